This design comes from an exercise in tuning for small area, a short achievable clock period and few clock cycles per item on the open sky130 flow, not from production work. At most, simulation tests tie the RTL to the original design; equivalence was not proved. The runs stand in the order in which they began. Some may have run side by side, so a run need not build on the results above it, and the first need not be the original design. Some runs may be left out. An edit can pass the tests and still lose a function that they never use. For runs 2 to 15, 18, 19, 26, 30, 31, 35, 36, 38, 39, 43 to 45, 47 and 51 to 53, only the layout was checked, not whether the RTL still works. Power figures rest on the tool's default switching activity, not on a simulated workload.

$ cat flow/config.mk
export PLATFORM = sky130hd
export DESIGN_NAME = wallace_multi
export DESIGN_NICKNAME = wallace_multi
export VERILOG_FILES = /design/flow/design.v
export SDC_FILE = /design/flow/constraint.sdc
export NUM_CORES = 4
export LEC_CHECK = 0
export CAP_MARGIN = 20
export CORE_MARGIN = 2
export CORE_UTILIZATION = 40
export SLEW_MARGIN = 20
$ cat flow/constraint.sdc
create_clock -name core_clock -period 4.0 [get_ports {clk}]
set_input_delay 0.8000 -clock core_clock [delete_from_list [all_inputs] [get_ports {clk}]]
set_output_delay 0.8000 -clock core_clock [all_outputs]
set_load 0.01 [all_outputs]
$ cat flow/design.v
`timescale 1ns / 1ps
module csa_32bit (
    input [31:0] a,
    input [31:0] b, 
    input [31:0] c,
    output [31:0] sum,
    output [31:0] carry
);
    assign sum = a ^ b ^ c;
    assign carry = ((a & b) | (a & c) | (b & c)) << 1;
endmodule
module comp_4to2_32bit (
    input [31:0] w,
    input [31:0] x, 
    input [31:0] y,
    input [31:0] z,
    output [31:0] sum,
    output [31:0] carry );
    wire [31:0] sum1, carry1;
    wire [31:0] sum2, carry2;
    csa_32bit csa1 (.a(w), .b(x), .c(y), .sum(sum1), .carry(carry1));
    csa_32bit csa2 (.a(sum1), .b(z), .c(carry1), .sum(sum2), .carry(carry2));
    assign sum = sum2;
    assign carry = carry2;
endmodule
module wallace_multi (
    input clk,                   
    input rst,                  
    input [15:0] a,             
    input [15:0] b,             
    output reg [31:0] p,         
    output reg done              
);
    reg [15:0] a_reg, b_reg;
    reg stage1_valid;
    always @(posedge clk or negedge rst) begin
        if (!rst) begin
            a_reg <= 0;
            b_reg <= 0;
            stage1_valid <= 0;
        end 
        else begin
            a_reg <= a;
            b_reg <= b;
            stage1_valid <= 1;
        end
    end
    wire [31:0] pp [0:15];
    reg [31:0] pp_reg [0:15];
    genvar i;
    generate
        for (i = 0; i < 16; i = i + 1) begin : pp_gen_loop
            wire [15:0] product_term = a_reg & {16{b_reg[i]}};
            assign pp[i] = product_term << i;
        end
    endgenerate
    reg stage2_valid;
    integer j; 
    always @(posedge clk or negedge rst) begin
        if (!rst) begin
            for (j = 0; j < 16; j = j + 1) begin
                pp_reg[j] <= 32'b0;
            end
            stage2_valid <= 0;
        end else begin
            for (j = 0; j < 16; j = j + 1) begin
                pp_reg[j] <= pp[j];
            end
            stage2_valid <= stage1_valid;
        end
    end
    wire [31:0] sum1_0, carry1_0, sum1_1, carry1_1;
    wire [31:0] sum1_2, carry1_2, sum1_3, carry1_3;
    comp_4to2_32bit comp_stage2_0 (.w(pp_reg[0]), .x(pp_reg[1]), .y(pp_reg[2]), .z(pp_reg[3]), .sum(sum1_0), .carry(carry1_0));
    comp_4to2_32bit comp_stage2_1 (.w(pp_reg[4]), .x(pp_reg[5]), .y(pp_reg[6]), .z(pp_reg[7]), .sum(sum1_1), .carry(carry1_1));
    comp_4to2_32bit comp_stage2_2 (.w(pp_reg[8]), .x(pp_reg[9]), .y(pp_reg[10]), .z(pp_reg[11]), .sum(sum1_2), .carry(carry1_2));
    comp_4to2_32bit comp_stage2_3 (.w(pp_reg[12]), .x(pp_reg[13]), .y(pp_reg[14]), .z(pp_reg[15]), .sum(sum1_3), .carry(carry1_3));
    reg [31:0] sum1_0_reg, sum1_1_reg, sum1_2_reg, sum1_3_reg;
    reg [31:0] carry1_0_reg, carry1_1_reg, carry1_2_reg, carry1_3_reg;
    reg stage3_valid;
    always @(posedge clk or negedge rst) begin
        if (!rst) begin
            sum1_0_reg <= 0; sum1_1_reg <= 0; sum1_2_reg <= 0; sum1_3_reg <= 0;
            carry1_0_reg <= 0; carry1_1_reg <= 0; carry1_2_reg <= 0; carry1_3_reg <= 0;
            stage3_valid <= 0;
        end else begin
            sum1_0_reg <= sum1_0; sum1_1_reg <= sum1_1; sum1_2_reg <= sum1_2; sum1_3_reg <= sum1_3;
            carry1_0_reg <= carry1_0; carry1_1_reg <= carry1_1; carry1_2_reg <= carry1_2; carry1_3_reg <= carry1_3;
            stage3_valid <= stage2_valid;
        end
    end
    wire [31:0] sum2_0, carry2_0, sum2_1, carry2_1;
    comp_4to2_32bit comp_stage3_0 (.w(sum1_0_reg), .x(sum1_1_reg), .y(sum1_2_reg), .z(sum1_3_reg), .sum(sum2_0), .carry(carry2_0));
    comp_4to2_32bit comp_stage3_1 (.w(carry1_0_reg), .x(carry1_1_reg), .y(carry1_2_reg), .z(carry1_3_reg), .sum(sum2_1), .carry(carry2_1));
    reg [31:0] sum2_0_reg, sum2_1_reg;
    reg [31:0] carry2_0_reg, carry2_1_reg;
    reg stage4_valid;
    always @(posedge clk or negedge rst) begin
        if (!rst) begin
            sum2_0_reg <= 0; sum2_1_reg <= 0;
            carry2_0_reg <= 0; carry2_1_reg <= 0; 
            stage4_valid <= 0;
        end else begin
            sum2_0_reg <= sum2_0; sum2_1_reg <= sum2_1;
            carry2_0_reg <= carry2_0; carry2_1_reg <= carry2_1;
            stage4_valid <= stage3_valid;
        end
    end
    wire [31:0] final_sum, final_carry;
    comp_4to2_32bit comp_stage4_0 (.w(sum2_0_reg), .x(sum2_1_reg), .y(carry2_0_reg), .z(carry2_1_reg), .sum(final_sum), .carry(final_carry));
    reg stage5_valid;
    reg [31:0] final_sum_reg, final_carry_reg;
    always @(posedge clk or negedge rst) begin
        if (!rst) begin
            final_sum_reg <= 0; final_carry_reg <= 0;
            stage5_valid <= 0;
        end else begin
            final_sum_reg <= final_sum; final_carry_reg <= final_carry;
            stage5_valid <= stage4_valid;
        end
    end
    wire [31:0] final_product;
    wire final_cout;
    cla_32bit_O_log_n final_cla (
        .x(final_sum_reg),
        .y(final_carry_reg),
        .cin(1'b0),
        .s(final_product),
        .cout(final_cout)
    );
    always @(posedge clk or negedge rst) begin
        if (!rst) begin
            p <= 0;
            done <= 0;
        end else begin
            p <= final_product;
            done <= stage5_valid;
        end
    end
endmodule
module cla_32bit_O_log_n (
    input [31:0] x,
    input [31:0] y,
    input cin,
    output [31:0] s,
    output cout);
    wire [7:0] P_g, G_g;
    wire [8:0] C_block;
    assign C_block[0] = cin;
    genvar i;
    generate
        for (i = 0; i < 8; i = i + 1) begin : block_gen
            cla_4bit_block cla_block (
                .x(x[4*i + 3 : 4*i]),
                .y(y[4*i + 3 : 4*i]),
                .cin(C_block[i]),
                .s(s[4*i + 3 : 4*i]),
                .P_g(P_g[i]),
                .G_g(G_g[i])
            );
            assign C_block[i+1] = G_g[i] | (P_g[i] & C_block[i]);
        end
    endgenerate
    assign cout = C_block[8];
endmodule
module cla_4bit_block (
    input [3:0] x, y,
    input cin,
    output [3:0] s,
    output P_g, G_g
);
    wire [3:0] p, g;
    wire [4:0] c;
    assign p = x ^ y;
    assign g = x & y;
    assign c[0] = cin;
    assign c[1] = g[0] | (p[0] & c[0]);
    assign c[2] = g[1] | (p[1] & c[1]);
    assign c[3] = g[2] | (p[2] & c[2]);
    assign c[4] = g[3] | (p[3] & c[3]);
    assign s = p ^ c[3:0];
    assign P_g = p[0] & p[1] & p[2] & p[3];
    assign G_g = g[3] | (p[3] & g[2]) | (p[3] & p[2] & g[1]) | (p[3] & p[2] & p[1] & g[0]);
endmodule
$ cat flow/run.sh
#!/bin/bash
# synth_recipe.tcl (not shown) runs the flow's synth.tcl, then flattens the netlist and writes it again
# the make line also repeats each setting of config.mk as NAME=value (left out here)
make -C /OpenROAD-flow-scripts/flow DESIGN_CONFIG=/design/flow/config.mk WORK_HOME=/design/flow/orfs CLKGATE_MAP_FILE= SYNTH_SCRIPT=/design/flow/synth_recipe.tcl finish
==> results of run 1 <==
layout by cell type (no fill, tap or decap), drive strengths merged:
cell type	count
a211oi	1
a21o	3
a21oi	8
a32oi	1
and2	257
and3	1
and4	2
buf	13
bufinv	7
clkbuf	73
clkdlybuf4s50	65
clkinv	21
clkinvlp	7
conb	1
dfrtp	625
fa	216
ha	85
inv	79
nand2	3
nand3	4
nand4	4
nor2	1
nor2b	1
o2111ai	1
o21ai	2
o22ai	1
or3	1
xnor2	3
xor2	5
cell families after synthesis:
family          Yosys count  share of synthesized area
xor+xnor                  8                   0.003005
compound gates           17                   0.004454
flops                   625                     0.6708
simple gates            274                    0.07330
other cells               1                  0.0001608
fa+ha+maj               301                     0.2311
buf+inv                 107                    0.01723
path summary, 6_finish.rpt:
| kind | depth (start not counted) | from | slack, ps | endpoint |
|---|---|---|---|---|
| min in group core_clock | 0 | comp_stage2_0.csa2.b[18]$_DFF_PN0_ | 340 | sum1_0_reg[18]$_DFF_PN0_ |
| max in group asynchronous | 2 | rst | 2830 | final_carry_reg[7]$_DFF_PN0_ |
| hold / removal | 1 | rst | 160 | a_reg[13]$_DFF_PN0_ |
| hold reg to reg | 0 | comp_stage2_0.csa2.b[18]$_DFF_PN0_ | 340 | sum1_0_reg[18]$_DFF_PN0_ |
| setup reg to reg | 10 | final_carry_reg[15]$_DFF_PN0_ | 670 | p[31]$_DFF_PN0_ |
| setup / recovery | 10 | final_carry_reg[15]$_DFF_PN0_ | 670 | p[31]$_DFF_PN0_ |
power breakdown:
part | leakage, nW | switching, W | internal, W
sequential | 7.88 | 0.000629 | 0.00742
combinational | 4.14 | 0.00149 | 0.00145
clock | 0.996 | 0.00241 | 0.00334
total | 13.0 | 0.00452 | 0.0122
worst max-delay path: stages (launching register included):
cell and delay, ps:
dfrtp_1 380, ha_1 370, a21oi_1 160, and3_1 220, o22ai_1 100, a211oi_1 420
a32oi_1 220, fa_1 420, fa_1 390, fa_1 380, xnor2_1 130
per-layer routing:
metal,share of wire,vias to the layer above,track usage
met5,0,-,0
met4,0.020,0,0.04100
met3,0.039,62,0.02859
met2,0.44,123,0.2096
met1,0.50,5355,0.2228
li1,-,4307,-
area by class of cell:
type | instances | area (um^2)
fill | 4886 | 30660
sequential | 625 | 15640
multi-input combinational | 601 | 7274
clock buffer | 73 | 1622
tap | 765 | 957.2
timing repair buffer | 78 | 855.8
clock inverter | 39 | 406.6
inverter | 75 | 281.5
metrics by stage:
step | setup WS (ps) | hold slack (ps) | power, W
2_1_floorplan | 1138 | 331.2 | 0.009694
3_3_place_gp | 668.8 | 333.1 | 0.01111
3_5_place_dp | 614.5 | 334.7 | 0.01125
4_1_cts | 584.2 | 166.8 | 0.01707
5_1_grt | 472.7 | 195.4 | 0.01787
6_report | 672.5 | 160.0 | 0.01674
cells in the mapped netlist:
master	instances	area [um^2]
dfrtp_1	625	15640
and2_1	257	1608
fa_1	216	4324
ha_1	85	1064
inv_1	75	281.5
clkbuf_1	32	120.1
a21oi_1	8	40.04
xor2_1	5	43.79
nand3_1	4	20.02
nand4_1	4	25.02
a21o_1	3	22.52
nand2_1	3	11.26
xnor2_1	3	26.28
and4_1	2	17.52
o21ai_0	2	10.01
a211oi_1	1	7.510
a32oi_1	1	8.760
and3_1	1	6.260
conb_1	1	3.750
nor2_1	1	3.750
nor2b_1	1	6.260
o2111ai_1	1	8.760
o22ai_1	1	6.260
or3_4	1	11.26
==> out/metrics.cfg, run 1 <==
[logic_synthesis]
synth.yosys.seq_area_share = 0.6708
syn_area_per_cell_um2 = 17.49
synth_cell_types = 24
synth_warnings = 3
synth_nets = 1668
syn_inst = 1333
syn_area_mm2 = 0.02332
synth-seq-cells = 625

[drt]
drcViolationCount = 0
ant_nets = 0
drtIter0Drc = 561
wl_um = 40420
drt-vias-per-instance = 4.365
wl_per_cell_um = 17.92
num_vias = 9847
dr.pass1.iters = 4

[timing]
worst_pin_slew_ps = 841.0
period_needed_ps = 3328
hold_violations = 0
setup_viol = 0
rsz0062_at_grt = no
slew_viol_final = 0
period_share = 0.8319
slew_headroom = 0.4394
fmax_ghz = 0.3005
finClkSkew_ps = 19.13
fin_setup_tns_ps = 0

[floorplanning]
ios = 67
core.rowCount = 88
start_util = 0.4041
die_y_um = 245.4
dieArea_mm2 = 0.06024
core_mm2 = 0.05770
die_width_um = 245.4

[clock_network]
path_clk_slew_ps = 60
clock_sinks = 625
cts_max_level = 2
clk_latency_ps = 620
cts_tree = built
postCtsSetupBuffers = 0
cts_root_buffer = clkbuf_16
ctsResizeCount = 0
cts_buffer_depth = 3
cts_buffers = 60
cts-hold-fix-buffers = 0

[cells_and_area]
drive_above_1_share = 0.07981
antenna_cells = 0
final_core_util = 0.4686
area_growth_pct = 15.96
final_cells = 2256
postLayoutCellArea_mm2 = 0.02704
nNetsFinal = 1776

[place]
dp_hpwl_um = 27590
place.gp.congestion = 0.7154
port_buffers = 66
place_inst = 2144
placed_area_mm2 = 0.02501

[critical_path]
worstPathMaxFanout = 5
critPathKind = reg2reg
arrival_ps = 3820
worstSetupEndpointType = flip-flop
required_ps = 4490
critPathLaunchType = flip-flop

[global_routing]
grt_pass1_wl_um = 66380
gr-total-overflow = 0
antenna_found_initial = 0
grt_use_total = 0.1446
first_global_vias = 11560
grt_max_degree = 101

[power]
ir_worst_vdd_v = 0.0003339
p_leak_nw = 13.02
power.density_mw_per_mm2 = 619.1

[job]
drv_cap = 0

[hold_path]
hold_path_class = in2async

[status]
status = complete, no violations

Testbench counts, summed over its fixed seeds: cycles 16,040, items 16,000.
==> run 2: too many edits to list; what changed since run 1 <==
flow/design.v: 184 -> 1981 lines; modules unchanged: 0
  wallace_multi: edited, 115 -> 1981 lines, shown in part
  removed: csa_32bit, comp_4to2_32bit, cla_32bit_O_log_n, cla_4bit_block
  code outside the modules changed too, not shown
==> module wallace_multi, changes in run 2, first 48 of 2085 lines <==
@@ -1,113 +1,1979 @@
 module wallace_multi (
-    input clk,                   
-    input rst,                  
-    input [15:0] a,             
-    input [15:0] b,             
-    output reg [31:0] p,         
-    output reg done              
+    input clk,
+    input rst,
+    input [15:0] a,
+    input [15:0] b,
+    output reg [31:0] p,
+    output reg done
 );
-    reg [15:0] a_reg, b_reg;
-    reg stage1_valid;
-    always @(posedge clk or negedge rst) begin
-        if (!rst) begin
-            a_reg <= 0;
-            b_reg <= 0;
-            stage1_valid <= 0;
-        end 
-        else begin
-            a_reg <= a;
-            b_reg <= b;
-            stage1_valid <= 1;
-        end
-    end
-    wire [31:0] pp [0:15];
-    reg [31:0] pp_reg [0:15];
-    genvar i;
-    generate
-        for (i = 0; i < 16; i = i + 1) begin : pp_gen_loop
-            wire [15:0] product_term = a_reg & {16{b_reg[i]}};
-            assign pp[i] = product_term << i;
-        end
-    endgenerate
-    reg stage2_valid;
-    integer j; 
-    always @(posedge clk or negedge rst) begin
-        if (!rst) begin
-            for (j = 0; j < 16; j = j + 1) begin
-                pp_reg[j] <= 32'b0;
-            end
-            stage2_valid <= 0;
-        end else begin
-            for (j = 0; j < 16; j = j + 1) begin
==> out/metrics.cfg, run 2 <==
[critical_path]
cp_top_family = adder cells
regToRegSetupSlack_ps = -170  ; -850 ps
rr_worst_depth = 14  ; +4
required_ps = 4320  ; -170 ps
slowest_delay_ps = 560  ; +140 ps
critical_path_buf_inv_count = 6  ; +6
path_cells = buf_6 > nand2_4 > fa_2 > fa_1 > inv_2 > fa_1 > inv_1 > fa_2 > inv_2 > fa_2 > inv_2 > fa_2 > inv_2 > ha_4
worstPathMaxFanout = 5  ; unchanged
critPathKind = reg2reg
worstSetupEndpointType = flip-flop
r2r_end = r753$_DFF_P_
critical_path_depth = 14  ; +4
arrival_ps = 4490  ; +670 ps
r2r-start = a_r[13]$_DFF_P_
critPathLaunchType = flip-flop
crit_slowest_cell = fa_2

[floorplanning]
start_util = 0.4057  ; +0.001596
core.rowCount = 59  ; -33%
core_mm2 = 0.02598  ; -55%
ios = 67  ; unchanged
die_width_um = 166.3  ; -32%
die_y_um = 166.3  ; -32%
dieArea_mm2 = 0.02767  ; -54%

[logic_synthesis]
synth-seq-cells = 129  ; -79%
yosysTopAreaCellShare = 0.3760  ; -0.2948
synth_warnings = 1  ; -2
synth_top_cells_by_area = fa_1 (38%), dfxtp_1 (24%), and2_1 (10%)
yosysTopAreaCell = fa_1
syn_area_per_cell_um2 = 10.18  ; -42%
synth.yosys.seq_area_share = 0.2464  ; -0.4244
synth_cell_types = 47  ; +96%
synth_top_family_by_area = adder cells
synth_ff_type = dfxtp_1
synth-async-reset-ratio = 0.02326  ; -0.9767
yosys.area_share.simple = 0.1670  ; +0.09368
syn_area_mm2 = 0.01054  ; -55%
synth-xor-area-share = 0.01246  ; +0.009456
synth_nets = 1314  ; -21%
syn_inst = 1036  ; -22%
synthTopCellsByCount = inv_1 (215), fa_1 (198), and2_1 (172)
synth.most_common_cell = inv_1
synth-adder-area-share = 0.4306  ; +0.1995
synth.area.mux_share = 0.001899  ; +0.001899
synth-compound-area-share = 0.04961  ; +0.04515
synth_edf_count = 0  ; unchanged

[timing]
finClkSkew_ps = 11.32  ; -7.811 ps
fmax_ghz = 0.2395  ; -20%
setup_viol = 13  ; +13
period_share = 1.044  ; +0.2118
slew_viol_final = 0  ; unchanged
rsz0062_at_grt = yes
fin_setup_tns_ps = -1502  ; -1502 ps
hold_violations = 0  ; unchanged
period_needed_ps = 4175  ; +847.3 ps
hold_slack_ps = 318.1  ; +158.1 ps
final.setup.worst_slack_ps = -174.8  ; -847.3 ps
worst_pin_slew_ps = 669.4  ; -171.5 ps
slew_headroom = 0.5537  ; +0.1144

[drt]
drtIter0Drc = 378  ; -33%
drt-vias-per-instance = 4.743  ; +8.7%
wl_per_cell_um = 16.37  ; -8.7%
num_vias = 7380  ; -25%
drcViolationCount = 0  ; unchanged
ant_nets = 0  ; unchanged
wl_um = 25470  ; -37%
dr.pass1.iters = 5  ; +1

[hold_path]
hold_path_class = reg2reg
worstHoldStart = r965$_DFF_P_
holdPathStages = 0
holdPathEnd = p[0]$_DFF_P_

[clock_network]
cts_max_level = 4  ; +2
clk_latency_ps = 430  ; -190 ps
cts_root_buffer = clkbuf_16
clock_sinks = 129  ; -79%
cts_buffers = 17  ; -72%
path_clk_slew_ps = 70  ; about the same
cts-hold-fix-buffers = 0  ; unchanged
cts_buffer_depth = 2  ; -1
cts_tree = built

[cells_and_area]
nNetsFinal = 1486  ; -16%
final_core_util = 0.5306  ; +0.06200
antenna_cells = 0  ; unchanged
final_common_cell = inv_1
largest_reg_flops = 32
drive_above_1_share = 0.2768  ; +0.1970
area_growth_pct = 30.79
layout_common_cells = inv_1 (181), fa_1 (151), and2_1 (146)
top_register = p

[power]
swShare = 0.3883  ; +0.1181
internal_power_w = 0.006371  ; -48%
pwr-share-clk = 0.162  ; -0.182
p_sw_w = 0.004044  ; -11%
comb_power_share = 0.639  ; +0.463
power.share.sequential = 0.199  ; -0.282
ir_worst_vdd_v = 0.0005242  ; +57%
power.density_mw_per_mm2 = 755.3  ; +22%
p_leak_nw = 6.343  ; -51%

[status]
violations = setup timing
status = failed layout checks

[place]
dp_hpwl_um = 18800  ; -32%
port_buffers = 66  ; unchanged
place.gp.congestion = 0.8744  ; +22%

[global_routing]
gr-total-overflow = 0  ; unchanged
grt_use_total = 0.1927  ; +0.04806
first_global_vias = 8100  ; -30%
grt_max_degree = 20  ; -80%
grt_pass1_wl_um = 41460  ; -38%
antenna_found_initial = 0  ; unchanged

[job]
drv_cap = 0  ; unchanged

## run 2: per-stage QoR
step	worst slack (ps)	total power, W	cell area (um^2)	std cells
floorplan	-56.30	0.005574	10980	1036
global placement	-276.2	0.007218	12270	1483
detailed placement	-388.1	0.007333	12270	1483
CTS	-152.6	0.009724	13410	1541
global route	-316.4	0.01142	13790	1556
finish	-174.8	0.01041	13790	1556
## run 2: metal layers
layer  GRT usage  part of all wire  up-vias
met5           0                 0        -
met4     0.07046             0.031        0
met3     0.03027             0.033       50
met2      0.3433              0.51      139
met1      0.2366              0.43     3756
li1            -                 -     3435
## run 2: how the worst max path moves through the flow
stage,from,endpoint,slack [ps]
after floorplan,b_r[10]$_DFF_P_,r832$_DFF_P_,-60
after global placement,a_r[6]$_DFF_P_,r860$_DFF_P_,-280
after detailed placement,a_r[6]$_DFF_P_,r860$_DFF_P_,-390
after CTS,b_r[2]$_DFF_P_,r977$_DFF_P_,-150
after global routing,b_r[2]$_DFF_P_,r934$_DFF_P_,-320
final,a_r[13]$_DFF_P_,r753$_DFF_P_,-170
## run 2: cells by family after synthesis
| family | after synthesis |
|---|---|
| simple gates | 325 |
| buf+inv | 252 |
| fa+ha+maj | 244 |
| flops | 129 |
| compound gates | 68 |
| xor+xnor | 15 |
| mux | 2 |
| other cells | 1 |
## run 2: final cells by class
class / instances / area [um^2]
fill: 2332 / 12200
multi-input combinational: 655 / 7502
sequential: 129 / 2694
timing repair buffer: 190 / 1739
inverter: 215 / 809.5
clock buffer: 17 / 425.4
tap: 335 / 419.2
clock inverter: 15 / 198.9
## run 2: repair_timing
action,in CTS,in global routing
setup endpoints to repair,31,30
resized for setup,105,85
pin swaps,27,64
endpoints found under the hold margin,0,0
buffers inserted,26,16
## run 2: power groups by stage
stage	Clock (W)	Combinational [W]	Sequential, W
4_1_cts	0.00172	0.00592	0.00208
5_1_grt	0.00178	0.00751	0.00213
6_report	0.00168	0.00666	0.00208
3_3_place_gp	0	0.00511	0.00211
2_1_floorplan	0	0.00349	0.00208
3_5_place_dp	0	0.00521	0.00212
==> run 3: too many edits to list; what changed since run 2 <==
flow/design.v: 1981 -> 2145 lines; modules unchanged: 0
  wallace_multi: edited, 1981 -> 2145 lines, shown in part
==> module wallace_multi, changes in run 3, first 83 of 2397 lines <==
@@ -40,3 +40,2 @@
     wire c310;
-    wire c312;
     wire c314;
@@ -49,3 +48,2 @@
     wire c328;
-    wire c330;
     wire c332;
@@ -58,5 +56,3 @@
     wire c346;
-    wire c348;
-    wire c350;
-    wire c352;
+    wire c351;
     wire c354;
@@ -70,16 +66,13 @@
     wire c370;
-    wire c372;
-    wire c374;
-    wire c376;
-    wire c378;
-    wire c380;
-    wire c382;
-    wire c384;
-    wire c386;
-    wire c388;
-    wire c390;
-    wire c392;
-    wire c394;
-    wire c396;
-    wire c398;
+    wire c375;
+    wire c377;
+    wire c379;
+    wire c381;
+    wire c383;
+    wire c385;
+    wire c387;
+    wire c389;
+    wire c391;
+    wire c393;
+    wire c395;
     wire c400;
@@ -96,18 +89,15 @@
     wire c422;
-    wire c424;
-    wire c426;
-    wire c428;
-    wire c430;
-    wire c432;
-    wire c434;
-    wire c436;
-    wire c438;
-    wire c440;
-    wire c442;
-    wire c444;
-    wire c446;
-    wire c448;
-    wire c450;
-    wire c452;
-    wire c454;
+    wire c427;
+    wire c429;
+    wire c431;
+    wire c433;
+    wire c435;
+    wire c437;
+    wire c439;
+    wire c441;
+    wire c443;
+    wire c445;
+    wire c447;
+    wire c449;
+    wire c451;
     wire c456;
@@ -126,20 +116,16 @@
     wire c482;
-    wire c484;
-    wire c486;
-    wire c488;
-    wire c490;
-    wire c492;
-    wire c494;
==> out/metrics.cfg, run 3 <==
[timing]
fin_setup_tns_ps = 0  ; +1502 ps
slew_headroom = 0.5008  ; -0.05290
period_share = 0.7766  ; -0.2671
slew_viol_final = 0  ; unchanged
finClkSkew_ps = 14.28  ; +2.960 ps
fmax_ghz = 0.3219  ; +34%
period_needed_ps = 3106  ; -1068 ps
rsz0062_at_grt = no
setup_viol = 0  ; -13
final.setup.worst_slack_ps = 893.5  ; +1068 ps
worst_pin_slew_ps = 747.8  ; +78.33 ps
hold_violations = 0  ; unchanged

[cells_and_area]
nNetsFinal = 1433  ; -3.6%
fillers = 2798  ; +20%
antenna_cells = 0  ; unchanged
largest_reg_flops = 32  ; unchanged
final_core_util = 0.4652  ; -0.06543
final_cells = 1559  ; +0.19%
area_growth_pct = 15.17
top_register = p
final_common_cell = inv_1
drive_above_1_share = 0.03764  ; -0.2392
layout_common_cells = inv_1 (239), dfxtp_1 (206), fa_1 (199)

[logic_synthesis]
synth.most_common_cell = inv_1
synth-seq-cells = 210  ; +63%
synth_top_cells_by_area = dfxtp_1 (35%), fa_1 (33%), and2_1 (8.4%)
yosysTopAreaCell = dfxtp_1
synth.yosys.seq_area_share = 0.3547  ; +0.1084
synth_edf_count = 0  ; unchanged
syn_area_mm2 = 0.01191  ; +13%
syn_inst = 1093  ; +5.5%
synthTopCellsByCount = inv_1 (239), dfxtp_1 (206), fa_1 (199)
synth_nets = 1371  ; +4.3%
synth_warnings = 1  ; unchanged
synth-async-reset-ratio = 0.01905  ; -0.004208
syn_area_per_cell_um2 = 10.89  ; +7.1%
synth_cell_types = 37  ; -21%
synth_ff_type = dfxtp_1
yosysTopAreaCellShare = 0.3463  ; -0.02965

[power]
internal_power_w = 0.006141  ; -3.6%
pwr-share-clk = 0.223  ; +0.061
ir_worst_vdd_v = 0.0003682  ; -30%
swShare = 0.3500  ; -0.03830
power.density_mw_per_mm2 = 688.9  ; -8.8%
comb_power_share = 0.434  ; -0.205
p_leak_nw = 6.596  ; +4.0%
p_sw_w = 0.003306  ; -18%
power.share.sequential = 0.344  ; +0.145

[clock_network]
cts_buffer_depth = 3  ; +1
cts-hold-fix-buffers = 0  ; unchanged
clk_latency_ps = 520  ; +90 ps
cts_max_level = 1  ; -3
ctsResizeCount = 0  ; -100%
postCtsSetupBuffers = 0  ; -100%
clock_sinks = 210  ; +63%
cts_buffers = 23  ; +6
path_clk_slew_ps = 60  ; about the same
cts_root_buffer = clkbuf_16
cts_tree = built

[floorplanning]
core_mm2 = 0.02948  ; +13%
die_y_um = 176.5  ; +6.1%
dieArea_mm2 = 0.03116  ; +13%
core.rowCount = 63  ; +6.8%
start_util = 0.4039  ; -0.001807
die_width_um = 176.5  ; +6.1%
ios = 67  ; unchanged

[global_routing]
grt_max_degree = 17  ; -15%
gr-total-overflow = 0  ; unchanged
antenna_found_initial = 0  ; unchanged
first_global_vias = 7842  ; -3.2%
grt_pass1_wl_um = 39560  ; -4.6%
grt_use_total = 0.1611  ; -0.03160

[place]
place_inst = 1520  ; +2.5%
dp_hpwl_um = 17280  ; -8.1%
pre_cts_ws_ps = 904.3  ; +1292 ps
place.gp.congestion = 0.8367  ; -4.3%
port_buffers = 66  ; unchanged

[drt]
drt-vias-per-instance = 4.493  ; -5.3%
wl_met1_um = 10270  ; -5.3%
wl_um = 23450  ; -7.9%
wl_per_cell_um = 15.04  ; -8.1%
ant_nets = 0  ; unchanged
wl_met2_um = 10840  ; -17%
dr.pass1.iters = 4  ; -1
routed.top_layer = met4
drtIter0Drc = 308  ; -19%
num_vias = 7005  ; -5.1%
dr_wl_met3_um = 1776  ; +110%
drcViolationCount = 0  ; unchanged

[critical_path]
rr_worst_depth = 11  ; -3
worstPathMaxFanout = 5  ; unchanged
cpMostUsedCell = inv_1
r2r-start = r454$_DFF_P_
critPathKind = reg2reg
critical_path_buf_inv_count = 3  ; -3
critPathLaunchType = flip-flop
slowest_delay_ps = 550  ; about the same
r2r_end = r1058$_DFF_P_
worstSetupEndpointType = flip-flop
required_ps = 4410  ; +90 ps
arrival_ps = 3510  ; -980 ps
cp_top_family = adder cells
path_cells = inv_1 > fa_1 > inv_1 > ha_1 > ha_1 > nand3_1 > o211a_1 > o22ai_1 > nor2_1 > fa_1 > inv_1
crit_slowest_cell = fa_1
regToRegSetupSlack_ps = 890  ; +1070 ps

[job]
drv_cap = 0  ; unchanged

[hold_path]
hold_path_class = reg2reg
holdPathStages = 0  ; unchanged
holdPathEnd = p[16]$_DFF_P_
worstHoldStart = r1058$_DFF_P_

[status]
status = complete, no violations

## run 3: kinds of logic after synthesis
group,synth area share
other,0.0003149
AND/OR/NAND/NOR,0.1274
flip-flops,0.3547
AO/OA/AOI/OAI,0.03236
buffers and inverters,0.08574
XOR/XNOR,0.01765
adder cells (fa/ha/maj),0.3818
## run 3: cell type report
cell class	instances	area [um^2]	area share
timing repair buffer	70	690.7	0.05036
multi-input combinational	611	6663	0.4858
clock buffer	29	639.4	0.04662
inverter	239	897.1	0.06541
sequential	210	4224	0.3080
tap	390	488.0	0.03558
clock inverter	10	112.6	0.008211
## run 3: routing by layer
layer,vias up,global-route usage
li1,3288,-
met1,3488,0.2114
met2,185,0.2694
met3,44,0.03402
met4,0,0.04649
met5,-,0
## run 3: worst reg2reg max path, stage by stage, from the launching register on
cell	delay [ps]
dfxtp_1	370
inv_1	80
fa_1	480
inv_1	40
ha_1	290
ha_1	380
nand3_1	120
o211a_1	250
o22ai_1	310
nor2_1	110
fa_1	550
inv_1	30
## run 3: through the flow
stage,instance area [um^2],hold slack (ps),total power [W]
after floorplan,11910,309.6,0.006197
after CTS,13710,326.6,0.009656
final,13710,324.1,0.009448
after detailed placement,12960,312.1,0.007489
after global placement,12960,309.7,0.007429
after global routing,13710,331.3,0.01050
## run 3: worst max path at each step
stage                     slack, ps       endpoint  cells after the start    startpoint
after global placement          940  r1058$_DFF_P_                     11  r396$_DFF_P_
after floorplan                1160  r1058$_DFF_P_                     11  r396$_DFF_P_
after detailed placement        900  r1058$_DFF_P_                     11  r454$_DFF_P_
after CTS                       880  r1058$_DFF_P_                     11  r454$_DFF_P_
after global routing            690  r1058$_DFF_P_                     11  r396$_DFF_P_
final                           890  r1058$_DFF_P_                     11  r454$_DFF_P_
## run 3: power by group through the flow
stage / registers [W] / logic, W / clock network [W]
after floorplan: 0.00325 / 0.00295 / 0
after global placement: 0.00329 / 0.00414 / 0
after detailed placement: 0.00330 / 0.00419 / 0
after CTS: 0.00326 / 0.00422 / 0.00218
after global routing: 0.00333 / 0.00490 / 0.00227
final: 0.00325 / 0.00410 / 0.00210
--- run 4: outline of the changes from run 3 ---
flow/design.v: 2145 -> 1651 lines; modules unchanged: 0
  wallace_multi: edited, 2145 -> 1643 lines, shown in part
  mfa: new, 4 lines
  mha: new, 4 lines
==> module wallace_multi, changes in run 4, first 57 of 2658 lines <==
@@ -10,4 +10,4 @@
     always @(posedge clk) begin
-        a_r <= a;
-        b_r <= b;
+        a_r <= ~a;
+        b_r <= ~b;
     end
@@ -40,2 +40,3 @@
     wire c310;
+    wire c312;
     wire c314;
@@ -48,2 +49,3 @@
     wire c328;
+    wire c330;
     wire c332;
@@ -56,3 +58,5 @@
     wire c346;
-    wire c351;
+    wire c348;
+    wire c350;
+    wire c352;
     wire c354;
@@ -66,13 +70,16 @@
     wire c370;
-    wire c375;
-    wire c377;
-    wire c379;
-    wire c381;
-    wire c383;
-    wire c385;
-    wire c387;
-    wire c389;
-    wire c391;
-    wire c393;
-    wire c395;
+    wire c372;
+    wire c374;
+    wire c376;
+    wire c378;
+    wire c380;
+    wire c382;
+    wire c384;
+    wire c386;
+    wire c388;
+    wire c390;
+    wire c392;
+    wire c394;
+    wire c396;
+    wire c398;
     wire c400;
@@ -89,15 +96,18 @@
     wire c422;
-    wire c427;
-    wire c429;
-    wire c431;
-    wire c433;
-    wire c435;
==> module mfa as of run 4 <==
module mfa (input a, input b, input c, output s, output co);
    assign s = a ^ b ^ c;
    assign co = (a & b) | (a & c) | (b & c);
endmodule
==> module mha as of run 4 <==
module mha (input a, input b, output s, output co);
    assign s = a ^ b;
    assign co = a & b;
endmodule
--- a/flow/config.mk
+++ b/flow/config.mk
@@ -11 +11,2 @@
 export SLEW_MARGIN = 20
+export SYNTH_HIERARCHICAL = 1
==> out/metrics.cfg, run 4 <==
[status]
status = failed layout checks
violations = setup timing

[critical_path]
worstSetupEndpointType = flip-flop
critPathLaunchType = flip-flop
r2r-start = a_r[2]$_DFF_P_
arrival_ps = 5250  ; +1740 ps
slowest_delay_ps = 590  ; +40 ps
crit_slowest_cell = fa_1
required_ps = 4290  ; -120 ps
cpMostUsedCell = fa_1
rr_worst_depth = 17  ; +6
critPathKind = reg2reg
critical_path_buf_inv_count = 1  ; -2
regToRegSetupSlack_ps = -950  ; -1850 ps
worstPathMaxFanout = 7  ; +2
path_cells = buf_12 > nor2_4 > fa_1 > fa_2 > fa_2 > fa_1 > fa_1 > ha_2 > ha_4 > ha_4 > and3_4 > nand2b_4 > a211o_4 > a31oi_4 > nor2_4 > or3_1 > nand3_1
cp_top_family = adder cells
r2r_end = p[28]$_DFF_P_

[clock_network]
cts_max_level = 3  ; +2
clock_sinks = 66  ; -69%
cts_buffers = 9  ; -61%
cts_buffer_depth = 2  ; -1
cts_tree = built
path_clk_slew_ps = 60  ; about the same
cts_root_buffer = clkbuf_16
cts-hold-fix-buffers = 0  ; unchanged
clk_latency_ps = 350  ; -170 ps

[drt]
drcViolationCount = 0  ; unchanged
routed.top_layer = met4
ant_nets = 0  ; unchanged
num_vias = 6212  ; -11%
wl_met1_um = 9961  ; -3.0%
dr_wl_met3_um = 1351  ; -24%
drt-vias-per-instance = 5.026  ; +12%
drtIter0Drc = 395  ; +28%
wl_met2_um = 10580  ; -2.4%
wl_um = 22170  ; -5.4%
wl_per_cell_um = 17.94  ; +19%
dr.pass1.iters = 5  ; +1

[global_routing]
gr-usage-met1 = 0.3118  ; +0.1004
first_global_vias = 6964  ; -11%
grt_pass1_wl_um = 36510  ; -7.7%
gr-total-overflow = 0  ; unchanged
grt_use_total = 0.2208  ; +0.05967
busiest_layer = met2
use_met2 = 0.3547  ; +0.08535
antenna_found_initial = 0  ; unchanged
grt_max_degree = 14  ; -3
grt_util_met3 = 0.03730  ; +0.003282

[hold_path]
holdPathEnd = done$_DFF_PN0_
worstHoldStart = v$_DFF_PN0_
holdPathStages = 0  ; unchanged
hold_path_class = reg2reg

[logic_synthesis]
synth-async-reset-ratio = 0.03030  ; +0.01126
synth-seq-cells = 66  ; -69%
synth_ff_type = dfxtp_1
syn_area_mm2 = 0.008028  ; -33%
yosysTopAreaCell = fa_1
synth_cell_types = 41  ; +11%
synth_top_cells_by_area = fa_1 (50%), dfxtp_1 (16%), nor2_1 (13%)
synth_edf_count = 0  ; unchanged
synth.yosys.seq_area_share = 0.1658  ; -0.1889
yosysTopAreaCellShare = 0.4963  ; +0.1499
syn_inst = 798  ; -27%
syn_area_per_cell_um2 = 10.06  ; -7.7%
synth.most_common_cell = nor2_1
synth_warnings = 7  ; +6
synthTopCellsByCount = nor2_1 (269), fa_1 (199), dfxtp_1 (64)
synth_nets = 1076  ; -22%

[cells_and_area]
antenna_cells = 0  ; unchanged
final_common_cell = nor2_1
nNetsFinal = 1244  ; -13%
largest_reg_flops = 32  ; unchanged
final_core_util = 0.5648  ; +0.09960
multi_input_area_mm2 = 0.006902  ; +3.6%
layout_common_cells = nor2_1 (233), fa_1 (158), buf_4 (128)
top_register = p
area_growth_pct = 37.83
final_cells = 1236  ; -21%
fillers = 1706  ; -39%
postLayoutCellArea_mm2 = 0.01106  ; -19%
drive_above_1_share = 0.3347  ; +0.2971
regArea_mm2 = 0.001389  ; -67%

[place]
dp_hpwl_um = 17780  ; +2.9%
placed_area_mm2 = 0.01008  ; -22%
pre_cts_ws_ps = -1132  ; -2036 ps
place_inst = 1204  ; -21%
place.gp.congestion = 0.8770  ; +4.8%
port_buffers = 66  ; unchanged

[timing]
slew_viol_final = 0  ; unchanged
final.setup.worst_slack_ps = -952.4  ; -1846 ps
finClkSkew_ps = 10.97  ; -3.308 ps
rsz0062_at_grt = yes
hold_violations = 0  ; unchanged
fmax_ghz = 0.2019  ; -37%
period_share = 1.238  ; +0.4615
setup_viol = 22  ; +22
period_needed_ps = 4952  ; +1846 ps

[power]
p_sw_w = 0.004917  ; +49%
pwr-share-clk = 0.073  ; -0.150
power.density_mw_per_mm2 = 1045  ; +52%
comb_power_share = 0.839  ; +0.405
ir_worst_vdd_v = 0.0008128  ; +120%
internal_power_w = 0.006639  ; +8.1%
p_leak_nw = 4.971  ; -25%
swShare = 0.4255  ; +0.07553
power.total_w = 0.01156  ; +22%
power.share.sequential = 0.088  ; -0.256

[floorplanning]
core.rowCount = 51  ; -19%
dieArea_mm2 = 0.02122  ; -32%
core_mm2 = 0.01959  ; -34%
die_width_um = 145.7  ; -17%
die_y_um = 145.7  ; -17%
start_util = 0.4098  ; +0.005872
ios = 67  ; unchanged

[job]
drv_cap = 0  ; unchanged

[run 4: cell types whose count changed after synthesis, moves of 4 or more]
cell	before	now
nor2_1	3	269
inv_1	239	45
and2_1	160	2
dfxtp_1	206	64
nand2_1	106	10
clkbuf_1	33	62
a21o_1	17	4
o21ai_0	3	11
and3_1	8	2
nand3_1	2	7
nor2b_1	0	5
nor3_1	1	5
xnor2_1	15	11
[run 4: worst max-delay path by stage]
stage	start	endpoint	slack (ps)	depth (start not counted)
2_1_floorplan	b_r[14]$_DFF_P_	p[28]$_DFF_P_	-880	18
3_3_place_gp	b_r[3]$_DFF_P_	p[28]$_DFF_P_	-1090	16
3_5_place_dp	b_r[0]$_DFF_P_	p[28]$_DFF_P_	-1130	16
4_1_cts	a_r[2]$_DFF_P_	p[28]$_DFF_P_	-980	17
5_1_grt	a_r[2]$_DFF_P_	p[28]$_DFF_P_	-1090	17
6_report	a_r[2]$_DFF_P_	p[28]$_DFF_P_	-950	17
[run 4: timing repair]
item                       CTS  global route
buffers inserted            12             6
setup endpoints to repair   24            23
gates resized for setup    108            50
pin swaps                   46            26
[run 4: power by group through the flow]
stage / registers (W) / clock network (W) / logic (W)
floorplan: 0.00108 / 0 / 0.00524
global placement: 0.00103 / 0 / 0.00831
detailed placement: 0.00103 / 0 / 0.00837
CTS: 0.00102 / 0.000876 / 0.00912
global route: 0.00104 / 0.000901 / 0.0107
finish: 0.00102 / 0.000845 / 0.00969
[run 4: kinds of logic after synthesis]
kind of cell               Yosys count  share of synthesized area
and+or+nand+nor                    314                     0.1574
xor gates and xnor gates            18                    0.01964
adders and majority gates          244                     0.5664
DFF                                 66                     0.1658
buffers and inverters              107                    0.05003
AOI/OAI and AO/OA                   48                    0.04021
other                                1                  0.0004671
[run 4: area by class of cell]
type                    instances  share of cell area
flip-flops and latches         66              0.1255
repair buffers                219              0.1775
clock inverters                 6            0.006333
clock buffers                  10             0.02160
inverters                      45             0.01527
well taps                     265             0.02997
multi-input cells             625              0.6238
[run 4: per-stage QoR]
stage / hold slack, ps / TNS (ps)
2_1_floorplan: 331.2 / -12820
3_3_place_gp: 332.3 / -19630
3_5_place_dp: 334.7 / -20080
4_1_cts: 348.8 / -14980
5_1_grt: 356.5 / -17450
6_report: 347.3 / -14450
[run 4: modules after synthesis, one instance, submodules excluded]
module	copies in the design	cells inside	cell area (um^2)
wallace_multi	1	588	3936
mha	15	1	12.51
mfa	195	1	20.02
--- run 5: outline of the changes from run 4 ---
flow/design.v: 1651 -> 1785 lines; modules unchanged: 2
  wallace_multi: edited, 1643 -> 1777 lines, shown in part
==> module wallace_multi, changes in run 5, first 83 of 1295 lines <==
@@ -131,3 +131,2 @@
     wire c492;
-    wire c494;
     wire c496;
@@ -145,80 +144,81 @@
     wire c520;
-    wire c522;
-    wire c524;
-    wire c526;
-    wire c528;
-    wire c530;
-    wire c532;
-    wire c534;
-    wire c536;
-    wire c538;
-    wire c540;
-    wire c542;
-    wire c544;
-    wire c546;
-    wire c548;
-    wire c550;
-    wire c552;
-    wire c554;
-    wire c556;
-    wire c558;
-    wire c560;
-    wire c562;
-    wire c564;
-    wire c566;
-    wire c568;
-    wire c570;
-    wire c572;
-    wire c574;
-    wire c576;
-    wire c578;
-    wire c580;
-    wire c582;
-    wire c584;
-    wire c586;
-    wire c588;
-    wire c590;
-    wire c592;
-    wire c594;
-    wire c596;
-    wire c598;
-    wire c600;
-    wire c602;
-    wire c604;
-    wire c606;
-    wire c608;
-    wire c610;
-    wire c612;
-    wire c614;
-    wire c616;
-    wire c618;
-    wire c620;
-    wire c622;
-    wire c624;
-    wire c626;
-    wire c628;
-    wire c630;
-    wire c632;
-    wire c634;
-    wire c636;
-    wire c638;
-    wire c640;
-    wire c642;
-    wire c644;
-    wire c646;
-    wire c648;
-    wire c650;
-    wire c652;
-    wire c654;
-    wire c656;
-    wire c658;
-    wire c660;
-    wire c662;
-    wire c664;
-    wire c666;
-    wire c668;
-    wire c670;
-    wire c672;
-    wire c674;
==> out/metrics.cfg, run 5 <==
[power]
internal_power_w = 0.004430  ; -33%
p_leak_nw = 5.265  ; +5.9%
power.share.sequential = 0.292  ; +0.204
comb_power_share = 0.480  ; -0.359
p_sw_w = 0.002542  ; -48%
ir_worst_vdd_v = 0.0003743  ; -54%
power.density_mw_per_mm2 = 620.2  ; -41%
pwr-share-clk = 0.228  ; +0.155
power.total_w = 0.006971  ; -40%
swShare = 0.3646  ; -0.06093

[cells_and_area]
final_common_cell = nor2_1
area_growth_pct = 19.75
nNetsFinal = 1212  ; -2.6%
top_register = p
layout_common_cells = nor2_1 (262), fa_1 (199), dfxtp_1 (129)
largest_reg_flops = 32  ; unchanged
final_core_util = 0.4832  ; -0.08158
antenna_cells = 0  ; unchanged
drive_above_1_share = 0.09810  ; -0.2366
fillers = 2188  ; +28%
postLayoutCellArea_mm2 = 0.01124  ; +1.6%

[floorplanning]
ios = 67  ; unchanged
core.rowCount = 56  ; +9.8%
start_util = 0.4035  ; -0.006278
dieArea_mm2 = 0.02471  ; +16%
core_mm2 = 0.02326  ; +19%
die_y_um = 157.2  ; +7.9%
die_width_um = 157.2  ; +7.9%

[timing]
period_needed_ps = 3885  ; -1067 ps
hold_violations = 0  ; unchanged
setup_viol = 0  ; -100%
period_share = 0.9713  ; -0.2668
worst_pin_slew_ps = 589.8
slew_headroom = 0.6068
rsz0062_at_grt = no
slew_viol_final = 0  ; unchanged
fmax_ghz = 0.2574  ; +27%
finClkSkew_ps = 10.50  ; -0.4737 ps
fin_setup_tns_ps = 0  ; +14450 ps
hold_slack_ps = 326.5  ; -20.78 ps

[logic_synthesis]
synth_ff_type = dfxtp_1
synth_cell_types = 35  ; -15%
synth_edf_count = 0  ; unchanged
syn_inst = 859  ; +7.6%
yosysTopAreaCell = fa_1
synthTopCellsByCount = nor2_1 (262), fa_1 (199), dfxtp_1 (129)
syn_area_per_cell_um2 = 10.93  ; +8.6%
synth.most_common_cell = nor2_1
synth.yosys.seq_area_share = 0.2831  ; +0.1173
synth_warnings = 7  ; unchanged
synth_top_cells_by_area = fa_1 (42%), dfxtp_1 (28%), nor2_1 (10%)
yosysTopAreaCellShare = 0.4244  ; -0.07184
synth-async-reset-ratio = 0.02273  ; -0.007576
synth_nets = 1136  ; +5.6%
synth-seq-cells = 132  ; +100%
syn_area_mm2 = 0.009387  ; +17%

[critical_path]
critical_path_buf_inv_count = 0  ; -1
critPathKind = reg2reg
crit_slowest_cell = fa_1
worstPathMaxFanout = 7  ; unchanged
required_ps = 4310  ; +20 ps
slowest_delay_ps = 620  ; +30 ps
path_cells = nor2_1 > fa_1 > fa_1 > fa_1 > fa_1 > fa_1 > ha_1 > ha_1
cp_top_family = adder cells
arrival_ps = 4190  ; -1060 ps
critPathLaunchType = flip-flop
cpMostUsedCell = fa_1
worstSetupEndpointType = flip-flop

[drt]
ant_nets = 0  ; unchanged
wl_per_cell_um = 17.27  ; -3.7%
drcViolationCount = 0  ; unchanged
wl_um = 21880  ; -1.3%
drtIter0Drc = 320  ; -19%
num_vias = 6174  ; -0.61%
dr.pass1.iters = 6  ; +1
drt-vias-per-instance = 4.873  ; -3.0%

[global_routing]
use_met2 = 0.3273  ; -0.02741
grt_util_met3 = 0.05094  ; +0.01363
grt_use_total = 0.1954  ; -0.02536
antenna_found_initial = 0  ; unchanged
gr-total-overflow = 0  ; unchanged
gr-usage-met1 = 0.2474  ; -0.06440
grt_max_degree = 17  ; +3
first_global_vias = 6882  ; -1.2%
grt_pass1_wl_um = 36140  ; -1.0%
busiest_layer = met2

[place]
dp_hpwl_um = 17410  ; -2.1%
port_buffers = 66  ; unchanged
placed_area_mm2 = 0.01065  ; +5.6%
place.gp.congestion = 0.9762  ; +11%

[clock_network]
cts-hold-fix-buffers = 0  ; unchanged
cts_root_buffer = clkbuf_16
clk_latency_ps = 420  ; +70 ps
path_clk_slew_ps = 60  ; about the same
cts_tree = built
clock_sinks = 132  ; +100%
cts_max_level = 4  ; +1
cts_buffers = 17  ; +8
postCtsSetupBuffers = 0  ; -12
ctsResizeCount = 0  ; -100%
cts_buffer_depth = 2  ; unchanged

[status]
status = complete, no violations

[job]
drv_cap = 0  ; unchanged

[hold_path]
hold_path_class = reg2reg

[run 5: changes by cell type after synthesis, moves of 3 or more]
cell / before / now
and2_1: 2 / 5
nor2_1: 269 / 262
nand3_1: 7 / 4
nor3_1: 5 / 2
a21o_1: 4 / 14
dfxtp_1: 64 / 129
o21ai_0: 11 / 5
a311o_1: 0 / 3
nand2_1: 10 / 6
xor2_1: 7 / 12
[run 5: modules after synthesis (local to each module, per instance)]
module,cell area (um^2),flip-flops and latches
mfa,20.02,0
mha,12.51,0
wallace_multi,5295,132
[run 5: worst paths after layout]
| kind | depth (start not counted) | start | slack, ps | endpoint |
|---|---|---|---|---|
| max in group asynchronous | 1 | rst | 3300 | v[1]$_DFF_PN0_ |
| min in group asynchronous | 1 | rst | 560 | v[0]$_DFF_PN0_ |
| min | 0 | r975$_DFF_P_ | 330 | p[3]$_DFF_P_ |
| max reg2reg | 8 | a_r[4]$_DFF_P_ | 110 | r772$_DFF_P_ |
| min reg2reg | 0 | r975$_DFF_P_ | 330 | p[3]$_DFF_P_ |
| max | 8 | a_r[4]$_DFF_P_ | 110 | r772$_DFF_P_ |
[run 5: cell type report]
class                   count  area (um^2)  area share
repair buffers            121         1111     0.09884
well taps                 319        399.1     0.03551
clock inverters            13        148.9     0.01325
multi-input cells         616         6305      0.5609
flip-flops and latches    132         2658      0.2364
clock buffers              19        442.9     0.03940
inverters                  47        176.4     0.01569
[run 5: power by group through the flow]
stage                     sequential [W]  clock [W]  combinational (W)
after floorplan                  0.00209          0            0.00230
after global placement           0.00207          0            0.00334
after detailed placement         0.00207          0            0.00341
after CTS                        0.00204    0.00163            0.00344
after global routing             0.00208    0.00169            0.00388
final                            0.00204    0.00159            0.00335
[run 5: through the flow]
stage / worst slack [ps] / std cells
3_3_place_gp: 246.2 / 1235
2_1_floorplan: 94.93 / 859
3_5_place_dp: 178.9 / 1235
4_1_cts: 135.2 / 1267
6_report: 114.9 / 1267
5_1_grt: 24.42 / 1267
[run 5: cells by family after synthesis]
logic type,Yosys count,synth area share
DFF,132,0.2831
adders and majority gates,243,0.4831
AOI/OAI and AO/OA,53,0.04199
buffers and inverters,111,0.04519
other,1,0.0003995
and+or+nand+nor,297,0.1257
xor gates and xnor gates,22,0.02053
[run 5: per-layer routing]
metal | wire [um] | up-vias
met5 | 0 | -
met4 | 510 | 0
met3 | 1467 | 46
met2 | 10750 | 217
met1 | 9148 | 3134
li1 | - | 2777
## Run 6: large edit since run 5, in outline
flow/design.v: 1785 -> 1943 lines; modules unchanged: 2
  wallace_multi: edited, 1777 -> 1935 lines, shown in part
==> module wallace_multi, changes in run 6, first 83 of 1870 lines <==
@@ -40,3 +40,2 @@
     wire c310;
-    wire c312;
     wire c314;
@@ -49,3 +48,2 @@
     wire c328;
-    wire c330;
     wire c332;
@@ -58,5 +56,3 @@
     wire c346;
-    wire c348;
-    wire c350;
-    wire c352;
+    wire c351;
     wire c354;
@@ -70,16 +66,13 @@
     wire c370;
-    wire c372;
-    wire c374;
-    wire c376;
-    wire c378;
-    wire c380;
-    wire c382;
-    wire c384;
-    wire c386;
-    wire c388;
-    wire c390;
-    wire c392;
-    wire c394;
-    wire c396;
-    wire c398;
+    wire c375;
+    wire c377;
+    wire c379;
+    wire c381;
+    wire c383;
+    wire c385;
+    wire c387;
+    wire c389;
+    wire c391;
+    wire c393;
+    wire c395;
     wire c400;
@@ -96,18 +89,15 @@
     wire c422;
-    wire c424;
-    wire c426;
-    wire c428;
-    wire c430;
-    wire c432;
-    wire c434;
-    wire c436;
-    wire c438;
-    wire c440;
-    wire c442;
-    wire c444;
-    wire c446;
-    wire c448;
-    wire c450;
-    wire c452;
-    wire c454;
+    wire c427;
+    wire c429;
+    wire c431;
+    wire c433;
+    wire c435;
+    wire c437;
+    wire c439;
+    wire c441;
+    wire c443;
+    wire c445;
+    wire c447;
+    wire c449;
+    wire c451;
     wire c456;
@@ -126,32 +116,29 @@
     wire c482;
-    wire c484;
-    wire c486;
-    wire c488;
-    wire c490;
-    wire c492;
-    wire c496;
==> out/metrics.cfg, run 6 <==
[status]
status = complete, no violations

[clock_network]
cts_buffers = 22  ; +5
cts_tree = built
clock_sinks = 210  ; +59%
cts_buffer_depth = 3  ; +1
clk_latency_ps = 510  ; +90 ps
cts_max_level = 1  ; -3
path_clk_slew_ps = 60  ; about the same
ctsResizeCount = 0  ; unchanged
cts_root_buffer = clkbuf_16
postCtsSetupBuffers = 0  ; unchanged
cts-hold-fix-buffers = 0  ; unchanged

[drt]
drtIter0Drc = 351  ; +9.7%
wl_met1_um = 9533  ; +4.2%
drt-vias-per-instance = 4.843  ; -0.61%
dr_wl_met3_um = 1952  ; +33%
wl_per_cell_um = 16.09  ; -6.8%
ant_nets = 0  ; unchanged
routed.top_layer = met4
dr.pass1.iters = 4  ; -2
wl_met2_um = 9639  ; -10%
wl_um = 21440  ; -2.0%
drcViolationCount = 0  ; unchanged
num_vias = 6451  ; +4.5%

[logic_synthesis]
yosysTopAreaCellShare = 0.3748  ; -0.04966
synth_edf_count = 0  ; unchanged
synth_ff_type = dfxtp_1
synth.yosys.seq_area_share = 0.3839  ; +0.1007
yosysTopAreaCell = dfxtp_1
synth.most_common_cell = nor2_1
synth_warnings = 7  ; unchanged
syn_inst = 939  ; +9.3%
synthTopCellsByCount = nor2_1 (259), dfxtp_1 (206), fa_1 (199)
synth_nets = 1217  ; +7.1%
syn_area_per_cell_um2 = 11.72  ; +7.2%
synth_cell_types = 42  ; +20%
synth-async-reset-ratio = 0.01905  ; -0.003680
syn_area_mm2 = 0.01100  ; +17%
synth_top_cells_by_area = dfxtp_1 (37%), fa_1 (36%), nor2_1 (8.8%)
synth-seq-cells = 210  ; +59%

[cells_and_area]
top_register = p
antenna_cells = 0  ; unchanged
drive_above_1_share = 0.05752  ; -0.04058
largest_reg_flops = 32  ; unchanged
layout_common_cells = nor2_1 (259), dfxtp_1 (206), fa_1 (199)
postLayoutCellArea_mm2 = 0.01264  ; +12%
final_common_cell = nor2_1
fillers = 2405  ; +9.9%
area_growth_pct = 14.85
nNetsFinal = 1255  ; +3.5%
final_cells = 1332  ; +5.1%

[global_routing]
first_global_vias = 7031  ; +2.2%
grt_util_met3 = 0.04605  ; -0.004890
antenna_found_initial = 0  ; unchanged
grt_pass1_wl_um = 36020  ; -0.33%
grt_use_total = 0.1587  ; -0.03675
grt_max_degree = 17  ; unchanged
busiest_layer = met2
use_met2 = 0.2500  ; -0.07726
gr-total-overflow = 0  ; unchanged
gr-usage-met1 = 0.2174  ; -0.03004

[floorplanning]
die_y_um = 169.9  ; +8.1%
start_util = 0.4083  ; +0.004803
ios = 67  ; unchanged
core_mm2 = 0.02695  ; +16%
core.rowCount = 60  ; +7.1%
dieArea_mm2 = 0.02885  ; +17%
die_width_um = 169.9  ; +8.1%

[critical_path]
arrival_ps = 3460  ; -730 ps
worstPathMaxFanout = 16  ; +9
critPathKind = reg2reg
r2r-start = b_r[2]$_DFF_P_
path_cells = nor2_1 > fa_1 > fa_1 > fa_1 > fa_1
slowest_delay_ps = 820  ; +200 ps
critPathLaunchType = flip-flop
r2r_end = r547$_DFF_P_
required_ps = 4390  ; +80 ps
rr_worst_depth = 5  ; -3
regToRegSetupSlack_ps = 930  ; +810 ps
cpMostUsedCell = fa_1
worstSetupEndpointType = flip-flop
crit_slowest_cell = dfxtp_1

[timing]
period_needed_ps = 3070  ; -814.7 ps
hold_violations = 0  ; unchanged
setup_viol = 0  ; unchanged
fmax_ghz = 0.3257  ; +27%
rsz0062_at_grt = no
slew_viol_final = 0  ; unchanged
fin_setup_tns_ps = 0  ; unchanged
worst_pin_slew_ps = 767.0  ; +177.2 ps
slew_headroom = 0.4880  ; -0.1188
finClkSkew_ps = 7.003  ; -3.494 ps
final.setup.worst_slack_ps = 929.6  ; +814.7 ps
period_share = 0.7676  ; -0.2037

[place]
place.gp.congestion = 0.8336  ; -15%
place_inst = 1294  ; +4.8%
placed_area_mm2 = 0.01193  ; +12%
pre_cts_ws_ps = 950.7  ; +771.8 ps
dp_hpwl_um = 15940  ; -8.5%
port_buffers = 66  ; unchanged

[power]
ir_worst_vdd_v = 0.0003061  ; -18%
power.density_mw_per_mm2 = 748.0  ; +21%
p_leak_nw = 5.824  ; +11%
power.total_w = 0.009453  ; +36%

[job]
drv_cap = 0  ; unchanged

[hold_path]
holdPathEnd = p[0]$_DFF_P_
worstHoldStart = r1037$_DFF_P_
hold_path_class = reg2reg
holdPathStages = 0  ; unchanged

## run 6: cell count changes in the layout (fill, tap and decap cells not counted), moves of 4 or more
cell       before  now
xnor2_1        10   14
nor2b_1         6    1
and3_1          4    8
clkbuf_16      17   22
clkinv_2        1    5
dfxtp_1       129  206
buf_4          52   12
a21o_1         14   20
## run 6: how the worst max path moves through the flow
stage / endpoint / slack, ps / cells after the start / startpoint
floorplan: r485$_DFF_P_ / 1100 / 7 / a_r[8]$_DFF_P_
global placement: r485$_DFF_P_ / 950 / 5 / b_r[1]$_DFF_P_
detailed placement: r1058$_DFF_P_ / 950 / 9 / r396$_DFF_P_
CTS: r1058$_DFF_P_ / 940 / 9 / r396$_DFF_P_
global route: r1058$_DFF_P_ / 740 / 9 / r425$_DFF_P_
finish: r547$_DFF_P_ / 930 / 5 / b_r[2]$_DFF_P_
## run 6: critical path: cells and delay by family, from the launching register on
kind          cells  cell delay (ps)
fa+ha+maj         4             1970
flops             1              820
simple gates      1              160
## run 6: logic make-up (layout without fill, tap and decap cells)
group,after synthesis,count (layout),share of synthesized area
flops,210,210,0.3839
buf+inv,110,162,0.03832
other cells,1,1,0.0003408
xor+xnor,23,23,0.01831
fa+ha+maj,244,244,0.4132
compound gates,60,60,0.04025
simple gates,291,291,0.1057
## run 6: area by class of cell
type                            instances  area, um^2  share of cell area
Clock buffer                           27       579.3             0.04584
Clock inverter                         11       126.4            0.009999
Inverter                               46       172.7             0.01366
Multi-Input combinational cell        619        6359              0.5031
Sequential cell                       210        4224              0.3342
Tap cell                              341       426.7             0.03376
Timing Repair Buffer                   78       750.7             0.05940
## run 6: through the flow
| step | hold slack [ps] | utilization |
|---|---|---|
| 6_report | 323.9 | 0.4689 |
| 2_1_floorplan | 309.6 | - |
| 4_1_cts | 326.8 | 0.4689 |
| 3_5_place_dp | 312.1 | 0.4428 |
| 3_3_place_gp | 309.7 | 0.4428 |
| 5_1_grt | 329.9 | 0.4689 |
## run 6: Yosys stat by module, one instance, submodules excluded
| module | cells | area (um^2) |
|---|---|---|
| mfa | 1 | 20.02 |
| mha | 1 | 12.51 |
| wallace_multi | 729 | 6913 |
## run 6: where the power goes
group	leakage, nW	switching (W)	internal [W]
clock network	0.347	0.000814	0.00117
logic	3.70	0.00212	0.00209
registers	1.77	0.000341	0.00293
==> inputs of run 7 (changes only) <==
--- a/flow/config.mk
+++ b/flow/config.mk
@@ -10,2 +10,3 @@
 export CORE_UTILIZATION = 40
+export SETUP_SLACK_MARGIN = 1.5
 export SLEW_MARGIN = 20
==> out/metrics.cfg, run 7 <==
[power]
p_leak_nw = 6.598  ; +13%
power.total_w = 0.01123  ; +19%
power.density_mw_per_mm2 = 743.0  ; -0.67%
ir_worst_vdd_v = 0.0004084  ; +33%

[hold_path]
hold_path_class = reg2reg
holdPathStages = 0  ; unchanged
worstHoldStart = r1039$_DFF_P_
holdPathEnd = p[1]$_DFF_P_

[logic_synthesis]
synth.yosys.seq_area_share = 0.3839  ; unchanged
synth_nets = 1217  ; unchanged
synth_edf_count = 0  ; unchanged
synth_cell_types = 42  ; unchanged
synth_warnings = 7  ; unchanged
synth.most_common_cell = nor2_1
syn_inst = 939  ; unchanged
synth_ff_type = dfxtp_1
synth-seq-cells = 210  ; unchanged
yosysTopAreaCellShare = 0.3748  ; unchanged
synth_top_cells_by_area = dfxtp_1 (37%), fa_1 (36%), nor2_1 (8.8%)
synthTopCellsByCount = nor2_1 (259), dfxtp_1 (206), fa_1 (199)
syn_area_per_cell_um2 = 11.72  ; unchanged
syn_area_mm2 = 0.01100  ; unchanged
yosysTopAreaCell = dfxtp_1
synth-async-reset-ratio = 0.01905  ; unchanged

[clock_network]
cts_max_level = 1  ; unchanged
cts_buffer_depth = 3  ; unchanged
cts_tree = built
cts_buffers = 24  ; +9.1%
cts_root_buffer = clkbuf_16
path_clk_slew_ps = 60  ; about the same
clk_latency_ps = 540  ; +30 ps
clock_sinks = 210  ; unchanged

[critical_path]
cp-endpoint = r1058$_DFF_P_
worstSetupEndpointType = flip-flop
r2r_end = r1058$_DFF_P_
rr_worst_depth = 9  ; +4
regToRegSetupSlack_ps = 1360  ; +430 ps
required_ps = 4460  ; +70 ps
worstPathMaxFanout = 4  ; -12
critPathKind = reg2reg
crit_path_start = r423$_DFF_P_
arrival_ps = 3110  ; -350 ps
critPathLaunchType = flip-flop
r2r-start = r423$_DFF_P_

[drt]
ant_nets = 0  ; unchanged
wl_um = 26590  ; +24%
drt-vias-per-instance = 4.987  ; +3.0%
num_vias = 7356  ; +14%
drcViolationCount = 0  ; unchanged
dr.pass1.iters = 5  ; +1
wl_per_cell_um = 18.03  ; +12%
drtIter0Drc = 589  ; +68%

[place]
dp_hpwl_um = 16330  ; +2.5%
place.gp.congestion = 0.8604  ; +3.2%
port_buffers = 66  ; unchanged

[timing]
fmax_ghz = 0.3783  ; +16%
rsz0062_at_grt = yes
hold_violations = 0  ; unchanged
fin_setup_tns_ps = 0  ; unchanged
finClkSkew_ps = 29.54  ; +22.53 ps
slew_viol_final = 0  ; unchanged
setup_viol = 0  ; unchanged
period_share = 0.6609  ; -0.1067
period_needed_ps = 2644  ; -426.8 ps

[cells_and_area]
top_register = p
final_common_cell = nor2_1
area_growth_pct = 37.32
nNetsFinal = 1393  ; +11%
drive_above_1_share = 0.3707  ; +0.3132
largest_reg_flops = 32  ; unchanged
layout_common_cells = nor2_1 (179), dfxtp_1 (169), fa_1 (114)

[floorplanning]
core.rowCount = 60  ; unchanged
start_util = 0.4083  ; unchanged
die_width_um = 169.9  ; unchanged
dieArea_mm2 = 0.02885  ; unchanged
core_mm2 = 0.02695  ; unchanged
ios = 67  ; unchanged
die_y_um = 169.9  ; unchanged

[global_routing]
grt_max_degree = 17  ; unchanged
gr-total-overflow = 0  ; unchanged
grt_pass1_wl_um = 40860  ; +13%
antenna_found_initial = 1  ; +1
first_global_vias = 7912  ; +13%
grt_use_total = 0.1846  ; +0.02592

[job]
drv_cap = 0  ; unchanged

[status]
status = complete, no violations

run 7: cells by family after synthesis:
| group | Yosys count | share of synthesized area |
|---|---|---|
| AO/OA/AOI/OAI | 60 | 0.04025 |
| XOR/XNOR | 23 | 0.01831 |
| adder cells (fa/ha/maj) | 244 | 0.4132 |
| buffers and inverters | 110 | 0.03832 |
| flip-flops | 210 | 0.3839 |
| other | 1 | 0.0003408 |
| AND/OR/NAND/NOR | 291 | 0.1057 |
run 7: power breakdown:
group / internal (W) / switching [W]
clock: 0.00153 / 0.000890
combinational: 0.00294 / 0.00262
sequential: 0.00293 / 0.000323
run 7: area by class of cell:
class | instances | area, um^2
multi-input cells | 619 | 7143
fillers | 2133 | 11840
flip-flops and latches | 210 | 4348
inverters | 46 | 172.7
diodes | 1 | 2.502
clock buffers | 28 | 635.6
clock inverters | 16 | 257.7
repair buffers | 214 | 2125
well taps | 341 | 426.7
run 7: critical path: stages, from the launching register on:
cell,delay [ps]
dfxtp_2,320
fa_1,580
ha_4,220
ha_4,230
a21o_1,190
a221oi_4,320
o32ai_4,140
nor2_2,110
fa_1,410
inv_1,60
run 7: modules after synthesis (local to each module, per instance):
module         times used  flip-flops and latches
mfa                   195                       0
mha                    15                       0
wallace_multi           1                     210
run 7: stage by stage:
stage	cell area (um^2)	utilization	hold WS [ps]	worst slack, ps	std cells
after floorplan	11850	-	309.6	1322	939
after global placement	12170	0.4516	310.6	975.6	1289
after detailed placement	12170	0.4516	312.1	952.0	1289
after CTS	14430	0.5355	326.3	1290	1427
after global routing	15110	0.5606	329.5	1254	1474
final	15110	0.5607	323.9	1356	1475
run 7: timing repair:
| action | 4_1_cts | 5_1_grt |
|---|---|---|
| cloned | 0 | 2 |
| resized for setup | 180 | 73 |
| endpoints found under the setup margin | 77 | 37 |
| pin swaps | 35 | 48 |
| setup buffers | 94 | 45 |
| hold buffers | 0 | 0 |
run 7: per-layer routing:
metal / vias up / share of wire / wire (um) / GRT usage
met2: 349 / 0.49 / 13160 / 0.3200
met4: 0 / 0.051 / 1355 / 0.07655
li1: 3238 / - / - / -
met5: - / 0 / 0 / 0
met1: 3657 / 0.37 / 9882 / 0.2210
met3: 112 / 0.082 / 2191 / 0.04395
## Run 8: large edit since run 7, in outline
flow/design.v: 1943 -> 1532 lines; modules unchanged: 2
  wallace_multi: edited, 1935 -> 1524 lines, shown in part
==> module wallace_multi, changes in run 8, first 73 of 2904 lines <==
@@ -8,25 +8,49 @@
 );
-    reg [15:0] a_r, b_r;
-    always @(posedge clk) begin
-        a_r <= ~a;
-        b_r <= ~b;
-    end
-    wire c258;
-    wire c260;
-    wire c262;
-    wire c264;
-    wire c266;
-    wire c268;
-    wire c270;
-    wire c272;
-    wire c274;
+    wire c185;
+    wire c187;
+    wire c189;
+    wire c191;
+    wire c193;
+    wire c195;
+    wire c197;
+    wire c199;
+    wire c201;
+    wire c203;
+    wire c205;
+    wire c207;
+    wire c209;
+    wire c211;
+    wire c213;
+    wire c215;
+    wire c217;
+    wire c219;
+    wire c221;
+    wire c225;
+    wire c227;
+    wire c229;
+    wire c231;
+    wire c233;
+    wire c237;
+    wire c239;
+    wire c241;
+    wire c243;
+    wire c245;
+    wire c249;
+    wire c251;
+    wire c253;
+    wire c255;
+    wire c257;
+    wire c259;
+    wire c263;
+    wire c265;
+    wire c267;
+    wire c269;
+    wire c271;
     wire c276;
-    wire c278;
-    wire c280;
-    wire c282;
-    wire c284;
-    wire c286;
-    wire c288;
-    wire c290;
-    wire c292;
+    wire c279;
+    wire c281;
+    wire c283;
+    wire c285;
+    wire c287;
+    wire c289;
     wire c294;
@@ -38,26 +62,24 @@
--- a/flow/config.mk
+++ b/flow/config.mk
@@ -10,3 +10,2 @@
 export CORE_UTILIZATION = 40
-export SETUP_SLACK_MARGIN = 1.5
 export SLEW_MARGIN = 20
==> out/metrics.cfg, run 8 <==
[status]
status = complete, no violations

[hold_path]
hold_path_class = reg2reg

[critical_path]
required_ps = 4300  ; -160 ps
critPathKind = in2reg
arrival_ps = 3830  ; +720 ps
critPathLaunchType = input port
worstSetupEndpointType = flip-flop
worstPathMaxFanout = 15  ; +11

[timing]
period_needed_ps = 3528  ; +884.0 ps
setup_viol = 0  ; unchanged
fmax_ghz = 0.2835  ; -25%
hold_violations = 0  ; unchanged
slew_headroom = 0.5955
period_share = 0.8819  ; +0.2210
worst_pin_slew_ps = 602.1
rsz0062_at_grt = no
finClkSkew_ps = 6.113  ; -23.42 ps
fin_setup_tns_ps = 0  ; unchanged
final.setup.worst_slack_ps = 472.4  ; -884.0 ps
slew_viol_final = 0  ; unchanged

[clock_network]
cts-hold-fix-buffers = 0  ; unchanged
clk_latency_ps = 420  ; -120 ps
path_clk_slew_ps = 60  ; about the same
cts_root_buffer = clkbuf_16
ctsResizeCount = 0  ; -100%
cts_max_level = 4  ; +3
postCtsSetupBuffers = 0  ; -100%
clock_sinks = 124  ; -41%
cts_buffers = 17  ; -29%
cts_buffer_depth = 2  ; -1
cts_tree = built

[logic_synthesis]
syn_inst = 1478  ; +57%
syn_area_per_cell_um2 = 8.242  ; -30%
synthTopCellsByCount = a21oi_1 (216), nand2_1 (130), dfxtp_1 (122)
synth.most_common_cell = a21oi_1
synth-async-reset-ratio = 0.01613  ; -0.002919
synth_edf_count = 0  ; unchanged
syn_area_mm2 = 0.01218  ; +11%
synth_top_cells_by_area = dfxtp_1 (20%), fa_1 (19%), a21oi_1 (8.9%)
yosysTopAreaCellShare = 0.2005  ; -0.1743
synth_nets = 1672  ; +37%
synth_warnings = 7  ; unchanged
yosysTopAreaCell = dfxtp_1
synth_cell_types = 52  ; +24%
synth.yosys.seq_area_share = 0.2046  ; -0.1793
synth-seq-cells = 124  ; -41%
synth_ff_type = dfxtp_1

[global_routing]
grt_util_met3 = 0.02813  ; -0.01582
gr-total-overflow = 0  ; unchanged
busiest_layer = met1
grt_max_degree = 84  ; +67
gr-usage-met1 = 0.3083  ; +0.08726
grt_use_total = 0.2041  ; +0.01950
first_global_vias = 9264  ; +17%
grt_pass1_wl_um = 51210  ; +25%
antenna_found_initial = 0  ; -1
use_met2 = 0.3071  ; -0.01285

[power]
p_leak_nw = 5.283  ; -20%
ir_worst_vdd_v = 0.0004698  ; +15%
power.total_w = 0.008519  ; -24%
power.density_mw_per_mm2 = 616.3  ; -17%

[drt]
wl_met2_um = 13810  ; +4.9%
drtIter0Drc = 996  ; +69%
dr_wl_met3_um = 2398  ; +9.4%
drcViolationCount = 0  ; unchanged
routed.top_layer = met4
wl_um = 31850  ; +20%
dr.pass1.iters = 6  ; +1
ant_nets = 0  ; unchanged
drt-vias-per-instance = 5.624  ; +13%
wl_met1_um = 15300  ; +55%
wl_per_cell_um = 17.30  ; -4.0%
num_vias = 10350  ; +41%

[floorplanning]
ios = 67  ; unchanged
dieArea_mm2 = 0.03187  ; +10%
core.rowCount = 63  ; +5.0%
die_width_um = 178.5  ; +5.1%
die_y_um = 178.5  ; +5.1%
core_mm2 = 0.02980  ; +11%
start_util = 0.4088  ; +0.0005250

[place]
place_inst = 1809  ; +40%
place.gp.congestion = 0.8463  ; -1.6%
port_buffers = 66  ; unchanged
pre_cts_ws_ps = 43.18  ; -908.8 ps
dp_hpwl_um = 22870  ; +40%

[cells_and_area]
final_cells = 1841  ; +25%
final_core_util = 0.4639  ; -0.09675
drive_above_1_share = 0.08270  ; -0.2880
layout_common_cells = a21oi_1 (216), nand2_1 (130), dfxtp_1 (122)
final_common_cell = a21oi_1
nNetsFinal = 1632  ; +17%
area_growth_pct = 13.48
antenna_cells = 0  ; -1

[job]
drv_cap = 0  ; unchanged

run 8: cell types whose count changed after synthesis, moves of 47 or more:
| cell | before | now |
|---|---|---|
| nor2_1 | 259 | 71 |
| o22ai_1 | 0 | 98 |
| dfxtp_1 | 206 | 122 |
| maj3_1 | 0 | 85 |
| fa_1 | 199 | 115 |
| nor2b_1 | 1 | 83 |
| a21oi_1 | 16 | 216 |
| clkbuf_1 | 62 | 120 |
| nand2_1 | 3 | 130 |
| o31ai_1 | 1 | 48 |
run 8: cells by family (layout without fill, tap and decap cells):
kind of cell               after synthesis  count (layout)  synth area share
AOI/OAI and AO/OA                      479             479            0.2373
xor gates and xnor gates                41              41           0.02948
adders and majority gates              245             245            0.3051
buffers and inverters                  223             196           0.08011
DFF                                    124             124            0.2046
other                                    1               1         0.0003078
and+or+nand+nor                        365             365            0.1432
run 8: worst max-delay path: stages:
cell	delay (ps)
clkdlybuf4s50_1	580
xor2_1	190
and2_1	500
a221oi_1	200
fa_1	570
fa_1	420
ha_1	290
ha_1	280
run 8: per-module statistics from Yosys, one instance, submodules excluded:
| module | copies in the design | cells inside | area (um^2) |
|---|---|---|---|
| mha | 14 | 1 | 12.51 |
| mfa | 112 | 1 | 20.02 |
| wallace_multi | 1 | 1352 | 9764 |
run 8: power by group:
group          switching, W  internal, W  total [W]
logic               0.00259      0.00233    0.00492
registers          0.000254      0.00191    0.00217
clock network      0.000605     0.000830    0.00143
total               0.00345      0.00507    0.00852
run 8: final cells by class:
type	count	area [um^2]
fillers	2887	15970
multi-input cells	1131	8713
flip-flops and latches	124	2492
repair buffers	136	1459
well taps	390	488.0
clock buffers	18	439.2
clock inverters	14	126.4
inverters	28	105.1
run 8: worst paths after layout:
path | cells past startpoint | end | start | slack [ps]
worst max register to register | 9 | r779$_DFF_P_ | r324$_DFF_P_ | 1020
min in group asynchronous | 1 | done$_DFF_PN0_ | rst | 540
worst min-delay path | 0 | r800$_DFF_P_ | r799$_DFF_P_ | 320
max in group asynchronous | 1 | v$_DFF_PN0_ | rst | 3350
worst max-delay path | 8 | r558$_DFF_P_ | b[2] | 470
worst min register to register | 0 | r800$_DFF_P_ | r799$_DFF_P_ | 320
run 8: stage by stage:
stage / area [um^2] / hold slack [ps]
2_1_floorplan: 12180 / 309.6
3_3_place_gp: 13260 / 309.6
3_5_place_dp: 13260 / 313.2
4_1_cts: 13820 / 326.3
5_1_grt: 13820 / 332.4
6_report: 13820 / 323.1
--- run 9: outline of the changes from run 8 ---
flow/design.v: 1532 -> 1618 lines; modules unchanged: 2
  wallace_multi: edited, 1524 -> 1610 lines, shown in part
==> module wallace_multi, changes in run 9, first 83 of 1965 lines <==
@@ -16,3 +16,2 @@
     wire c199;
-    wire c201;
     wire c203;
@@ -20,3 +19,2 @@
     wire c207;
-    wire c209;
     wire c211;
@@ -25,20 +23,18 @@
     wire c217;
-    wire c219;
     wire c221;
+    wire c223;
     wire c225;
-    wire c227;
-    wire c229;
-    wire c231;
+    wire c230;
     wire c233;
+    wire c235;
     wire c237;
     wire c239;
-    wire c241;
-    wire c243;
-    wire c245;
-    wire c249;
-    wire c251;
-    wire c253;
-    wire c255;
+    wire c244;
+    wire c246;
+    wire c248;
+    wire c250;
+    wire c252;
     wire c257;
     wire c259;
+    wire c261;
     wire c263;
@@ -46,18 +42,17 @@
     wire c267;
-    wire c269;
-    wire c271;
+    wire c272;
+    wire c274;
     wire c276;
-    wire c279;
-    wire c281;
-    wire c283;
+    wire c278;
+    wire c280;
     wire c285;
-    wire c287;
     wire c289;
-    wire c294;
-    wire c296;
-    wire c298;
-    wire c300;
-    wire c302;
+    wire c291;
+    wire c293;
+    wire c295;
+    wire c297;
+    wire c299;
     wire c304;
-    wire c306;
+    wire c307;
+    wire c309;
     wire c311;
@@ -66,6 +61,6 @@
     wire c317;
-    wire c319;
-    wire c321;
-    wire c323;
-    wire c328;
+    wire c322;
+    wire c325;
+    wire c327;
+    wire c329;
     wire c331;
@@ -73,20 +68,18 @@
     wire c335;
-    wire c337;
-    wire c339;
==> out/metrics.cfg, run 9 <==
[drt]
drtIter0Drc = 978  ; -1.8%
num_vias = 9471  ; -8.5%
drcViolationCount = 0  ; unchanged
dr.pass1.iters = 6  ; unchanged
wl_um = 32380  ; +1.7%
drt-vias-per-instance = 5.431  ; -3.4%
ant_nets = 0  ; unchanged
wl_per_cell_um = 18.57  ; +7.3%

[cells_and_area]
layout_common_cells = nand2_1 (215), dfxtp_1 (195), a21oi_1 (118)
nNetsFinal = 1536  ; -5.9%
antenna_cells = 0  ; unchanged
final_cells = 1744  ; -5.3%
largest_reg_flops = 32
postLayoutCellArea_mm2 = 0.01383  ; about the same
area_growth_pct = 16.39
drive_above_1_share = 0.09158  ; +0.008879
final_common_cell = nand2_1
top_register = p

[logic_synthesis]
synth.yosys.seq_area_share = 0.3349  ; +0.1303
synth.area.mux_share = 0.01179  ; +0.01179
synth_nets = 1492  ; -11%
synth_cell_types = 42  ; -19%
syn_area_per_cell_um2 = 9.161  ; +11%
syn_area_mm2 = 0.01188  ; -2.5%
syn_inst = 1297  ; -12%
synth_top_cells_by_area = dfxtp_1 (33%), fa_1 (19%), a221oi_1 (6.9%)
synthTopCellsByCount = nand2_1 (215), dfxtp_1 (195), a21oi_1 (118)
synth-seq-cells = 198  ; +60%
synth-compound-area-share = 0.1764  ; -0.06087
yosys.area_share.simple = 0.1462  ; +0.002987
synth_top_family_by_area = adder cells
synth_edf_count = 0  ; unchanged
yosysTopAreaCell = dfxtp_1
synth_ff_type = dfxtp_1
synth_warnings = 7  ; unchanged
synth-adder-area-share = 0.2466  ; -0.05842
synth-async-reset-ratio = 0.01515  ; -0.0009775
synth-xor-area-share = 0.03022  ; +0.0007450
yosysTopAreaCellShare = 0.3286  ; +0.1281
synth.most_common_cell = nand2_1

[power]
power.share.sequential = 0.348  ; +0.093
power.density_mw_per_mm2 = 667.7  ; +8.3%
internal_power_w = 0.005883  ; +16%
comb_power_share = 0.469  ; -0.108
p_leak_nw = 5.848  ; +11%
pg_comb_w = 0.00433  ; -12%
pwr-share-clk = 0.183  ; +0.015
ir_worst_vdd_v = 0.0003829  ; -19%
p_seq_w = 0.00322  ; +48%
p_clk_w = 0.00169  ; +18%
p_sw_w = 0.003350  ; -2.8%
maxPowerGroup = combinational logic
swShare = 0.3628  ; -0.04171
power.total_w = 0.009233  ; +8.4%

[timing]
slew_viol_final = 0  ; unchanged
period_share = 0.8655  ; -0.01643
fin_setup_tns_ps = 0  ; unchanged
setup_viol = 0  ; unchanged
fmax_ghz = 0.2889  ; +1.9%
period_needed_ps = 3462  ; -65.70 ps
hold_violations = 0  ; unchanged
final.setup.worst_slack_ps = 538.1  ; +65.70 ps
slew_headroom = 0.3455  ; -0.2500
worst_pin_slew_ps = 981.7  ; +379.6 ps
finClkSkew_ps = 11.40  ; +5.292 ps
rsz0062_at_grt = no

[critical_path]
critPathLaunchType = input port
rr_worst_depth = 8  ; -1
r2r-start = r452$_DFF_P_
r2r_end = r751$_DFF_P_
path_cells = clkdlybuf4s50_1 > buf_4 > nand2_1 > nand2_1 > a21oi_1 > nor2_1 > a221oi_1 > fa_1 > fa_1
crit_slowest_cell = fa_1
regToRegSetupSlack_ps = 1340  ; +320 ps
slowest_delay_ps = 550  ; -30 ps
worstPathMaxFanout = 13  ; -2
arrival_ps = 3770  ; -60 ps
crit_path_start = b[1]
worstSetupEndpointType = flip-flop
required_ps = 4310  ; about the same
cp-endpoint = r359$_DFF_P_
critPathKind = in2reg

[floorplanning]
dieArea_mm2 = 0.03110  ; -2.4%
core_mm2 = 0.02948  ; -1.1%
die_y_um = 176.3  ; -1.2%
start_util = 0.4030  ; -0.005813
core.rowCount = 63  ; unchanged
ios = 67  ; unchanged
die_width_um = 176.3  ; -1.2%

[global_routing]
first_global_vias = 9227  ; -0.40%
grt_util_met3 = 0.03252  ; +0.004382
grt_max_degree = 37  ; -56%
antenna_found_initial = 0  ; unchanged
gr-total-overflow = 0  ; unchanged
grt_pass1_wl_um = 52450  ; +2.4%
busiest_layer = met2
use_met2 = 0.3399  ; +0.03276
gr-usage-met1 = 0.3106  ; +0.002338
grt_use_total = 0.2168  ; +0.01275

[clock_network]
clock_sinks = 198  ; +60%
cts_buffer_depth = 2  ; unchanged
cts-hold-fix-buffers = 0  ; unchanged
clk_latency_ps = 440  ; +20 ps
ctsResizeCount = 0  ; unchanged
path_clk_slew_ps = 70  ; about the same
cts_max_level = 4  ; unchanged
cts_tree = built
cts_buffers = 17  ; unchanged
postCtsSetupBuffers = 0  ; unchanged
cts_root_buffer = clkbuf_16

[place]
pre_cts_ws_ps = 123.7  ; +80.54 ps
dp_hpwl_um = 24010  ; +5.0%
port_buffers = 66  ; unchanged
place_inst = 1712  ; -5.4%
place.gp.congestion = 0.9192  ; +8.6%
placed_area_mm2 = 0.01325  ; about the same

[job]
drv_cap = 0  ; unchanged

[status]
status = complete, no violations

[hold_path]
hold_path_class = reg2reg

==> run 9: cell count changes after synthesis, moves of 68 or more <==
cell | previous run | this run
a221oi_1 | 25 | 93
a21oi_1 | 216 | 118
o22ai_1 | 98 | 14
nand2_1 | 130 | 215
maj3_1 | 85 | 6
dfxtp_1 | 122 | 195
nor2b_1 | 83 | 13
==> run 9: logic make-up after synthesis <==
group / Yosys count
AOI/OAI and AO/OA: 303
xor gates and xnor gates: 41
adders and majority gates: 167
buffers and inverters: 162
DFF: 198
muxes: 14
other: 1
and+or+nand+nor: 411
==> run 9: layer usage <==
| layer | routed length (um) | vias up |
|---|---|---|
| li1 | - | 4491 |
| met1 | 14920 | 4594 |
| met2 | 14880 | 354 |
| met3 | 1918 | 32 |
| met4 | 666 | 0 |
| met5 | 0 | - |
==> run 9: critical path: cells and delay by family <==
kind	cells	cell delay (ps)
AO/OA/AOI/OAI	2	650
adder cells (fa/ha/maj)	2	1040
buffers and inverters	2	740
AND/OR/NAND/NOR	3	540
==> run 9: per-module statistics from Yosys, one instance, submodules excluded <==
module	cells inside	flip-flops and latches	area, um^2
mfa	1	0	20.02
mha	1	0	12.51
wallace_multi	1171	198	9464
==> run 9: per-stage QoR <==
stage | utilization | hold slack [ps]
final | 0.4691 | 325.8
after global routing | 0.4691 | 340.8
after CTS | 0.4690 | 329.4
after detailed placement | 0.4496 | 312.1
after global placement | 0.4496 | 309.7
after floorplan | - | 309.6
==> run 9: final cells by class <==
type,instances,area [um^2]
Inverter,36,135.1
Fill cell,2814,15650
Timing Repair Buffer,151,1386
Tap cell,390,488.0
Sequential cell,198,3979
Clock buffer,18,429.2
Clock inverter,14,142.6
Multi-Input combinational cell,937,7268
==> run 9: how the worst min path moves through the flow <==
stage	startpoint	to	slack, ps	depth (start not counted)
final	r855$_DFF_P_	p[10]$_DFF_P_	330	0
after CTS	r855$_DFF_P_	p[10]$_DFF_P_	330	0
after global routing	r856$_DFF_P_	p[11]$_DFF_P_	340	0
after global placement	r851$_DFF_P_	p[6]$_DFF_P_	310	0
after floorplan	r842$_DFF_P_	p[0]$_DFF_P_	310	0
after detailed placement	r848$_DFF_P_	p[3]$_DFF_P_	310	0
--- run 10: outline of the changes from run 9 ---
flow/design.v: 1618 -> 1499 lines; modules unchanged: 2
  wallace_multi: edited, 1610 -> 1488 lines, shown in part
  mbs: new, 3 lines
==> module wallace_multi, changes in run 10, first 74 of 2364 lines <==
@@ -8,21 +8,6 @@
 );
-    wire c185;
-    wire c187;
-    wire c189;
-    wire c191;
-    wire c193;
-    wire c195;
-    wire c197;
-    wire c199;
-    wire c203;
-    wire c205;
-    wire c207;
-    wire c211;
-    wire c213;
-    wire c215;
-    wire c217;
-    wire c221;
-    wire c223;
     wire c225;
-    wire c230;
+    wire c227;
+    wire c229;
+    wire c231;
     wire c233;
@@ -31,7 +16,10 @@
     wire c239;
-    wire c244;
-    wire c246;
-    wire c248;
-    wire c250;
-    wire c252;
+    wire c241;
+    wire c243;
+    wire c245;
+    wire c247;
+    wire c249;
+    wire c251;
+    wire c253;
+    wire c255;
     wire c257;
@@ -42,8 +30,12 @@
     wire c267;
-    wire c272;
-    wire c274;
-    wire c276;
-    wire c278;
-    wire c280;
+    wire c269;
+    wire c271;
+    wire c273;
+    wire c275;
+    wire c277;
+    wire c279;
+    wire c281;
+    wire c283;
     wire c285;
+    wire c287;
     wire c289;
@@ -54,4 +46,5 @@
     wire c299;
-    wire c304;
-    wire c307;
+    wire c301;
+    wire c303;
+    wire c305;
     wire c309;
@@ -61,3 +54,4 @@
     wire c317;
-    wire c322;
+    wire c319;
+    wire c321;
     wire c325;
@@ -68,18 +62,20 @@
==> module mbs as of run 10 <==
module mbs (input one, input a1, input two, input a0, input neg, output x);
    assign x = ((one & a1) | (two & a0)) ^ neg;
endmodule
==> out/metrics.cfg, run 10 <==
[status]
status = complete, no violations

[timing]
finClkSkew_ps = 9.658  ; -1.747 ps
period_needed_ps = 3277  ; -185.3 ps
fmax_ghz = 0.3052  ; +5.7%
setup_viol = 0  ; unchanged
rsz0062_at_grt = no
slew_viol_final = 0  ; unchanged
slew_headroom = 0.4378  ; +0.09230
fin_setup_tns_ps = 0  ; unchanged
period_share = 0.8191  ; -0.04634
worst_pin_slew_ps = 842.1  ; -139.6 ps
hold_violations = 0  ; unchanged
hold_slack_ps = 326.6  ; +0.7550 ps

[logic_synthesis]
synth_edf_count = 0  ; unchanged
synth.yosys.seq_area_share = 0.2927  ; -0.04221
synth-seq-cells = 139  ; -30%
syn_inst = 752  ; -42%
synth_ff_type = dfxtp_1
syn_area_mm2 = 0.009559  ; -20%
synth-async-reset-ratio = 0.02158  ; +0.006431
synth_nets = 947  ; -37%
synth_warnings = 7  ; unchanged
synth.most_common_cell = xnor2_1
synth_top_cells_by_area = dfxtp_1 (28%), fa_1 (24%), a22oi_2 (16%)
synthTopCellsByCount = xnor2_1 (150), dfxtp_1 (136), a22oi_2 (120)
yosysTopAreaCellShare = 0.2848  ; -0.04374
syn_area_per_cell_um2 = 12.71  ; +39%
synth_cell_types = 38  ; -9.5%
yosysTopAreaCell = dfxtp_1

[global_routing]
grt_pass1_wl_um = 34970  ; -33%
busiest_layer = met2
use_met2 = 0.2822  ; -0.05766
first_global_vias = 6496  ; -30%
grt_max_degree = 27  ; -27%
grt_util_met3 = 0.03838  ; +0.005863
grt_use_total = 0.1844  ; -0.03246
antenna_found_initial = 0  ; unchanged
gr-usage-met1 = 0.2623  ; -0.04831
gr-total-overflow = 0  ; unchanged

[place]
placed_area_mm2 = 0.01099  ; -17%
dp_hpwl_um = 16410  ; -32%
place.gp.congestion = 0.8026  ; -13%
port_buffers = 66  ; unchanged

[clock_network]
clk_latency_ps = 430  ; about the same
cts-hold-fix-buffers = 0  ; unchanged
postCtsSetupBuffers = 0  ; unchanged
cts_tree = built
cts_buffer_depth = 2  ; unchanged
ctsResizeCount = 0  ; unchanged
path_clk_slew_ps = 60  ; about the same
clock_sinks = 139  ; -30%
cts_max_level = 4  ; unchanged
cts_root_buffer = clkbuf_16
cts_buffers = 17  ; unchanged

[drt]
num_vias = 6103  ; -36%
dr.pass1.iters = 4  ; -2
wl_met1_um = 10660  ; -29%
wl_met2_um = 9387  ; -37%
drcViolationCount = 0  ; unchanged
wl_um = 21240  ; -34%
drt-vias-per-instance = 5.019  ; -7.6%
routed.top_layer = met4
dr_wl_met3_um = 922  ; -52%
ant_nets = 0  ; unchanged
wl_per_cell_um = 17.46  ; -5.9%
drtIter0Drc = 330  ; -66%

[cells_and_area]
multi_input_cells = 590  ; -37%
postLayoutCellArea_mm2 = 0.01158  ; -16%
buf_share = 0.09014  ; -0.01011
area_growth_pct = 21.10
layout_common_cells = xnor2_1 (150), dfxtp_1 (136), a22oi_2 (120)
top_register = p
largest_class = multi-input combinational cells
clkbuf_count = 18  ; unchanged
multi_input_area_mm2 = 0.006675  ; -8.2%
design.seq.count = 139  ; -30%
regArea_mm2 = 0.002798  ; -30%
clkCellAreaFrac = 0.05091  ; +0.009558
nNetsFinal = 1079  ; -30%
largest_reg_flops = 32  ; unchanged
antenna_cells = 0  ; unchanged
buffers = 117  ; -23%
drive_above_1_share = 0.2375  ; +0.1459
fillers = 2109  ; -25%
sh_seq_area = 0.2417  ; -0.04605
inverters = 19  ; -47%
multi_input_area_share = 0.5766  ; +0.05103
final_common_cell = xnor2_1

[critical_path]
worstSetupEndpointType = flip-flop
required_ps = 4280  ; -30 ps
arrival_ps = 3550  ; -220 ps
critPathKind = reg2reg
worstPathMaxFanout = 12  ; -1
critPathLaunchType = flip-flop

[floorplanning]
nWellTaps = 319  ; -18%
start_util = 0.4072  ; +0.004228
ios = 67  ; unchanged
die_y_um = 158.6  ; -10%
die_width_um = 158.6  ; -10%
dieArea_mm2 = 0.02515  ; -19%
core_mm2 = 0.02347  ; -20%
core.rowCount = 56  ; -11%

[job]
drv_cap = 0  ; unchanged

[power]
p_leak_nw = 4.357  ; -26%
ir_worst_vdd_v = 0.0003074  ; -20%
power.density_mw_per_mm2 = 691.1  ; +3.5%

[hold_path]
hold_path_class = reg2reg

run 10: cell types whose count changed after synthesis, moves of 21 or more:
cell and delta:
and2_1 -21, dfxtp_1 -59, a21oi_1 -108, a221oi_1 -93
buf_2 -23, clkbuf_1 -79, nor2_1 -99, a22oi_2 +120
nand2_1 -184, xnor2_1 +128
run 10: cells by family after synthesis:
family | after synthesis | share of synthesized area
other | 1 | 0.0003923
XOR/XNOR | 166 | 0.1521
buffers and inverters | 23 | 0.009031
AO/OA/AOI/OAI | 172 | 0.1969
AND/OR/NAND/NOR | 90 | 0.04791
flip-flops | 139 | 0.2927
adder cells (fa/ha/maj) | 161 | 0.3010
run 10: worst paths after layout:
| kind | from | to | slack, ps | cells after the start |
|---|---|---|---|---|
| hold reg to reg | r793$_DFF_P_ | p[4]$_DFF_P_ | 330 | 0 |
| setup reg to reg | r158$_DFF_P_ | r532$_DFF_P_ | 720 | 6 |
| max in group asynchronous | rst | v[1]$_DFF_PN0_ | 3300 | 1 |
| hold / removal | r793$_DFF_P_ | p[4]$_DFF_P_ | 330 | 0 |
| setup / recovery | r158$_DFF_P_ | r532$_DFF_P_ | 720 | 6 |
| min in group asynchronous | rst | done$_DFF_PN0_ | 560 | 1 |
run 10: report_power, final:
part,leakage [nW],switching (W),internal (W)
combinational,2.89,0.00207,0.00208
sequential,1.18,0.000276,0.00199
clock,0.286,0.000658,0.000931
total,4.36,0.00300,0.00500
run 10: metrics by stage:
| step | worst slack [ps] | total power (W) | util | cells |
|---|---|---|---|---|
| after floorplan | 395.1 | 0.005203 | - | 752 |
| after global placement | 742.5 | 0.006417 | 0.4681 | 1184 |
| after detailed placement | 718.9 | 0.006494 | 0.4681 | 1184 |
| after CTS | 708.5 | 0.008125 | 0.4932 | 1216 |
| after global routing | 583.2 | 0.008794 | 0.4932 | 1216 |
| final | 723.4 | 0.008000 | 0.4932 | 1216 |
run 10: modules after synthesis (local to each module, per instance):
module         area, um^2  flip-flops and latches  copies in the design
wallace_multi        4589                     139                     1
mbs                 21.27                       0                   120
mfa                 20.02                       0                   112
mha                 12.51                       0                    14
run 10: worst max-delay path, cell delays in order, from the launching register on:
cell and delay (ps):
dfxtp_1 840, a22oi_2 180, xnor2_1 260, fa_1 500
fa_1 470, fa_1 410, fa_1 460
--- run 11: outline of the changes from run 10 ---
flow/design.v: 1499 -> 1914 lines; modules unchanged: 2
  wallace_multi: edited, 1488 -> 1906 lines, shown in part
  removed: mbs
==> module wallace_multi, changes in run 11, first 84 of 3033 lines <==
@@ -8,64 +8,20 @@
 );
-    wire c225;
-    wire c227;
-    wire c229;
-    wire c231;
-    wire c233;
-    wire c235;
-    wire c237;
-    wire c239;
-    wire c241;
-    wire c243;
-    wire c245;
-    wire c247;
-    wire c249;
-    wire c251;
-    wire c253;
-    wire c255;
-    wire c257;
-    wire c259;
-    wire c261;
-    wire c263;
-    wire c265;
-    wire c267;
-    wire c269;
-    wire c271;
-    wire c273;
-    wire c275;
-    wire c277;
-    wire c279;
-    wire c281;
-    wire c283;
-    wire c285;
-    wire c287;
-    wire c289;
-    wire c291;
-    wire c293;
-    wire c295;
-    wire c297;
-    wire c299;
-    wire c301;
-    wire c303;
-    wire c305;
-    wire c309;
-    wire c311;
-    wire c313;
-    wire c315;
-    wire c317;
-    wire c319;
-    wire c321;
-    wire c325;
-    wire c327;
-    wire c329;
-    wire c331;
-    wire c333;
-    wire c335;
-    wire c337;
-    wire c341;
-    wire c343;
-    wire c345;
-    wire c347;
-    wire c349;
-    wire c351;
-    wire c353;
+    wire c322;
+    wire c324;
+    wire c326;
+    wire c328;
+    wire c330;
+    wire c332;
+    wire c334;
+    wire c336;
+    wire c338;
+    wire c340;
+    wire c342;
+    wire c344;
+    wire c346;
+    wire c348;
+    wire c350;
+    wire c352;
+    wire c354;
+    wire c356;
     wire c358;
@@ -77,59 +33,187 @@
==> out/metrics.cfg, run 11 <==
[logic_synthesis]
synth_warnings = 7  ; unchanged
synth_cell_types = 44  ; +16%
syn_area_per_cell_um2 = 10.94  ; -14%
synth-seq-cells = 134  ; -3.6%
synth.most_common_cell = nor2_1
synthTopCellsByCount = nor2_1 (267), fa_1 (198), dfxtp_1 (131)
synth_edf_count = 0  ; unchanged
yosysTopAreaCellShare = 0.4204  ; +0.1356
synth_nets = 1138  ; +20%
syn_inst = 862  ; +15%
synth-async-reset-ratio = 0.02239  ; +0.0008053
syn_area_mm2 = 0.009429  ; -1.4%
yosysTopAreaCell = fa_1
synth.yosys.seq_area_share = 0.2861  ; -0.006577
synth_ff_type = dfxtp_1
synth_top_cells_by_area = fa_1 (42%), dfxtp_1 (28%), nor2_1 (11%)

[clock_network]
cts_max_level = 4  ; unchanged
clock_sinks = 134  ; -3.6%
cts-hold-fix-buffers = 0  ; unchanged
cts_buffers = 17  ; unchanged
cts_buffer_depth = 2  ; unchanged
cts_tree = built
clk_latency_ps = 430  ; about the same
path_clk_slew_ps = 60  ; about the same
postCtsSetupBuffers = 0  ; unchanged
ctsResizeCount = 0  ; unchanged
cts_root_buffer = clkbuf_16

[critical_path]
critical_path_buf_inv_count = 0  ; unchanged
cpMostUsedCell = fa_1
crit_slowest_cell = dfxtp_1
worstSetupEndpointType = flip-flop
critPathKind = reg2reg
slowest_delay_ps = 750  ; -90 ps
arrival_ps = 3830  ; +280 ps
cp_top_family = adder cells
worstPathMaxFanout = 16  ; +4
path_cells = nor2_1 > fa_1 > fa_1 > fa_1 > fa_1 > ha_1 > ha_1
critPathLaunchType = flip-flop
required_ps = 4310  ; +30 ps

[drt]
drcViolationCount = 0  ; unchanged
wl_per_cell_um = 16.78  ; -3.9%
ant_nets = 0  ; unchanged
num_vias = 6067  ; -0.59%
drtIter0Drc = 343  ; +3.9%
dr.pass1.iters = 5  ; +1
wl_um = 21000  ; -1.1%
drt-vias-per-instance = 4.846  ; -3.4%

[global_routing]
grt_max_degree = 17  ; -37%
gr-total-overflow = 0  ; unchanged
antenna_found_initial = 0  ; unchanged
first_global_vias = 6540  ; +0.68%
grt_use_total = 0.1848  ; +0.0003884
grt_pass1_wl_um = 34620  ; -0.99%

[cells_and_area]
nNetsFinal = 1196  ; +11%
antenna_cells = 0  ; unchanged
layout_common_cells = nor2_1 (267), fa_1 (198), dfxtp_1 (131)
final_common_cell = nor2_1
area_growth_pct = 18.10
largest_reg_flops = 32  ; unchanged
postLayoutCellArea_mm2 = 0.01114  ; -3.8%
top_register = p
drive_above_1_share = 0.08467  ; -0.1528

[power]
ir_worst_vdd_v = 0.0002834  ; -7.8%
power.density_mw_per_mm2 = 670.1  ; -3.0%
p_leak_nw = 5.172  ; +19%

[timing]
finClkSkew_ps = 18.19  ; +8.527 ps
worst_pin_slew_ps = 672.9  ; -169.2 ps
slew_viol_final = 0  ; unchanged
period_share = 0.8820  ; +0.06288
period_needed_ps = 3528  ; +251.5 ps
hold_violations = 0  ; unchanged
rsz0062_at_grt = no
fin_setup_tns_ps = 0  ; unchanged
setup_viol = 0  ; unchanged
fmax_ghz = 0.2834  ; -7.1%
slew_headroom = 0.5508  ; +0.1130

[floorplanning]
die_width_um = 157.5  ; -0.67%
dieArea_mm2 = 0.02482  ; -1.3%
die_y_um = 157.5  ; -0.67%
ios = 67  ; unchanged
core_mm2 = 0.02333  ; -0.60%
core.rowCount = 56  ; unchanged
start_util = 0.4041  ; -0.003131

[status]
status = complete, no violations

[place]
port_buffers = 66  ; unchanged
placed_area_mm2 = 0.01052  ; -4.3%
dp_hpwl_um = 16190  ; -1.4%
place.gp.congestion = 0.8884  ; +11%

[job]
drv_cap = 0  ; unchanged

[hold_path]
hold_path_class = reg2reg

[run 11: final timing paths]
path | startpoint | to | cells past startpoint | slack, ps
worst max register to register | r83$_DFF_P_ | r850$_DFF_P_ | 7 | 470
worst min-delay path | r1040$_DFF_P_ | p[1]$_DFF_P_ | 0 | 330
worst max-delay path | r83$_DFF_P_ | r850$_DFF_P_ | 7 | 470
max in group asynchronous | rst | v[0]$_DFF_PN0_ | 1 | 3300
worst min register to register | r1040$_DFF_P_ | p[1]$_DFF_P_ | 0 | 330
min in group asynchronous | rst | done$_DFF_PN0_ | 1 | 560
[run 11: area by class of cell]
cell class / instances / area, um^2
multi-input combinational: 618 / 6319
sequential: 134 / 2698
clock inverter: 15 / 191.4
timing repair buffer: 101 / 923.4
fill: 2135 / 12200
inverter: 48 / 180.2
tap: 319 / 399.1
clock buffer: 17 / 425.4
[run 11: cells by family (layout without fill, tap and decap cells)]
group / Yosys count / in the layout / share of synthesized area
AOI/OAI and AO/OA: 51 / 51 / 0.04220
xor gates and xnor gates: 25 / 25 / 0.02322
adders and majority gates: 242 / 242 / 0.4788
buffers and inverters: 110 / 181 / 0.04379
DFF: 134 / 134 / 0.2861
other: 1 / 1 / 0.0003977
and+or+nand+nor: 299 / 299 / 0.1255
[run 11: stage by stage]
| step | utilization | setup slack, ps | hold slack, ps | cells | total power, W |
|---|---|---|---|---|---|
| floorplan | - | 579.0 | 309.6 | 862 | 0.004736 |
| global placement | 0.4508 | 511.5 | 310.4 | 1220 | 0.005820 |
| detailed placement | 0.4508 | 508.0 | 312.1 | 1220 | 0.005894 |
| CTS | 0.4773 | 484.5 | 330.2 | 1252 | 0.007581 |
| global route | 0.4773 | 356.2 | 331.4 | 1252 | 0.008134 |
| finish | 0.4773 | 471.9 | 327.7 | 1252 | 0.007462 |
[run 11: modules after synthesis, one instance, submodules excluded]
module	cells inside	flip-flops and latches
mfa	1	0
mha	1	0
wallace_multi	652	134
[run 11: worst register-to-register path: stages, from the launching register on]
cell	delay, ps
dfxtp_1	750
nor2_1	150
fa_1	500
fa_1	440
fa_1	570
fa_1	450
ha_1	300
ha_1	270
[run 11: per-layer routing]
layer,vias up,track usage,wire length [um]
met5,-,0,0
met4,0,0.05411,304
met3,23,0.04681,1515
met2,232,0.2859,9412
met1,3064,0.2577,9773
li1,2748,-,-
[run 11: report_power, final]
part	switching, W	internal, W
Clock	0.000642	0.000995
Combinational	0.00193	0.00179
Sequential	0.000229	0.00187
==> inputs of run 12 (changes only) <==
==> flow/design.v: back to that of run 10 <==
==> flow/flow/run.sh (new file) <==
#!/bin/bash
set -euo pipefail
export BUFFER_PORTS_ARGS="-buffer_cell sky130_fd_sc_hd__buf_2"
bash standard.sh finish > orfs_make.log 2>&1
==> flow/standard.sh (new file) <==
#!/bin/bash
# synth_recipe.tcl (not shown) runs the flow's synth.tcl, then flattens the netlist and writes it again
# the make line also repeats each setting of config.mk as NAME=value (left out here)
make -C /OpenROAD-flow-scripts/flow DESIGN_CONFIG=/design/flow/config.mk WORK_HOME=/design/flow/orfs CLKGATE_MAP_FILE= SYNTH_SCRIPT=/design/flow/synth_recipe.tcl "${@:-finish}"
--- a/flow/config.mk
+++ b/flow/config.mk
@@ -10,2 +10,3 @@
 export CORE_UTILIZATION = 40
+export SETUP_SLACK_MARGIN = 0.8
 export SLEW_MARGIN = 20
removed: flow/run.sh
==> out/metrics.cfg, run 12 <==
[status]
status = complete, no violations

[timing]
worst_pin_slew_ps = 715.7  ; +42.74 ps
fin_setup_tns_ps = 0  ; unchanged
hold_violations = 0  ; unchanged
slew_viol_final = 0  ; unchanged
rsz0062_at_grt = yes
fmax_ghz = 0.3233  ; +14%
hold_slack_ps = 164.5  ; -163.2 ps
period_share = 0.7733  ; -0.1087
finClkSkew_ps = 9.608  ; -8.577 ps
setup_viol = 0  ; unchanged
slew_headroom = 0.5222  ; -0.02854
period_needed_ps = 3093  ; -434.8 ps

[floorplanning]
dieArea_mm2 = 0.02515  ; +1.3%
core_mm2 = 0.02347  ; +0.60%
core.rowCount = 56  ; unchanged
start_util = 0.4072  ; +0.003131
ios = 67  ; unchanged
die_y_um = 158.6  ; +0.67%
die_width_um = 158.6  ; +0.67%

[logic_synthesis]
synth_cell_types = 38  ; -14%
synth-compound-area-share = 0.1969  ; +0.1547
syn_area_per_cell_um2 = 12.71  ; +16%
synth-async-reset-ratio = 0.02158  ; -0.0008053
yosysTopAreaCellShare = 0.2848  ; -0.1356
synth_top_cells_by_area = dfxtp_1 (28%), fa_1 (24%), a22oi_2 (16%)
synth-xor-area-share = 0.1521  ; +0.1289
synth-seq-cells = 139  ; +3.7%
syn_inst = 752  ; -13%
synth_edf_count = 0  ; unchanged
synth_ff_type = dfxtp_1
synth.yosys.seq_area_share = 0.2927  ; +0.006577
syn_area_mm2 = 0.009559  ; +1.4%
synth.area.mux_share = 0  ; unchanged
yosys.area_share.simple = 0.04791  ; -0.07763
synth-adder-area-share = 0.3010  ; -0.1777
synth_warnings = 7  ; unchanged
synth.most_common_cell = xnor2_1
synthTopCellsByCount = xnor2_1 (150), dfxtp_1 (136), a22oi_2 (120)
yosysTopAreaCell = dfxtp_1
synth_nets = 947  ; -17%
synth_top_family_by_area = adder cells

[critical_path]
rr_worst_depth = 6  ; -1
slowest_delay_ps = 620  ; -130 ps
critical_path_depth = 6  ; -1
crit_slowest_cell = dfxtp_1
cpMostUsedCell = fa_1
cp_top_family = adder cells
path_cells = a22oi_2 > xnor2_1 > fa_1 > fa_1 > fa_1 > fa_1
critPathLaunchType = flip-flop
worstSetupEndpointType = flip-flop
required_ps = 4290  ; -20 ps
critical_path_buf_inv_count = 0  ; unchanged
worstPathMaxFanout = 9  ; -7
critPathKind = reg2reg
arrival_ps = 3390  ; -440 ps

[cells_and_area]
fillers = 2154  ; +0.89%
final_common_cell = xnor2_1
nNetsFinal = 1084  ; -9.4%
layout_common_cells = xnor2_1 (150), a22oi_2 (120), dfxtp_1 (116)
area_growth_pct = 18.61
top_register = p
drive_above_1_share = 0.3370  ; +0.2524
antenna_cells = 0  ; unchanged
postLayoutCellArea_mm2 = 0.01134  ; +1.8%
largest_reg_flops = 32  ; unchanged

[global_routing]
antenna_found_initial = 0  ; unchanged
grt_pass1_wl_um = 35040  ; +1.2%
grt_max_degree = 36  ; +19
grt_use_total = 0.1828  ; -0.001919
gr-total-overflow = 0  ; unchanged
first_global_vias = 6481  ; -0.90%

[clock_network]
clk_latency_ps = 420  ; about the same
cts_tree = built
postCtsSetupBuffers = 0  ; unchanged
cts_buffers = 17  ; unchanged
ctsResizeCount = 3  ; +3
cts_root_buffer = clkbuf_16
clock_sinks = 139  ; +3.7%
cts_max_level = 4  ; unchanged
cts-hold-fix-buffers = 0  ; unchanged
path_clk_slew_ps = 60  ; about the same
cts_buffer_depth = 2  ; unchanged

[drt]
drt-vias-per-instance = 4.957  ; +2.3%
num_vias = 6052  ; -0.25%
wl_per_cell_um = 17.28  ; +3.0%
ant_nets = 0  ; unchanged
dr.pass1.iters = 4  ; -1
drcViolationCount = 0  ; unchanged
drtIter0Drc = 286  ; -17%
wl_um = 21100  ; +0.44%

[power]
internal_power_w = 0.004830  ; +3.7%
ir_worst_vdd_v = 0.0002954  ; +4.2%
swShare = 0.3798  ; +0.003829
power.density_mw_per_mm2 = 686.9  ; +2.5%
p_sw_w = 0.002958  ; +5.4%
pwr-share-clk = 0.205  ; -0.014
p_leak_nw = 4.392  ; -15%
power.share.sequential = 0.291  ; +0.010
comb_power_share = 0.504  ; +0.004

[place]
placed_area_mm2 = 0.01069  ; +1.6%
place.gp.congestion = 0.8483  ; -4.5%
port_buffers = 66  ; unchanged
dp_hpwl_um = 16060  ; -0.76%

[hold_path]
hold_path_class = in2async

[job]
drv_cap = 0  ; unchanged

## run 12: cell types whose count changed after synthesis, moves of 22 or more
cell / delta
nand2_1: +22
fa_1: -83
inv_1: -29
nor2_1: -252
a22oi_2: +119
clkbuf_1: -58
xnor2_1: +136
## run 12: worst paths after layout
path,endpoint,slack [ps],startpoint
max,r537$_DFF_P_,910,r49$_DFF_P_
min,v[1]$_DFF_PN0_,160,rst
max reg2reg,r537$_DFF_P_,910,r49$_DFF_P_
min reg2reg,p[1]$_DFF_P_,330,r790$_DFF_P_
max in group asynchronous,v[0]$_DFF_PN0_,3730,rst
min in group core_clock,p[1]$_DFF_P_,330,r790$_DFF_P_
## run 12: Yosys stat by module (local to each module, per instance)
module	area [um^2]	cells inside	times used	flops+latches
mha	12.51	1	14	0
wallace_multi	4589	386	1	139
mbs	21.27	2	120	0
mfa	20.02	1	112	0
## run 12: final cells by class
class / count / area, um^2 / share of cell area
clock inverter: 13 / 153.9 / 0.01357
clock buffer: 19 / 442.9 / 0.03906
inverter: 19 / 71.32 / 0.006290
sequential: 139 / 2825 / 0.2492
timing repair buffer: 122 / 770.7 / 0.06798
multi-input combinational: 590 / 6675 / 0.5887
tap: 319 / 399.1 / 0.03520
## run 12: per-layer routing
metal	part of all wire	track usage	up-vias	routed length, um
met5	0	0	-	0
met1	0.50	0.2602	3033	10540
li1	-	-	2898	-
met3	0.036	0.03620	14	764
met4	0.011	0.04505	0	223
met2	0.45	0.2863	107	9569
## run 12: metrics by stage
stage	total power [W]	instances	utilization	worst slack, ps
final	0.007788	1221	0.4830	906.7
after global routing	0.008617	1221	0.4830	765.4
after CTS	0.007938	1220	0.4810	766.6
after detailed placement	0.006265	1188	0.4554	758.6
after global placement	0.006203	1188	0.4554	715.5
after floorplan	0.005203	752	-	825.4
## run 12: kinds of logic after synthesis
| group | Yosys count |
|---|---|
| fa+ha+maj | 161 |
| compound gates | 172 |
| xor+xnor | 166 |
| simple gates | 90 |
| flops | 139 |
| other cells | 1 |
| buf+inv | 23 |
## run 12: power by group through the flow
stage               clock network, W  registers, W  logic [W]
finish                       0.00159       0.00227    0.00393
global route                 0.00172       0.00233    0.00457
CTS                          0.00165       0.00228    0.00401
detailed placement                 0       0.00230    0.00396
global placement                   0       0.00229    0.00391
floorplan                          0       0.00239    0.00281
==> inputs of run 13 (changes only) <==
==> flow/run.sh (new file) <==
#!/bin/bash
# synth_recipe.tcl (not shown) runs the flow's synth.tcl, then flattens the netlist and writes it again
# the make line also repeats each setting of config.mk as NAME=value (left out here)
make -C /OpenROAD-flow-scripts/flow DESIGN_CONFIG=/design/flow/config.mk WORK_HOME=/design/flow/orfs CLKGATE_MAP_FILE= SYNTH_SCRIPT=/design/flow/synth_recipe.tcl finish
removed: flow/flow/run.sh
removed: flow/standard.sh
==> out/metrics.cfg, run 13 <==
[critical_path]
critPathLaunchType = flip-flop
arrival_ps = 3380  ; about the same
required_ps = 4290  ; about the same
critPathKind = reg2reg
worstSetupEndpointType = flip-flop
worstPathMaxFanout = 11  ; +2

[logic_synthesis]
syn_inst = 752  ; unchanged
synth_warnings = 7  ; unchanged
yosysTopAreaCell = dfxtp_1
synth-xor-area-share = 0.1521  ; unchanged
synth_top_cells_by_area = dfxtp_1 (28%), fa_1 (24%), a22oi_2 (16%)
synth.yosys.seq_area_share = 0.2927  ; unchanged
synth_ff_type = dfxtp_1
synth_edf_count = 0  ; unchanged
syn_area_mm2 = 0.009559  ; unchanged
synth-async-reset-ratio = 0.02158  ; unchanged
synth_nets = 947  ; unchanged
yosysTopAreaCellShare = 0.2848  ; unchanged
synth-seq-cells = 139  ; unchanged
synth-adder-area-share = 0.3010  ; unchanged
synth_top_family_by_area = adder cells
syn_area_per_cell_um2 = 12.71  ; unchanged
yosys.area_share.simple = 0.04791  ; unchanged
synth_cell_types = 38  ; unchanged
synthTopCellsByCount = xnor2_1 (150), dfxtp_1 (136), a22oi_2 (120)
synth.most_common_cell = xnor2_1
synth-compound-area-share = 0.1969  ; unchanged
synth.area.mux_share = 0  ; unchanged

[cells_and_area]
layout_common_cells = xnor2_1 (150), a22oi_2 (120), fa_1 (115)
largest_reg_flops = 32  ; unchanged
final_common_cell = xnor2_1
area_growth_pct = 22.33
drive_above_1_share = 0.2729  ; -0.06410
postLayoutCellArea_mm2 = 0.01169  ; +3.1%
nNetsFinal = 1087  ; +0.28%
antenna_cells = 0  ; unchanged
top_register = p

[timing]
fin_setup_tns_ps = 0  ; unchanged
rsz0062_at_grt = yes
hold_violations = 0  ; unchanged
period_share = 0.7716  ; -0.001781
slew_viol_final = 0  ; unchanged
period_needed_ps = 3086  ; -7.122 ps
finClkSkew_ps = 11.01  ; +1.401 ps
slew_headroom = 0.5136  ; -0.008591
fmax_ghz = 0.3240  ; +0.23%
setup_viol = 0  ; unchanged
hold_slack_ps = 327.2  ; +162.8 ps
worst_pin_slew_ps = 728.5  ; +12.87 ps

[hold_path]
hold_path_class = reg2reg

[floorplanning]
die_y_um = 158.6  ; unchanged
dieArea_mm2 = 0.02515  ; unchanged
ios = 67  ; unchanged
core.rowCount = 56  ; unchanged
die_width_um = 158.6  ; unchanged
core_mm2 = 0.02347  ; unchanged
start_util = 0.4072  ; unchanged

[drt]
ant_nets = 0  ; unchanged
num_vias = 6159  ; +1.8%
wl_um = 21460  ; +1.7%
drcViolationCount = 0  ; unchanged
drtIter0Drc = 311  ; +8.7%
wl_per_cell_um = 17.53  ; +1.5%
drt-vias-per-instance = 5.032  ; +1.5%
dr.pass1.iters = 4  ; unchanged

[place]
placed_area_mm2 = 0.01104  ; +3.3%
place.gp.congestion = 0.8393  ; -1.1%
port_buffers = 66  ; unchanged
dp_hpwl_um = 16470  ; +2.5%

[job]
drv_cap = 0  ; unchanged

[power]
ir_worst_vdd_v = 0.0002939  ; -0.50%
p_leak_nw = 4.405  ; +0.30%
power.total_w = 0.007962  ; +2.2%
power.density_mw_per_mm2 = 680.9  ; -0.88%

[status]
status = complete, no violations

[clock_network]
clk_latency_ps = 420  ; about the same
cts_buffer_depth = 2  ; unchanged
cts_tree = built
clock_sinks = 139  ; unchanged
path_clk_slew_ps = 60  ; about the same
cts-hold-fix-buffers = 0  ; unchanged
cts_root_buffer = clkbuf_16
cts_buffers = 17  ; unchanged
cts_max_level = 4  ; unchanged

[global_routing]
busiest_layer = met2
grt_max_degree = 36  ; unchanged
gr-usage-met1 = 0.2753  ; +0.01510
grt_pass1_wl_um = 35570  ; +1.5%
first_global_vias = 6471  ; -0.15%
grt_use_total = 0.1859  ; +0.003025
grt_util_met3 = 0.03021  ; -0.005988
gr-total-overflow = 0  ; unchanged
use_met2 = 0.2787  ; -0.007627
antenna_found_initial = 0  ; unchanged

## run 13: cell count changes in the layout (fill, tap and decap cells not counted)
| cell | change |
|---|---|
| buf_2 | -66 |
| clkdlybuf4s50_1 | +66 |
| dfxtp_1 | -5 |
| dfxtp_2 | +5 |
| buf_4 | +3 |
| clkbuf_8 | +2 |
| clkinv_4 | +2 |
| bufinv_16 | -1 |
| clkbuf_1 | -1 |
| inv_4 | -1 |
| inv_6 | -1 |
## run 13: timing repair
item | 4_1_cts | 5_1_grt
buffers inserted | 0 | 1
endpoints found under the setup margin | 10 | 24
pin swaps | 0 | 0
endpoints found under the hold margin | 0 | 0
resized for setup | 8 | 16
## run 13: power by group
group | total (W) | switching [W] | leakage, nW | internal (W)
logic | 0.00410 | 0.00204 | 2.94 | 0.00206
clock network | 0.00157 | 0.000653 | 0.286 | 0.000921
registers | 0.00228 | 0.000289 | 1.18 | 0.00199
## run 13: metal layers
layer  vias up  part of all wire
met5         -                 0
met4         0             0.014
met3        23             0.038
met2       121              0.44
met1      3110              0.51
li1       2905                 -
## run 13: final timing paths
check	depth (start not counted)	slack (ps)	from	endpoint
worst min-delay path	0	330	r794$_DFF_P_	p[5]$_DFF_P_
min in group asynchronous	1	560	rst	done$_DFF_PN0_
max in group asynchronous	1	3300	rst	v[0]$_DFF_PN0_
worst max-delay path	6	910	r21$_DFF_P_	r339$_DFF_P_
worst min register to register	0	330	r794$_DFF_P_	p[5]$_DFF_P_
worst max register to register	6	910	r21$_DFF_P_	r339$_DFF_P_
## run 13: area by class of cell
class | count | area (um^2)
inverter | 19 | 71.32
sequential | 139 | 2831
clock inverter | 12 | 126.4
clock buffer | 20 | 466.7
fill | 2102 | 11780
tap | 319 | 399.1
multi-input combinational | 590 | 6675
timing repair buffer | 125 | 1124
## run 13: per-stage QoR
step	instances	setup slack, ps	util
2_1_floorplan	752	825.4	-
3_3_place_gp	1191	750.5	0.4705
3_5_place_dp	1191	742.1	0.4705
4_1_cts	1223	816.5	0.4962
5_1_grt	1224	782.5	0.4982
6_report	1224	913.8	0.4982
## run 13: worst max-delay path: stages, from the launching register on
cell     delay, ps
dfxtp_1        700
a22oi_2        120
xnor2_1        230
fa_1           510
fa_1           450
fa_1           540
fa_1           400
## run 13: per-module statistics from Yosys, one instance, submodules excluded
| module | flops+latches | times used |
|---|---|---|
| mha | 0 | 14 |
| mfa | 0 | 112 |
| mbs | 0 | 120 |
| wallace_multi | 139 | 1 |
--- run 14: outline of the changes from run 13 ---
flow/design.v: 1499 -> 1643 lines; modules unchanged: 3
  wallace_multi: edited, 1488 -> 1632 lines, shown in part
==> module wallace_multi, changes in run 14, first 43 of 1613 lines <==
@@ -32,3 +32,2 @@
     wire c271;
-    wire c273;
     wire c275;
@@ -38,3 +37,2 @@
     wire c283;
-    wire c285;
     wire c287;
@@ -45,3 +43,2 @@
     wire c297;
-    wire c299;
     wire c301;
@@ -49,6 +46,5 @@
     wire c305;
+    wire c307;
     wire c309;
-    wire c311;
-    wire c313;
-    wire c315;
+    wire c314;
     wire c317;
@@ -56,13 +52,12 @@
     wire c321;
+    wire c323;
     wire c325;
     wire c327;
-    wire c329;
-    wire c331;
-    wire c333;
-    wire c335;
-    wire c337;
-    wire c341;
-    wire c343;
-    wire c345;
-    wire c347;
+    wire c332;
+    wire c334;
+    wire c336;
+    wire c338;
+    wire c340;
+    wire c342;
+    wire c344;
     wire c349;
removed: flow/run.sh
==> flow/flow/run.sh (new file) <==
#!/bin/bash
set -euo pipefail
export BUFFER_PORTS_ARGS="-buffer_cell sky130_fd_sc_hd__buf_2"
bash standard.sh finish > orfs_make.log 2>&1
==> flow/standard.sh (new file) <==
#!/bin/bash
# synth_recipe.tcl (not shown) runs the flow's synth.tcl, then flattens the netlist and writes it again
# the make line also repeats each setting of config.mk as NAME=value (left out here)
make -C /OpenROAD-flow-scripts/flow DESIGN_CONFIG=/design/flow/config.mk WORK_HOME=/design/flow/orfs CLKGATE_MAP_FILE= SYNTH_SCRIPT=/design/flow/synth_recipe.tcl "${@:-finish}"
--- a/flow/config.mk
+++ b/flow/config.mk
@@ -10,3 +10,3 @@
 export CORE_UTILIZATION = 40
-export SETUP_SLACK_MARGIN = 0.8
+export SETUP_SLACK_MARGIN = 1.2
 export SLEW_MARGIN = 20
==> out/metrics.cfg, run 14 <==
[global_routing]
grt_pass1_wl_um = 38470  ; +8.2%
gr-total-overflow = 0  ; unchanged
first_global_vias = 6841  ; +5.7%
grt_max_degree = 20  ; -44%
grt_use_total = 0.1768  ; -0.009044
antenna_found_initial = 0  ; unchanged

[clock_network]
cts_max_level = 4  ; unchanged
cts_root_buffer = clkbuf_16
clock_sinks = 175  ; +26%
clk_latency_ps = 430  ; about the same
cts_tree = built
cts_buffers = 17  ; unchanged
cts-hold-fix-buffers = 0  ; unchanged
path_clk_slew_ps = 70  ; about the same
cts_buffer_depth = 2  ; unchanged

[cells_and_area]
largest_reg_flops = 2  ; -94%
area_growth_pct = 15.54
nNetsFinal = 1139  ; +4.8%
top_register = v
final_core_util = 0.4726  ; -0.02558
antenna_cells = 0  ; unchanged
layout_common_cells = xnor2_1 (149), dfxtp_1 (136), a22oi_2 (120)
drive_above_1_share = 0.3539  ; +0.08093
final_cells = 1293  ; +5.6%
postLayoutCellArea_mm2 = 0.01235  ; +5.6%
fillers = 2447  ; +16%
final_common_cell = xnor2_1

[logic_synthesis]
synth_nets = 1035  ; +9.3%
synth_warnings = 7  ; unchanged
synth.yosys.seq_area_share = 0.3292  ; +0.03649
synth_edf_count = 0  ; unchanged
syn_area_mm2 = 0.01069  ; +12%
synth-seq-cells = 175  ; +26%
synthTopCellsByCount = dfxtp_1 (172), xnor2_1 (149), a22oi_2 (120)
yosysTopAreaCellShare = 0.3221  ; +0.03732
yosysTopAreaCell = dfxtp_1
synth-async-reset-ratio = 0.01714  ; -0.004440
synth_cell_types = 41  ; +7.9%
synth.most_common_cell = dfxtp_1
synth_ff_type = dfxtp_1
syn_area_per_cell_um2 = 12.71  ; about the same
synth_top_cells_by_area = dfxtp_1 (32%), fa_1 (22%), a22oi_2 (14%)
syn_inst = 841  ; +12%

[place]
place_inst = 1239  ; +4.0%
placed_area_mm2 = 0.01148  ; +4.0%
place.gp.congestion = 0.8187  ; -2.5%
port_buffers = 66  ; unchanged
pre_cts_ws_ps = 999.9  ; +257.8 ps
dp_hpwl_um = 16920  ; +2.8%

[power]
power.total_w = 0.009901  ; +24%
p_leak_nw = 4.801  ; +9.0%
power.density_mw_per_mm2 = 801.6  ; +18%
ir_worst_vdd_v = 0.0003731  ; +27%

[timing]
period_needed_ps = 2714  ; -372.4 ps
worst_pin_slew_ps = 780.8  ; +52.23 ps
fmax_ghz = 0.3685  ; +14%
setup_viol = 0  ; unchanged
rsz0062_at_grt = yes
fin_setup_tns_ps = 0  ; unchanged
hold_slack_ps = 149.0  ; -178.2 ps
final.setup.worst_slack_ps = 1286  ; +372.4 ps
hold_violations = 0  ; unchanged
slew_viol_final = 0  ; unchanged
finClkSkew_ps = 15.91  ; +4.906 ps
period_share = 0.6785  ; -0.09309
slew_headroom = 0.4788  ; -0.03487

[drt]
drcViolationCount = 0  ; unchanged
drt-vias-per-instance = 4.987  ; -0.89%
ant_nets = 0  ; unchanged
wl_per_cell_um = 18.05  ; +2.9%
wl_um = 23340  ; +8.7%
num_vias = 6448  ; +4.7%
drtIter0Drc = 305  ; -1.9%
dr.pass1.iters = 15  ; +11

[critical_path]
arrival_ps = 3020  ; -360 ps
slowest_delay_ps = 660  ; -40 ps
worstPathMaxFanout = 15  ; +4
critical_path_buf_inv_count = 0  ; unchanged
cp_top_family = adder cells
required_ps = 4310  ; +20 ps
critPathLaunchType = flip-flop
path_cells = a22oi_2 > xnor2_1 > fa_1 > fa_1 > ha_1 > ha_1
worstSetupEndpointType = flip-flop
crit_slowest_cell = dfxtp_2
critPathKind = reg2reg

[floorplanning]
dieArea_mm2 = 0.02805  ; +12%
die_y_um = 167.5  ; +5.6%
core.rowCount = 59  ; +5.4%
start_util = 0.4090  ; +0.001781
die_width_um = 167.5  ; +5.6%
ios = 67  ; unchanged
core_mm2 = 0.02613  ; +11%

[hold_path]
hold_path_class = in2async

[status]
status = complete, no violations

[job]
drv_cap = 0  ; unchanged

==> run 14: cell count changes after synthesis, sizes merged, moves of 3 or more <==
cell and delta:
a21oi +5, nor3 -3, o21bai +8, buf +32
dfxtp +36, xor2 +4, inv +10, nor2 -6
and3 +4, a221oi +3
==> run 14: repair_timing <==
item | CTS | global route
pin swaps | 0 | 5
resized for setup | 25 | 15
endpoints found under the setup margin | 49 | 31
buffers inserted | 1 | 21
==> run 14: cell families after synthesis <==
logic type	Yosys count	share of synthesized area
DFF	175	0.3292
buffers and inverters	65	0.03406
and+or+nand+nor	86	0.04191
adders and majority gates	160	0.2681
AOI/OAI and AO/OA	185	0.1880
xor gates and xnor gates	169	0.1385
other	1	0.0003508
==> run 14: modules after synthesis (local to each module, per instance) <==
module | cell area [um^2] | copies in the design | flops+latches
mfa | 20.02 | 112 | 0
mha | 12.51 | 14 | 0
mbs | 21.27 | 120 | 0
wallace_multi | 5719 | 1 | 175
==> run 14: final timing paths <==
kind | end | start | slack [ps] | cells past startpoint
min in group core_clock | r853$_DFF_P_ | r852$_DFF_P_ | 320 | 0
min reg2reg | r853$_DFF_P_ | r852$_DFF_P_ | 320 | 0
max reg2reg | r601$_DFF_P_ | r74$_DFF_P_ | 1290 | 6
max in group asynchronous | v[0]$_DFF_PN0_ | rst | 3750 | 1
max | r601$_DFF_P_ | r74$_DFF_P_ | 1290 | 6
min | done$_DFF_PN0_ | rst | 150 | 1
==> run 14: area by class of cell <==
class | count | area [um^2] | area share
Clock buffer | 17 | 425.4 | 0.03444
Multi-Input combinational cell | 601 | 6884 | 0.5574
Tap cell | 335 | 419.2 | 0.03394
Inverter | 29 | 108.9 | 0.008814
Clock inverter | 15 | 151.4 | 0.01226
Sequential cell | 175 | 3586 | 0.2903
Timing Repair Buffer | 121 | 775.7 | 0.06281
==> run 14: metal layers <==
metal | share of wire | global-route usage
met5 | 0 | 0
met2 | 0.46 | 0.2721
met3 | 0.051 | 0.03569
met1 | 0.48 | 0.2547
met4 | 0.012 | 0.04688
==> run 14: where the power goes <==
| part | internal, W | switching, W | leakage [nW] | total, W |
|---|---|---|---|---|
| Sequential | 0.00250 | 0.000421 | 1.49 | 0.00292 |
| Clock | 0.000831 | 0.000777 | 0.275 | 0.00161 |
| Combinational | 0.00251 | 0.00286 | 3.04 | 0.00537 |
| Total | 0.00584 | 0.00406 | 4.80 | 0.00990 |
==> run 15: too many edits to list; what changed since run 14 <==
flow/design.v: 1643 -> 1695 lines; modules unchanged: 3
  wallace_multi: edited, 1632 -> 1684 lines, shown in part
==> module wallace_multi, changes in run 15, first 72 of 1942 lines <==
@@ -19,3 +19,2 @@
     wire c245;
-    wire c247;
     wire c249;
@@ -24,3 +23,2 @@
     wire c255;
-    wire c257;
     wire c259;
@@ -28,17 +26,15 @@
     wire c263;
-    wire c265;
-    wire c267;
-    wire c269;
+    wire c268;
     wire c271;
+    wire c273;
     wire c275;
     wire c277;
-    wire c279;
-    wire c281;
-    wire c283;
-    wire c287;
-    wire c289;
-    wire c291;
-    wire c293;
+    wire c282;
+    wire c284;
+    wire c286;
+    wire c288;
+    wire c290;
     wire c295;
     wire c297;
+    wire c299;
     wire c301;
@@ -46,18 +42,17 @@
     wire c305;
-    wire c307;
-    wire c309;
+    wire c310;
+    wire c312;
     wire c314;
-    wire c317;
-    wire c319;
-    wire c321;
+    wire c316;
+    wire c318;
     wire c323;
-    wire c325;
     wire c327;
-    wire c332;
-    wire c334;
-    wire c336;
-    wire c338;
-    wire c340;
+    wire c329;
+    wire c331;
+    wire c333;
+    wire c335;
+    wire c337;
     wire c342;
-    wire c344;
+    wire c345;
+    wire c347;
     wire c349;
@@ -66,6 +61,6 @@
     wire c355;
-    wire c357;
-    wire c359;
-    wire c361;
-    wire c366;
+    wire c360;
+    wire c363;
--- a/flow/config.mk
+++ b/flow/config.mk
@@ -10,3 +10,3 @@
 export CORE_UTILIZATION = 40
-export SETUP_SLACK_MARGIN = 1.2
+export SETUP_SLACK_MARGIN = 1.6
 export SLEW_MARGIN = 20
==> out/metrics.cfg, run 15 <==
[timing]
worst_pin_slew_ps = 602.1  ; -178.7 ps
setup_viol = 0  ; unchanged
slew_viol_final = 0  ; unchanged
period_share = 0.6137  ; -0.06479
final.setup.worst_slack_ps = 1545  ; +259.2 ps
fmax_ghz = 0.4074  ; +11%
hold_violations = 0  ; unchanged
fin_setup_tns_ps = 0  ; unchanged
finClkSkew_ps = 8.077  ; -7.838 ps
slew_headroom = 0.5986  ; +0.1198
rsz0062_at_grt = yes
period_needed_ps = 2455  ; -259.2 ps

[floorplanning]
core.rowCount = 61  ; +3.4%
die_width_um = 173.2  ; +3.4%
start_util = 0.4089  ; about the same
dieArea_mm2 = 0.03000  ; +7.0%
ios = 67  ; unchanged
die_y_um = 173.2  ; +3.4%
core_mm2 = 0.02801  ; +7.2%

[cells_and_area]
fillers = 2571  ; +5.1%
top_register = p
final_cells = 1348  ; +4.3%
nNetsFinal = 1145  ; +0.53%
layout_common_cells = dfxtp_1 (192), xnor2_1 (156), a22oi_2 (120)
area_growth_pct = 17.90
antenna_cells = 0  ; unchanged
postLayoutCellArea_mm2 = 0.01350  ; +9.3%
drive_above_1_share = 0.3155  ; -0.03840
final_common_cell = dfxtp_1
largest_reg_flops = 32  ; +30

[logic_synthesis]
synth_nets = 1038  ; +0.29%
synth-async-reset-ratio = 0.01702  ; -0.0001216
synth.yosys.seq_area_share = 0.4125  ; +0.08338
syn_area_per_cell_um2 = 13.59  ; +6.9%
yosysTopAreaCell = dfxtp_1
yosysTopAreaCellShare = 0.4038  ; +0.08167
synth.area.mux_share = 0  ; unchanged
synth_cell_types = 31  ; -24%
synth_ff_type = dfxtp_1
synthTopCellsByCount = dfxtp_1 (231), xnor2_1 (156), a22oi_2 (120)
synth-compound-area-share = 0.1646  ; -0.02334
syn_area_mm2 = 0.01145  ; +7.1%
synth-xor-area-share = 0.1292  ; -0.009229
synth-seq-cells = 235  ; +34%
synth_edf_count = 0  ; unchanged
synth_top_cells_by_area = dfxtp_1 (40%), fa_1 (20%), a22oi_2 (13%)
yosys.area_share.simple = 0.03474  ; -0.007163
syn_inst = 843  ; +0.24%
synth_top_family_by_area = adder cells
synth-adder-area-share = 0.2506  ; -0.01743
synth.most_common_cell = dfxtp_1
synth_warnings = 7  ; unchanged

[global_routing]
grt_max_degree = 20  ; unchanged
grt_use_total = 0.1706  ; -0.006181
first_global_vias = 7218  ; +5.5%
antenna_found_initial = 0  ; unchanged
gr-total-overflow = 0  ; unchanged
grt_pass1_wl_um = 40610  ; +5.5%

[place]
pre_cts_ws_ps = 1278  ; +277.8 ps
placed_area_mm2 = 0.01242  ; +8.2%
dp_hpwl_um = 17310  ; +2.3%
place_inst = 1297  ; +4.7%
place.gp.congestion = 0.7871  ; -3.9%
port_buffers = 66  ; unchanged

[critical_path]
cp_top_family = compound AO/OA/AOI/OAI gates
required_ps = 4420  ; +110 ps
critPathLaunchType = flip-flop
r2r_end = r787$_DFF_P_
critical_path_depth = 8  ; +2
regToRegSetupSlack_ps = 1550  ; +260 ps
r2r-start = r491$_DFF_P_
cp-endpoint = r787$_DFF_P_
worstSetupEndpointType = flip-flop
critPathKind = reg2reg
cpMostUsedCell = a21o_1
arrival_ps = 2870  ; -150 ps
critical_path_buf_inv_count = 0  ; unchanged
rr_worst_depth = 8  ; +2
worstPathMaxFanout = 3  ; -12
path_cells = fa_2 > fa_2 > ha_4 > a21o_1 > a21o_1 > a221o_1 > a21o_1 > a21o_1
slowest_delay_ps = 450  ; -210 ps
crit_path_start = r491$_DFF_P_
crit_slowest_cell = fa_2

[drt]
dr.pass1.iters = 5  ; -10
drt-vias-per-instance = 4.893  ; -1.9%
drtIter0Drc = 255  ; -16%
ant_nets = 0  ; unchanged
drcViolationCount = 0  ; unchanged
wl_per_cell_um = 18.32  ; +1.5%
wl_um = 24690  ; +5.8%
num_vias = 6596  ; +2.3%

[power]
power.density_mw_per_mm2 = 830.7  ; +3.6%
p_leak_nw = 5.305  ; +11%
power.total_w = 0.01122  ; +13%
ir_worst_vdd_v = 0.0004127  ; +11%

[clock_network]
clk_latency_ps = 520  ; +90 ps
cts_max_level = 1  ; -3
path_clk_slew_ps = 60  ; about the same
cts_buffer_depth = 3  ; +1
cts_root_buffer = clkbuf_16
cts_tree = built
cts_buffers = 27  ; +10
clock_sinks = 235  ; +34%
cts-hold-fix-buffers = 0  ; unchanged

[hold_path]
hold_path_class = in2async

[status]
status = complete, no violations

[job]
drv_cap = 0  ; unchanged

## run 15: through the flow
step           hold slack, ps  utilization
6_report                76.08       0.4820
5_1_grt                 61.39       0.4820
4_1_cts                 54.78       0.4807
3_5_place_dp            312.1       0.4435
3_3_place_gp            310.7       0.4435
2_1_floorplan           309.6            -
## run 15: final cells by class
| type | count | area, um^2 | area share |
|---|---|---|---|
| Clock inverter | 10 | 158.9 | 0.01177 |
| Tap cell | 378 | 473.0 | 0.03503 |
| Timing Repair Buffer | 82 | 475.5 | 0.03521 |
| Clock buffer | 39 | 800.8 | 0.05931 |
| Multi-Input combinational cell | 584 | 6718 | 0.4975 |
| Sequential cell | 235 | 4801 | 0.3556 |
| Inverter | 20 | 75.07 | 0.005560 |
## run 15: logic make-up (layout without fill, tap and decap cells)
family,after synthesis,in the layout
AO/OA/AOI/OAI,178,178
XOR/XNOR,169,169
adder cells (fa/ha/maj),161,161
buffers and inverters,24,151
flip-flops,235,235
other,1,1
AND/OR/NAND/NOR,75,75
## run 15: repair_timing
action	4_1_cts	5_1_grt
buffers inserted	2	0
pin swaps	8	1
gates resized for setup	29	11
endpoints found under the setup margin	54	28
## run 15: worst min-delay path by stage
stage                      start              to  slack (ps)  cells after the start
global route                 rst  done$_DFF_PN0_          60                      1
detailed placement  r892$_DFF_P_   p[12]$_DFF_P_         310                      0
CTS                          rst  done$_DFF_PN0_          50                      1
finish                       rst  done$_DFF_PN0_          80                      1
global placement    r884$_DFF_P_    p[4]$_DFF_P_         310                      0
floorplan           r877$_DFF_P_    p[0]$_DFF_P_         310                      0
## run 15: per-module statistics from Yosys, one instance, submodules excluded
| module | flops+latches | cells |
|---|---|---|
| wallace_multi | 235 | 477 |
| mfa | 0 | 1 |
| mbs | 0 | 2 |
| mha | 0 | 1 |
## run 15: per-layer routing
metal  vias up  share of wire  GRT usage
met5         -              0          0
met4         0          0.018    0.04061
met3        33          0.054    0.02858
met2       159           0.46     0.2782
met1      3278           0.47     0.2376
li1       3126              -          -
## run 15: power breakdown
part,internal (W),switching (W),total (W),leakage (nW)
clock,0.00164,0.000948,0.00259,0.477
sequential,0.00339,0.000536,0.00393,1.99
combinational,0.00239,0.00231,0.00470,2.83
total,0.00743,0.00379,0.0112,5.31
==> inputs of run 16 (changes only) <==
--- a/flow/design.v
+++ b/flow/design.v
@@ -1693,3 +1693,11 @@
 module mbs (input one, input a1, input two, input a0, input neg, output x);
-    assign x = ((one & a1) | (two & a0)) ^ neg;
+    wire m;
+    ma22o u0 (.a(one), .b(a1), .c(two), .d(a0), .y(m));
+    mxor u1 (.a(m), .b(neg), .y(x));
+endmodule
+module ma22o (input a, input b, input c, input d, output y);
+    assign y = (a & b) | (c & d);
+endmodule
+module mxor (input a, input b, output y);
+    assign y = a ^ b;
 endmodule
--- a/flow/config.mk
+++ b/flow/config.mk
@@ -9,3 +9,3 @@
 export CORE_MARGIN = 2
-export CORE_UTILIZATION = 40
+export CORE_UTILIZATION = 60
 export SETUP_SLACK_MARGIN = 1.6
==> out/metrics.cfg, run 16 <==
[status]
status = complete, no violations

[power]
internal_power_w = 0.007071  ; -4.8%
p_leak_nw = 5.648  ; +6.4%
p_sw_w = 0.003681  ; -2.9%
ir_worst_vdd_v = 0.001010  ; +140%
power.density_mw_per_mm2 = 851.5  ; +2.5%
swShare = 0.3424  ; +0.004443
power.share.sequential = 0.360  ; +0.010
comb_power_share = 0.438  ; +0.019
pwr-share-clk = 0.202  ; -0.029

[cells_and_area]
layout_common_cells = dfxtp_1 (198), xor2_1 (133), a22o_1 (120)
inverters = 20  ; unchanged
largest_class = multi-input combinational cells
top_register = p
multi_input_area_share = 0.4955  ; -0.002003
fillers = 1334  ; -48%
buffers = 79  ; -3.7%
area_growth_pct = 14.77
antenna_cells = 0  ; unchanged
buf_share = 0.03547  ; +0.0002592
final_core_util = 0.7029  ; +0.2209
multi_input_area_mm2 = 0.006257  ; -6.9%
multi_input_cells = 584  ; unchanged
largest_reg_flops = 32  ; unchanged
regArea_mm2 = 0.004778  ; -0.47%
design.seq.count = 235  ; unchanged
sh_seq_area = 0.3784  ; +0.02284
clkCellAreaFrac = 0.06193  ; -0.009147
clkbuf_count = 34  ; -13%
nNetsFinal = 1140  ; -0.44%
final_common_cell = dfxtp_1
drive_above_1_share = 0.1740  ; -0.1415

[logic_synthesis]
synth-compound-area-share = 0.1304  ; -0.03420
synth_top_cells_by_area = dfxtp_1 (42%), fa_1 (21%), xor2_1 (11%)
synth_top_family_by_area = adder cells
synth-xor-area-share = 0.1345  ; +0.005292
synth_nets = 1038  ; unchanged
synth_warnings = 7  ; unchanged
synth-seq-cells = 235  ; unchanged
synth_cell_types = 31  ; unchanged
synth.yosys.seq_area_share = 0.4294  ; +0.01689
synthTopCellsByCount = dfxtp_1 (231), xor2_1 (133), a22o_1 (120)
syn_area_mm2 = 0.01100  ; -3.9%
synth-adder-area-share = 0.2609  ; +0.01026
yosys.area_share.simple = 0.03617  ; +0.001422
syn_area_per_cell_um2 = 13.05  ; -3.9%
syn_inst = 843  ; unchanged
synth_edf_count = 0  ; unchanged
synth.area.mux_share = 0  ; unchanged
synth.most_common_cell = dfxtp_1
synth_ff_type = dfxtp_1
yosysTopAreaCellShare = 0.4203  ; +0.01653
synth-async-reset-ratio = 0.01702  ; unchanged
yosysTopAreaCell = dfxtp_1

[clock_network]
path_clk_slew_ps = 60  ; about the same
cts_max_level = 1  ; unchanged
clk_latency_ps = 520  ; about the same
clock_sinks = 235  ; unchanged
cts_root_buffer = clkbuf_16
cts_buffers = 25  ; -7.4%
cts_tree = built
cts_buffer_depth = 3  ; unchanged

[floorplanning]
core_mm2 = 0.01796  ; -36%
die_width_um = 139.4  ; -20%
core.rowCount = 49  ; -20%
die_y_um = 139.4  ; -20%
ios = 67  ; unchanged
dieArea_mm2 = 0.01944  ; -35%
start_util = 0.6125  ; +0.2036
nWellTaps = 229  ; -39%

[place]
place.gp.congestion = 0.9015  ; +15%
pre_cts_ws_ps = 1432  ; +154.0 ps
dp_hpwl_um = 16070  ; -7.2%
port_buffers = 66  ; unchanged

[global_routing]
gr-total-overflow = 0  ; unchanged
grt_use_total = 0.2380  ; +0.06740
antenna_found_initial = 0  ; unchanged
first_global_vias = 7169  ; -0.68%
grt_max_degree = 20  ; unchanged
grt_pass1_wl_um = 37080  ; -8.7%

[timing]
period_share = 0.6189  ; +0.005190
hold_violations = 0  ; unchanged
fmax_ghz = 0.4040  ; -0.84%
fin_setup_tns_ps = 0  ; unchanged
period_needed_ps = 2475  ; +20.76 ps
rsz0062_at_grt = yes
slew_headroom = 0.5310  ; -0.06760
finClkSkew_ps = 10.89  ; +2.812 ps
worst_pin_slew_ps = 702.5  ; +100.4 ps
setup_viol = 0  ; unchanged
final.setup.worst_slack_ps = 1525  ; -20.76 ps
slew_viol_final = 0  ; unchanged

[critical_path]
arrival_ps = 2890  ; +20 ps
worstPathMaxFanout = 2  ; -1
critPathKind = reg2reg
critPathLaunchType = flip-flop
worstSetupEndpointType = flip-flop
required_ps = 4410  ; about the same

[drt]
dr_wl_met3_um = 1947  ; +47%
drcViolationCount = 0  ; unchanged
wl_um = 22550  ; -8.7%
drtIter0Drc = 328  ; +29%
wl_met1_um = 9693  ; -16%
wl_met2_um = 10510  ; -8.0%
num_vias = 6717  ; +1.8%
drt-vias-per-instance = 5.649  ; +15%
routed.top_layer = met4
dr.pass1.iters = 7  ; +2
ant_nets = 0  ; unchanged
wl_per_cell_um = 18.96  ; +3.5%

[job]
drv_cap = 0  ; unchanged

[hold_path]
hold_path_class = in2async

## run 16: changes by cell type after synthesis, sizes merged
cell and delta:
xnor2 -120, a22oi -120, a22o +120, xor2 +120
## run 16: repair_timing
action	4_1_cts	5_1_grt
gates resized for setup	15	18
hold buffers	0	0
endpoints found under the setup margin	17	26
pin swaps	6	1
buffers inserted	4	2
## run 16: worst paths after layout
kind | start | end | slack [ps] | depth (start not counted)
max | r492$_DFF_P_ | r787$_DFF_P_ | 1520 | 8
min | rst | v[2]$_DFF_PN0_ | 80 | 1
max reg2reg | r492$_DFF_P_ | r787$_DFF_P_ | 1520 | 8
min reg2reg | r883$_DFF_P_ | p[3]$_DFF_P_ | 320 | 0
max in group asynchronous | rst | done$_DFF_PN0_ | 3800 | 1
min in group core_clock | r883$_DFF_P_ | p[3]$_DFF_P_ | 320 | 0
## run 16: stage by stage
step                hold slack, ps  total power (W)  instance area, um^2  std cells
global route                 68.36          0.01173                12630       1189
floorplan                    309.6         0.007125                11080        843
CTS                          61.40          0.01083                12580       1187
global placement             310.0         0.008247                11710       1141
finish                       81.02          0.01075                12630       1189
detailed placement           312.1         0.008487                11710       1141
## run 16: Yosys stat by module, one instance, submodules excluded, a selection
| module | times used | cells inside | cell area, um^2 | flops+latches |
|---|---|---|---|---|
| wallace_multi | 1 | 477 | 6482 | 235 |
| mfa | 112 | 1 | 20.02 | 0 |
| mha | 14 | 1 | 12.51 | 0 |
| ma22o | 120 | 1 | 8.758 | 0 |
| mxor | 120 | 1 | 8.758 | 0 |
## run 16: power by group through the flow
stage / Clock (W) / Combinational (W) / Sequential, W
floorplan: 0 / 0.00322 / 0.00390
global placement: 0 / 0.00435 / 0.00390
CTS: 0.00222 / 0.00472 / 0.00389
detailed placement: 0 / 0.00455 / 0.00394
finish: 0.00217 / 0.00471 / 0.00388
global route: 0.00232 / 0.00543 / 0.00398
## run 16: critical path, stage by stage (launching register included)
cell and delay, ps:
dfxtp_2 320, fa_2 390, fa_2 460, ha_4 190
a21o_1 180, a21o_1 180, a221o_1 310, a21o_1 180
a21o_1 170
## run 16: routing by layer
layer  track usage  vias to the layer above
met5             0                        -
met4       0.06007                        0
met3       0.05678                       35
met2        0.3798                      253
met1        0.3316                     3321
li1              -                     3108
Testbench counts for the RTL of run 16, summed over its fixed seeds: cycles 16,024, items 16,000.
==> inputs of run 17 (changes only) <==
--- a/flow/config.mk
+++ b/flow/config.mk
@@ -9,3 +9,3 @@
 export CORE_MARGIN = 2
-export CORE_UTILIZATION = 60
+export CORE_UTILIZATION = 40
 export SETUP_SLACK_MARGIN = 1.6
==> out/metrics.cfg, run 17 <==
[drt]
dr.pass1.iters = 5  ; -2
drtIter0Drc = 374  ; +14%
drcViolationCount = 0  ; unchanged
drt-vias-per-instance = 5.053  ; -11%
wl_um = 23220  ; +3.0%
ant_nets = 0  ; unchanged
wl_per_cell_um = 17.81  ; -6.1%
num_vias = 6589  ; -1.9%

[critical_path]
critPathKind = reg2reg
worstPathMaxFanout = 2  ; unchanged
required_ps = 4410  ; about the same
regToRegSetupSlack_ps = 1600  ; +70 ps
crit_slowest_cell = fa_2
path_cells = fa_2 > fa_2 > ha_2 > a21o_1 > a21o_1 > a221o_1 > a21o_1 > a21o_1
critPathLaunchType = flip-flop
rr_worst_depth = 8  ; unchanged
worstSetupEndpointType = flip-flop
cp_top_family = adder cells
r2r_end = r787$_DFF_P_
cp-endpoint = r787$_DFF_P_
critical_path_depth = 8  ; unchanged
cpMostUsedCell = a21o_1
slowest_delay_ps = 460  ; about the same
crit_path_start = r490$_DFF_P_
critical_path_buf_inv_count = 0  ; unchanged
r2r-start = r490$_DFF_P_
arrival_ps = 2820  ; -70 ps

[place]
dp_hpwl_um = 16060  ; about the same
port_buffers = 66  ; unchanged
place.gp.congestion = 0.8465  ; -6.1%
pre_cts_ws_ps = 1420  ; -12.12 ps

[clock_network]
cts_tree = built
clock_sinks = 235  ; unchanged
cts_root_buffer = clkbuf_16
cts_buffer_depth = 3  ; unchanged
cts_max_level = 1  ; unchanged
cts_buffers = 26  ; +4.0%
path_clk_slew_ps = 60  ; about the same
clk_latency_ps = 520  ; about the same

[logic_synthesis]
synth_top_cells_by_area = dfxtp_1 (42%), fa_1 (21%), xor2_1 (11%)
synth-compound-area-share = 0.1304  ; unchanged
synth.yosys.seq_area_share = 0.4294  ; unchanged
yosysTopAreaCell = dfxtp_1
synth_cell_types = 31  ; unchanged
synth.area.mux_share = 0  ; unchanged
synth-xor-area-share = 0.1345  ; unchanged
synth_nets = 1038  ; unchanged
syn_inst = 843  ; unchanged
synth-seq-cells = 235  ; unchanged
synth.most_common_cell = dfxtp_1
synth_top_family_by_area = adder cells
synth_warnings = 7  ; unchanged
synth_ff_type = dfxtp_1
yosys.area_share.simple = 0.03617  ; unchanged
synthTopCellsByCount = dfxtp_1 (231), xor2_1 (133), a22o_1 (120)
synth_edf_count = 0  ; unchanged
syn_area_per_cell_um2 = 13.05  ; unchanged
yosysTopAreaCellShare = 0.4203  ; unchanged
synth-adder-area-share = 0.2609  ; unchanged
syn_area_mm2 = 0.01100  ; unchanged
synth-async-reset-ratio = 0.01702  ; unchanged

[floorplanning]
die_width_um = 169.8  ; +22%
core.rowCount = 60  ; +22%
ios = 67  ; unchanged
dieArea_mm2 = 0.02885  ; +48%
start_util = 0.4082  ; -0.2042
die_y_um = 169.8  ; +22%
core_mm2 = 0.02695  ; +50%

[status]
status = complete, no violations

[power]
power.density_mw_per_mm2 = 844.3  ; -0.85%
p_leak_nw = 5.693  ; +0.80%
ir_worst_vdd_v = 0.0004119  ; -59%
power.share.sequential = 0.358  ; -0.002
internal_power_w = 0.007193  ; +1.7%
p_sw_w = 0.003670  ; -0.30%
swShare = 0.3379  ; -0.004525
power.total_w = 0.01086  ; +1.0%
pwr-share-clk = 0.221  ; +0.019
comb_power_share = 0.421  ; -0.017

[cells_and_area]
top_register = p
layout_common_cells = dfxtp_1 (193), xor2_1 (133), a22o_1 (120)
drive_above_1_share = 0.1807  ; +0.006727
nNetsFinal = 1140  ; unchanged
area_growth_pct = 16.96
final_common_cell = dfxtp_1
largest_reg_flops = 32  ; unchanged
antenna_cells = 0  ; unchanged

[timing]
fmax_ghz = 0.4158  ; +2.9%
finClkSkew_ps = 15.71  ; +4.822 ps
hold_violations = 0  ; unchanged
setup_viol = 0  ; unchanged
worst_pin_slew_ps = 708.5  ; +5.936 ps
fin_setup_tns_ps = 0  ; unchanged
period_needed_ps = 2405  ; -70.54 ps
period_share = 0.6012  ; -0.01764
final.setup.worst_slack_ps = 1595  ; +70.54 ps
rsz0062_at_grt = yes
slew_viol_final = 0  ; unchanged
slew_headroom = 0.5270  ; -0.003963

[global_routing]
first_global_vias = 7075  ; -1.3%
grt_use_total = 0.1670  ; -0.07104
gr-total-overflow = 0  ; unchanged
antenna_found_initial = 0  ; unchanged
grt_max_degree = 20  ; unchanged
grt_pass1_wl_um = 37970  ; +2.4%

[hold_path]
hold_path_class = in2async

[job]
drv_cap = 0  ; unchanged

## run 17: changes by cell type in the layout (fill, tap and decap cells not counted), sizes merged
cell / delta
clkbuf: +4
buf: -1
bufinv: +1
clkinv: -1
## run 17: through the flow
stage / utilization / instances / hold WS [ps] / cell area (um^2)
6_report: 0.4774 / 1304 / 75.71 / 12870
5_1_grt: 0.4774 / 1304 / 56.29 / 12870
4_1_cts: 0.4750 / 1301 / 52.72 / 12800
3_5_place_dp: 0.4398 / 1253 / 312.1 / 11850
3_3_place_gp: 0.4398 / 1253 / 310.4 / 11850
2_1_floorplan: - / 843 / 309.6 / 11080
## run 17: how the worst min path moves through the flow
stage                            start              to  slack [ps]  cells past startpoint
final                              rst  v[2]$_DFF_PN0_          80                      1
after global routing               rst  v[2]$_DFF_PN0_          60                      1
after CTS                          rst  v[2]$_DFF_PN0_          50                      1
after detailed placement  r881$_DFF_P_    p[2]$_DFF_P_         310                      0
after global placement    r878$_DFF_P_    r879$_DFF_P_         310                      0
after floorplan           r877$_DFF_P_    p[0]$_DFF_P_         310                      0
## run 17: cell type report
| cell class | count | area [um^2] |
|---|---|---|
| clock buffer | 38 | 788.3 |
| sequential | 235 | 4790 |
| inverter | 20 | 75.07 |
| fill | 2400 | 14080 |
| timing repair buffer | 78 | 444.2 |
| multi-input combinational | 584 | 6247 |
| clock inverter | 8 | 96.34 |
| tap | 341 | 426.7 |
## run 17: layer usage
layer	global-route usage	wire, um	vias to the layer above
met2	0.2658	10460	193
met5	0	0	-
met4	0.05983	641	0
li1	-	-	3111
met3	0.02558	1292	47
met1	0.2322	10820	3238
## run 17: timing repair
| item | 4_1_cts | 5_1_grt |
|---|---|---|
| setup endpoints to repair | 28 | 25 |
| pin swaps | 3 | 3 |
| gates resized for setup | 16 | 24 |
| hold buffers | 0 | 0 |
| buffers inserted | 2 | 3 |
## run 17: power groups by stage
| stage | sequential, W | combinational [W] | clock (W) |
|---|---|---|---|
| global placement | 0.00393 | 0.00448 | 0 |
| CTS | 0.00390 | 0.00463 | 0.00247 |
| detailed placement | 0.00395 | 0.00456 | 0 |
| floorplan | 0.00390 | 0.00322 | 0 |
| finish | 0.00388 | 0.00458 | 0.00240 |
| global route | 0.00399 | 0.00532 | 0.00259 |
==> run 18: too many edits to list; what changed since run 17 <==
flow/design.v: 1703 -> 1785 lines; modules unchanged: 5
  wallace_multi: edited, 1684 -> 1766 lines, shown in part
==> module wallace_multi, changes in run 18, first 84 of 2719 lines <==
@@ -8,2 +8,16 @@
 );
+    wire c185;
+    wire c187;
+    wire c189;
+    wire c191;
+    wire c193;
+    wire c197;
+    wire c199;
+    wire c204;
+    wire c207;
+    wire c209;
+    wire c214;
+    wire c216;
+    wire c218;
+    wire c220;
     wire c225;
@@ -11,21 +25,17 @@
     wire c229;
-    wire c231;
-    wire c233;
-    wire c235;
-    wire c237;
-    wire c239;
-    wire c241;
-    wire c243;
-    wire c245;
+    wire c234;
+    wire c238;
+    wire c240;
+    wire c242;
+    wire c244;
     wire c249;
-    wire c251;
-    wire c253;
-    wire c255;
-    wire c259;
-    wire c261;
+    wire c252;
+    wire c254;
+    wire c256;
+    wire c258;
     wire c263;
+    wire c266;
     wire c268;
-    wire c271;
-    wire c273;
-    wire c275;
+    wire c270;
+    wire c272;
     wire c277;
@@ -37,3 +47,2 @@
     wire c295;
-    wire c297;
     wire c299;
@@ -42,15 +51,15 @@
     wire c305;
-    wire c310;
-    wire c312;
+    wire c307;
+    wire c309;
     wire c314;
-    wire c316;
     wire c318;
-    wire c323;
-    wire c327;
-    wire c329;
+    wire c320;
+    wire c322;
+    wire c324;
+    wire c326;
     wire c331;
-    wire c333;
-    wire c335;
-    wire c337;
-    wire c342;
+    wire c336;
+    wire c339;
+    wire c341;
+    wire c343;
     wire c345;
@@ -58,7 +67,5 @@
     wire c349;
-    wire c351;
==> out/metrics.cfg, run 18 <==
[status]
status = complete, no violations

[cells_and_area]
largest_reg_flops = 2  ; -94%
area_growth_pct = 15.23
drive_above_1_share = 0.1624  ; -0.01833
nNetsFinal = 1177  ; +3.2%
layout_common_cells = dfxtp_1 (236), xor2_1 (129), a22o_1 (121)
top_register = v
final_common_cell = dfxtp_1

[timing]
finClkSkew_ps = 18.54  ; +2.827 ps
hold_violations = 0  ; unchanged
period_needed_ps = 2308  ; -97.05 ps
slew_headroom = 0.4017  ; -0.1253
rsz0062_at_grt = yes
worst_pin_slew_ps = 896.6  ; +188.1 ps
fin_setup_tns_ps = 0  ; unchanged
fmax_ghz = 0.4333  ; +4.2%
hold_slack_ps = 52.56  ; -23.16 ps
setup_viol = 0  ; unchanged
slew_viol_final = 0  ; unchanged
period_share = 0.5770  ; -0.02426

[logic_synthesis]
yosysTopAreaCellShare = 0.4126  ; -0.007712
synth_nets = 1111  ; +7.0%
synth.most_common_cell = dfxtp_1
synth_cell_types = 38  ; +23%
synth-async-reset-ratio = 0.01250  ; -0.004521
synth_ff_type = dfxtp_1
synth-seq-cells = 240  ; +2.1%
synth_top_cells_by_area = dfxtp_1 (41%), fa_1 (20%), xor2_1 (10%)
yosysTopAreaCell = dfxtp_1
synth.yosys.seq_area_share = 0.4192  ; -0.01028
synth_warnings = 7  ; unchanged
syn_inst = 917  ; +8.8%
synth_edf_count = 0  ; unchanged
syn_area_per_cell_um2 = 12.54  ; -3.9%
synthTopCellsByCount = dfxtp_1 (237), xor2_1 (136), a22o_1 (121)
syn_area_mm2 = 0.01150  ; +4.5%

[place]
port_buffers = 66  ; unchanged
place.gp.congestion = 0.8060  ; -4.8%
dp_hpwl_um = 17650  ; +9.9%

[critical_path]
slowest_delay_ps = 490  ; +30 ps
critPathKind = in2reg
arrival_ps = 2720  ; -100 ps
path_cells = buf_2 > buf_4 > o21ai_4 > a22o_1 > xor2_1 > fa_1
critPathLaunchType = input port
worstPathMaxFanout = 19  ; +17
required_ps = 4410  ; about the same
worstSetupEndpointType = flip-flop
crit_slowest_cell = o21ai_4

[power]
p_leak_nw = 5.800  ; +1.9%
power.density_mw_per_mm2 = 773.9  ; -8.3%
ir_worst_vdd_v = 0.0002326  ; -44%
power.total_w = 0.01025  ; -5.6%

[drt]
dr.pass1.iters = 5  ; unchanged
ant_nets = 0  ; unchanged
num_vias = 7012  ; +6.4%
drtIter0Drc = 459  ; +23%
drt-vias-per-instance = 5.048  ; about the same
wl_per_cell_um = 18.26  ; +2.6%
wl_um = 25370  ; +9.3%
drcViolationCount = 0  ; unchanged

[global_routing]
grt_pass1_wl_um = 40620  ; +7.0%
grt_max_degree = 25  ; +25%
gr-total-overflow = 0  ; unchanged
grt_use_total = 0.1709  ; +0.003949
antenna_found_initial = 1  ; +1
first_global_vias = 7438  ; +5.1%

[clock_network]
clock_sinks = 240  ; +2.1%
cts_buffer_depth = 3  ; unchanged
cts_root_buffer = clkbuf_16
cts-hold-fix-buffers = 0  ; unchanged
cts_tree = built
cts_max_level = 1  ; unchanged
cts_buffers = 27  ; +3.8%
path_clk_slew_ps = 60  ; about the same
clk_latency_ps = 540  ; +20 ps

[floorplanning]
start_util = 0.4039  ; -0.004332
core_mm2 = 0.02847  ; +5.6%
core.rowCount = 62  ; +3.3%
ios = 67  ; unchanged
die_width_um = 173.5  ; +2.2%
die_y_um = 173.5  ; +2.2%
dieArea_mm2 = 0.03012  ; +4.4%

[hold_path]
hold_path_class = in2async

[job]
drv_cap = 0  ; unchanged

==> run 18: kinds of logic after synthesis <==
kind of cell | synth area share
flops | 0.4192
compound gates | 0.1399
other cells | 0.0003261
fa+ha+maj | 0.2479
xor+xnor | 0.1226
buf+inv | 0.03232
simple gates | 0.03776
==> run 18: cell type report <==
class                           count  area (um^2)
Antenna cell                        1        2.502
Clock buffer                       33        738.2
Fill cell                        2633        15220
Tap cell                          384        480.5
Timing Repair Buffer               80        440.4
Multi-Input combinational cell    612         6515
Clock inverter                     17        165.2
Inverter                           22        87.58
Sequential cell                   240         4821
==> run 18: worst max-delay path: cells and delay by family <==
kind,cells,cell delay [ps]
buf+inv,2,510
compound gates,2,710
fa+ha+maj,1,460
xor+xnor,1,230
==> run 18: Yosys stat by module, one instance, submodules excluded, excerpt <==
| module | copies in the design | cell area, um^2 | flops+latches |
|---|---|---|---|
| mxor | 120 | 8.758 | 0 |
| mfa | 112 | 20.02 | 0 |
| mha | 14 | 12.51 | 0 |
| wallace_multi | 1 | 6979 | 240 |
| ma22o | 120 | 8.758 | 0 |
==> run 18: final timing paths <==
check                                   from        endpoint  slack [ps]  cells after the start
worst max-delay path                    b[9]    r378$_DFF_P_        1690                      6
worst min-delay path                     rst  v[0]$_DFF_PN0_          50                      1
worst max register to register  r384$_DFF_P_    r842$_DFF_P_        1720                      7
worst min register to register  r900$_DFF_P_    r901$_DFF_P_         330                      0
max in group asynchronous                rst  v[1]$_DFF_PN0_        3840                      1
min in group core_clock         r900$_DFF_P_    r901$_DFF_P_         330                      0
==> run 18: power breakdown <==
group	switching, W	internal [W]	leakage [nW]
Clock	0.00101	0.00145	0.447
Sequential	0.000443	0.00337	2.03
Combinational	0.00209	0.00189	3.32
==> run 18: metal layers <==
metal	vias up	GRT usage	wire, um
li1	3275	-	-
met1	3514	0.2288	11590
met2	184	0.2823	11870
met3	39	0.03136	1392
met4	0	0.05297	522
met5	-	0	0
==> run 18: per-stage QoR <==
stage	cells	utilization	instance area [um^2]	worst slack [ps]
finish	1389	0.4654	13250	1692
global route	1389	0.4654	13250	1579
CTS	1386	0.4637	13200	1596
detailed placement	1335	0.4312	12280	953.8
global placement	1335	0.4312	12280	996.9
floorplan	917	-	11780	1582
==> run 18: timing repair <==
action,4_1_cts,5_1_grt
setup buffers,1,2
setup endpoints to repair,29,20
pin swaps,1,2
resized for setup,5,4
==> run 19: too many edits to list; what changed since run 18 <==
flow/design.v: 1785 -> 1623 lines; modules unchanged: 5
  wallace_multi: edited, 1766 -> 1604 lines, shown in part
==> module wallace_multi, changes in run 19, first 72 of 2250 lines <==
@@ -13,39 +13,44 @@
     wire c193;
+    wire c195;
     wire c197;
     wire c199;
-    wire c204;
-    wire c207;
+    wire c201;
+    wire c203;
+    wire c205;
     wire c209;
-    wire c214;
-    wire c216;
-    wire c218;
-    wire c220;
-    wire c225;
-    wire c227;
-    wire c229;
-    wire c234;
-    wire c238;
-    wire c240;
+    wire c211;
+    wire c213;
+    wire c215;
+    wire c219;
+    wire c221;
+    wire c223;
+    wire c228;
+    wire c231;
+    wire c233;
+    wire c235;
+    wire c237;
     wire c242;
     wire c244;
-    wire c249;
-    wire c252;
-    wire c254;
-    wire c256;
-    wire c258;
+    wire c246;
+    wire c248;
+    wire c250;
+    wire c255;
+    wire c257;
+    wire c259;
+    wire c261;
     wire c263;
-    wire c266;
-    wire c268;
+    wire c265;
     wire c270;
     wire c272;
-    wire c277;
-    wire c282;
-    wire c284;
-    wire c286;
-    wire c288;
-    wire c290;
+    wire c274;
+    wire c276;
+    wire c278;
+    wire c283;
+    wire c287;
+    wire c289;
+    wire c291;
+    wire c293;
     wire c295;
-    wire c299;
-    wire c301;
-    wire c303;
+    wire c297;
+    wire c302;
--- a/flow/config.mk
+++ b/flow/config.mk
@@ -10,3 +10,3 @@
 export CORE_UTILIZATION = 40
-export SETUP_SLACK_MARGIN = 1.6
+export SETUP_SLACK_MARGIN = 1.2
 export SLEW_MARGIN = 20
==> out/metrics.cfg, run 19 <==
[global_routing]
grt_use_total = 0.1907  ; +0.01977
grt_pass1_wl_um = 37890  ; -6.7%
grt_util_met3 = 0.03926  ; +0.007897
antenna_found_initial = 3  ; +2
gr-total-overflow = 0  ; unchanged
use_met2 = 0.3162  ; +0.03389
first_global_vias = 6769  ; -9.0%
grt_max_degree = 36  ; +44%
busiest_layer = met2
gr-usage-met1 = 0.2553  ; +0.02658

[clock_network]
cts_buffer_depth = 2  ; -1
path_clk_slew_ps = 70  ; about the same
cts_root_buffer = clkbuf_16
postCtsSetupBuffers = 3  ; +2
cts_buffers = 17  ; -37%
cts_max_level = 4  ; +3
cts-hold-fix-buffers = 0  ; unchanged
ctsResizeCount = 4  ; -1
clk_latency_ps = 430  ; -110 ps
cts_tree = built
clock_sinks = 162  ; -33%

[timing]
slew_headroom = 0.6215  ; +0.2198
hold_violations = 0  ; unchanged
rsz0062_at_grt = yes
period_needed_ps = 2822  ; +514.1 ps
slew_viol_final = 0  ; unchanged
fin_setup_tns_ps = 0  ; unchanged
worst_pin_slew_ps = 567.2  ; -329.4 ps
finClkSkew_ps = 7.251  ; -11.29 ps
setup_viol = 0  ; unchanged
period_share = 0.7055  ; +0.1285
fmax_ghz = 0.3544  ; -18%

[power]
p_leak_nw = 5.055  ; -13%
power.total_w = 0.009660  ; -5.8%
comb_power_share = 0.526  ; +0.138
swShare = 0.3843  ; +0.03860
internal_power_w = 0.005947  ; -11%
p_sw_w = 0.003712  ; +4.7%
power.share.sequential = 0.287  ; -0.085
pwr-share-clk = 0.187  ; -0.053
power.density_mw_per_mm2 = 845.2  ; +9.2%
ir_worst_vdd_v = 0.0004016  ; +73%

[logic_synthesis]
synthTopCellsByCount = dfxtp_1 (160), xor2_1 (135), a22o_1 (120)
synth.most_common_cell = dfxtp_1
syn_area_mm2 = 0.009828  ; -15%
synth_edf_count = 0  ; unchanged
synth-async-reset-ratio = 0.01235  ; -0.0001543
syn_area_per_cell_um2 = 12.04  ; -3.9%
synth_ff_type = dfxtp_1
syn_inst = 816  ; -11%
yosysTopAreaCellShare = 0.3259  ; -0.08672
yosysTopAreaCell = dfxtp_1
synth.yosys.seq_area_share = 0.3310  ; -0.08815
synth_warnings = 7  ; unchanged
synth_nets = 1009  ; -9.2%
synth_cell_types = 33  ; -13%
synth_top_cells_by_area = dfxtp_1 (33%), fa_1 (23%), xor2_1 (12%)
synth-seq-cells = 162  ; -33%

[critical_path]
critPathLaunchType = flip-flop
crit_slowest_cell = a311o_2
required_ps = 3200  ; -1210 ps
arrival_ps = 2020  ; -700 ps
slowest_delay_ps = 420  ; -70 ps
critPathKind = reg2out
worstPathMaxFanout = 8  ; -11
path_cells = and2_1 > a311o_2 > a21o_4 > a21oi_2 > xnor2_1 > buf_2
regToRegSetupSlack_ps = 1350  ; -370 ps
worstSetupEndpointType = output port

[place]
dp_hpwl_um = 16600  ; -5.9%
place.gp.congestion = 0.8635  ; +7.1%
port_buffers = 66  ; unchanged

[drt]
num_vias = 6406  ; -8.6%
ant_nets = 0  ; unchanged
wl_um = 23550  ; -7.2%
drtIter0Drc = 386  ; -16%
drcViolationCount = 0  ; unchanged
drt-vias-per-instance = 5.234  ; +3.7%
dr.pass1.iters = 5  ; unchanged
wl_per_cell_um = 19.24  ; +5.4%

[cells_and_area]
fillers = 2316  ; -12%
multi_input_area_mm2 = 0.006496  ; -0.29%
regArea_mm2 = 0.003253  ; -33%
drive_above_1_share = 0.1837  ; +0.02139
layout_common_cells = dfxtp_1 (160), xor2_1 (128), a22o_1 (120)
final_common_cell = dfxtp_1
area_growth_pct = 16.28
nNetsFinal = 1078  ; -8.4%

[floorplanning]
die_y_um = 160.8  ; -7.4%
start_util = 0.4053  ; +0.001430
dieArea_mm2 = 0.02584  ; -14%
core.rowCount = 57  ; -8.1%
ios = 67  ; unchanged
core_mm2 = 0.02425  ; -15%
die_width_um = 160.8  ; -7.4%

[job]
drv_cap = 0  ; unchanged

[hold_path]
hold_path_class = in2async

[status]
status = complete, no violations

==> run 19: power by group through the flow <==
| stage | Sequential, W | Combinational, W | Clock [W] |
|---|---|---|---|
| CTS | 0.00278 | 0.00511 | 0.00185 |
| detailed placement | 0.00281 | 0.00505 | 0 |
| finish | 0.00277 | 0.00508 | 0.00180 |
| global placement | 0.00280 | 0.00494 | 0 |
| floorplan | 0.00274 | 0.00392 | 0 |
| global route | 0.00285 | 0.00588 | 0.00192 |
==> run 19: path summary, 6_finish.rpt <==
check,start,cells past startpoint,end
min in group core_clock,r843$_DFF_P_,0,r844$_DFF_P_
setup / recovery,r676$_DFF_P_,6,p[28]
setup reg to reg,r316$_DFF_P_,7,r674$_DFF_P_
hold / removal,rst,1,done$_DFF_PN0_
hold reg to reg,r843$_DFF_P_,0,r844$_DFF_P_
max in group asynchronous,rst,1,v$_DFF_PN0_
==> run 19: final cells by class <==
class	instances	share of cell area
Antenna cell	2	0.0004379
Clock buffer	17	0.03722
Clock inverter	15	0.01916
Inverter	23	0.007773
Multi-Input combinational cell	591	0.5684
Sequential cell	162	0.2846
Tap cell	324	0.03547
Timing Repair Buffer	90	0.04686
==> run 19: kinds of logic after synthesis <==
logic type | Yosys count | synth area share
XOR/XNOR | 164 | 0.1461
AO/OA/AOI/OAI | 193 | 0.1560
other | 1 | 0.0003816
AND/OR/NAND/NOR | 71 | 0.03959
buffers and inverters | 66 | 0.03819
adder cells (fa/ha/maj) | 159 | 0.2887
flip-flops | 162 | 0.3310
==> run 19: stage by stage <==
step / instances / hold slack, ps / util / cell area [um^2] / worst slack, ps
finish: 1224 / 152.9 / 0.4713 / 11430 / 1178
global route: 1222 / 138.2 / 0.4711 / 11420 / 1047
CTS: 1215 / 140.9 / 0.4656 / 11290 / 1136
detailed placement: 1179 / 316.0 / 0.4366 / 10590 / 715.2
global placement: 1179 / 311.6 / 0.4366 / 10590 / 728.4
floorplan: 816 / 309.6 / - / 10110 / 1183
==> run 19: worst max-delay path, delay by kind of cell (launching register included) <==
family	cells	cell delay, ps
buf+inv	1	150
compound gates	3	850
flops	1	310
xor+xnor	1	130
simple gates	1	150
==> run 19: routing by layer <==
layer / share of wire / wire length (um)
met1: 0.45 / 10500
met3: 0.057 / 1335
met5: 0.00047 / 11
met4: 0.014 / 329
met2: 0.48 / 11380
==> inputs of run 20 (changes only) <==
==> flow/design.v: back to that of run 16 <==
--- a/flow/config.mk
+++ b/flow/config.mk
@@ -10,3 +10,4 @@
 export CORE_UTILIZATION = 40
-export SETUP_SLACK_MARGIN = 1.2
+export CTS_BUF_LIST = sky130_fd_sc_hd__clkbuf_4
+export SETUP_SLACK_MARGIN = 1.6
 export SLEW_MARGIN = 20
==> out/metrics.cfg, run 20 <==
[floorplanning]
dieArea_mm2 = 0.02885  ; +12%
core.rowCount = 60  ; +5.3%
die_y_um = 169.8  ; +5.7%
die_width_um = 169.8  ; +5.7%
ios = 67  ; unchanged
core_mm2 = 0.02695  ; +11%
start_util = 0.4082  ; +0.002903

[logic_synthesis]
syn_area_mm2 = 0.01100  ; +12%
synth_warnings = 7  ; unchanged
synth.yosys.seq_area_share = 0.4294  ; +0.09843
synth_edf_count = 0  ; unchanged
synth-async-reset-ratio = 0.01702  ; +0.004676
synthTopCellsByCount = dfxtp_1 (231), xor2_1 (133), a22o_1 (120)
yosysTopAreaCellShare = 0.4203  ; +0.09443
synth.most_common_cell = dfxtp_1
synth_cell_types = 31  ; -6.1%
synth_nets = 1038  ; +2.9%
yosysTopAreaCell = dfxtp_1
syn_inst = 843  ; +3.3%
synth-seq-cells = 235  ; +45%
synth_top_cells_by_area = dfxtp_1 (42%), fa_1 (21%), xor2_1 (11%)
synth_ff_type = dfxtp_1
syn_area_per_cell_um2 = 13.05  ; +8.4%

[cells_and_area]
final_common_cell = dfxtp_1
top_register = p
drive_above_1_share = 0.2122  ; +0.02844
area_growth_pct = 15.48
final_core_util = 0.4714  ; about the same
largest_reg_flops = 32
nNetsFinal = 1173  ; +8.8%
layout_common_cells = dfxtp_1 (197), xor2_1 (133), a22o_1 (120)

[place]
dp_hpwl_um = 16060  ; -3.3%
port_buffers = 66  ; unchanged
place.gp.congestion = 0.8465  ; -2.0%

[clock_network]
path_clk_slew_ps = 70  ; about the same
clock_sinks = 235  ; +45%
cts_root_buffer = clkbuf_4
cts_tree = built
cts_buffers = 61  ; +44
cts_buffer_depth = 3  ; +1
cts_max_level = 2  ; -2
clk_latency_ps = 680  ; +250 ps

[drt]
ant_nets = 0  ; unchanged
drcViolationCount = 0  ; unchanged
dr.pass1.iters = 5  ; unchanged
routed.top_layer = met4
wl_met1_um = 10840  ; +3.2%
num_vias = 6802  ; +6.2%
wl_per_cell_um = 17.27  ; -10%
drt-vias-per-instance = 5.001  ; -4.4%
drtIter0Drc = 387  ; +0.26%
wl_met2_um = 10780  ; -5.3%
wl_um = 23490  ; -0.29%
dr_wl_met3_um = 1363  ; +2.1%

[global_routing]
first_global_vias = 7332  ; +8.3%
antenna_found_initial = 1  ; -2
grt_pass1_wl_um = 38260  ; +0.98%
grt_util_met3 = 0.03698  ; -0.002279
gr-usage-met1 = 0.2263  ; -0.02907
grt_max_degree = 20  ; -44%
busiest_layer = met2
grt_use_total = 0.1693  ; -0.02144
use_met2 = 0.2708  ; -0.04542
gr-total-overflow = 0  ; unchanged

[critical_path]
cpMostUsedCell = a21o_1
worstSetupEndpointType = flip-flop
regToRegSetupSlack_ps = 1590  ; +240 ps
arrival_ps = 2980  ; +960 ps
critPathKind = reg2reg
path_cells = fa_2 > fa_2 > ha_2 > a21o_1 > a21o_1 > a221o_1 > a21o_1 > a21o_1
worstPathMaxFanout = 2  ; -6
crit_path_start = r490$_DFF_P_
r2r-start = r490$_DFF_P_
required_ps = 4570  ; +1370 ps
slowest_delay_ps = 460  ; +40 ps
critPathLaunchType = flip-flop
crit_slowest_cell = fa_2

[power]
power.density_mw_per_mm2 = 816.6  ; -3.4%
p_leak_nw = 5.678  ; +12%
ir_worst_vdd_v = 0.0004496  ; +12%

[timing]
fin_setup_tns_ps = 0  ; unchanged
hold_violations = 0  ; unchanged
worst_pin_slew_ps = 741.0  ; +173.8 ps
slew_headroom = 0.5054  ; -0.1162
rsz0062_at_grt = yes
setup_viol = 0  ; unchanged
fmax_ghz = 0.4145  ; +17%
finClkSkew_ps = 32.92  ; +25.67 ps
period_needed_ps = 2413  ; -409.1 ps
period_share = 0.6032  ; -0.1023
slew_viol_final = 0  ; unchanged

[status]
status = complete, no violations

[job]
drv_cap = 0  ; unchanged

[hold_path]
hold_path_class = in2reg
worstHoldStart = a[14]

run 20: final timing paths:
| check | endpoint | depth (start not counted) |
|---|---|---|
| worst max-delay path | r787$_DFF_P_ | 8 |
| worst min-delay path | r47$_DFF_P_ | 1 |
| worst max register to register | r787$_DFF_P_ | 8 |
| worst min register to register | p[2]$_DFF_P_ | 0 |
| max in group asynchronous | v[2]$_DFF_PN0_ | 2 |
| min in group asynchronous | done$_DFF_PN0_ | 2 |
run 20: area by class of cell:
| class | instances | area (um^2) |
|---|---|---|
| repair buffers | 76 | 431.7 |
| clock buffers | 85 | 638.1 |
| fillers | 2462 | 14250 |
| multi-input cells | 584 | 6247 |
| clock inverters | 18 | 101.3 |
| diodes | 1 | 2.502 |
| flip-flops and latches | 235 | 4782 |
| well taps | 341 | 426.7 |
| inverters | 20 | 75.07 |
run 20: worst max-delay path: cells and delay by family, from the launching register on:
kind | cells | cell delay, ps
AO/OA/AOI/OAI | 5 | 1000
adder cells (fa/ha/maj) | 3 | 990
flip-flops | 1 | 320
run 20: per-stage QoR:
stage	area (um^2)	setup slack [ps]	std cells	power [W]	hold WS, ps
floorplan	11080	1518	843	0.007125	309.6
global placement	11850	1456	1253	0.008408	310.4
detailed placement	11850	1420	1253	0.008505	312.1
CTS	12660	1551	1359	0.01055	149.7
global route	12700	1530	1360	0.01146	146.2
finish	12700	1587	1360	0.01037	217.5
run 20: modules after synthesis (local to each module, per instance), a selection:
module / flip-flops and latches / cell area (um^2)
wallace_multi: 235 / 6482
mfa: 0 / 20.02
mha: 0 / 12.51
ma22o: 0 / 8.758
mxor: 0 / 8.758
run 20: cell families (layout without fill, tap and decap cells):
logic type	after synthesis	in the layout	synth area share
flops	235	235	0.4294
simple gates	75	75	0.03617
fa+ha+maj	161	161	0.2609
compound gates	178	178	0.1304
xor+xnor	169	169	0.1345
other cells	1	2	0.0003409
buf+inv	24	199	0.008188
run 20: power breakdown:
| group | switching (W) | internal (W) |
|---|---|---|
| combinational | 0.00224 | 0.00231 |
| sequential | 0.000498 | 0.00339 |
| clock | 0.000900 | 0.00103 |
| total | 0.00364 | 0.00673 |
run 20: what timing repair did:
item | in CTS | in global routing
hold endpoints to repair | 4 | 0
buffers inserted | 2 | 0
setup endpoints to repair | 16 | 23
hold buffers | 1 | 0
pin swaps | 3 | 3
resized for setup | 12 | 23
Testbench counts for the RTL of run 20, summed over its fixed seeds: cycles 16,024, items 16,000.
==> inputs of run 21 (changes only) <==
--- a/flow/config.mk
+++ b/flow/config.mk
@@ -10,3 +10,4 @@
 export CORE_UTILIZATION = 40
-export CTS_BUF_LIST = sky130_fd_sc_hd__clkbuf_4
+export CTS_BUF_LIST = sky130_fd_sc_hd__clkbuf_8
+export CTS_CLUSTER_SIZE = 30
 export SETUP_SLACK_MARGIN = 1.6
==> out/metrics.cfg, run 21 <==
[status]
status = complete, no violations

[logic_synthesis]
synth-xor-area-share = 0.1345  ; unchanged
synth-seq-cells = 235  ; unchanged
yosysTopAreaCell = dfxtp_1
synth.area.mux_share = 0  ; unchanged
synth_nets = 1038  ; unchanged
synth_top_family_by_area = adder cells
syn_area_per_cell_um2 = 13.05  ; unchanged
synth_cell_types = 31  ; unchanged
synth_ff_type = dfxtp_1
synth_warnings = 7  ; unchanged
yosys.area_share.simple = 0.03617  ; unchanged
synth_edf_count = 0  ; unchanged
syn_area_mm2 = 0.01100  ; unchanged
synth.most_common_cell = dfxtp_1
syn_inst = 843  ; unchanged
synth-async-reset-ratio = 0.01702  ; unchanged
synth-adder-area-share = 0.2609  ; unchanged
yosysTopAreaCellShare = 0.4203  ; unchanged
synth_top_cells_by_area = dfxtp_1 (42%), fa_1 (21%), xor2_1 (11%)
synth-compound-area-share = 0.1304  ; unchanged
synthTopCellsByCount = dfxtp_1 (231), xor2_1 (133), a22o_1 (120)
synth.yosys.seq_area_share = 0.4294  ; unchanged

[timing]
fmax_ghz = 0.4152  ; +0.18%
setup_viol = 0  ; unchanged
finClkSkew_ps = 16.53  ; -16.39 ps
rsz0062_at_grt = yes
period_share = 0.6021  ; -0.001107
slew_viol_final = 0  ; unchanged
fin_setup_tns_ps = 0  ; unchanged
worst_pin_slew_ps = 712.3  ; -28.68 ps
slew_headroom = 0.5245  ; +0.01914
hold_violations = 0  ; unchanged
period_needed_ps = 2408  ; -4.430 ps

[critical_path]
worstSetupEndpointType = flip-flop
crit_slowest_cell = fa_2
critPathLaunchType = flip-flop
critical_path_buf_inv_count = 0  ; unchanged
worstPathMaxFanout = 2  ; unchanged
arrival_ps = 2830  ; -150 ps
cpMostUsedCell = a21o_1
cp_top_family = adder cells
critPathKind = reg2reg
required_ps = 4420  ; -150 ps
slowest_delay_ps = 460  ; about the same
path_cells = fa_2 > fa_2 > ha_2 > a21o_1 > a21o_1 > a221o_1 > a21o_1 > a21o_1

[cells_and_area]
area_growth_pct = 16.91
antenna_cells = 0  ; -1
fillers = 2424  ; -1.5%
drive_above_1_share = 0.1951  ; -0.01706
layout_common_cells = dfxtp_1 (193), xor2_1 (133), a22o_1 (120)
final_core_util = 0.4773  ; +0.005850
largest_reg_flops = 32  ; unchanged
top_register = p
nNetsFinal = 1152  ; -1.8%
final_common_cell = dfxtp_1

[drt]
dr.pass1.iters = 5  ; unchanged
routed.top_layer = met4
drtIter0Drc = 320  ; -17%
drt-vias-per-instance = 5.038  ; +0.74%
drcViolationCount = 0  ; unchanged
wl_met1_um = 10720  ; -1.1%
ant_nets = 0  ; unchanged
num_vias = 6676  ; -1.9%
wl_um = 23520  ; +0.14%
wl_met2_um = 10590  ; -1.7%
dr_wl_met3_um = 1483  ; +8.8%
wl_per_cell_um = 17.75  ; +2.8%

[power]
p_sw_w = 0.003668  ; +0.69%
swShare = 0.3395  ; -0.01157
maxPowerGroup = combinational logic
p_clk_w = 0.00241  ; +25%
power.density_mw_per_mm2 = 839.9  ; +2.9%
p_leak_nw = 5.736  ; +1.0%
comb_power_share = 0.416  ; -0.023
internal_power_w = 0.007135  ; +6.0%
power.share.sequential = 0.360  ; -0.015
p_seq_w = 0.00389  ; about the same
pwr-share-clk = 0.223  ; +0.037
pg_comb_w = 0.00450  ; -1%
ir_worst_vdd_v = 0.0003953  ; -12%

[place]
dp_hpwl_um = 16060  ; unchanged
place.gp.congestion = 0.8465  ; unchanged
port_buffers = 66  ; unchanged

[global_routing]
gr-total-overflow = 0  ; unchanged
antenna_found_initial = 0  ; -1
grt_pass1_wl_um = 38400  ; +0.36%
grt_use_total = 0.1699  ; +0.0006217
first_global_vias = 7204  ; -1.7%
grt_max_degree = 20  ; unchanged

[clock_network]
cts_root_buffer = clkbuf_8
cts-hold-fix-buffers = 0  ; -1
clock_sinks = 235  ; unchanged
clk_latency_ps = 530  ; -150 ps
cts_max_level = 2  ; unchanged
path_clk_slew_ps = 60  ; about the same
cts_tree = built
cts_buffer_depth = 3  ; unchanged
cts_buffers = 41  ; -33%

[hold_path]
hold_path_class = in2async

[floorplanning]
die_y_um = 169.8  ; unchanged
start_util = 0.4082  ; unchanged
ios = 67  ; unchanged
core_mm2 = 0.02695  ; unchanged
die_width_um = 169.8  ; unchanged
dieArea_mm2 = 0.02885  ; unchanged
core.rowCount = 60  ; unchanged

[job]
drv_cap = 0  ; unchanged

==> run 21: cell counts after synthesis <==
Identical to the previous run, type by type.
==> run 21: metrics by stage <==
stage                     std cells  instance area [um^2]  hold WS, ps  total power [W]  worst slack, ps
final                          1325                 12860        78.74          0.01080             1592
after global routing           1325                 12860        45.02          0.01186             1528
after CTS                      1325                 12830        37.94          0.01103             1551
after detailed placement       1253                 11850        312.1         0.008505             1420
after global placement         1253                 11850        310.4         0.008408             1456
after floorplan                 843                 11080        309.6         0.007125             1518
==> run 21: modules after synthesis, one instance, submodules excluded, excerpt <==
module	cells	copies in the design
mxor	1	120
wallace_multi	477	1
mha	1	14
mfa	1	112
ma22o	1	120
==> run 21: layout make-up <==
class	instances	area, um^2	area share
well taps	341	426.7	0.03317
clock buffers	51	701.9	0.05457
repair buffers	75	421.7	0.03278
flip-flops and latches	235	4787	0.3722
inverters	20	75.07	0.005837
multi-input cells	584	6235	0.4847
clock inverters	19	215.2	0.01673
==> run 21: cells by family after synthesis <==
| family | Yosys count |
|---|---|
| AND/OR/NAND/NOR | 75 |
| flip-flops | 235 |
| other | 1 |
| buffers and inverters | 24 |
| adder cells (fa/ha/maj) | 161 |
| AO/OA/AOI/OAI | 178 |
| XOR/XNOR | 169 |
==> run 21: final timing paths <==
path                               from              to  slack (ps)  cells after the start
max                        r490$_DFF_P_    r787$_DFF_P_        1590                      8
min                                 rst  v[1]$_DFF_PN0_          80                      1
max reg2reg                r490$_DFF_P_    r787$_DFF_P_        1590                      8
min reg2reg                r881$_DFF_P_    p[2]$_DFF_P_         320                      0
max in group asynchronous           rst  done$_DFF_PN0_        3810                      1
min in group core_clock    r881$_DFF_P_    p[2]$_DFF_P_         320                      0
==> run 21: worst register-to-register path, delay by kind of cell (launching register included) <==
family                   cells  cell delay [ps]
AO/OA/AOI/OAI                5              990
adder cells (fa/ha/maj)      3              990
flip-flops                   1              320
==> run 21: what timing repair did <==
| item | CTS | global route |
|---|---|---|
| gates resized for setup | 14 | 24 |
| setup endpoints to repair | 27 | 25 |
| cloned | 0 | 0 |
| pin swaps | 3 | 1 |
| setup buffers | 2 | 0 |
==> run 21: metal layers <==
layer  vias up  GRT usage
li1       3142          -
met1      3247     0.2307
met2       231     0.2671
met3        56    0.03302
met4         0    0.07061
met5         -          0
==> inputs of run 22 (changes only) <==
--- a/flow/config.mk
+++ b/flow/config.mk
@@ -10,4 +10,5 @@
 export CORE_UTILIZATION = 40
-export CTS_BUF_LIST = sky130_fd_sc_hd__clkbuf_8
-export CTS_CLUSTER_SIZE = 30
+export CTS_BUF_LIST = sky130_fd_sc_hd__clkbuf_4
+export CTS_CLUSTER_DIAMETER = 60
+export CTS_CLUSTER_SIZE = 10
 export SETUP_SLACK_MARGIN = 1.6
==> out/metrics.cfg, run 22 <==
[cells_and_area]
clkbuf_count = 35  ; -31%
drive_above_1_share = 0.1845  ; -0.01067
multi_input_area_share = 0.5030  ; +0.01830
sh_seq_area = 0.3863  ; +0.01415
final_core_util = 0.4599  ; -0.01736
buf_share = 0.03816  ; +0.005377
design.seq.count = 235  ; unchanged
inverters = 20  ; unchanged
regArea_mm2 = 0.004788  ; about the same
buffers = 82  ; +9.3%
largest_reg_flops = 32  ; unchanged
nNetsFinal = 1149  ; -0.26%
antenna_cells = 1  ; +1
clkCellAreaFrac = 0.03180  ; -0.03950
area_growth_pct = 12.66
top_register = p
postLayoutCellArea_mm2 = 0.01239  ; -3.6%
multi_input_cells = 584  ; unchanged
layout_common_cells = dfxtp_1 (192), xor2_1 (133), a22o_1 (120)
multi_input_area_mm2 = 0.006235  ; unchanged
fillers = 2456  ; +1.3%
final_common_cell = dfxtp_1
largest_class = multi-input combinational cells

[clock_network]
clock_sinks = 235  ; unchanged
cts_root_buffer = clkbuf_4
cts_buffer_depth = 3  ; unchanged
cts_max_level = 1  ; -1
cts_tree = built
clk_latency_ps = 700  ; +170 ps
cts_buffers = 31  ; -24%
path_clk_slew_ps = 110  ; +50 ps

[power]
p_leak_nw = 5.490  ; -4.3%
internal_power_w = 0.006293  ; -12%
power.total_w = 0.009810  ; -9.2%
pwr-share-clk = 0.144  ; -0.079
ir_worst_vdd_v = 0.0004439  ; +12%
power.density_mw_per_mm2 = 791.5  ; -5.8%
swShare = 0.3585  ; +0.01895
p_sw_w = 0.003516  ; -4.1%
comb_power_share = 0.460  ; +0.044
power.share.sequential = 0.396  ; +0.036

[drt]
drcViolationCount = 0  ; unchanged
wl_um = 23290  ; -0.96%
wl_per_cell_um = 17.82  ; +0.41%
drtIter0Drc = 337  ; +5.3%
ant_nets = 0  ; unchanged
drt-vias-per-instance = 5.080  ; +0.83%
dr.pass1.iters = 5  ; unchanged
num_vias = 6640  ; -0.54%

[place]
place.gp.congestion = 0.8465  ; unchanged
dp_hpwl_um = 16060  ; unchanged
placed_area_mm2 = 0.01185  ; unchanged
port_buffers = 66  ; unchanged

[critical_path]
required_ps = 4600  ; +180 ps
r2r-start = r490$_DFF_P_
regToRegSetupSlack_ps = 1570  ; -20 ps
critPathLaunchType = flip-flop
slowest_delay_ps = 460  ; about the same
path_cells = fa_2 > fa_2 > ha_2 > a21o_1 > a21o_1 > a221o_1 > a21o_1 > a21o_1
cp_top_family = compound AO/OA/AOI/OAI gates
worstPathMaxFanout = 2  ; unchanged
critPathKind = reg2reg
r2r_end = r787$_DFF_P_
rr_worst_depth = 8  ; unchanged
critical_path_buf_inv_count = 0  ; unchanged
cpMostUsedCell = a21o_1
worstSetupEndpointType = flip-flop
crit_slowest_cell = fa_2
arrival_ps = 3020  ; +190 ps

[timing]
rsz0062_at_grt = yes
slew_headroom = 0.5082  ; -0.01626
hold_violations = 0  ; unchanged
fin_setup_tns_ps = 0  ; unchanged
slew_viol_final = 0  ; unchanged
worst_pin_slew_ps = 736.6  ; +24.35 ps
setup_viol = 0  ; unchanged
period_needed_ps = 2427  ; +19.01 ps
finClkSkew_ps = 28.30  ; +11.77 ps
period_share = 0.6069  ; +0.004752
fmax_ghz = 0.4120  ; -0.78%

[logic_synthesis]
synth_warnings = 7  ; unchanged
synth.most_common_cell = dfxtp_1
synth-seq-cells = 235  ; unchanged
syn_area_mm2 = 0.01100  ; unchanged
synthTopCellsByCount = dfxtp_1 (231), xor2_1 (133), a22o_1 (120)
syn_inst = 843  ; unchanged
synth_top_cells_by_area = dfxtp_1 (42%), fa_1 (21%), xor2_1 (11%)
synth_ff_type = dfxtp_1
yosysTopAreaCell = dfxtp_1
synth.yosys.seq_area_share = 0.4294  ; unchanged
synth_cell_types = 31  ; unchanged
synth-async-reset-ratio = 0.01702  ; unchanged
synth_edf_count = 0  ; unchanged
synth_nets = 1038  ; unchanged
yosysTopAreaCellShare = 0.4203  ; unchanged
syn_area_per_cell_um2 = 13.05  ; unchanged

[global_routing]
grt_use_total = 0.1672  ; -0.002651
antenna_found_initial = 1  ; +1
grt_pass1_wl_um = 38000  ; -1.0%
first_global_vias = 7080  ; -1.7%
grt_max_degree = 20  ; unchanged
gr-total-overflow = 0  ; unchanged

[hold_path]
hold_path_class = in2reg
worstHoldStart = a[13]
holdPathEnd = r45$_DFF_P_
holdPathStages = 1

[floorplanning]
core_mm2 = 0.02695  ; unchanged
ios = 67  ; unchanged
core.rowCount = 60  ; unchanged
nWellTaps = 341  ; unchanged
die_width_um = 169.8  ; unchanged
dieArea_mm2 = 0.02885  ; unchanged
start_util = 0.4082  ; unchanged
die_y_um = 169.8  ; unchanged

[status]
status = complete, no violations

[job]
drv_cap = 0  ; unchanged

[run 22: worst max path at each step]
stage / end / start / depth (start not counted) / slack (ps)
6_report: r787$_DFF_P_ / r490$_DFF_P_ / 8 / 1570
5_1_grt: r787$_DFF_P_ / r490$_DFF_P_ / 8 / 1510
4_1_cts: r787$_DFF_P_ / r490$_DFF_P_ / 8 / 1530
3_5_place_dp: r648$_DFF_P_ / r138$_DFF_P_ / 5 / 1420
3_3_place_gp: r648$_DFF_P_ / r138$_DFF_P_ / 5 / 1460
2_1_floorplan: r648$_DFF_P_ / r180$_DFF_P_ / 8 / 1520
[run 22: layer usage]
layer | track usage | up-vias | part of all wire
li1 | - | 3127 | -
met1 | 0.2316 | 3214 | 0.47
met2 | 0.2671 | 253 | 0.45
met3 | 0.02767 | 46 | 0.061
met4 | 0.05723 | 0 | 0.027
met5 | 0 | - | 0
[run 22: what timing repair did]
item / in CTS / in global routing
hold buffers: 1 / 0
endpoints found under the setup margin: 25 / 25
endpoints found under the hold margin: 4 / 0
resized for setup: 12 / 26
pin swaps: 3 / 1
buffers inserted: 2 / 6
[run 22: power groups by stage]
| stage | logic (W) | registers [W] | clock network [W] |
|---|---|---|---|
| 2_1_floorplan | 0.00322 | 0.00390 | 0 |
| 3_3_place_gp | 0.00448 | 0.00393 | 0 |
| 3_5_place_dp | 0.00456 | 0.00395 | 0 |
| 4_1_cts | 0.00463 | 0.00389 | 0.00149 |
| 5_1_grt | 0.00527 | 0.00399 | 0.00159 |
| 6_report | 0.00451 | 0.00388 | 0.00142 |
[run 22: per-module statistics from Yosys (local to each module, per instance), a selection]
module         copies in the design  flip-flops and latches  cells  area, um^2
ma22o                           120                       0      1       8.758
mfa                             112                       0      1       20.02
mha                              14                       0      1       12.51
mxor                            120                       0      1       8.758
wallace_multi                     1                     235    477        6482
[run 22: cells by family after synthesis]
logic type               share of synthesized area
adder cells (fa/ha/maj)                     0.2609
flip-flops                                  0.4294
AND/OR/NAND/NOR                            0.03617
AO/OA/AOI/OAI                               0.1304
other                                    0.0003409
XOR/XNOR                                    0.1345
buffers and inverters                     0.008188
[run 22: stage by stage]
step / hold slack (ps) / worst slack [ps] / cells
after floorplan: 309.6 / 1518 / 843
after global placement: 310.4 / 1456 / 1253
after detailed placement: 312.1 / 1420 / 1253
after CTS: 128.6 / 1531 / 1300
after global routing: 147.9 / 1509 / 1307
final: 201.9 / 1573 / 1307
==> inputs of run 23 (changes only) <==
--- a/flow/config.mk
+++ b/flow/config.mk
@@ -10,5 +10,5 @@
 export CORE_UTILIZATION = 40
-export CTS_BUF_LIST = sky130_fd_sc_hd__clkbuf_4
-export CTS_CLUSTER_DIAMETER = 60
-export CTS_CLUSTER_SIZE = 10
+export CTS_BUF_LIST = sky130_fd_sc_hd__clkbuf_8
+export CTS_CLUSTER_DIAMETER = 80
+export CTS_CLUSTER_SIZE = 16
 export SETUP_SLACK_MARGIN = 1.6
==> out/metrics.cfg, run 23 <==
[timing]
period_share = 0.6023  ; -0.004535
fin_setup_tns_ps = 0  ; unchanged
slew_headroom = 0.5471  ; +0.03891
worst_pin_slew_ps = 678.3  ; -58.28 ps
period_needed_ps = 2409  ; -18.14 ps
rsz0062_at_grt = yes
setup_viol = 0  ; unchanged
hold_violations = 0  ; unchanged
finClkSkew_ps = 11.71  ; -16.59 ps
fmax_ghz = 0.4151  ; +0.75%
slew_viol_final = 0  ; unchanged
hold_slack_ps = 45.90  ; -156.0 ps

[floorplanning]
die_y_um = 169.8  ; unchanged
core.rowCount = 60  ; unchanged
die_width_um = 169.8  ; unchanged
ios = 67  ; unchanged
start_util = 0.4082  ; unchanged
dieArea_mm2 = 0.02885  ; unchanged
core_mm2 = 0.02695  ; unchanged

[clock_network]
clock_sinks = 235  ; unchanged
cts_buffer_depth = 3  ; unchanged
path_clk_slew_ps = 100  ; about the same
clk_latency_ps = 530  ; -170 ps
cts_buffers = 18  ; -42%
cts_tree = built
cts_max_level = 1  ; unchanged
cts_root_buffer = clkbuf_8

[logic_synthesis]
synth_cell_types = 31  ; unchanged
syn_area_mm2 = 0.01100  ; unchanged
synth_ff_type = dfxtp_1
syn_inst = 843  ; unchanged
synth.most_common_cell = dfxtp_1
synth_nets = 1038  ; unchanged
yosysTopAreaCellShare = 0.4203  ; unchanged
synth_top_cells_by_area = dfxtp_1 (42%), fa_1 (21%), xor2_1 (11%)
synth-async-reset-ratio = 0.01702  ; unchanged
synthTopCellsByCount = dfxtp_1 (231), xor2_1 (133), a22o_1 (120)
yosysTopAreaCell = dfxtp_1
synth_warnings = 7  ; unchanged
synth_edf_count = 0  ; unchanged
synth-seq-cells = 235  ; unchanged
synth.yosys.seq_area_share = 0.4294  ; unchanged
syn_area_per_cell_um2 = 13.05  ; unchanged

[cells_and_area]
nNetsFinal = 1135  ; -1.2%
drive_above_1_share = 0.1667  ; -0.01779
final_common_cell = dfxtp_1
fillers = 2441  ; -0.61%
layout_common_cells = dfxtp_1 (192), xor2_1 (133), a22o_1 (120)
area_growth_pct = 11.68
antenna_cells = 0  ; -1
top_register = p
postLayoutCellArea_mm2 = 0.01229  ; -0.87%
regArea_mm2 = 0.004788  ; unchanged
largest_reg_flops = 32  ; unchanged
multi_input_area_mm2 = 0.006257  ; +0.36%

[global_routing]
grt_use_total = 0.1660  ; -0.001199
first_global_vias = 6946  ; -1.9%
antenna_found_initial = 0  ; -1
grt_max_degree = 20  ; unchanged
grt_util_met3 = 0.02814  ; +0.0004651
gr-usage-met1 = 0.2321  ; +0.0004838
grt_pass1_wl_um = 37650  ; -0.91%
gr-total-overflow = 0  ; unchanged
use_met2 = 0.2660  ; -0.001065
busiest_layer = met2

[power]
power.density_mw_per_mm2 = 788.6  ; -0.37%
ir_worst_vdd_v = 0.0005145  ; +16%
p_leak_nw = 5.414  ; -1.4%

[drt]
wl_um = 23160  ; -0.56%
dr.pass1.iters = 5  ; unchanged
drt-vias-per-instance = 5.108  ; +0.55%
num_vias = 6554  ; -1.3%
ant_nets = 0  ; unchanged
drtIter0Drc = 401  ; +19%
drcViolationCount = 0  ; unchanged
wl_per_cell_um = 18.05  ; +1.3%

[job]
drv_cap = 0  ; unchanged

[critical_path]
worstPathMaxFanout = 2  ; unchanged
arrival_ps = 2840  ; -180 ps
required_ps = 4430  ; -170 ps
slowest_delay_ps = 440  ; -20 ps
cpMostUsedCell = a21o_1
critPathKind = reg2reg
cp_top_family = adder cells
critPathLaunchType = flip-flop
worstSetupEndpointType = flip-flop
critical_path_buf_inv_count = 0  ; unchanged
path_cells = fa_2 > fa_2 > ha_4 > a21o_1 > a21o_1 > a221o_1 > a21o_1 > a21o_1
crit_slowest_cell = fa_2

[status]
status = complete, no violations

[place]
port_buffers = 66  ; unchanged
dp_hpwl_um = 16060  ; unchanged
placed_area_mm2 = 0.01185  ; unchanged
place.gp.congestion = 0.8465  ; unchanged

[hold_path]
hold_path_class = in2async

-- run 23: worst register-to-register path: cells and delay by family (launching register included) --
| kind | cells | cell delay (ps) |
|---|---|---|
| adder cells (fa/ha/maj) | 3 | 1000 |
| flip-flops | 1 | 340 |
| AO/OA/AOI/OAI | 5 | 980 |
-- run 23: worst paths after layout --
path	start	to	slack [ps]	cells past startpoint
max	r491$_DFF_P_	r787$_DFF_P_	1590	8
min	rst	v[2]$_DFF_PN0_	50	1
max reg2reg	r491$_DFF_P_	r787$_DFF_P_	1590	8
min reg2reg	r886$_DFF_P_	p[6]$_DFF_P_	330	0
max in group asynchronous	rst	v[0]$_DFF_PN0_	3840	1
min in group core_clock	r886$_DFF_P_	p[6]$_DFF_P_	330	0
-- run 23: Yosys stat by module (local to each module, per instance), excerpt --
module         copies in the design  cell area [um^2]  cells
mxor                            120             8.758      1
mha                              14             12.51      1
mfa                             112             20.02      1
ma22o                           120             8.758      1
wallace_multi                     1              6482    477
-- run 23: stage by stage --
stage / setup slack [ps] / util / total power (W) / cells
finish: 1591 / 0.4559 / 0.009689 / 1283
global route: 1524 / 0.4559 / 0.01071 / 1283
CTS: 1555 / 0.4526 / 0.009786 / 1277
detailed placement: 1420 / 0.4398 / 0.008505 / 1253
global placement: 1456 / 0.4398 / 0.008408 / 1253
floorplan: 1518 / - / 0.007125 / 843
-- run 23: cell families after synthesis --
group | share of synthesized area
xor gates and xnor gates | 0.1345
and+or+nand+nor | 0.03617
other | 0.0003409
AOI/OAI and AO/OA | 0.1304
buffers and inverters | 0.008188
adders and majority gates | 0.2609
DFF | 0.4294
-- run 23: area by class of cell --
type	count	share of cell area
inverters	20	0.006110
clock buffers	19	0.02128
repair buffers	81	0.03768
clock inverters	3	0.001222
well taps	341	0.03472
multi-input cells	584	0.5093
flip-flops and latches	235	0.3897
-- run 23: report_power, final --
group	switching, W	internal, W	total [W]
clock	0.000728	0.000433	0.00116
sequential	0.000494	0.00339	0.00388
combinational	0.00228	0.00237	0.00465
total	0.00350	0.00619	0.00969
-- run 23: repair_timing --
action,CTS,global route
endpoints found under the setup margin,27,27
hold buffers,0,0
pin swaps,8,3
gates resized for setup,16,24
setup buffers,2,6
-- run 23: metal layers --
| layer | wire [um] | vias up |
|---|---|---|
| met4 | 508 | 0 |
| met2 | 10340 | 217 |
| met5 | 0 | - |
| met1 | 10870 | 3222 |
| li1 | - | 3077 |
| met3 | 1448 | 38 |
--- run 24: outline of the changes from run 23 ---
flow/design.v: 1703 -> 1585 lines; modules unchanged: 5
  wallace_multi: edited, 1684 -> 1566 lines, shown in part
==> module wallace_multi, changes in run 24, first 82 of 1047 lines <==
@@ -325,6 +325,6 @@
     wire n556;
-    wire n557;
-    wire n558;
-    wire n561;
+    wire n559;
+    wire n560;
     wire n562;
+    wire n563;
     wire n564;
@@ -365,3 +365,2 @@
     wire n599;
-    wire n600;
     wire n601;
@@ -371,2 +370,3 @@
     wire n605;
+    wire n606;
     wire n607;
@@ -377,9 +377,10 @@
     wire n612;
-    wire n613;
-    wire n614;
     wire n615;
-    wire n616;
     wire n617;
     wire n618;
+    wire n619;
+    wire n620;
+    wire n621;
     wire n622;
+    wire n623;
     wire n624;
@@ -398,23 +399,15 @@
     wire n637;
-    wire n638;
-    wire n639;
     wire n640;
     wire n641;
-    wire n642;
-    wire n643;
-    wire n644;
     wire n645;
-    wire n646;
+    wire n647;
+    wire n648;
     wire n649;
     wire n650;
-    wire n654;
-    wire n656;
+    wire n651;
+    wire n652;
+    wire n653;
     wire n657;
-    wire n658;
     wire n659;
-    wire n660;
-    wire n661;
-    wire n662;
     wire n663;
-    wire n664;
     wire n665;
@@ -426,6 +419,6 @@
     wire n671;
-    wire n672;
-    wire n676;
-    wire n678;
-    wire n681;
+    wire n673;
+    wire n675;
+    wire n677;
+    wire n679;
     wire n682;
@@ -434,8 +427,4 @@
     wire n685;
-    wire n686;
     wire n687;
-    wire n688;
     wire n689;
-    wire n690;
-    wire n691;
     wire n692;
@@ -443,3 +432,5 @@
==> out/metrics.cfg, run 24 <==
[status]
status = complete, no violations

[logic_synthesis]
synth_top_family_by_area = adder cells
synth_ff_type = dfxtp_1
syn_area_per_cell_um2 = 13.23  ; +1.3%
synth.most_common_cell = dfxtp_1
yosysTopAreaCellShare = 0.4173  ; -0.002991
synth-seq-cells = 229  ; -2.6%
synth_edf_count = 0  ; unchanged
synth-compound-area-share = 0.1217  ; -0.008720
syn_inst = 816  ; -3.2%
synthTopCellsByCount = dfxtp_1 (225), xor2_1 (133), a22o_1 (120)
synth-adder-area-share = 0.2780  ; +0.01711
synth.area.mux_share = 0  ; unchanged
synth.yosys.seq_area_share = 0.4266  ; -0.002815
synth_cell_types = 32  ; +3.2%
yosys.area_share.simple = 0.03675  ; +0.0005842
syn_area_mm2 = 0.01079  ; -1.9%
yosysTopAreaCell = dfxtp_1
synth_warnings = 7  ; unchanged
synth_top_cells_by_area = dfxtp_1 (42%), fa_1 (22%), xor2_1 (11%)
synth-async-reset-ratio = 0.01747  ; +0.0004460
synth-xor-area-share = 0.1290  ; -0.005510
synth_nets = 1019  ; -1.8%

[drt]
wl_met1_um = 10450  ; -3.8%
wl_um = 22340  ; -3.6%
wl_met2_um = 10080  ; -2.6%
drcViolationCount = 0  ; unchanged
routed.top_layer = met4
drt-vias-per-instance = 4.990  ; -2.3%
dr.pass1.iters = 5  ; unchanged
num_vias = 6282  ; -4.2%
drtIter0Drc = 354  ; -12%
ant_nets = 0  ; unchanged
dr_wl_met3_um = 1319  ; -8.9%
wl_per_cell_um = 17.74  ; -1.7%

[critical_path]
critPathKind = reg2reg
worstPathMaxFanout = 16  ; +14
r2r_end = r397$_DFF_P_
crit_slowest_cell = dfxtp_1
rr_worst_depth = 4  ; -4
cpMostUsedCell = fa_1
crit_path_start = r56$_DFF_P_
regToRegSetupSlack_ps = 1620  ; +30 ps
worstSetupEndpointType = flip-flop
arrival_ps = 2850  ; about the same
path_cells = a22o_1 > xor2_1 > fa_1 > fa_1
cp-endpoint = r397$_DFF_P_
required_ps = 4480  ; +50 ps
r2r-start = r56$_DFF_P_
slowest_delay_ps = 770  ; +330 ps
critPathLaunchType = flip-flop

[power]
power.density_mw_per_mm2 = 733.0  ; -7.0%
comb_power_share = 0.444  ; -0.036
power.share.sequential = 0.426  ; +0.025
power.total_w = 0.008818  ; -9.0%
internal_power_w = 0.005692  ; -8.0%
p_sw_w = 0.003125  ; -11%
p_leak_nw = 5.326  ; -1.6%
ir_worst_vdd_v = 0.0003101  ; -40%
pwr-share-clk = 0.130  ; +0.010
swShare = 0.3544  ; -0.006669

[floorplanning]
die_width_um = 168.3  ; -0.93%
start_util = 0.4038  ; -0.004378
ios = 67  ; unchanged
dieArea_mm2 = 0.02831  ; -1.9%
core.rowCount = 60  ; unchanged
core_mm2 = 0.02673  ; -0.84%
die_y_um = 168.3  ; -0.93%

[clock_network]
path_clk_slew_ps = 100  ; about the same
cts_tree = built
clk_latency_ps = 530  ; about the same
clock_sinks = 229  ; -2.6%
cts_max_level = 1  ; unchanged
cts_buffer_depth = 3  ; unchanged
cts_buffers = 18  ; unchanged
cts_root_buffer = clkbuf_8

[hold_path]
hold_path_class = reg2reg
holdPathEnd = r821$_DFF_P_
worstHoldStart = r820$_DFF_P_
holdPathStages = 0

[place]
place_inst = 1231  ; -1.8%
dp_hpwl_um = 15870  ; -1.2%
place.gp.congestion = 0.8672  ; +2.4%
placed_area_mm2 = 0.01164  ; -1.8%
port_buffers = 66  ; unchanged

[job]
drv_cap = 0  ; unchanged

[timing]
worst_pin_slew_ps = 728.4  ; +50.06 ps
hold_slack_ps = 314.3  ; +268.4 ps
setup_viol = 0  ; unchanged
rsz0062_at_grt = yes
fmax_ghz = 0.4203  ; +1.3%
slew_headroom = 0.5137  ; -0.03342
period_share = 0.5948  ; -0.007503
fin_setup_tns_ps = 0  ; unchanged
hold_violations = 0  ; unchanged
slew_viol_final = 0  ; unchanged
period_needed_ps = 2379  ; -30.01 ps
finClkSkew_ps = 28.98  ; +17.27 ps

[global_routing]
first_global_vias = 6772  ; -2.5%
grt_use_total = 0.1666  ; +0.0005696
grt_pass1_wl_um = 37200  ; -1.2%
antenna_found_initial = 0  ; unchanged
gr-total-overflow = 0  ; unchanged
grt_max_degree = 20  ; unchanged

[cells_and_area]
layout_common_cells = dfxtp_1 (197), xor2_1 (133), a22o_1 (120)
area_growth_pct = 11.45
fillers = 2513  ; +2.9%
final_common_cell = dfxtp_1
top_register = p
largest_reg_flops = 32  ; unchanged
drive_above_1_share = 0.1492  ; -0.01743
final_cells = 1259  ; -1.9%
postLayoutCellArea_mm2 = 0.01203  ; -2.1%
antenna_cells = 0  ; unchanged
nNetsFinal = 1118  ; -1.5%

run 24: area by class of cell:
type	instances	area, um^2	area share
Multi-Input combinational cell	566	6117	0.5085
Sequential cell	229	4649	0.3865
Timing Repair Buffer	83	488.0	0.04057
Tap cell	341	426.7	0.03547
Clock buffer	19	261.5	0.02174
Inverter	17	63.81	0.005305
Clock inverter	4	22.52	0.001872
run 24: cell families after synthesis:
kind of cell    Yosys count
flops                   229
fa+ha+maj               169
compound gates          159
xor+xnor                159
simple gates             78
buf+inv                  21
other cells               1
run 24: metal layers:
layer	vias to the layer above	track usage
met5	-	0
met4	0	0.04685
met3	37	0.02445
met2	187	0.2655
met1	3069	0.2373
li1	2989	-
run 24: stage by stage:
| stage | worst slack [ps] | util |
|---|---|---|
| 6_report | 1621 | 0.4501 |
| 5_1_grt | 1527 | 0.4501 |
| 4_1_cts | 1601 | 0.4478 |
| 3_5_place_dp | 1410 | 0.4355 |
| 3_3_place_gp | 1447 | 0.4355 |
| 2_1_floorplan | 1515 | - |
run 24: modules after synthesis (local to each module, per instance), a selection:
module         flip-flops and latches  copies in the design  cell area, um^2  cells
ma22o                               0                   120            8.758      1
mfa                                 0                   115            20.02      1
mha                                 0                    11            12.51      1
wallace_multi                     229                     1             6251    450
mxor                                0                   120            8.758      1
run 24: power groups by stage:
stage	sequential [W]	clock [W]	combinational (W)
after detailed placement	0.00383	0	0.00399
after global routing	0.00387	0.00131	0.00466
final	0.00376	0.00115	0.00391
after floorplan	0.00381	0	0.00274
after CTS	0.00377	0.00122	0.00404
after global placement	0.00381	0	0.00396
run 24: repair_timing:
item | in CTS | in global routing
endpoints found under the setup margin | 13 | 24
cloned | 0 | 0
hold buffers | 0 | 1
buffers inserted | 1 | 3
hold endpoints to repair | 0 | 3
gates resized for setup | 9 | 19
run 24: critical path: cells and delay by family, from the launching register on:
family / cells / cell delay (ps)
XOR/XNOR: 1 / 270
AO/OA/AOI/OAI: 1 / 240
flip-flops: 1 / 770
adder cells (fa/ha/maj): 2 / 1050
Testbench counts for the RTL of run 24, summed over its fixed seeds: cycles 16,024, items 16,000.
## Run 25: large edit since run 24, in outline
flow/design.v: 1585 -> 1773 lines; modules unchanged: 5
  wallace_multi: edited, 1566 -> 1754 lines, shown in part
==> module wallace_multi, changes in run 25, first 71 of 2117 lines <==
@@ -13,25 +13,21 @@
     wire c233;
-    wire c235;
-    wire c237;
-    wire c239;
-    wire c241;
-    wire c243;
+    wire c238;
+    wire c240;
     wire c245;
-    wire c249;
-    wire c251;
-    wire c253;
+    wire c248;
+    wire c250;
     wire c255;
+    wire c257;
     wire c259;
     wire c261;
-    wire c263;
+    wire c266;
     wire c268;
-    wire c271;
-    wire c273;
+    wire c270;
     wire c275;
-    wire c277;
-    wire c282;
-    wire c284;
-    wire c286;
-    wire c288;
+    wire c279;
+    wire c281;
+    wire c283;
+    wire c285;
     wire c290;
+    wire c293;
     wire c295;
@@ -39,11 +35,10 @@
     wire c299;
-    wire c301;
-    wire c303;
-    wire c305;
-    wire c310;
-    wire c312;
-    wire c314;
-    wire c316;
+    wire c304;
+    wire c307;
+    wire c309;
+    wire c311;
+    wire c313;
     wire c318;
     wire c323;
+    wire c325;
     wire c327;
@@ -51,39 +46,31 @@
     wire c331;
-    wire c333;
-    wire c335;
-    wire c337;
+    wire c336;
+    wire c340;
     wire c342;
-    wire c345;
-    wire c347;
-    wire c349;
-    wire c351;
-    wire c353;
+    wire c344;
+    wire c346;
--- a/flow/config.mk
+++ b/flow/config.mk
@@ -13,3 +13,3 @@
 export CTS_CLUSTER_SIZE = 16
-export SETUP_SLACK_MARGIN = 1.6
+export SETUP_SLACK_MARGIN = 2.0
 export SLEW_MARGIN = 20
==> out/metrics.cfg, run 25 <==
[logic_synthesis]
yosysTopAreaCellShare = 0.4999  ; +0.08256
syn_area_mm2 = 0.01273  ; +18%
synth_top_cells_by_area = dfxtp_1 (50%), fa_1 (19%), xor2_1 (9.1%)
synth_edf_count = 0  ; unchanged
syn_area_per_cell_um2 = 13.78  ; +4.2%
synth_cell_types = 31  ; -3.1%
synthTopCellsByCount = dfxtp_1 (318), xor2_1 (133), a22o_1 (120)
synth_warnings = 7  ; unchanged
synth.yosys.seq_area_share = 0.5097  ; +0.08311
yosysTopAreaCell = dfxtp_1
synth-seq-cells = 323  ; +41%
synth_ff_type = dfxtp_1
synth_nets = 1124  ; +10%
syn_inst = 924  ; +13%
synth-async-reset-ratio = 0.01548  ; -0.001987
synth.most_common_cell = dfxtp_1

[place]
placed_area_mm2 = 0.01359  ; +17%
port_buffers = 66  ; unchanged
dp_hpwl_um = 17440  ; +9.9%
place.gp.congestion = 0.8459  ; -2.5%
pre_cts_ws_ps = 1872  ; +461.8 ps
place_inst = 1392  ; +13%

[timing]
fin_setup_tns_ps = 0  ; unchanged
worst_pin_slew_ps = 752.4  ; +24.01 ps
period_share = 0.4928  ; -0.1020
hold_slack_ps = 324.8  ; +10.48 ps
period_needed_ps = 1971  ; -408.0 ps
rsz0062_at_grt = yes
setup_viol = 0  ; unchanged
hold_violations = 0  ; unchanged
fmax_ghz = 0.5073  ; +21%
slew_headroom = 0.4977  ; -0.01603
finClkSkew_ps = 22.21  ; -6.764 ps
final.setup.worst_slack_ps = 2029  ; +408.0 ps
slew_viol_final = 0  ; unchanged

[cells_and_area]
final_cells = 1424  ; +13%
largest_reg_flops = 32  ; unchanged
area_growth_pct = 10.30
fillers = 2830  ; +13%
drive_above_1_share = 0.1223  ; -0.02693
antenna_cells = 0  ; unchanged
layout_common_cells = dfxtp_1 (294), xor2_1 (133), a22o_1 (120)
postLayoutCellArea_mm2 = 0.01405  ; +17%
top_register = p
final_common_cell = dfxtp_1
nNetsFinal = 1218  ; +8.9%

[clock_network]
path_clk_slew_ps = 110  ; about the same
cts_tree = built
clock_sinks = 323  ; +41%
cts_buffer_depth = 3  ; unchanged
cts_buffers = 24  ; +6
cts_max_level = 1  ; unchanged
cts_root_buffer = clkbuf_8
clk_latency_ps = 570  ; +40 ps

[drt]
drtIter0Drc = 386  ; +9.0%
drcViolationCount = 0  ; unchanged
wl_per_cell_um = 17.28  ; -2.6%
wl_um = 24610  ; +10%
ant_nets = 0  ; unchanged
num_vias = 6979  ; +11%
dr.pass1.iters = 4  ; -1
drt-vias-per-instance = 4.901  ; -1.8%

[floorplanning]
core_mm2 = 0.03147  ; +18%
die_y_um = 182.4  ; +8.4%
core.rowCount = 65  ; +8.3%
dieArea_mm2 = 0.03328  ; +18%
die_width_um = 182.4  ; +8.4%
ios = 67  ; unchanged
start_util = 0.4046  ; +0.0007725

[global_routing]
grt_use_total = 0.1560  ; -0.01066
grt_pass1_wl_um = 40950  ; +10%
first_global_vias = 7501  ; +11%
grt_max_degree = 20  ; unchanged
antenna_found_initial = 0  ; unchanged
gr-total-overflow = 0  ; unchanged

[hold_path]
holdPathStages = 1  ; +1
hold_path_class = in2reg

[critical_path]
arrival_ps = 2430  ; -420 ps
required_ps = 4450  ; -30 ps
worstSetupEndpointType = flip-flop
critPathKind = reg2reg
rr_worst_depth = 4  ; unchanged
critPathLaunchType = flip-flop
worstPathMaxFanout = 1  ; -15

[status]
status = complete, no violations

[power]
p_leak_nw = 6.125  ; +15%
ir_worst_vdd_v = 0.0003151  ; +1.6%
power.density_mw_per_mm2 = 686.9  ; -6.3%

[job]
drv_cap = 0  ; unchanged

run 25: layer usage:
layer | wire (um) | track usage | vias to the layer above
met5 | 0 | 0 | -
met4 | 578 | 0.04774 | 0
met3 | 1226 | 0.02475 | 48
met2 | 11280 | 0.2496 | 182
met1 | 11520 | 0.2186 | 3458
li1 | - | - | 3291
run 25: area by class of cell:
class	count	area (um^2)	share of cell area
clock inverters	4	21.27	0.001514
clock buffers	26	357.8	0.02548
flip-flops and latches	323	6539	0.4655
multi-input cells	571	6130	0.4364
repair buffers	72	397.9	0.02833
well taps	402	503.0	0.03581
inverters	26	97.59	0.006948
run 25: timing repair:
item,4_1_cts,5_1_grt
hold buffers,1,0
pin swaps,0,1
setup endpoints to repair,16,20
resized for setup,12,13
setup buffers,1,0
hold endpoints to repair,5,0
run 25: kinds of logic after synthesis:
logic type | share of synthesized area
and+or+nand+nor | 0.03468
xor gates and xnor gates | 0.1107
buffers and inverters | 0.009136
AOI/OAI and AO/OA | 0.1028
adders and majority gates | 0.2327
DFF | 0.5097
other | 0.0002945
run 25: through the flow:
| stage | total power (W) | utilization |
|---|---|---|
| 3_3_place_gp | 0.008189 | 0.4318 |
| 4_1_cts | 0.009856 | 0.4457 |
| 3_5_place_dp | 0.008245 | 0.4318 |
| 6_report | 0.009648 | 0.4463 |
| 5_1_grt | 0.01059 | 0.4463 |
| 2_1_floorplan | 0.007090 | - |
run 25: power by group:
group | leakage [nW] | internal, W | switching (W)
Combinational | 3.19 | 0.00153 | 0.00157
Sequential | 2.74 | 0.00443 | 0.000550
Clock | 0.200 | 0.000589 | 0.000981
run 25: critical path: stages (launching register included):
cell     delay [ps]
dfxtp_1         330
fa_1            560
fa_1            420
ha_1            290
ha_1            270
run 25: worst paths after layout:
kind                                   start              to  slack [ps]
worst max-delay path            r319$_DFF_P_    r691$_DFF_P_        2030
worst min-delay path                   a[13]     r45$_DFF_P_         320
worst max register to register  r319$_DFF_P_    r691$_DFF_P_        2030
worst min register to register  r920$_DFF_P_    p[8]$_DFF_P_         330
max in group asynchronous                rst  done$_DFF_PN0_        3300
min in group asynchronous                rst  v[3]$_DFF_PN0_         580
run 25: per-module statistics from Yosys (local to each module, per instance), a selection:
module | cells inside | area [um^2]
wallace_multi | 558 | 8185
mfa | 1 | 20.02
mha | 1 | 12.51
ma22o | 1 | 8.758
mxor | 1 | 8.758
Testbench counts for the RTL of run 25, summed over its fixed seeds: cycles 16,032, items 16,000.
--- run 26: outline of the changes from run 25 ---
flow/design.v: 1773 -> 1689 lines; modules unchanged: 5
  wallace_multi: edited, 1754 -> 1670 lines, shown in part
==> module wallace_multi, changes in run 26, first 84 of 2822 lines <==
@@ -8,13 +8,25 @@
 );
+    wire c185;
+    wire c190;
+    wire c192;
+    wire c196;
+    wire c198;
+    wire c202;
+    wire c204;
+    wire c209;
+    wire c212;
+    wire c214;
+    wire c219;
+    wire c221;
+    wire c223;
     wire c225;
-    wire c227;
-    wire c229;
-    wire c231;
-    wire c233;
-    wire c238;
-    wire c240;
+    wire c230;
+    wire c232;
+    wire c234;
+    wire c239;
+    wire c243;
     wire c245;
-    wire c248;
-    wire c250;
-    wire c255;
+    wire c247;
+    wire c249;
+    wire c254;
     wire c257;
@@ -22,37 +34,36 @@
     wire c261;
-    wire c266;
+    wire c263;
     wire c268;
-    wire c270;
+    wire c271;
+    wire c273;
     wire c275;
-    wire c279;
-    wire c281;
-    wire c283;
-    wire c285;
-    wire c290;
+    wire c277;
+    wire c282;
+    wire c287;
+    wire c289;
+    wire c291;
     wire c293;
     wire c295;
-    wire c297;
-    wire c299;
+    wire c300;
     wire c304;
-    wire c307;
-    wire c309;
-    wire c311;
-    wire c313;
-    wire c318;
+    wire c306;
+    wire c308;
+    wire c310;
+    wire c312;
+    wire c314;
+    wire c319;
     wire c323;
     wire c325;
-    wire c327;
-    wire c329;
-    wire c331;
-    wire c336;
-    wire c340;
-    wire c342;
+    wire c330;
+    wire c332;
+    wire c334;
+    wire c339;
     wire c344;
==> out/metrics.cfg, run 26 <==
[floorplanning]
start_util = 0.4048  ; about the same
dieArea_mm2 = 0.03124  ; -6.1%
ios = 67  ; unchanged
core_mm2 = 0.02948  ; -6.3%
die_y_um = 176.7  ; -3.1%
core.rowCount = 63  ; -3.1%
die_width_um = 176.7  ; -3.1%

[timing]
finClkSkew_ps = 29.91  ; +7.699 ps
setup_viol = 0  ; unchanged
period_needed_ps = 2081  ; +109.8 ps
period_share = 0.5203  ; +0.02744
rsz0062_at_grt = yes
fmax_ghz = 0.4805  ; -5.3%
fin_setup_tns_ps = 0  ; unchanged
hold_violations = 0  ; unchanged
hold_slack_ps = 313.0  ; -11.73 ps
slew_viol_final = 0  ; unchanged

[drt]
num_vias = 6970  ; -0.13%
wl_per_cell_um = 18.38  ; +6.4%
dr.pass1.iters = 5  ; +1
wl_um = 25830  ; +4.9%
ant_nets = 0  ; unchanged
drt-vias-per-instance = 4.961  ; +1.2%
drcViolationCount = 0  ; unchanged
drtIter0Drc = 444  ; +15%

[clock_network]
path_clk_slew_ps = 120  ; about the same
clk_latency_ps = 560  ; about the same
cts_tree = built
cts_buffer_depth = 3  ; unchanged
cts_max_level = 1  ; unchanged
cts_buffers = 21  ; -13%
clock_sinks = 282  ; -13%
cts_root_buffer = clkbuf_8

[logic_synthesis]
synth_cell_types = 35  ; +13%
yosysTopAreaCell = dfxtp_1
synth-xor-area-share = 0.1122  ; +0.001442
syn_area_per_cell_um2 = 13.40  ; -2.8%
syn_inst = 891  ; -3.6%
yosys.area_share.simple = 0.03543  ; +0.0007508
synth_edf_count = 0  ; unchanged
synth.yosys.seq_area_share = 0.4747  ; -0.03504
synthTopCellsByCount = dfxtp_1 (278), xor2_1 (133), a22o_1 (121)
synth.most_common_cell = dfxtp_1
synth_ff_type = dfxtp_1
synth-compound-area-share = 0.1176  ; +0.01485
synth_top_family_by_area = adder cells
yosysTopAreaCellShare = 0.4663  ; -0.03361
synth_nets = 1091  ; -2.9%
synth.area.mux_share = 0  ; unchanged
synth_warnings = 7  ; unchanged
syn_area_mm2 = 0.01194  ; -6.3%
synth-adder-area-share = 0.2482  ; +0.01559
synth-async-reset-ratio = 0.01418  ; -0.001295
synth-seq-cells = 282  ; -13%
synth_top_cells_by_area = dfxtp_1 (47%), fa_1 (20%), xor2_1 (9.8%)

[critical_path]
critPathKind = reg2reg
critPathLaunchType = flip-flop
cp_top_family = adder cells
crit_slowest_cell = fa_1
worstSetupEndpointType = flip-flop
critical_path_buf_inv_count = 0  ; unchanged
required_ps = 4430  ; -20 ps
arrival_ps = 2510  ; +80 ps
slowest_delay_ps = 600  ; +40 ps
worstPathMaxFanout = 1  ; unchanged
path_cells = fa_1 > fa_1 > ha_1 > ha_1

[global_routing]
grt_pass1_wl_um = 41410  ; +1.1%
gr-total-overflow = 0  ; unchanged
first_global_vias = 7258  ; -3.2%
antenna_found_initial = 0  ; unchanged
grt_use_total = 0.1710  ; +0.01508
grt_max_degree = 27  ; +35%

[cells_and_area]
largest_reg_flops = 32  ; unchanged
layout_common_cells = dfxtp_1 (273), xor2_1 (126), a22o_1 (120)
nNetsFinal = 1215  ; -0.25%
area_growth_pct = 16.99
antenna_cells = 0  ; unchanged
top_register = p
drive_above_1_share = 0.2069  ; +0.08459
final_common_cell = dfxtp_1
final_cells = 1405  ; -1.3%
fillers = 2725  ; -3.7%

[power]
pwr-share-clk = 0.148  ; -0.015
pg_comb_w = 0.00340  ; +9.7%
swShare = 0.3332  ; +0.01182
p_leak_nw = 6.046  ; -1.3%
internal_power_w = 0.006093  ; -6.9%
p_sw_w = 0.003045  ; -1.8%
power.density_mw_per_mm2 = 654.4  ; -4.7%
p_seq_w = 0.00439  ; -12%
p_clk_w = 0.00135  ; -14%
comb_power_share = 0.372  ; +0.050
power.share.sequential = 0.480  ; -0.036
maxPowerGroup = registers
ir_worst_vdd_v = 0.0003236  ; +2.7%

[place]
place.gp.congestion = 0.8073  ; -4.6%
port_buffers = 66  ; unchanged
dp_hpwl_um = 17480  ; +0.26%
place_inst = 1345  ; -3.4%

[job]
drv_cap = 0  ; unchanged

[status]
status = complete, no violations

[hold_path]
hold_path_class = reg2reg

[run 26: final timing paths]
check	endpoint	startpoint	slack, ps	cells past startpoint
max in group asynchronous	v[0]$_DFF_PN0_	rst	3310	2
worst min-delay path	p[3]$_DFF_P_	r871$_DFF_P_	310	0
min in group asynchronous	v[1]$_DFF_PN0_	rst	570	2
worst min register to register	p[3]$_DFF_P_	r871$_DFF_P_	310	0
worst max-delay path	r653$_DFF_P_	r264$_DFF_P_	1920	4
worst max register to register	r653$_DFF_P_	r264$_DFF_P_	1920	4
[run 26: metal layers]
layer / up-vias / GRT usage / part of all wire
li1: 3268 / - / -
met1: 3474 / 0.2385 / 0.46
met2: 187 / 0.2721 / 0.46
met3: 41 / 0.03565 / 0.063
met4: 0 / 0.04339 / 0.021
met5: - / 0 / 0
[run 26: final cells by class]
class,instances,area (um^2),area share
clock inverter,2,12.51,0.0008961
tap,390,488.0,0.03495
inverter,21,100.1,0.007168
sequential,282,5672,0.4062
multi-input combinational,578,6544,0.4686
timing repair buffer,111,858.3,0.06147
clock buffer,21,289.0,0.02070
[run 26: cell families (layout without fill, tap and decap cells)]
family                     count (synthesis)  count (layout)
AOI/OAI and AO/OA                        175             175
xor gates and xnor gates                 152             152
adders and majority gates                166             166
buffers and inverters                     31             155
DFF                                      282             282
other                                      1               1
and+or+nand+nor                           84              84
[run 26: per-module statistics from Yosys, one instance, submodules excluded, a selection]
module / cell area, um^2 / times used / flip-flops and latches
wallace_multi: 7386 / 1 / 282
mfa: 20.02 / 116 / 0
ma22o: 8.758 / 120 / 0
mha: 12.51 / 10 / 0
mxor: 8.758 / 120 / 0
[run 26: timing repair]
| action | 4_1_cts | 5_1_grt |
|---|---|---|
| buffers inserted | 26 | 10 |
| gates resized for setup | 19 | 15 |
| hold buffers | 1 | 0 |
| pin swaps | 18 | 9 |
| endpoints found under the hold margin | 4 | 0 |
| gates cloned | 0 | 0 |
| setup endpoints to repair | 76 | 31 |
[run 26: stage by stage]
stage	instance area, um^2	util	total power [W]	worst slack, ps
4_1_cts	13800	0.4682	0.009267	1908
6_report	13960	0.4736	0.009138	1919
2_1_floorplan	12430	-	0.006648	1747
5_1_grt	13960	0.4736	0.01002	1892
3_5_place_dp	13150	0.4459	0.007820	909.7
3_3_place_gp	13150	0.4459	0.007744	943.6
==> inputs of run 27 (changes only) <==
==> flow/design.v: back to that of run 25 <==
--- a/flow/config.mk
+++ b/flow/config.mk
@@ -9,3 +9,3 @@
 export CORE_MARGIN = 2
-export CORE_UTILIZATION = 40
+export CORE_UTILIZATION = 55
 export CTS_BUF_LIST = sky130_fd_sc_hd__clkbuf_8
==> out/metrics.cfg, run 27 <==
[status]
status = complete, no violations

[logic_synthesis]
synthTopCellsByCount = dfxtp_1 (318), xor2_1 (133), a22o_1 (120)
synth-adder-area-share = 0.2327  ; -0.01559
syn_area_mm2 = 0.01273  ; +6.7%
synth.most_common_cell = dfxtp_1
synth_cell_types = 31  ; -11%
synth-compound-area-share = 0.1028  ; -0.01485
synth_top_cells_by_area = dfxtp_1 (50%), fa_1 (19%), xor2_1 (9.1%)
synth.area.mux_share = 0  ; unchanged
yosysTopAreaCell = dfxtp_1
synth_edf_count = 0  ; unchanged
synth-seq-cells = 323  ; +15%
synth-xor-area-share = 0.1107  ; -0.001442
syn_area_per_cell_um2 = 13.78  ; +2.9%
synth-async-reset-ratio = 0.01548  ; +0.001295
syn_inst = 924  ; +3.7%
synth_nets = 1124  ; +3.0%
synth_ff_type = dfxtp_1
synth_warnings = 7  ; unchanged
yosys.area_share.simple = 0.03468  ; -0.0007508
synth.yosys.seq_area_share = 0.5097  ; +0.03504
yosysTopAreaCellShare = 0.4999  ; +0.03361
synth_top_family_by_area = adder cells

[global_routing]
first_global_vias = 7507  ; +3.4%
grt_use_total = 0.2103  ; +0.03928
grt_util_met3 = 0.03389  ; -0.001764
grt_max_degree = 20  ; -26%
gr-usage-met1 = 0.3003  ; +0.06180
grt_pass1_wl_um = 40280  ; -2.7%
antenna_found_initial = 0  ; unchanged
gr-total-overflow = 0  ; unchanged
use_met2 = 0.3382  ; +0.06604
busiest_layer = met2

[floorplanning]
ios = 67  ; unchanged
start_util = 0.5608  ; +0.1559
die_y_um = 156.2  ; -12%
core.rowCount = 55  ; -13%
core_mm2 = 0.02271  ; -23%
dieArea_mm2 = 0.02439  ; -22%
die_width_um = 156.2  ; -12%

[timing]
fmax_ghz = 0.5111  ; +6.4%
hold_slack_ps = 320.5  ; +7.482 ps
slew_headroom = 0.4845
fin_setup_tns_ps = 0  ; unchanged
slew_viol_final = 0  ; unchanged
finClkSkew_ps = 15.41  ; -14.50 ps
setup_viol = 0  ; unchanged
worst_pin_slew_ps = 772.3
hold_violations = 0  ; unchanged
period_share = 0.4892  ; -0.03109
period_needed_ps = 1957  ; -124.4 ps
rsz0062_at_grt = yes

[critical_path]
critPathKind = reg2reg
r2r_end = r691$_DFF_P_
critPathLaunchType = flip-flop
arrival_ps = 2420  ; -90 ps
r2r-start = r319$_DFF_P_
rr_worst_depth = 4  ; unchanged
regToRegSetupSlack_ps = 2040  ; +120 ps
worstPathMaxFanout = 1  ; unchanged
worstSetupEndpointType = flip-flop
required_ps = 4460  ; +30 ps

[job]
drv_cap = 0  ; unchanged

[hold_path]
holdPathEnd = r47$_DFF_P_
worstHoldStart = a[14]
holdPathStages = 1  ; +1
hold_path_class = in2reg

[drt]
routed.top_layer = met4
drt-vias-per-instance = 5.315  ; +7.1%
drcViolationCount = 0  ; unchanged
wl_per_cell_um = 18.51  ; +0.71%
dr.pass1.iters = 6  ; +1
wl_met1_um = 11420  ; -3.4%
wl_met2_um = 11180  ; -5.6%
ant_nets = 0  ; unchanged
num_vias = 6968  ; -0.029%
wl_um = 24270  ; -6.0%
dr_wl_met3_um = 1220  ; -25%
drtIter0Drc = 333  ; -25%

[power]
ir_worst_vdd_v = 0.0004097  ; +27%
p_leak_nw = 6.146  ; +1.6%
swShare = 0.3222  ; -0.01099
power.density_mw_per_mm2 = 691.7  ; +5.7%
power.share.sequential = 0.518  ; +0.038
pwr-share-clk = 0.158  ; +0.010
p_sw_w = 0.003099  ; +1.8%
internal_power_w = 0.006520  ; +7.0%
comb_power_share = 0.324  ; -0.048

[clock_network]
cts_tree = built
cts_buffer_depth = 3  ; unchanged
clk_latency_ps = 570  ; about the same
clock_sinks = 323  ; +15%
cts_buffers = 24  ; +14%
path_clk_slew_ps = 110  ; about the same
cts_max_level = 1  ; unchanged
cts_root_buffer = clkbuf_8

[cells_and_area]
area_growth_pct = 9.196
top_register = p
fillers = 1797  ; -34%
nNetsFinal = 1221  ; +0.49%
layout_common_cells = dfxtp_1 (297), xor2_1 (133), a22o_1 (120)
largest_reg_flops = 32  ; unchanged
final_common_cell = dfxtp_1
drive_above_1_share = 0.1189  ; -0.08799
antenna_cells = 0  ; unchanged

[place]
dp_hpwl_um = 17380  ; -0.62%
port_buffers = 66  ; unchanged
place.gp.congestion = 0.8513  ; +5.5%

run 27: timing repair:
item	in CTS	in global routing
hold buffers	1	0
gates resized for setup	11	8
setup buffers	1	0
pin swaps	0	2
hold endpoints to repair	5	0
endpoints found under the setup margin	13	12
run 27: final cells by class:
cell class	instances	area (um^2)	area share
inverter	26	97.59	0.007018
tap	285	356.6	0.02564
clock inverter	7	41.29	0.002969
clock buffer	24	330.3	0.02375
sequential	323	6533	0.4698
timing repair buffer	75	420.4	0.03023
multi-input combinational	571	6127	0.4406
run 27: per-stage QoR:
step,setup slack [ps],utilization,cell area (um^2),std cells,power [W]
after floorplan,1962,-,12750,924,0.007090
after global placement,1847,0.5930,13470,1278,0.008128
after detailed placement,1781,0.5930,13470,1278,0.008263
after CTS,1969,0.6118,13890,1311,0.009803
after global routing,1958,0.6123,13910,1311,0.01050
final,2043,0.6123,13910,1311,0.009619
run 27: worst max-delay path: stages, from the launching register on:
cell and delay [ps]:
dfxtp_1 330, fa_1 560, fa_1 420, ha_1 290, ha_1 260
run 27: cells by family after synthesis:
family | after synthesis
AOI/OAI and AO/OA | 158
adders and majority gates | 166
DFF | 323
other | 1
and+or+nand+nor | 85
buffers and inverters | 30
xor gates and xnor gates | 161
run 27: worst max path at each step:
stage	startpoint	end	slack, ps	cells after the start
after floorplan	r180$_DFF_P_	r467$_DFF_P_	1960	6
after global placement	r18$_DFF_P_	r907$_DFF_P_	1850	5
after detailed placement	r18$_DFF_P_	r907$_DFF_P_	1780	5
after CTS	r21$_DFF_P_	r907$_DFF_P_	1970	6
after global routing	r23$_DFF_P_	r907$_DFF_P_	1960	6
final	r319$_DFF_P_	r691$_DFF_P_	2040	4
run 27: power by group through the flow:
| stage | sequential [W] | clock (W) | combinational (W) |
|---|---|---|---|
| after floorplan | 0.00501 | 0 | 0.00208 |
| after global placement | 0.00503 | 0 | 0.00310 |
| after detailed placement | 0.00508 | 0 | 0.00319 |
| after CTS | 0.00500 | 0.00158 | 0.00322 |
| after global routing | 0.00511 | 0.00171 | 0.00369 |
| final | 0.00498 | 0.00152 | 0.00311 |
run 27: modules after synthesis (local to each module, per instance), a selection:
module / copies in the design / cells / flops+latches
mha: 10 / 1 / 0
ma22o: 120 / 1 / 0
mfa: 116 / 1 / 0
wallace_multi: 1 / 558 / 323
mxor: 120 / 1 / 0
Testbench counts for the RTL of run 27, summed over its fixed seeds: cycles 16,032, items 16,000.
==> inputs of run 28 (changes only) <==
--- a/flow/config.mk
+++ b/flow/config.mk
@@ -9,3 +9,3 @@
 export CORE_MARGIN = 2
-export CORE_UTILIZATION = 55
+export CORE_UTILIZATION = 40
 export CTS_BUF_LIST = sky130_fd_sc_hd__clkbuf_8
@@ -13,3 +13,3 @@
 export CTS_CLUSTER_SIZE = 16
-export SETUP_SLACK_MARGIN = 2.0
+export SETUP_SLACK_MARGIN = 2.2
 export SLEW_MARGIN = 20
==> out/metrics.cfg, run 28 <==
[status]
status = complete, no violations

[place]
port_buffers = 66  ; unchanged
place.gp.congestion = 0.8636  ; +1.4%
placed_area_mm2 = 0.01363  ; +1.2%
dp_hpwl_um = 17620  ; +1.4%

[cells_and_area]
postLayoutCellArea_mm2 = 0.01464  ; +5.3%
fillers = 2813  ; +57%
area_growth_pct = 14.93
drive_above_1_share = 0.2350  ; +0.1160
final_common_cell = dfxtp_1
final_core_util = 0.4650  ; -0.1473
largest_reg_flops = 32  ; unchanged
multi_input_area_mm2 = 0.006340  ; +3.5%
nNetsFinal = 1242  ; +1.7%
layout_common_cells = dfxtp_1 (248), xor2_1 (132), a22o_1 (120)
antenna_cells = 0  ; unchanged
regArea_mm2 = 0.006639  ; +1.6%
top_register = p

[logic_synthesis]
synth_top_cells_by_area = dfxtp_1 (50%), fa_1 (19%), xor2_1 (9.1%)
synthTopCellsByCount = dfxtp_1 (318), xor2_1 (133), a22o_1 (120)
yosysTopAreaCell = dfxtp_1
syn_inst = 924  ; unchanged
synth-async-reset-ratio = 0.01548  ; unchanged
syn_area_per_cell_um2 = 13.78  ; unchanged
synth_warnings = 7  ; unchanged
synth.most_common_cell = dfxtp_1
synth-seq-cells = 323  ; unchanged
syn_area_mm2 = 0.01273  ; unchanged
synth_ff_type = dfxtp_1
yosysTopAreaCellShare = 0.4999  ; unchanged
synth.yosys.seq_area_share = 0.5097  ; unchanged
synth_nets = 1124  ; unchanged
synth_cell_types = 31  ; unchanged
synth_edf_count = 0  ; unchanged

[clock_network]
cts_tree = built
clk_latency_ps = 580  ; about the same
path_clk_slew_ps = 110  ; about the same
cts_buffer_depth = 3  ; unchanged
cts_max_level = 1  ; unchanged
clock_sinks = 323  ; unchanged
cts_root_buffer = clkbuf_8
cts_buffers = 24  ; unchanged

[power]
power.density_mw_per_mm2 = 688.2  ; -0.51%
p_leak_nw = 6.284  ; +2.2%
power.total_w = 0.01007  ; +4.7%
ir_worst_vdd_v = 0.0003881  ; -5.3%

[timing]
slew_viol_final = 0  ; unchanged
fin_setup_tns_ps = 0  ; unchanged
fmax_ghz = 0.5118  ; +0.15%
rsz0062_at_grt = yes
hold_slack_ps = 306.2  ; -14.37 ps
finClkSkew_ps = 42.89  ; +27.48 ps
period_share = 0.4885  ; -0.0007150
period_needed_ps = 1954  ; -2.860 ps
hold_violations = 0  ; unchanged
setup_viol = 0  ; unchanged

[critical_path]
worstPathMaxFanout = 1  ; unchanged
r2r-start = r319$_DFF_P_
critPathLaunchType = flip-flop
arrival_ps = 2420  ; about the same
critPathKind = reg2reg
crit_path_start = r319$_DFF_P_
required_ps = 4470  ; about the same
worstSetupEndpointType = flip-flop

[drt]
num_vias = 7057  ; +1.3%
drtIter0Drc = 380  ; +14%
ant_nets = 0  ; unchanged
drt-vias-per-instance = 4.870  ; -8.4%
drcViolationCount = 0  ; unchanged
dr.pass1.iters = 5  ; -1
wl_per_cell_um = 17.63  ; -4.8%
wl_um = 25540  ; +5.2%

[job]
drv_cap = 0  ; unchanged

[hold_path]
hold_path_class = in2reg
worstHoldStart = a[13]

[floorplanning]
die_width_um = 182.4  ; +17%
core.rowCount = 65  ; +18%
start_util = 0.4046  ; -0.1562
dieArea_mm2 = 0.03328  ; +36%
core_mm2 = 0.03147  ; +39%
die_y_um = 182.4  ; +17%
ios = 67  ; unchanged

[global_routing]
antenna_found_initial = 1  ; +1
grt_use_total = 0.1601  ; -0.05017
gr-total-overflow = 0  ; unchanged
first_global_vias = 7529  ; +0.29%
grt_pass1_wl_um = 41760  ; +3.7%
grt_max_degree = 20  ; unchanged

==> run 28: per-layer routing <==
layer	global-route usage	up-vias	wire length (um)
met4	0.04742	0	645
met5	0	-	0
li1	-	3337	-
met2	0.2649	152	12050
met1	0.2183	3529	11670
met3	0.02475	39	1172
==> run 28: per-stage QoR <==
step	setup slack (ps)	cells
floorplan	2088	924
global placement	1973	1388
detailed placement	1939	1388
CTS	2040	1435
global route	1997	1449
finish	2046	1449
==> run 28: cell type report <==
type | count | share of cell area
Tap cell | 402 | 0.03436
Clock buffer | 26 | 0.02445
Multi-Input combinational cell | 571 | 0.4332
Clock inverter | 5 | 0.001881
Inverter | 26 | 0.006668
Timing Repair Buffer | 96 | 0.04591
Sequential cell | 323 | 0.4536
==> run 28: logic make-up after synthesis <==
group / after synthesis / synth area share
xor+xnor: 161 / 0.1107
fa+ha+maj: 166 / 0.2327
other cells: 1 / 0.0002945
simple gates: 85 / 0.03468
flops: 323 / 0.5097
compound gates: 158 / 0.1028
buf+inv: 30 / 0.009136
==> run 28: worst paths after layout <==
path | depth (start not counted) | slack, ps | to
min reg2reg | 0 | 320 | p[0]$_DFF_P_
min | 1 | 310 | r45$_DFF_P_
max reg2reg | 4 | 2050 | r691$_DFF_P_
max in group asynchronous | 2 | 3300 | v[2]$_DFF_PN0_
min in group asynchronous | 2 | 570 | v[1]$_DFF_PN0_
max | 4 | 2050 | r691$_DFF_P_
==> run 28: what timing repair did <==
action,in CTS,in global routing
setup endpoints to repair,129,75
pin swaps,8,14
setup buffers,15,14
hold endpoints to repair,2,0
hold buffers,1,0
gates resized for setup,78,51
==> run 28: where the power goes <==
group | total (W) | leakage [nW] | switching (W) | internal (W)
clock network | 0.00156 | 0.207 | 0.000973 | 0.000590
logic | 0.00350 | 3.33 | 0.00169 | 0.00181
registers | 0.00501 | 2.74 | 0.000564 | 0.00445
==> run 28: per-module statistics from Yosys (local to each module, per instance), excerpt <==
module	flops+latches	times used	cell area, um^2
ma22o	0	120	8.758
mxor	0	120	8.758
wallace_multi	323	1	8185
mfa	0	116	20.02
mha	0	10	12.51
==> run 28: worst max-delay path, stage by stage, from the launching register on <==
cell and delay [ps]:
dfxtp_2 330, fa_1 560, fa_1 420, ha_1 290, ha_2 260
==> inputs of run 29 (changes only) <==
==> flow/design.v: back to that of run 24 <==
--- a/flow/config.mk
+++ b/flow/config.mk
@@ -13,3 +13,3 @@
 export CTS_CLUSTER_SIZE = 16
-export SETUP_SLACK_MARGIN = 2.2
+export SETUP_SLACK_MARGIN = 2.0
 export SLEW_MARGIN = 20
==> out/metrics.cfg, run 29 <==
[logic_synthesis]
synth_warnings = 7  ; unchanged
synth.most_common_cell = dfxtp_1
synth_cell_types = 32  ; +3.2%
synth.yosys.seq_area_share = 0.4266  ; -0.08311
synth-seq-cells = 229  ; -29%
synth_edf_count = 0  ; unchanged
synth_nets = 1019  ; -9.3%
synth_top_cells_by_area = dfxtp_1 (42%), fa_1 (22%), xor2_1 (11%)
syn_area_per_cell_um2 = 13.23  ; -4.0%
synth_ff_type = dfxtp_1
yosysTopAreaCellShare = 0.4173  ; -0.08256
syn_inst = 816  ; -12%
yosysTopAreaCell = dfxtp_1
synth-async-reset-ratio = 0.01747  ; +0.001987
synthTopCellsByCount = dfxtp_1 (225), xor2_1 (133), a22o_1 (120)
syn_area_mm2 = 0.01079  ; -15%

[drt]
drcViolationCount = 0  ; unchanged
num_vias = 6610  ; -6.3%
wl_um = 24120  ; -5.6%
dr.pass1.iters = 4  ; -1
wl_per_cell_um = 18.41  ; +4.5%
ant_nets = 0  ; unchanged
drt-vias-per-instance = 5.046  ; +3.6%
drtIter0Drc = 410  ; +7.9%

[clock_network]
clock_sinks = 229  ; -29%
path_clk_slew_ps = 90  ; -20 ps
cts_buffer_depth = 3  ; unchanged
cts_root_buffer = clkbuf_8
cts_tree = built
cts_buffers = 18  ; -25%
cts_max_level = 1  ; unchanged
clk_latency_ps = 530  ; -50 ps

[timing]
rsz0062_at_grt = yes
period_needed_ps = 2186  ; +232.6 ps
fmax_ghz = 0.4574  ; -11%
fin_setup_tns_ps = 0  ; unchanged
final.setup.worst_slack_ps = 1814  ; -232.6 ps
slew_viol_final = 0  ; unchanged
hold_slack_ps = 326.4  ; +20.25 ps
period_share = 0.5466  ; +0.05816
finClkSkew_ps = 19.64  ; -23.25 ps
setup_viol = 0  ; unchanged
hold_violations = 0  ; unchanged

[floorplanning]
dieArea_mm2 = 0.02831  ; -15%
start_util = 0.4038  ; -0.0007725
ios = 67  ; unchanged
core_mm2 = 0.02673  ; -15%
core.rowCount = 60  ; -7.7%
die_width_um = 168.3  ; -7.8%
die_y_um = 168.3  ; -7.8%

[cells_and_area]
top_register = p
final_common_cell = dfxtp_1
postLayoutCellArea_mm2 = 0.01305  ; -11%
final_core_util = 0.4884  ; +0.02340
area_growth_pct = 20.95
largest_reg_flops = 32  ; unchanged
final_cells = 1310  ; -9.6%
layout_common_cells = dfxtp_1 (178), xor2_1 (127), a22o_1 (119)
antenna_cells = 0  ; unchanged
fillers = 2364  ; -16%
drive_above_1_share = 0.3055  ; +0.07051
nNetsFinal = 1167  ; -6.0%

[power]
swShare = 0.3510  ; +0.03033
power.density_mw_per_mm2 = 746.5  ; +8.5%
power.share.sequential = 0.386  ; -0.111
ir_worst_vdd_v = 0.0003247  ; -16%
power.total_w = 0.009745  ; -3.3%
pwr-share-clk = 0.119  ; -0.036
p_leak_nw = 5.615  ; -11%
internal_power_w = 0.006324  ; -7.6%
p_sw_w = 0.003421  ; +5.9%
comb_power_share = 0.495  ; +0.148

[place]
placed_area_mm2 = 0.01166  ; -15%
dp_hpwl_um = 15640  ; -11%
pre_cts_ws_ps = 1454  ; -485.1 ps
port_buffers = 66  ; unchanged
place_inst = 1221  ; -12%
place.gp.congestion = 0.8144  ; -5.7%

[global_routing]
gr-total-overflow = 0  ; unchanged
grt_max_degree = 20  ; unchanged
grt_use_total = 0.1757  ; +0.01558
first_global_vias = 7059  ; -6.2%
antenna_found_initial = 0  ; -1
grt_pass1_wl_um = 39010  ; -6.6%

[critical_path]
path_cells = buf_8 > buf_4 > and2_1 > fa_1 > fa_2 > fa_1
worstPathMaxFanout = 7  ; +6
arrival_ps = 2600  ; +180 ps
r2r-start = r180$_DFF_P_
worstSetupEndpointType = flip-flop
crit_path_start = r180$_DFF_P_
cp_top_family = adder cells
critPathKind = reg2reg
crit_slowest_cell = fa_1
critPathLaunchType = flip-flop
cpMostUsedCell = fa_1
critical_path_buf_inv_count = 2  ; +2
required_ps = 4410  ; -60 ps
slowest_delay_ps = 460  ; -100 ps

[hold_path]
hold_path_class = reg2reg
worstHoldStart = r823$_DFF_P_

[status]
status = complete, no violations

[job]
drv_cap = 0  ; unchanged

[run 29: cell count changes after synthesis, sizes merged, moves of 2 or more]
cell / previous run / this run
a21oi: 4 / 7
and2: 24 / 16
dfxtp: 318 / 225
ha: 48 / 51
inv: 26 / 17
xnor2: 28 / 26
o211ai: 2 / 0
nand3: 3 / 1
[run 29: what timing repair did]
action | 4_1_cts | 5_1_grt
pin swaps | 23 | 28
hold endpoints to repair | 4 | 0
hold buffers | 1 | 0
gates cloned | 0 | 1
resized for setup | 99 | 50
endpoints found under the setup margin | 79 | 64
setup buffers | 56 | 6
[run 29: cell families (layout without fill, tap and decap cells)]
group	after synthesis	after routing	share of synthesized area
AO/OA/AOI/OAI	159	159	0.1217
adder cells (fa/ha/maj)	169	169	0.2780
AND/OR/NAND/NOR	78	78	0.03675
XOR/XNOR	159	159	0.1290
other	1	1	0.0003475
flip-flops	229	229	0.4266
buffers and inverters	21	174	0.007536
[run 29: final timing paths]
path | endpoint | slack [ps] | depth (start not counted)
max | r525$_DFF_P_ | 1810 | 6
min in group asynchronous | v[2]$_DFF_PN0_ | 580 | 2
max reg2reg | r525$_DFF_P_ | 1810 | 6
max in group asynchronous | done$_DFF_PN0_ | 3310 | 2
min | p[2]$_DFF_P_ | 330 | 0
min reg2reg | p[2]$_DFF_P_ | 330 | 0
[run 29: cell type report]
cell class / count / area (um^2) / share of cell area
multi-input combinational: 566 / 6510 / 0.4987
tap: 341 / 426.7 / 0.03268
clock buffer: 20 / 275.3 / 0.02109
clock inverter: 5 / 22.52 / 0.001725
timing repair buffer: 132 / 999.7 / 0.07658
inverter: 17 / 66.31 / 0.005080
sequential: 229 / 4753 / 0.3641
[run 29: Yosys stat by module, one instance, submodules excluded, a selection]
module         cells  area, um^2  copies in the design
wallace_multi    450        6251                     1
mfa                1       20.02                   115
mha                1       12.51                    11
ma22o              1       8.758                   120
mxor               1       8.758                   120
[run 29: metal layers]
metal,up-vias,track usage,share of wire
met1,3296,0.2396,0.44
met3,52,0.02515,0.054
met4,0,0.06934,0.035
li1,3078,-,-
met2,184,0.2838,0.47
met5,-,0,0
[run 29: power groups by stage]
stage	Clock (W)	Combinational [W]	Sequential, W
4_1_cts	0.00123	0.00475	0.00377
3_5_place_dp	0	0.00415	0.00387
6_report	0.00116	0.00483	0.00376
3_3_place_gp	0	0.00411	0.00385
5_1_grt	0.00132	0.00562	0.00387
2_1_floorplan	0	0.00289	0.00382
Testbench counts for the RTL of run 29, summed over its fixed seeds: cycles 16,024, items 16,000.
--- run 30: outline of the changes from run 29 ---
flow/design.v: 1585 -> 1687 lines; modules unchanged: 5
  wallace_multi: edited, 1566 -> 1668 lines, shown in part
==> module wallace_multi, changes in run 30, first 72 of 1992 lines <==
@@ -13,123 +13,123 @@
     wire c233;
-    wire c235;
-    wire c237;
-    wire c239;
-    wire c241;
-    wire c243;
-    wire c245;
-    wire c249;
-    wire c251;
-    wire c253;
-    wire c255;
-    wire c259;
-    wire c261;
-    wire c263;
+    wire c238;
+    wire c240;
+    wire c242;
+    wire c246;
+    wire c248;
+    wire c250;
+    wire c254;
+    wire c256;
+    wire c258;
+    wire c260;
+    wire c264;
+    wire c266;
     wire c268;
-    wire c271;
     wire c273;
-    wire c275;
-    wire c277;
+    wire c276;
+    wire c278;
+    wire c280;
     wire c282;
-    wire c284;
-    wire c286;
-    wire c288;
-    wire c290;
+    wire c287;
+    wire c289;
+    wire c291;
+    wire c293;
     wire c295;
-    wire c297;
-    wire c299;
-    wire c301;
-    wire c303;
-    wire c305;
+    wire c300;
+    wire c302;
+    wire c304;
+    wire c306;
+    wire c308;
     wire c310;
-    wire c312;
-    wire c314;
-    wire c316;
-    wire c318;
+    wire c315;
+    wire c317;
+    wire c319;
+    wire c321;
     wire c323;
-    wire c327;
-    wire c329;
-    wire c331;
-    wire c333;
-    wire c335;
-    wire c337;
+    wire c328;
--- a/flow/config.mk
+++ b/flow/config.mk
@@ -13,3 +13,3 @@
 export CTS_CLUSTER_SIZE = 16
-export SETUP_SLACK_MARGIN = 2.0
+export SETUP_SLACK_MARGIN = 1.9
 export SLEW_MARGIN = 20
==> out/metrics.cfg, run 30 <==
[logic_synthesis]
yosysTopAreaCellShare = 0.4207  ; +0.003374
syn_area_mm2 = 0.01099  ; +1.8%
synth_top_family_by_area = adder cells
synth_cell_types = 33  ; +3.1%
yosys.area_share.simple = 0.03791  ; +0.001156
synth-async-reset-ratio = 0.01702  ; -0.0004460
synth_ff_type = dfxtp_1
synth-adder-area-share = 0.2598  ; -0.01824
synth.yosys.seq_area_share = 0.4298  ; +0.003206
synth-compound-area-share = 0.1268  ; +0.005082
synth_warnings = 7  ; unchanged
yosysTopAreaCell = dfxtp_1
synthTopCellsByCount = dfxtp_1 (231), xor2_1 (138), a22o_1 (120)
synth_edf_count = 0  ; unchanged
synth-xor-area-share = 0.1347  ; +0.005633
syn_area_per_cell_um2 = 13.05  ; -1.3%
syn_inst = 842  ; +3.2%
synth_nets = 1034  ; +1.5%
synth_top_cells_by_area = dfxtp_1 (42%), fa_1 (21%), xor2_1 (11%)
synth-seq-cells = 235  ; +2.6%
synth.area.mux_share = 0  ; unchanged
synth.most_common_cell = dfxtp_1

[clock_network]
cts_buffers = 18  ; unchanged
cts_root_buffer = clkbuf_8
cts_max_level = 1  ; unchanged
clk_latency_ps = 550  ; +20 ps
cts_buffer_depth = 3  ; unchanged
cts_tree = built
path_clk_slew_ps = 100  ; about the same
clock_sinks = 235  ; +2.6%

[status]
status = complete, no violations

[drt]
wl_um = 23870  ; -1.0%
dr.pass1.iters = 5  ; +1
wl_met1_um = 11050  ; +3.4%
routed.top_layer = met4
ant_nets = 0  ; unchanged
drt-vias-per-instance = 5.067  ; +0.41%
num_vias = 6612  ; +0.030%
wl_met2_um = 10890  ; -3.4%
drtIter0Drc = 464  ; +13%
drcViolationCount = 0  ; unchanged
dr_wl_met3_um = 1474  ; +12%
wl_per_cell_um = 18.29  ; -0.64%

[global_routing]
first_global_vias = 6863  ; -2.8%
grt_use_total = 0.1704  ; -0.005315
gr-total-overflow = 0  ; unchanged
antenna_found_initial = 0  ; unchanged
grt_max_degree = 20  ; unchanged
grt_pass1_wl_um = 38120  ; -2.3%

[timing]
fin_setup_tns_ps = 0  ; unchanged
slew_viol_final = 0  ; unchanged
final.setup.worst_slack_ps = 1779  ; -34.41 ps
worst_pin_slew_ps = 759.8
hold_violations = 0  ; unchanged
period_needed_ps = 2221  ; +34.41 ps
rsz0062_at_grt = yes
finClkSkew_ps = 26.64  ; +6.998 ps
period_share = 0.5552  ; +0.008603
slew_headroom = 0.4916
setup_viol = 0  ; unchanged
fmax_ghz = 0.4503  ; -1.5%

[power]
internal_power_w = 0.005910  ; -6.5%
power.density_mw_per_mm2 = 724.6  ; -2.9%
ir_worst_vdd_v = 0.0004931  ; +52%
power.share.sequential = 0.421  ; +0.035
swShare = 0.3569  ; +0.005898
p_leak_nw = 5.509  ; -1.9%
comb_power_share = 0.452  ; -0.043
pwr-share-clk = 0.127  ; +0.008
p_sw_w = 0.003280  ; -4.1%

[place]
dp_hpwl_um = 16050  ; +2.7%
pre_cts_ws_ps = 1490  ; +35.95 ps
place.gp.congestion = 0.8462  ; +3.9%
placed_area_mm2 = 0.01179  ; +1.2%
port_buffers = 66  ; unchanged

[floorplanning]
start_util = 0.4078  ; +0.004007
die_y_um = 169.8  ; +0.90%
core_mm2 = 0.02695  ; +0.84%
dieArea_mm2 = 0.02882  ; +1.8%
die_width_um = 169.8  ; +0.90%
ios = 67  ; unchanged
core.rowCount = 60  ; unchanged

[critical_path]
worstSetupEndpointType = flip-flop
critPathKind = reg2reg
arrival_ps = 2690  ; +90 ps
r2r-start = r180$_DFF_P_
required_ps = 4470  ; +60 ps
crit_path_start = r180$_DFF_P_
critPathLaunchType = flip-flop
worstPathMaxFanout = 6  ; -1

[cells_and_area]
fillers = 2462  ; +4.1%
drive_above_1_share = 0.2168  ; -0.08866
top_register = p
largest_reg_flops = 32  ; unchanged
antenna_cells = 0  ; unchanged
final_core_util = 0.4706  ; -0.01782
final_common_cell = dfxtp_1
area_growth_pct = 15.39
nNetsFinal = 1153  ; -1.2%
layout_common_cells = dfxtp_1 (185), xor2_1 (135), a22o_1 (120)
postLayoutCellArea_mm2 = 0.01268  ; -2.8%

[job]
drv_cap = 0  ; unchanged

[hold_path]
hold_path_class = in2async

==> run 30: modules after synthesis, one instance, submodules excluded, excerpt <==
module	flip-flops and latches	times used
ma22o	0	120
mxor	0	120
wallace_multi	235	1
mfa	0	115
mha	0	11
==> run 30: layout make-up <==
| cell class | count | area [um^2] | area share |
|---|---|---|---|
| Sequential cell | 235 | 4872 | 0.3841 |
| Multi-Input combinational cell | 576 | 6314 | 0.4978 |
| Timing Repair Buffer | 104 | 695.7 | 0.05485 |
| Clock inverter | 4 | 16.27 | 0.001282 |
| Tap cell | 341 | 426.7 | 0.03364 |
| Inverter | 26 | 97.59 | 0.007695 |
| Clock buffer | 19 | 261.5 | 0.02062 |
==> run 30: per-stage QoR <==
stage | total power, W | hold slack [ps] | instances
6_report | 0.009190 | 54.23 | 1305
5_1_grt | 0.01016 | 17.81 | 1305
4_1_cts | 0.009236 | 25.49 | 1296
3_5_place_dp | 0.007815 | 312.1 | 1247
3_3_place_gp | 0.007702 | 311.1 | 1247
2_1_floorplan | 0.006547 | 309.6 | 842
==> run 30: critical path, stage by stage (launching register included) <==
cell     delay [ps]
dfxtp_4         390
buf_12          140
and2_4          130
fa_2            520
fa_2            440
fa_2            530
==> run 30: timing repair <==
item / CTS / global route
gates resized for setup: 63 / 49
hold buffers: 0 / 0
setup buffers: 26 / 9
pin swaps: 4 / 16
setup endpoints to repair: 76 / 41
==> run 30: worst paths after layout <==
check	to	slack (ps)	cells past startpoint
max in group asynchronous	v[1]$_DFF_PN0_	3830	1
setup / recovery	r440$_DFF_P_	1780	5
setup reg to reg	r440$_DFF_P_	1780	5
hold reg to reg	p[5]$_DFF_P_	330	0
hold / removal	done$_DFF_PN0_	50	1
min in group core_clock	p[5]$_DFF_P_	330	0
==> run 30: layer usage <==
layer	global-route usage	up-vias
met3	0.03055	28
met1	0.2401	3269
met5	0	-
li1	-	3111
met2	0.2726	204
met4	0.04311	0
==> run 30: power groups by stage <==
| stage | logic (W) | clock network (W) | registers (W) |
|---|---|---|---|
| after floorplan | 0.00265 | 0 | 0.00390 |
| after global placement | 0.00375 | 0 | 0.00395 |
| after detailed placement | 0.00385 | 0 | 0.00397 |
| after CTS | 0.00412 | 0.00123 | 0.00389 |
| after global routing | 0.00485 | 0.00133 | 0.00398 |
| final | 0.00415 | 0.00116 | 0.00387 |
==> inputs of run 31 (changes only) <==
--- a/flow/config.mk
+++ b/flow/config.mk
@@ -13,3 +13,3 @@
 export CTS_CLUSTER_SIZE = 16
-export SETUP_SLACK_MARGIN = 1.9
+export SETUP_SLACK_MARGIN = 1.7
 export SLEW_MARGIN = 20
==> out/metrics.cfg, run 31 <==
[status]
status = complete, no violations

[logic_synthesis]
yosysTopAreaCell = dfxtp_1
synth_nets = 1034  ; unchanged
synth.yosys.seq_area_share = 0.4298  ; unchanged
synthTopCellsByCount = dfxtp_1 (231), xor2_1 (138), a22o_1 (120)
syn_inst = 842  ; unchanged
synth-seq-cells = 235  ; unchanged
synth-async-reset-ratio = 0.01702  ; unchanged
syn_area_mm2 = 0.01099  ; unchanged
synth_top_cells_by_area = dfxtp_1 (42%), fa_1 (21%), xor2_1 (11%)
synth_warnings = 7  ; unchanged
synth_cell_types = 33  ; unchanged
synth_edf_count = 0  ; unchanged
yosysTopAreaCellShare = 0.4207  ; unchanged
synth_ff_type = dfxtp_1
synth.most_common_cell = dfxtp_1
syn_area_per_cell_um2 = 13.05  ; unchanged

[clock_network]
cts_root_buffer = clkbuf_8
cts-hold-fix-buffers = 0  ; unchanged
cts_buffers = 18  ; unchanged
cts_tree = built
clk_latency_ps = 540  ; about the same
cts_max_level = 1  ; unchanged
path_clk_slew_ps = 100  ; about the same
cts_buffer_depth = 3  ; unchanged
clock_sinks = 235  ; unchanged

[cells_and_area]
final_common_cell = dfxtp_1
layout_common_cells = dfxtp_1 (193), xor2_1 (138), a22o_1 (120)
antenna_cells = 0  ; unchanged
top_register = p
fillers = 2443  ; -0.77%
drive_above_1_share = 0.1622  ; -0.05456
nNetsFinal = 1132  ; -1.8%
largest_reg_flops = 32  ; unchanged
area_growth_pct = 11.85
postLayoutCellArea_mm2 = 0.01229  ; -3.1%
final_core_util = 0.4562  ; -0.01444

[timing]
finClkSkew_ps = 33.73  ; +7.087 ps
rsz0062_at_grt = no
period_needed_ps = 2257  ; +35.86 ps
worst_pin_slew_ps = 726.6  ; -33.22 ps
slew_headroom = 0.5138  ; +0.02223
setup_viol = 0  ; unchanged
fmax_ghz = 0.4431  ; -1.6%
fin_setup_tns_ps = 0  ; unchanged
period_share = 0.5642  ; +0.008965
hold_violations = 0  ; unchanged
slew_viol_final = 0  ; unchanged

[power]
ir_worst_vdd_v = 0.0004648  ; -5.8%
p_leak_nw = 5.393  ; -2.1%
internal_power_w = 0.005722  ; -3.2%
pwr-share-clk = 0.135  ; +0.008
swShare = 0.3561  ; -0.0008062
comb_power_share = 0.426  ; -0.026
p_sw_w = 0.003164  ; -3.5%
power.density_mw_per_mm2 = 722.8  ; -0.25%
power.share.sequential = 0.439  ; +0.018

[floorplanning]
start_util = 0.4078  ; unchanged
core_mm2 = 0.02695  ; unchanged
core.rowCount = 60  ; unchanged
die_width_um = 169.8  ; unchanged
ios = 67  ; unchanged
dieArea_mm2 = 0.02882  ; unchanged
die_y_um = 169.8  ; unchanged

[critical_path]
cp-endpoint = r440$_DFF_P_
regToRegSetupSlack_ps = 1740  ; -40 ps
critical_path_depth = 5  ; unchanged
critPathKind = reg2reg
arrival_ps = 2660  ; -30 ps
cpMostUsedCell = fa_1
cp_top_family = adder cells
path_cells = buf_4 > and2_1 > fa_1 > fa_1 > fa_1
crit_slowest_cell = fa_1
r2r_end = r440$_DFF_P_
worstPathMaxFanout = 9  ; +3
r2r-start = r25$_DFF_P_
worstSetupEndpointType = flip-flop
critical_path_buf_inv_count = 1  ; unchanged
slowest_delay_ps = 530  ; about the same
critPathLaunchType = flip-flop
rr_worst_depth = 5  ; unchanged
required_ps = 4400  ; -70 ps
crit_path_start = r25$_DFF_P_

[drt]
num_vias = 6490  ; -1.8%
drtIter0Drc = 389  ; -16%
drt-vias-per-instance = 5.055  ; -0.24%
ant_nets = 0  ; unchanged
dr.pass1.iters = 5  ; unchanged
wl_um = 23250  ; -2.6%
wl_per_cell_um = 18.11  ; -1.0%
drcViolationCount = 0  ; unchanged

[global_routing]
gr-total-overflow = 0  ; unchanged
first_global_vias = 6976  ; +1.6%
grt_pass1_wl_um = 38360  ; +0.63%
antenna_found_initial = 0  ; unchanged
grt_max_degree = 20  ; unchanged
gr-usage-met1 = 0.2361  ; -0.004054
use_met2 = 0.2731  ; +0.0005324
busiest_layer = met2
grt_use_total = 0.1681  ; -0.002360
grt_util_met3 = 0.03055  ; unchanged

[job]
drv_cap = 0  ; unchanged

[place]
dp_hpwl_um = 16080  ; +0.17%
placed_area_mm2 = 0.01182  ; +0.18%
place.gp.congestion = 0.8423  ; -0.46%
port_buffers = 66  ; unchanged

[hold_path]
hold_path_class = in2async

## run 31: logic make-up after synthesis
group / synth area share
DFF: 0.4298
AOI/OAI and AO/OA: 0.1268
xor gates and xnor gates: 0.1347
adders and majority gates: 0.2598
and+or+nand+nor: 0.03791
buffers and inverters: 0.01070
other: 0.0003412
## run 31: per-stage QoR
| step | setup slack, ps | hold WS (ps) | power [W] | cells |
|---|---|---|---|---|
| finish | 1743 | 62.12 | 0.008886 | 1284 |
| detailed placement | 1509 | 312.1 | 0.007774 | 1250 |
| floorplan | 1612 | 309.6 | 0.006547 | 842 |
| CTS | 1701 | 27.80 | 0.009031 | 1274 |
| global placement | 1513 | 310.7 | 0.007694 | 1250 |
| global route | 1701 | 24.53 | 0.009856 | 1284 |
## run 31: timing repair
| item | CTS | global route |
|---|---|---|
| setup endpoints to repair | 44 | 29 |
| buffers inserted | 1 | 10 |
| gates cloned | 0 | 0 |
| resized for setup | 29 | 14 |
## run 31: how the worst min path moves through the flow
stage / start / endpoint
global route: rst / done$_DFF_PN0_
detailed placement: r879$_DFF_P_ / p[3]$_DFF_P_
floorplan: r874$_DFF_P_ / p[0]$_DFF_P_
finish: rst / done$_DFF_PN0_
global placement: r880$_DFF_P_ / p[4]$_DFF_P_
CTS: rst / done$_DFF_PN0_
## run 31: final cells by class
class	count	area, um^2	share of cell area
Sequential cell	235	4797	0.3902
Clock buffer	21	289.0	0.02351
Multi-Input combinational cell	576	6198	0.5042
Timing Repair Buffer	83	478.0	0.03888
Inverter	26	97.59	0.007938
Clock inverter	2	7.507	0.0006106
Tap cell	341	426.7	0.03470
## run 31: power by group through the flow
| stage | combinational (W) | sequential (W) | clock (W) |
|---|---|---|---|
| finish | 0.00379 | 0.00390 | 0.00120 |
| global route | 0.00448 | 0.00401 | 0.00137 |
| CTS | 0.00384 | 0.00392 | 0.00127 |
| detailed placement | 0.00380 | 0.00398 | 0 |
| global placement | 0.00374 | 0.00395 | 0 |
| floorplan | 0.00265 | 0.00390 | 0 |
## run 31: routing by layer
layer,wire (um),share of wire
met1,10580,0.46
met3,1720,0.074
met5,0,0
met2,10660,0.46
met4,284,0.012
## run 31: worst register-to-register path: cells and delay by family (launching register included)
kind	cells	cell delay, ps
buffers and inverters	1	180
flip-flops	1	390
adder cells (fa/ha/maj)	3	1390
AND/OR/NAND/NOR	1	170
==> inputs of run 32 (changes only) <==
==> flow/design.v: back to that of run 24 <==
--- a/flow/config.mk
+++ b/flow/config.mk
@@ -13,3 +13,3 @@
 export CTS_CLUSTER_SIZE = 16
-export SETUP_SLACK_MARGIN = 1.7
+export SETUP_SLACK_MARGIN = 1.8
 export SLEW_MARGIN = 20
==> out/metrics.cfg, run 32 <==
[critical_path]
required_ps = 4420  ; +20 ps
arrival_ps = 2630  ; -30 ps
critPathKind = reg2reg
worstPathMaxFanout = 5  ; -4
cpMostUsedCell = fa_1
critical_path_buf_inv_count = 1  ; unchanged
worstSetupEndpointType = flip-flop
crit_slowest_cell = fa_2
critPathLaunchType = flip-flop
slowest_delay_ps = 550  ; +20 ps
path_cells = buf_12 > and2_1 > fa_2 > fa_1 > fa_1
cp_top_family = adder cells

[logic_synthesis]
synth.most_common_cell = dfxtp_1
yosys.area_share.simple = 0.03675  ; -0.001156
synth_edf_count = 0  ; unchanged
synth-compound-area-share = 0.1217  ; -0.005082
synth_ff_type = dfxtp_1
syn_area_mm2 = 0.01079  ; -1.8%
synth_top_cells_by_area = dfxtp_1 (42%), fa_1 (22%), xor2_1 (11%)
syn_inst = 816  ; -3.1%
synth_cell_types = 32  ; -3.0%
synth_top_family_by_area = adder cells
synth.area.mux_share = 0  ; unchanged
syn_area_per_cell_um2 = 13.23  ; +1.3%
synth-seq-cells = 229  ; -2.6%
synth-async-reset-ratio = 0.01747  ; +0.0004460
synth-xor-area-share = 0.1290  ; -0.005633
synth.yosys.seq_area_share = 0.4266  ; -0.003206
synth_warnings = 7  ; unchanged
yosysTopAreaCell = dfxtp_1
synth-adder-area-share = 0.2780  ; +0.01824
synth_nets = 1019  ; -1.5%
synthTopCellsByCount = dfxtp_1 (225), xor2_1 (133), a22o_1 (120)
yosysTopAreaCellShare = 0.4173  ; -0.003374

[drt]
drtIter0Drc = 464  ; +19%
num_vias = 6517  ; +0.42%
drcViolationCount = 0  ; unchanged
ant_nets = 0  ; unchanged
dr.pass1.iters = 5  ; unchanged
wl_um = 23500  ; +1.1%
drt-vias-per-instance = 5.103  ; +0.97%
wl_per_cell_um = 18.40  ; +1.6%

[timing]
period_share = 0.5531  ; -0.01110
fmax_ghz = 0.4520  ; +2.0%
slew_viol_final = 0  ; unchanged
period_needed_ps = 2212  ; -44.39 ps
hold_violations = 0  ; unchanged
rsz0062_at_grt = yes
setup_viol = 0  ; unchanged
finClkSkew_ps = 26.81  ; -6.919 ps
final.setup.worst_slack_ps = 1788  ; +44.39 ps
fin_setup_tns_ps = 0  ; unchanged

[clock_network]
cts_max_level = 1  ; unchanged
clock_sinks = 229  ; -2.6%
cts_buffers = 18  ; unchanged
clk_latency_ps = 540  ; about the same
cts_tree = built
path_clk_slew_ps = 110  ; about the same
cts_buffer_depth = 3  ; unchanged
cts_root_buffer = clkbuf_8

[place]
place_inst = 1224  ; -2.1%
pre_cts_ws_ps = 1445  ; -64.19 ps
place.gp.congestion = 0.8378  ; -0.53%
dp_hpwl_um = 15890  ; -1.2%
port_buffers = 66  ; unchanged

[cells_and_area]
multi_input_area_mm2 = 0.006191  ; -0.12%
final_common_cell = dfxtp_1
regArea_mm2 = 0.004713  ; -1.7%
area_growth_pct = 14.48
layout_common_cells = dfxtp_1 (182), xor2_1 (133), a22o_1 (120)
top_register = p
fillers = 2449  ; +0.25%
largest_reg_flops = 32  ; unchanged
final_core_util = 0.4623  ; +0.006138
antenna_cells = 0  ; unchanged
drive_above_1_share = 0.2062  ; +0.04395
nNetsFinal = 1135  ; +0.27%
final_cells = 1277  ; -0.55%

[floorplanning]
ios = 67  ; unchanged
dieArea_mm2 = 0.02831  ; -1.8%
die_y_um = 168.3  ; -0.89%
core_mm2 = 0.02673  ; -0.84%
start_util = 0.4038  ; -0.004007
core.rowCount = 60  ; unchanged
die_width_um = 168.3  ; -0.89%

[global_routing]
grt_pass1_wl_um = 38920  ; +1.5%
gr-total-overflow = 0  ; unchanged
first_global_vias = 7095  ; +1.7%
antenna_found_initial = 0  ; unchanged
grt_max_degree = 20  ; unchanged
grt_use_total = 0.1725  ; +0.004491

[job]
drv_cap = 0  ; unchanged

[power]
p_leak_nw = 5.427  ; +0.64%
p_sw_w = 0.003272  ; +3.4%
power.total_w = 0.009170  ; +3.2%
power.share.sequential = 0.411  ; -0.028
ir_worst_vdd_v = 0.0003379  ; -27%
swShare = 0.3568  ; +0.0007015
power.density_mw_per_mm2 = 742.1  ; +2.7%
pwr-share-clk = 0.130  ; -0.005
internal_power_w = 0.005898  ; +3.1%
comb_power_share = 0.459  ; +0.033

[status]
status = complete, no violations

[hold_path]
hold_path_class = reg2reg

[run 32: cell types whose count changed in the layout (fill, tap and decap cells not counted), sizes merged, moves of 2 or more]
cell    before  now
a211oi       3    0
a221o        2    0
a31oi        5    1
a41oi        2    0
and2        19   16
and3         6    2
buf         83   99
dfxtp      231  225
ha          41   51
inv         28   21
nor2         8   11
xnor2       31   26
xor2       138  133
[run 32: what timing repair did]
item | 4_1_cts | 5_1_grt
hold endpoints to repair | 1 | 0
pin swaps | 5 | 10
endpoints found under the setup margin | 58 | 18
resized for setup | 58 | 22
hold buffers | 1 | 0
buffers inserted | 10 | 18
[run 32: path summary, 6_finish.rpt]
check	from	slack, ps	cells after the start	to
min in group asynchronous	rst	570	2	v[0]$_DFF_PN0_
setup reg to reg	r180$_DFF_P_	1790	5	r435$_DFF_P_
setup / recovery	r180$_DFF_P_	1790	5	r435$_DFF_P_
max in group asynchronous	rst	3310	2	v[1]$_DFF_PN0_
hold / removal	r819$_DFF_P_	310	0	p[0]$_DFF_P_
hold reg to reg	r819$_DFF_P_	310	0	p[0]$_DFF_P_
[run 32: power by group through the flow]
stage | clock network [W] | logic, W | registers, W
floorplan | 0 | 0.00275 | 0.00381
global placement | 0 | 0.00395 | 0.00383
detailed placement | 0 | 0.00400 | 0.00386
CTS | 0.00126 | 0.00421 | 0.00379
global route | 0.00133 | 0.00495 | 0.00388
finish | 0.00119 | 0.00421 | 0.00377
[run 32: per-stage QoR]
step / area [um^2] / hold WS (ps)
CTS: 12160 / 317.0
detailed placement: 11620 / 312.1
global route: 12360 / 319.2
global placement: 11620 / 311.9
floorplan: 10850 / 309.6
finish: 12360 / 314.5
[run 32: area by class of cell]
class	count	share of cell area
clock buffer	20	0.02228
clock inverter	4	0.001823
inverter	17	0.005165
multi-input combinational	566	0.5011
sequential	229	0.3815
tap	341	0.03453
timing repair buffer	100	0.05367
[run 32: per-module statistics from Yosys (local to each module, per instance), a selection]
| module | flip-flops and latches | cells inside |
|---|---|---|
| wallace_multi | 229 | 450 |
| mha | 0 | 1 |
| mfa | 0 | 1 |
| mxor | 0 | 1 |
| ma22o | 0 | 1 |
[run 32: metal layers]
metal	part of all wire	vias up	wire length (um)	global-route usage
met5	0	-	0	0
li1	-	3011	-	-
met1	0.46	3245	10800	0.2411
met4	0.027	0	643	0.05772
met3	0.061	48	1423	0.02844
met2	0.45	213	10640	0.2738
Testbench counts for the RTL of run 32, summed over its fixed seeds: cycles 16,024, items 16,000.
==> inputs of run 33 (changes only) <==
==> flow/design.v: back to that of run 25 <==
==> flow/flow/run.sh (replaced) <==
#!/bin/bash
set -euo pipefail
export BUFFER_PORTS_ARGS="-buffer_cell sky130_fd_sc_hd__buf_1"
bash standard.sh finish > orfs_make.log 2>&1
--- a/flow/config.mk
+++ b/flow/config.mk
@@ -13,3 +13,3 @@
 export CTS_CLUSTER_SIZE = 16
-export SETUP_SLACK_MARGIN = 1.8
+export SETUP_SLACK_MARGIN = 2.0
 export SLEW_MARGIN = 20
==> out/metrics.cfg, run 33 <==
[global_routing]
antenna_found_initial = 0  ; unchanged
gr-total-overflow = 0  ; unchanged
grt_pass1_wl_um = 40630  ; +4.4%
grt_use_total = 0.1552  ; -0.01736
grt_max_degree = 20  ; unchanged
first_global_vias = 7474  ; +5.3%

[drt]
drt-vias-per-instance = 4.902  ; -3.9%
wl_met2_um = 11610  ; +9.2%
drcViolationCount = 0  ; unchanged
drtIter0Drc = 290  ; -38%
dr_wl_met3_um = 1201  ; -16%
wl_per_cell_um = 17.47  ; -5.1%
wl_met1_um = 11570  ; +7.2%
dr.pass1.iters = 6  ; +1
num_vias = 6976  ; +7.0%
ant_nets = 0  ; unchanged
routed.top_layer = met4
wl_um = 24850  ; +5.8%

[logic_synthesis]
synth_top_cells_by_area = dfxtp_1 (50%), fa_1 (19%), xor2_1 (9.1%)
syn_inst = 924  ; +13%
synthTopCellsByCount = dfxtp_1 (318), xor2_1 (133), a22o_1 (120)
syn_area_per_cell_um2 = 13.78  ; +4.2%
synth_cell_types = 31  ; -3.1%
yosysTopAreaCell = dfxtp_1
synth.most_common_cell = dfxtp_1
synth-seq-cells = 323  ; +41%
synth_ff_type = dfxtp_1
synth-async-reset-ratio = 0.01548  ; -0.001987
synth_edf_count = 0  ; unchanged
syn_area_mm2 = 0.01273  ; +18%
synth_nets = 1124  ; +10%
synth.yosys.seq_area_share = 0.5097  ; +0.08311
synth_warnings = 7  ; unchanged
yosysTopAreaCellShare = 0.4999  ; +0.08256

[timing]
final.setup.worst_slack_ps = 2028  ; +240.0 ps
slew_headroom = 0.4817
hold_violations = 0  ; unchanged
fmax_ghz = 0.5070  ; +12%
worst_pin_slew_ps = 776.4
hold_slack_ps = 69.35  ; -245.1 ps
period_share = 0.4931  ; -0.06001
fin_setup_tns_ps = 0  ; unchanged
period_needed_ps = 1972  ; -240.0 ps
finClkSkew_ps = 16.76  ; -10.04 ps
rsz0062_at_grt = no
setup_viol = 0  ; unchanged
slew_viol_final = 0  ; unchanged

[power]
swShare = 0.3246  ; -0.03219
pwr-share-clk = 0.158  ; +0.028
internal_power_w = 0.006550  ; +11%
maxPowerGroup = registers
p_sw_w = 0.003148  ; -3.8%
comb_power_share = 0.327  ; -0.132
power.density_mw_per_mm2 = 694.1  ; -6.5%
p_seq_w = 0.00499  ; +32%
pg_comb_w = 0.00318  ; -24%
ir_worst_vdd_v = 0.0003733  ; +10%
power.share.sequential = 0.514  ; +0.103
p_leak_nw = 5.934  ; +9.3%
p_clk_w = 0.00153  ; +29%

[clock_network]
clk_latency_ps = 570  ; +30 ps
clock_sinks = 323  ; +41%
cts-hold-fix-buffers = 0  ; -1
cts_max_level = 1  ; unchanged
cts_tree = built
cts_buffer_depth = 3  ; unchanged
cts_root_buffer = clkbuf_8
path_clk_slew_ps = 100  ; about the same
cts_buffers = 24  ; +6

[cells_and_area]
layout_common_cells = dfxtp_1 (292), xor2_1 (133), a22o_1 (120)
area_growth_pct = 9.707
top_register = p
antenna_cells = 0  ; unchanged
largest_reg_flops = 32  ; unchanged
final_common_cell = dfxtp_1
nNetsFinal = 1217  ; +7.2%
multi_input_area_mm2 = 0.006152  ; -0.63%
regArea_mm2 = 0.006541  ; +39%
drive_above_1_share = 0.05975  ; -0.1465
fillers = 2833  ; +16%

[place]
dp_hpwl_um = 17470  ; +9.9%
port_buffers = 66  ; unchanged
place.gp.congestion = 0.8339  ; -0.47%
pre_cts_ws_ps = 1841  ; +395.7 ps

[critical_path]
worstPathMaxFanout = 1  ; -4
worstSetupEndpointType = flip-flop
critPathKind = reg2reg
path_cells = fa_1 > fa_1 > ha_4 > ha_4
crit_slowest_cell = fa_1
arrival_ps = 2430  ; -200 ps
required_ps = 4460  ; +40 ps
critPathLaunchType = flip-flop
slowest_delay_ps = 570  ; +20 ps
regToRegSetupSlack_ps = 2030  ; +240 ps

[floorplanning]
ios = 67  ; unchanged
die_width_um = 182.4  ; +8.4%
core_mm2 = 0.03147  ; +18%
core.rowCount = 65  ; +8.3%
start_util = 0.4046  ; +0.0007725
die_y_um = 182.4  ; +8.4%
dieArea_mm2 = 0.03328  ; +18%

[job]
drv_cap = 0  ; unchanged

[status]
status = complete, no violations

[hold_path]
hold_path_class = in2async

[run 33: routing by layer]
metal / global-route usage / vias up
met5: 0 / -
met4: 0.04000 / 0
met3: 0.02175 / 42
met2: 0.2560 / 172
met1: 0.2159 / 3472
li1: - / 3290
[run 33: worst max-delay path: cells and delay by family, from the launching register on]
family                   cells  cell delay, ps
adder cells (fa/ha/maj)      4            1520
flip-flops                   1             340
[run 33: cell families after synthesis]
group	after synthesis	share of synthesized area
flops	323	0.5097
simple gates	85	0.03468
fa+ha+maj	166	0.2327
buf+inv	30	0.009136
compound gates	158	0.1028
xor+xnor	161	0.1107
other cells	1	0.0002945
[run 33: per-module statistics from Yosys, one instance, submodules excluded, excerpt]
module,cells,cell area (um^2),flip-flops and latches,copies in the design
wallace_multi,558,8185,323,1
mha,1,12.51,0,10
mxor,1,8.758,0,120
mfa,1,20.02,0,116
ma22o,1,8.758,0,120
[run 33: layout make-up]
class                           instances  area share
Sequential cell                       323      0.4682
Multi-Input combinational cell        571      0.4404
Tap cell                              402     0.03600
Clock buffer                           25     0.02463
Timing Repair Buffer                   71     0.02185
Inverter                               26    0.006985
Clock inverter                          5    0.001970
[run 33: per-stage QoR]
stage               power [W]  instance area (um^2)  instances    util
finish               0.009698                 13970       1423  0.4439
global route          0.01062                 13970       1423  0.4439
CTS                  0.009800                 13930       1423  0.4427
detailed placement   0.008228                 13510       1392  0.4292
global placement     0.008153                 13510       1392  0.4292
floorplan            0.007090                 12750        924       -
[run 33: repair_timing]
| action | 4_1_cts | 5_1_grt |
|---|---|---|
| buffers inserted | 1 | 0 |
| endpoints found under the setup margin | 15 | 12 |
| resized for setup | 15 | 13 |
| pin swaps | 1 | 3 |
[run 33: worst paths after layout]
| kind | startpoint | endpoint | depth (start not counted) |
|---|---|---|---|
| setup reg to reg | r319$_DFF_P_ | r691$_DFF_P_ | 4 |
| hold reg to reg | r843$_DFF_P_ | r844$_DFF_P_ | 0 |
| hold / removal | rst | v[2]$_DFF_PN0_ | 1 |
| max in group asynchronous | rst | done$_DFF_PN0_ | 1 |
| min in group core_clock | a[12] | r43$_DFF_P_ | 1 |
| setup / recovery | r319$_DFF_P_ | r691$_DFF_P_ | 4 |
Testbench counts for the RTL of run 33, summed over its fixed seeds: cycles 16,032, items 16,000.
==> inputs of run 34 (changes only) <==
==> flow/design.v: back to that of run 24 <==
--- a/flow/config.mk
+++ b/flow/config.mk
@@ -11,5 +11,5 @@
 export CTS_BUF_LIST = sky130_fd_sc_hd__clkbuf_8
-export CTS_CLUSTER_DIAMETER = 80
-export CTS_CLUSTER_SIZE = 16
-export SETUP_SLACK_MARGIN = 2.0
+export CTS_CLUSTER_DIAMETER = 100
+export CTS_CLUSTER_SIZE = 20
+export SETUP_SLACK_MARGIN = 1.8
 export SLEW_MARGIN = 20
==> out/metrics.cfg, run 34 <==
[status]
status = complete, no violations

[timing]
period_share = 0.5519  ; +0.05887
hold_slack_ps = 103.6  ; +34.23 ps
rsz0062_at_grt = yes
slew_viol_final = 0  ; unchanged
setup_viol = 0  ; unchanged
fin_setup_tns_ps = 0  ; unchanged
period_needed_ps = 2208  ; +235.5 ps
hold_violations = 0  ; unchanged
finClkSkew_ps = 23.92  ; +7.157 ps
fmax_ghz = 0.4530  ; -11%

[global_routing]
antenna_found_initial = 0  ; unchanged
grt_use_total = 0.1673  ; +0.01212
grt_pass1_wl_um = 37420  ; -7.9%
gr-total-overflow = 0  ; unchanged
first_global_vias = 6727  ; -10%
grt_max_degree = 22  ; +10%

[clock_network]
cts_buffer_depth = 3  ; unchanged
cts_max_level = 1  ; unchanged
cts_root_buffer = clkbuf_8
clk_latency_ps = 520  ; -50 ps
cts_buffers = 15  ; -38%
cts-hold-fix-buffers = 0  ; unchanged
path_clk_slew_ps = 110  ; about the same
cts_tree = built
clock_sinks = 229  ; -29%

[logic_synthesis]
synth-async-reset-ratio = 0.01747  ; +0.001987
synth_top_cells_by_area = dfxtp_1 (42%), fa_1 (22%), xor2_1 (11%)
synth.most_common_cell = dfxtp_1
yosysTopAreaCell = dfxtp_1
syn_inst = 816  ; -12%
synth_cell_types = 32  ; +3.2%
synth.area.mux_share = 0  ; unchanged
synth-seq-cells = 229  ; -29%
synth_ff_type = dfxtp_1
yosys.area_share.simple = 0.03675  ; +0.002067
yosysTopAreaCellShare = 0.4173  ; -0.08256
synthTopCellsByCount = dfxtp_1 (225), xor2_1 (133), a22o_1 (120)
syn_area_mm2 = 0.01079  ; -15%
synth-compound-area-share = 0.1217  ; +0.01895
synth_edf_count = 0  ; unchanged
synth_top_family_by_area = adder cells
synth_nets = 1019  ; -9.3%
synth-xor-area-share = 0.1290  ; +0.01830
synth-adder-area-share = 0.2780  ; +0.04534
synth_warnings = 7  ; unchanged
synth.yosys.seq_area_share = 0.4266  ; -0.08311
syn_area_per_cell_um2 = 13.23  ; -4.0%

[drt]
routed.top_layer = met4
wl_met2_um = 10490  ; -9.7%
dr.pass1.iters = 5  ; -1
drtIter0Drc = 427  ; +47%
drcViolationCount = 0  ; unchanged
drt-vias-per-instance = 5.024  ; +2.5%
wl_per_cell_um = 17.99  ; +3.0%
wl_met1_um = 10490  ; -9.4%
dr_wl_met3_um = 1319  ; +9.8%
num_vias = 6370  ; -8.7%
ant_nets = 0  ; unchanged
wl_um = 22810  ; -8.2%

[floorplanning]
core_mm2 = 0.02673  ; -15%
core.rowCount = 60  ; -7.7%
die_y_um = 168.3  ; -7.8%
die_width_um = 168.3  ; -7.8%
ios = 67  ; unchanged
start_util = 0.4038  ; -0.0007725
dieArea_mm2 = 0.02831  ; -15%

[job]
drv_cap = 0  ; unchanged

[critical_path]
r2r_end = r435$_DFF_P_
critPathKind = reg2reg
crit_path_start = r20$_DFF_P_
worstSetupEndpointType = flip-flop
r2r-start = r20$_DFF_P_
arrival_ps = 2600  ; +170 ps
critPathLaunchType = flip-flop
worstPathMaxFanout = 10  ; +9
required_ps = 4390  ; -70 ps
regToRegSetupSlack_ps = 1790  ; -240 ps
rr_worst_depth = 6  ; +2

[power]
ir_worst_vdd_v = 0.0003619  ; -3.0%
p_leak_nw = 5.190  ; -13%
power.density_mw_per_mm2 = 740.7  ; +6.7%

[place]
placed_area_mm2 = 0.01153  ; -15%
place.gp.congestion = 0.8431  ; +1.1%
port_buffers = 66  ; unchanged
place_inst = 1224  ; -12%
dp_hpwl_um = 15810  ; -9.5%

[cells_and_area]
multi_input_area_mm2 = 0.006188  ; +0.59%
antenna_cells = 0  ; unchanged
final_common_cell = dfxtp_1
area_growth_pct = 12.71
final_core_util = 0.4552  ; +0.01126
regArea_mm2 = 0.004712  ; -28%
drive_above_1_share = 0.1273  ; +0.06755
largest_reg_flops = 32  ; unchanged
top_register = p
final_cells = 1268  ; -11%
postLayoutCellArea_mm2 = 0.01216  ; -13%
layout_common_cells = dfxtp_1 (181), xor2_1 (133), a22o_1 (120)
nNetsFinal = 1128  ; -7.3%
fillers = 2451  ; -13%

[hold_path]
hold_path_class = in2async

[run 34: changes by cell type after synthesis, moves of 2 or more]
cell      change
a21oi_1       +2
nand3_1       -2
ha_1          +3
inv_1         -9
o211ai_1      -2
xnor2_1       -2
and2_1        -8
dfxtp_1      -93
[run 34: per-layer routing]
| layer | up-vias | track usage |
|---|---|---|
| li1 | 3000 | - |
| met1 | 3174 | 0.2360 |
| met2 | 168 | 0.2668 |
| met5 | - | 0 |
| met4 | 0 | 0.05285 |
| met3 | 28 | 0.02421 |
[run 34: worst max-delay path by stage]
stage,to
after CTS,r664$_DFF_P_
after floorplan,r435$_DFF_P_
after detailed placement,r639$_DFF_P_
after global placement,r639$_DFF_P_
final,r435$_DFF_P_
after global routing,r639$_DFF_P_
[run 34: worst max-delay path, stage by stage, from the launching register on]
cell	delay (ps)
dfxtp_4	360
buf_6	140
nand2_2	120
inv_2	50
fa_2	520
fa_1	430
fa_1	450
[run 34: cell families (layout without fill, tap and decap cells)]
group | Yosys count | count (layout)
flops | 229 | 229
fa+ha+maj | 169 | 169
compound gates | 159 | 159
xor+xnor | 159 | 159
simple gates | 78 | 78
buf+inv | 21 | 132
other cells | 1 | 1
[run 34: timing repair]
item                                    in CTS  in global routing
resized for setup                           52                 20
buffers inserted                            11                 14
endpoints found under the setup margin      56                 18
pin swaps                                    3                  7
[run 34: cell type report]
class | instances | area share
Multi-Input combinational cell | 566 | 0.5087
Inverter | 17 | 0.005246
Clock inverter | 4 | 0.003806
Clock buffer | 15 | 0.01697
Tap cell | 341 | 0.03507
Sequential cell | 229 | 0.3874
Timing Repair Buffer | 96 | 0.04279
[run 34: per-module statistics from Yosys, one instance, submodules excluded, excerpt]
| module | flip-flops and latches | copies in the design | cells inside |
|---|---|---|---|
| ma22o | 0 | 120 | 1 |
| mxor | 0 | 120 | 1 |
| wallace_multi | 229 | 1 | 450 |
| mha | 0 | 11 | 1 |
| mfa | 0 | 115 | 1 |
[run 34: through the flow]
step	total power (W)	setup slack, ps
floorplan	0.006565	1625
global placement	0.007742	1500
detailed placement	0.007816	1481
CTS	0.009127	1769
global route	0.01003	1720
finish	0.009010	1792
[run 34: report_power, final]
part | leakage (nW) | total (W) | internal [W] | switching, W
combinational | 3.10 | 0.00414 | 0.00208 | 0.00205
sequential | 1.95 | 0.00377 | 0.00330 | 0.000470
clock | 0.137 | 0.00111 | 0.000416 | 0.000691
total | 5.19 | 0.00901 | 0.00580 | 0.00321
Testbench counts for the RTL of run 34, summed over its fixed seeds: cycles 16,024, items 16,000.
==> inputs of run 35 (changes only) <==
--- a/flow/design.v
+++ b/flow/design.v
@@ -1576,10 +1576,10 @@
     wire m;
-    ma22o u0 (.a(one), .b(a1), .c(two), .d(a0), .y(m));
-    mxor u1 (.a(m), .b(neg), .y(x));
+    ma22oi u0 (.a(one), .b(a1), .c(two), .d(a0), .y(m));
+    mxnor u1 (.a(m), .b(neg), .y(x));
 endmodule
-module ma22o (input a, input b, input c, input d, output y);
-    assign y = (a & b) | (c & d);
+module ma22oi (input a, input b, input c, input d, output y);
+    assign y = ~((a & b) | (c & d));
 endmodule
-module mxor (input a, input b, output y);
-    assign y = a ^ b;
+module mxnor (input a, input b, output y);
+    assign y = ~(a ^ b);
 endmodule
==> flow/flow/run.sh (replaced) <==
#!/bin/bash
set -euo pipefail
export BUFFER_PORTS_ARGS="-buffer_cell sky130_fd_sc_hd__buf_1"
bash standard.sh ABC_LOAD_IN_FF=1 finish > orfs_make.log 2>&1
--- a/flow/config.mk
+++ b/flow/config.mk
@@ -11,4 +11,4 @@
 export CTS_BUF_LIST = sky130_fd_sc_hd__clkbuf_8
-export CTS_CLUSTER_DIAMETER = 100
-export CTS_CLUSTER_SIZE = 20
+export CTS_CLUSTER_DIAMETER = 80
+export CTS_CLUSTER_SIZE = 16
 export SETUP_SLACK_MARGIN = 1.8
==> out/metrics.cfg, run 35 <==
[logic_synthesis]
synth_cell_types = 33  ; +3.1%
synth_ff_type = dfxtp_1
yosysTopAreaCellShare = 0.4233  ; +0.005938
synth_edf_count = 0  ; unchanged
yosysTopAreaCell = dfxtp_1
synth-seq-cells = 229  ; unchanged
synth.most_common_cell = dfxtp_1
synthTopCellsByCount = dfxtp_1 (225), xnor2_1 (146), a22oi_1 (120)
syn_inst = 815  ; -0.12%
synth-async-reset-ratio = 0.01747  ; unchanged
synth.yosys.seq_area_share = 0.4327  ; +0.006069
synth_nets = 1018  ; -0.098%
synth_top_cells_by_area = dfxtp_1 (42%), fa_1 (22%), xnor2_1 (12%)
syn_area_mm2 = 0.01064  ; -1.4%
synth_warnings = 7  ; unchanged
syn_area_per_cell_um2 = 13.06  ; -1.3%

[clock_network]
cts_root_buffer = clkbuf_8
cts_max_level = 1  ; unchanged
cts_tree = built
path_clk_slew_ps = 110  ; about the same
cts_buffers = 18  ; +3
clk_latency_ps = 540  ; +20 ps
cts-hold-fix-buffers = 0  ; unchanged
cts_buffer_depth = 3  ; unchanged
clock_sinks = 229  ; unchanged

[floorplanning]
die_width_um = 167.1  ; -0.69%
core.rowCount = 59  ; -1.7%
die_y_um = 167.1  ; -0.69%
core_mm2 = 0.02606  ; -2.5%
ios = 67  ; unchanged
start_util = 0.4084  ; +0.004525
dieArea_mm2 = 0.02792  ; -1.4%

[cells_and_area]
antenna_cells = 0  ; unchanged
drive_above_1_share = 0.1386  ; +0.01130
largest_reg_flops = 32  ; unchanged
area_growth_pct = 14.12
final_common_cell = dfxtp_1
top_register = p
final_core_util = 0.4660  ; +0.01088
nNetsFinal = 1138  ; +0.89%
layout_common_cells = dfxtp_1 (183), xnor2_1 (146), a22oi_1 (120)

[job]
drv_cap = 0  ; unchanged

[global_routing]
first_global_vias = 6838  ; +1.7%
grt_use_total = 0.1693  ; +0.002020
grt_pass1_wl_um = 37820  ; +1.1%
grt_max_degree = 20  ; -9.1%
gr-total-overflow = 0  ; unchanged
antenna_found_initial = 0  ; unchanged

[drt]
drcViolationCount = 0  ; unchanged
wl_met2_um = 10440  ; -0.49%
ant_nets = 0  ; unchanged
wl_per_cell_um = 18.14  ; +0.83%
drt-vias-per-instance = 5.101  ; +1.5%
drtIter0Drc = 494  ; +16%
dr.pass1.iters = 9  ; +4
dr_wl_met3_um = 1620  ; +23%
routed.top_layer = met4
wl_um = 23090  ; +1.2%
num_vias = 6494  ; +1.9%
wl_met1_um = 10390  ; -0.94%

[timing]
finClkSkew_ps = 30.51  ; +6.586 ps
setup_viol = 0  ; unchanged
fin_setup_tns_ps = 0  ; unchanged
fmax_ghz = 0.4438  ; -2.0%
hold_violations = 0  ; unchanged
rsz0062_at_grt = yes
period_share = 0.5633  ; +0.01140
slew_viol_final = 0  ; unchanged
period_needed_ps = 2253  ; +45.61 ps
hold_slack_ps = 78.90  ; -24.68 ps

[power]
internal_power_w = 0.005838  ; +0.73%
swShare = 0.3559  ; -0.0008896
pwr-share-clk = 0.134  ; +0.011
ir_worst_vdd_v = 0.0003214  ; -11%
power.share.sequential = 0.416  ; -0.002
power.total_w = 0.009063  ; +0.59%
comb_power_share = 0.450  ; -0.009
p_leak_nw = 4.767  ; -8.2%
pg_comb_w = 0.00407  ; -2%
power.density_mw_per_mm2 = 746.3  ; +0.76%
p_clk_w = 0.00121  ; +9%
p_sw_w = 0.003225  ; +0.34%
p_seq_w = 0.00377  ; about the same
maxPowerGroup = combinational logic

[hold_path]
hold_path_class = in2async

[critical_path]
cpMostUsedCell = fa_1
critPathKind = reg2reg
critPathLaunchType = flip-flop
required_ps = 4400  ; about the same
worstPathMaxFanout = 6  ; -4
cp_top_family = adder cells
path_cells = buf_6 > nand2_4 > inv_2 > fa_1 > fa_2 > fa_1
worstSetupEndpointType = flip-flop
crit_path_start = r180$_DFF_P_
r2r-start = r180$_DFF_P_
arrival_ps = 2660  ; +60 ps
critical_path_buf_inv_count = 2  ; unchanged
crit_slowest_cell = fa_2
slowest_delay_ps = 560  ; +40 ps

[status]
status = complete, no violations

[place]
dp_hpwl_um = 15780  ; -0.17%
port_buffers = 66  ; unchanged
place.gp.congestion = 0.8473  ; +0.50%

==> run 35: cell count changes after synthesis, moves of 14 or more <==
cell	delta
xnor2_1	+120
and2_0	+14
and2_1	-14
a22oi_1	+120
a22o_1	-120
xor2_1	-120
==> run 35: kinds of logic (layout without fill, tap and decap cells) <==
| group | after synthesis | count (layout) | synth area share |
|---|---|---|---|
| AOI/OAI and AO/OA | 159 | 159 | 0.1097 |
| xor gates and xnor gates | 159 | 159 | 0.1309 |
| adders and majority gates | 169 | 169 | 0.2820 |
| buffers and inverters | 20 | 143 | 0.007172 |
| DFF | 229 | 229 | 0.4327 |
| other | 1 | 1 | 0.0003524 |
| and+or+nand+nor | 78 | 78 | 0.03727 |
==> run 35: per-module statistics from Yosys, one instance, submodules excluded, excerpt <==
module | cells inside | flip-flops and latches
mfa | 1 | 0
mxnor | 1 | 0
wallace_multi | 449 | 229
ma22oi | 1 | 0
mha | 1 | 0
==> run 35: metal layers <==
metal | vias up | global-route usage
met2 | 234 | 0.2614
met3 | 43 | 0.02765
met4 | 0 | 0.05322
li1 | 3020 | -
met1 | 3197 | 0.2447
met5 | - | 0
==> run 35: what timing repair did <==
action                                  4_1_cts  5_1_grt
pin swaps                                     4        5
endpoints found under the setup margin       67       21
buffers inserted                             17       17
resized for setup                            52       24
==> run 35: area by class of cell <==
cell class / count / area [um^2]
Fill cell: 2381 / 13910
Timing Repair Buffer: 103 / 580.6
Inverter: 17 / 63.81
Sequential cell: 229 / 4710
Multi-Input combinational cell: 566 / 6063
Tap cell: 335 / 419.2
Clock inverter: 4 / 46.29
Clock buffer: 19 / 261.5
==> run 35: stage by stage <==
step | cell area (um^2) | setup WS [ps] | std cells
after floorplan | 10700 | 1692 | 815
after global placement | 11370 | 1552 | 1216
after detailed placement | 11370 | 1467 | 1216
after CTS | 11950 | 1745 | 1256
after global routing | 12140 | 1727 | 1273
final | 12140 | 1747 | 1273
==> run 35: worst paths after layout <==
kind	depth (start not counted)	to	slack, ps
worst max-delay path	6	r467$_DFF_P_	1750
worst min-delay path	1	v[1]$_DFF_PN0_	80
worst max register to register	6	r467$_DFF_P_	1750
worst min register to register	0	r821$_DFF_P_	320
max in group asynchronous	1	v[2]$_DFF_PN0_	3730
min in group core_clock	0	r821$_DFF_P_	320
==> run 36: too many edits to list; what changed since run 35 <==
flow/design.v: 1585 -> 1589 lines; modules unchanged: 2
  wallace_multi: edited, 1566 -> 1570 lines, shown in part
  mbs: edited, 5 -> 5 lines
  ma22o: new, 3 lines
  mxor: new, 3 lines
  removed: ma22oi, mxnor
==> module wallace_multi, changes in run 36, first 46 of 1846 lines <==
@@ -13,123 +13,123 @@
     wire c233;
-    wire c235;
-    wire c237;
-    wire c239;
-    wire c241;
-    wire c243;
-    wire c245;
-    wire c249;
-    wire c251;
-    wire c253;
-    wire c255;
-    wire c259;
-    wire c261;
-    wire c263;
+    wire c238;
+    wire c240;
+    wire c242;
+    wire c246;
+    wire c248;
+    wire c250;
+    wire c254;
+    wire c256;
+    wire c258;
+    wire c260;
+    wire c264;
+    wire c266;
     wire c268;
-    wire c271;
     wire c273;
-    wire c275;
-    wire c277;
+    wire c276;
+    wire c278;
+    wire c280;
     wire c282;
-    wire c284;
-    wire c286;
-    wire c288;
-    wire c290;
+    wire c287;
+    wire c289;
+    wire c291;
+    wire c293;
     wire c295;
-    wire c297;
==> module mbs as of run 36 <==
module mbs (input one, input a1, input two, input a0, input neg, output x);
    wire m;
    ma22o u0 (.a(one), .b(a1), .c(two), .d(a0), .y(m));
    mxor u1 (.a(m), .b(neg), .y(x));
endmodule
==> module ma22o as of run 36 <==
module ma22o (input a, input b, input c, input d, output y);
    assign y = (a & b) | (c & d);
endmodule
==> module mxor as of run 36 <==
module mxor (input a, input b, output y);
    assign y = a ^ b;
endmodule
==> flow/flow/run.sh (replaced) <==
#!/bin/bash
set -euo pipefail
export BUFFER_PORTS_ARGS="-buffer_cell sky130_fd_sc_hd__buf_1"
bash standard.sh finish > orfs_make.log 2>&1
==> out/metrics.cfg, run 36 <==
[drt]
drcViolationCount = 0  ; unchanged
wl_um = 24030  ; +4.1%
ant_nets = 0  ; unchanged
wl_per_cell_um = 18.70  ; +3.1%
drt-vias-per-instance = 5.102  ; about the same
num_vias = 6556  ; +0.95%
drtIter0Drc = 416  ; -16%
dr.pass1.iters = 5  ; -4

[critical_path]
crit_path_start = r180$_DFF_P_
path_cells = buf_4 > nand2_4 > inv_2 > fa_2 > fa_1 > fa_1
crit_slowest_cell = fa_1
critPathKind = reg2reg
critical_path_depth = 6  ; unchanged
critical_path_buf_inv_count = 2  ; unchanged
cp-endpoint = r440$_DFF_P_
r2r-start = r180$_DFF_P_
critPathLaunchType = flip-flop
worstSetupEndpointType = flip-flop
arrival_ps = 2680  ; +20 ps
cpMostUsedCell = fa_1
worstPathMaxFanout = 7  ; +1
rr_worst_depth = 6  ; unchanged
slowest_delay_ps = 550  ; about the same
cp_top_family = adder cells
required_ps = 4390  ; about the same
r2r_end = r440$_DFF_P_
regToRegSetupSlack_ps = 1720  ; -30 ps

[logic_synthesis]
synth_cell_types = 30  ; -9.1%
synth_top_cells_by_area = dfxtp_1 (42%), fa_1 (22%), xor2_1 (11%)
synth_warnings = 7  ; unchanged
syn_inst = 820  ; +0.61%
synth-seq-cells = 231  ; +0.87%
yosysTopAreaCell = dfxtp_1
synth_edf_count = 0  ; unchanged
synth_ff_type = dfxtp_1
synth.most_common_cell = dfxtp_1
syn_area_per_cell_um2 = 13.25  ; +1.4%
synth_nets = 1023  ; +0.49%
yosysTopAreaCellShare = 0.4184  ; -0.004895
synth.yosys.seq_area_share = 0.4276  ; -0.005086
synthTopCellsByCount = dfxtp_1 (227), xor2_1 (134), a22o_1 (120)
synth-async-reset-ratio = 0.01732  ; -0.0001512
syn_area_mm2 = 0.01086  ; +2.1%

[clock_network]
cts-hold-fix-buffers = 0  ; unchanged
cts_root_buffer = clkbuf_8
clock_sinks = 231  ; +0.87%
clk_latency_ps = 540  ; about the same
cts_buffers = 18  ; unchanged
cts_tree = built
cts_buffer_depth = 3  ; unchanged
path_clk_slew_ps = 100  ; about the same
cts_max_level = 1  ; unchanged

[floorplanning]
core.rowCount = 60  ; +1.7%
die_y_um = 168.8  ; +1.0%
die_width_um = 168.8  ; +1.0%
dieArea_mm2 = 0.02849  ; +2.0%
start_util = 0.4053  ; -0.003089
core_mm2 = 0.02680  ; +2.8%
ios = 67  ; unchanged

[global_routing]
gr-total-overflow = 0  ; unchanged
grt_max_degree = 20  ; unchanged
first_global_vias = 6961  ; +1.8%
antenna_found_initial = 0  ; unchanged
grt_use_total = 0.1734  ; +0.004085
grt_pass1_wl_um = 38600  ; +2.1%

[place]
place_inst = 1228  ; +0.99%
place.gp.congestion = 0.8189  ; -3.4%
dp_hpwl_um = 16320  ; +3.4%
port_buffers = 66  ; unchanged

[cells_and_area]
area_growth_pct = 13.62
nNetsFinal = 1143  ; +0.44%
final_cells = 1285  ; +0.94%
layout_common_cells = dfxtp_1 (186), xor2_1 (134), a22o_1 (120)
top_register = p
fillers = 2429  ; +2.0%
largest_reg_flops = 32  ; unchanged
drive_above_1_share = 0.1261  ; -0.01253
final_common_cell = dfxtp_1
antenna_cells = 0  ; unchanged

[hold_path]
hold_path_class = in2async

[timing]
fmax_ghz = 0.4377  ; -1.4%
hold_violations = 0  ; unchanged
period_needed_ps = 2285  ; +31.20 ps
finClkSkew_ps = 39.27  ; +8.760 ps
worst_pin_slew_ps = 568.3
period_share = 0.5711  ; +0.007800
slew_viol_final = 0  ; unchanged
rsz0062_at_grt = yes
setup_viol = 0  ; unchanged
hold_slack_ps = 83.93  ; +5.036 ps
slew_headroom = 0.6163
fin_setup_tns_ps = 0  ; unchanged

[power]
power.density_mw_per_mm2 = 730.5  ; -2.1%
p_leak_nw = 5.332  ; +12%
ir_worst_vdd_v = 0.0003286  ; +2.2%
power.total_w = 0.009015  ; -0.54%

[status]
status = complete, no violations

[job]
drv_cap = 0  ; unchanged

[run 36: cell types whose count changed after synthesis, sizes merged, moves of 3 or more]
cell / delta
xnor2: -121
a22o: +120
a21o: +3
a22oi: -120
inv: +6
xor2: +121
a21oi: -4
[run 36: Yosys stat by module, one instance, submodules excluded, a selection]
module,copies in the design,cells inside,area [um^2],flops+latches
mfa,115,1,20.02,0
ma22o,120,1,8.758,0
mha,11,1,12.51,0
wallace_multi,1,454,6320,231
mxor,120,1,8.758,0
[run 36: what timing repair did]
item                                    in CTS  in global routing
setup buffers                               24                  9
gates cloned                                 0                  0
resized for setup                           50                 13
endpoints found under the setup margin      51                 14
pin swaps                                    8                  9
[run 36: logic make-up (layout without fill, tap and decap cells)]
| family | Yosys count | count (layout) | share of synthesized area |
|---|---|---|---|
| AO/OA/AOI/OAI | 160 | 160 | 0.1229 |
| XOR/XNOR | 159 | 159 | 0.1282 |
| adder cells (fa/ha/maj) | 169 | 169 | 0.2769 |
| buffers and inverters | 27 | 151 | 0.009330 |
| flip-flops | 231 | 231 | 0.4276 |
| other | 1 | 1 | 0.0003453 |
| AND/OR/NAND/NOR | 73 | 73 | 0.03467 |
[run 36: area by class of cell]
type | count | area (um^2) | share of cell area
Tap cell | 341 | 426.7 | 0.03457
Clock inverter | 4 | 20.02 | 0.001622
Clock buffer | 20 | 275.3 | 0.02231
Multi-Input combinational cell | 562 | 6191 | 0.5017
Timing Repair Buffer | 104 | 585.6 | 0.04745
Sequential cell | 231 | 4756 | 0.3854
Inverter | 23 | 86.33 | 0.006996
[run 36: report_power, final]
part / total, W / internal [W] / switching (W)
sequential: 0.00378 / 0.00331 / 0.000468
combinational: 0.00406 / 0.00200 / 0.00206
clock: 0.00118 / 0.000456 / 0.000722
[run 36: per-layer routing]
| layer | part of all wire | vias up | track usage |
|---|---|---|---|
| met3 | 0.058 | 49 | 0.02759 |
| li1 | - | 3041 | - |
| met1 | 0.46 | 3252 | 0.2402 |
| met5 | 0 | - | 0 |
| met2 | 0.46 | 214 | 0.2769 |
| met4 | 0.028 | 0 | 0.06147 |
[run 36: through the flow]
step	util	area (um^2)	setup WS (ps)
2_1_floorplan	-	10940	1622
3_3_place_gp	0.4329	11600	1520
3_5_place_dp	0.4329	11600	1497
4_1_cts	0.4567	12240	1734
5_1_grt	0.4605	12340	1624
6_report	0.4605	12340	1715
==> inputs of run 37 (changes only) <==
==> flow/design.v: back to that of run 24 <==
==> out/metrics.cfg, run 37 <==
[power]
power.share.sequential = 0.409  ; -0.010
swShare = 0.3520  ; -0.008211
internal_power_w = 0.005965  ; +3.4%
comb_power_share = 0.450  ; about the same
p_sw_w = 0.003240  ; -0.22%
power.total_w = 0.009205  ; +2.1%
power.density_mw_per_mm2 = 750.1  ; +2.7%
ir_worst_vdd_v = 0.0003386  ; +3.0%
pwr-share-clk = 0.141  ; +0.010
p_leak_nw = 5.257  ; -1.4%

[place]
port_buffers = 66  ; unchanged
pre_cts_ws_ps = 1481  ; -15.31 ps
place.gp.congestion = 0.8431  ; +3.0%
dp_hpwl_um = 15810  ; -3.2%
place_inst = 1224  ; -0.33%

[global_routing]
grt_util_met3 = 0.02774  ; +0.0001492
gr-usage-met1 = 0.2331  ; -0.007124
grt_max_degree = 20  ; unchanged
busiest_layer = met2
grt_pass1_wl_um = 37550  ; -2.7%
use_met2 = 0.2675  ; -0.009417
first_global_vias = 6792  ; -2.4%
antenna_found_initial = 0  ; unchanged
gr-total-overflow = 0  ; unchanged
grt_use_total = 0.1675  ; -0.005902

[logic_synthesis]
synth_top_cells_by_area = dfxtp_1 (42%), fa_1 (22%), xor2_1 (11%)
synth_ff_type = dfxtp_1
yosysTopAreaCellShare = 0.4173  ; -0.001042
synth-async-reset-ratio = 0.01747  ; +0.0001512
synth.yosys.seq_area_share = 0.4266  ; -0.0009833
syn_inst = 816  ; -0.49%
synth-seq-cells = 229  ; -0.87%
yosysTopAreaCell = dfxtp_1
synth.most_common_cell = dfxtp_1
syn_area_mm2 = 0.01079  ; -0.63%
synth_warnings = 7  ; unchanged
synth_cell_types = 32  ; +6.7%
synth_edf_count = 0  ; unchanged
synth_nets = 1019  ; -0.39%
syn_area_per_cell_um2 = 13.23  ; -0.15%
synthTopCellsByCount = dfxtp_1 (225), xor2_1 (133), a22o_1 (120)

[floorplanning]
core.rowCount = 60  ; unchanged
dieArea_mm2 = 0.02831  ; -0.62%
ios = 67  ; unchanged
start_util = 0.4038  ; -0.001436
die_y_um = 168.3  ; -0.31%
die_width_um = 168.3  ; -0.31%
core_mm2 = 0.02673  ; -0.28%

[status]
status = complete, no violations

[critical_path]
required_ps = 4400  ; about the same
r2r-start = r25$_DFF_P_
cp-endpoint = r435$_DFF_P_
crit_path_start = r25$_DFF_P_
r2r_end = r435$_DFF_P_
worstPathMaxFanout = 13  ; +6
regToRegSetupSlack_ps = 1810  ; +100 ps
worstSetupEndpointType = flip-flop
critPathKind = reg2reg
critPathLaunchType = flip-flop
arrival_ps = 2590  ; -90 ps
rr_worst_depth = 5  ; -1

[drt]
wl_per_cell_um = 17.92  ; -4.2%
dr.pass1.iters = 5  ; unchanged
wl_met2_um = 10410  ; -5.4%
routed.top_layer = met4
drcViolationCount = 0  ; unchanged
wl_um = 22890  ; -4.8%
num_vias = 6411  ; -2.2%
drt-vias-per-instance = 5.020  ; -1.6%
dr_wl_met3_um = 1297  ; -7.4%
wl_met1_um = 10610  ; -3.0%
drtIter0Drc = 381  ; -8.4%
ant_nets = 0  ; unchanged

[timing]
fmax_ghz = 0.4573  ; +4.5%
setup_viol = 0  ; unchanged
rsz0062_at_grt = yes
period_share = 0.5467  ; -0.02440
fin_setup_tns_ps = 0  ; unchanged
hold_violations = 0  ; unchanged
period_needed_ps = 2187  ; -97.61 ps
final.setup.worst_slack_ps = 1813  ; +97.61 ps
finClkSkew_ps = 13.78  ; -25.49 ps
slew_viol_final = 0  ; unchanged

[cells_and_area]
nNetsFinal = 1135  ; -0.70%
largest_reg_flops = 32  ; unchanged
layout_common_cells = dfxtp_1 (183), xor2_1 (133), a22o_1 (120)
drive_above_1_share = 0.1314  ; +0.005351
area_growth_pct = 13.70  ; about the same
final_common_cell = dfxtp_1
top_register = p
final_cells = 1277  ; -0.62%
antenna_cells = 0  ; unchanged

[clock_network]
path_clk_slew_ps = 100  ; about the same
cts_buffer_depth = 3  ; unchanged
cts_tree = built
cts_max_level = 1  ; unchanged
cts_root_buffer = clkbuf_8
cts_buffers = 18  ; unchanged
clk_latency_ps = 520  ; -20 ps
cts-hold-fix-buffers = 0  ; unchanged
clock_sinks = 229  ; -0.87%

[job]
drv_cap = 0  ; unchanged

[hold_path]
hold_path_class = in2async

run 37: final cells by class:
type | count | area [um^2]
Sequential cell | 229 | 4705
Fill cell | 2429 | 14450
Inverter | 17 | 63.81
Multi-Input combinational cell | 566 | 6183
Clock buffer | 20 | 275.3
Clock inverter | 4 | 67.56
Tap cell | 341 | 426.7
Timing Repair Buffer | 100 | 550.5
run 37: kinds of logic (layout without fill, tap and decap cells):
kind of cell | Yosys count | count (layout) | synth area share
buf+inv | 21 | 141 | 0.007536
simple gates | 78 | 78 | 0.03675
compound gates | 159 | 159 | 0.1217
other cells | 1 | 1 | 0.0003475
xor+xnor | 159 | 159 | 0.1290
fa+ha+maj | 169 | 169 | 0.2780
flops | 229 | 229 | 0.4266
run 37: worst min-delay path by stage:
stage,startpoint,endpoint,slack [ps],cells after the start
CTS,rst,v[2]$_DFF_PN0_,40,1
global placement,r819$_DFF_P_,p[0]$_DFF_P_,310,0
finish,rst,v[2]$_DFF_PN0_,80,1
global route,rst,v[1]$_DFF_PN0_,60,1
detailed placement,r832$_DFF_P_,p[10]$_DFF_P_,310,0
floorplan,r819$_DFF_P_,p[0]$_DFF_P_,310,0
run 37: power by group through the flow:
| stage | registers [W] | logic, W | clock network [W] |
|---|---|---|---|
| global route | 0.00387 | 0.00489 | 0.00146 |
| global placement | 0.00384 | 0.00390 | 0 |
| detailed placement | 0.00386 | 0.00395 | 0 |
| floorplan | 0.00381 | 0.00275 | 0 |
| CTS | 0.00380 | 0.00415 | 0.00137 |
| finish | 0.00376 | 0.00414 | 0.00130 |
run 37: per-module statistics from Yosys, one instance, submodules excluded, a selection:
| module | flops+latches | cells |
|---|---|---|
| mxor | 0 | 1 |
| mfa | 0 | 1 |
| ma22o | 0 | 1 |
| mha | 0 | 1 |
| wallace_multi | 229 | 450 |
run 37: timing repair:
item                                    in CTS  in global routing
pin swaps                                    2                  6
setup buffers                                7                 22
resized for setup                           48                 18
endpoints found under the setup margin      58                 19
cloned                                       0                  0
run 37: critical path, stage by stage, from the launching register on:
cell and delay, ps:
dfxtp_1 330, buf_8 150, and2_1 180, fa_1 520, fa_1 440, fa_1 450
run 37: stage by stage:
step | util | instance area (um^2) | hold slack, ps
2_1_floorplan | - | 10850 | 309.6
3_3_place_gp | 0.4316 | 11530 | 310.1
3_5_place_dp | 0.4316 | 11530 | 312.1
4_1_cts | 0.4512 | 12060 | 44.65
5_1_grt | 0.4592 | 12270 | 59.54
6_report | 0.4592 | 12270 | 84.42
Testbench counts for the RTL of run 37, summed over its fixed seeds: cycles 16,024, items 16,000.
## Run 38: large edit since run 37, in outline
flow/design.v: 1585 -> 1591 lines; modules unchanged: 5
  wallace_multi: edited, 1566 -> 1572 lines, shown in part
==> module wallace_multi, changes in run 38, first 82 of 852 lines <==
@@ -367,8 +367,4 @@
     wire n602;
-    wire n603;
-    wire n604;
     wire n605;
     wire n606;
-    wire n607;
-    wire n608;
     wire n609;
@@ -377,7 +373,7 @@
     wire n612;
+    wire n613;
+    wire n614;
     wire n615;
-    wire n617;
-    wire n618;
+    wire n616;
     wire n619;
-    wire n620;
     wire n621;
@@ -391,5 +387,2 @@
     wire n629;
-    wire n630;
-    wire n631;
-    wire n632;
     wire n633;
@@ -399,9 +392,12 @@
     wire n637;
+    wire n638;
+    wire n639;
     wire n640;
     wire n641;
+    wire n642;
+    wire n643;
+    wire n644;
     wire n645;
-    wire n647;
-    wire n648;
+    wire n646;
     wire n649;
-    wire n650;
     wire n651;
@@ -409,8 +405,9 @@
     wire n653;
+    wire n654;
+    wire n655;
+    wire n656;
     wire n657;
-    wire n659;
+    wire n661;
     wire n663;
-    wire n665;
     wire n666;
-    wire n667;
     wire n668;
@@ -419,17 +416,15 @@
     wire n671;
+    wire n672;
     wire n673;
-    wire n675;
-    wire n677;
-    wire n679;
+    wire n674;
+    wire n676;
+    wire n678;
+    wire n680;
     wire n682;
-    wire n683;
-    wire n684;
     wire n685;
-    wire n687;
-    wire n689;
-    wire n692;
+    wire n686;
+    wire n690;
+    wire n691;
     wire n693;
-    wire n694;
     wire n695;
-    wire n696;
     wire n697;
@@ -439,2 +434,4 @@
==> out/metrics.cfg, run 38 <==
[status]
status = complete, no violations

[drt]
drtIter0Drc = 366  ; -3.9%
drcViolationCount = 0  ; unchanged
dr.pass1.iters = 5  ; unchanged
drt-vias-per-instance = 5.082  ; +1.2%
wl_um = 22530  ; -1.6%
ant_nets = 0  ; unchanged
wl_per_cell_um = 17.90  ; -0.17%
num_vias = 6398  ; -0.20%

[power]
power.density_mw_per_mm2 = 746.7  ; -0.46%
p_clk_w = 0.00116  ; -11%
comb_power_share = 0.444  ; -0.006
swShare = 0.3571  ; +0.005102
ir_worst_vdd_v = 0.0003731  ; +10%
p_leak_nw = 5.132  ; -2.4%
p_sw_w = 0.003213  ; -0.83%
maxPowerGroup = combinational logic
pg_comb_w = 0.00400  ; -3%
internal_power_w = 0.005785  ; -3.0%
power.total_w = 0.008998  ; -2.2%
power.share.sequential = 0.426  ; +0.017
pwr-share-clk = 0.129  ; -0.012
p_seq_w = 0.00384  ; +2%

[timing]
setup_viol = 0  ; unchanged
finClkSkew_ps = 20.65  ; +6.877 ps
rsz0062_at_grt = yes
period_share = 0.5519  ; +0.005202
fmax_ghz = 0.4529  ; -0.94%
hold_violations = 0  ; unchanged
slew_headroom = 0.5811
slew_viol_final = 0  ; unchanged
period_needed_ps = 2208  ; +20.81 ps
final.setup.worst_slack_ps = 1792  ; -20.81 ps
worst_pin_slew_ps = 628.4
fin_setup_tns_ps = 0  ; unchanged

[cells_and_area]
fillers = 2439  ; +0.41%
nNetsFinal = 1118  ; -1.5%
layout_common_cells = dfxtp_1 (183), xor2_1 (134), a22o_1 (120)
area_growth_pct = 11.03
drive_above_1_share = 0.1013  ; -0.03010
top_register = p
final_common_cell = dfxtp_1
multi_input_area_mm2 = 0.006193  ; +0.16%
postLayoutCellArea_mm2 = 0.01205  ; -1.8%
largest_reg_flops = 32  ; unchanged
final_core_util = 0.4497  ; -0.009503
regArea_mm2 = 0.004720  ; +0.32%
antenna_cells = 0  ; unchanged

[critical_path]
worstSetupEndpointType = flip-flop
critPathLaunchType = flip-flop
critPathKind = reg2reg
regToRegSetupSlack_ps = 1790  ; -20 ps
cpMostUsedCell = fa_1
crit_slowest_cell = fa_1
worstPathMaxFanout = 10  ; -3
arrival_ps = 2640  ; +50 ps
required_ps = 4430  ; +30 ps
slowest_delay_ps = 440  ; -80 ps
path_cells = buf_4 > a22o_1 > xor2_1 > fa_1 > fa_1 > ha_1

[logic_synthesis]
synth_ff_type = dfxtp_1
syn_area_per_cell_um2 = 13.19  ; -0.29%
synth_warnings = 7  ; unchanged
synth.most_common_cell = dfxtp_1
syn_area_mm2 = 0.01085  ; +0.57%
synth-async-reset-ratio = 0.01732  ; -0.0001512
synth.yosys.seq_area_share = 0.4279  ; +0.001279
yosysTopAreaCellShare = 0.4187  ; +0.001331
yosysTopAreaCell = dfxtp_1
synth_cell_types = 29  ; -9.4%
synthTopCellsByCount = dfxtp_1 (227), xor2_1 (134), a22o_1 (120)
synth_edf_count = 0  ; unchanged
syn_inst = 823  ; +0.86%
synth-seq-cells = 231  ; +0.87%
synth_top_cells_by_area = dfxtp_1 (42%), fa_1 (22%), xor2_1 (11%)
synth_nets = 1025  ; +0.59%

[clock_network]
cts_root_buffer = clkbuf_8
clk_latency_ps = 540  ; +20 ps
cts_buffer_depth = 3  ; unchanged
cts_tree = built
path_clk_slew_ps = 100  ; about the same
cts_buffers = 18  ; unchanged
cts-hold-fix-buffers = 0  ; unchanged
cts_max_level = 1  ; unchanged
clock_sinks = 231  ; +0.87%

[floorplanning]
ios = 67  ; unchanged
start_util = 0.4050  ; +0.001156
core.rowCount = 60  ; unchanged
core_mm2 = 0.02680  ; +0.28%
die_width_um = 168.7  ; +0.28%
die_y_um = 168.7  ; +0.28%
dieArea_mm2 = 0.02847  ; +0.56%

[global_routing]
grt_pass1_wl_um = 37460  ; -0.24%
antenna_found_initial = 0  ; unchanged
first_global_vias = 6906  ; +1.7%
gr-total-overflow = 0  ; unchanged
grt_use_total = 0.1659  ; -0.001648
grt_max_degree = 20  ; unchanged

[place]
dp_hpwl_um = 15650  ; -1.0%
port_buffers = 66  ; unchanged
pre_cts_ws_ps = 1538  ; +56.93 ps
placed_area_mm2 = 0.01158  ; +0.37%
place.gp.congestion = 0.8210  ; -2.6%

[hold_path]
hold_path_class = in2async

[job]
drv_cap = 0  ; unchanged

==> run 38: changes by cell type in the layout (fill, tap and decap cells not counted), sizes merged, moves of 2 or more <==
cell / delta
a21o: -2
buf: -23
bufinv: -2
dfxtp: +2
inv: +3
o21ai: +3
==> run 38: final cells by class <==
| class | count | area share |
|---|---|---|
| Sequential cell | 231 | 0.3916 |
| Clock inverter | 3 | 0.001350 |
| Inverter | 19 | 0.005918 |
| Timing Repair Buffer | 77 | 0.03011 |
| Tap cell | 341 | 0.03540 |
| Clock buffer | 19 | 0.02170 |
| Multi-Input combinational cell | 569 | 0.5139 |
==> run 38: final timing paths <==
check / startpoint / endpoint / depth (start not counted)
max: r17$_DFF_P_ / r558$_DFF_P_ / 6
min: rst / done$_DFF_PN0_ / 1
max reg2reg: r17$_DFF_P_ / r558$_DFF_P_ / 6
min reg2reg: r830$_DFF_P_ / p[4]$_DFF_P_ / 0
max in group asynchronous: rst / v[0]$_DFF_PN0_ / 1
min in group core_clock: r830$_DFF_P_ / p[4]$_DFF_P_ / 0
==> run 38: cell families after synthesis <==
group,count (synthesis),synth area share
fa+ha+maj,168,0.2753
other cells,1,0.0003455
compound gates,160,0.1209
flops,231,0.4279
xor+xnor,160,0.1291
buf+inv,23,0.007954
simple gates,80,0.03850
==> run 38: modules after synthesis, one instance, submodules excluded, a selection <==
module / times used / flip-flops and latches
mfa: 115 / 0
wallace_multi: 1 / 231
mxor: 120 / 0
ma22o: 120 / 0
mha: 11 / 0
==> run 38: repair_timing <==
action | in CTS | in global routing
setup buffers | 1 | 6
pin swaps | 3 | 6
endpoints found under the setup margin | 55 | 15
resized for setup | 39 | 13
==> run 38: through the flow <==
step | std cells | hold WS, ps
2_1_floorplan | 823 | 309.6
5_1_grt | 1259 | 57.84
3_3_place_gp | 1230 | 310.6
3_5_place_dp | 1230 | 312.1
6_report | 1259 | 81.76
4_1_cts | 1253 | 44.27
==> run 38: critical path, delay by kind of cell (launching register included) <==
kind | cells | cell delay (ps)
buffers and inverters | 1 | 210
flip-flops | 1 | 410
AO/OA/AOI/OAI | 1 | 190
XOR/XNOR | 1 | 150
adder cells (fa/ha/maj) | 3 | 1130
==> run 38: per-layer routing <==
metal | wire length [um] | part of all wire | global-route usage
met1 | 10170 | 0.45 | 0.2261
met2 | 10290 | 0.46 | 0.2698
met3 | 1548 | 0.069 | 0.03273
met4 | 513 | 0.023 | 0.04723
met5 | 0 | 0 | 0
--- run 39: outline of the changes from run 38 ---
flow/design.v: 1591 -> 1687 lines; modules unchanged: 5
  wallace_multi: edited, 1572 -> 1668 lines, shown in part
==> module wallace_multi, changes in run 39, first 71 of 1793 lines <==
@@ -16,6 +16,5 @@
     wire c239;
-    wire c241;
     wire c243;
     wire c245;
-    wire c249;
+    wire c247;
     wire c251;
@@ -23,7 +22,7 @@
     wire c255;
-    wire c259;
+    wire c257;
     wire c261;
     wire c263;
-    wire c268;
-    wire c271;
+    wire c265;
+    wire c270;
     wire c273;
@@ -31,3 +30,3 @@
     wire c277;
-    wire c282;
+    wire c279;
     wire c284;
@@ -36,3 +35,3 @@
     wire c290;
-    wire c295;
+    wire c292;
     wire c297;
@@ -42,3 +41,3 @@
     wire c305;
-    wire c310;
+    wire c307;
     wire c312;
@@ -47,4 +46,4 @@
     wire c318;
-    wire c323;
-    wire c327;
+    wire c320;
+    wire c325;
     wire c329;
@@ -54,4 +53,4 @@
     wire c337;
-    wire c342;
-    wire c345;
+    wire c339;
+    wire c344;
     wire c347;
@@ -61,4 +60,4 @@
     wire c355;
-    wire c360;
-    wire c363;
+    wire c357;
+    wire c362;
     wire c365;
@@ -68,4 +67,4 @@
     wire c373;
-    wire c378;
-    wire c382;
+    wire c375;
+    wire c380;
     wire c384;
@@ -76,3 +75,3 @@
     wire c394;
-    wire c399;
+    wire c396;
     wire c401;
@@ -83,4 +82,4 @@
     wire c411;
-    wire c416;
-    wire c419;
--- a/flow/config.mk
+++ b/flow/config.mk
@@ -13,3 +13,3 @@
 export CTS_CLUSTER_SIZE = 16
-export SETUP_SLACK_MARGIN = 1.8
+export SETUP_SLACK_MARGIN = 1.9
 export SLEW_MARGIN = 20
==> out/metrics.cfg, run 39 <==
[global_routing]
busiest_layer = met2
grt_util_met3 = 0.03014  ; -0.002591
use_met2 = 0.2703  ; +0.0005576
antenna_found_initial = 0  ; unchanged
grt_pass1_wl_um = 38140  ; +1.8%
grt_max_degree = 20  ; unchanged
grt_use_total = 0.1664  ; +0.0004949
first_global_vias = 7037  ; +1.9%
gr-usage-met1 = 0.2286  ; +0.002541
gr-total-overflow = 0  ; unchanged

[critical_path]
cpMostUsedCell = a21o_1
worstSetupEndpointType = flip-flop
arrival_ps = 2600  ; -40 ps
slowest_delay_ps = 560  ; +120 ps
worstPathMaxFanout = 4  ; -6
cp_top_family = adder cells
path_cells = fa_1 > fa_1 > ha_4 > a21o_1 > a21o_1 > a21o_1
critical_path_buf_inv_count = 0  ; -1
required_ps = 4420  ; about the same
critPathKind = reg2reg
critPathLaunchType = flip-flop
crit_slowest_cell = fa_1

[timing]
period_share = 0.5442  ; -0.007727
setup_viol = 0  ; unchanged
period_needed_ps = 2177  ; -30.91 ps
slew_viol_final = 0  ; unchanged
fmax_ghz = 0.4594  ; +1.4%
fin_setup_tns_ps = 0  ; unchanged
hold_violations = 0  ; unchanged
rsz0062_at_grt = yes
finClkSkew_ps = 32.71  ; +12.06 ps

[cells_and_area]
final_core_util = 0.4589  ; +0.009208
final_common_cell = dfxtp_1
area_growth_pct = 13.33
top_register = p
largest_reg_flops = 32  ; unchanged
nNetsFinal = 1161  ; +3.8%
drive_above_1_share = 0.1357  ; +0.03436
layout_common_cells = dfxtp_1 (187), xor2_1 (140), a22o_1 (120)
antenna_cells = 0  ; unchanged

[power]
swShare = 0.3717  ; +0.01456
p_clk_w = 0.00124  ; +7%
p_seq_w = 0.00391  ; +2%
comb_power_share = 0.487  ; +0.043
internal_power_w = 0.006300  ; +8.9%
power.share.sequential = 0.390  ; -0.036
p_sw_w = 0.003727  ; +16%
ir_worst_vdd_v = 0.0004392  ; +18%
maxPowerGroup = combinational logic
pg_comb_w = 0.00488  ; +22%
pwr-share-clk = 0.123  ; -0.006
p_leak_nw = 5.286  ; +3.0%
power.density_mw_per_mm2 = 790.9  ; +5.9%

[drt]
wl_met2_um = 11100  ; +7.9%
drcViolationCount = 0  ; unchanged
dr_wl_met3_um = 1541  ; -0.45%
drt-vias-per-instance = 5.019  ; -1.2%
routed.top_layer = met4
drtIter0Drc = 490  ; +34%
wl_per_cell_um = 17.50  ; -2.2%
dr.pass1.iters = 5  ; unchanged
num_vias = 6781  ; +6.0%
wl_um = 23650  ; +5.0%
wl_met1_um = 10540  ; +3.6%
ant_nets = 0  ; unchanged

[floorplanning]
start_util = 0.4049  ; about the same
die_width_um = 171.2  ; +1.5%
ios = 67  ; unchanged
dieArea_mm2 = 0.02932  ; +3.0%
core.rowCount = 61  ; +1.7%
core_mm2 = 0.02763  ; +3.1%
die_y_um = 171.2  ; +1.5%

[clock_network]
cts_buffers = 19  ; +1
path_clk_slew_ps = 100  ; about the same
cts_root_buffer = clkbuf_8
clock_sinks = 236  ; +2.2%
cts_buffer_depth = 3  ; unchanged
clk_latency_ps = 540  ; about the same
cts_tree = built
cts_max_level = 1  ; unchanged
postCtsSetupBuffers = 9  ; +8
cts-hold-fix-buffers = 0  ; unchanged
ctsResizeCount = 55  ; +41%

[logic_synthesis]
syn_inst = 869  ; +5.6%
synth-seq-cells = 236  ; +2.2%
synth_ff_type = dfxtp_1
synth_nets = 1061  ; +3.5%
synth_top_cells_by_area = dfxtp_1 (42%), fa_1 (21%), xor2_1 (11%)
synth-async-reset-ratio = 0.01695  ; -0.0003669
synth.yosys.seq_area_share = 0.4241  ; -0.003783
synth_cell_types = 38  ; +31%
syn_area_mm2 = 0.01119  ; +3.1%
synth_warnings = 7  ; unchanged
yosysTopAreaCell = dfxtp_1
yosysTopAreaCellShare = 0.4152  ; -0.003508
synthTopCellsByCount = dfxtp_1 (232), xor2_1 (140), a22o_1 (120)
syn_area_per_cell_um2 = 12.87  ; -2.4%
synth.most_common_cell = dfxtp_1
synth_edf_count = 0  ; unchanged

[place]
dp_hpwl_um = 16260  ; +3.9%
place.gp.congestion = 0.8425  ; +2.6%
port_buffers = 66  ; unchanged

[job]
drv_cap = 0  ; unchanged

[hold_path]
hold_path_class = in2async

[status]
status = complete, no violations

-- run 39: cell types whose count changed in the layout (fill, tap and decap cells not counted), moves of 6 or more --
cell       previous run  this run
dfxtp_4               8        37
ha_1                 48        33
inv_1                20        30
a21oi_2               1         7
a21oi_1               5        15
buf_4                 9        17
xor2_1              134       140
dfxtp_2              36         8
a2111oi_1             0         7
-- run 39: path summary, 6_finish.rpt --
path                                   start        endpoint  slack [ps]  depth (start not counted)
worst max-delay path            r448$_DFF_P_    r727$_DFF_P_        1820                          6
worst min-delay path                     rst  done$_DFF_PN0_          90                          1
worst max register to register  r448$_DFF_P_    r727$_DFF_P_        1820                          6
worst min register to register  r870$_DFF_P_    p[0]$_DFF_P_         330                          0
max in group asynchronous                rst  v[0]$_DFF_PN0_        3730                          1
min in group core_clock         r870$_DFF_P_    p[0]$_DFF_P_         330                          0
-- run 39: per-stage QoR --
| step | area (um^2) | worst slack [ps] | cells | hold slack [ps] | power [W] |
|---|---|---|---|---|---|
| after floorplan | 11280 | 1722 | 869 | 309.6 | 0.007078 |
| after global placement | 11950 | 1597 | 1308 | 310.4 | 0.008249 |
| after detailed placement | 11950 | 1590 | 1308 | 312.1 | 0.008349 |
| after CTS | 12480 | 1804 | 1342 | 49.26 | 0.009887 |
| after global routing | 12680 | 1722 | 1351 | 50.83 | 0.01107 |
| final | 12680 | 1823 | 1351 | 85.07 | 0.01003 |
-- run 39: modules after synthesis, one instance, submodules excluded, excerpt --
module | flip-flops and latches | cells inside | cell area [um^2]
ma22o | 0 | 1 | 8.758
mfa | 0 | 1 | 20.02
mha | 0 | 1 | 12.51
wallace_multi | 236 | 503 | 6645
mxor | 0 | 1 | 8.758
-- run 39: cell families (layout without fill, tap and decap cells) --
kind of cell | after synthesis | in the layout | share of synthesized area
compound gates | 179 | 179 | 0.1324
xor+xnor | 169 | 169 | 0.1323
fa+ha+maj | 158 | 158 | 0.2566
buf+inv | 39 | 143 | 0.01376
flops | 236 | 236 | 0.4241
other cells | 1 | 1 | 0.0003352
simple gates | 87 | 87 | 0.04049
-- run 39: layout make-up --
| type | instances | area (um^2) |
|---|---|---|
| Fill cell | 2593 | 14950 |
| Multi-Input combinational cell | 594 | 6445 |
| Sequential cell | 236 | 4893 |
| Timing Repair Buffer | 85 | 422.9 |
| Clock inverter | 4 | 31.28 |
| Clock buffer | 21 | 289.0 |
| Inverter | 33 | 123.9 |
| Tap cell | 378 | 473.0 |
==> inputs of run 40 (changes only) <==
--- a/flow/design.v
+++ b/flow/design.v
@@ -409,5 +409,3 @@
     wire n664;
-    wire n665;
     wire n666;
-    wire n667;
     wire n668;
@@ -417,14 +415,10 @@
     wire n672;
+    wire n673;
     wire n674;
+    wire n675;
     wire n676;
-    wire n677;
     wire n678;
-    wire n679;
     wire n680;
-    wire n681;
     wire n682;
-    wire n683;
     wire n684;
-    wire n685;
-    wire n686;
     wire n687;
@@ -433,6 +427,4 @@
     wire n690;
-    wire n691;
     wire n692;
     wire n694;
-    wire n696;
     wire n697;
@@ -447,3 +439,5 @@
     wire n706;
+    wire n709;
     wire n710;
+    wire n711;
     wire n712;
@@ -451,10 +445,10 @@
     wire n714;
-    wire n717;
+    wire n716;
     wire n718;
-    wire n721;
-    wire n722;
-    wire n725;
-    wire n726;
-    wire n729;
-    wire n730;
+    wire n719;
+    wire n720;
+    wire n723;
+    wire n724;
+    wire n727;
+    wire n728;
     wire n731;
@@ -471,7 +465,9 @@
     wire n742;
-    wire n743;
-    wire n744;
     wire n745;
     wire n746;
+    wire n747;
+    wire n748;
+    wire n749;
     wire n750;
+    wire n751;
     wire n752;
@@ -479,4 +475,2 @@
     wire n756;
-    wire n757;
-    wire n758;
     wire n759;
@@ -491,8 +485,15 @@
     wire n776;
+    wire n777;
+    wire n778;
     wire n779;
     wire n780;
+    wire n781;
+    wire n782;
     wire n783;
     wire n784;
+    wire n785;
+    wire n786;
     wire n787;
     wire n788;
+    wire n790;
     wire n791;
@@ -504,60 +505,13 @@
     wire n797;
-    wire n798;
     wire n799;
     wire n800;
-    wire n801;
     wire n802;
     wire n803;
-    wire n804;
     wire n805;
     wire n806;
-    wire n807;
     wire n808;
     wire n809;
-    wire n810;
     wire n811;
     wire n812;
-    wire n813;
     wire n814;
-    wire n815;
-    wire n816;
-    wire n817;
-    wire n818;
-    wire n819;
-    wire n820;
-    wire n821;
-    wire n822;
-    wire n823;
-    wire n824;
-    wire n825;
-    wire n826;
-    wire n827;
-    wire n828;
-    wire n829;
-    wire n830;
-    wire n831;
-    wire n832;
-    wire n833;
-    wire n834;
-    wire n835;
-    wire n838;
-    wire n840;
-    wire n841;
-    wire n842;
-    wire n843;
-    wire n844;
-    wire n845;
-    wire n846;
-    wire n847;
-    wire n849;
-    wire n851;
-    wire n853;
-    wire n854;
-    wire n856;
-    wire n858;
-    wire n860;
-    wire n862;
-    wire n864;
-    wire n866;
-    wire n868;
     reg r16;
@@ -699,24 +653,30 @@
     reg r644;
-    reg r673;
-    reg r675;
+    reg r665;
+    reg r667;
+    reg r677;
+    reg r679;
+    reg r681;
+    reg r683;
+    reg r685;
+    reg r686;
+    reg r691;
     reg r693;
     reg r695;
+    reg r696;
     reg r707;
     reg r708;
-    reg r709;
-    reg r711;
     reg r715;
-    reg r716;
-    reg r719;
-    reg r720;
-    reg r723;
-    reg r724;
-    reg r727;
-    reg r728;
-    reg r747;
-    reg r748;
-    reg r749;
-    reg r751;
+    reg r717;
+    reg r721;
+    reg r722;
+    reg r725;
+    reg r726;
+    reg r729;
+    reg r730;
+    reg r743;
+    reg r744;
     reg r753;
     reg r754;
+    reg r757;
+    reg r758;
     reg r761;
@@ -729,39 +689,25 @@
     reg r774;
-    reg r777;
-    reg r778;
-    reg r781;
-    reg r782;
-    reg r785;
-    reg r786;
     reg r789;
-    reg r790;
-    reg r836;
-    reg r837;
-    reg r839;
-    reg r848;
-    reg r850;
-    reg r852;
-    reg r855;
-    reg r857;
-    reg r859;
-    reg r861;
-    reg r863;
-    reg r865;
-    reg r867;
-    reg r869;
-    reg r870;
-    reg r871;
-    reg r872;
-    reg r873;
-    reg r874;
-    reg r875;
-    reg r876;
-    reg r877;
-    reg r878;
-    reg r879;
-    reg r880;
-    reg r881;
-    reg r882;
-    reg r883;
-    reg r884;
+    reg r798;
+    reg r801;
+    reg r804;
+    reg r807;
+    reg r810;
+    reg r813;
+    reg r815;
+    reg r816;
+    reg r817;
+    reg r818;
+    reg r819;
+    reg r820;
+    reg r821;
+    reg r822;
+    reg r823;
+    reg r824;
+    reg r825;
+    reg r826;
+    reg r827;
+    reg r828;
+    reg r829;
+    reg r830;
     wire s224;
@@ -1212,9 +1158,9 @@
     assign n628 = n556 & n554;
-    assign n659 = n553 | (n554 & n625);
-    assign n660 = n554 & n626;
-    assign n661 = n627 | (n628 & n625);
-    assign n662 = n628 & n626;
-    assign n825 = n22 ^ n551;
-    assign n826 = n554 ^ n625;
-    assign n827 = n556 ^ n659;
+    assign n659 = n627 | (n628 & n625);
+    assign n660 = n628 & n626;
+    assign n733 = n553 | (n554 & n625);
+    assign n734 = n554 & n626;
+    assign n777 = n22 ^ n551;
+    assign n778 = n554 ^ n625;
+    assign n779 = n556 ^ n733;
     always @(posedge clk) begin
@@ -1306,8 +1252,8 @@
         r629 <= s234;
-        r693 <= n661;
-        r695 <= n662;
-        r869 <= n552;
-        r871 <= n825;
-        r873 <= n826;
-        r875 <= n827;
+        r677 <= n659;
+        r679 <= n660;
+        r815 <= n552;
+        r817 <= n777;
+        r819 <= n778;
+        r821 <= n779;
     end
@@ -1417,60 +1363,38 @@
     assign n658 = n624 & n620;
-    assign n663 = n562 | (n563 & n630);
-    assign n664 = n563 & n631;
-    assign n665 = n632 | (n633 & n630);
-    assign n666 = n633 & n631;
-    assign n667 = s285 & n634;
-    assign n668 = s285 & n635;
-    assign n669 = n570 | (n636 & n634);
-    assign n670 = n636 & n635;
-    assign n671 = s348 & n637;
-    assign n672 = s348 & n638;
-    assign n681 = n598 | (n599 & n647);
-    assign n682 = n599 & n648;
-    assign n683 = n649 | (n650 & n647);
-    assign n684 = n650 & n648;
-    assign n685 = n606 | (n607 & n651);
-    assign n686 = n607 & n652;
-    assign n687 = n653 | (n654 & n651);
-    assign n688 = n654 & n652;
-    assign n689 = n619 | (n620 & n655);
-    assign n690 = n620 & n656;
-    assign n691 = n657 | (n658 & n655);
-    assign n692 = n658 & n656;
-    assign n694 = n559 | (n560 & r693);
-    assign n696 = n560 & r695;
-    assign n697 = n630 | (n631 & r693);
-    assign n698 = n631 & r695;
-    assign n699 = n663 | (n664 & r693);
-    assign n700 = n664 & r695;
-    assign n701 = n665 | (n666 & r693);
-    assign n702 = n666 & r695;
-    assign n703 = n572 | (n573 & n669);
-    assign n704 = n573 & n670;
-    assign n705 = n637 | (n638 & n669);
-    assign n706 = n638 & n670;
-    assign n731 = n611 | (n612 & n687);
-    assign n732 = n612 & n688;
-    assign n733 = n655 | (n656 & n687);
-    assign n734 = n656 & n688;
-    assign n735 = n689 | (n690 & n687);
-    assign n736 = n690 & n688;
-    assign n737 = n691 | (n692 & n687);
-    assign n738 = n692 & n688;
-    assign n739 = n566 | (n567 & n701);
-    assign n740 = n567 & n702;
-    assign n741 = n634 | (n635 & n701);
-    assign n742 = n635 & n702;
-    assign n743 = n667 | (n668 & n701);
-    assign n744 = n668 & n702;
-    assign n745 = n669 | (n670 & n701);
-    assign n746 = n670 & n702;
-    assign n828 = n560 ^ r693;
-    assign n829 = r629 ^ n694;
-    assign n830 = n563 ^ n697;
-    assign n831 = n565 ^ n699;
-    assign n832 = n567 ^ n701;
-    assign n833 = n569 ^ n739;
-    assign n834 = s285 ^ n741;
-    assign n835 = n571 ^ n743;
+    assign n661 = n632 | (n633 & n630);
+    assign n662 = n633 & n631;
+    assign n663 = n570 | (n636 & n634);
+    assign n664 = n636 & n635;
+    assign n671 = n649 | (n650 & n647);
+    assign n672 = n650 & n648;
+    assign n673 = n653 | (n654 & n651);
+    assign n674 = n654 & n652;
+    assign n675 = n657 | (n658 & n655);
+    assign n676 = n658 & n656;
+    assign n678 = n661 | (n662 & r677);
+    assign n680 = n662 & r679;
+    assign n689 = n675 | (n676 & n673);
+    assign n690 = n676 & n674;
+    assign n703 = n663 | (n664 & n678);
+    assign n704 = n664 & n680;
+    assign n711 = n630 | (n631 & r677);
+    assign n712 = n631 & r679;
+    assign n713 = n634 | (n635 & n678);
+    assign n714 = n635 & n680;
+    assign n735 = n559 | (n560 & r677);
+    assign n736 = n560 & r679;
+    assign n737 = n562 | (n563 & n711);
+    assign n738 = n563 & n712;
+    assign n739 = n566 | (n567 & n678);
+    assign n740 = n567 & n680;
+    assign n741 = s285 & n713;
+    assign n742 = s285 & n714;
+    assign n780 = n560 ^ r677;
+    assign n781 = r629 ^ n735;
+    assign n782 = n563 ^ n711;
+    assign n783 = n565 ^ n737;
+    assign n784 = n567 ^ n678;
+    assign n785 = n569 ^ n739;
+    assign n786 = s285 ^ n713;
+    assign n787 = n571 ^ n741;
     always @(posedge clk) begin
@@ -1487,63 +1411,55 @@
         r644 <= n593;
-        r673 <= n637;
-        r675 <= n638;
-        r707 <= n671;
-        r708 <= n672;
-        r709 <= n669;
-        r711 <= n670;
-        r715 <= n594;
-        r716 <= n595;
-        r719 <= n647;
-        r720 <= n648;
-        r723 <= n681;
-        r724 <= n682;
-        r727 <= n683;
-        r728 <= n684;
-        r747 <= n703;
-        r748 <= n704;
-        r749 <= n701;
-        r751 <= n702;
-        r753 <= n705;
-        r754 <= n706;
+        r665 <= n637;
+        r667 <= n638;
+        r681 <= n663;
+        r683 <= n664;
+        r685 <= n671;
+        r686 <= n672;
+        r691 <= n678;
+        r693 <= n680;
+        r695 <= n689;
+        r696 <= n690;
+        r707 <= n673;
+        r708 <= n674;
+        r715 <= n703;
+        r717 <= n704;
+        r721 <= n647;
+        r722 <= n648;
+        r725 <= n651;
+        r726 <= n652;
+        r729 <= n655;
+        r730 <= n656;
+        r743 <= n572;
+        r744 <= n573;
+        r753 <= n594;
+        r754 <= n595;
+        r757 <= n598;
+        r758 <= n599;
         r761 <= n602;
         r762 <= n603;
-        r765 <= n651;
-        r766 <= n652;
-        r769 <= n685;
-        r770 <= n686;
-        r773 <= n687;
-        r774 <= n688;
-        r777 <= n731;
-        r778 <= n732;
-        r781 <= n733;
-        r782 <= n734;
-        r785 <= n735;
-        r786 <= n736;
-        r789 <= n737;
-        r790 <= n738;
-        r836 <= n573;
-        r837 <= n745;
-        r839 <= n575;
-        r848 <= n597;
-        r850 <= n599;
-        r852 <= n601;
-        r855 <= n605;
-        r857 <= n607;
-        r859 <= n609;
-        r861 <= n612;
-        r863 <= n616;
-        r865 <= n620;
-        r867 <= n624;
-        r870 <= r869;
-        r872 <= r871;
-        r874 <= r873;
-        r876 <= r875;
-        r877 <= n828;
-        r878 <= n829;
-        r879 <= n830;
-        r880 <= n831;
-        r881 <= n832;
-        r882 <= n833;
-        r883 <= n834;
-        r884 <= n835;
+        r765 <= n606;
+        r766 <= n607;
+        r769 <= n611;
+        r770 <= n612;
+        r773 <= n619;
+        r774 <= n620;
+        r789 <= n575;
+        r798 <= n597;
+        r801 <= n601;
+        r804 <= n605;
+        r807 <= n609;
+        r810 <= n616;
+        r813 <= n624;
+        r816 <= r815;
+        r818 <= r817;
+        r820 <= r819;
+        r822 <= r821;
+        r823 <= n780;
+        r824 <= n781;
+        r825 <= n782;
+        r826 <= n783;
+        r827 <= n784;
+        r828 <= n785;
+        r829 <= n786;
+        r830 <= n787;
     end
@@ -1562,97 +1478,73 @@
     assign n646 = r644 & n591;
-    assign n674 = n578 | (n640 & r673);
-    assign n676 = n640 & r675;
-    assign n677 = n590 | (n591 & n641);
-    assign n678 = n591 & n642;
-    assign n679 = n645 | (n646 & n641);
-    assign n680 = n646 & n642;
-    assign n710 = r707 | (r708 & r709);
-    assign n712 = r708 & r711;
-    assign n713 = n674 | (n676 & r709);
-    assign n714 = n676 & r711;
-    assign n717 = r715 | (r716 & n679);
-    assign n718 = r716 & n680;
-    assign n721 = r719 | (r720 & n679);
-    assign n722 = r720 & n680;
-    assign n725 = r723 | (r724 & n679);
-    assign n726 = r724 & n680;
-    assign n729 = r727 | (r728 & n679);
-    assign n730 = r728 & n680;
-    assign n750 = r747 | (r748 & r749);
-    assign n752 = r748 & r751;
-    assign n755 = r753 | (r754 & r749);
-    assign n756 = r754 & r751;
-    assign n757 = n710 | (n712 & r749);
-    assign n758 = n712 & r751;
-    assign n759 = n713 | (n714 & r749);
-    assign n760 = n714 & r751;
-    assign n763 = r761 | (r762 & n729);
-    assign n764 = r762 & n730;
-    assign n767 = r765 | (r766 & n729);
-    assign n768 = r766 & n730;
-    assign n771 = r769 | (r770 & n729);
-    assign n772 = r770 & n730;
-    assign n775 = r773 | (r774 & n729);
-    assign n776 = r774 & n730;
-    assign n779 = r777 | (r778 & n729);
-    assign n780 = r778 & n730;
-    assign n783 = r781 | (r782 & n729);
-    assign n784 = r782 & n730;
-    assign n787 = r785 | (r786 & n729);
-    assign n788 = r786 & n730;
-    assign n791 = r789 | (r790 & n729);
-    assign n792 = r790 & n730;
-    assign n793 = n582 | (n583 & n759);
-    assign n794 = n583 & n760;
-    assign n795 = n641 | (n642 & n759);
-    assign n796 = n642 & n760;
-    assign n797 = n677 | (n678 & n759);
-    assign n798 = n678 & n760;
-    assign n799 = n679 | (n680 & n759);
-    assign n800 = n680 & n760;
-    assign n801 = n717 | (n718 & n759);
-    assign n802 = n718 & n760;
-    assign n803 = n721 | (n722 & n759);
-    assign n804 = n722 & n760;
-    assign n805 = n725 | (n726 & n759);
-    assign n806 = n726 & n760;
-    assign n807 = n729 | (n730 & n759);
-    assign n808 = n730 & n760;
-    assign n809 = n763 | (n764 & n759);
-    assign n810 = n764 & n760;
-    assign n811 = n767 | (n768 & n759);
-    assign n812 = n768 & n760;
-    assign n813 = n771 | (n772 & n759);
-    assign n814 = n772 & n760;
-    assign n815 = n775 | (n776 & n759);
-    assign n816 = n776 & n760;
-    assign n817 = n779 | (n780 & n759);
-    assign n818 = n780 & n760;
-    assign n819 = n783 | (n784 & n759);
-    assign n820 = n784 & n760;
-    assign n821 = n787 | (n788 & n759);
-    assign n822 = n788 & n760;
-    assign n823 = n791 | (n792 & n759);
-    assign n824 = n792 & n760;
-    assign n838 = r836 ^ r837;
-    assign n840 = r839 ^ n750;
-    assign n841 = r639 ^ n755;
-    assign n842 = n579 ^ n757;
-    assign n843 = n583 ^ n759;
-    assign n844 = n587 ^ n793;
-    assign n845 = n591 ^ n795;
-    assign n846 = r644 ^ n797;
-    assign n847 = r716 ^ n799;
-    assign n849 = r848 ^ n801;
-    assign n851 = r850 ^ n803;
-    assign n853 = r852 ^ n805;
-    assign n854 = r762 ^ n807;
-    assign n856 = r855 ^ n809;
-    assign n858 = r857 ^ n811;
-    assign n860 = r859 ^ n813;
-    assign n862 = r861 ^ n815;
-    assign n864 = r863 ^ n817;
-    assign n866 = r865 ^ n819;
-    assign n868 = r867 ^ n821;
-    always @(posedge clk) p <= {n868, n866, n864, n862, n860, n858, n856, n854, n853, n851, n849, n847, n846, n845, n844, n843, n842, n841, n840, n838, r884, r883, r882, r881, r880, r879, r878, r877, r876, r874, r872, r870};
+    assign n666 = n578 | (n640 & r665);
+    assign n668 = n640 & r667;
+    assign n669 = n645 | (n646 & n641);
+    assign n670 = n646 & n642;
+    assign n682 = n666 | (n668 & r681);
+    assign n684 = n668 & r683;
+    assign n687 = r685 | (r686 & n669);
+    assign n688 = r686 & n670;
+    assign n692 = n682 | (n684 & r691);
+    assign n694 = n684 & r693;
+    assign n697 = r695 | (r696 & n687);
+    assign n698 = r696 & n688;
+    assign n699 = n697 | (n698 & n692);
+    assign n700 = n698 & n694;
+    assign n701 = n687 | (n688 & n692);
+    assign n702 = n688 & n694;
+    assign n705 = n669 | (n670 & n692);
+    assign n706 = n670 & n694;
+    assign n709 = r707 | (r708 & n701);
+    assign n710 = r708 & n702;
+    assign n716 = r665 | (r667 & r715);
+    assign n718 = r667 & r717;
+    assign n719 = n641 | (n642 & n692);
+    assign n720 = n642 & n694;
+    assign n723 = r721 | (r722 & n705);
+    assign n724 = r722 & n706;
+    assign n727 = r725 | (r726 & n701);
+    assign n728 = r726 & n702;
+    assign n731 = r729 | (r730 & n709);
+    assign n732 = r730 & n710;
+    assign n745 = r743 | (r744 & r715);
+    assign n746 = r744 & r717;
+    assign n747 = r639 & n716;
+    assign n748 = r639 & n718;
+    assign n749 = n582 | (n583 & n692);
+    assign n750 = n583 & n694;
+    assign n751 = n590 | (n591 & n719);
+    assign n752 = n591 & n720;
+    assign n755 = r753 | (r754 & n705);
+    assign n756 = r754 & n706;
+    assign n759 = r757 | (r758 & n723);
+    assign n760 = r758 & n724;
+    assign n763 = r761 | (r762 & n701);
+    assign n764 = r762 & n702;
+    assign n767 = r765 | (r766 & n727);
+    assign n768 = r766 & n728;
+    assign n771 = r769 | (r770 & n709);
+    assign n772 = r770 & n710;
+    assign n775 = r773 | (r774 & n731);
+    assign n776 = r774 & n732;
+    assign n788 = r744 ^ r715;
+    assign n790 = r789 ^ n745;
+    assign n791 = r639 ^ n716;
+    assign n792 = n579 ^ n747;
+    assign n793 = n583 ^ n692;
+    assign n794 = n587 ^ n749;
+    assign n795 = n591 ^ n719;
+    assign n796 = r644 ^ n751;
+    assign n797 = r754 ^ n705;
+    assign n799 = r798 ^ n755;
+    assign n800 = r758 ^ n723;
+    assign n802 = r801 ^ n759;
+    assign n803 = r762 ^ n701;
+    assign n805 = r804 ^ n763;
+    assign n806 = r766 ^ n727;
+    assign n808 = r807 ^ n767;
+    assign n809 = r770 ^ n709;
+    assign n811 = r810 ^ n771;
+    assign n812 = r774 ^ n731;
+    assign n814 = r813 ^ n775;
+    always @(posedge clk) p <= {n814, n812, n811, n809, n808, n806, n805, n803, n802, n800, n799, n797, n796, n795, n794, n793, n792, n791, n790, n788, r830, r829, r828, r827, r826, r825, r824, r823, r822, r820, r818, r816};
     reg [2:0] v;
--- a/flow/config.mk
+++ b/flow/config.mk
@@ -13,3 +13,3 @@
 export CTS_CLUSTER_SIZE = 16
-export SETUP_SLACK_MARGIN = 1.9
+export SETUP_SLACK_MARGIN = 2.0
 export SLEW_MARGIN = 20
==> out/metrics.cfg, run 40 <==
[status]
status = complete, no violations

[drt]
routed.top_layer = met4
ant_nets = 0  ; unchanged
dr.pass1.iters = 5  ; unchanged
drt-vias-per-instance = 5.142  ; +2.4%
wl_um = 25440  ; +7.6%
wl_met2_um = 11880  ; +7.0%
dr_wl_met3_um = 1883  ; +22%
num_vias = 6792  ; +0.16%
wl_met1_um = 11160  ; +5.9%
drcViolationCount = 0  ; unchanged
drtIter0Drc = 446  ; -9.0%
wl_per_cell_um = 19.26  ; +10%

[timing]
fin_setup_tns_ps = 0  ; unchanged
final.setup.worst_slack_ps = 1824  ; +0.3400 ps
hold_violations = 0  ; unchanged
rsz0062_at_grt = yes
setup_viol = 0  ; unchanged
period_share = 0.5441  ; about the same
period_needed_ps = 2177  ; -0.3400 ps
fmax_ghz = 0.4595  ; about the same
finClkSkew_ps = 14.06  ; -18.65 ps
slew_viol_final = 0  ; unchanged
hold_slack_ps = 68.90  ; -16.17 ps

[critical_path]
r2r-start = r464$_DFF_P_
rr_worst_depth = 6  ; unchanged
cp-endpoint = r685$_DFF_P_
r2r_end = r685$_DFF_P_
worstPathMaxFanout = 2  ; -2
required_ps = 4440  ; +20 ps
critPathLaunchType = flip-flop
crit_path_start = r464$_DFF_P_
worstSetupEndpointType = flip-flop
arrival_ps = 2610  ; about the same
regToRegSetupSlack_ps = 1820  ; about the same
critPathKind = reg2reg

[floorplanning]
start_util = 0.4049  ; about the same
core.rowCount = 60  ; -1.6%
die_y_um = 168.5  ; -1.6%
ios = 67  ; unchanged
die_width_um = 168.5  ; -1.6%
core_mm2 = 0.02673  ; -3.3%
dieArea_mm2 = 0.02839  ; -3.2%

[logic_synthesis]
syn_area_mm2 = 0.01082  ; -3.3%
synth-seq-cells = 227  ; -3.8%
synth_edf_count = 0  ; unchanged
synth-async-reset-ratio = 0.01762  ; +0.0006720
synth_nets = 1020  ; -3.9%
synthTopCellsByCount = dfxtp_1 (223), xor2_1 (134), fa_1 (121)
synth.yosys.seq_area_share = 0.4218  ; -0.002331
yosysTopAreaCellShare = 0.4125  ; -0.002633
synth.most_common_cell = dfxtp_1
synth_top_cells_by_area = dfxtp_1 (41%), fa_1 (22%), xor2_1 (11%)
yosysTopAreaCell = dfxtp_1
synth_ff_type = dfxtp_1
syn_inst = 817  ; -6.0%
syn_area_per_cell_um2 = 13.25  ; +2.9%
synth_cell_types = 30  ; -21%
synth_warnings = 7  ; unchanged

[global_routing]
first_global_vias = 7003  ; -0.48%
antenna_found_initial = 0  ; unchanged
grt_use_total = 0.1717  ; +0.005372
grt_max_degree = 20  ; unchanged
gr-total-overflow = 0  ; unchanged
grt_pass1_wl_um = 38430  ; +0.76%

[power]
swShare = 0.3596  ; -0.01209
comb_power_share = 0.476  ; -0.011
p_sw_w = 0.003374  ; -9.5%
p_leak_nw = 5.565  ; +5.3%
ir_worst_vdd_v = 0.0004525  ; +3.0%
power.total_w = 0.009382  ; -6.4%
pwr-share-clk = 0.124  ; about the same
power.share.sequential = 0.400  ; +0.010
power.density_mw_per_mm2 = 715.0  ; -9.6%
internal_power_w = 0.006008  ; -4.6%

[clock_network]
path_clk_slew_ps = 100  ; about the same
clk_latency_ps = 530  ; about the same
cts_max_level = 1  ; unchanged
cts-hold-fix-buffers = 0  ; unchanged
ctsResizeCount = 109  ; +98%
postCtsSetupBuffers = 31  ; +22
cts_tree = built
cts_buffer_depth = 3  ; unchanged
cts_root_buffer = clkbuf_8
cts_buffers = 18  ; -1
clock_sinks = 227  ; -3.8%

[cells_and_area]
final_cells = 1321  ; -2.2%
top_register = p
drive_above_1_share = 0.2204  ; +0.08475
antenna_cells = 0  ; unchanged
postLayoutCellArea_mm2 = 0.01312  ; +3.5%
final_common_cell = dfxtp_1
fillers = 2367  ; -8.7%
final_core_util = 0.4910  ; +0.03208
largest_reg_flops = 32  ; unchanged
nNetsFinal = 1178  ; +1.5%
area_growth_pct = 21.25
layout_common_cells = dfxtp_1 (174), xor2_1 (124), a22o_1 (119)

[place]
place_inst = 1220  ; -6.7%
dp_hpwl_um = 15320  ; -5.8%
pre_cts_ws_ps = 1539  ; -50.66 ps
port_buffers = 66  ; unchanged
place.gp.congestion = 0.8423  ; about the same
placed_area_mm2 = 0.01152  ; -3.6%

[job]
drv_cap = 0  ; unchanged

[hold_path]
hold_path_class = in2async

## run 40: changes by cell type after synthesis, sizes merged, moves of 4 or more
cell,previous run,this run
inv,33,22
dfxtp,232,223
xnor2,29,25
a2111oi,7,0
a21oi,23,4
xor2,140,134
a21o,12,20
nor3,4,0
ha,39,48
## run 40: worst max-delay path, stage by stage (launching register included)
cell	delay, ps
dfxtp_2	330
fa_1	550
fa_1	460
ha_4	240
a21o_1	170
a21o_1	170
a21o_1	170
## run 40: area by class of cell
class	count	area (um^2)	share of cell area
Clock buffer	19	261.5	0.01993
Clock inverter	6	30.03	0.002289
Inverter	22	82.58	0.006294
Multi-Input combinational cell	564	6583	0.5017
Sequential cell	227	4726	0.3602
Tap cell	341	426.7	0.03252
Timing Repair Buffer	142	1012	0.07714
## run 40: logic make-up after synthesis
family,synth area share
xor+xnor,0.1287
other cells,0.0003465
simple gates,0.03515
fa+ha+maj,0.2793
compound gates,0.1257
flops,0.4218
buf+inv,0.009018
## run 40: how the worst min path moves through the flow
stage | startpoint | endpoint | slack (ps) | depth (start not counted)
final | rst | done$_DFF_PN0_ | 70 | 1
after global routing | rst | v[2]$_DFF_PN0_ | 60 | 1
after CTS | rst | done$_DFF_PN0_ | 50 | 1
after detailed placement | r827$_DFF_P_ | p[8]$_DFF_P_ | 310 | 0
after global placement | r817$_DFF_P_ | r818$_DFF_P_ | 310 | 0
after floorplan | r816$_DFF_P_ | p[0]$_DFF_P_ | 310 | 0
## run 40: power groups by stage
| stage | clock network (W) | logic (W) | registers [W] |
|---|---|---|---|
| 3_5_place_dp | 0 | 0.00369 | 0.00384 |
| 2_1_floorplan | 0 | 0.00257 | 0.00377 |
| 6_report | 0.00117 | 0.00446 | 0.00375 |
| 5_1_grt | 0.00132 | 0.00521 | 0.00385 |
| 4_1_cts | 0.00123 | 0.00422 | 0.00379 |
| 3_3_place_gp | 0 | 0.00365 | 0.00383 |
## run 40: layer usage
layer	global-route usage	up-vias
li1	-	3099
met1	0.2444	3373
met2	0.2748	280
met3	0.02619	40
met4	0.04610	0
met5	0	-
## run 40: modules after synthesis (local to each module, per instance), a selection
module / cell area [um^2] / copies in the design / cells inside / flip-flops and latches
mfa: 20.02 / 115 / 1 / 0
mxor: 8.758 / 120 / 1 / 0
ma22o: 8.758 / 120 / 1 / 0
mha: 12.51 / 11 / 1 / 0
wallace_multi: 6280 / 1 / 451 / 227
Testbench counts for the RTL of run 40, summed over its fixed seeds: cycles 16,024, items 16,000.
==> inputs of run 41 (changes only) <==
--- a/flow/config.mk
+++ b/flow/config.mk
@@ -9,3 +9,3 @@
 export CORE_MARGIN = 2
-export CORE_UTILIZATION = 40
+export CORE_UTILIZATION = 50
 export CTS_BUF_LIST = sky130_fd_sc_hd__clkbuf_8
@@ -13,3 +13,3 @@
 export CTS_CLUSTER_SIZE = 16
-export SETUP_SLACK_MARGIN = 2.0
+export SETUP_SLACK_MARGIN = 1.9
 export SLEW_MARGIN = 20
==> out/metrics.cfg, run 41 <==
[power]
ir_worst_vdd_v = 0.0004350  ; -3.9%
p_leak_nw = 5.218  ; -6.2%
power.density_mw_per_mm2 = 723.9  ; +1.2%

[logic_synthesis]
synth-async-reset-ratio = 0.01762  ; unchanged
synth.yosys.seq_area_share = 0.4218  ; unchanged
yosysTopAreaCellShare = 0.4125  ; unchanged
synth_cell_types = 30  ; unchanged
syn_area_per_cell_um2 = 13.25  ; unchanged
synth_nets = 1020  ; unchanged
syn_area_mm2 = 0.01082  ; unchanged
yosysTopAreaCell = dfxtp_1
synth_ff_type = dfxtp_1
synth_edf_count = 0  ; unchanged
synth_warnings = 7  ; unchanged
synthTopCellsByCount = dfxtp_1 (223), xor2_1 (134), fa_1 (121)
synth-seq-cells = 227  ; unchanged
synth_top_cells_by_area = dfxtp_1 (41%), fa_1 (22%), xor2_1 (11%)
synth.most_common_cell = dfxtp_1
syn_inst = 817  ; unchanged

[critical_path]
critical_path_buf_inv_count = 0  ; unchanged
critPathLaunchType = flip-flop
rr_worst_depth = 6  ; unchanged
r2r_end = r685$_DFF_P_
path_cells = fa_1 > fa_1 > ha_4 > a21o_1 > a21o_1 > a21o_1
cpMostUsedCell = a21o_1
slowest_delay_ps = 560  ; about the same
arrival_ps = 2620  ; about the same
worstPathMaxFanout = 3  ; +1
required_ps = 4420  ; -20 ps
cp_top_family = adder cells
crit_slowest_cell = fa_1
regToRegSetupSlack_ps = 1800  ; -20 ps
worstSetupEndpointType = flip-flop
r2r-start = r464$_DFF_P_
critPathKind = reg2reg

[place]
place.gp.congestion = 0.8597  ; +2.1%
port_buffers = 66  ; unchanged
placed_area_mm2 = 0.01142  ; -0.89%
dp_hpwl_um = 15770  ; +3.0%

[timing]
fin_setup_tns_ps = 0  ; unchanged
slew_viol_final = 0  ; unchanged
worst_pin_slew_ps = 557.4
hold_slack_ps = 81.82  ; +12.92 ps
rsz0062_at_grt = yes
hold_violations = 0  ; unchanged
setup_viol = 0  ; unchanged
period_share = 0.5499  ; +0.005777
period_needed_ps = 2200  ; +23.11 ps
finClkSkew_ps = 35.34  ; +21.28 ps
fmax_ghz = 0.4546  ; -1.1%
slew_headroom = 0.6284

[cells_and_area]
top_register = p
layout_common_cells = dfxtp_1 (178), xor2_1 (134), a22o_1 (120)
fillers = 1744  ; -26%
drive_above_1_share = 0.1234  ; -0.09703
final_common_cell = dfxtp_1
nNetsFinal = 1124  ; -4.6%
postLayoutCellArea_mm2 = 0.01221  ; -7.0%
antenna_cells = 0  ; unchanged
final_core_util = 0.5770  ; +0.08602
area_growth_pct = 12.79
largest_reg_flops = 32  ; unchanged

[global_routing]
grt_use_total = 0.2185  ; +0.04676
antenna_found_initial = 0  ; unchanged
first_global_vias = 7110  ; +1.5%
gr-total-overflow = 0  ; unchanged
grt_max_degree = 20  ; unchanged
grt_pass1_wl_um = 38500  ; +0.16%

[clock_network]
cts_buffers = 18  ; unchanged
clk_latency_ps = 540  ; about the same
cts_buffer_depth = 3  ; unchanged
cts-hold-fix-buffers = 0  ; unchanged
path_clk_slew_ps = 100  ; about the same
clock_sinks = 227  ; unchanged
cts_tree = built
cts_max_level = 1  ; unchanged
cts_root_buffer = clkbuf_8

[job]
drv_cap = 0  ; unchanged

[drt]
drt-vias-per-instance = 5.512  ; +7.2%
dr.pass1.iters = 5  ; unchanged
num_vias = 6609  ; -2.7%
wl_per_cell_um = 19.72  ; +2.4%
ant_nets = 0  ; unchanged
drcViolationCount = 0  ; unchanged
drtIter0Drc = 320  ; -28%
wl_um = 23650  ; -7.1%

[floorplanning]
core_mm2 = 0.02115  ; -21%
dieArea_mm2 = 0.02284  ; -20%
core.rowCount = 53  ; -12%
ios = 67  ; unchanged
start_util = 0.5116  ; +0.1066
die_width_um = 151.1  ; -10%
die_y_um = 151.1  ; -10%

[hold_path]
hold_path_class = in2async

[status]
status = complete, no violations

## run 41: cell counts after synthesis
Identical to the previous run, type by type.
## run 41: area by class of cell
type	count	area [um^2]	share of cell area
inverter	22	82.58	0.006766
sequential	227	4721	0.3868
tap	275	344.1	0.02819
timing repair buffer	88	457.9	0.03752
multi-input combinational	564	6315	0.5174
clock inverter	4	23.77	0.001948
clock buffer	19	261.5	0.02142
## run 41: per-layer routing
metal | wire (um) | vias to the layer above | GRT usage
li1 | - | 3005 | -
met1 | 10430 | 3318 | 0.3023
met2 | 11170 | 240 | 0.3580
met3 | 1588 | 46 | 0.03554
met4 | 459 | 0 | 0.06168
met5 | 0 | - | 0
## run 41: repair_timing
action	in CTS	in global routing
pin swaps	8	13
resized for setup	60	42
setup endpoints to repair	80	39
buffers inserted	13	8
## run 41: per-module statistics from Yosys (local to each module, per instance), excerpt
| module | cells inside | times used | area, um^2 |
|---|---|---|---|
| ma22o | 1 | 120 | 8.758 |
| mfa | 1 | 115 | 20.02 |
| mha | 1 | 11 | 12.51 |
| mxor | 1 | 120 | 8.758 |
| wallace_multi | 451 | 1 | 6280 |
## run 41: logic make-up (layout without fill, tap and decap cells)
family	after synthesis	after routing	synth area share
AO/OA/AOI/OAI	162	162	0.1257
XOR/XNOR	159	159	0.1287
adder cells (fa/ha/maj)	169	169	0.2793
buffers and inverters	26	133	0.009018
flip-flops	227	227	0.4218
other	1	1	0.0003465
AND/OR/NAND/NOR	73	73	0.03515
## run 41: how the worst max path moves through the flow
stage | from | end | cells after the start
5_1_grt | r464$_DFF_P_ | r685$_DFF_P_ | 6
3_3_place_gp | r54$_DFF_P_ | r434$_DFF_P_ | 3
2_1_floorplan | r180$_DFF_P_ | r507$_DFF_P_ | 7
3_5_place_dp | r39$_DFF_P_ | r610$_DFF_P_ | 5
6_report | r464$_DFF_P_ | r685$_DFF_P_ | 6
4_1_cts | r464$_DFF_P_ | r685$_DFF_P_ | 6
## run 41: report_power, final
part / switching (W) / total [W] / internal (W) / leakage [nW]
Clock: 0.000714 / 0.00115 / 0.000439 / 0.157
Combinational: 0.00193 / 0.00390 / 0.00197 / 3.12
Sequential: 0.000536 / 0.00378 / 0.00325 / 1.94
## run 41: stage by stage
stage	total power (W)	std cells	setup slack [ps]
2_1_floorplan	0.006311	817	1730
3_3_place_gp	0.007351	1155	1618
3_5_place_dp	0.007495	1155	1542
4_1_cts	0.008828	1191	1779
5_1_grt	0.009797	1199	1727
6_report	0.008836	1199	1800
==> inputs of run 42 (changes only) <==
--- a/flow/config.mk
+++ b/flow/config.mk
@@ -9,3 +9,3 @@
 export CORE_MARGIN = 2
-export CORE_UTILIZATION = 50
+export CORE_UTILIZATION = 40
 export CTS_BUF_LIST = sky130_fd_sc_hd__clkbuf_8
==> out/metrics.cfg, run 42 <==
[clock_network]
cts_tree = built
cts_buffer_depth = 3  ; unchanged
clock_sinks = 227  ; unchanged
path_clk_slew_ps = 100  ; about the same
cts_buffers = 18  ; unchanged
clk_latency_ps = 540  ; about the same
postCtsSetupBuffers = 9  ; -4
ctsResizeCount = 51  ; -15%
cts_max_level = 1  ; unchanged
cts-hold-fix-buffers = 0  ; unchanged
cts_root_buffer = clkbuf_8

[floorplanning]
dieArea_mm2 = 0.02839  ; +24%
ios = 67  ; unchanged
die_y_um = 168.5  ; +11%
die_width_um = 168.5  ; +11%
core_mm2 = 0.02673  ; +26%
start_util = 0.4049  ; -0.1066
core.rowCount = 60  ; +13%

[timing]
final.setup.worst_slack_ps = 1825  ; +24.17 ps
finClkSkew_ps = 24.33  ; -11.01 ps
fmax_ghz = 0.4597  ; +1.1%
rsz0062_at_grt = yes
period_needed_ps = 2175  ; -24.17 ps
period_share = 0.5439  ; -0.006042
slew_viol_final = 0  ; unchanged
setup_viol = 0  ; unchanged
fin_setup_tns_ps = 0  ; unchanged
hold_violations = 0  ; unchanged

[logic_synthesis]
synth_nets = 1020  ; unchanged
syn_inst = 817  ; unchanged
synth_top_cells_by_area = dfxtp_1 (41%), fa_1 (22%), xor2_1 (11%)
synth.yosys.seq_area_share = 0.4218  ; unchanged
yosysTopAreaCell = dfxtp_1
synth-async-reset-ratio = 0.01762  ; unchanged
synth_warnings = 7  ; unchanged
syn_area_per_cell_um2 = 13.25  ; unchanged
syn_area_mm2 = 0.01082  ; unchanged
synth_edf_count = 0  ; unchanged
synth-seq-cells = 227  ; unchanged
synthTopCellsByCount = dfxtp_1 (223), xor2_1 (134), fa_1 (121)
synth.most_common_cell = dfxtp_1
synth_ff_type = dfxtp_1
yosysTopAreaCellShare = 0.4125  ; unchanged
synth_cell_types = 30  ; unchanged

[critical_path]
worstPathMaxFanout = 3  ; unchanged
path_cells = fa_1 > fa_1 > ha_4 > a21o_1 > a21o_1 > a21o_1
critPathLaunchType = flip-flop
cpMostUsedCell = a21o_1
slowest_delay_ps = 550  ; about the same
worstSetupEndpointType = flip-flop
crit_slowest_cell = fa_1
required_ps = 4440  ; +20 ps
critPathKind = reg2reg
arrival_ps = 2620  ; about the same

[global_routing]
gr-total-overflow = 0  ; unchanged
use_met2 = 0.2607  ; -0.09726
grt_max_degree = 20  ; unchanged
grt_pass1_wl_um = 37540  ; -2.5%
grt_use_total = 0.1660  ; -0.05250
first_global_vias = 6712  ; -5.6%
grt_util_met3 = 0.03133  ; -0.004212
busiest_layer = met2
gr-usage-met1 = 0.2385  ; -0.06380
antenna_found_initial = 0  ; unchanged

[cells_and_area]
fillers = 2444  ; +40%
drive_above_1_share = 0.1253  ; +0.001893
top_register = p
postLayoutCellArea_mm2 = 0.01228  ; +0.57%
antenna_cells = 0  ; unchanged
final_common_cell = dfxtp_1
largest_reg_flops = 32  ; unchanged
nNetsFinal = 1126  ; +0.18%
final_core_util = 0.4593  ; -0.1177
area_growth_pct = 13.43
layout_common_cells = dfxtp_1 (177), xor2_1 (134), a22o_1 (120)

[drt]
drcViolationCount = 0  ; unchanged
routed.top_layer = met4
wl_um = 23080  ; -2.4%
wl_per_cell_um = 18.21  ; -7.6%
dr.pass1.iters = 5  ; unchanged
drt-vias-per-instance = 5.098  ; -7.5%
num_vias = 6459  ; -2.3%
ant_nets = 0  ; unchanged
wl_met1_um = 10450  ; +0.21%
drtIter0Drc = 470  ; +47%
dr_wl_met3_um = 1765  ; +11%
wl_met2_um = 10430  ; -6.6%

[power]
p_leak_nw = 5.218  ; about the same
power.total_w = 0.008933  ; +1.1%
ir_worst_vdd_v = 0.0003760  ; -14%
power.density_mw_per_mm2 = 727.7  ; +0.53%

[place]
pre_cts_ws_ps = 1560  ; +18.00 ps
place.gp.congestion = 0.8337  ; -3.0%
dp_hpwl_um = 15740  ; -0.21%
placed_area_mm2 = 0.01150  ; +0.72%
port_buffers = 66  ; unchanged

[job]
drv_cap = 0  ; unchanged

[status]
status = complete, no violations

[hold_path]
hold_path_class = in2async

-- run 42: cell counts after synthesis --
Identical to the previous run, type by type.
-- run 42: path summary, 6_finish.rpt --
| path | start | endpoint | slack (ps) | cells after the start |
|---|---|---|---|---|
| max | r464$_DFF_P_ | r685$_DFF_P_ | 1820 | 6 |
| min | rst | v[2]$_DFF_PN0_ | 60 | 1 |
| max reg2reg | r464$_DFF_P_ | r685$_DFF_P_ | 1820 | 6 |
| min reg2reg | r830$_DFF_P_ | p[11]$_DFF_P_ | 330 | 0 |
| max in group asynchronous | rst | v[0]$_DFF_PN0_ | 3760 | 1 |
| min in group core_clock | r830$_DFF_P_ | p[11]$_DFF_P_ | 330 | 0 |
-- run 42: area by class of cell --
type	instances	area [um^2]	share of cell area
Clock inverter	4	23.77	0.001937
Multi-Input combinational cell	564	6314	0.5143
Timing Repair Buffer	90	457.9	0.03731
Sequential cell	227	4710	0.3837
Clock buffer	19	261.5	0.02130
Tap cell	341	426.7	0.03476
Inverter	22	82.58	0.006727
-- run 42: power breakdown --
part / internal [W] / leakage, nW / switching, W
logic: 0.00203 / 3.13 / 0.00197
registers: 0.00325 / 1.94 / 0.000526
clock network: 0.000437 / 0.152 / 0.000727
-- run 42: through the flow --
stage | hold slack (ps) | cells
2_1_floorplan | 309.6 | 817
3_3_place_gp | 310.9 | 1221
3_5_place_dp | 312.1 | 1221
4_1_cts | 38.50 | 1253
5_1_grt | 53.56 | 1267
6_report | 62.07 | 1267
-- run 42: Yosys stat by module (local to each module, per instance), a selection --
| module | cells inside | copies in the design | area [um^2] | flip-flops and latches |
|---|---|---|---|---|
| wallace_multi | 451 | 1 | 6280 | 227 |
| mfa | 1 | 115 | 20.02 | 0 |
| mha | 1 | 11 | 12.51 | 0 |
| ma22o | 1 | 120 | 8.758 | 0 |
| mxor | 1 | 120 | 8.758 | 0 |
-- run 42: worst max-delay path, delay by kind of cell, from the launching register on --
kind	cells	cell delay, ps
adder cells (fa/ha/maj)	3	1250
flip-flops	1	330
AO/OA/AOI/OAI	3	520
-- run 42: cell families (layout without fill, tap and decap cells) --
kind of cell    after synthesis  after routing  share of synthesized area
flops                       227            227                     0.4218
compound gates              162            162                     0.1257
fa+ha+maj                   169            169                     0.2793
other cells                   1              1                  0.0003465
simple gates                 73             73                    0.03515
buf+inv                      26            135                   0.009018
xor+xnor                    159            159                     0.1287
==> run 43: too many edits to list; what changed since run 42 <==
flow/design.v: 1579 -> 1575 lines; modules unchanged: 5
  wallace_multi: edited, 1560 -> 1556 lines, shown in part
==> module wallace_multi, changes in run 43, first 82 of 859 lines <==
@@ -317,16 +317,10 @@
     wire n223;
-    wire n551;
-    wire n552;
     wire n553;
     wire n554;
-    wire n555;
-    wire n556;
-    wire n559;
-    wire n560;
+    wire n557;
+    wire n558;
+    wire n561;
     wire n562;
-    wire n563;
-    wire n564;
     wire n565;
     wire n566;
-    wire n567;
     wire n568;
@@ -347,32 +341,20 @@
     wire n591;
-    wire n592;
-    wire n593;
     wire n594;
     wire n595;
-    wire n596;
-    wire n597;
     wire n598;
     wire n599;
-    wire n600;
-    wire n601;
     wire n602;
     wire n603;
-    wire n604;
-    wire n605;
     wire n606;
     wire n607;
-    wire n608;
-    wire n609;
+    wire n610;
     wire n611;
-    wire n612;
+    wire n614;
     wire n615;
-    wire n616;
+    wire n618;
     wire n619;
-    wire n620;
+    wire n622;
     wire n623;
-    wire n624;
-    wire n625;
     wire n626;
     wire n627;
-    wire n628;
     wire n630;
@@ -383,6 +365,4 @@
     wire n635;
-    wire n636;
     wire n637;
     wire n638;
-    wire n640;
     wire n641;
@@ -391,7 +371,4 @@
     wire n646;
-    wire n647;
-    wire n648;
     wire n649;
     wire n650;
-    wire n651;
     wire n652;
@@ -400,3 +377,2 @@
     wire n655;
-    wire n656;
     wire n657;
@@ -407,4 +383,4 @@
     wire n662;
-    wire n663;
     wire n664;
+    wire n665;
     wire n666;
==> out/metrics.cfg, run 43 <==
[critical_path]
r2r_end = p[24]$_DFF_P_
worstPathMaxFanout = 4  ; +1
required_ps = 4450  ; about the same
cp_top_family = adder cells
critical_path_buf_inv_count = 2  ; +2
regToRegSetupSlack_ps = 1800  ; -30 ps
arrival_ps = 2650  ; +30 ps
critPathKind = reg2reg
worstSetupEndpointType = flip-flop
slowest_delay_ps = 510  ; -40 ps
rr_worst_depth = 8  ; +2
crit_path_start = r585$_DFF_P_
critical_path_depth = 8  ; +2
crit_slowest_cell = fa_2
critPathLaunchType = flip-flop
r2r-start = r585$_DFF_P_
path_cells = ha_4 > and4_4 > and3_4 > a2bb2oi_4 > o31a_4 > buf_6 > fa_2 > inv_1
cp-endpoint = p[24]$_DFF_P_

[timing]
setup_viol = 0  ; unchanged
period_share = 0.5512  ; +0.007373
fin_setup_tns_ps = 0  ; unchanged
fmax_ghz = 0.4535  ; -1.3%
finClkSkew_ps = 26.08  ; +1.752 ps
hold_slack_ps = 70.35  ; +8.281 ps
hold_violations = 0  ; unchanged
slew_viol_final = 0  ; unchanged
rsz0062_at_grt = yes
period_needed_ps = 2205  ; +29.49 ps

[logic_synthesis]
synth.most_common_cell = dfxtp_1
synth_warnings = 7  ; unchanged
synth_cell_types = 36  ; +20%
synth_edf_count = 0  ; unchanged
yosysTopAreaCellShare = 0.4119  ; -0.0006191
syn_inst = 817  ; unchanged
synthTopCellsByCount = dfxtp_1 (223), xor2_1 (137), fa_1 (125)
synth-async-reset-ratio = 0.01762  ; unchanged
synth_nets = 1020  ; unchanged
synth-seq-cells = 227  ; unchanged
synth_ff_type = dfxtp_1
syn_area_mm2 = 0.01084  ; +0.15%
yosysTopAreaCell = dfxtp_1
synth.yosys.seq_area_share = 0.4211  ; -0.0006330
syn_area_per_cell_um2 = 13.27  ; +0.15%
synth_top_cells_by_area = dfxtp_1 (41%), fa_1 (23%), xor2_1 (11%)

[clock_network]
cts_buffers = 19  ; +1
path_clk_slew_ps = 100  ; about the same
ctsResizeCount = 62  ; +22%
cts-hold-fix-buffers = 0  ; unchanged
cts_max_level = 1  ; unchanged
cts_root_buffer = clkbuf_8
cts_buffer_depth = 3  ; unchanged
clock_sinks = 227  ; unchanged
postCtsSetupBuffers = 12  ; +3
clk_latency_ps = 550  ; about the same
cts_tree = built

[global_routing]
antenna_found_initial = 0  ; unchanged
first_global_vias = 6847  ; +2.0%
grt_max_degree = 20  ; unchanged
grt_use_total = 0.1676  ; +0.001607
gr-total-overflow = 0  ; unchanged
grt_pass1_wl_um = 37830  ; +0.79%

[floorplanning]
die_y_um = 168.6  ; about the same
dieArea_mm2 = 0.02843  ; +0.15%
core.rowCount = 60  ; unchanged
core_mm2 = 0.02680  ; +0.28%
ios = 67  ; unchanged
die_width_um = 168.6  ; about the same
start_util = 0.4044  ; -0.0005273

[drt]
drtIter0Drc = 373  ; -21%
wl_met2_um = 10560  ; +1.2%
wl_met1_um = 10410  ; -0.42%
drcViolationCount = 0  ; unchanged
wl_um = 23030  ; -0.21%
ant_nets = 0  ; unchanged
routed.top_layer = met4
dr.pass1.iters = 4  ; -1
dr_wl_met3_um = 1491  ; -16%
wl_per_cell_um = 18.05  ; -0.92%
drt-vias-per-instance = 5.033  ; -1.3%
num_vias = 6422  ; -0.57%

[power]
comb_power_share = 0.407  ; -0.041
ir_worst_vdd_v = 0.0004189  ; +11%
p_sw_w = 0.003072  ; -4.7%
pg_comb_w = 0.00353  ; -12%
p_seq_w = 0.00377  ; about the same
swShare = 0.3547  ; -0.006103
maxPowerGroup = registers
p_clk_w = 0.00136  ; +17%
p_leak_nw = 5.248  ; +0.58%
power.density_mw_per_mm2 = 693.9  ; -4.7%
internal_power_w = 0.005589  ; -2.1%
pwr-share-clk = 0.158  ; +0.028
power.share.sequential = 0.435  ; +0.013

[hold_path]
hold_path_class = in2async

[cells_and_area]
nNetsFinal = 1132  ; +0.53%
final_core_util = 0.4657  ; +0.006417
largest_reg_flops = 32  ; unchanged
final_common_cell = dfxtp_1
antenna_cells = 0  ; unchanged
top_register = p
drive_above_1_share = 0.1433  ; +0.01805
layout_common_cells = dfxtp_1 (176), xor2_1 (137), a22o_1 (120)
area_growth_pct = 15.17

[place]
port_buffers = 66  ; unchanged
place.gp.congestion = 0.7993  ; -4.1%
dp_hpwl_um = 15610  ; -0.83%

[job]
drv_cap = 0  ; unchanged

[status]
status = complete, no violations

-- run 43: changes by cell type after synthesis, sizes merged, moves of 3 or more --
cell | before | now
o21bai | 1 | 4
a31o | 4 | 1
ha | 48 | 44
nand2 | 25 | 30
inv | 22 | 29
xnor2 | 25 | 22
nor2 | 10 | 4
a21oi | 4 | 8
xor2 | 134 | 137
fa | 121 | 125
a21o | 20 | 9
-- run 43: per-module statistics from Yosys, one instance, submodules excluded, a selection --
module,cell area (um^2),flip-flops and latches,cells
mha,12.51,0,1
mxor,8.758,0,1
mfa,20.02,0,1
wallace_multi,6296,227,451
ma22o,8.758,0,1
-- run 43: per-stage QoR --
| stage | cells | area [um^2] | total power [W] | setup WS [ps] |
|---|---|---|---|---|
| global placement | 1222 | 11550 | 0.006988 | 1584 |
| detailed placement | 1222 | 11550 | 0.007071 | 1582 |
| CTS | 1261 | 12220 | 0.008693 | 1720 |
| finish | 1276 | 12480 | 0.008661 | 1795 |
| floorplan | 817 | 10900 | 0.005997 | 1722 |
| global route | 1276 | 12480 | 0.009553 | 1737 |
-- run 43: cell families after synthesis --
family / after synthesis / synth area share
AO/OA/AOI/OAI: 161 / 0.1251
XOR/XNOR: 159 / 0.1285
adder cells (fa/ha/maj): 169 / 0.2817
buffers and inverters: 33 / 0.01143
flip-flops: 227 / 0.4212
other: 1 / 0.0003460
AND/OR/NAND/NOR: 67 / 0.03175
-- run 43: per-layer routing --
metal	global-route usage	vias to the layer above
li1	-	2999
met1	0.2302	3179
met2	0.2748	203
met3	0.03203	41
met4	0.04160	0
met5	0	-
-- run 43: cell type report --
class	count	area [um^2]
Fill cell	2407	14320
Clock buffer	20	275.3
Tap cell	341	426.7
Inverter	29	108.9
Timing Repair Buffer	95	505.5
Multi-Input combinational cell	557	6362
Sequential cell	227	4706
Clock inverter	7	97.59
-- run 43: worst min-delay path by stage --
stage / slack, ps / depth (start not counted) / start / to
global route: 60 / 1 / rst / done$_DFF_PN0_
detailed placement: 310 / 0 / r823$_DFF_P_ / p[5]$_DFF_P_
floorplan: 310 / 0 / r818$_DFF_P_ / p[0]$_DFF_P_
CTS: 30 / 1 / rst / done$_DFF_PN0_
global placement: 310 / 0 / r820$_DFF_P_ / p[2]$_DFF_P_
finish: 70 / 1 / rst / done$_DFF_PN0_
--- run 44: outline of the changes from run 43 ---
flow/design.v: 1575 -> 1745 lines; modules unchanged: 5
  wallace_multi: edited, 1556 -> 1726 lines, shown in part
==> module wallace_multi, changes in run 44, first 72 of 2054 lines <==
@@ -11,46 +11,40 @@
     wire c229;
-    wire c231;
     wire c233;
     wire c235;
-    wire c237;
     wire c239;
-    wire c243;
-    wire c245;
-    wire c247;
+    wire c241;
+    wire c246;
+    wire c249;
     wire c251;
-    wire c253;
-    wire c255;
-    wire c257;
-    wire c261;
-    wire c263;
-    wire c265;
-    wire c270;
-    wire c273;
-    wire c275;
-    wire c277;
-    wire c279;
+    wire c256;
+    wire c258;
+    wire c260;
+    wire c262;
+    wire c267;
+    wire c269;
+    wire c271;
+    wire c276;
+    wire c280;
+    wire c282;
     wire c284;
     wire c286;
-    wire c288;
-    wire c290;
-    wire c292;
-    wire c297;
-    wire c299;
-    wire c301;
-    wire c303;
+    wire c291;
+    wire c294;
+    wire c296;
+    wire c298;
+    wire c300;
     wire c305;
-    wire c307;
+    wire c308;
+    wire c310;
     wire c312;
     wire c314;
-    wire c316;
-    wire c318;
-    wire c320;
-    wire c325;
-    wire c329;
-    wire c331;
-    wire c333;
-    wire c335;
+    wire c319;
+    wire c324;
+    wire c326;
+    wire c328;
+    wire c330;
+    wire c332;
     wire c337;
-    wire c339;
-    wire c344;
--- a/flow/config.mk
+++ b/flow/config.mk
@@ -13,3 +13,3 @@
 export CTS_CLUSTER_SIZE = 16
-export SETUP_SLACK_MARGIN = 1.9
+export SETUP_SLACK_MARGIN = 2.05
 export SLEW_MARGIN = 20
==> out/metrics.cfg, run 44 <==
[floorplanning]
ios = 67  ; unchanged
die_y_um = 180.1  ; +6.8%
dieArea_mm2 = 0.03244  ; +14%
core_mm2 = 0.03059  ; +14%
start_util = 0.4056  ; +0.001166
core.rowCount = 64  ; +6.7%
die_width_um = 180.1  ; +6.8%

[place]
dp_hpwl_um = 16340  ; +4.6%
place.gp.congestion = 0.7729  ; -3.3%
port_buffers = 66  ; unchanged

[critical_path]
worstPathMaxFanout = 4  ; unchanged
r2r-start = r434$_DFF_P_
arrival_ps = 2870  ; +220 ps
cp-endpoint = r911$_DFF_P_
slowest_delay_ps = 510  ; about the same
cp_top_family = adder cells
critical_path_depth = 8  ; unchanged
critical_path_buf_inv_count = 2  ; unchanged
r2r_end = r911$_DFF_P_
crit_path_start = r434$_DFF_P_
cpMostUsedCell = fa_1
crit_slowest_cell = fa_1
path_cells = fa_1 > ha_4 > nand3_2 > or2_4 > o21ai_4 > inv_2 > fa_1 > inv_1
worstSetupEndpointType = flip-flop
required_ps = 4460  ; about the same
critPathLaunchType = flip-flop
critPathKind = reg2reg
regToRegSetupSlack_ps = 1580  ; -210 ps
rr_worst_depth = 8  ; unchanged

[clock_network]
clock_sinks = 304  ; +34%
cts_max_level = 1  ; unchanged
cts_buffers = 23  ; +4
cts_tree = built
path_clk_slew_ps = 90  ; about the same
cts_root_buffer = clkbuf_8
cts-hold-fix-buffers = 0  ; unchanged
cts_buffer_depth = 3  ; unchanged
clk_latency_ps = 560  ; about the same

[timing]
slew_viol_final = 0  ; unchanged
period_needed_ps = 2419  ; +214.1 ps
rsz0062_at_grt = yes
fin_setup_tns_ps = 0  ; unchanged
worst_pin_slew_ps = 748.8
hold_violations = 0  ; unchanged
finClkSkew_ps = 20.91  ; -5.169 ps
setup_viol = 0  ; unchanged
period_share = 0.6048  ; +0.05353
slew_headroom = 0.5001
fmax_ghz = 0.4134  ; -8.9%

[drt]
drtIter0Drc = 444  ; +19%
wl_um = 24110  ; +4.7%
drcViolationCount = 0  ; unchanged
ant_nets = 0  ; unchanged
num_vias = 6828  ; +6.3%
dr.pass1.iters = 5  ; +1
wl_per_cell_um = 17.14  ; -5.1%
drt-vias-per-instance = 4.853  ; -3.6%

[cells_and_area]
largest_reg_flops = 32  ; unchanged
top_register = p
area_growth_pct = 11.75
layout_common_cells = dfxtp_1 (257), xor2_1 (133), a22o_1 (120)
antenna_cells = 0  ; unchanged
final_common_cell = dfxtp_1
drive_above_1_share = 0.1187  ; -0.02462
fillers = 2853  ; +19%
nNetsFinal = 1214  ; +7.2%

[power]
power.total_w = 0.01021  ; +18%
p_leak_nw = 5.848  ; +11%
ir_worst_vdd_v = 0.0003821  ; -8.8%
power.density_mw_per_mm2 = 736.5  ; +6.1%

[logic_synthesis]
synth_cell_types = 36  ; unchanged
synthTopCellsByCount = dfxtp_1 (299), xor2_1 (133), fa_1 (121)
synth_nets = 1113  ; +9.1%
synth_ff_type = dfxtp_1
syn_inst = 909  ; +11%
synth-seq-cells = 304  ; +34%
syn_area_mm2 = 0.01241  ; +14%
synth_warnings = 7  ; unchanged
yosysTopAreaCell = dfxtp_1
syn_area_per_cell_um2 = 13.65  ; +2.9%
synth.most_common_cell = dfxtp_1
synth-async-reset-ratio = 0.01645  ; -0.001174
synth.yosys.seq_area_share = 0.4926  ; +0.07144
synth_edf_count = 0  ; unchanged
yosysTopAreaCellShare = 0.4825  ; +0.07059
synth_top_cells_by_area = dfxtp_1 (48%), fa_1 (20%), xor2_1 (9.4%)

[global_routing]
gr-total-overflow = 0  ; unchanged
grt_pass1_wl_um = 39880  ; +5.4%
grt_use_total = 0.1522  ; -0.01541
grt_max_degree = 20  ; unchanged
first_global_vias = 7441  ; +8.7%
antenna_found_initial = 0  ; unchanged

[job]
drv_cap = 0  ; unchanged

[status]
status = complete, no violations

[hold_path]
hold_path_class = in2async

-- run 44: report_power, final --
group	switching (W)	internal, W	total [W]
logic	0.00197	0.00203	0.00401
clock network	0.000932	0.000531	0.00146
registers	0.000554	0.00419	0.00474
-- run 44: worst min-delay path by stage --
stage,cells after the start,slack [ps],endpoint,start
detailed placement,0,310,r777$_DFF_P_,r776$_DFF_P_
CTS,1,40,v[2]$_DFF_PN0_,rst
global placement,0,310,r885$_DFF_P_,r884$_DFF_P_
finish,1,80,done$_DFF_PN0_,rst
global route,1,60,v[3]$_DFF_PN0_,rst
floorplan,0,310,p[0]$_DFF_P_,r883$_DFF_P_
-- run 44: through the flow --
| stage | utilization | instance area (um^2) | hold slack, ps | setup WS [ps] | instances |
|---|---|---|---|---|---|
| floorplan | - | 12470 | 309.6 | 1735 | 909 |
| global placement | 0.4315 | 13200 | 310.5 | 1507 | 1370 |
| detailed placement | 0.4315 | 13200 | 312.1 | 1459 | 1370 |
| CTS | 0.4483 | 13710 | 43.86 | 1558 | 1403 |
| global route | 0.4532 | 13860 | 64.11 | 1471 | 1407 |
| finish | 0.4532 | 13860 | 82.55 | 1581 | 1407 |
-- run 44: cells by family after synthesis --
family | Yosys count | share of synthesized area
AOI/OAI and AO/OA | 156 | 0.1059
xor gates and xnor gates | 159 | 0.1123
adders and majority gates | 170 | 0.2447
buffers and inverters | 47 | 0.01422
DFF | 304 | 0.4926
other | 1 | 0.0003023
and+or+nand+nor | 72 | 0.03006
-- run 44: routing by layer --
metal | up-vias | part of all wire | track usage
met5 | - | 0 | 0
li1 | 3230 | - | -
met1 | 3397 | 0.47 | 0.2151
met4 | 0 | 0.019 | 0.04258
met3 | 32 | 0.060 | 0.02930
met2 | 169 | 0.45 | 0.2394
-- run 44: cell type report --
class	instances	area, um^2	area share
clock inverter	3	23.77	0.001715
multi-input combinational	558	6301	0.4545
tap	396	495.5	0.03574
inverter	43	161.4	0.01164
clock buffer	23	316.6	0.02283
timing repair buffer	80	376.6	0.02717
sequential	304	6188	0.4464
-- run 44: Yosys stat by module (local to each module, per instance), a selection --
module	cells	cell area, um^2	times used
mfa	1	20.02	114
mxor	1	8.758	120
wallace_multi	543	7871	1
mha	1	12.51	12
ma22o	1	8.758	120
-- run 44: timing repair --
action | in CTS | in global routing
setup buffers | 7 | 4
setup endpoints to repair | 36 | 46
pin swaps | 16 | 15
gates resized for setup | 40 | 38
cloned | 0 | 0
--- run 45: outline of the changes from run 44 ---
flow/design.v: 1745 -> 1627 lines; modules unchanged: 5
  wallace_multi: edited, 1726 -> 1602 lines, shown in part
  mao21: new, 3 lines
  mxor2: new, 3 lines
==> module wallace_multi, changes in run 45, first 57 of 2043 lines <==
@@ -11,9 +11,11 @@
     wire c229;
+    wire c231;
     wire c233;
-    wire c235;
-    wire c239;
-    wire c241;
+    wire c238;
+    wire c240;
+    wire c242;
     wire c246;
-    wire c249;
-    wire c251;
+    wire c248;
+    wire c250;
+    wire c254;
     wire c256;
@@ -21,37 +23,41 @@
     wire c260;
-    wire c262;
-    wire c267;
-    wire c269;
-    wire c271;
+    wire c264;
+    wire c266;
+    wire c268;
+    wire c273;
     wire c276;
+    wire c278;
     wire c280;
     wire c282;
-    wire c284;
-    wire c286;
+    wire c287;
+    wire c289;
     wire c291;
-    wire c294;
-    wire c296;
-    wire c298;
+    wire c293;
+    wire c295;
     wire c300;
-    wire c305;
+    wire c302;
+    wire c304;
+    wire c306;
     wire c308;
     wire c310;
-    wire c312;
-    wire c314;
+    wire c315;
+    wire c317;
     wire c319;
-    wire c324;
-    wire c326;
+    wire c321;
+    wire c323;
==> module mao21 as of run 45 <==
module mao21 (input g, input p, input c, output y);
    assign y = g | (p & c);
endmodule
==> module mxor2 as of run 45 <==
module mxor2 (input a, input b, output y);
    assign y = a ^ b;
endmodule
--- a/flow/config.mk
+++ b/flow/config.mk
@@ -13,3 +13,3 @@
 export CTS_CLUSTER_SIZE = 16
-export SETUP_SLACK_MARGIN = 2.05
+export SETUP_SLACK_MARGIN = 1.9
 export SLEW_MARGIN = 20
==> out/metrics.cfg, run 45 <==
[status]
status = complete, no violations

[timing]
period_share = 0.5351  ; -0.06969
finClkSkew_ps = 22.83  ; +1.917 ps
period_needed_ps = 2140  ; -278.7 ps
fmax_ghz = 0.4672  ; +13%
fin_setup_tns_ps = 0  ; unchanged
rsz0062_at_grt = yes
final.setup.worst_slack_ps = 1860  ; +278.7 ps
slew_viol_final = 0  ; unchanged
setup_viol = 0  ; unchanged
hold_violations = 0  ; unchanged

[logic_synthesis]
yosysTopAreaCell = dfxtp_1
synth-async-reset-ratio = 0.01908  ; +0.002637
syn_area_mm2 = 0.01153  ; -7.1%
synth_edf_count = 0  ; unchanged
syn_area_per_cell_um2 = 13.47  ; -1.3%
syn_inst = 856  ; -5.8%
synthTopCellsByCount = dfxtp_1 (257), xor2_1 (158), a22o_1 (120)
synth_ff_type = dfxtp_1
yosysTopAreaCellShare = 0.4463  ; -0.03618
synth.yosys.seq_area_share = 0.4572  ; -0.03541
synth_cell_types = 21  ; -42%
synth_top_cells_by_area = dfxtp_1 (45%), fa_1 (20%), xor2_1 (12%)
synth_nets = 1044  ; -6.2%
synth_warnings = 7  ; unchanged
synth.most_common_cell = dfxtp_1
synth-seq-cells = 262  ; -14%

[global_routing]
gr-total-overflow = 0  ; unchanged
grt_max_degree = 20  ; unchanged
grt_pass1_wl_um = 38070  ; -4.5%
grt_use_total = 0.1577  ; +0.005461
antenna_found_initial = 0  ; unchanged
first_global_vias = 6983  ; -6.2%

[drt]
drt-vias-per-instance = 4.927  ; +1.5%
dr.pass1.iters = 5  ; unchanged
wl_per_cell_um = 17.37  ; +1.4%
drtIter0Drc = 367  ; -17%
ant_nets = 0  ; unchanged
drcViolationCount = 0  ; unchanged
wl_um = 23280  ; -3.4%
num_vias = 6602  ; -3.3%

[critical_path]
worstPathMaxFanout = 3  ; -1
r2r-start = r580$_DFF_P_
regToRegSetupSlack_ps = 1860  ; +280 ps
required_ps = 4420  ; -40 ps
r2r_end = r816$_DFF_P_
slowest_delay_ps = 350  ; -160 ps
critPathKind = reg2reg
rr_worst_depth = 9  ; +1
crit_slowest_cell = dfxtp_2
crit_path_start = r580$_DFF_P_
worstSetupEndpointType = flip-flop
cpMostUsedCell = a21o_1
critPathLaunchType = flip-flop
cp-endpoint = r816$_DFF_P_
arrival_ps = 2570  ; -300 ps
path_cells = ha_4 > and2_4 > a21o_1 > a21o_1 > a21o_4 > a21o_4 > a21o_1 > a21o_1 > a21o_1

[place]
dp_hpwl_um = 15580  ; -4.6%
pre_cts_ws_ps = 1595  ; +135.8 ps
port_buffers = 66  ; unchanged
place.gp.congestion = 0.8197  ; +6.1%
place_inst = 1302  ; -5.0%

[power]
ir_worst_vdd_v = 0.0004082  ; +6.8%
p_leak_nw = 5.630  ; -3.7%
power.density_mw_per_mm2 = 748.2  ; +1.6%

[job]
drv_cap = 0  ; unchanged

[cells_and_area]
area_growth_pct = 12.03
fillers = 2632  ; -7.7%
antenna_cells = 0  ; unchanged
layout_common_cells = dfxtp_1 (213), xor2_1 (156), a22o_1 (120)
final_cells = 1340  ; -4.8%
largest_reg_flops = 32  ; unchanged
final_common_cell = dfxtp_1
nNetsFinal = 1141  ; -6.0%
top_register = p
drive_above_1_share = 0.09937  ; -0.01932

[clock_network]
clk_latency_ps = 540  ; -20 ps
clock_sinks = 262  ; -14%
cts_max_level = 1  ; unchanged
cts_root_buffer = clkbuf_8
path_clk_slew_ps = 110  ; +20 ps
cts_tree = built
cts_buffer_depth = 3  ; unchanged
cts_buffers = 20  ; -13%

[floorplanning]
ios = 67  ; unchanged
dieArea_mm2 = 0.03019  ; -6.9%
core_mm2 = 0.02855  ; -6.7%
die_width_um = 173.8  ; -3.5%
die_y_um = 173.8  ; -3.5%
start_util = 0.4038  ; -0.001759
core.rowCount = 62  ; -3.1%

[hold_path]
hold_path_class = in2async

[run 45: cell families after synthesis]
logic type,after synthesis,synth area share
and+or+nand+nor,73,0.03560
adders and majority gates,154,0.2420
buffers and inverters,19,0.008465
DFF,262,0.4572
xor gates and xnor gates,174,0.1322
other,1,0.0003253
AOI/OAI and AO/OA,173,0.1242
[run 45: worst max-delay path, delay by kind of cell, from the launching register on]
kind | cells | cell delay (ps)
AOI/OAI and AO/OA | 7 | 1300
adders and majority gates | 1 | 240
DFF | 1 | 350
and+or+nand+nor | 1 | 130
[run 45: layout make-up]
cell class	instances	area [um^2]	area share
repair buffers	79	389.1	0.03013
clock buffers	22	302.8	0.02345
clock inverters	3	15.01	0.001163
multi-input cells	575	6255	0.4844
flip-flops and latches	262	5415	0.4193
inverters	15	56.30	0.004360
well taps	384	480.5	0.03721
[run 45: report_power, final]
group	leakage [nW]	switching (W)	internal, W
Combinational	3.22	0.00194	0.00211
Sequential	2.24	0.000564	0.00375
Clock	0.172	0.000800	0.000498
Total	5.63	0.00330	0.00636
[run 45: timing repair]
action | CTS | global route
gates resized for setup | 51 | 42
setup buffers | 6 | 7
setup endpoints to repair | 73 | 35
pin swaps | 8 | 13
hold buffers | 0 | 0
[run 45: layer usage]
metal / global-route usage / vias to the layer above / share of wire
met5: 0 / - / 0
met4: 0.03641 / 0 / 0.014
met3: 0.02368 / 23 / 0.052
met2: 0.2508 / 165 / 0.45
met1: 0.2274 / 3329 / 0.48
li1: - / 3085 / -
[run 45: through the flow]
step	utilization	total power (W)	hold slack (ps)	instance area (um^2)
final	0.4524	0.009662	83.56	12910
after global routing	0.4524	0.01062	71.30	12910
after CTS	0.4452	0.009590	36.78	12710
after detailed placement	0.4281	0.008137	312.1	12220
after global placement	0.4281	0.008039	309.8	12220
after floorplan	-	0.006929	309.6	11530
[run 45: per-module statistics from Yosys, one instance, submodules excluded, excerpt]
module,flops+latches,times used,cells,cell area (um^2)
mfa,0,115,1,20.02
ma22o,0,120,1,8.758
mxor,0,120,1,8.758
mao21,0,46,1,7.507
mha,0,39,1,12.51
wallace_multi,262,1,385,6018
mxor2,0,31,1,8.758
==> run 46: too many edits to list; what changed since run 45 <==
flow/design.v: 1627 -> 1559 lines; modules unchanged: 7
  wallace_multi: edited, 1602 -> 1534 lines, shown in part
==> module wallace_multi, changes in run 46, first 83 of 1897 lines <==
@@ -13,124 +13,127 @@
     wire c233;
-    wire c238;
-    wire c240;
-    wire c242;
-    wire c246;
-    wire c248;
-    wire c250;
-    wire c254;
-    wire c256;
-    wire c258;
-    wire c260;
-    wire c264;
-    wire c266;
-    wire c268;
+    wire c235;
+    wire c237;
+    wire c239;
+    wire c243;
+    wire c245;
+    wire c247;
+    wire c251;
+    wire c253;
+    wire c255;
+    wire c257;
+    wire c261;
+    wire c263;
+    wire c265;
+    wire c270;
     wire c273;
-    wire c276;
-    wire c278;
-    wire c280;
-    wire c282;
-    wire c287;
-    wire c289;
-    wire c291;
-    wire c293;
-    wire c295;
-    wire c300;
-    wire c302;
-    wire c304;
-    wire c306;
-    wire c308;
-    wire c310;
-    wire c315;
-    wire c317;
-    wire c319;
-    wire c321;
-    wire c323;
-    wire c328;
-    wire c332;
-    wire c334;
-    wire c336;
-    wire c338;
-    wire c340;
-    wire c342;
+    wire c275;
+    wire c277;
+    wire c279;
+    wire c284;
+    wire c286;
+    wire c288;
+    wire c290;
+    wire c292;
+    wire c297;
+    wire c299;
+    wire c301;
+    wire c303;
+    wire c305;
+    wire c307;
+    wire c312;
+    wire c314;
+    wire c316;
+    wire c318;
+    wire c320;
+    wire c325;
+    wire c329;
+    wire c331;
+    wire c333;
+    wire c335;
+    wire c337;
+    wire c339;
==> out/metrics.cfg, run 46 <==
[status]
status = complete, no violations

[job]
drv_cap = 0  ; unchanged

[cells_and_area]
fillers = 2461  ; -6.5%
regArea_mm2 = 0.004716  ; -13%
final_common_cell = dfxtp_1
nNetsFinal = 1109  ; -2.8%
antenna_cells = 0  ; unchanged
top_register = p
multi_input_area_mm2 = 0.006275  ; +0.32%
largest_reg_flops = 32  ; unchanged
final_core_util = 0.4557  ; +0.003307
drive_above_1_share = 0.1105  ; +0.01114
layout_common_cells = dfxtp_1 (178), xor2_1 (158), a22o_1 (120)
area_growth_pct = 12.56

[clock_network]
path_clk_slew_ps = 100  ; about the same
cts_max_level = 1  ; unchanged
cts_buffer_depth = 3  ; unchanged
cts_buffers = 18  ; -10%
cts_root_buffer = clkbuf_8
clk_latency_ps = 520  ; -20 ps
clock_sinks = 227  ; -13%
cts_tree = built

[logic_synthesis]
yosys.area_share.simple = 0.03770  ; +0.002099
synthTopCellsByCount = dfxtp_1 (223), xor2_1 (158), a22o_1 (120)
synth_cell_types = 20  ; -4.8%
synth-async-reset-ratio = 0.01762  ; -0.001463
synth_top_family_by_area = adder cells
synth.most_common_cell = dfxtp_1
syn_area_per_cell_um2 = 13.18  ; -2.1%
synth_edf_count = 0  ; unchanged
synth_nets = 1009  ; -3.4%
synth-xor-area-share = 0.1409  ; +0.008654
synth-adder-area-share = 0.2579  ; +0.01584
synth_top_cells_by_area = dfxtp_1 (41%), fa_1 (21%), xor2_1 (13%)
yosysTopAreaCellShare = 0.4126  ; -0.03370
syn_inst = 821  ; -4.1%
yosysTopAreaCell = dfxtp_1
synth-seq-cells = 227  ; -13%
synth.area.mux_share = 0  ; unchanged
synth.yosys.seq_area_share = 0.4219  ; -0.03530
synth_ff_type = dfxtp_1
synth_warnings = 7  ; unchanged
syn_area_mm2 = 0.01082  ; -6.1%
synth-compound-area-share = 0.1323  ; +0.008128

[critical_path]
cp_top_family = adder cells
r2r-start = r33$_DFF_P_
critPathKind = reg2reg
worstPathMaxFanout = 17  ; +14
rr_worst_depth = 4  ; -5
slowest_delay_ps = 530  ; +180 ps
path_cells = and2_1 > fa_2 > fa_1 > fa_1
required_ps = 4400  ; -20 ps
r2r_end = r507$_DFF_P_
critPathLaunchType = flip-flop
regToRegSetupSlack_ps = 1940  ; +80 ps
crit_slowest_cell = fa_1
worstSetupEndpointType = flip-flop
critical_path_buf_inv_count = 0  ; unchanged
arrival_ps = 2470  ; -100 ps
cpMostUsedCell = fa_1
crit_path_start = r33$_DFF_P_

[global_routing]
grt_pass1_wl_um = 37560  ; -1.3%
gr-total-overflow = 0  ; unchanged
first_global_vias = 6732  ; -3.6%
antenna_found_initial = 0  ; unchanged
grt_max_degree = 20  ; unchanged
grt_use_total = 0.1666  ; +0.008990

[power]
power.density_mw_per_mm2 = 743.7  ; -0.60%
p_leak_nw = 5.324  ; -5.5%
ir_worst_vdd_v = 0.0003395  ; -17%

[drt]
drcViolationCount = 0  ; unchanged
dr.pass1.iters = 4  ; -1
drtIter0Drc = 501  ; +37%
drt-vias-per-instance = 5.026  ; +2.0%
wl_um = 22550  ; -3.2%
ant_nets = 0  ; unchanged
num_vias = 6353  ; -3.8%
wl_per_cell_um = 17.84  ; +2.7%

[timing]
hold_slack_ps = 96.82  ; +13.26 ps
fin_setup_tns_ps = 0  ; unchanged
setup_viol = 0  ; unchanged
final.setup.worst_slack_ps = 1938  ; +78.05 ps
slew_viol_final = 0  ; unchanged
period_share = 0.5156  ; -0.01951
fmax_ghz = 0.4849  ; +3.8%
hold_violations = 0  ; unchanged
rsz0062_at_grt = yes
period_needed_ps = 2062  ; -78.05 ps
finClkSkew_ps = 15.32  ; -7.511 ps

[floorplanning]
die_y_um = 168.5  ; -3.1%
dieArea_mm2 = 0.02838  ; -6.0%
core.rowCount = 60  ; -3.2%
core_mm2 = 0.02673  ; -6.4%
ios = 67  ; unchanged
start_util = 0.4048  ; +0.001026
die_width_um = 168.5  ; -3.1%

[place]
port_buffers = 66  ; unchanged
pre_cts_ws_ps = 1563  ; -32.50 ps
place.gp.congestion = 0.8017  ; -2.2%
dp_hpwl_um = 15300  ; -1.8%

[hold_path]
hold_path_class = in2async

## run 46: report_power, final
group	internal (W)	switching, W
sequential	0.00325	0.000509
clock	0.000436	0.000706
combinational	0.00215	0.00200
total	0.00584	0.00322
## run 46: layer usage
| metal | vias up | track usage | share of wire |
|---|---|---|---|
| li1 | 2999 | - | - |
| met1 | 3171 | 0.2371 | 0.47 |
| met2 | 156 | 0.2639 | 0.45 |
| met3 | 27 | 0.02899 | 0.062 |
| met4 | 0 | 0.04498 | 0.018 |
| met5 | - | 0 | 0 |
## run 46: kinds of logic (layout without fill, tap and decap cells)
| group | count (synthesis) | in the layout |
|---|---|---|
| AOI/OAI and AO/OA | 173 | 173 |
| xor gates and xnor gates | 174 | 174 |
| adders and majority gates | 154 | 154 |
| buffers and inverters | 19 | 121 |
| DFF | 227 | 227 |
| other | 1 | 1 |
| and+or+nand+nor | 73 | 73 |
## run 46: cell type report
cell class | instances | share of cell area
Clock buffer | 19 | 0.02147
Clock inverter | 3 | 0.001644
Inverter | 15 | 0.004623
Multi-Input combinational cell | 575 | 0.5153
Sequential cell | 227 | 0.3872
Tap cell | 341 | 0.03504
Timing Repair Buffer | 84 | 0.03473
## run 46: how the worst max path moves through the flow
stage               slack [ps]  cells past startpoint            end
finish                    1940                      4   r507$_DFF_P_
global placement          1570                      4   r295$_DFF_P_
detailed placement        1560                      4   r295$_DFF_P_
floorplan                 1790                      7   r600$_DFF_P_
global route              1860                      9  p[30]$_DFF_P_
CTS                       1830                      4   r295$_DFF_P_
## run 46: per-module statistics from Yosys, one instance, submodules excluded, excerpt
module	cells inside	flops+latches
ma22o	1	0
mha	1	0
wallace_multi	350	227
mao21	1	0
mxor	1	0
mfa	1	0
mxor2	1	0
## run 46: what timing repair did
action,in CTS,in global routing
resized for setup,48,44
hold buffers,0,0
setup endpoints to repair,70,42
cloned,0,0
pin swaps,12,11
endpoints found under the hold margin,0,0
setup buffers,11,7
## run 46: metrics by stage
stage	instances	power, W	cell area (um^2)
2_1_floorplan	821	0.006484	10850
3_5_place_dp	1224	0.007654	11480
5_1_grt	1264	0.01007	12180
6_report	1264	0.009057	12180
4_1_cts	1257	0.008982	11950
3_3_place_gp	1224	0.007608	11480
Testbench counts for the RTL of run 46, summed over its fixed seeds: cycles 16,024, items 16,000.
--- run 47: outline of the changes from run 46 ---
flow/design.v: 1559 -> 1565 lines; modules unchanged: 7
  wallace_multi: edited, 1534 -> 1540 lines, shown in part
==> module wallace_multi, changes in run 47, first 72 of 1812 lines <==
@@ -13,127 +13,124 @@
     wire c233;
-    wire c235;
-    wire c237;
-    wire c239;
-    wire c243;
-    wire c245;
-    wire c247;
-    wire c251;
-    wire c253;
-    wire c255;
-    wire c257;
-    wire c261;
-    wire c263;
-    wire c265;
-    wire c270;
+    wire c238;
+    wire c240;
+    wire c242;
+    wire c246;
+    wire c248;
+    wire c250;
+    wire c254;
+    wire c256;
+    wire c258;
+    wire c260;
+    wire c264;
+    wire c266;
+    wire c268;
     wire c273;
-    wire c275;
-    wire c277;
-    wire c279;
-    wire c284;
-    wire c286;
-    wire c288;
-    wire c290;
-    wire c292;
-    wire c297;
-    wire c299;
-    wire c301;
-    wire c303;
-    wire c305;
-    wire c307;
-    wire c312;
-    wire c314;
-    wire c316;
-    wire c318;
-    wire c320;
-    wire c325;
-    wire c329;
-    wire c331;
-    wire c333;
-    wire c335;
-    wire c337;
-    wire c339;
-    wire c344;
+    wire c276;
+    wire c278;
+    wire c280;
+    wire c282;
+    wire c287;
+    wire c289;
+    wire c291;
+    wire c293;
+    wire c295;
+    wire c300;
+    wire c302;
+    wire c304;
+    wire c306;
+    wire c308;
+    wire c310;
--- a/flow/config.mk
+++ b/flow/config.mk
@@ -13,3 +13,3 @@
 export CTS_CLUSTER_SIZE = 16
-export SETUP_SLACK_MARGIN = 1.9
+export SETUP_SLACK_MARGIN = 2.0
 export SLEW_MARGIN = 20
==> out/metrics.cfg, run 47 <==
[logic_synthesis]
yosysTopAreaCellShare = 0.4159  ; +0.003243
synth.most_common_cell = dfxtp_1
synth_cell_types = 20  ; unchanged
synth_edf_count = 0  ; unchanged
synth-async-reset-ratio = 0.01739  ; -0.0002298
synth_nets = 1012  ; +0.30%
synth-adder-area-share = 0.2565  ; -0.001424
synth_top_cells_by_area = dfxtp_1 (42%), fa_1 (21%), xor2_1 (13%)
syn_area_mm2 = 0.01088  ; +0.56%
yosysTopAreaCell = dfxtp_1
synth-xor-area-share = 0.1401  ; -0.0007776
synth_ff_type = dfxtp_1
synth_warnings = 7  ; unchanged
syn_inst = 824  ; +0.37%
syn_area_per_cell_um2 = 13.20  ; +0.19%
synth-seq-cells = 230  ; +1.3%
synth_top_family_by_area = adder cells
synth.yosys.seq_area_share = 0.4251  ; +0.003191
yosys.area_share.simple = 0.03749  ; -0.0002081
synth-compound-area-share = 0.1316  ; -0.0007304
synthTopCellsByCount = dfxtp_1 (226), xor2_1 (158), a22o_1 (120)
synth.area.mux_share = 0  ; unchanged

[power]
power.share.sequential = 0.390  ; -0.025
p_seq_w = 0.00377  ; about the same
p_leak_nw = 5.713  ; +7.3%
p_sw_w = 0.003382  ; +5.1%
pwr-share-clk = 0.121  ; -0.005
ir_worst_vdd_v = 0.0005233  ; +54%
internal_power_w = 0.006294  ; +7.8%
pg_comb_w = 0.00473  ; +14%
p_clk_w = 0.00117  ; about the same
comb_power_share = 0.489  ; +0.030
swShare = 0.3495  ; -0.005902
power.density_mw_per_mm2 = 741.8  ; -0.25%
maxPowerGroup = combinational logic

[cells_and_area]
fillers = 2343  ; -4.8%
antenna_cells = 0  ; unchanged
drive_above_1_share = 0.2057  ; +0.09519
layout_common_cells = dfxtp_1 (175), xor2_1 (151), a22o_1 (120)
final_common_cell = dfxtp_1
nNetsFinal = 1167  ; +5.2%
area_growth_pct = 19.88
top_register = p
largest_reg_flops = 32  ; unchanged

[drt]
wl_um = 25430  ; +13%
num_vias = 6820  ; +7.4%
drt-vias-per-instance = 5.155  ; +2.6%
drtIter0Drc = 474  ; -5.4%
wl_per_cell_um = 19.22  ; +7.8%
dr.pass1.iters = 5  ; +1
ant_nets = 0  ; unchanged
drcViolationCount = 0  ; unchanged

[timing]
fmax_ghz = 0.4591  ; -5.3%
period_needed_ps = 2178  ; +115.7 ps
rsz0062_at_grt = yes
hold_slack_ps = 91.48  ; -5.341 ps
finClkSkew_ps = 25.85  ; +10.53 ps
setup_viol = 0  ; unchanged
fin_setup_tns_ps = 0  ; unchanged
slew_viol_final = 0  ; unchanged
hold_violations = 0  ; unchanged
period_share = 0.5445  ; +0.02893

[clock_network]
cts_buffers = 18  ; unchanged
clk_latency_ps = 540  ; +20 ps
cts-hold-fix-buffers = 0  ; unchanged
cts_tree = built
cts_root_buffer = clkbuf_8
cts_max_level = 1  ; unchanged
clock_sinks = 230  ; +1.3%
cts_buffer_depth = 3  ; unchanged
path_clk_slew_ps = 90  ; about the same

[floorplanning]
dieArea_mm2 = 0.02853  ; +0.55%
die_y_um = 168.9  ; +0.27%
core.rowCount = 60  ; unchanged
core_mm2 = 0.02680  ; +0.28%
start_util = 0.4059  ; +0.001107
ios = 67  ; unchanged
die_width_um = 168.9  ; +0.27%

[critical_path]
critPathLaunchType = flip-flop
slowest_delay_ps = 340  ; -190 ps
worstPathMaxFanout = 3  ; -14
critical_path_buf_inv_count = 0  ; unchanged
cpMostUsedCell = a21o_1
crit_slowest_cell = dfxtp_2
worstSetupEndpointType = flip-flop
critPathKind = reg2reg
path_cells = ha_4 > and2_4 > a21o_1 > a21o_1 > a21o_4 > a21o_1 > a21o_1 > a21o_1 > a21o_1 > xor2_1
cp_top_family = compound AO/OA/AOI/OAI gates
arrival_ps = 2590  ; +120 ps
required_ps = 4410  ; about the same

[global_routing]
grt_pass1_wl_um = 37850  ; +0.77%
grt_max_degree = 20  ; unchanged
grt_use_total = 0.1690  ; +0.002384
antenna_found_initial = 0  ; unchanged
first_global_vias = 6931  ; +3.0%
gr-total-overflow = 0  ; unchanged

[hold_path]
hold_path_class = in2async

[place]
place.gp.congestion = 0.7842  ; -2.2%
dp_hpwl_um = 15440  ; +0.92%
port_buffers = 66  ; unchanged

[status]
status = complete, no violations

[job]
drv_cap = 0  ; unchanged

==> run 47: changes by cell type in the layout (fill, tap and decap cells not counted), moves of 9 or more <==
| cell | change |
|---|---|
| and2_4 | +9 |
| fa_1 | -18 |
| buf_4 | +24 |
| and2_1 | -9 |
| fa_2 | +18 |
| buf_6 | +11 |
| buf_12 | +11 |
==> run 47: per-module statistics from Yosys, one instance, submodules excluded, excerpt <==
module / cell area [um^2] / flip-flops and latches / times used
mxor: 8.758 / 0 / 120
wallace_multi: 5370 / 230 / 1
mao21: 7.507 / 0 / 46
ma22o: 8.758 / 0 / 120
mxor2: 8.758 / 0 / 31
mha: 12.51 / 0 / 39
mfa: 20.02 / 0 / 115
==> run 47: metrics by stage <==
stage,total power [W],cell area (um^2),util,worst slack (ps),instances
3_5_place_dp,0.007776,11560,0.4313,1573,1227
2_1_floorplan,0.006591,10930,-,1786,824
4_1_cts,0.009402,12240,0.4567,1657,1271
6_report,0.009675,13040,0.4866,1822,1323
5_1_grt,0.01070,13040,0.4866,1730,1323
3_3_place_gp,0.007748,11560,0.4313,1602,1227
==> run 47: cell type report <==
type	count	area, um^2	share of cell area
multi-input cells	575	6460	0.4953
flip-flops and latches	230	4788	0.3671
repair buffers	139	1020	0.07819
well taps	341	426.7	0.03271
clock buffers	20	275.3	0.02111
inverters	15	56.30	0.004317
clock inverters	3	16.27	0.001247
==> run 47: worst paths after layout <==
kind,from,end,slack [ps],cells after the start
worst max register to register,r580$_DFF_P_,p[31]$_DFF_P_,1820,10
worst min register to register,r655$_DFF_P_,r817$_DFF_P_,330,0
worst min-delay path,rst,done$_DFF_PN0_,90,1
max in group asynchronous,rst,v[1]$_DFF_PN0_,3740,1
worst max-delay path,r580$_DFF_P_,p[31]$_DFF_P_,1820,10
min in group core_clock,r655$_DFF_P_,r817$_DFF_P_,330,0
==> run 47: worst register-to-register path: stages (launching register included) <==
cell,delay [ps]
dfxtp_2,340
ha_4,240
and2_4,130
a21o_1,150
a21o_1,150
a21o_4,200
a21o_1,210
a21o_1,190
a21o_1,170
a21o_1,160
xor2_1,150
==> run 47: timing repair <==
item	CTS	global route
gates resized for setup	87	69
endpoints found under the setup margin	82	45
setup buffers	21	52
pin swaps	27	41
==> run 47: routing by layer <==
layer	vias to the layer above	part of all wire	track usage
met3	37	0.067	0.02408
li1	3115	-	-
met5	-	0	0
met2	264	0.48	0.2751
met4	0	0.022	0.05210
met1	3404	0.44	0.2342
==> inputs of run 48 (changes only) <==
==> flow/design.v: back to that of run 46 <==
--- a/flow/config.mk
+++ b/flow/config.mk
@@ -13,3 +13,3 @@
 export CTS_CLUSTER_SIZE = 16
-export SETUP_SLACK_MARGIN = 2.0
+export SETUP_SLACK_MARGIN = 1.8
 export SLEW_MARGIN = 20
==> out/metrics.cfg, run 48 <==
[status]
status = complete, no violations

[logic_synthesis]
synth-async-reset-ratio = 0.01762  ; +0.0002298
synth_warnings = 7  ; unchanged
synth.yosys.seq_area_share = 0.4219  ; -0.003191
syn_area_per_cell_um2 = 13.18  ; -0.19%
syn_area_mm2 = 0.01082  ; -0.55%
synth-seq-cells = 227  ; -1.3%
synth.most_common_cell = dfxtp_1
synth_cell_types = 20  ; unchanged
synth_edf_count = 0  ; unchanged
syn_inst = 821  ; -0.36%
yosysTopAreaCellShare = 0.4126  ; -0.003243
synth-compound-area-share = 0.1323  ; +0.0007304
synth_top_family_by_area = adder cells
synth.area.mux_share = 0  ; unchanged
synth-xor-area-share = 0.1409  ; +0.0007776
synth_nets = 1009  ; -0.30%
yosysTopAreaCell = dfxtp_1
synthTopCellsByCount = dfxtp_1 (223), xor2_1 (158), a22o_1 (120)
yosys.area_share.simple = 0.03770  ; +0.0002081
synth-adder-area-share = 0.2579  ; +0.001424
synth_ff_type = dfxtp_1
synth_top_cells_by_area = dfxtp_1 (41%), fa_1 (21%), xor2_1 (13%)

[critical_path]
worstPathMaxFanout = 17  ; +14
path_cells = and2_1 > fa_1 > fa_1 > fa_1
critical_path_depth = 4  ; -6
cpMostUsedCell = fa_1
rr_worst_depth = 4  ; -6
cp_top_family = adder cells
arrival_ps = 2560  ; -30 ps
worstSetupEndpointType = flip-flop
slowest_delay_ps = 510  ; +170 ps
critPathKind = reg2reg
critPathLaunchType = flip-flop
critical_path_buf_inv_count = 0  ; unchanged
crit_slowest_cell = fa_1
regToRegSetupSlack_ps = 1850  ; +30 ps
required_ps = 4420  ; about the same

[place]
pre_cts_ws_ps = 1544  ; -28.66 ps
placed_area_mm2 = 0.01149  ; -0.57%
place.gp.congestion = 0.8380  ; +6.9%
dp_hpwl_um = 15520  ; +0.52%
port_buffers = 66  ; unchanged
place_inst = 1228  ; +0.081%

[global_routing]
antenna_found_initial = 0  ; unchanged
gr-total-overflow = 0  ; unchanged
grt_pass1_wl_um = 37280  ; -1.5%
grt_max_degree = 20  ; unchanged
use_met2 = 0.2627  ; -0.01247
busiest_layer = met2
gr-usage-met1 = 0.2317  ; -0.002469
grt_use_total = 0.1659  ; -0.003086
grt_util_met3 = 0.02759  ; +0.003507
first_global_vias = 6852  ; -1.1%

[floorplanning]
core_mm2 = 0.02673  ; -0.28%
start_util = 0.4048  ; -0.001107
core.rowCount = 60  ; unchanged
die_width_um = 168.5  ; -0.27%
die_y_um = 168.5  ; -0.27%
ios = 67  ; unchanged
dieArea_mm2 = 0.02838  ; -0.54%

[timing]
final.setup.worst_slack_ps = 1855  ; +32.91 ps
hold_violations = 0  ; unchanged
finClkSkew_ps = 23.66  ; -2.183 ps
period_needed_ps = 2145  ; -32.91 ps
fmax_ghz = 0.4662  ; +1.5%
slew_headroom = 0.6079
setup_viol = 0  ; unchanged
worst_pin_slew_ps = 588.2
rsz0062_at_grt = no
slew_viol_final = 0  ; unchanged
period_share = 0.5363  ; -0.008227
fin_setup_tns_ps = 0  ; unchanged
hold_slack_ps = 63.04  ; -28.44 ps

[job]
drv_cap = 0  ; unchanged

[clock_network]
cts_max_level = 1  ; unchanged
cts_tree = built
clk_latency_ps = 540  ; about the same
cts_buffers = 18  ; unchanged
clock_sinks = 227  ; -1.3%
cts_buffer_depth = 3  ; unchanged
path_clk_slew_ps = 100  ; about the same
cts_root_buffer = clkbuf_8

[power]
swShare = 0.3569  ; +0.007371
internal_power_w = 0.005621  ; -11%
power.share.sequential = 0.430  ; +0.040
comb_power_share = 0.437  ; -0.052
pwr-share-clk = 0.133  ; +0.012
p_sw_w = 0.003119  ; -7.8%
ir_worst_vdd_v = 0.0003985  ; -24%
p_leak_nw = 5.328  ; -6.7%
power.density_mw_per_mm2 = 729.1  ; -1.7%

[drt]
ant_nets = 0  ; unchanged
dr_wl_met3_um = 1641  ; -4.3%
routed.top_layer = met4
dr.pass1.iters = 5  ; unchanged
drt-vias-per-instance = 5.090  ; -1.3%
num_vias = 6449  ; -5.4%
drcViolationCount = 0  ; unchanged
wl_per_cell_um = 17.98  ; -6.5%
wl_um = 22790  ; -10%
wl_met2_um = 10330  ; -15%
drtIter0Drc = 392  ; -17%
wl_met1_um = 10160  ; -8.2%

[cells_and_area]
top_register = p
largest_reg_flops = 32  ; unchanged
layout_common_cells = dfxtp_1 (185), xor2_1 (158), a22o_1 (120)
final_common_cell = dfxtp_1
antenna_cells = 0  ; unchanged
area_growth_pct = 10.79
final_cells = 1267  ; -4.2%
postLayoutCellArea_mm2 = 0.01199  ; -8.1%
drive_above_1_share = 0.08963  ; -0.1161
nNetsFinal = 1110  ; -4.9%

[hold_path]
hold_path_class = in2async

## run 48: cell count changes in the layout (fill, tap and decap cells not counted), moves of 12 or more
cell | before | now
buf_12 | 12 | 0
buf_4 | 38 | 18
buf_6 | 13 | 0
dfxtp_2 | 11 | 32
dfxtp_4 | 40 | 6
fa_1 | 90 | 113
fa_2 | 25 | 2
## run 48: logic make-up (layout without fill, tap and decap cells)
kind of cell | after synthesis | after routing
compound gates | 173 | 173
simple gates | 73 | 73
fa+ha+maj | 154 | 154
flops | 227 | 227
other cells | 1 | 1
buf+inv | 19 | 124
xor+xnor | 174 | 174
## run 48: metrics by stage
stage / util / power, W
after global routing: 0.4485 / 0.009678
after floorplan: - / 0.006482
after CTS: 0.4448 / 0.008905
final: 0.4485 / 0.008740
after global placement: 0.4301 / 0.007567
after detailed placement: 0.4301 / 0.007659
## run 48: final cells by class
cell class	count	area (um^2)
repair buffers	85	410.4
clock inverters	5	25.02
well taps	341	426.7
fillers	2501	14740
clock buffers	19	261.5
multi-input cells	575	6180
inverters	15	56.30
flip-flops and latches	227	4627
## run 48: modules after synthesis, one instance, submodules excluded, a selection
module         cells  times used
mha                1          39
ma22o              1         120
mxor               1         120
mxor2              1          31
mfa                1         115
mao21              1          46
wallace_multi    350           1
## run 48: repair_timing
item | in CTS | in global routing
setup buffers | 3 | 12
resized for setup | 41 | 4
setup endpoints to repair | 57 | 8
hold buffers | 0 | 0
pin swaps | 3 | 2
## run 48: final timing paths
check                                   from             end
worst max register to register   r33$_DFF_P_    r507$_DFF_P_
min in group core_clock         r827$_DFF_P_    p[7]$_DFF_P_
max in group asynchronous                rst  v[2]$_DFF_PN0_
worst max-delay path             r33$_DFF_P_    r507$_DFF_P_
worst min-delay path                     rst  v[0]$_DFF_PN0_
worst min register to register  r827$_DFF_P_    p[7]$_DFF_P_
## run 48: worst reg2reg max path: cells and delay by family, from the launching register on
family | cells | cell delay (ps)
simple gates | 1 | 240
flops | 1 | 450
fa+ha+maj | 3 | 1340
## run 48: power by group through the flow
| stage | Sequential (W) | Combinational, W | Clock [W] |
|---|---|---|---|
| 5_1_grt | 0.00386 | 0.00450 | 0.00131 |
| 4_1_cts | 0.00377 | 0.00390 | 0.00123 |
| 2_1_floorplan | 0.00377 | 0.00271 | 0 |
| 3_5_place_dp | 0.00382 | 0.00384 | 0 |
| 6_report | 0.00376 | 0.00382 | 0.00116 |
| 3_3_place_gp | 0.00381 | 0.00376 | 0 |
Testbench counts for the RTL of run 48, summed over its fixed seeds: cycles 16,024, items 16,000.
==> inputs of run 49 (changes only) <==
--- a/flow/config.mk
+++ b/flow/config.mk
@@ -13,3 +13,3 @@
 export CTS_CLUSTER_SIZE = 16
-export SETUP_SLACK_MARGIN = 1.8
+export SETUP_SLACK_MARGIN = 2.0
 export SLEW_MARGIN = 20
==> out/metrics.cfg, run 49 <==
[logic_synthesis]
syn_inst = 821  ; unchanged
synth_top_cells_by_area = dfxtp_1 (41%), fa_1 (21%), xor2_1 (13%)
synth_cell_types = 20  ; unchanged
synth_edf_count = 0  ; unchanged
synth.yosys.seq_area_share = 0.4219  ; unchanged
synth.most_common_cell = dfxtp_1
synth_ff_type = dfxtp_1
synthTopCellsByCount = dfxtp_1 (223), xor2_1 (158), a22o_1 (120)
synth-seq-cells = 227  ; unchanged
synth_nets = 1009  ; unchanged
yosysTopAreaCell = dfxtp_1
syn_area_per_cell_um2 = 13.18  ; unchanged
yosysTopAreaCellShare = 0.4126  ; unchanged
synth_warnings = 7  ; unchanged
synth-async-reset-ratio = 0.01762  ; unchanged
syn_area_mm2 = 0.01082  ; unchanged

[clock_network]
path_clk_slew_ps = 100  ; about the same
clk_latency_ps = 530  ; about the same
cts_root_buffer = clkbuf_8
cts_buffers = 18  ; unchanged
cts_max_level = 1  ; unchanged
cts_tree = built
cts_buffer_depth = 3  ; unchanged
clock_sinks = 227  ; unchanged

[timing]
fmax_ghz = 0.4786  ; +2.7%
final.setup.worst_slack_ps = 1911  ; +55.66 ps
period_share = 0.5224  ; -0.01392
setup_viol = 0  ; unchanged
slew_viol_final = 0  ; unchanged
hold_violations = 0  ; unchanged
fin_setup_tns_ps = 0  ; unchanged
rsz0062_at_grt = yes
period_needed_ps = 2089  ; -55.66 ps
finClkSkew_ps = 30.79  ; +7.133 ps
hold_slack_ps = 85.96  ; +22.93 ps

[critical_path]
worstPathMaxFanout = 6  ; -11
path_cells = buf_4 > a22o_1 > xor2_1 > fa_1 > fa_1
rr_worst_depth = 5  ; +1
critPathKind = reg2reg
regToRegSetupSlack_ps = 1910  ; +60 ps
slowest_delay_ps = 560  ; +50 ps
crit_slowest_cell = fa_1
arrival_ps = 2470  ; -90 ps
r2r-start = r41$_DFF_P_
cp-endpoint = r363$_DFF_P_
cpMostUsedCell = fa_1
crit_path_start = r41$_DFF_P_
r2r_end = r363$_DFF_P_
required_ps = 4380  ; -40 ps
worstSetupEndpointType = flip-flop
critPathLaunchType = flip-flop

[status]
status = complete, no violations

[power]
pwr-share-clk = 0.136  ; +0.003
power.total_w = 0.009577  ; +9.6%
internal_power_w = 0.006242  ; +11%
p_sw_w = 0.003335  ; +6.9%
swShare = 0.3482  ; -0.008683
power.density_mw_per_mm2 = 748.8  ; +2.7%
p_leak_nw = 5.587  ; +4.9%
ir_worst_vdd_v = 0.0004338  ; +8.8%
comb_power_share = 0.471  ; +0.034
power.share.sequential = 0.393  ; -0.037

[drt]
drt-vias-per-instance = 5.115  ; +0.49%
wl_per_cell_um = 18.95  ; +5.4%
drtIter0Drc = 497  ; +27%
ant_nets = 0  ; unchanged
num_vias = 6685  ; +3.7%
wl_um = 24770  ; +8.7%
drcViolationCount = 0  ; unchanged
dr.pass1.iters = 5  ; unchanged

[floorplanning]
start_util = 0.4048  ; unchanged
die_y_um = 168.5  ; unchanged
core.rowCount = 60  ; unchanged
die_width_um = 168.5  ; unchanged
dieArea_mm2 = 0.02838  ; unchanged
core_mm2 = 0.02673  ; unchanged
ios = 67  ; unchanged

[hold_path]
hold_path_class = in2async

[place]
dp_hpwl_um = 15680  ; +1.0%
pre_cts_ws_ps = 1597  ; +52.84 ps
place.gp.congestion = 0.8453  ; +0.87%
port_buffers = 66  ; unchanged

[global_routing]
grt_pass1_wl_um = 37880  ; +1.6%
first_global_vias = 6785  ; -0.98%
grt_max_degree = 20  ; unchanged
gr-total-overflow = 0  ; unchanged
grt_use_total = 0.1698  ; +0.003888
antenna_found_initial = 0  ; unchanged

[cells_and_area]
area_growth_pct = 18.21
layout_common_cells = dfxtp_1 (173), xor2_1 (150), a22o_1 (119)
final_common_cell = dfxtp_1
top_register = p
drive_above_1_share = 0.1915  ; +0.1019
nNetsFinal = 1150  ; +3.6%
largest_reg_flops = 32  ; unchanged
antenna_cells = 0  ; unchanged

[job]
drv_cap = 0  ; unchanged

## run 49: worst max-delay path, delay by kind of cell (launching register included)
family	cells	cell delay [ps]
xor gates and xnor gates	1	160
DFF	1	380
buffers and inverters	1	160
adders and majority gates	2	1010
AOI/OAI and AO/OA	1	220
## run 49: cell type report
class	instances	area [um^2]
multi-input cells	575	6449
clock inverters	4	68.82
inverters	15	56.30
fillers	2425	13940
well taps	341	426.7
clock buffers	20	275.3
flip-flops and latches	227	4727
repair buffers	125	787.0
## run 49: metal layers
layer	up-vias	GRT usage	routed length (um)
li1	3068	-	-
met4	0	0.04685	500
met3	41	0.02549	1784
met1	3313	0.2355	10760
met2	263	0.2788	11720
met5	-	0	0
## run 49: power by group through the flow
stage	registers (W)	clock network (W)	logic, W
2_1_floorplan	0.00377	0	0.00277
3_3_place_gp	0.00382	0	0.00384
3_5_place_dp	0.00384	0	0.00386
4_1_cts	0.00378	0.00137	0.00431
5_1_grt	0.00387	0.00145	0.00521
6_report	0.00377	0.00130	0.00451
## run 49: timing repair
action / in CTS / in global routing
setup endpoints to repair: 81 / 58
cloned: 0 / 1
pin swaps: 23 / 28
gates resized for setup: 87 / 53
buffers inserted: 25 / 33
hold buffers: 0 / 0
## run 49: through the flow
stage	cells	util	instance area (um^2)
after global placement	1224	0.4304	11500
final	1307	0.4786	12790
after floorplan	821	-	10870
after global routing	1307	0.4786	12790
after detailed placement	1224	0.4304	11500
after CTS	1273	0.4601	12300
## run 49: per-module statistics from Yosys, one instance, submodules excluded, a selection
module / flops+latches / cells inside
mxor2: 0 / 1
mxor: 0 / 1
wallace_multi: 227 / 350
mfa: 0 / 1
ma22o: 0 / 1
mao21: 0 / 1
mha: 0 / 1
## run 49: cell families after synthesis
family / count (synthesis) / share of synthesized area
AO/OA/AOI/OAI: 173 / 0.1323
XOR/XNOR: 174 / 0.1409
adder cells (fa/ha/maj): 154 / 0.2579
buffers and inverters: 19 / 0.009019
flip-flops: 227 / 0.4219
other: 1 / 0.0003466
AND/OR/NAND/NOR: 73 / 0.03770
==> inputs of run 50 (changes only) <==
--- a/flow/config.mk
+++ b/flow/config.mk
@@ -9,3 +9,3 @@
 export CORE_MARGIN = 2
-export CORE_UTILIZATION = 40
+export CORE_UTILIZATION = 50
 export CTS_BUF_LIST = sky130_fd_sc_hd__clkbuf_8
@@ -13,3 +13,3 @@
 export CTS_CLUSTER_SIZE = 16
-export SETUP_SLACK_MARGIN = 2.0
+export SETUP_SLACK_MARGIN = 1.9
 export SLEW_MARGIN = 20
==> out/metrics.cfg, run 50 <==
[power]
p_sw_w = 0.003228  ; -3.2%
internal_power_w = 0.005818  ; -6.8%
power.density_mw_per_mm2 = 742.2  ; -0.88%
ir_worst_vdd_v = 0.0003332  ; -23%
p_clk_w = 0.00114  ; -12%
power.total_w = 0.009047  ; -5.5%
pwr-share-clk = 0.126  ; -0.010
comb_power_share = 0.457  ; -0.014
p_seq_w = 0.00377  ; about the same
maxPowerGroup = combinational logic
pg_comb_w = 0.00414  ; -8.2%
swShare = 0.3569  ; +0.008660
power.share.sequential = 0.417  ; +0.024
p_leak_nw = 5.383  ; -3.7%

[floorplanning]
core.rowCount = 53  ; -12%
die_width_um = 151.1  ; -10%
ios = 67  ; unchanged
dieArea_mm2 = 0.02283  ; -20%
die_y_um = 151.1  ; -10%
start_util = 0.5114  ; +0.1066
core_mm2 = 0.02115  ; -21%

[critical_path]
crit_slowest_cell = fa_1
cpMostUsedCell = fa_1
worstPathMaxFanout = 8  ; +2
critPathLaunchType = flip-flop
arrival_ps = 2480  ; about the same
worstSetupEndpointType = flip-flop
slowest_delay_ps = 560  ; about the same
critPathKind = reg2reg
cp_top_family = adder cells
required_ps = 4390  ; about the same
critical_path_buf_inv_count = 1  ; unchanged
path_cells = buf_4 > a22o_1 > xor2_2 > fa_1 > fa_1

[drt]
drtIter0Drc = 301  ; -39%
wl_um = 23100  ; -6.8%
num_vias = 6586  ; -1.5%
drcViolationCount = 0  ; unchanged
ant_nets = 0  ; unchanged
dr.pass1.iters = 5  ; unchanged
drt-vias-per-instance = 5.452  ; +6.6%
wl_per_cell_um = 19.12  ; +0.88%

[cells_and_area]
final_cells = 1208  ; -7.6%
final_core_util = 0.5762  ; +0.09765
top_register = p
drive_above_1_share = 0.1190  ; -0.07254
postLayoutCellArea_mm2 = 0.01219  ; -4.7%
area_growth_pct = 12.66
antenna_cells = 0  ; unchanged
largest_reg_flops = 32  ; unchanged
fillers = 1768  ; -27%
nNetsFinal = 1118  ; -2.8%
layout_common_cells = dfxtp_1 (179), xor2_1 (157), a22o_1 (120)
final_common_cell = dfxtp_1

[clock_network]
cts_root_buffer = clkbuf_8
clock_sinks = 227  ; unchanged
cts-hold-fix-buffers = 0  ; unchanged
cts_max_level = 1  ; unchanged
clk_latency_ps = 520  ; about the same
cts_buffers = 18  ; unchanged
path_clk_slew_ps = 100  ; about the same
cts_buffer_depth = 3  ; unchanged
cts_tree = built

[logic_synthesis]
syn_inst = 821  ; unchanged
synth.yosys.seq_area_share = 0.4219  ; unchanged
synth_warnings = 7  ; unchanged
synth-async-reset-ratio = 0.01762  ; unchanged
yosysTopAreaCell = dfxtp_1
yosys.area_share.simple = 0.03770  ; unchanged
synth-xor-area-share = 0.1409  ; unchanged
synth.area.mux_share = 0  ; unchanged
synth_top_family_by_area = adder cells
synth-seq-cells = 227  ; unchanged
synth_nets = 1009  ; unchanged
syn_area_per_cell_um2 = 13.18  ; unchanged
synth_cell_types = 20  ; unchanged
synth_edf_count = 0  ; unchanged
synth_top_cells_by_area = dfxtp_1 (41%), fa_1 (21%), xor2_1 (13%)
syn_area_mm2 = 0.01082  ; unchanged
synthTopCellsByCount = dfxtp_1 (223), xor2_1 (158), a22o_1 (120)
synth-compound-area-share = 0.1323  ; unchanged
synth.most_common_cell = dfxtp_1
yosysTopAreaCellShare = 0.4126  ; unchanged
synth_ff_type = dfxtp_1
synth-adder-area-share = 0.2579  ; unchanged

[status]
status = complete, no violations

[timing]
period_needed_ps = 2088  ; -1.090 ps
period_share = 0.5221  ; about the same
setup_viol = 0  ; unchanged
hold_slack_ps = 90.91  ; +4.945 ps
hold_violations = 0  ; unchanged
finClkSkew_ps = 24.56  ; -6.237 ps
fmax_ghz = 0.4789  ; about the same
rsz0062_at_grt = yes
fin_setup_tns_ps = 0  ; unchanged
slew_viol_final = 0  ; unchanged
final.setup.worst_slack_ps = 1912  ; +1.090 ps

[global_routing]
grt_use_total = 0.2081  ; +0.03832
antenna_found_initial = 0  ; unchanged
grt_max_degree = 20  ; unchanged
gr-total-overflow = 0  ; unchanged
first_global_vias = 6983  ; +2.9%
grt_pass1_wl_um = 37150  ; -1.9%

[place]
pre_cts_ws_ps = 1578  ; -19.07 ps
dp_hpwl_um = 15690  ; about the same
place_inst = 1158  ; -5.4%
port_buffers = 66  ; unchanged
place.gp.congestion = 0.8646  ; +2.3%
placed_area_mm2 = 0.01140  ; -0.94%

[hold_path]
hold_path_class = in2async

[job]
drv_cap = 0  ; unchanged

[run 50: changes by cell type in the layout (fill, tap and decap cells not counted), moves of 4 or more]
cell,change
and2_1,+6
buf_4,-23
and2_4,-6
fa_2,-16
xor2_1,+7
dfxtp_1,+6
ha_4,-4
xor2_2,-7
ha_1,+4
fa_1,+16
buf_6,-9
[run 50: area by class of cell]
| type | count | area, um^2 | share of cell area |
|---|---|---|---|
| multi-input cells | 575 | 6282 | 0.5154 |
| clock buffers | 19 | 261.5 | 0.02145 |
| inverters | 15 | 56.30 | 0.004619 |
| well taps | 275 | 344.1 | 0.02823 |
| clock inverters | 4 | 25.02 | 0.002053 |
| repair buffers | 93 | 508.0 | 0.04168 |
| flip-flops and latches | 227 | 4712 | 0.3866 |
[run 50: kinds of logic (layout without fill, tap and decap cells)]
kind of cell / after synthesis / after routing
compound gates: 173 / 173
fa+ha+maj: 154 / 154
other cells: 1 / 1
flops: 227 / 227
xor+xnor: 174 / 174
buf+inv: 19 / 131
simple gates: 73 / 73
[run 50: final timing paths]
kind | start | endpoint | slack, ps | cells past startpoint
worst max-delay path | r33$_DFF_P_ | r310$_DFF_P_ | 1910 | 5
worst min-delay path | rst | v[0]$_DFF_PN0_ | 90 | 1
worst max register to register | r33$_DFF_P_ | r310$_DFF_P_ | 1910 | 5
worst min register to register | r820$_DFF_P_ | r821$_DFF_P_ | 330 | 0
max in group asynchronous | rst | done$_DFF_PN0_ | 3740 | 1
min in group core_clock | r820$_DFF_P_ | r821$_DFF_P_ | 330 | 0
[run 50: what timing repair did]
action,4_1_cts,5_1_grt
buffers inserted,9,18
resized for setup,52,37
setup endpoints to repair,72,43
pin swaps,11,6
gates cloned,0,0
[run 50: routing by layer]
layer,vias to the layer above,track usage,part of all wire
li1,3012,-,-
met1,3319,0.2978,0.46
met2,226,0.3341,0.47
met3,29,0.03042,0.062
met4,0,0.05421,0.015
met5,-,0,0
[run 50: per-module statistics from Yosys (local to each module, per instance), excerpt]
module / area, um^2 / flip-flops and latches
mxor2: 8.758 / 0
mxor: 8.758 / 0
mha: 12.51 / 0
mao21: 7.507 / 0
ma22o: 8.758 / 0
wallace_multi: 5310 / 227
mfa: 20.02 / 0
[run 50: worst reg2reg max path, stage by stage (launching register included)]
cell and delay (ps):
dfxtp_4 400, buf_4 190, a22o_1 220, xor2_2 170, fa_1 560, fa_1 400
==> inputs of run 51 (changes only) <==
--- a/flow/design.v
+++ b/flow/design.v
@@ -1550,10 +1550,10 @@
     wire m;
-    ma22o u0 (.a(one), .b(a1), .c(two), .d(a0), .y(m));
-    mxor u1 (.a(m), .b(neg), .y(x));
+    ma22oi u0 (.a(one), .b(a1), .c(two), .d(a0), .y(m));
+    mxnor u1 (.a(m), .b(neg), .y(x));
 endmodule
-module ma22o (input a, input b, input c, input d, output y);
-    assign y = (a & b) | (c & d);
+module ma22oi (input a, input b, input c, input d, output y);
+    assign y = ~((a & b) | (c & d));
 endmodule
-module mxor (input a, input b, output y);
-    assign y = a ^ b;
+module mxnor (input a, input b, output y);
+    assign y = ~(a ^ b);
 endmodule
==> flow/flow/run.sh (replaced) <==
#!/bin/bash
set -euo pipefail
export BUFFER_PORTS_ARGS="-buffer_cell sky130_fd_sc_hd__buf_1"
bash standard.sh ABC_LOAD_IN_FF=1 finish > orfs_make.log 2>&1
--- a/flow/config.mk
+++ b/flow/config.mk
@@ -9,3 +9,3 @@
 export CORE_MARGIN = 2
-export CORE_UTILIZATION = 50
+export CORE_UTILIZATION = 40
 export CTS_BUF_LIST = sky130_fd_sc_hd__clkbuf_8
==> out/metrics.cfg, run 51 <==
[critical_path]
crit_path_start = r282$_DFF_P_
r2r-start = r282$_DFF_P_
worstSetupEndpointType = flip-flop
required_ps = 4440  ; +50 ps
arrival_ps = 2510  ; +30 ps
critPathKind = reg2reg
cp-endpoint = r713$_DFF_P_
rr_worst_depth = 6  ; +1
regToRegSetupSlack_ps = 1930  ; about the same
critPathLaunchType = flip-flop
r2r_end = r713$_DFF_P_
worstPathMaxFanout = 2  ; -6

[logic_synthesis]
syn_area_mm2 = 0.01066  ; -1.5%
synth_edf_count = 0  ; unchanged
yosysTopAreaCellShare = 0.4188  ; +0.006151
synth_nets = 1008  ; -0.099%
synth_top_cells_by_area = dfxtp_1 (42%), fa_1 (22%), xnor2_1 (11%)
synth-async-reset-ratio = 0.01762  ; unchanged
synth.area.mux_share = 0  ; unchanged
yosysTopAreaCell = dfxtp_1
synthTopCellsByCount = dfxtp_1 (223), xnor2_1 (136), a22oi_1 (120)
syn_area_per_cell_um2 = 13.00  ; -1.3%
synth-seq-cells = 227  ; unchanged
synth.yosys.seq_area_share = 0.4282  ; +0.006289
synth-xor-area-share = 0.1430  ; +0.002100
synth-compound-area-share = 0.1202  ; -0.01211
synth_ff_type = dfxtp_1
synth_warnings = 7  ; unchanged
synth_cell_types = 21  ; +5.0%
synth_top_family_by_area = adder cells
yosys.area_share.simple = 0.03932  ; +0.001618
synth-adder-area-share = 0.2617  ; +0.003844
syn_inst = 820  ; -0.12%
synth.most_common_cell = dfxtp_1

[drt]
drcViolationCount = 0  ; unchanged
num_vias = 6472  ; -1.7%
drtIter0Drc = 399  ; +33%
drt-vias-per-instance = 5.108  ; -6.3%
wl_met2_um = 10470  ; -2.8%
wl_met1_um = 10040  ; -4.9%
ant_nets = 0  ; unchanged
wl_per_cell_um = 17.83  ; -6.8%
routed.top_layer = met4
wl_um = 22590  ; -2.2%
dr.pass1.iters = 16  ; +11
dr_wl_met3_um = 1552  ; +8.1%

[power]
power.density_mw_per_mm2 = 751.8  ; +1.3%
ir_worst_vdd_v = 0.0003474  ; +4.2%
p_leak_nw = 4.874  ; -9.5%

[clock_network]
cts_buffer_depth = 3  ; unchanged
clk_latency_ps = 550  ; +30 ps
cts_tree = built
path_clk_slew_ps = 110  ; about the same
cts_root_buffer = clkbuf_8
clock_sinks = 227  ; unchanged
cts_max_level = 1  ; unchanged
cts_buffers = 18  ; unchanged

[floorplanning]
start_util = 0.4079  ; -0.1035
die_y_um = 167.3  ; +11%
ios = 67  ; unchanged
core.rowCount = 59  ; +11%
die_width_um = 167.3  ; +11%
core_mm2 = 0.02613  ; +24%
dieArea_mm2 = 0.02797  ; +23%

[timing]
period_needed_ps = 2074  ; -14.67 ps
rsz0062_at_grt = yes
slew_viol_final = 0  ; unchanged
hold_slack_ps = 92.60  ; +1.692 ps
fin_setup_tns_ps = 0  ; unchanged
setup_viol = 0  ; unchanged
period_share = 0.5184  ; -0.003668
finClkSkew_ps = 32.30  ; +7.744 ps
fmax_ghz = 0.4822  ; +0.71%
final.setup.worst_slack_ps = 1926  ; +14.67 ps
hold_violations = 0  ; unchanged

[cells_and_area]
drive_above_1_share = 0.1309  ; +0.01193
top_register = p
largest_reg_flops = 32  ; unchanged
regArea_mm2 = 0.004696  ; -0.35%
final_core_util = 0.4622  ; -0.1140
antenna_cells = 0  ; unchanged
nNetsFinal = 1116  ; -0.18%
multi_input_area_mm2 = 0.006133  ; -2.4%
fillers = 2440  ; +38%
layout_common_cells = dfxtp_1 (176), xnor2_1 (136), a22oi_1 (120)
final_common_cell = dfxtp_1
area_growth_pct = 13.31

[place]
dp_hpwl_um = 15180  ; -3.2%
pre_cts_ws_ps = 1538  ; -39.27 ps
port_buffers = 66  ; unchanged
place.gp.congestion = 0.8405  ; -2.8%

[global_routing]
first_global_vias = 6966  ; -0.24%
grt_use_total = 0.1680  ; -0.04017
grt_pass1_wl_um = 37510  ; +0.97%
antenna_found_initial = 0  ; unchanged
grt_max_degree = 20  ; unchanged
gr-total-overflow = 0  ; unchanged

[status]
status = complete, no violations

[hold_path]
hold_path_class = in2async

[job]
drv_cap = 0  ; unchanged

## run 51: area by class of cell
| type | instances | area share |
|---|---|---|
| multi-input cells | 575 | 0.5078 |
| clock buffers | 19 | 0.02165 |
| inverters | 15 | 0.004661 |
| well taps | 335 | 0.03470 |
| flip-flops and latches | 227 | 0.3887 |
| clock inverters | 5 | 0.002382 |
| repair buffers | 91 | 0.04009 |
## run 51: how the worst min path moves through the flow
stage / cells past startpoint / end
4_1_cts: 1 / done$_DFF_PN0_
6_report: 1 / v[1]$_DFF_PN0_
3_5_place_dp: 0 / p[11]$_DFF_P_
2_1_floorplan: 0 / p[0]$_DFF_P_
5_1_grt: 1 / v[2]$_DFF_PN0_
3_3_place_gp: 0 / p[5]$_DFF_P_
## run 51: critical path, stage by stage, from the launching register on
cell     delay, ps
dfxtp_2        360
fa_1           500
fa_2           380
ha_4           230
and2_1         160
and2_0         160
a21o_1         180
## run 51: cell families (layout without fill, tap and decap cells)
family	after synthesis	in the layout
compound gates	173	173
xor+xnor	174	174
fa+ha+maj	154	154
buf+inv	18	130
flops	227	227
other cells	1	1
simple gates	73	73
## run 51: where the power goes
group          internal (W)  leakage [nW]  total, W  switching (W)
Sequential          0.00326          1.94   0.00376       0.000507
Clock              0.000441         0.159   0.00117       0.000734
Combinational       0.00215          2.78   0.00414        0.00199
## run 51: metrics by stage
step	cells	area, um^2	total power, W
2_1_floorplan	820	10680	0.006484
3_3_place_gp	1218	11330	0.007593
3_5_place_dp	1218	11330	0.007640
4_1_cts	1257	11870	0.009057
5_1_grt	1267	12080	0.01008
6_report	1267	12080	0.009081
## run 51: layer usage
| layer | track usage | up-vias |
|---|---|---|
| li1 | - | 3007 |
| met4 | 0.05028 | 0 |
| met1 | 0.2314 | 3204 |
| met2 | 0.2739 | 222 |
| met3 | 0.02765 | 39 |
| met5 | 0 | - |
## run 51: timing repair
action                     4_1_cts  5_1_grt
pin swaps                       13       10
setup endpoints to repair       74       38
gates resized for setup         51       34
buffers inserted                15       10
hold buffers                     0        0
## run 51: modules after synthesis, one instance, submodules excluded, excerpt
module	copies in the design	cell area [um^2]
mxor2	31	8.758
ma22oi	120	7.507
mha	39	12.51
wallace_multi	1	5301
mao21	46	7.507
mfa	115	20.02
mxnor	120	8.758
--- run 52: outline of the changes from run 51 ---
flow/design.v: 1559 -> 1561 lines; modules unchanged: 4
  wallace_multi: edited, 1534 -> 1536 lines, shown in part
  mbs: edited, 5 -> 5 lines
  ma22o: new, 3 lines
  mxor: new, 3 lines
  removed: ma22oi, mxnor
==> module wallace_multi, changes in run 52, first 45 of 950 lines <==
@@ -116,4 +116,3 @@
     wire c503;
-    wire c505;
-    wire c509;
+    wire c508;
     wire c511;
@@ -121,12 +120,11 @@
     wire c515;
-    wire c520;
-    wire c522;
-    wire c524;
-    wire c529;
-    wire c531;
-    wire c533;
-    wire c538;
-    wire c540;
-    wire c542;
-    wire c544;
+    wire c517;
+    wire c521;
+    wire c523;
+    wire c525;
+    wire c530;
+    wire c532;
+    wire c534;
+    wire c539;
+    wire c541;
     wire c546;
@@ -138,4 +136,4 @@
     wire c558;
-    wire c561;
-    wire c563;
+    wire c560;
+    wire c562;
     wire c565;
@@ -158,4 +156,6 @@
     wire c599;
-    wire c602;
-    wire c606;
+    wire c601;
+    wire c603;
+    wire c605;
+    wire c608;
     wire c610;
@@ -349,4 +349,3 @@
==> module mbs as of run 52 <==
module mbs (input one, input a1, input two, input a0, input neg, output x);
    wire m;
    ma22o u0 (.a(one), .b(a1), .c(two), .d(a0), .y(m));
    mxor u1 (.a(m), .b(neg), .y(x));
endmodule
==> module ma22o as of run 52 <==
module ma22o (input a, input b, input c, input d, output y);
    assign y = (a & b) | (c & d);
endmodule
==> module mxor as of run 52 <==
module mxor (input a, input b, output y);
    assign y = a ^ b;
endmodule
==> flow/flow/run.sh (replaced) <==
#!/bin/bash
set -euo pipefail
export BUFFER_PORTS_ARGS="-buffer_cell sky130_fd_sc_hd__buf_1"
bash standard.sh finish > orfs_make.log 2>&1
==> out/metrics.cfg, run 52 <==
[status]
status = complete, no violations

[timing]
rsz0062_at_grt = yes
setup_viol = 0  ; unchanged
period_needed_ps = 2051  ; -22.23 ps
fin_setup_tns_ps = 0  ; unchanged
slew_viol_final = 0  ; unchanged
period_share = 0.5129  ; -0.005557
fmax_ghz = 0.4875  ; +1.1%
finClkSkew_ps = 21.85  ; -10.45 ps
hold_violations = 0  ; unchanged

[floorplanning]
dieArea_mm2 = 0.02848  ; +1.8%
die_width_um = 168.8  ; +0.91%
die_y_um = 168.8  ; +0.91%
core.rowCount = 60  ; +1.7%
start_util = 0.4052  ; -0.002747
core_mm2 = 0.02680  ; +2.6%
ios = 67  ; unchanged

[clock_network]
cts_buffer_depth = 3  ; unchanged
cts-hold-fix-buffers = 0  ; unchanged
path_clk_slew_ps = 100  ; about the same
cts_max_level = 1  ; unchanged
cts_tree = built
cts_buffers = 18  ; unchanged
clk_latency_ps = 530  ; -20 ps
cts_root_buffer = clkbuf_8
clock_sinks = 229  ; +0.88%

[power]
power.share.sequential = 0.420  ; +0.006
p_leak_nw = 5.371  ; +10%
internal_power_w = 0.005871  ; +0.32%
power.density_mw_per_mm2 = 735.7  ; -2.1%
comb_power_share = 0.438  ; -0.018
power.total_w = 0.009008  ; -0.81%
pwr-share-clk = 0.142  ; +0.013
p_sw_w = 0.003137  ; -2.8%
ir_worst_vdd_v = 0.0003881  ; +12%
swShare = 0.3483  ; -0.007318

[drt]
num_vias = 6395  ; -1.2%
routed.top_layer = met4
drt-vias-per-instance = 5.055  ; -1.0%
dr.pass1.iters = 4  ; -12
wl_met1_um = 9806  ; -2.3%
drtIter0Drc = 324  ; -19%
wl_per_cell_um = 18.16  ; +1.8%
wl_met2_um = 11090  ; +5.9%
dr_wl_met3_um = 1360  ; -12%
wl_um = 22970  ; +1.7%
drcViolationCount = 0  ; unchanged
ant_nets = 0  ; unchanged

[global_routing]
use_met2 = 0.2762  ; +0.002335
grt_use_total = 0.1657  ; -0.002293
gr-usage-met1 = 0.2157  ; -0.01564
gr-total-overflow = 0  ; unchanged
grt_max_degree = 20  ; unchanged
grt_util_met3 = 0.02829  ; +0.0006378
antenna_found_initial = 0  ; unchanged
first_global_vias = 6818  ; -2.1%
grt_pass1_wl_um = 37020  ; -1.3%
busiest_layer = met2

[logic_synthesis]
synth_warnings = 7  ; unchanged
yosysTopAreaCell = dfxtp_1
synth.most_common_cell = dfxtp_1
synth_edf_count = 0  ; unchanged
synth_ff_type = dfxtp_1
yosysTopAreaCellShare = 0.4148  ; -0.003985
synth_nets = 1011  ; +0.30%
synth-seq-cells = 229  ; +0.88%
synth-async-reset-ratio = 0.01747  ; -0.0001539
syn_inst = 823  ; +0.37%
synthTopCellsByCount = dfxtp_1 (225), xor2_1 (158), a22o_1 (120)
synth.yosys.seq_area_share = 0.4240  ; -0.004157
synth_top_cells_by_area = dfxtp_1 (41%), fa_1 (21%), xor2_1 (13%)
synth_cell_types = 20  ; -4.8%
syn_area_mm2 = 0.01086  ; +1.9%
syn_area_per_cell_um2 = 13.19  ; +1.5%

[cells_and_area]
fillers = 2404  ; -1.5%
largest_reg_flops = 32  ; unchanged
nNetsFinal = 1108  ; -0.72%
drive_above_1_share = 0.1017  ; -0.02917
final_common_cell = dfxtp_1
layout_common_cells = dfxtp_1 (181), xor2_1 (158), a22o_1 (120)
final_cells = 1265  ; -0.16%
area_growth_pct = 12.75
antenna_cells = 0  ; unchanged
top_register = p
final_core_util = 0.4569  ; -0.005360

[critical_path]
path_cells = fa_1 > fa_1 > ha_4 > a21o_1 > a21o_1
worstSetupEndpointType = flip-flop
crit_slowest_cell = fa_1
critPathKind = reg2reg
critical_path_buf_inv_count = 0  ; unchanged
critPathLaunchType = flip-flop
arrival_ps = 2470  ; -40 ps
cp_top_family = adder cells
required_ps = 4420  ; -20 ps
slowest_delay_ps = 540  ; +40 ps
worstPathMaxFanout = 3  ; +1

[place]
port_buffers = 66  ; unchanged
dp_hpwl_um = 15680  ; +3.2%
place_inst = 1226  ; +0.66%
place.gp.congestion = 0.8533  ; +1.5%

[hold_path]
hold_path_class = in2async

[job]
drv_cap = 0  ; unchanged

## run 52: changes by cell type in the layout (fill, tap and decap cells not counted), sizes merged
cell,delta
buf,-10
xnor2,-120
a22oi,-120
a22o,+120
clkinv,-1
bufinv,+2
inv,-1
dfxtp,+2
xor2,+120
## run 52: worst reg2reg max path, cell delays in order (launching register included)
cell and delay [ps]:
dfxtp_1 400, fa_1 450, fa_1 540, ha_4 210
a21o_1 180, a21o_1 160
## run 52: area by class of cell
type	instances	area, um^2	share of cell area
clock buffers	19	261.5	0.02136
clock inverters	5	72.57	0.005927
inverters	15	56.30	0.004598
multi-input cells	575	6240	0.5096
flip-flops and latches	229	4757	0.3885
well taps	341	426.7	0.03485
repair buffers	81	430.4	0.03515
## run 52: power by group through the flow
stage	registers [W]	clock network [W]	logic, W
CTS	0.00380	0.00135	0.00392
finish	0.00378	0.00127	0.00395
global placement	0.00384	0	0.00375
floorplan	0.00379	0	0.00271
global route	0.00388	0.00143	0.00470
detailed placement	0.00386	0	0.00379
## run 52: path summary, 6_finish.rpt
kind                               from             end  slack, ps  depth (start not counted)
min in group core_clock    r826$_DFF_P_    p[5]$_DFF_P_        320                          0
hold / removal                      rst  done$_DFF_PN0_         80                          1
max in group asynchronous           rst  v[1]$_DFF_PN0_       3750                          1
setup / recovery           r466$_DFF_P_    r686$_DFF_P_       1950                          5
hold reg to reg            r826$_DFF_P_    p[5]$_DFF_P_        320                          0
setup reg to reg           r466$_DFF_P_    r686$_DFF_P_       1950                          5
## run 52: metrics by stage
stage	area, um^2	hold WS, ps	worst slack, ps
2_1_floorplan	10870	309.6	1888
6_report	12240	75.11	1949
3_5_place_dp	11510	312.1	1607
4_1_cts	12010	32.57	1847
5_1_grt	12240	50.69	1881
3_3_place_gp	11510	310.1	1597
## run 52: cell families after synthesis
kind of cell / share of synthesized area
AOI/OAI and AO/OA: 0.1318
xor gates and xnor gates: 0.1403
adders and majority gates: 0.2569
buffers and inverters: 0.008986
DFF: 0.4240
other: 0.0003453
and+or+nand+nor: 0.03756
## run 52: modules after synthesis (local to each module, per instance), a selection
module	copies in the design	cells	flip-flops and latches
wallace_multi	1	352	229
mfa	115	1	0
mao21	46	1	0
mxor	120	1	0
mha	39	1	0
ma22o	120	1	0
mxor2	31	1	0
## run 52: what timing repair did
| item | CTS | global route |
|---|---|---|
| pin swaps | 9 | 7 |
| buffers inserted | 7 | 8 |
| endpoints found under the setup margin | 67 | 32 |
| resized for setup | 51 | 36 |
--- run 53: outline of the changes from run 52 ---
flow/design.v: 1561 -> 1562 lines; modules unchanged: 7
  wallace_multi: edited, 1536 -> 1537 lines, shown in part
==> module wallace_multi, changes in run 53, first 83 of 1544 lines <==
@@ -47,3 +47,4 @@
     wire c320;
-    wire c325;
+    wire c322;
+    wire c327;
     wire c329;
@@ -55,9 +56,9 @@
     wire c344;
-    wire c347;
-    wire c349;
-    wire c351;
-    wire c353;
-    wire c355;
-    wire c357;
-    wire c362;
+    wire c346;
+    wire c348;
+    wire c350;
+    wire c352;
+    wire c354;
+    wire c359;
+    wire c363;
     wire c365;
@@ -69,2 +70,3 @@
     wire c380;
+    wire c382;
     wire c384;
@@ -74,52 +76,52 @@
     wire c392;
-    wire c394;
-    wire c396;
-    wire c401;
-    wire c403;
-    wire c405;
-    wire c407;
-    wire c409;
-    wire c411;
-    wire c413;
+    wire c397;
+    wire c400;
+    wire c402;
+    wire c404;
+    wire c406;
+    wire c408;
+    wire c410;
+    wire c415;
     wire c418;
-    wire c421;
-    wire c423;
-    wire c425;
-    wire c427;
-    wire c429;
-    wire c431;
+    wire c420;
+    wire c422;
+    wire c424;
+    wire c426;
+    wire c428;
+    wire c433;
     wire c436;
-    wire c439;
-    wire c441;
-    wire c443;
-    wire c445;
-    wire c447;
+    wire c438;
+    wire c440;
+    wire c442;
+    wire c444;
+    wire c449;
     wire c452;
-    wire c455;
-    wire c457;
-    wire c459;
-    wire c461;
-    wire c463;
+    wire c454;
+    wire c456;
+    wire c458;
+    wire c460;
+    wire c465;
     wire c468;
-    wire c471;
==> out/metrics.cfg, run 53 <==
[timing]
setup_viol = 0  ; unchanged
fmax_ghz = 0.4616  ; -5.3%
rsz0062_at_grt = yes
slew_viol_final = 0  ; unchanged
fin_setup_tns_ps = 0  ; unchanged
finClkSkew_ps = 31.19  ; +9.335 ps
period_share = 0.5416  ; +0.02878
hold_violations = 0  ; unchanged
period_needed_ps = 2167  ; +115.1 ps

[clock_network]
cts_root_buffer = clkbuf_8
cts_max_level = 1  ; unchanged
cts_tree = built
cts_buffer_depth = 3  ; unchanged
clk_latency_ps = 540  ; about the same
clock_sinks = 225  ; -1.7%
path_clk_slew_ps = 100  ; about the same
cts_buffers = 18  ; unchanged

[place]
dp_hpwl_um = 15590  ; -0.55%
place.gp.congestion = 0.8268  ; -3.1%
port_buffers = 66  ; unchanged
place_inst = 1224  ; -0.16%

[cells_and_area]
fillers = 2407  ; +0.12%
area_growth_pct = 21.78
final_cells = 1350  ; +6.7%
antenna_cells = 0  ; unchanged
drive_above_1_share = 0.2230  ; +0.1213
top_register = p
nNetsFinal = 1195  ; +7.9%
largest_reg_flops = 32  ; unchanged
layout_common_cells = dfxtp_1 (178), xor2_1 (140), a22o_1 (120)
final_common_cell = dfxtp_1

[logic_synthesis]
synth.most_common_cell = dfxtp_1
synth_top_cells_by_area = dfxtp_1 (41%), fa_1 (21%), xor2_1 (13%)
synth-async-reset-ratio = 0.01778  ; +0.0003105
synth_ff_type = dfxtp_1
syn_area_mm2 = 0.01080  ; -0.56%
yosysTopAreaCellShare = 0.4097  ; -0.005061
synth_warnings = 7  ; unchanged
yosysTopAreaCell = dfxtp_1
synth_edf_count = 0  ; unchanged
synthTopCellsByCount = dfxtp_1 (221), xor2_1 (158), a22o_1 (120)
synth_nets = 1010  ; -0.099%
synth_cell_types = 21  ; +5.0%
syn_inst = 821  ; -0.24%
synth-seq-cells = 225  ; -1.7%
synth.yosys.seq_area_share = 0.4190  ; -0.005009
syn_area_per_cell_um2 = 13.15  ; -0.32%

[hold_path]
hold_path_class = in2async

[drt]
drcViolationCount = 0  ; unchanged
wl_met2_um = 11280  ; +1.7%
drt-vias-per-instance = 5.001  ; -1.1%
routed.top_layer = met4
drtIter0Drc = 458  ; +41%
dr.pass1.iters = 7  ; +3
wl_per_cell_um = 17.90  ; -1.4%
ant_nets = 0  ; unchanged
wl_met1_um = 10710  ; +9.2%
dr_wl_met3_um = 1506  ; +11%
num_vias = 6751  ; +5.6%
wl_um = 24160  ; +5.2%

[global_routing]
use_met2 = 0.2802  ; +0.003999
antenna_found_initial = 0  ; unchanged
grt_use_total = 0.1721  ; +0.006397
busiest_layer = met2
gr-usage-met1 = 0.2340  ; +0.01824
grt_pass1_wl_um = 38610  ; +4.3%
first_global_vias = 7155  ; +4.9%
grt_util_met3 = 0.02797  ; -0.0003172
grt_max_degree = 20  ; unchanged
gr-total-overflow = 0  ; unchanged

[floorplanning]
dieArea_mm2 = 0.02832  ; -0.55%
start_util = 0.4040  ; -0.001156
die_width_um = 168.3  ; -0.28%
ios = 67  ; unchanged
core_mm2 = 0.02673  ; -0.28%
die_y_um = 168.3  ; -0.28%
core.rowCount = 60  ; unchanged

[power]
p_leak_nw = 5.796  ; +7.9%
power.density_mw_per_mm2 = 726.9  ; -1.2%
ir_worst_vdd_v = 0.0003427  ; -12%

[critical_path]
critPathLaunchType = flip-flop
critPathKind = reg2reg
arrival_ps = 2580  ; +110 ps
required_ps = 4410  ; about the same
worstSetupEndpointType = flip-flop
worstPathMaxFanout = 7  ; +4

[status]
status = complete, no violations

[job]
drv_cap = 0  ; unchanged

run 53: final cells by class:
type | count | area, um^2 | share of cell area
repair buffers | 169 | 1169 | 0.08887
flip-flops and latches | 225 | 4678 | 0.3558
clock inverters | 5 | 33.78 | 0.002569
clock buffers | 18 | 247.7 | 0.01884
multi-input cells | 577 | 6539 | 0.4972
well taps | 341 | 426.7 | 0.03245
inverters | 15 | 56.30 | 0.004282
run 53: stage by stage:
stage                     total power, W  utilization  cell area [um^2]  worst slack [ps]  hold slack [ps]
after floorplan                 0.006648            -             10870              1667            309.6
after global placement          0.007782       0.4305             11500              1593            309.5
after detailed placement        0.007869       0.4305             11500              1511            312.1
after CTS                       0.009425       0.4791             12800              1856            53.49
after global routing             0.01057       0.4920             13150              1786            59.52
final                           0.009559       0.4920             13150              1833            80.44
run 53: cell families (layout without fill, tap and decap cells):
kind of cell	Yosys count	in the layout	share of synthesized area
other cells	1	1	0.0003473
xor+xnor	174	174	0.1411
compound gates	175	175	0.1340
fa+ha+maj	155	155	0.2589
simple gates	72	72	0.03766
flops	225	225	0.4190
buf+inv	19	207	0.009037
run 53: worst max-delay path, stage by stage, from the launching register on:
cell and delay, ps:
dfxtp_4 400, a22o_1 230, xor2_1 160, fa_2 420, fa_2 410, fa_1 430
run 53: timing repair:
action                     CTS  global route
hold buffers                 0             0
gates resized for setup     80            34
setup buffers               86            17
setup endpoints to repair   50            37
pin swaps                   27            33
run 53: modules after synthesis (local to each module, per instance), excerpt:
module | flops+latches | cells
mxor | 0 | 1
wallace_multi | 225 | 347
mxor2 | 0 | 1
mha | 0 | 1
mfa | 0 | 1
mao21 | 0 | 1
ma22o | 0 | 1
run 53: final timing paths:
| path | startpoint | endpoint | slack, ps | cells past startpoint |
|---|---|---|---|---|
| worst max-delay path | r53$_DFF_P_ | r325$_DFF_P_ | 1830 | 5 |
| worst min-delay path | rst | done$_DFF_PN0_ | 80 | 1 |
| worst max register to register | r53$_DFF_P_ | r325$_DFF_P_ | 1830 | 5 |
| worst min register to register | r816$_DFF_P_ | r817$_DFF_P_ | 320 | 0 |
| max in group asynchronous | rst | v[0]$_DFF_PN0_ | 3750 | 1 |
| min in group core_clock | r816$_DFF_P_ | r817$_DFF_P_ | 320 | 0 |
run 53: power by group:
part	total [W]	internal (W)	switching (W)
Clock	0.00113	0.000423	0.000708
Sequential	0.00363	0.00323	0.000394
Combinational	0.00480	0.00249	0.00231

## re-timing with driven ports
In the flow no input, the clock included, has a driving cell. The finished layouts below were timed again as built, in two steps.
Step 1 (the two cells are an assumption about what drives the block):
set clk [get_ports {clk}]
set_driving_cell -lib_cell sky130_fd_sc_hd__clkbuf_16 $clk
set_driving_cell -lib_cell sky130_fd_sc_hd__buf_2 [delete_from_list [all_inputs] $clk]
Step 2, shift: input delay + t, output delay - t, t = (earliest + latest rising clock arrival at the registers) / 2. This alone moves slack from input paths to output paths.
a / b / c = no drivers / after step 1 / after step 2; a / b = the first two.
run	shift t [ns]	slack for setup (ns)	worst hold slack (ns)	worst setup path at the end
run 1	0.661	0.672 / 0.672 / 0.672	0.160 / 0.160 / 0.343	register to register
run 2	0.472	-0.175 / -0.175 / -0.175	0.318 / 0.318 / 0.318	register to register
run 3	0.562	0.894 / 0.894 / 0.894	0.324 / 0.324 / 0.324	register to register
run 4	0.389	-0.952 / -0.952 / -0.952	0.347 / 0.347 / 0.347	register to register
run 5	0.463	0.115 / 0.115 / 0.115	0.327 / 0.327 / 0.327	register to register
run 6	0.558	0.930 / 0.930 / 0.930	0.324 / 0.324 / 0.324	register to register
run 7	0.577	1.356 / 1.356 / 1.356	0.324 / 0.324 / 0.324	register to register
run 8	0.459	0.472 / 0.481 / 0.022	0.323 / 0.323 / 0.323	input to register
run 9	0.484	0.538 / 0.568 / 0.084	0.326 / 0.326 / 0.326	input to register
run 10	0.472	0.723 / 0.723 / 0.723	0.327 / 0.327 / 0.327	register to register
run 11	0.467	0.472 / 0.472 / 0.472	0.328 / 0.328 / 0.328	register to register
run 12	0.465	0.907 / 0.907 / 0.907	0.164 / 0.141 / 0.327	register to register
run 13	0.465	0.914 / 0.914 / 0.914	0.327 / 0.327 / 0.327	register to register
run 14	0.476	1.286 / 1.286 / 1.286	0.149 / 0.122 / 0.324	register to register
run 15	0.564	1.545 / 1.545 / 1.545	0.076 / 0.053 / 0.322	register to register
run 16	0.558	1.525 / 1.525 / 1.525	0.081 / 0.060 / 0.321	register to register
run 17	0.563	1.595 / 1.595 / 1.595	0.076 / 0.053 / 0.325	register to register
run 18	0.581	1.692 / 1.714 / 1.133	0.053 / 0.022 / 0.326	input to register
run 19	0.468	1.178 / 1.130 / 0.749	0.153 / 0.130 / 0.330	input to register
run 20	0.704	1.587 / 1.587 / 1.587	0.217 / 0.198 / 0.316	register to register
run 21	0.561	1.592 / 1.592 / 1.592	0.079 / 0.061 / 0.324	register to register
run 22	0.728	1.573 / 1.573 / 1.573	0.202 / 0.177 / 0.331	register to register
run 23	0.569	1.591 / 1.591 / 1.591	0.046 / 0.027 / 0.330	register to register
run 24	0.559	1.621 / 1.621 / 1.621	0.314 / 0.314 / 0.314	register to register
run 25	0.605	2.029 / 2.029 / 2.029	0.325 / 0.299 / 0.325	register to register
run 26	0.589	1.919 / 1.919 / 1.448	0.313 / 0.313 / 0.313	input to register
run 27	0.609	2.043 / 2.043 / 2.043	0.321 / 0.297 / 0.329	register to register
run 28	0.609	2.046 / 2.046 / 2.046	0.306 / 0.279 / 0.321	register to register
run 29	0.566	1.814 / 1.814 / 1.814	0.326 / 0.326 / 0.326	register to register
run 30	0.574	1.779 / 1.779 / 1.779	0.054 / 0.037 / 0.334	register to register
run 31	0.566	1.743 / 1.743 / 1.743	0.062 / 0.044 / 0.334	register to register
run 32	0.571	1.788 / 1.788 / 1.788	0.314 / 0.314 / 0.314	register to register
run 33	0.607	2.028 / 2.028 / 2.028	0.069 / 0.043 / 0.333	register to register
run 34	0.548	1.792 / 1.792 / 1.792	0.104 / 0.083 / 0.337	register to register
run 35	0.568	1.747 / 1.747 / 1.747	0.079 / 0.059 / 0.324	register to register
run 36	0.567	1.715 / 1.715 / 1.715	0.084 / 0.063 / 0.328	register to register
run 37	0.558	1.813 / 1.813 / 1.813	0.084 / 0.063 / 0.329	register to register
run 38	0.576	1.792 / 1.792 / 1.792	0.082 / 0.061 / 0.334	register to register
run 39	0.570	1.823 / 1.823 / 1.823	0.085 / 0.069 / 0.334	register to register
run 40	0.570	1.823 / 1.823 / 1.823	0.069 / 0.045 / 0.331	register to register
run 41	0.561	1.800 / 1.800 / 1.800	0.082 / 0.068 / 0.335	register to register
run 42	0.573	1.825 / 1.825 / 1.825	0.062 / 0.042 / 0.333	register to register
run 43	0.583	1.795 / 1.795 / 1.795	0.070 / 0.049 / 0.334	register to register
run 44	0.593	1.581 / 1.581 / 1.581	0.083 / 0.057 / 0.312	register to register
run 45	0.577	1.860 / 1.860 / 1.860	0.084 / 0.063 / 0.318	register to register
run 46	0.555	1.938 / 1.938 / 1.938	0.097 / 0.079 / 0.335	register to register
run 47	0.566	1.822 / 1.822 / 1.822	0.091 / 0.073 / 0.332	register to register
run 48	0.567	1.855 / 1.855 / 1.855	0.063 / 0.048 / 0.334	register to register
run 49	0.560	1.911 / 1.911 / 1.911	0.086 / 0.072 / 0.333	register to register
run 50	0.552	1.912 / 1.912 / 1.912	0.091 / 0.075 / 0.330	register to register
run 51	0.571	1.926 / 1.926 / 1.926	0.093 / 0.076 / 0.334	register to register
run 52	0.570	1.949 / 1.949 / 1.949	0.075 / 0.053 / 0.324	register to register
run 53	0.566	1.833 / 1.833 / 1.833	0.080 / 0.060 / 0.321	register to register
For run 18, which loses most, drivers alone change the setup slack by +0.022 ns; drivers and shift together by -0.559 ns.
